Source: an optimization exercise on an open RTL-to-GDS flow (aim: small area). Production flows keep margins and buffers that such runs may drop. At most, simulation tests tie the RTL to the original design; equivalence was not proved. Order is by start time. A run may have started before the one above it ended, and the first run may already hold edits. Some runs may be left out. An edit can pass the tests and still lose a function that they never use. Function not checked in runs 1, 21, 24 and 25: the RTL went through the layout flow alone. The clock cells of runs 13 to 31 come from the design's own scripts or RTL, not from TritonCTS. No driver is modelled on the clock port, so clock power and skew are understated where the tree is cut down; a real chip needs a root buffer or a tree. No activity file was given, so power comes from the tool's default toggle rates.

===== flow/config.mk =====
export PLATFORM = sky130hd
export DESIGN_NAME = pcs_8b_10b
export DESIGN_NICKNAME = pcs_8b_10b
export VERILOG_FILES = /design/flow/design.v
export SDC_FILE = /design/flow/constraint.sdc
export NUM_CORES = 4
export LEC_CHECK = 0
export CAP_MARGIN = 20
export CORE_MARGIN = 2
export CORE_UTILIZATION = 40
export SLEW_MARGIN = 20

===== flow/constraint.sdc =====
create_clock -name core_clock -period 4.0 [get_ports {clk}]
set_input_delay 0.8000 -clock core_clock [delete_from_list [all_inputs] [get_ports {clk}]]
set_output_delay 0.8000 -clock core_clock [all_outputs]
set_load 0.01 [all_outputs]

===== flow/design.v =====
module pcs_8b_10b (
        input  logic       clk,
        input  logic       reset,
        input  logic       tx_rd_in,
        input  logic       tx_char_val,
        input  logic [7:0] tx_data_in,
        output logic [9:0] tx_data_out,
        input  logic       rx_rd_in,
        output logic       rx_char_val,
        input  logic [9:0] rx_data_in,
        output logic [7:0] rx_data_out
);
enc_8b10b enc_8b10b_inst (
        .clk      ( clk         ) ,
        .reset    ( reset       ) ,
        .rd_in    ( tx_rd_in    ) ,
        .char_val ( tx_char_val ) ,
        .data_in  ( tx_data_in  ) ,
        .data_out ( tx_data_out ) 
);
dec_8b10b dec_8b10b_inst (
        .clk      ( clk         ) ,
        .reset    ( reset       ) ,
        .rd_in    ( rx_rd_in    ) ,
        .char_val ( rx_char_val ) ,
        .data_in  ( rx_data_in  ) ,
        .data_out ( rx_data_out ) 
);
endmodule
module dec_8b10b (
        input  logic clk,
        input  logic reset,
        input  logic rd_in,
        input  logic [9:0] data_in,
        output logic char_val,
        output logic [7:0] data_out
);
typedef struct packed {
        logic [4:0] enc_5b_6b;
        logic [2:0] enc_3b_4b;
        logic [7:0] data;
        logic       char;
} struct_8b_10b;
struct_8b_10b data_8b_10b;
struct_8b_10b comb_8b_10b;
logic [9:0] data_int_p;
logic [9:0] data_int_n;
logic [9:0] data_int_r;
assign data_int_p = rd_in ? ~data_in :  data_in;
assign data_int_n = rd_in ?  data_in : ~data_in;
always_ff @( posedge clk ) begin
        if (comb_8b_10b.char) begin
                data_int_r <= data_int_n;
        end else begin
                data_int_r <= data_int_p;
        end
end
always_ff @( posedge clk ) begin
        data_8b_10b <= comb_8b_10b;
end
always_ff @( posedge clk ) begin
        if (data_8b_10b.char) begin
                data_out <= data_8b_10b.data;
        end else begin
                data_out <= {data_8b_10b.enc_3b_4b,data_8b_10b.enc_5b_6b};
        end
        char_val <= data_8b_10b.char;
end
always_comb begin
        case(data_int_r[9:4])
                6'b100111,6'b011000 : begin comb_8b_10b.enc_5b_6b = 5'd00; end
                6'b011101,6'b100010 : begin comb_8b_10b.enc_5b_6b = 5'd01; end
                6'b101101,6'b010010 : begin comb_8b_10b.enc_5b_6b = 5'd02; end
                6'b110001           : begin comb_8b_10b.enc_5b_6b = 5'd03; end
                6'b110101,6'b001010 : begin comb_8b_10b.enc_5b_6b = 5'd04; end
                6'b101001           : begin comb_8b_10b.enc_5b_6b = 5'd05; end
                6'b011001           : begin comb_8b_10b.enc_5b_6b = 5'd06; end
                6'b111000,6'b000111 : begin comb_8b_10b.enc_5b_6b = 5'd07; end
                6'b111001,6'b000110 : begin comb_8b_10b.enc_5b_6b = 5'd08; end
                6'b100101           : begin comb_8b_10b.enc_5b_6b = 5'd09; end
                6'b010101           : begin comb_8b_10b.enc_5b_6b = 5'd10; end
                6'b110100           : begin comb_8b_10b.enc_5b_6b = 5'd11; end
                6'b001101           : begin comb_8b_10b.enc_5b_6b = 5'd12; end
                6'b101100           : begin comb_8b_10b.enc_5b_6b = 5'd13; end
                6'b011100           : begin comb_8b_10b.enc_5b_6b = 5'd14; end
                6'b010111,6'b101000 : begin comb_8b_10b.enc_5b_6b = 5'd15; end
                6'b011011,6'b100100 : begin comb_8b_10b.enc_5b_6b = 5'd16; end
                6'b100011           : begin comb_8b_10b.enc_5b_6b = 5'd17; end
                6'b010011           : begin comb_8b_10b.enc_5b_6b = 5'd18; end
                6'b110010           : begin comb_8b_10b.enc_5b_6b = 5'd19; end
                6'b001011           : begin comb_8b_10b.enc_5b_6b = 5'd20; end
                6'b101010           : begin comb_8b_10b.enc_5b_6b = 5'd21; end
                6'b011010           : begin comb_8b_10b.enc_5b_6b = 5'd22; end
                6'b111010,6'b000101 : begin comb_8b_10b.enc_5b_6b = 5'd23; end
                6'b110011,6'b001100 : begin comb_8b_10b.enc_5b_6b = 5'd24; end
                6'b100110           : begin comb_8b_10b.enc_5b_6b = 5'd25; end
                6'b010110           : begin comb_8b_10b.enc_5b_6b = 5'd26; end
                6'b110110,6'b001001 : begin comb_8b_10b.enc_5b_6b = 5'd27; end
                6'b001110           : begin comb_8b_10b.enc_5b_6b = 5'd28; end
                6'b101110,6'b010001 : begin comb_8b_10b.enc_5b_6b = 5'd29; end
                6'b011110,6'b100001 : begin comb_8b_10b.enc_5b_6b = 5'd30; end
                6'b101011,6'b010100 : begin comb_8b_10b.enc_5b_6b = 5'd31; end
                default             : begin comb_8b_10b.enc_5b_6b = 5'd0; end
        endcase
end
always_comb begin
        case(data_int_r[3:0])
                4'b1011,4'b0100 : begin comb_8b_10b.enc_3b_4b = 3'd0; end
                4'b1001         : begin comb_8b_10b.enc_3b_4b = 3'd1; end
                4'b0101         : begin comb_8b_10b.enc_3b_4b = 3'd2; end
                4'b1100,4'b0011 : begin comb_8b_10b.enc_3b_4b = 3'd3; end
                4'b1101,4'b0010 : begin comb_8b_10b.enc_3b_4b = 3'd4; end
                4'b1010         : begin comb_8b_10b.enc_3b_4b = 3'd5; end
                4'b0110         : begin comb_8b_10b.enc_3b_4b = 3'd6; end
                4'b1110,4'b0001 : begin comb_8b_10b.enc_3b_4b = 3'd7; end
                default         : begin comb_8b_10b.enc_3b_4b = 3'd0; end
        endcase
end
always_comb begin
        case(data_int_p)
                10'b001111_0100 : begin comb_8b_10b.char = 1; comb_8b_10b.data = 8'h1C; end 
                10'b001111_1001 : begin comb_8b_10b.char = 1; comb_8b_10b.data = 8'h3C; end 
                10'b001111_0101 : begin comb_8b_10b.char = 1; comb_8b_10b.data = 8'h5C; end 
                10'b001111_0011 : begin comb_8b_10b.char = 1; comb_8b_10b.data = 8'h7C; end 
                10'b001111_0010 : begin comb_8b_10b.char = 1; comb_8b_10b.data = 8'h9C; end 
                10'b001111_1010 : begin comb_8b_10b.char = 1; comb_8b_10b.data = 8'hBC; end 
                10'b001111_0110 : begin comb_8b_10b.char = 1; comb_8b_10b.data = 8'hDC; end 
                10'b001111_1000 : begin comb_8b_10b.char = 1; comb_8b_10b.data = 8'hFC; end 
                10'b111010_1000 : begin comb_8b_10b.char = 1; comb_8b_10b.data = 8'hF7; end 
                10'b110110_1000 : begin comb_8b_10b.char = 1; comb_8b_10b.data = 8'hFB; end 
                10'b101110_1000 : begin comb_8b_10b.char = 1; comb_8b_10b.data = 8'hFD; end 
                10'b011110_1000 : begin comb_8b_10b.char = 1; comb_8b_10b.data = 8'hFE; end 
                default         : begin comb_8b_10b.char = 0; comb_8b_10b.data = 8'h00; end
        endcase
end
endmodule
module enc_8b10b (
        input  logic clk,
        input  logic reset,
        input  logic rd_in,
        input  logic char_val,
        input  logic [7:0] data_in,
        output logic [9:0] data_out
);
typedef struct packed {
        logic [5:0] enc_5b_6b;
        logic [3:0] enc_3b_4b;
        logic       mux_5b_6b;
        logic       mux_3b_4b;
} struct_8b_10b;
struct_8b_10b data_8b_10b_0,data_8b_10b_1;
struct_8b_10b comb_8b_10b_0,comb_8b_10b_1;
logic [9:0] control_char;
logic [9:0] control_char_r;
always_ff @( posedge clk ) begin
        data_8b_10b_0.enc_5b_6b <= rd_in && comb_8b_10b_0.mux_5b_6b ?  ~comb_8b_10b_0.enc_5b_6b : comb_8b_10b_0.enc_5b_6b;
        data_8b_10b_1.enc_5b_6b <= rd_in && comb_8b_10b_1.mux_5b_6b ?  ~comb_8b_10b_1.enc_5b_6b : comb_8b_10b_1.enc_5b_6b;
        data_8b_10b_0.enc_3b_4b <= rd_in && comb_8b_10b_0.mux_3b_4b ?  ~comb_8b_10b_0.enc_3b_4b : comb_8b_10b_0.enc_3b_4b;
        data_8b_10b_1.enc_3b_4b <= rd_in && comb_8b_10b_1.mux_3b_4b ?  ~comb_8b_10b_1.enc_3b_4b : comb_8b_10b_1.enc_3b_4b;
        data_8b_10b_0.mux_5b_6b <= comb_8b_10b_0.mux_5b_6b;
        data_8b_10b_1.mux_5b_6b <= comb_8b_10b_1.mux_5b_6b;
        data_8b_10b_0.mux_3b_4b <= comb_8b_10b_0.mux_3b_4b;
        data_8b_10b_1.mux_3b_4b <= comb_8b_10b_1.mux_3b_4b;
end
always_ff @( posedge clk ) begin
        if (char_val) begin
                data_out <= control_char_r;
        end else begin
                case ({data_in[7],data_in[4]})
                        2'd0 : data_out <= {data_8b_10b_0.enc_5b_6b,data_8b_10b_0.enc_3b_4b};
                        2'd1 : data_out <= {data_8b_10b_1.enc_5b_6b,data_8b_10b_0.enc_3b_4b};
                        2'd2 : data_out <= {data_8b_10b_0.enc_5b_6b,data_8b_10b_1.enc_3b_4b};
                        2'd3 : data_out <= {data_8b_10b_1.enc_5b_6b,data_8b_10b_1.enc_3b_4b};
                endcase
        end
end
always_ff @( posedge clk ) begin
        control_char_r <= rd_in ? ~control_char : control_char;
end
always_comb begin
        case(data_in)
                8'h1C   : begin control_char = 10'b001111_0100; end  
                8'h3C   : begin control_char = 10'b001111_1001; end  
                8'h5C   : begin control_char = 10'b001111_0101; end  
                8'h7C   : begin control_char = 10'b001111_0011; end  
                8'h9C   : begin control_char = 10'b001111_0010; end  
                8'hBC   : begin control_char = 10'b001111_1010; end  
                8'hDC   : begin control_char = 10'b001111_0110; end  
                8'hFC   : begin control_char = 10'b001111_1000; end  
                8'hF7   : begin control_char = 10'b111010_1000; end  
                8'hFB   : begin control_char = 10'b110110_1000; end  
                8'hFD   : begin control_char = 10'b101110_1000; end  
                8'hFE   : begin control_char = 10'b011110_1000; end  
                default : begin control_char = 10'b000000_0000;   end
        endcase
end
always_comb begin
        case(data_in[3:0])
                4'd00   : begin comb_8b_10b_0.enc_5b_6b = 6'b100111; comb_8b_10b_0.mux_5b_6b = 1'b1; end
                4'd01   : begin comb_8b_10b_0.enc_5b_6b = 6'b011101; comb_8b_10b_0.mux_5b_6b = 1'b1; end
                4'd02   : begin comb_8b_10b_0.enc_5b_6b = 6'b101101; comb_8b_10b_0.mux_5b_6b = 1'b1; end
                4'd03   : begin comb_8b_10b_0.enc_5b_6b = 6'b110001; comb_8b_10b_0.mux_5b_6b = 1'b0; end
                4'd04   : begin comb_8b_10b_0.enc_5b_6b = 6'b110101; comb_8b_10b_0.mux_5b_6b = 1'b1; end
                4'd05   : begin comb_8b_10b_0.enc_5b_6b = 6'b101001; comb_8b_10b_0.mux_5b_6b = 1'b0; end
                4'd06   : begin comb_8b_10b_0.enc_5b_6b = 6'b011001; comb_8b_10b_0.mux_5b_6b = 1'b0; end
                4'd07   : begin comb_8b_10b_0.enc_5b_6b = 6'b111000; comb_8b_10b_0.mux_5b_6b = 1'b1; end
                4'd08   : begin comb_8b_10b_0.enc_5b_6b = 6'b111001; comb_8b_10b_0.mux_5b_6b = 1'b1; end
                4'd09   : begin comb_8b_10b_0.enc_5b_6b = 6'b100101; comb_8b_10b_0.mux_5b_6b = 1'b0; end
                4'd10   : begin comb_8b_10b_0.enc_5b_6b = 6'b010101; comb_8b_10b_0.mux_5b_6b = 1'b0; end
                4'd11   : begin comb_8b_10b_0.enc_5b_6b = 6'b110100; comb_8b_10b_0.mux_5b_6b = 1'b0; end
                4'd12   : begin comb_8b_10b_0.enc_5b_6b = 6'b001101; comb_8b_10b_0.mux_5b_6b = 1'b0; end
                4'd13   : begin comb_8b_10b_0.enc_5b_6b = 6'b101100; comb_8b_10b_0.mux_5b_6b = 1'b0; end
                4'd14   : begin comb_8b_10b_0.enc_5b_6b = 6'b011100; comb_8b_10b_0.mux_5b_6b = 1'b0; end
                4'd15   : begin comb_8b_10b_0.enc_5b_6b = 6'b010111; comb_8b_10b_0.mux_5b_6b = 1'b1; end
                default : begin comb_8b_10b_0.enc_5b_6b = 6'b100111; comb_8b_10b_0.mux_5b_6b = 1'b1; end
        endcase
end
always_comb begin
        case(data_in[3:0])
                4'd00   : begin comb_8b_10b_1.enc_5b_6b = 6'b011011; comb_8b_10b_1.mux_5b_6b = 1'b1; end
                4'd01   : begin comb_8b_10b_1.enc_5b_6b = 6'b100011; comb_8b_10b_1.mux_5b_6b = 1'b0; end
                4'd02   : begin comb_8b_10b_1.enc_5b_6b = 6'b010011; comb_8b_10b_1.mux_5b_6b = 1'b0; end
                4'd03   : begin comb_8b_10b_1.enc_5b_6b = 6'b110010; comb_8b_10b_1.mux_5b_6b = 1'b0; end
                4'd04   : begin comb_8b_10b_1.enc_5b_6b = 6'b001011; comb_8b_10b_1.mux_5b_6b = 1'b0; end
                4'd05   : begin comb_8b_10b_1.enc_5b_6b = 6'b101010; comb_8b_10b_1.mux_5b_6b = 1'b0; end
                4'd06   : begin comb_8b_10b_1.enc_5b_6b = 6'b011010; comb_8b_10b_1.mux_5b_6b = 1'b0; end
                4'd07   : begin comb_8b_10b_1.enc_5b_6b = 6'b111010; comb_8b_10b_1.mux_5b_6b = 1'b1; end
                4'd08   : begin comb_8b_10b_1.enc_5b_6b = 6'b110011; comb_8b_10b_1.mux_5b_6b = 1'b1; end
                4'd09   : begin comb_8b_10b_1.enc_5b_6b = 6'b100110; comb_8b_10b_1.mux_5b_6b = 1'b0; end
                4'd10   : begin comb_8b_10b_1.enc_5b_6b = 6'b010110; comb_8b_10b_1.mux_5b_6b = 1'b0; end
                4'd11   : begin comb_8b_10b_1.enc_5b_6b = 6'b110110; comb_8b_10b_1.mux_5b_6b = 1'b1; end
                4'd12   : begin comb_8b_10b_1.enc_5b_6b = 6'b001110; comb_8b_10b_1.mux_5b_6b = 1'b0; end
                4'd13   : begin comb_8b_10b_1.enc_5b_6b = 6'b101110; comb_8b_10b_1.mux_5b_6b = 1'b1; end
                4'd14   : begin comb_8b_10b_1.enc_5b_6b = 6'b011110; comb_8b_10b_1.mux_5b_6b = 1'b1; end
                4'd15   : begin comb_8b_10b_1.enc_5b_6b = 6'b101011; comb_8b_10b_1.mux_5b_6b = 1'b1; end
                default : begin comb_8b_10b_1.enc_5b_6b = 6'b011011; comb_8b_10b_1.mux_5b_6b = 1'b1; end
        endcase
end
always_comb begin
        case(data_in[6:5])
                2'd00   : begin comb_8b_10b_0.enc_3b_4b = 4'b1011; comb_8b_10b_0.mux_3b_4b = 1'b1; end
                2'd01   : begin comb_8b_10b_0.enc_3b_4b = 4'b1001; comb_8b_10b_0.mux_3b_4b = 1'b0; end
                2'd02   : begin comb_8b_10b_0.enc_3b_4b = 4'b0101; comb_8b_10b_0.mux_3b_4b = 1'b0; end
                2'd03   : begin comb_8b_10b_0.enc_3b_4b = 4'b1100; comb_8b_10b_0.mux_3b_4b = 1'b1; end
                default : begin comb_8b_10b_0.enc_3b_4b = 4'b1011; comb_8b_10b_0.mux_3b_4b = 1'b1; end
        endcase
end
always_comb begin
        case(data_in[6:5])
                2'd00   : begin comb_8b_10b_1.enc_3b_4b = 4'b1101; comb_8b_10b_1.mux_3b_4b = 1'b1; end
                2'd01   : begin comb_8b_10b_1.enc_3b_4b = 4'b1010; comb_8b_10b_1.mux_3b_4b = 1'b0; end
                2'd02   : begin comb_8b_10b_1.enc_3b_4b = 4'b0110; comb_8b_10b_1.mux_3b_4b = 1'b0; end
                2'd03   : begin comb_8b_10b_1.enc_3b_4b = 4'b1110; comb_8b_10b_1.mux_3b_4b = 1'b1; end
                default : begin comb_8b_10b_1.enc_3b_4b = 4'b1101; comb_8b_10b_1.mux_3b_4b = 1'b1; end
        endcase
end
endmodule

===== flow/run.sh =====
#!/bin/bash
# synth_recipe.tcl (not shown) runs the flow's synth.tcl, then flattens the netlist and writes it again
# the make line also repeats each setting of config.mk as NAME=value (left out here)
make -C /OpenROAD-flow-scripts/flow DESIGN_CONFIG=/design/flow/config.mk WORK_HOME=/design/flow/orfs CLKGATE_MAP_FILE= SYNTH_SCRIPT=/design/flow/synth_recipe.tcl finish

==> results of run 1 <==
[area by class of cell]
cell class	instances	area, um2	area share, %
multi-input cells	321	2340	49.6
flip-flops and latches	74	1480	31.4
repair buffers	45	438	9.29
well taps	133	166	3.53
clock buffers	9	124	2.63
clock inverters	7	85.1	1.81
inverters	21	78.8	1.67
[critical path, delay by kind of cell]
kind,cells,cell delay [ns]
buf+inv,2,1.05
simple gates,1,0.12
compound gates,3,0.94
xor+xnor,1,0.29
[final timing paths]
path                                          to                              from  slack, ns  cells after the start
hold / removal        enc_8b10b_inst.data_out[4]  enc_8b10b_inst.control_char_r[4]       0.43                      2
hold reg to reg       enc_8b10b_inst.data_out[4]  enc_8b10b_inst.control_char_r[4]       0.43                      2
setup / recovery    dec_8b10b_inst.data_int_r[6]                          rx_rd_in       1.02                      7
setup reg to reg  dec_8b10b_inst.data_8b_10b[15]      dec_8b10b_inst.data_int_r[4]       1.89                      7
[cells in the mapped netlist (5+ instances only)]
cell type and number:
a211oi_1 10, a21oi_1 26, buf_2 7, clkbuf_1 23, dfxtp_1 74, ha_1 15, inv_1 20, mux2_2 11
mux2i_1 21, nand2_1 33, nand2b_1 13, nand3_1 9, nor2_1 20, nor2b_1 10, o21ai_0 45, o31ai_1 5
xnor2_1 24, xnor3_1 8, xor2_1 9
[report_power, final]
| group | internal (mW) | switching (mW) | leakage, nW |
|---|---|---|---|
| Clock | 0.300 | 0.293 | 0.106 |
| Combinational | 0.237 | 0.202 | 1.20 |
| Sequential | 0.841 | 0.0582 | 0.620 |
| Total | 1.38 | 0.554 | 1.93 |
[cell usage in the layout, fill, tap and decap left out, types with 5 or more instances in the layout]
cell / synthesis / layout
o31ai_1: 5 / 5
inv_1: 20 / 20
nand3_1: 9 / 9
xor2_1: 9 / 9
nand2b_1: 13 / 13
xnor2_1: 24 / 24
dfxtp_1: 74 / 74
nor2b_1: 10 / 10
xnor3_1: 8 / 8
mux2_2: 11 / 11
buf_4: 0 / 5
o21ai_0: 45 / 45
nor2_1: 20 / 20
clkdlybuf4s50_1: 0 / 40
mux2i_1: 21 / 21
ha_1: 15 / 15
clkbuf_8: 0 / 9
a21oi_1: 26 / 26
a211oi_1: 10 / 10
nand2_1: 33 / 33
[cells by family after synthesis]
| kind of cell | Yosys count | synth area share [%] |
|---|---|---|
| buffers and inverters | 55 | 5.94 |
| multiplexers | 33 | 8.78 |
| AO/OA/AOI/OAI | 124 | 19.4 |
| flip-flops | 74 | 36.5 |
| adder cells (fa/ha/maj) | 15 | 4.62 |
| XOR/XNOR | 41 | 11.5 |
| AND/OR/NAND/NOR | 108 | 13.2 |
[layer usage]
layer / vias up / wire length (um)
met4: 0 / 114
met5: - / 0
met2: 71 / 3670
li1: 1619 / -
met1: 1441 / 3570
met3: 11 / 363
[per-stage QoR]
step	total power, mW	hold slack [ns]	utilization [%]	std cells	setup slack, ns
2_1_floorplan	1.20	0.329	-	450	1.58
3_3_place_gp	1.35	0.414	45.9	594	0.651
3_5_place_dp	1.36	0.416	45.9	594	0.641
4_1_cts	1.95	0.437	48.0	610	1.01
5_1_grt	2.05	0.475	48.0	610	0.834
6_report	1.93	0.434	48.0	610	1.02
==> impl_metrics.ini, run 1 <==
[run_status]
status = complete, no violations

[final_layout]
nNetsFinal = 510
fill_cells = 992
area_growth_syn_to_layout_pct = 16.0
fin_area_um2 = 4710
n_antenna_cell = 0
drive_gt1_share_pct = 7.97
largest_reg_flops = 17
regMostFlops = dec_8b10b_inst.data_8b_10b

[place]
place.gp.congestion = 0.852
port_buffers = 40
dp_hpwl_um = 5590
place_area_um2 = 4500

[global_routing]
met1_usage_pct = 19.0
overflow = 0
grt_busiest_layer = met2
grt_pass1_wl_um = 13400
antenna_found_initial = 0
track_usage_pct = 14.7
grt_max_degree = 27
grt_pass1_vias = 2888
grt_use_met2_pct = 23.7
grt_util_met3_pct = 3.43

[cts]
cts_root_buf = clkbuf_8
cts_setup_buffers = 0
hold_buffers = 0
clk_pin_slew_ns = 0.08
clk_latency_ns = 0.35
clock_path_buffers = 2
post_cts_resized = 0
htreeDepth = 3
numCtsBuffers = 9
tritoncts = yes
clock-sinks = 74

[floorplan]
start_util_pct = 41.4
num_rows = 36
design.die.area_um2 = 11000
fp.dieH_um = 105
core_um2 = 9820
die_x_um = 105
boundaryPins = 42

[synthesis]
ys_top_cells_by_area = dfxtp_1 (36%), o21ai_0 (5.5%), mux2i_1 (5.2%)
yosysWarnings = 2
synth_area_leader_cell = dfxtp_1
syn_inst = 450
synth_fp_nets = 488
syn_area_um2 = 4060
postSynthAreaPerCell_um2 = 9.03
synth_top_area_share_pct = 36.5
ys_ff_latch = 74
synth_edf_count = 0
ys_types = 58
ys_seq_area_share_pct = 36.5
synth_flop_cell = dfxtp_1
async_flop_share_pct = 0

[timing]
period_needed_ns = 2.98
fin_skew_ns = 0.00818
setup_viol_count_final = 0
tightest_slew_ns = 0.847
slew-limit-headroom_pct = 43.5
fin_crit_sh_pct = 74.6
slew_violations = 0
hold_viol_final = 0
max_freq_ghz = 0.335
tns_ns = 0
rsz0062_at_grt = no

[drt]
drt-total-wl_um = 7710
vias_per_cell = 5.15
vias = 3142
drc = 0
drt_iter0_drc = 97
drtAntennaViolNets = 0
post_drt_wl_per_cell_um = 12.6
dr.pass1.iters = 4

[power]
irDropWorstVdd_mv = 0.202
p_leak_nw = 1.93
power_density_nw_per_um2 = 410

[setup_path]
crit_required_ns = 4.22
path_max_fanout = 17
cp_slowest_cell = clkdlybuf4s50_1
arrival_ns = 3.21
cpPeakStageDelay_ns = 0.79
crit_chain = clkdlybuf4s50_1, buf_4, nand3b_1, a21oi_1, o221ai_1, o211a_1, xnor3_1
crit_path_start_kind = primary input
crit_type = primary input to flip-flop
critPathCaptureType = flip-flop

[job]
cap_violations = 0

[min_path]
hp-class = flip-flop to flip-flop
==> inputs of run 2 (changes only) <==
==> flow/design.v (replaced) <==
module pcs_8b_10b(clk, reset, tx_rd_in, tx_char_val, tx_data_in, tx_data_out, rx_rd_in, rx_char_val, rx_data_in, rx_data_out);
  input clk;
  wire clk;
  input reset;
  wire reset;
  input tx_rd_in;
  wire tx_rd_in;
  input tx_char_val;
  wire tx_char_val;
  input [7:0] tx_data_in;
  wire [7:0] tx_data_in;
  output [9:0] tx_data_out;
  reg [9:0] tx_data_out;
  input rx_rd_in;
  wire rx_rd_in;
  output rx_char_val;
  reg rx_char_val;
  input [9:0] rx_data_in;
  wire [9:0] rx_data_in;
  output [7:0] rx_data_out;
  reg [7:0] rx_data_out;
  wire [7:0] n000;
  wire [1:0] n001;
  wire [9:0] n002;
  wire [8:0] n003;
  wire n004;
  wire n005;
  wire n006;
  wire n007;
  wire n008;
  wire n009;
  wire n010;
  wire n011;
  wire n012;
  wire n013;
  wire n014;
  wire n015;
  wire n016;
  wire n017;
  wire n018;
  wire n019;
  wire n020;
  wire n021;
  wire n022;
  wire n023;
  wire n024;
  wire n025;
  wire n026;
  wire n027;
  wire n028;
  wire n029;
  wire n030;
  wire n031;
  wire n032;
  wire n033;
  wire n034;
  wire n035;
  wire n036;
  wire n037;
  wire n038;
  wire n039;
  wire n040;
  wire n041;
  wire n042;
  wire n043;
  wire n044;
  wire n045;
  wire n046;
  wire n047;
  wire n048;
  wire n049;
  wire n050;
  wire n051;
  wire n052;
  wire n053;
  wire n054;
  wire n055;
  wire n056;
  wire n057;
  wire n058;
  wire n059;
  wire n060;
  wire n061;
  wire n062;
  wire n063;
  wire n064;
  wire n065;
  wire n066;
  wire n067;
  wire n068;
  wire n069;
  wire n070;
  wire n071;
  wire n072;
  wire n073;
  wire n074;
  wire n075;
  wire n076;
  wire n077;
  wire n078;
  wire n079;
  wire n080;
  wire n081;
  wire n082;
  wire n083;
  wire n084;
  wire n085;
  wire n086;
  wire n087;
  wire n088;
  wire n089;
  wire n090;
  wire n091;
  wire n092;
  wire n093;
  wire n094;
  wire n095;
  wire n096;
  wire n097;
  wire n098;
  wire n099;
  wire n100;
  wire n101;
  wire n102;
  wire n103;
  wire n104;
  wire n105;
  wire n106;
  wire n107;
  wire n108;
  wire n109;
  wire n110;
  wire n111;
  wire n112;
  wire n113;
  wire n114;
  wire n115;
  wire n116;
  wire n117;
  wire n118;
  wire n119;
  wire n120;
  wire n121;
  wire n122;
  wire n123;
  wire n124;
  wire n125;
  wire n126;
  wire n127;
  wire n128;
  wire n129;
  wire n130;
  wire n131;
  wire n132;
  wire n133;
  wire n134;
  wire n135;
  wire n136;
  wire n137;
  wire n138;
  wire n139;
  wire n140;
  wire n141;
  wire n142;
  wire n143;
  wire n144;
  wire n145;
  wire n146;
  wire n147;
  wire n148;
  wire n149;
  wire n150;
  wire n151;
  wire n152;
  wire n153;
  wire n154;
  wire n155;
  wire n156;
  wire n157;
  wire n158;
  wire n159;
  wire n160;
  wire n161;
  wire n162;
  wire n163;
  wire n164;
  wire n165;
  wire n166;
  wire n167;
  wire n168;
  wire n169;
  wire n170;
  wire n171;
  wire n172;
  wire n173;
  wire n174;
  wire n175;
  wire n176;
  wire n177;
  wire n178;
  wire n179;
  wire n180;
  wire n181;
  wire n182;
  wire n183;
  wire n184;
  wire n185;
  wire n186;
  wire n187;
  wire n188;
  wire n189;
  wire n190;
  wire n191;
  wire n192;
  wire n193;
  wire n194;
  wire n195;
  wire n196;
  wire n197;
  wire n198;
  wire n199;
  wire n200;
  wire n201;
  wire n202;
  wire n203;
  wire n204;
  wire n205;
  wire n206;
  wire n207;
  wire n208;
  wire n209;
  wire n210;
  wire n211;
  wire n212;
  wire n213;
  wire n214;
  wire n215;
  wire n216;
  wire n217;
  wire n218;
  wire n219;
  wire n220;
  wire n221;
  wire n222;
  wire n223;
  wire n224;
  wire n225;
  wire n226;
  wire n227;
  wire n228;
  wire n229;
  wire n230;
  wire n231;
  wire n232;
  wire n233;
  wire n234;
  wire n235;
  wire n236;
  wire n237;
  wire n238;
  wire n239;
  wire n240;
  wire [4:0] d5;
  reg [7:0] dec_r;
  reg [1:0] e_hi_r;
  wire [1:0] e_kk_r;
  reg [3:0] e_lo_r;
  reg e_rd_r;
  wire in_k28;
  reg k28;
  wire kc;
  reg [8:0] sel_r;
  assign n208 = rx_data_in[7] & ~(rx_data_in[5]);
  assign n209 = ~(rx_data_in[7] & rx_data_in[4]);
  assign n210 = rx_data_in[5] | rx_data_in[4];
  assign n211 = ~(n210 & n209);
  assign n212 = n211 & ~(n208);
  assign n213 = rx_data_in[6] & rx_data_in[7];
  assign n214 = ~(rx_data_in[6] | rx_data_in[7]);
  assign n215 = ~(n214 | n213);
  assign n216 = n215 & ~(n212);
  assign n217 = ~(rx_data_in[9] ^ rx_data_in[4]);
  assign n218 = n216 & ~(n217);
  assign n219 = rx_data_in[9] & ~(rx_rd_in);
  assign n220 = rx_rd_in & ~(rx_data_in[9]);
  assign n221 = n220 | n219;
  assign n222 = n221 & n217;
  assign n223 = n222 & ~(n216);
  assign n224 = ~(rx_data_in[6] | rx_data_in[5]);
  assign n225 = rx_data_in[8] & ~(n224);
  assign n226 = n225 & n209;
  assign n227 = ~rx_data_in[8];
  assign n228 = rx_data_in[6] & rx_data_in[5];
  assign n229 = n227 & ~(n228);
  assign n230 = ~(rx_data_in[7] | rx_data_in[4]);
  assign n231 = n229 & ~(n230);
  assign n232 = rx_rd_in ? n231 : n226;
  assign n233 = n232 | n223;
  assign n234 = n233 | n218;
  assign n235 = n220 & ~(n228);
  assign n236 = n219 & ~(n224);
  assign n237 = ~(n236 | n235);
  assign n238 = n213 | rx_data_in[4];
  assign n239 = n225 & ~(n238);
  assign n240 = ~rx_data_in[4];
  assign n004 = n214 | n240;
  assign n005 = n229 & ~(n004);
  assign n006 = ~(n005 | n239);
  assign n007 = n006 & ~(n237);
  assign d5[1] = n234 & ~(n007);
  assign n008 = ~(rx_data_in[6] ^ rx_data_in[8]);
  assign n009 = ~(n224 | n228);
  assign n010 = ~(rx_data_in[6] | rx_data_in[4]);
  assign n011 = rx_data_in[6] & rx_data_in[4];
  assign n012 = ~(n011 | n010);
  assign n013 = ~(n012 | n009);
  assign n014 = ~(n008 | n212);
  assign n015 = n014 & ~(n013);
  assign d5[3] = d5[1] ? n008 : n015;
  assign n016 = d5[3] & ~(n013);
  assign n017 = ~(rx_data_in[6] ^ rx_data_in[9]);
  assign n018 = ~(n017 | n212);
  assign d5[0] = n018 ^ n016;
  assign n019 = ~(rx_data_in[5] & rx_data_in[4]);
  assign n020 = n227 ? n210 : n019;
  assign n021 = n020 | d5[0];
  assign n022 = n019 & n210;
  assign n023 = n022 | ~(n217);
  assign n024 = ~(n023 & n215);
  assign n025 = n024 ^ n016;
  assign d5[2] = n021 & ~(n025);
  assign n026 = rx_data_in[2] & ~(rx_data_in[3]);
  assign n027 = rx_data_in[3] & ~(rx_data_in[2]);
  assign n028 = ~(n027 | n026);
  assign n029 = ~(rx_data_in[1] | rx_data_in[0]);
  assign n030 = n029 | n028;
  assign n031 = rx_data_in[1] | ~(rx_data_in[2]);
  assign n032 = rx_data_in[3] & ~(n031);
  assign n033 = n032 | rx_data_in[4];
  assign n034 = n030 & ~(n033);
  assign n035 = rx_data_in[1] & rx_data_in[0];
  assign n036 = n035 | n028;
  assign n037 = rx_data_in[1] & ~(rx_data_in[2]);
  assign n038 = n037 & ~(rx_data_in[3]);
  assign n039 = n038 | n240;
  assign n040 = n036 & ~(n039);
  assign n041 = n040 | n034;
  assign n042 = ~rx_data_in[9];
  assign n043 = ~(n011 | n208);
  assign n044 = ~(n043 & n227);
  assign n045 = rx_data_in[5] & ~(rx_data_in[7]);
  assign n046 = ~(n045 | n010);
  assign n047 = rx_data_in[8] & ~(n043);
  assign n048 = ~(n047 | n046);
  assign n049 = n044 & ~(n048);
  assign n050 = n042 & ~(n049);
  assign n051 = n049 & ~(n042);
  assign n052 = n012 | n215;
  assign n053 = rx_data_in[8] ? n043 : n046;
  assign n054 = ~(n053 & n052);
  assign n055 = rx_data_in[5] & ~(rx_rd_in);
  assign n056 = n027 & ~(rx_data_in[1]);
  assign n057 = ~(n056 & n055);
  assign n058 = rx_rd_in & ~(rx_data_in[5]);
  assign n059 = ~(n026 & rx_data_in[1]);
  assign n060 = n058 & ~(n059);
  assign n061 = n057 & ~(n060);
  assign n062 = n061 | n054;
  assign n063 = ~(n062 | n051);
  assign n064 = n063 & ~(n050);
  assign n065 = n041 & ~(n064);
  assign n066 = rx_data_in[8] | rx_rd_in;
  assign n067 = n066 | n019;
  assign n068 = n067 | n017;
  assign n069 = n068 | d5[0];
  assign n070 = n234 & ~(n237);
  assign n071 = n054 & ~(n070);
  assign n072 = n230 & ~(n227);
  assign n073 = ~(n072 & n058);
  assign n074 = n071 & ~(n073);
  assign n075 = n074 | n041;
  assign n076 = n069 & ~(n075);
  assign kc = ~(n076 | n065);
  assign n077 = rx_data_in[0] & ~(rx_data_in[1]);
  assign n078 = rx_data_in[0] & ~(rx_data_in[3]);
  assign n079 = n078 | n077;
  assign n080 = rx_data_in[3] & ~(rx_data_in[0]);
  assign n081 = rx_data_in[1] & ~(rx_data_in[0]);
  assign n082 = n081 | n080;
  assign n083 = rx_rd_in ? n079 : n082;
  assign n003[7] = kc ? n083 : dec_r[7];
  assign n084 = ~(n081 | n077);
  assign n085 = rx_data_in[2] ^ rx_rd_in;
  assign n086 = n085 ^ n084;
  assign n003[6] = kc ? n086 : dec_r[6];
  assign n087 = ~(n080 | n078);
  assign n088 = n028 & ~(n087);
  assign n089 = rx_data_in[3] ^ rx_rd_in;
  assign n090 = n089 | n088;
  assign n003[5] = kc ? n090 : dec_r[5];
  assign n091 = n051 & ~(n058);
  assign n092 = n050 & ~(n055);
  assign n093 = ~(n092 | n091);
  assign d5[4] = n093 & ~(n071);
  assign n003[4] = kc | dec_r[4];
  assign n094 = ~n009;
  assign n003[3] = kc ? n094 : dec_r[3];
  assign n095 = ~(n012 & n215);
  assign n003[2] = kc ? n095 : dec_r[2];
  assign n003[1] = kc ? n232 : dec_r[1];
  assign n003[0] = kc ? d5[0] : dec_r[0];
  assign n096 = rx_rd_in & ~(n074);
  assign n097 = n069 & ~(n096);
  assign n098 = n026 & ~(n084);
  assign n099 = n098 | n088;
  assign n100 = n027 & ~(n084);
  assign n101 = n100 | n088;
  assign n000[6] = n097 ? n099 : n101;
  assign n000[5] = n097 ? n101 : n099;
  assign n102 = ~(k28 & tx_char_val);
  assign n103 = tx_char_val & ~(e_kk_r[0]);
  assign n104 = n102 & ~(n103);
  assign n105 = e_lo_r[2] | e_lo_r[0];
  assign n106 = e_lo_r[1] & e_lo_r[0];
  assign n107 = ~(e_lo_r[1] | e_lo_r[0]);
  assign n108 = e_lo_r[2] ? n106 : n107;
  assign n109 = ~e_lo_r[3];
  assign n110 = n106 ^ n109;
  assign n111 = n110 & n108;
  assign n112 = e_lo_r[1] & ~(n111);
  assign n113 = n105 & ~(n112);
  assign n114 = n104 & ~(n113);
  assign n115 = n108 | tx_char_val;
  assign n116 = e_lo_r[3] & ~(e_lo_r[2]);
  assign n117 = ~e_lo_r[2];
  assign n118 = n106 ? e_lo_r[3] : n117;
  assign n119 = n118 & ~(n116);
  assign n120 = e_lo_r[2] & e_lo_r[3];
  assign n121 = n107 & ~(n120);
  assign n122 = ~(n121 | n119);
  assign n123 = e_lo_r[3] & ~(n107);
  assign n124 = n117 & ~(n106);
  assign n125 = n124 | ~(n123);
  assign n126 = tx_data_in[4] ? n125 : n122;
  assign n127 = n126 & ~(n115);
  assign n128 = ~e_rd_r;
  assign n129 = tx_data_in[4] | tx_char_val;
  assign n130 = n110 & ~(n129);
  assign n131 = n130 ^ n128;
  assign n132 = ~(n131 | n127);
  assign n002[8] = n132 ^ n114;
  assign n133 = e_rd_r & ~(n127);
  assign n134 = ~(n107 & n109);
  assign n135 = n129 | n106;
  assign n136 = n135 | n123;
  assign n137 = n134 & ~(n136);
  assign n138 = n102 & ~(n137);
  assign n139 = ~n103;
  assign n140 = n134 & ~(e_lo_r[2]);
  assign n141 = n139 & ~(n140);
  assign n142 = n141 & ~(n130);
  assign n143 = n142 | ~(n138);
  assign n002[7] = n143 ^ n133;
  assign n144 = e_lo_r[3] & ~(n103);
  assign n145 = n144 & ~(n108);
  assign n146 = n145 | ~(n102);
  assign n002[6] = n146 ^ n132;
  assign n147 = n129 | n111;
  assign n148 = n103 & ~(k28);
  assign n149 = n147 & ~(n148);
  assign n002[5] = n149 ^ n133;
  assign n150 = n139 & ~(n122);
  assign n151 = n138 & ~(n150);
  assign n152 = n129 | e_lo_r[2];
  assign n153 = n152 | n110;
  assign n154 = ~(n153 & n151);
  assign n002[4] = n133 ? n151 : n154;
  assign n155 = tx_data_in[7] & ~(tx_char_val);
  assign n156 = ~(e_hi_r[1] | tx_char_val);
  assign n157 = e_hi_r[0] ? e_hi_r[1] : n156;
  assign n158 = n157 & ~(n155);
  assign n159 = tx_char_val & ~(k28);
  assign n160 = e_hi_r[0] | e_hi_r[1];
  assign n161 = n103 & ~(n160);
  assign n162 = n161 | n159;
  assign n163 = ~(n162 | n158);
  assign n164 = ~(n160 | tx_char_val);
  assign n165 = n103 & ~(n162);
  assign n166 = n165 | n164;
  assign n167 = ~tx_data_in[7];
  assign n168 = e_hi_r[0] & e_hi_r[1];
  assign n169 = n168 | tx_char_val;
  assign n170 = n169 ? e_rd_r : n167;
  assign n002[0] = n166 ? n128 : n170;
  assign n171 = ~(n002[0] ^ n163);
  assign n172 = n171 | e_hi_r[1];
  assign n173 = ~(n159 | e_hi_r[0]);
  assign n174 = e_rd_r & tx_char_val;
  assign n175 = ~(n174 & e_hi_r[1]);
  assign n176 = ~(n175 & n173);
  assign n177 = n172 & ~(n176);
  assign n178 = n174 & ~(n173);
  assign n179 = e_rd_r | tx_char_val;
  assign n180 = e_hi_r[1] & ~(n179);
  assign n181 = n180 | n178;
  assign n002[2] = n181 | n177;
  assign n002[1] = ~n171;
  assign n182 = n097 & ~(n028);
  assign n183 = n077 & ~(n182);
  assign n184 = ~(n097 | n028);
  assign n185 = n081 & ~(n184);
  assign n000[7] = n185 | n183;
  assign n186 = n116 & ~(e_lo_r[1]);
  assign n187 = ~(n186 | e_lo_r[0]);
  assign n188 = n104 & ~(n187);
  assign n002[9] = n188 ^ n132;
  assign n189 = n156 & e_hi_r[0];
  assign n190 = e_kk_r[0] & ~(n173);
  assign n191 = n156 | e_hi_r[0];
  assign n192 = k28 & ~(e_hi_r[1]);
  assign n193 = tx_char_val & ~(n192);
  assign n194 = n191 & ~(n193);
  assign n195 = n194 | n190;
  assign n196 = n195 ? n128 : n174;
  assign n002[3] = n196 | n189;
  assign n197 = ~(tx_data_in[0] | tx_data_in[1]);
  assign n198 = tx_data_in[2] & tx_data_in[3];
  assign n199 = ~(n198 & tx_data_in[4]);
  assign in_k28 = n197 & ~(n199);
  assign n200 = tx_data_in[0] & tx_data_in[1];
  assign n201 = n200 ^ n198;
  assign n202 = ~(tx_data_in[6] & tx_data_in[5]);
  assign n203 = n202 & ~(n197);
  assign n204 = ~(tx_data_in[2] | tx_data_in[3]);
  assign n205 = ~(tx_data_in[7] & tx_data_in[4]);
  assign n206 = n205 | n204;
  assign n207 = n206 | n203;
  assign n001[0] = n201 & ~(n207);
  always @(posedge clk)
    dec_r[0] <= d5[0];
  always @(posedge clk)
    dec_r[1] <= d5[1];
  always @(posedge clk)
    dec_r[2] <= d5[2];
  always @(posedge clk)
    dec_r[3] <= d5[3];
  always @(posedge clk)
    dec_r[4] <= d5[4];
  always @(posedge clk)
    dec_r[5] <= n000[5];
  always @(posedge clk)
    dec_r[6] <= n000[6];
  always @(posedge clk)
    dec_r[7] <= n000[7];
  always @(posedge clk)
    sel_r[0] <= n003[0];
  always @(posedge clk)
    sel_r[1] <= n003[1];
  always @(posedge clk)
    sel_r[2] <= n003[2];
  always @(posedge clk)
    sel_r[3] <= n003[3];
  always @(posedge clk)
    sel_r[4] <= n003[4];
  always @(posedge clk)
    sel_r[5] <= n003[5];
  always @(posedge clk)
    sel_r[6] <= n003[6];
  always @(posedge clk)
    sel_r[7] <= n003[7];
  always @(posedge clk)
    sel_r[8] <= kc;
  always @(posedge clk)
    rx_data_out[0] <= sel_r[0];
  always @(posedge clk)
    rx_data_out[1] <= sel_r[1];
  always @(posedge clk)
    rx_data_out[2] <= sel_r[2];
  always @(posedge clk)
    rx_data_out[3] <= sel_r[3];
  always @(posedge clk)
    rx_data_out[4] <= sel_r[4];
  always @(posedge clk)
    rx_data_out[5] <= sel_r[5];
  always @(posedge clk)
    rx_data_out[6] <= sel_r[6];
  always @(posedge clk)
    rx_data_out[7] <= sel_r[7];
  always @(posedge clk)
    rx_char_val <= sel_r[8];
  always @(posedge clk)
    e_lo_r[0] <= tx_data_in[0];
  always @(posedge clk)
    e_lo_r[1] <= tx_data_in[1];
  always @(posedge clk)
    e_lo_r[2] <= tx_data_in[2];
  always @(posedge clk)
    e_lo_r[3] <= tx_data_in[3];
  always @(posedge clk)
    e_hi_r[0] <= tx_data_in[5];
  always @(posedge clk)
    e_hi_r[1] <= tx_data_in[6];
  always @(posedge clk)
    e_rd_r <= tx_rd_in;
  reg \e_kk_r_reg[0] ;
  always @(posedge clk)
    \e_kk_r_reg[0]  <= n001[0];
  assign e_kk_r[0] = \e_kk_r_reg[0] ;
  always @(posedge clk)
    k28 <= in_k28;
  always @(posedge clk)
    tx_data_out[0] <= n002[0];
  always @(posedge clk)
    tx_data_out[1] <= n002[1];
  always @(posedge clk)
    tx_data_out[2] <= n002[2];
  always @(posedge clk)
    tx_data_out[3] <= n002[3];
  always @(posedge clk)
    tx_data_out[4] <= n002[4];
  always @(posedge clk)
    tx_data_out[5] <= n002[5];
  always @(posedge clk)
    tx_data_out[6] <= n002[6];
  always @(posedge clk)
    tx_data_out[7] <= n002[7];
  always @(posedge clk)
    tx_data_out[8] <= n002[8];
  always @(posedge clk)
    tx_data_out[9] <= n002[9];
  assign n000[4:0] = d5;
  assign n001[1] = in_k28;
  assign n003[8] = kc;
  assign e_kk_r[1] = k28;
endmodule
==> flow/flow/run.sh (new file) <==
#!/bin/bash
# Own layout flow: the standard layout, with two changes.
#  1. Synthesis is the standard script (synth_recipe.tcl) with the combinational
#     mapping step changed: no half/full-adder extraction and an area-only ABC
#     mapping (flow/area.abc). Registers are made by the same passes as in the
#     standard synthesis, so they keep their names and cell types.
#  2. Ports are buffered with sky130_fd_sc_hd__buf_1 instead of the default.
# Each tool's output goes to a log file of its own in the work folder.
set -euo pipefail
WORK="$(cd "$(dirname "$0")/.." && pwd)"
cd "$WORK"

# synthesis script: the standard one with our mapping step
sed -e "s#@AREA_ABC@#$WORK/flow/area.abc#" flow/synth_pre.tcl > "$WORK/own_synth.tcl"
tail -n +2 synth_recipe.tcl >> "$WORK/own_synth.tcl"

# the standard make line, with our synthesis script
sed -e "s#SYNTH_SCRIPT=[^ ]*#SYNTH_SCRIPT=$WORK/own_synth.tcl#" standard.sh > own_standard.sh

bash own_standard.sh synth > "$WORK/log_synth.txt" 2>&1
BUFFER_PORTS_ARGS="-buffer_cell sky130_fd_sc_hd__buf_1" bash own_standard.sh > "$WORK/log_layout.txt" 2>&1
test -s out/final.def
==> flow/flow/area.abc (new file) <==
strash
&get -n
&dch -f
&nf -R 1000
&put
topo
==> flow/flow/synth_pre.tcl (new file) <==
proc synth {args} { yosys synth -nofsm -noshare {*}$args }
# no half/full-adder extraction
proc extract_fa {args} { puts "extract_fa skipped" }
# area-only mapping script in place of the standard one
proc abc {args} {
  set out {}
  set skip 0
  foreach a $args {
    if { $skip } { set skip 0; continue }
    if { $a eq "-script" } { lappend out -script @AREA_ABC@; set skip 1; continue }
    if { $a eq "-D" } { set skip 1; continue }
    lappend out $a
  }
  yosys abc {*}$out
}
==> flow/standard.sh (new file) <==
#!/bin/bash
# synth_recipe.tcl (not shown) runs the flow's synth.tcl, then flattens the netlist and writes it again
# the make line also repeats each setting of config.mk as NAME=value (left out here)
make -C /OpenROAD-flow-scripts/flow DESIGN_CONFIG=/design/flow/config.mk WORK_HOME=/design/flow/orfs CLKGATE_MAP_FILE= SYNTH_SCRIPT=/design/flow/synth_recipe.tcl "${@:-finish}"
removed: flow/run.sh
==> impl_metrics.ini, run 2 <==
[synthesis]
ys_top_cells_by_area = dfxtp_1 (44%), a21oi_1 (7.4%), xnor2_1 (6.9%)
postSynthAreaPerCell_um2 = 8.34
ys_types = 33
synth_top_area_share_pct = 44.3
ys_seq_area_share_pct = 44.3
syn_area_um2 = 2030
synth.most_common_cell = dfxtp_1
synth_area_leader_cell = dfxtp_1
ys_ff_latch = 45
async_flop_share_pct = 0
yosysWarnings = 1
synthTopCellsByCount = dfxtp_1 (45), nor2_1 (32), a21oi_1 (30)
syn_inst = 244
synth_fp_nets = 267
synth_flop_cell = dfxtp_1
synth_edf_count = 0

[global_routing]
grt_max_degree = 21
antenna_found_initial = 0
grt_busiest_layer = met2
grt_util_met3_pct = 4.10
met1_usage_pct = 18.6
overflow = 0
grt_pass1_vias = 1642
grt_pass1_wl_um = 6990
track_usage_pct = 16.3
grt_use_met2_pct = 27.9

[setup_path]
crit_chain = buf_1, or2_0, a21boi_0, buf_4, nor3_1, nor2_1, o21ai_0, and2_0, mux2_1, nor2b_1, xnor2_1, nand2_1, a31oi_1, buf_4, nor2_1, a31oi_1
regToRegEndpoint = tx_data_out[7]
reg2reg_depth = 9
crit_path_start_kind = primary input
path_buf_inv = 3
cp_top_family = simple AND/OR/NAND/NOR gates
critPathCaptureType = flip-flop
crit_required_ns = 4.23
cpPeakStageDelay_ns = 0.36
cp.depth = 16
crit_type = primary input to flip-flop
cp_slowest_cell = a21boi_0
rrSetupSlack_ns = 2.19
path_max_fanout = 14
arrival_ns = 3.68
worstReg2RegStart = e_lo_r[0]

[run_status]
status = complete, no violations

[timing]
slew-limit-headroom_pct = 51.5
rsz0062_at_grt = no
setup_ws_ns = 0.544
period_needed_ns = 3.46
tightest_slew_ns = 0.727
hold_viol_final = 0
fin_skew_ns = 0.00790
fin_crit_sh_pct = 86.4
tns_ns = 0
slew_violations = 0
max_freq_ghz = 0.289
setup_viol_count_final = 0

[cts]
tritoncts = yes
numCtsBuffers = 5
clk_pin_slew_ns = 0.08
hold_buffers = 0
clock-sinks = 45
cts_setup_buffers = 0
cts_root_buf = clkbuf_8
post_cts_resized = 0
clock_path_buffers = 2
clk_latency_ns = 0.30
htreeDepth = 2

[floorplan]
boundaryPins = 42
design.die.area_um2 = 5670
num_rows = 25
start_util_pct = 42.2
die_x_um = 75.3
core_um2 = 4820
fp.dieH_um = 75.3

[place]
dp_hpwl_um = 3190
place.gp.congestion = 0.833
place_ws_ns = 0.227
dp.cells = 359
port_buffers = 40

[final_layout]
nNetsFinal = 322
final_cell_mix = dfxtp_1 (45), buf_1 (40), nor2_1 (32), a21oi_1 (30), nand2_1 (18)
drive_gt1_share_pct = 5.00
top_regs = tx_data_out x10, sel_r x9
largest_reg_flops = 10
mostFrequentLayoutCell = dfxtp_1
regMostFlops = tx_data_out
n_antenna_cell = 0
final_util_pct = 50.6
stdcell_count = 367
fill_cells = 483
area_growth_syn_to_layout_pct = 19.9

[power]
p_total_mw = 1.11
p_switching_uw = 305
p_leak_nw = 0.920
pwr-share-seq_pct = 49.3
power_density_nw_per_um2 = 457
power.share.clock_pct = 30.1
p_int_uw = 810
p_comb_share_pct = 20.6
swShare_pct = 27.3
irDropWorstVdd_mv = 0.162

[drt]
vias_per_cell = 4.85
post_drt_wl_per_cell_um = 11.1
drt-total-wl_um = 4080
vias = 1779
drtAntennaViolNets = 0
drc = 0
dr.pass1.iters = 4
drt_iter0_drc = 85

[min_path]
hp-class = flip-flop to flip-flop
hold_path_depth = 0
min_to = rx_data_out[1]
hp-start = sel_r[1]

[job]
cap_violations = 0
## run 2: cell types whose count changed after synthesis, sizes merged, moves of 11 or more
cell	delta
inv	-20
buf	-11
nand2	-15
ha	-15
clkbuf	-23
mux2i	-15
nor2	+12
o21ai	-29
dfxtp	-29
## run 2: metal layers
layer,wire length (um),vias to the layer above,part of all wire (%)
met5,0,-,0
met4,59,0,1.4
met3,151,5,3.7
met2,2040,35,50
met1,1830,777,45
li1,-,962,-
## run 2: worst max path at each step
stage,start,to,slack [ns]
after floorplan,rx_data_in[4],sel_r[1],0.22
final,rx_data_in[4],sel_r[2],0.54
after CTS,rx_data_in[4],sel_r[2],0.55
after global placement,rx_data_in[4],sel_r[2],0.22
after global routing,rx_data_in[4],sel_r[2],0.22
after detailed placement,rx_data_in[4],sel_r[2],0.23
## run 2: worst reg2reg max path, stage by stage (launching register included)
cell and delay, ns:
dfxtp_1 0.41, nand2_1 0.13, clkinv_1 0.09, nor2_1 0.05, a21oi_1 0.12, a21oi_1 0.05, nor3_1 0.26, o21ai_0 0.15
and2_0 0.25, xor2_1 0.18
## run 2: final cells by class
cell class | count | area [um2] | share of cell area [%]
Clock buffer | 6 | 72.6 | 2.97
Multi-Input combinational cell | 190 | 1100 | 45.1
Clock inverter | 2 | 38.8 | 1.59
Sequential cell | 45 | 901 | 36.9
Inverter | 9 | 33.8 | 1.38
Timing Repair Buffer | 48 | 210 | 8.62
Tap cell | 67 | 83.8 | 3.44
## run 2: power by group through the flow
stage | registers, mW | clock network (mW) | logic, mW
floorplan | 0.578 | 0 | 0.126
global placement | 0.560 | 0 | 0.228
detailed placement | 0.562 | 0 | 0.231
CTS | 0.551 | 0.351 | 0.231
global route | 0.560 | 0.360 | 0.262
finish | 0.550 | 0.336 | 0.229
## run 2: cells by family (layout without fill, tap and decap cells)
| family | after synthesis | count (layout) | synth area share (%) |
|---|---|---|---|
| buffers and inverters | 9 | 65 | 1.66 |
| multiplexers | 8 | 8 | 4.06 |
| AO/OA/AOI/OAI | 66 | 66 | 18.5 |
| AND/OR/NAND/NOR | 96 | 96 | 22.9 |
| flip-flops | 45 | 45 | 44.3 |
| XOR/XNOR | 20 | 20 | 8.61 |
## run 2: metrics by stage
step                area, um2  hold slack (ns)
floorplan                2030            0.310
global placement         2330            0.310
detailed placement       2330            0.312
CTS                      2440            0.332
global route             2440            0.343
finish                   2440            0.332
==> inputs of run 3 (changes only) <==
--- a/flow/config.mk
+++ b/flow/config.mk
@@ -8,4 +8,5 @@
 export CAP_MARGIN = 20
 export CORE_MARGIN = 2
 export CORE_UTILIZATION = 40
+export GPL_TIMING_DRIVEN = 0
 export SLEW_MARGIN = 20
==> impl_metrics.ini, run 3 <==
[setup_path]
worstReg2RegStart = e_kk_r_reg[0]
cp_slowest_cell = mux2_1
crit_required_ns = 4.18
cp_top_family = simple AND/OR/NAND/NOR gates
crit_path_start_kind = primary input
path_max_fanout = 12
cpPeakStageDelay_ns = 0.35
crit_chain = buf_1, or2_0, a21boi_2, o21ai_0, o21ai_0, and2_0, mux2_1, nor2b_1, xnor2_1, nand2_1, a31oi_4, mux2_1
crit_type = primary input to flip-flop
arrival_ns = 3.83
path_buf_inv = 1
crit_start = rx_data_in[4]
critPathCaptureType = flip-flop

[synthesis]
synth_fp_nets = 267
synth_flop_cell = dfxtp_1
synth_edf_count = 0
syn_inst = 244
postSynthAreaPerCell_um2 = 8.34
ys_seq_area_share_pct = 44.3
synth_area_leader_cell = dfxtp_1
ys_top_cells_by_area = dfxtp_1 (44%), a21oi_1 (7.4%), xnor2_1 (6.9%)
async_flop_share_pct = 0
synth_top_area_share_pct = 44.3
yosysWarnings = 1
synthTopCellsByCount = dfxtp_1 (45), nor2_1 (32), a21oi_1 (30)
syn_area_um2 = 2030
synth.most_common_cell = dfxtp_1
ys_types = 33
ys_ff_latch = 45

[drt]
post_drt_wl_per_cell_um = 11.0
drt-total-wl_um = 3990
dr.pass1.iters = 4
drc = 0
vias = 1783
drtAntennaViolNets = 0
drt_iter0_drc = 65
vias_per_cell = 4.91

[timing]
setup_viol_count_final = 0
fin_crit_sh_pct = 91.1
period_needed_ns = 3.65
slew_violations = 0
slew-limit-headroom_pct = 50.8
tightest_slew_ns = 0.738
max_freq_ghz = 0.274
setup_ws_ns = 0.355
fin_skew_ns = 0.00844
hold_viol_final = 0
rsz0062_at_grt = no
fin_hold_ws_ns = 0.331

[place]
port_buffers = 40
dp.cells = 351
dp_hpwl_um = 3010
place_area_um2 = 2270
place.gp.congestion = 0.872
place_ws_ns = -0.435

[power]
irDropWorstVdd_mv = 0.164
p_comb_share_pct = 21.0
swShare_pct = 27.8
power.share.clock_pct = 28.1
p_int_uw = 780
p_leak_nw = 0.903
pwr-share-seq_pct = 50.9
p_switching_uw = 300
power_density_nw_per_um2 = 446

[final_layout]
mostFrequentLayoutCell = dfxtp_1
final_util_pct = 50.3
regMostFlops = tx_data_out
n_antenna_cell = 0
fin_area_um2 = 2420
stdcell_count = 363
seqCellArea_um2 = 901
top_regs = tx_data_out x10, sel_r x9
largest_reg_flops = 10
drive_gt1_share_pct = 4.73
nNetsFinal = 318
fill_cells = 482
multi_input_area_um2 = 1120
area_growth_syn_to_layout_pct = 19.1
final_cell_mix = dfxtp_1 (45), buf_1 (40), nor2_1 (32), a21oi_1 (30), nand2_1 (18)

[job]
cap_violations = 0

[cts]
clk_latency_ns = 0.29
htreeDepth = 2
tritoncts = yes
cts_root_buf = clkbuf_8
numCtsBuffers = 5
clock-sinks = 45
hold_buffers = 0
clock_path_buffers = 2
clk_pin_slew_ns = 0.08

[floorplan]
num_rows = 25
start_util_pct = 42.2
die_x_um = 75.3
boundaryPins = 42
fp.dieH_um = 75.3
core_um2 = 4820
design.die.area_um2 = 5670

[global_routing]
grt_pass1_wl_um = 6930
track_usage_pct = 15.9
antenna_found_initial = 0
overflow = 0
grt_pass1_vias = 1628
grt_max_degree = 21

[min_path]
hp-start = sel_r[3]
hp-class = flip-flop to flip-flop

[run_status]
status = complete, no violations
==> run 3: cell types whose count changed in the layout (fill, tap and decap cells not counted), sizes merged <==
cell	delta
buf	-4
bufinv	-1
clkbuf	+1
clkinv	-1
inv	+1
==> run 3: worst paths after layout <==
| check | endpoint | slack, ns | depth (start not counted) |
|---|---|---|---|
| max | sel_r[1] | 0.35 | 12 |
| min | rx_data_out[3] | 0.33 | 0 |
| max reg2reg | tx_data_out[2] | 2.14 | 9 |
| min reg2reg | rx_data_out[3] | 0.33 | 0 |
==> run 3: layout make-up <==
type / count / share of cell area (%)
clock inverters: 1 / 0.362
inverters: 9 / 1.39
repair buffers: 44 / 7.44
flip-flops and latches: 45 / 37.2
well taps: 67 / 3.46
clock buffers: 7 / 3.98
multi-input cells: 190 / 46.2
==> run 3: worst register-to-register path, delay by kind of cell (launching register included) <==
kind            cells  cell delay (ns)
mux                 1             0.27
simple gates        3             0.46
compound gates      4             0.54
flops               1             0.33
xor+xnor            1             0.16
==> run 3: what timing repair did <==
item,4_1_cts,5_1_grt
setup endpoints to repair,1,9
buffers inserted,0,4
gates resized for setup,1,2
pin swaps,0,1
==> run 3: power groups by stage <==
| stage | clock network, mW | registers (mW) | logic, mW |
|---|---|---|---|
| floorplan | 0 | 0.578 | 0.126 |
| global placement | 0 | 0.560 | 0.216 |
| detailed placement | 0 | 0.562 | 0.219 |
| CTS | 0.318 | 0.551 | 0.221 |
| global route | 0.337 | 0.561 | 0.259 |
| finish | 0.303 | 0.550 | 0.227 |
==> run 3: cells by family (layout without fill, tap and decap cells) <==
family                    count (synthesis)  after routing  synth area share, %
AOI/OAI and AO/OA                        66             66                 18.5
xor gates and xnor gates                 20             20                 8.61
buffers and inverters                     9             61                 1.66
DFF                                      45             45                 44.3
muxes                                     8              8                 4.06
and+or+nand+nor                          96             96                 22.9
==> run 3: metrics by stage <==
step / setup TNS (ns) / total power, mW
6_report: 0 / 1.08
3_3_place_gp: -4.91 / 0.776
3_5_place_dp: -2.15 / 0.781
5_1_grt: 0 / 1.16
2_1_floorplan: 0 / 0.704
4_1_cts: 0 / 1.09
==> run 3: routing by layer <==
layer	share of wire, %	global-route usage, %	vias to the layer above	wire [um]
li1	-	-	960	-
met1	45	19.2	781	1800
met2	49	26.7	37	1950
met3	4.1	3.84	5	164
met4	1.9	7.60	0	74
met5	0	0	-	0
==> inputs of run 4 (changes only) <==
--- a/flow/flow/run.sh
+++ b/flow/flow/run.sh
@@ -5,6 +5,7 @@
 #     mapping (flow/area.abc). Registers are made by the same passes as in the
 #     standard synthesis, so they keep their names and cell types.
 #  2. Ports are buffered with sky130_fd_sc_hd__buf_1 instead of the default.
+#  3. Clock tree synthesis arguments from flow/cts_args.txt when it exists.
 # Each tool's output goes to a log file of its own in the work folder.
 set -euo pipefail
 WORK="$(cd "$(dirname "$0")/.." && pwd)"
@@ -18,5 +19,8 @@
 sed -e "s#SYNTH_SCRIPT=[^ ]*#SYNTH_SCRIPT=$WORK/own_synth.tcl#" standard.sh > own_standard.sh
 
 bash own_standard.sh synth > "$WORK/log_synth.txt" 2>&1
+if [[ -f flow/cts_args.txt ]]; then
+  export CTS_ARGS="$(tr '\n' ' ' < flow/cts_args.txt)"
+fi
 BUFFER_PORTS_ARGS="-buffer_cell sky130_fd_sc_hd__buf_1" bash own_standard.sh > "$WORK/log_layout.txt" 2>&1
 test -s out/final.def
==> flow/flow/cts_args.txt (new file) <==
-sink_clustering_enable -repair_clock_nets -dont_use_dummy_load
--- a/flow/config.mk
+++ b/flow/config.mk
@@ -8,5 +8,4 @@
 export CAP_MARGIN = 20
 export CORE_MARGIN = 2
 export CORE_UTILIZATION = 40
-export GPL_TIMING_DRIVEN = 0
 export SLEW_MARGIN = 20
==> impl_metrics.ini, run 4 <==
[run_status]
status = complete, no violations

[cts]
clock_path_buffers = 2
cts_root_buf = clkbuf_8
tritoncts = yes
clk_pin_slew_ns = 0.07
numCtsBuffers = 5
htreeDepth = 2
post_cts_resized = 0
hold_buffers = 0
clk_latency_ns = 0.30
cts_setup_buffers = 0
clock-sinks = 45

[final_layout]
final_util_pct = 49.8
final_cell_mix = dfxtp_1 (45), buf_1 (40), nor2_1 (32), a21oi_1 (30), nand2_1 (18)
fin_area_um2 = 2400
fill_cells = 485
multi_input_area_um2 = 1100
area_growth_syn_to_layout_pct = 17.8
regMostFlops = tx_data_out
largest_reg_flops = 10
seqCellArea_um2 = 901
n_antenna_cell = 0
drive_gt1_share_pct = 4.38
nNetsFinal = 322
top_regs = tx_data_out x10, sel_r x9
mostFrequentLayoutCell = dfxtp_1

[setup_path]
crit_start = rx_data_in[4]
arrival_ns = 3.67
critPathCaptureType = flip-flop
path_max_fanout = 14
crit_required_ns = 4.22
crit_path_start_kind = primary input
crit_type = primary input to flip-flop
worstReg2RegStart = e_lo_r[0]

[global_routing]
grt_max_degree = 21
antenna_found_initial = 0
grt_pass1_wl_um = 6980
grt_pass1_vias = 1631
overflow = 0
track_usage_pct = 16.3

[timing]
fin_crit_sh_pct = 86.1
slew-limit-headroom_pct = 51.0
tns_ns = 0
fin_skew_ns = 0.0204
hold_viol_final = 0
fin_hold_ws_ns = 0.330
max_freq_ghz = 0.290
rsz0062_at_grt = no
slew_violations = 0
tightest_slew_ns = 0.735
period_needed_ns = 3.44
setup_viol_count_final = 0

[place]
port_buffers = 40
dp_hpwl_um = 3190
place_area_um2 = 2330
place.gp.congestion = 0.833

[power]
p_total_mw = 1.02
power_density_nw_per_um2 = 427
irDropWorstVdd_mv = 0.132
p_leak_nw = 0.901

[synthesis]
ys_types = 33
postSynthAreaPerCell_um2 = 8.34
synthTopCellsByCount = dfxtp_1 (45), nor2_1 (32), a21oi_1 (30)
synth_area_leader_cell = dfxtp_1
yosysWarnings = 1
syn_area_um2 = 2030
ys_ff_latch = 45
synth_flop_cell = dfxtp_1
ys_top_cells_by_area = dfxtp_1 (44%), a21oi_1 (7.4%), xnor2_1 (6.9%)
synth_top_area_share_pct = 44.3
synth.most_common_cell = dfxtp_1
syn_inst = 244
ys_seq_area_share_pct = 44.3
synth_edf_count = 0
synth_fp_nets = 267
async_flop_share_pct = 0

[floorplan]
die_x_um = 75.3
core_um2 = 4820
start_util_pct = 42.2
fp.dieH_um = 75.3
design.die.area_um2 = 5670
num_rows = 25
boundaryPins = 42

[drt]
drtAntennaViolNets = 0
drt-total-wl_um = 4070
drc = 0
post_drt_wl_per_cell_um = 11.2
dr.pass1.iters = 4
vias = 1780
drt_iter0_drc = 93
vias_per_cell = 4.89

[min_path]
hp-class = flip-flop to flip-flop
hp-start = sel_r[1]

[job]
cap_violations = 0
[run 4: cell counts after synthesis]
No cell type changed its count.
[run 4: path summary, 6_finish.rpt]
kind	depth (start not counted)	to	slack (ns)
setup / recovery	16	sel_r[2]	0.56
hold reg to reg	0	rx_data_out[1]	0.33
setup reg to reg	9	tx_data_out[7]	2.19
hold / removal	0	rx_data_out[1]	0.33
[run 4: layout make-up]
type                            count  share of cell area, %
Multi-Input combinational cell    190                   45.9
Timing Repair Buffer               48                   8.77
Clock buffer                        5                   2.87
Inverter                            9                   1.41
Sequential cell                    45                   37.6
Tap cell                           67                   3.50
[run 4: worst max-delay path, stage by stage]
cell      delay (ns)
buf_1           0.16
or2_0           0.29
a21boi_0        0.36
buf_4           0.18
nor3_1          0.04
nor2_1          0.08
o21ai_0         0.10
and2_0          0.18
mux2_1          0.33
nor2b_1         0.17
xnor2_1         0.21
nand2_1         0.10
a31oi_1         0.24
buf_4           0.24
nor2_1          0.05
a31oi_1         0.14
[run 4: per-layer routing]
| layer | vias up | global-route usage (%) | part of all wire [%] |
|---|---|---|---|
| met5 | - | 0 | 0 |
| met2 | 37 | 27.7 | 50 |
| met4 | 0 | 8.58 | 1.4 |
| met1 | 777 | 18.8 | 45 |
| met3 | 5 | 4.10 | 3.8 |
| li1 | 961 | - | - |
[run 4: report_power, final]
group,leakage (nW),internal [mW],switching (mW)
Sequential,0.378,0.527,0.0230
Clock,0.0359,0.112,0.131
Combinational,0.486,0.0958,0.133
[run 4: cells by family after synthesis]
group           after synthesis  share of synthesized area (%)
flops                        45                           44.3
compound gates               66                           18.5
simple gates                 96                           22.9
buf+inv                       9                           1.66
mux                           8                           4.06
xor+xnor                     20                           8.61
[run 4: per-stage QoR]
step                      std cells  setup WS [ns]
final                           364          0.555
after detailed placement        359          0.227
after floorplan                 244          0.225
after global routing            364          0.220
after CTS                       364          0.546
after global placement          359          0.219
==> inputs of run 5 (changes only) <==
==> flow/flow/cts_args.txt (replaced) <==
-sink_clustering_enable -repair_clock_nets -dont_use_dummy_load -buf_list sky130_fd_sc_hd__clkbuf_4 -root_buf sky130_fd_sc_hd__clkbuf_4
==> impl_metrics.ini, run 5 <==
[synthesis]
postSynthAreaPerCell_um2 = 8.34
ys_seq_area_share_pct = 44.3
synthTopCellsByCount = dfxtp_1 (45), nor2_1 (32), a21oi_1 (30)
ys_ff_latch = 45
syn_area_um2 = 2030
synth.most_common_cell = dfxtp_1
syn_inst = 244
async_flop_share_pct = 0
yosysWarnings = 1
synth_fp_nets = 267
ys_top_cells_by_area = dfxtp_1 (44%), a21oi_1 (7.4%), xnor2_1 (6.9%)
synth_flop_cell = dfxtp_1
synth_top_area_share_pct = 44.3
synth_edf_count = 0
synth_area_leader_cell = dfxtp_1
ys_types = 33

[drt]
routed-wl-met2_um = 2050
vias_per_cell = 4.87
drtAntennaViolNets = 0
dr.pass1.iters = 4
post_drt_wl_per_cell_um = 11.1
drt-total-wl_um = 4040
top_layer = met4
met1_length_um = 1810
vias = 1771
drt_iter0_drc = 82
wl_met3_um = 142
drc = 0

[power]
pwr-share-seq_pct = 57.4
p_comb_share_pct = 23.9
power_density_nw_per_um2 = 405
p_switching_uw = 276
power.share.clock_pct = 18.7
p_int_uw = 681
swShare_pct = 28.9
irDropWorstVdd_mv = 0.111
p_leak_nw = 0.888

[global_routing]
grt_pass1_vias = 1633
overflow = 0
track_usage_pct = 16.0
grt_pass1_wl_um = 6980
grt_max_degree = 21
antenna_found_initial = 0

[cts]
clk_pin_slew_ns = 0.12
numCtsBuffers = 5
cts_root_buf = clkbuf_4
cts_setup_buffers = 0
clock-sinks = 45
clk_latency_ns = 0.34
hold_buffers = 0
htreeDepth = 2
post_cts_resized = 0
tritoncts = yes
clock_path_buffers = 2

[final_layout]
n_antenna_cell = 0
area_growth_syn_to_layout_pct = 16.3
fill_cells = 492
largest_reg_flops = 10
drive_gt1_share_pct = 4.38
final_cell_mix = dfxtp_1 (45), buf_1 (40), nor2_1 (32), a21oi_1 (30), nand2_1 (18)
regMostFlops = tx_data_out
mostFrequentLayoutCell = dfxtp_1
fin_area_um2 = 2370
top_regs = tx_data_out x10, sel_r x9
nNetsFinal = 322
stdcell_count = 364

[setup_path]
arrival_ns = 3.67
crit_chain = buf_1, or2_0, a21boi_0, buf_4, nor3_1, nor2_1, o21ai_0, and2_0, mux2_1, nor2b_1, xnor2_1, nand2_1, a31oi_1, buf_4, nor2_1, a31oi_1
path_max_fanout = 14
cp_slowest_cell = a21boi_0
cpPeakStageDelay_ns = 0.36
rrSetupSlack_ns = 2.19
crit_path_start_kind = primary input
crit_required_ns = 4.27
crit_type = primary input to flip-flop
path_buf_inv = 3
cp_top_family = simple AND/OR/NAND/NOR gates
critPathCaptureType = flip-flop

[floorplan]
fp.dieH_um = 75.3
num_rows = 25
core_um2 = 4820
design.die.area_um2 = 5670
start_util_pct = 42.2
boundaryPins = 42
die_x_um = 75.3

[place]
dp_hpwl_um = 3190
dp.cells = 359
port_buffers = 40
place.gp.congestion = 0.833
place_ws_ns = 0.227
place_area_um2 = 2330

[timing]
tightest_slew_ns = 0.733
slew-limit-headroom_pct = 51.1
slew_violations = 0
period_needed_ns = 3.39
hold_viol_final = 0
setup_viol_count_final = 0
fin_crit_sh_pct = 84.9
tns_ns = 0
fin_skew_ns = 0.0319
setup_ws_ns = 0.605
max_freq_ghz = 0.295
fin_hold_ws_ns = 0.341
rsz0062_at_grt = no

[min_path]
hp-class = flip-flop to flip-flop

[job]
cap_violations = 0

[run_status]
status = complete, no violations
## run 5: logic make-up after synthesis
family	Yosys count	share of synthesized area [%]
simple gates	96	22.9
xor+xnor	20	8.61
flops	45	44.3
buf+inv	9	1.66
compound gates	66	18.5
mux	8	4.06
## run 5: stage by stage
stage | util, % | power [mW]
floorplan | - | 0.704
global placement | 48.3 | 0.788
detailed placement | 48.3 | 0.793
CTS | 49.1 | 0.973
global route | 49.1 | 1.03
finish | 49.1 | 0.958
## run 5: worst register-to-register path, delay by kind of cell, from the launching register on
| family | cells | cell delay, ns |
|---|---|---|
| AO/OA/AOI/OAI | 4 | 0.51 |
| XOR/XNOR | 1 | 0.15 |
| flip-flops | 1 | 0.33 |
| multiplexers | 1 | 0.27 |
| AND/OR/NAND/NOR | 3 | 0.45 |
## run 5: final timing paths
check                                    from             end  cells after the start
worst max-delay path            rx_data_in[4]        sel_r[2]                     16
worst min register to register       sel_r[1]  rx_data_out[1]                      0
worst min-delay path                 sel_r[1]  rx_data_out[1]                      0
worst max register to register  e_kk_r_reg[0]  tx_data_out[2]                      9
## run 5: layout make-up
cell class                 instances  area (um2)  share of cell area, %
clock buffer                       5        37.5                   1.59
inverter                           9        33.8                   1.43
multi-input combinational        190        1100                   46.5
sequential                        45         901                   38.1
tap                               67        83.8                   3.54
timing repair buffer              48         210                   8.88
## run 5: metal layers
metal / track usage [%] / vias to the layer above
met5: 0 / -
met4: 7.41 / 0
met3: 3.70 / 2
met2: 27.9 / 34
met1: 18.7 / 773
li1: - / 962
## run 5: power by group through the flow
| stage | logic (mW) | registers [mW] | clock network (mW) |
|---|---|---|---|
| 6_report | 0.229 | 0.550 | 0.179 |
| 3_3_place_gp | 0.228 | 0.560 | 0 |
| 3_5_place_dp | 0.231 | 0.562 | 0 |
| 5_1_grt | 0.262 | 0.560 | 0.205 |
| 4_1_cts | 0.231 | 0.551 | 0.191 |
| 2_1_floorplan | 0.126 | 0.578 | 0 |
==> inputs of run 6 (changes only) <==
==> flow/flow/cts_args.txt (replaced) <==
-sink_clustering_enable -repair_clock_nets -dont_use_dummy_load -buf_list sky130_fd_sc_hd__clkbuf_8 -root_buf sky130_fd_sc_hd__clkbuf_8 -sink_clustering_size 25 -sink_clustering_max_diameter 100
==> impl_metrics.ini, run 6 <==
[synthesis]
async_flop_share_pct = 0
yosysWarnings = 1
yosys.area_share.simple_pct = 22.9
ys_ff_latch = 45
synth_top_area_share_pct = 44.3
synth_compound_area_share_pct = 18.5
synth_fp_nets = 267
ys_top_cells_by_area = dfxtp_1 (44%), a21oi_1 (7.4%), xnor2_1 (6.9%)
synth_area_leader_cell = dfxtp_1
synth_top_family_by_area = simple AND/OR/NAND/NOR gates
synthTopCellsByCount = dfxtp_1 (45), nor2_1 (32), a21oi_1 (30)
synth_flop_cell = dfxtp_1
ys_seq_area_share_pct = 44.3
synth.most_common_cell = dfxtp_1
syn_inst = 244
muxShareOfSynthArea_pct = 4.06
syn_area_um2 = 2030
ys_types = 33
synth-adder-area-share_pct = 0
synth-xor-area-share_pct = 8.61
postSynthAreaPerCell_um2 = 8.34
synth_edf_count = 0

[final_layout]
mostFrequentLayoutCell = dfxtp_1
largest_reg_flops = 10
final_cell_mix = dfxtp_1 (45), buf_1 (40), nor2_1 (32), a21oi_1 (30), nand2_1 (18)
n_antenna_cell = 0
area_growth_syn_to_layout_pct = 17.8
nNetsFinal = 322
top_regs = tx_data_out x10, sel_r x9
fill_cells = 485
regMostFlops = tx_data_out
drive_gt1_share_pct = 4.38

[timing]
tns_ns = 0
slew-limit-headroom_pct = 51.0
rsz0062_at_grt = no
fin_skew_ns = 0.0204
period_needed_ns = 3.44
max_freq_ghz = 0.290
hold_viol_final = 0
setup_viol_count_final = 0
slew_violations = 0
fin_crit_sh_pct = 86.1
setup_ws_ns = 0.555
tightest_slew_ns = 0.735

[floorplan]
fp.dieH_um = 75.3
start_util_pct = 42.2
design.die.area_um2 = 5670
core_um2 = 4820
num_rows = 25
die_x_um = 75.3
boundaryPins = 42

[place]
port_buffers = 40
place_ws_ns = 0.227
dp_hpwl_um = 3190
place.gp.congestion = 0.833

[drt]
drt-total-wl_um = 4070
drc = 0
vias = 1780
vias_per_cell = 4.89
drtAntennaViolNets = 0
post_drt_wl_per_cell_um = 11.2
drt_iter0_drc = 93
dr.pass1.iters = 4

[power]
power_density_nw_per_um2 = 427
p_int_uw = 735
p_leak_nw = 0.901
p_switching_uw = 287
swShare_pct = 28.1
p_comb_share_pct = 22.4
pwr-share-seq_pct = 53.8
irDropWorstVdd_mv = 0.132
power.share.clock_pct = 23.8

[setup_path]
path_max_fanout = 14
cp_slowest_cell = a21boi_0
crit_chain = buf_1, or2_0, a21boi_0, buf_4, nor3_1, nor2_1, o21ai_0, and2_0, mux2_1, nor2b_1, xnor2_1, nand2_1, a31oi_1, buf_4, nor2_1, a31oi_1
crit_required_ns = 4.22
reg2reg_depth = 9
crit_path_start_kind = primary input
critPathCaptureType = flip-flop
arrival_ns = 3.67
cpPeakStageDelay_ns = 0.36
crit_type = primary input to flip-flop

[cts]
htreeDepth = 2
clock_path_buffers = 2
cts_setup_buffers = 0
post_cts_resized = 0
clk_latency_ns = 0.30
cts_root_buf = clkbuf_8
clk_pin_slew_ns = 0.07
hold_buffers = 0
clock-sinks = 45
tritoncts = yes
numCtsBuffers = 5

[global_routing]
grt_max_degree = 21
track_usage_pct = 16.3
overflow = 0
grt_pass1_vias = 1631
antenna_found_initial = 0
grt_pass1_wl_um = 6980

[job]
cap_violations = 0

[min_path]
hp-class = flip-flop to flip-flop
hold_path_depth = 0

[run_status]
status = complete, no violations
[run 6: cell type report]
class / count / area [um2] / area share (%)
flip-flops and latches: 45 / 901 / 37.6
multi-input cells: 190 / 1100 / 45.9
clock buffers: 5 / 68.8 / 2.87
inverters: 9 / 33.8 / 1.41
repair buffers: 48 / 210 / 8.77
well taps: 67 / 83.8 / 3.50
[run 6: logic make-up (layout without fill, tap and decap cells)]
logic type / Yosys count / after routing
AND/OR/NAND/NOR: 96 / 96
AO/OA/AOI/OAI: 66 / 66
flip-flops: 45 / 45
XOR/XNOR: 20 / 20
buffers and inverters: 9 / 62
multiplexers: 8 / 8
[run 6: metrics by stage]
| step | hold WS (ns) | total power, mW | util, % | cells | area [um2] |
|---|---|---|---|---|---|
| final | 0.330 | 1.02 | 49.8 | 364 | 2400 |
| after global routing | 0.345 | 1.09 | 49.8 | 364 | 2400 |
| after CTS | 0.332 | 1.04 | 49.8 | 364 | 2400 |
| after detailed placement | 0.312 | 0.793 | 48.3 | 359 | 2330 |
| after global placement | 0.310 | 0.788 | 48.3 | 359 | 2330 |
| after floorplan | 0.310 | 0.704 | - | 244 | 2030 |
[run 6: worst paths after layout]
| kind | startpoint | slack (ns) | endpoint |
|---|---|---|---|
| worst max-delay path | rx_data_in[4] | 0.56 | sel_r[2] |
| worst min-delay path | sel_r[1] | 0.33 | rx_data_out[1] |
| worst max register to register | e_lo_r[0] | 2.19 | tx_data_out[7] |
| worst min register to register | sel_r[1] | 0.33 | rx_data_out[1] |
[run 6: worst max-delay path: cells and delay by family]
kind                   cells  cell delay [ns]
multiplexers               1             0.33
XOR/XNOR                   1             0.21
AO/OA/AOI/OAI              4             0.84
buffers and inverters      3             0.58
AND/OR/NAND/NOR            7             0.91
[run 6: power by group through the flow]
stage	sequential (mW)	clock (mW)	combinational, mW
5_1_grt	0.560	0.268	0.262
3_5_place_dp	0.562	0	0.231
3_3_place_gp	0.560	0	0.228
2_1_floorplan	0.578	0	0.126
6_report	0.550	0.244	0.229
4_1_cts	0.551	0.260	0.231
[run 6: layer usage]
metal / part of all wire [%] / routed length (um) / up-vias / global-route usage [%]
li1: - / - / 961 / -
met1: 45 / 1820 / 777 / 18.8
met2: 50 / 2040 / 37 / 27.7
met3: 3.8 / 155 / 5 / 4.10
met4: 1.4 / 59 / 0 / 8.58
met5: 0 / 0 / - / 0
==> inputs of run 7 (changes only) <==
==> flow/flow/cts_args.txt (replaced) <==
-sink_clustering_enable -repair_clock_nets -dont_use_dummy_load -buf_list sky130_fd_sc_hd__clkbuf_4 -root_buf sky130_fd_sc_hd__clkbuf_8 -sink_clustering_size 12 -sink_clustering_max_diameter 60
==> impl_metrics.ini, run 7 <==
[run_status]
status = complete, no violations

[final_layout]
regMostFlops = tx_data_out
fill_cells = 485
final_util_pct = 49.8
nNetsFinal = 322
n_antenna_cell = 0
drive_gt1_share_pct = 4.38
largest_reg_flops = 10
mostFrequentLayoutCell = dfxtp_1
stdcell_count = 364
final_cell_mix = dfxtp_1 (45), buf_1 (40), nor2_1 (32), a21oi_1 (30), nand2_1 (18)
top_regs = tx_data_out x10, sel_r x9
fin_area_um2 = 2400
area_growth_syn_to_layout_pct = 17.8

[floorplan]
design.die.area_um2 = 5670
boundaryPins = 42
fp.dieH_um = 75.3
die_x_um = 75.3
core_um2 = 4820
num_rows = 25
start_util_pct = 42.2

[place]
place_area_um2 = 2330
dp.cells = 359
dp_hpwl_um = 3190
place.gp.congestion = 0.833
port_buffers = 40

[synthesis]
synth_fp_nets = 267
synth_top_area_share_pct = 44.3
synth_edf_count = 0
ys_seq_area_share_pct = 44.3
postSynthAreaPerCell_um2 = 8.34
syn_area_um2 = 2030
synth.most_common_cell = dfxtp_1
async_flop_share_pct = 0
synth_flop_cell = dfxtp_1
yosysWarnings = 1
synthTopCellsByCount = dfxtp_1 (45), nor2_1 (32), a21oi_1 (30)
ys_top_cells_by_area = dfxtp_1 (44%), a21oi_1 (7.4%), xnor2_1 (6.9%)
synth_area_leader_cell = dfxtp_1
ys_ff_latch = 45
ys_types = 33
syn_inst = 244

[setup_path]
arrival_ns = 3.67
critPathCaptureType = flip-flop
cp_slowest_cell = a21boi_0
crit_required_ns = 4.22
cp_top_family = simple AND/OR/NAND/NOR gates
path_max_fanout = 14
crit_path_start_kind = primary input
cpPeakStageDelay_ns = 0.36
crit_type = primary input to flip-flop
path_buf_inv = 3
crit_chain = buf_1, or2_0, a21boi_0, buf_4, nor3_1, nor2_1, o21ai_0, and2_0, mux2_1, nor2b_1, xnor2_1, nand2_1, a31oi_1, buf_4, nor2_1, a31oi_1

[power]
irDropWorstVdd_mv = 0.132
pwr-share-seq_pct = 53.8
swShare_pct = 28.1
p_comb_share_pct = 22.4
power.share.clock_pct = 23.8
p_int_uw = 735
p_switching_uw = 287
power_density_nw_per_um2 = 427
p_leak_nw = 0.901

[cts]
tritoncts = yes
clock_path_buffers = 2
hold_buffers = 0
numCtsBuffers = 5
cts_root_buf = clkbuf_8
htreeDepth = 2
post_cts_resized = 0
clk_latency_ns = 0.30
clk_pin_slew_ns = 0.07
cts_setup_buffers = 0
clock-sinks = 45

[timing]
tns_ns = 0
period_needed_ns = 3.44
slew_violations = 0
hold_viol_final = 0
tightest_slew_ns = 0.735
fin_skew_ns = 0.0204
max_freq_ghz = 0.290
setup_viol_count_final = 0
rsz0062_at_grt = no
fin_crit_sh_pct = 86.1
slew-limit-headroom_pct = 51.0
fin_hold_ws_ns = 0.330

[drt]
post_drt_wl_per_cell_um = 11.2
drc = 0
vias = 1780
drt-total-wl_um = 4070
vias_per_cell = 4.89
drtAntennaViolNets = 0
dr.pass1.iters = 4
drt_iter0_drc = 93

[global_routing]
grt_pass1_vias = 1631
grt_max_degree = 21
antenna_found_initial = 0
met1_usage_pct = 18.8
grt_busiest_layer = met2
track_usage_pct = 16.3
grt_pass1_wl_um = 6980
grt_util_met3_pct = 4.10
grt_use_met2_pct = 27.7
overflow = 0

[job]
cap_violations = 0

[min_path]
hp-class = flip-flop to flip-flop
## run 7: cells by family (layout without fill, tap and decap cells)
kind of cell / after synthesis / count (layout) / synth area share, %
DFF: 45 / 45 / 44.3
AOI/OAI and AO/OA: 66 / 66 / 18.5
buffers and inverters: 9 / 62 / 1.66
and+or+nand+nor: 96 / 96 / 22.9
xor gates and xnor gates: 20 / 20 / 8.61
muxes: 8 / 8 / 4.06
## run 7: final cells by class
type | count | area [um2] | area share, %
clock buffers | 5 | 68.8 | 2.87
inverters | 9 | 33.8 | 1.41
repair buffers | 48 | 210 | 8.77
flip-flops and latches | 45 | 901 | 37.6
well taps | 67 | 83.8 | 3.50
multi-input cells | 190 | 1100 | 45.9
## run 7: path summary, 6_finish.rpt
kind | startpoint | to | slack [ns] | cells after the start
worst max-delay path | rx_data_in[4] | sel_r[2] | 0.56 | 16
worst min-delay path | sel_r[1] | rx_data_out[1] | 0.33 | 0
worst min register to register | sel_r[1] | rx_data_out[1] | 0.33 | 0
worst max register to register | e_lo_r[0] | tx_data_out[7] | 2.19 | 9
## run 7: per-layer routing
layer	share of wire, %	vias up
li1	-	961
met1	45	777
met2	50	37
met3	3.8	5
met4	1.4	0
met5	0	-
## run 7: power by group through the flow
| stage | Clock, mW | Sequential, mW | Combinational (mW) |
|---|---|---|---|
| final | 0.244 | 0.550 | 0.229 |
| after global routing | 0.268 | 0.560 | 0.262 |
| after CTS | 0.260 | 0.551 | 0.231 |
| after detailed placement | 0 | 0.562 | 0.231 |
| after global placement | 0 | 0.560 | 0.228 |
| after floorplan | 0 | 0.578 | 0.126 |
## run 7: stage by stage
stage | power, mW | setup slack, ns
5_1_grt | 1.09 | 0.220
4_1_cts | 1.04 | 0.546
6_report | 1.02 | 0.555
3_5_place_dp | 0.793 | 0.227
2_1_floorplan | 0.704 | 0.225
3_3_place_gp | 0.788 | 0.219
==> inputs of run 8 (changes only) <==
==> flow/flow/cts_args.txt (replaced) <==
-sink_clustering_enable -repair_clock_nets -dont_use_dummy_load
--- a/flow/config.mk
+++ b/flow/config.mk
@@ -7,5 +7,7 @@
 export LEC_CHECK = 0
 export CAP_MARGIN = 20
 export CORE_MARGIN = 2
-export CORE_UTILIZATION = 40
+export CORE_UTILIZATION = 60
+export GPL_TIMING_DRIVEN = 0
+export PLACE_DENSITY = 0.7
 export SLEW_MARGIN = 20
==> impl_metrics.ini, run 8 <==
[timing]
fin_skew_ns = 0.0203
setup_viol_count_final = 0
tightest_slew_ns = 0.717
hold_viol_final = 0
slew-limit-headroom_pct = 52.2
max_freq_ghz = 0.271
fin_crit_sh_pct = 92.3
rsz0062_at_grt = no
period_needed_ns = 3.69
slew_violations = 0

[global_routing]
grt_max_degree = 21
overflow = 0
track_usage_pct = 20.4
grt_pass1_wl_um = 6400
antenna_found_initial = 0
grt_pass1_vias = 1614

[final_layout]
n_antenna_cell = 0
final_util_pct = 70.3
stdcell_count = 337
regMostFlops = tx_data_out
largest_reg_flops = 10
nNetsFinal = 316
mostFrequentLayoutCell = dfxtp_1
fin_area_um2 = 2310
top_regs = tx_data_out x10, sel_r x9
drive_gt1_share_pct = 2.75
fill_cells = 285
area_growth_syn_to_layout_pct = 13.5
final_cell_mix = dfxtp_1 (45), buf_1 (40), nor2_1 (32), a21oi_1 (30), nand2_1 (18)

[min_path]
hp-class = flip-flop to flip-flop
hold_path_depth = 0

[setup_path]
crit_required_ns = 4.21
cpPeakStageDelay_ns = 0.36
cp.depth = 12
path_buf_inv = 1
cp_slowest_cell = mux2_1
crit_chain = buf_1, or2_0, a21boi_1, o21ai_0, o21ai_0, and2_0, mux2_1, nor2b_1, xnor2_1, nand2_1, a31oi_4, mux2_1
reg2reg_depth = 9
arrival_ns = 3.90
crit_path_start_kind = primary input
crit_type = primary input to flip-flop
critPathCaptureType = flip-flop
cp_top_family = compound AO/OA/AOI/OAI gates
path_max_fanout = 12

[synthesis]
synth_area_leader_cell = dfxtp_1
synthTopCellsByCount = dfxtp_1 (45), nor2_1 (32), a21oi_1 (30)
ys_seq_area_share_pct = 44.3
ys_top_cells_by_area = dfxtp_1 (44%), a21oi_1 (7.4%), xnor2_1 (6.9%)
ys_types = 33
synth_fp_nets = 267
postSynthAreaPerCell_um2 = 8.34
syn_inst = 244
ys_ff_latch = 45
synth_top_area_share_pct = 44.3
syn_area_um2 = 2030
synth.most_common_cell = dfxtp_1
async_flop_share_pct = 0
yosysWarnings = 1
synth_edf_count = 0
synth_flop_cell = dfxtp_1

[power]
irDropWorstVdd_mv = 0.255
p_leak_nw = 0.861
power_density_nw_per_um2 = 411

[floorplan]
num_rows = 21
boundaryPins = 42
design.die.area_um2 = 3870
die_x_um = 62.2
start_util_pct = 61.9
fp.dieH_um = 62.2
core_um2 = 3280

[cts]
numCtsBuffers = 5
htreeDepth = 2
clock_path_buffers = 2
clk_pin_slew_ns = 0.12
clk_latency_ns = 0.34
clock-sinks = 45
tritoncts = yes
cts_root_buf = clkbuf_4

[drt]
met1_length_um = 1640
post_drt_wl_per_cell_um = 11.2
dr.pass1.iters = 4
routed-wl-met2_um = 1850
vias_per_cell = 5.39
wl_met3_um = 231
drtAntennaViolNets = 0
top_layer = met4
drt_iter0_drc = 71
drt-total-wl_um = 3780
drc = 0
vias = 1816

[run_status]
status = complete, no violations

[place]
place_area_um2 = 2250
place.gp.congestion = 0.851
dp.cells = 330
dp_hpwl_um = 2850
port_buffers = 40

[job]
cap_violations = 0
## run 8: cell counts after synthesis
No cell type changed its count.
## run 8: path summary, 6_finish.rpt
kind	slack [ns]	to	from
setup reg to reg	2.13	tx_data_out[2]	e_kk_r_reg[0]
setup / recovery	0.31	sel_r[1]	rx_data_in[4]
hold / removal	0.32	rx_data_out[3]	sel_r[3]
hold reg to reg	0.32	rx_data_out[3]	sel_r[3]
## run 8: cell type report
class                   instances  area [um2]  share of cell area (%)
repair buffers                 42         165                    7.15
multi-input cells             190        1110                    48.3
clock buffers                   5        37.5                    1.63
well taps                      46        57.6                    2.49
inverters                       9        33.8                    1.46
flip-flops and latches         45         901                    39.0
## run 8: per-layer routing
| layer | GRT usage [%] | vias to the layer above |
|---|---|---|
| li1 | - | 946 |
| met1 | 22.2 | 804 |
| met2 | 38.2 | 60 |
| met3 | 4.53 | 6 |
| met4 | 8.33 | 0 |
| met5 | 0 | - |
## run 8: kinds of logic (layout without fill, tap and decap cells)
family / after synthesis / after routing / synth area share (%)
XOR/XNOR: 20 / 20 / 8.61
buffers and inverters: 9 / 56 / 1.66
flip-flops: 45 / 45 / 44.3
multiplexers: 8 / 8 / 4.06
AND/OR/NAND/NOR: 96 / 96 / 22.9
AO/OA/AOI/OAI: 66 / 66 / 18.5
## run 8: what timing repair did
| action | 4_1_cts | 5_1_grt |
|---|---|---|
| setup buffers | 2 | 0 |
| pin swaps | 1 | 0 |
| resized for setup | 1 | 1 |
| setup endpoints to repair | 1 | 9 |
| cloned | 0 | 0 |
| hold buffers | 0 | 0 |
## run 8: where the power goes
part / total, mW / internal [mW] / switching, mW
combinational: 0.224 / 0.0910 / 0.133
sequential: 0.548 / 0.527 / 0.0218
clock: 0.176 / 0.0589 / 0.117
## run 8: through the flow
| step | power, mW | setup slack (ns) | hold WS (ns) | setup TNS, ns |
|---|---|---|---|---|
| after detailed placement | 0.779 | -0.496 | 0.312 | -2.46 |
| after floorplan | 0.704 | 0.225 | 0.310 | 0 |
| after global placement | 0.772 | -0.813 | 0.310 | -5.61 |
| after global routing | 1.01 | 0.0261 | 0.323 | 0 |
| final | 0.949 | 0.307 | 0.316 | 0 |
| after CTS | 0.960 | 0.196 | 0.317 | 0 |
==> inputs of run 9 (changes only) <==
--- a/flow/config.mk
+++ b/flow/config.mk
@@ -7,7 +7,6 @@
 export LEC_CHECK = 0
 export CAP_MARGIN = 20
 export CORE_MARGIN = 2
-export CORE_UTILIZATION = 60
+export CORE_UTILIZATION = 40
 export GPL_TIMING_DRIVEN = 0
-export PLACE_DENSITY = 0.7
 export SLEW_MARGIN = 20
==> impl_metrics.ini, run 9 <==
[global_routing]
overflow = 0
grt_busiest_layer = met2
grt_pass1_wl_um = 6910
track_usage_pct = 15.8
grt_pass1_vias = 1625
grt_use_met2_pct = 27.0
met1_usage_pct = 18.9
antenna_found_initial = 0
grt_util_met3_pct = 3.44
grt_max_degree = 21

[timing]
setup_viol_count_final = 0
slew_violations = 0
tns_ns = 0
tightest_slew_ns = 0.747
period_needed_ns = 3.63
max_freq_ghz = 0.275
fin_crit_sh_pct = 90.8
rsz0062_at_grt = no
slew-limit-headroom_pct = 50.2
hold_viol_final = 0
fin_skew_ns = 0.0209

[job]
cap_violations = 0

[drt]
drtAntennaViolNets = 0
vias_per_cell = 5.00
dr.pass1.iters = 4
drc = 0
vias = 1801
drt-total-wl_um = 4000
post_drt_wl_per_cell_um = 11.1
drt_iter0_drc = 84

[power]
irDropWorstVdd_mv = 0.135
power_density_nw_per_um2 = 425
p_leak_nw = 0.884

[synthesis]
ys_top_cells_by_area = dfxtp_1 (44%), a21oi_1 (7.4%), xnor2_1 (6.9%)
async_flop_share_pct = 0
synth_area_leader_cell = dfxtp_1
synthTopCellsByCount = dfxtp_1 (45), nor2_1 (32), a21oi_1 (30)
syn_inst = 244
ys_seq_area_share_pct = 44.3
syn_area_um2 = 2030
synth.most_common_cell = dfxtp_1
synth_top_area_share_pct = 44.3
synth_edf_count = 0
postSynthAreaPerCell_um2 = 8.34
ys_ff_latch = 45
ys_types = 33
synth_fp_nets = 267
yosysWarnings = 1
synth_flop_cell = dfxtp_1

[final_layout]
n_antenna_cell = 0
final_cell_mix = dfxtp_1 (45), buf_1 (40), nor2_1 (32), a21oi_1 (30), nand2_1 (18)
multi_input_area_um2 = 1120
area_growth_syn_to_layout_pct = 17.3
nNetsFinal = 318
fin_area_um2 = 2390
regMostFlops = tx_data_out
mostFrequentLayoutCell = dfxtp_1
drive_gt1_share_pct = 3.75
top_regs = tx_data_out x10, sel_r x9
seqCellArea_um2 = 901
fill_cells = 486
largest_reg_flops = 10

[cts]
clk_latency_ns = 0.29
numCtsBuffers = 5
tritoncts = yes
hold_buffers = 0
htreeDepth = 2
clock-sinks = 45
cts_root_buf = clkbuf_8
clk_pin_slew_ns = 0.07
clock_path_buffers = 2

[floorplan]
core_um2 = 4820
design.die.area_um2 = 5670
num_rows = 25
boundaryPins = 42
fp.dieH_um = 75.3
die_x_um = 75.3
start_util_pct = 42.2

[setup_path]
crit_start = rx_data_in[4]
crit_path_start_kind = primary input
regToRegEndpoint = tx_data_out[2]
worstReg2RegStart = e_kk_r_reg[0]
rrSetupSlack_ns = 2.14
critPathCaptureType = flip-flop
arrival_ns = 3.81
crit_type = primary input to flip-flop
crit_required_ns = 4.18
reg2reg_depth = 9
cp-endpoint = sel_r[1]
path_max_fanout = 12

[min_path]
hp-class = flip-flop to flip-flop

[run_status]
status = complete, no violations

[place]
place.gp.congestion = 0.872
dp_hpwl_um = 3010
port_buffers = 40
place_area_um2 = 2270
## run 9: cell families (layout without fill, tap and decap cells)
family / Yosys count / in the layout / synth area share, %
AOI/OAI and AO/OA: 66 / 66 / 18.5
xor gates and xnor gates: 20 / 20 / 8.61
buffers and inverters: 9 / 58 / 1.66
DFF: 45 / 45 / 44.3
muxes: 8 / 8 / 4.06
and+or+nand+nor: 96 / 96 / 22.9
## run 9: critical path, stage by stage
cell      delay [ns]
buf_1           0.23
or2_0           0.34
a21boi_2        0.23
o21ai_0         0.12
o21ai_0         0.24
and2_0          0.21
mux2_1          0.35
nor2b_1         0.17
xnor2_1         0.31
nand2_1         0.17
a31oi_4         0.28
mux2_1          0.34
## run 9: how the worst min path moves through the flow
stage                     startpoint              to  slack (ns)  cells past startpoint
final                       sel_r[3]  rx_data_out[3]        0.33                      0
after global routing        sel_r[5]  rx_data_out[5]        0.34                      0
after CTS                   sel_r[3]  rx_data_out[3]        0.33                      0
after detailed placement    sel_r[3]  rx_data_out[3]        0.31                      0
after global placement      sel_r[1]  rx_data_out[1]        0.31                      0
after floorplan             sel_r[8]     rx_char_val        0.31                      0
## run 9: stage by stage
step                util (%)  hold WS (ns)  power [mW]  instances  worst slack, ns
finish                  49.5         0.330        1.01        360            0.370
global route            49.5         0.337        1.09        360           0.0533
CTS                     48.8         0.330        1.02        356           0.0169
detailed placement      47.2         0.312       0.781        351           -0.435
global placement        47.1         0.310       0.776        351           -0.729
floorplan                  -         0.310       0.704        244            0.225
## run 9: report_power, final
group,internal (mW),total (mW),switching [mW]
combinational,0.0940,0.227,0.133
clock,0.112,0.236,0.124
sequential,0.527,0.550,0.0233
## run 9: final cells by class
class,instances,area share [%]
clock buffer,5,2.88
inverter,9,1.42
multi-input combinational,190,46.9
sequential,45,37.8
tap,67,3.51
timing repair buffer,44,7.55
## run 9: repair_timing
| action | 4_1_cts | 5_1_grt |
|---|---|---|
| buffers inserted | 0 | 4 |
| pin swaps | 0 | 1 |
| gates resized for setup | 1 | 2 |
| setup endpoints to repair | 1 | 10 |
## run 9: layer usage
metal  up-vias  part of all wire, %
met2        46                   49
met4         0                  1.8
met3         4                  4.7
li1        955                    -
met1       796                   45
met5         -                    0
==> inputs of run 10 (changes only) <==
==> flow/flow/cts_args.txt (replaced) <==
-sink_clustering_enable -repair_clock_nets -dont_use_dummy_load -buf_list sky130_fd_sc_hd__clkbuf_16 -root_buf sky130_fd_sc_hd__clkbuf_16 -sink_clustering_size 50 -sink_clustering_max_diameter 500
--- a/flow/config.mk
+++ b/flow/config.mk
@@ -7,6 +7,7 @@
 export LEC_CHECK = 0
 export CAP_MARGIN = 20
 export CORE_MARGIN = 2
-export CORE_UTILIZATION = 40
+export CORE_UTILIZATION = 60
 export GPL_TIMING_DRIVEN = 0
+export PLACE_DENSITY = 0.7
 export SLEW_MARGIN = 20
==> impl_metrics.ini, run 10 <==
[run_status]
status = complete, no violations

[drt]
vias = 1837
drc = 0
dr.pass1.iters = 4
vias_per_cell = 5.45
drt-total-wl_um = 3880
post_drt_wl_per_cell_um = 11.5
drt_iter0_drc = 96
drtAntennaViolNets = 0

[final_layout]
mostFrequentLayoutCell = dfxtp_1
final_cell_mix = dfxtp_1 (45), buf_1 (40), nor2_1 (32), a21oi_1 (30), nand2_1 (18)
nNetsFinal = 316
seqCellArea_um2 = 901
drive_gt1_share_pct = 3.09
largest_reg_flops = 10
n_antenna_cell = 0
final_util_pct = 73.2
fill_cells = 274
fin_area_um2 = 2400
top_regs = tx_data_out x10, sel_r x9
regMostFlops = tx_data_out
multi_input_area_um2 = 1120
area_growth_syn_to_layout_pct = 18.2

[place]
dp_hpwl_um = 2850
port_buffers = 40
place.gp.congestion = 0.851
place_area_um2 = 2250
place_ws_ns = -0.496

[synthesis]
synth.most_common_cell = dfxtp_1
synth_flop_cell = dfxtp_1
ys_types = 33
synth_top_area_share_pct = 44.3
syn_area_um2 = 2030
synthTopCellsByCount = dfxtp_1 (45), nor2_1 (32), a21oi_1 (30)
synth_edf_count = 0
synth_area_leader_cell = dfxtp_1
async_flop_share_pct = 0
synth_fp_nets = 267
yosysWarnings = 1
ys_ff_latch = 45
postSynthAreaPerCell_um2 = 8.34
ys_seq_area_share_pct = 44.3
ys_top_cells_by_area = dfxtp_1 (44%), a21oi_1 (7.4%), xnor2_1 (6.9%)
syn_inst = 244

[power]
irDropWorstVdd_mv = 0.288
power_density_nw_per_um2 = 472
p_leak_nw = 0.904

[cts]
htreeDepth = 2
cts_root_buf = clkbuf_16
clk_pin_slew_ns = 0.05
clock_path_buffers = 2
tritoncts = yes
hold_buffers = 0
numCtsBuffers = 5
clk_latency_ns = 0.27
clock-sinks = 45

[floorplan]
design.die.area_um2 = 3870
fp.dieH_um = 62.2
core_um2 = 3280
start_util_pct = 61.9
die_x_um = 62.2
boundaryPins = 42
num_rows = 21

[global_routing]
grt_pass1_wl_um = 6560
antenna_found_initial = 0
overflow = 0
track_usage_pct = 21.3
grt_use_met2_pct = 38.9
grt_util_met3_pct = 6.16
met1_usage_pct = 22.5
grt_pass1_vias = 1626
grt_busiest_layer = met2
grt_max_degree = 21

[setup_path]
critPathCaptureType = flip-flop
crit_required_ns = 4.15
reg2reg_depth = 9
cpPeakStageDelay_ns = 0.35
cp_slowest_cell = mux2_1
cp_top_family = compound AO/OA/AOI/OAI gates
crit_path_start_kind = primary input
regToRegEndpoint = tx_data_out[4]
rrSetupSlack_ns = 2.15
worstReg2RegStart = e_lo_r[0]
crit_chain = buf_1, or2_0, a21boi_1, o21ai_0, o21ai_0, and2_0, mux2_1, nor2b_1, xnor2_2, nand2_1, a31oi_4, mux2_1
crit_type = primary input to flip-flop
arrival_ns = 3.79
path_buf_inv = 1
path_max_fanout = 12

[min_path]
hold_path_depth = 0
hp-start = sel_r[2]
hp-class = flip-flop to flip-flop
min_to = rx_data_out[2]

[job]
cap_violations = 0

[timing]
setup_viol_count_final = 0
period_needed_ns = 3.64
tightest_slew_ns = 0.725
hold_viol_final = 0
slew_violations = 0
fin_skew_ns = 0.00441
tns_ns = 0
slew-limit-headroom_pct = 51.6
max_freq_ghz = 0.275
fin_crit_sh_pct = 91.0
rsz0062_at_grt = no
setup_ws_ns = 0.361
==> run 10: timing repair <==
| item | in CTS | in global routing |
|---|---|---|
| pin swaps | 1 | 0 |
| setup endpoints to repair | 7 | 10 |
| resized for setup | 1 | 2 |
| buffers inserted | 2 | 0 |
==> run 10: report_power, final <==
part	switching (mW)	leakage (nW)	internal, mW
Clock	0.136	0.0616	0.220
Sequential	0.0228	0.378	0.528
Combinational	0.135	0.464	0.0927
==> run 10: worst max path at each step <==
stage	from	end	slack (ns)	cells after the start
finish	rx_data_in[4]	sel_r[1]	0.36	12
detailed placement	rx_data_in[4]	sel_r[1]	-0.50	12
floorplan	rx_data_in[4]	sel_r[1]	0.22	11
CTS	rx_data_in[4]	sel_r[1]	0.12	12
global placement	rx_data_in[4]	sel_r[1]	-0.81	12
global route	rx_data_in[4]	sel_r[1]	0.08	12
==> run 10: per-stage QoR <==
stage | hold slack (ns) | total power, mW | instances
finish | 0.320 | 1.13 | 337
global route | 0.324 | 1.20 | 337
CTS | 0.318 | 1.14 | 337
detailed placement | 0.312 | 0.779 | 330
global placement | 0.310 | 0.772 | 330
floorplan | 0.310 | 0.704 | 244
==> run 10: routing by layer <==
metal | wire (um) | up-vias
li1 | - | 947
met1 | 1560 | 801
met2 | 1890 | 77
met3 | 317 | 12
met4 | 114 | 0
met5 | 0 | -
==> run 10: layout make-up <==
| class | count | share of cell area (%) |
|---|---|---|
| Sequential cell | 45 | 37.5 |
| Clock buffer | 5 | 5.20 |
| Timing Repair Buffer | 42 | 6.87 |
| Multi-Input combinational cell | 190 | 46.7 |
| Tap cell | 46 | 2.39 |
| Inverter | 9 | 1.40 |
==> run 10: kinds of logic (layout without fill, tap and decap cells) <==
family,count (synthesis),count (layout),share of synthesized area [%]
AOI/OAI and AO/OA,66,66,18.5
xor gates and xnor gates,20,20,8.61
buffers and inverters,9,56,1.66
DFF,45,45,44.3
muxes,8,8,4.06
and+or+nand+nor,96,96,22.9
==> inputs of run 11 (changes only) <==
==> flow/flow/cts_args.txt (replaced) <==
-sink_clustering_enable -repair_clock_nets -dont_use_dummy_load -buf_list sky130_fd_sc_hd__clkbuf_8 -root_buf sky130_fd_sc_hd__clkbuf_8
==> impl_metrics.ini, run 11 <==
[run_status]
status = complete, no violations

[timing]
setup_viol_count_final = 0
slew-limit-headroom_pct = 52.0
period_needed_ns = 3.65
fin_crit_sh_pct = 91.2
max_freq_ghz = 0.274
tns_ns = 0
slew_violations = 0
tightest_slew_ns = 0.720
fin_skew_ns = 0.0117
hold_viol_final = 0
rsz0062_at_grt = no

[floorplan]
num_rows = 21
design.die.area_um2 = 3870
boundaryPins = 42
core_um2 = 3280
fp.dieH_um = 62.2
start_util_pct = 61.9
die_x_um = 62.2

[synthesis]
syn_inst = 244
synth_edf_count = 0
ys_types = 33
synth.most_common_cell = dfxtp_1
synth_fp_nets = 267
synth_area_leader_cell = dfxtp_1
syn_area_um2 = 2030
ys_seq_area_share_pct = 44.3
yosysWarnings = 1
async_flop_share_pct = 0
ys_top_cells_by_area = dfxtp_1 (44%), a21oi_1 (7.4%), xnor2_1 (6.9%)
synth_top_area_share_pct = 44.3
ys_ff_latch = 45
synth_flop_cell = dfxtp_1
postSynthAreaPerCell_um2 = 8.34
synthTopCellsByCount = dfxtp_1 (45), nor2_1 (32), a21oi_1 (30)

[final_layout]
drive_gt1_share_pct = 3.09
area_growth_syn_to_layout_pct = 15.4
n_antenna_cell = 0
nNetsFinal = 316
regMostFlops = tx_data_out
final_cell_mix = dfxtp_1 (45), buf_1 (40), nor2_1 (32), a21oi_1 (30), nand2_1 (18)
largest_reg_flops = 10
fill_cells = 286
mostFrequentLayoutCell = dfxtp_1
final_util_pct = 71.5
top_regs = tx_data_out x10, sel_r x9
stdcell_count = 337

[drt]
vias_per_cell = 5.37
drtAntennaViolNets = 0
dr.pass1.iters = 4
post_drt_wl_per_cell_um = 11.4
drt-total-wl_um = 3830
drt_iter0_drc = 100
drc = 0
vias = 1811

[power]
power_density_nw_per_um2 = 431
p_leak_nw = 0.878
p_total_mw = 1.01
irDropWorstVdd_mv = 0.236

[setup_path]
arrival_ns = 3.80
crit_required_ns = 4.16
crit_type = primary input to flip-flop
cp_slowest_cell = mux2_1
cpPeakStageDelay_ns = 0.36
cp_top_family = compound AO/OA/AOI/OAI gates
critPathCaptureType = flip-flop
crit_path_start_kind = primary input
crit_chain = buf_1, or2_0, a21boi_1, o21ai_0, o21ai_0, and2_0, mux2_1, nor2b_1, xnor2_2, nand2_1, a31oi_4, mux2_1
path_buf_inv = 1
path_max_fanout = 12

[cts]
clk_pin_slew_ns = 0.08
clock_path_buffers = 2
cts_root_buf = clkbuf_8
htreeDepth = 2
tritoncts = yes
numCtsBuffers = 5
clk_latency_ns = 0.28
clock-sinks = 45

[place]
dp.cells = 330
dp_hpwl_um = 2850
place.gp.congestion = 0.851
port_buffers = 40

[global_routing]
grt_pass1_vias = 1612
grt_max_degree = 21
overflow = 0
antenna_found_initial = 0
track_usage_pct = 20.7
grt_pass1_wl_um = 6440

[min_path]
hp-class = flip-flop to flip-flop

[job]
cap_violations = 0
[run 11: cell counts after synthesis]
No cell type changed its count.
[run 11: worst reg2reg max path: cells and delay by family (launching register included)]
family          cells  cell delay [ns]
compound gates      4             0.51
xor+xnor            1             0.17
flops               1             0.32
mux                 1             0.27
simple gates        3             0.46
[run 11: through the flow]
| step | area [um2] | hold WS, ns | setup slack [ns] |
|---|---|---|---|
| 2_1_floorplan | 2030 | 0.310 | 0.225 |
| 3_3_place_gp | 2240 | 0.310 | -0.813 |
| 3_5_place_dp | 2250 | 0.312 | -0.496 |
| 4_1_cts | 2340 | 0.319 | 0.129 |
| 5_1_grt | 2350 | 0.328 | 0.0968 |
| 6_report | 2350 | 0.315 | 0.353 |
[run 11: final timing paths]
| check | from | slack (ns) | end | depth (start not counted) |
|---|---|---|---|---|
| setup reg to reg | e_kk_r_reg[0] | 2.16 | tx_data_out[2] | 9 |
| hold reg to reg | sel_r[2] | 0.31 | rx_data_out[2] | 0 |
| setup / recovery | rx_data_in[4] | 0.35 | sel_r[1] | 12 |
| hold / removal | sel_r[2] | 0.31 | rx_data_out[2] | 0 |
[run 11: layout make-up]
type                    count  area [um2]  area share (%)
clock buffers               5        68.8            2.93
well taps                  46        57.6            2.45
repair buffers             42         165            7.03
multi-input cells         190        1120            47.8
flip-flops and latches     45         901            38.4
inverters                   9        33.8            1.44
[run 11: repair_timing]
action / 4_1_cts / 5_1_grt
pin swaps: 1 / 0
setup buffers: 2 / 0
resized for setup: 1 / 2
endpoints found under the setup margin: 4 / 10
hold buffers: 0 / 0
[run 11: routing by layer]
metal  up-vias  GRT usage [%]  routed length [um]
li1        943              -                   -
met1       801           22.2                1630
met2        63           38.7                1900
met3         4           6.16                 259
met4         0           6.67                  34
met5         -              0                   0
[run 11: kinds of logic (layout without fill, tap and decap cells)]
kind of cell | after synthesis | after routing | synth area share [%]
and+or+nand+nor | 96 | 96 | 22.9
AOI/OAI and AO/OA | 66 | 66 | 18.5
DFF | 45 | 45 | 44.3
xor gates and xnor gates | 20 | 20 | 8.61
buffers and inverters | 9 | 56 | 1.66
muxes | 8 | 8 | 4.06
[run 11: power by group]
part	internal (mW)	switching (mW)	total [mW]
sequential	0.527	0.0221	0.549
combinational	0.0927	0.134	0.227
clock	0.113	0.125	0.237
==> inputs of run 12 (changes only) <==
==> flow/design.v (replaced) <==
module pcs_8b_10b(clk, reset, tx_rd_in, tx_char_val, tx_data_in, tx_data_out, rx_rd_in, rx_char_val, rx_data_in, rx_data_out);
  input clk ;
  wire clk ;
  input reset ;
  wire reset ;
  input tx_rd_in ;
  wire tx_rd_in ;
  input tx_char_val ;
  wire tx_char_val ;
  input [7:0] tx_data_in ;
  wire [7:0] tx_data_in ;
  output [9:0] tx_data_out ;
  reg [9:0] tx_data_out ;
  input rx_rd_in ;
  wire rx_rd_in ;
  output rx_char_val ;
  input [9:0] rx_data_in ;
  wire [9:0] rx_data_in ;
  output [7:0] rx_data_out ;
  wire [1:0] e000 ;
  wire [9:0] e001 ;
  wire e002 ;
  wire e003 ;
  wire e004 ;
  wire e005 ;
  wire e006 ;
  wire e007 ;
  wire e008 ;
  wire e009 ;
  wire e010 ;
  wire e011 ;
  wire e012 ;
  wire e013 ;
  wire e014 ;
  wire e015 ;
  wire e016 ;
  wire e017 ;
  wire e018 ;
  wire e019 ;
  wire e020 ;
  wire e021 ;
  wire e022 ;
  wire e023 ;
  wire e024 ;
  wire e025 ;
  wire e026 ;
  wire e027 ;
  wire e028 ;
  wire e029 ;
  wire e030 ;
  wire e031 ;
  wire e032 ;
  wire e033 ;
  wire e034 ;
  wire e035 ;
  wire e036 ;
  wire e037 ;
  wire e038 ;
  wire e039 ;
  wire e040 ;
  wire e041 ;
  wire e042 ;
  wire e043 ;
  wire e044 ;
  wire e045 ;
  wire e046 ;
  wire e047 ;
  wire e048 ;
  wire e049 ;
  wire e050 ;
  wire e051 ;
  wire e052 ;
  wire e053 ;
  wire e054 ;
  wire e055 ;
  wire e056 ;
  wire e057 ;
  wire e058 ;
  wire e059 ;
  wire e060 ;
  wire e061 ;
  wire e062 ;
  wire e063 ;
  wire e064 ;
  wire e065 ;
  wire e066 ;
  wire e067 ;
  wire e068 ;
  wire e069 ;
  wire e070 ;
  wire e071 ;
  wire e072 ;
  wire e073 ;
  wire e074 ;
  wire e075 ;
  wire e076 ;
  wire e077 ;
  wire e078 ;
  wire e079 ;
  wire e080 ;
  wire e081 ;
  wire e082 ;
  wire e083 ;
  wire e084 ;
  wire e085 ;
  wire e086 ;
  wire e087 ;
  wire e088 ;
  wire e089 ;
  wire e090 ;
  wire e091 ;
  reg [1:0] e_hi_r ;
  wire [1:0] e_kk_r ;
  reg [3:0] e_lo_r ;
  reg e_rd_r ;
  wire in_k28 ;
  reg k28 ;
  assign e074 = ~(e053 | e037) ;
  assign e075 = ~(e074 | e052) ;
  assign e076 = ~(e041 & e030) ;
  assign e077 = ~(e076 & e075) ;
  assign e001[4] = e062 ? e077 : e075 ;
  assign e078 = e_hi_r[0] & e_hi_r[1] ;
  assign e079 = ~(e078 | tx_char_val) ;
  assign e080 = ~(e_hi_r[0] | e_hi_r[1]) ;
  assign e081 = e079 & ~(e080) ;
  assign e082 = e_rd_r & ~(e081) ;
  assign e083 = tx_char_val | ~(e_hi_r[1]) ;
  assign e084 = ~e_kk_r[0] ;
  assign e085 = ~(e052 & e084) ;
  assign e086 = tx_data_in[7] & ~(tx_char_val) ;
  assign e087 = e_hi_r[1] & k28 ;
  assign e088 = e087 | e086 ;
  assign e089 = e088 | ~(e085) ;
  assign e090 = e089 & ~(e_hi_r[0]) ;
  assign e091 = e090 | ~(e083) ;
  assign e001[2] = e091 ^ e082 ;
  assign e002 = e052 & ~(e078) ;
  assign e003 = e002 | e086 ;
  assign e004 = e080 & e053 ;
  assign e005 = e003 & ~(e004) ;
  assign e006 = e080 ? tx_char_val : e085 ;
  assign e007 = ~(e006 ^ e082) ;
  assign e001[1] = e007 ^ e005 ;
  assign e008 = e081 & ~(tx_data_in[7]) ;
  assign e001[0] = e008 | e007 ;
  assign e009 = ~(e063 & e050) ;
  assign e010 = e009 & ~(e_lo_r[0]) ;
  assign e011 = e010 | e054 ;
  assign e012 = e038 ? e_lo_r[0] : e011 ;
  assign e001[9] = e012 ^ e062 ;
  assign e013 = e083 | e_hi_r[0] ;
  assign e014 = e084 & ~(e002) ;
  assign e015 = e_hi_r[0] & ~(e014) ;
  assign e016 = e054 & ~(e015) ;
  assign e017 = e016 ^ e082 ;
  assign e001[3] = e013 & ~(e017) ;
  assign e018 = tx_data_in[2] & tx_data_in[3] ;
  assign e019 = tx_data_in[1] | ~(tx_data_in[4]) ;
  assign e020 = e019 | tx_data_in[0] ;
  assign in_k28 = e018 & ~(e020) ;
  assign e021 = tx_data_in[2] | tx_data_in[3] ;
  assign e022 = tx_data_in[5] & tx_data_in[4] ;
  assign e023 = ~(e022 & tx_data_in[6]) ;
  assign e024 = e021 & ~(e023) ;
  assign e025 = e024 | in_k28 ;
  assign e026 = ~(tx_data_in[0] & tx_data_in[1]) ;
  assign e027 = ~(e026 ^ e018) ;
  assign e028 = ~(e027 & tx_data_in[7]) ;
  assign e000[0] = e025 & ~(e028) ;
  assign e029 = ~e_rd_r ;
  assign e030 = ~(tx_char_val | tx_data_in[4]) ;
  assign e031 = e_lo_r[3] & e_lo_r[1] ;
  assign e032 = ~(e_lo_r[2] | e_lo_r[0]) ;
  assign e033 = e031 | ~(e032) ;
  assign e034 = e_lo_r[2] & e_lo_r[0] ;
  assign e035 = ~(e_lo_r[3] | e_lo_r[1]) ;
  assign e036 = e034 ? e031 : e035 ;
  assign e037 = e033 & ~(e036) ;
  assign e038 = e030 & ~(e037) ;
  assign e039 = e031 & ~(e032) ;
  assign e040 = e034 & ~(e035) ;
  assign e041 = ~(e040 | e039) ;
  assign e042 = e041 | ~(tx_data_in[4]) ;
  assign e043 = e_lo_r[1] ? e034 : e032 ;
  assign e044 = e043 | tx_char_val ;
  assign e045 = e042 & ~(e044) ;
  assign e046 = e_rd_r & ~(e045) ;
  assign e047 = e038 ? e029 : e046 ;
  assign e048 = e038 | e034 ;
  assign e049 = ~(e048 & e_lo_r[3]) ;
  assign e050 = ~e_lo_r[1] ;
  assign e051 = e050 & ~(e032) ;
  assign e052 = k28 & tx_char_val ;
  assign e053 = tx_char_val & ~(e_kk_r[0]) ;
  assign e054 = e053 | e052 ;
  assign e055 = e054 | e051 ;
  assign e056 = e049 & ~(e055) ;
  assign e001[8] = e056 ^ e047 ;
  assign e057 = e035 & e032 ;
  assign e058 = e057 | e_lo_r[2] ;
  assign e059 = e058 & ~(e053) ;
  assign e060 = e059 | e052 ;
  assign e001[7] = e060 ^ e047 ;
  assign e061 = e038 & ~(e029) ;
  assign e062 = ~(e046 | e061) ;
  assign e063 = e_lo_r[3] & ~(e_lo_r[2]) ;
  assign e064 = e063 | ~(e038) ;
  assign e065 = e_lo_r[3] & ~(e053) ;
  assign e066 = e065 & ~(e043) ;
  assign e067 = e066 | e052 ;
  assign e068 = e064 & ~(e067) ;
  assign e001[6] = e068 ^ e062 ;
  assign e069 = k28 | ~(e053) ;
  assign e070 = ~(e034 & e031) ;
  assign e071 = e070 & e030 ;
  assign e072 = e071 & ~(e057) ;
  assign e073 = e072 | ~(e069) ;
  assign e001[5] = e073 ^ e062 ;
  always @(posedge clk)
      e_lo_r[0] <= tx_data_in[0] ;
  always @(posedge clk)
      e_lo_r[1] <= tx_data_in[1] ;
  always @(posedge clk)
      e_lo_r[2] <= tx_data_in[2] ;
  always @(posedge clk)
      e_lo_r[3] <= tx_data_in[3] ;
  always @(posedge clk)
      e_hi_r[0] <= tx_data_in[5] ;
  always @(posedge clk)
      e_hi_r[1] <= tx_data_in[6] ;
  always @(posedge clk)
      e_rd_r <= tx_rd_in ;
  reg e_kk_r_reg_0 ;
  always @(posedge clk)
      e_kk_r_reg_0  <= e000[0] ;
  assign e_kk_r[0] = e_kk_r_reg_0 ;
  always @(posedge clk)
      k28 <= in_k28 ;
  always @(posedge clk)
      tx_data_out[0] <= e001[0] ;
  always @(posedge clk)
      tx_data_out[1] <= e001[1] ;
  always @(posedge clk)
      tx_data_out[2] <= e001[2] ;
  always @(posedge clk)
      tx_data_out[3] <= e001[3] ;
  always @(posedge clk)
      tx_data_out[4] <= e001[4] ;
  always @(posedge clk)
      tx_data_out[5] <= e001[5] ;
  always @(posedge clk)
      tx_data_out[6] <= e001[6] ;
  always @(posedge clk)
      tx_data_out[7] <= e001[7] ;
  always @(posedge clk)
      tx_data_out[8] <= e001[8] ;
  always @(posedge clk)
      tx_data_out[9] <= e001[9] ;
  assign e000[1] = in_k28 ;
  assign e_kk_r[1] = k28 ;
  reg rx_char_val ;
  reg [7:0] rx_data_out ;
  wire [7:0] d000 ;
  wire [8:0] d001 ;
  wire d002 ;
  wire d003 ;
  wire d004 ;
  wire d005 ;
  wire d006 ;
  wire d007 ;
  wire d008 ;
  wire d009 ;
  wire d010 ;
  wire d011 ;
  wire d012 ;
  wire d013 ;
  wire d014 ;
  wire d015 ;
  wire d016 ;
  wire d017 ;
  wire d018 ;
  wire d019 ;
  wire d020 ;
  wire d021 ;
  wire d022 ;
  wire d023 ;
  wire d024 ;
  wire d025 ;
  wire d026 ;
  wire d027 ;
  wire d028 ;
  wire d029 ;
  wire d030 ;
  wire d031 ;
  wire d032 ;
  wire d033 ;
  wire d034 ;
  wire d035 ;
  wire d036 ;
  wire d037 ;
  wire d038 ;
  wire d039 ;
  wire d040 ;
  wire d041 ;
  wire d042 ;
  wire d043 ;
  wire d044 ;
  wire d045 ;
  wire d046 ;
  wire d047 ;
  wire d048 ;
  wire d049 ;
  wire d050 ;
  wire d051 ;
  wire d052 ;
  wire d053 ;
  wire d054 ;
  wire d055 ;
  wire d056 ;
  wire d057 ;
  wire d058 ;
  wire d059 ;
  wire d060 ;
  wire d061 ;
  wire d062 ;
  wire d063 ;
  wire d064 ;
  wire d065 ;
  wire d066 ;
  wire d067 ;
  wire d068 ;
  wire d069 ;
  wire d070 ;
  wire d071 ;
  wire d072 ;
  wire d073 ;
  wire d074 ;
  wire d075 ;
  wire d076 ;
  wire d077 ;
  wire d078 ;
  wire d079 ;
  wire d080 ;
  wire d081 ;
  wire d082 ;
  wire d083 ;
  wire d084 ;
  wire d085 ;
  wire d086 ;
  wire d087 ;
  wire d088 ;
  wire d089 ;
  wire d090 ;
  wire d091 ;
  wire d092 ;
  wire d093 ;
  wire d094 ;
  wire d095 ;
  wire d096 ;
  wire d097 ;
  wire d098 ;
  wire d099 ;
  wire d100 ;
  wire d101 ;
  wire [4:0] d5 ;
  reg [7:0] dec_r ;
  wire kc ;
  reg [8:0] sel_r ;
  assign d043 = rx_data_in[5] | rx_data_in[4] ;
  assign d044 = rx_data_in[5] & rx_data_in[4] ;
  assign d045 = d043 & ~(d044) ;
  assign d046 = ~rx_data_in[4] ;
  assign d047 = rx_data_in[7] & ~(rx_rd_in) ;
  assign d048 = rx_rd_in & ~(rx_data_in[7]) ;
  assign d049 = d046 ? d047 : d048 ;
  assign d050 = ~(rx_data_in[6] | rx_rd_in) ;
  assign d051 = rx_data_in[6] & rx_rd_in ;
  assign d052 = rx_data_in[5] ? d050 : d051 ;
  assign d053 = d052 | d049 ;
  assign d054 = rx_data_in[7] & rx_data_in[6] ;
  assign d055 = ~(rx_data_in[7] | rx_data_in[6]) ;
  assign d056 = d055 | d054 ;
  assign d057 = d045 & ~(d056) ;
  assign d058 = d057 | d053 ;
  assign d059 = d045 & ~(d058) ;
  assign d060 = d046 ? d054 : d055 ;
  assign d061 = d060 | d045 ;
  assign d062 = d053 & ~(d061) ;
  assign d063 = ~(rx_data_in[9] | rx_data_in[8]) ;
  assign d064 = rx_data_in[9] & rx_data_in[8] ;
  assign d065 = ~(d064 | d063) ;
  assign d066 = ~d065 ;
  assign d067 = d066 | d062 ;
  assign d068 = d067 | d059 ;
  assign d069 = d046 & ~(d054) ;
  assign d070 = ~(d063 | d055) ;
  assign d071 = d070 & ~(d069) ;
  assign d072 = d055 | d046 ;
  assign d073 = d064 | d054 ;
  assign d074 = d072 & ~(d073) ;
  assign d075 = d074 | d071 ;
  assign d076 = ~(d051 | d050) ;
  assign d077 = d076 | ~(d045) ;
  assign d078 = ~(d056 | d052) ;
  assign d079 = d077 & ~(d078) ;
  assign d080 = ~(d079 | d075) ;
  assign d081 = ~(rx_data_in[9] ^ rx_rd_in) ;
  assign d082 = d065 & ~(d081) ;
  assign d083 = d082 | d080 ;
  assign d084 = d061 | ~(d056) ;
  assign d085 = d084 & ~(d083) ;
  assign d5[1] = d068 ? d083 : d085 ;
  assign d086 = rx_data_in[8] & rx_data_in[6] ;
  assign d087 = ~(rx_data_in[8] | rx_data_in[6]) ;
  assign d088 = d087 | d086 ;
  assign d089 = d061 & ~(d088) ;
  assign d5[3] = d5[1] ? d088 : d089 ;
  assign d090 = d086 | d043 ;
  assign d091 = ~(rx_data_in[9] ^ rx_data_in[7]) ;
  assign d092 = d044 & ~(d087) ;
  assign d093 = d092 | d091 ;
  assign d094 = d090 & ~(d093) ;
  assign d095 = d066 | d058 ;
  assign d5[0] = d095 ? d083 : d085 ;
  assign d5[2] = d5[0] ^ d094 ;
  assign d096 = d058 & ~(d075) ;
  assign d097 = d046 & ~(d047) ;
  assign d098 = rx_data_in[4] & ~(d048) ;
  assign d099 = rx_data_in[6] ? d098 : d097 ;
  assign d100 = d065 & ~(d099) ;
  assign d101 = d100 | d096 ;
  assign d002 = d047 & ~(d063) ;
  assign d003 = d048 & ~(d064) ;
  assign d004 = rx_data_in[5] ? d003 : d002 ;
  assign d5[4] = d101 & ~(d004) ;
  assign d005 = ~rx_data_in[0] ;
  assign d006 = rx_data_in[2] | rx_data_in[1] ;
  assign d007 = d005 & ~(d006) ;
  assign d008 = ~(d007 & d070) ;
  assign d009 = ~rx_data_in[2] ;
  assign d010 = ~(rx_data_in[1] & rx_data_in[0]) ;
  assign d011 = d010 | d009 ;
  assign d012 = d011 | d070 ;
  assign d013 = d073 ? d008 : d012 ;
  assign d014 = d5[4] & ~(d013) ;
  assign d015 = ~(d084 | d075) ;
  assign d016 = ~(d048 | d047) ;
  assign d017 = d015 & ~(d016) ;
  assign d018 = ~(d017 | d014) ;
  assign d019 = ~(rx_data_in[3] ^ rx_data_in[2]) ;
  assign d020 = rx_data_in[1] ^ rx_data_in[0] ;
  assign d021 = ~(d020 | d019) ;
  assign d022 = ~(rx_data_in[0] ^ rx_rd_in) ;
  assign d023 = d021 & ~(d022) ;
  assign d024 = rx_data_in[2] ^ rx_data_in[1] ;
  assign d025 = rx_data_in[3] ^ rx_rd_in ;
  assign d026 = d024 & ~(d025) ;
  assign d027 = d019 & ~(d026) ;
  assign d028 = d027 | d023 ;
  assign kc = ~(d028 | d018) ;
  assign d029 = d024 & ~(d020) ;
  assign d030 = d022 & ~(d029) ;
  assign d001[7] = kc ? d030 : dec_r[7] ;
  assign d031 = d024 ^ d022 ;
  assign d001[6] = kc ? d031 : dec_r[6] ;
  assign d032 = d005 ? d009 : rx_data_in[3] ;
  assign d033 = d019 & ~(d032) ;
  assign d034 = d033 | d025 ;
  assign d001[5] = kc ? d034 : dec_r[5] ;
  assign d001[4] = kc | dec_r[4] ;
  assign d001[3] = kc ? d076 : dec_r[3] ;
  assign d035 = ~d016 ;
  assign d001[2] = kc ? d035 : dec_r[2] ;
  assign d001[1] = kc ? d5[1] : dec_r[1] ;
  assign d001[0] = kc ? d5[0] : dec_r[0] ;
  assign d036 = d015 ? rx_data_in[6] : rx_rd_in ;
  assign d037 = ~(d032 | d021) ;
  assign d038 = rx_data_in[2] | ~(rx_data_in[3]) ;
  assign d039 = d020 & ~(d038) ;
  assign d040 = d039 | d033 ;
  assign d000[6] = d036 ? d040 : d037 ;
  assign d000[5] = d036 ? d037 : d040 ;
  assign d041 = d036 ^ rx_data_in[1] ;
  assign d042 = ~(d041 | d019) ;
  assign d000[7] = d020 & ~(d042) ;
  always @(posedge clk)
      dec_r[0] <= d5[0] ;
  always @(posedge clk)
      dec_r[1] <= d5[1] ;
  always @(posedge clk)
      dec_r[2] <= d5[2] ;
  always @(posedge clk)
      dec_r[3] <= d5[3] ;
  always @(posedge clk)
      dec_r[4] <= d5[4] ;
  always @(posedge clk)
      dec_r[5] <= d000[5] ;
  always @(posedge clk)
      dec_r[6] <= d000[6] ;
  always @(posedge clk)
      dec_r[7] <= d000[7] ;
  always @(posedge clk)
      sel_r[0] <= d001[0] ;
  always @(posedge clk)
      sel_r[1] <= d001[1] ;
  always @(posedge clk)
      sel_r[2] <= d001[2] ;
  always @(posedge clk)
      sel_r[3] <= d001[3] ;
  always @(posedge clk)
      sel_r[4] <= d001[4] ;
  always @(posedge clk)
      sel_r[5] <= d001[5] ;
  always @(posedge clk)
      sel_r[6] <= d001[6] ;
  always @(posedge clk)
      sel_r[7] <= d001[7] ;
  always @(posedge clk)
      sel_r[8] <= kc ;
  always @(posedge clk)
      rx_data_out[0] <= sel_r[0] ;
  always @(posedge clk)
      rx_data_out[1] <= sel_r[1] ;
  always @(posedge clk)
      rx_data_out[2] <= sel_r[2] ;
  always @(posedge clk)
      rx_data_out[3] <= sel_r[3] ;
  always @(posedge clk)
      rx_data_out[4] <= sel_r[4] ;
  always @(posedge clk)
      rx_data_out[5] <= sel_r[5] ;
  always @(posedge clk)
      rx_data_out[6] <= sel_r[6] ;
  always @(posedge clk)
      rx_data_out[7] <= sel_r[7] ;
  always @(posedge clk)
      rx_char_val <= sel_r[8] ;
  assign d000[4:0] = d5 ;
  assign d001[8] = kc ;
endmodule
==> flow/flow/area.abc (replaced) <==
strash
&get -n
&dch -f
&nf -R 1000 -p -C 32 -F 8
&put
topo
==> impl_metrics.ini, run 12 <==
[synthesis]
synth_top_area_share_pct = 47.4
synth_area_leader_cell = dfxtp_1
postSynthAreaPerCell_um2 = 9.32
synth_flop_cell = dfxtp_1
synth_edf_count = 0
synth-adder-area-share_pct = 0
synth_fp_nets = 227
synth_compound_area_share_pct = 19.8
yosysWarnings = 1
synthTopCellsByCount = dfxtp_1 (45), nand2_1 (23), o21ai_0 (19)
syn_area_um2 = 1900
syn_inst = 204
ys_types = 37
ys_seq_area_share_pct = 47.4
ys_ff_latch = 45
synth_top_family_by_area = compound AO/OA/AOI/OAI gates
async_flop_share_pct = 0
synth-xor-area-share_pct = 11.5
yosys.area_share.simple_pct = 15.0
synth.most_common_cell = dfxtp_1
ys_top_cells_by_area = dfxtp_1 (47%), xor2_1 (7.4%), o21ai_0 (5.0%)
muxShareOfSynthArea_pct = 5.53

[timing]
tightest_slew_ns = 0.700
setup_ws_ns = 0.967
fin_crit_sh_pct = 75.8
period_needed_ns = 3.03
slew-limit-headroom_pct = 52.8
hold_viol_final = 0
setup_viol_count_final = 0
fin_skew_ns = 0.00867
slew_violations = 0
max_freq_ghz = 0.330
tns_ns = 0
rsz0062_at_grt = no

[floorplan]
core_um2 = 3030
start_util_pct = 62.8
design.die.area_um2 = 3640
boundaryPins = 42
num_rows = 20
die_x_um = 60.3
fp.dieH_um = 60.3

[global_routing]
grt_pass1_vias = 1448
grt_max_degree = 15
antenna_found_initial = 0
track_usage_pct = 22.4
overflow = 0
grt_pass1_wl_um = 6000

[setup_path]
cpPeakStageDelay_ns = 0.47
crit_path_start_kind = primary input
crit_required_ns = 4.18
rrSetupSlack_ns = 1.90
regToRegEndpoint = tx_data_out[4]
path_max_fanout = 14
crit_chain = buf_1, nand2_1, o21ai_0, nor2_1, o21ai_0, nand2_1, a221oi_1, a22oi_1, a221o_1, mux2_1
cp_slowest_cell = a221o_1
arrival_ns = 3.21
reg2reg_depth = 7
critPathCaptureType = flip-flop
crit_start = rx_data_in[6]
worstReg2RegStart = e_lo_r[0]
crit_type = primary input to flip-flop

[final_layout]
final_cell_mix = dfxtp_1 (45), buf_1 (40), nand2_1 (23), o21ai_0 (19)
nNetsFinal = 274
regMostFlops = tx_data_out
multi_input_area_um2 = 986
drive_gt1_share_pct = 2.01
mostFrequentLayoutCell = dfxtp_1
top_regs = tx_data_out x10, sel_r x9
largest_reg_flops = 10
n_antenna_cell = 0
fill_cells = 262
area_growth_syn_to_layout_pct = 14.4
seqCellArea_um2 = 901

[power]
p_leak_nw = 0.869
power_density_nw_per_um2 = 453
irDropWorstVdd_mv = 0.277

[min_path]
hp-class = flip-flop to flip-flop
hold_path_depth = 0
min_to = rx_data_out[7]
hp-start = sel_r[7]

[cts]
post_cts_resized = 0
cts_root_buf = clkbuf_8
htreeDepth = 2
clk_pin_slew_ns = 0.08
numCtsBuffers = 5
clock_path_buffers = 2
clk_latency_ns = 0.29
tritoncts = yes
cts_setup_buffers = 0
hold_buffers = 0
clock-sinks = 45

[place]
port_buffers = 40
place_ws_ns = 0.692
place.gp.congestion = 0.938
dp_hpwl_um = 2750

[drt]
drtAntennaViolNets = 0
dr.pass1.iters = 4
drt-total-wl_um = 3670
drt_iter0_drc = 110
post_drt_wl_per_cell_um = 12.5
vias_per_cell = 5.64
vias = 1652
drc = 0

[job]
cap_violations = 0

[run_status]
status = complete, no violations
run 12: cell count changes after synthesis, moves of 3 or more:
cell,previous run,this run
clkinv_1,9,4
a211o_1,0,3
a31oi_1,5,1
nor2b_1,9,6
o21ai_0,16,19
and2_0,5,1
nor3_1,10,1
xor2_1,4,16
a22oi_1,0,3
nor2_1,32,16
a21oi_1,30,14
xnor2_1,16,9
nand2_1,18,23
or2_0,5,0
run 12: how the worst max path moves through the flow:
stage	end	cells past startpoint	slack (ns)
floorplan	sel_r[0]	10	1.38
global placement	sel_r[2]	10	0.68
detailed placement	sel_r[2]	10	0.69
CTS	sel_r[2]	10	0.99
global route	sel_r[7]	12	0.64
finish	sel_r[2]	10	0.97
run 12: kinds of logic (layout without fill, tap and decap cells):
kind of cell / after synthesis / count (layout)
AO/OA/AOI/OAI: 59 / 59
buffers and inverters: 4 / 49
flip-flops: 45 / 45
multiplexers: 10 / 10
AND/OR/NAND/NOR: 61 / 61
XOR/XNOR: 25 / 25
run 12: through the flow:
stage	utilization, %	hold WS (ns)	instances	total power, mW	area [um2]
after CTS	71.9	0.331	293	0.991	2180
after global routing	71.9	0.337	293	1.04	2180
after global placement	69.6	0.310	288	0.740	2110
final	71.9	0.324	293	0.985	2180
after detailed placement	69.6	0.314	288	0.750	2110
after floorplan	-	0.310	204	0.680	1900
run 12: report_power, final:
group / switching (mW) / total [mW] / leakage (nW) / internal (mW)
clock network: 0.134 / 0.246 / 0.0359 / 0.113
registers: 0.0219 / 0.547 / 0.378 / 0.526
logic: 0.114 / 0.191 / 0.455 / 0.0767
run 12: area by class of cell:
class | count | area share [%]
repair buffers | 40 | 6.90
flip-flops and latches | 45 | 41.4
multi-input cells | 155 | 45.3
clock buffers | 5 | 3.16
well taps | 44 | 2.53
inverters | 4 | 0.690
run 12: layer usage:
metal,up-vias,global-route usage [%],wire [um]
met5,-,0,0
met4,0,10.5,110
met3,12,7.14,245
met2,63,39.1,1860
met1,756,24.5,1450
li1,821,-,-
run 12: critical path, delay by kind of cell:
kind / cells / cell delay (ns)
compound gates: 5 / 1.30
buf+inv: 1 / 0.44
mux: 1 / 0.37
simple gates: 3 / 0.30
==> inputs of run 13 (changes only) <==
--- a/flow/flow/run.sh
+++ b/flow/flow/run.sh
@@ -5,7 +5,8 @@
 #     mapping (flow/area.abc). Registers are made by the same passes as in the
 #     standard synthesis, so they keep their names and cell types.
 #  2. Ports are buffered with sky130_fd_sc_hd__buf_1 instead of the default.
-#  3. Clock tree synthesis arguments from flow/cts_args.txt when it exists.
+#  3. Clock tree synthesis arguments from flow/cts_args.txt when it exists, or,
+#     when flow/cts_pre.tcl exists, the clock tree that script builds.
 # Each tool's output goes to a log file of its own in the work folder.
 set -euo pipefail
 WORK="$(cd "$(dirname "$0")/.." && pwd)"
@@ -22,5 +23,14 @@
 if [[ -f flow/cts_args.txt ]]; then
   export CTS_ARGS="$(tr '\n' ' ' < flow/cts_args.txt)"
 fi
+if [[ -f flow/cts_pre.tcl ]]; then
+  export PRE_CTS_TCL="$WORK/flow/cts_pre.tcl"
+fi
+if [[ -f flow/clkbuf_cell.txt ]]; then
+  export CLKBUF_CELL="$(cat flow/clkbuf_cell.txt)"
+fi
+if [[ -f flow/clk_groups.txt ]]; then
+  export CLK_GROUPS="$(cat flow/clk_groups.txt)"
+fi
 BUFFER_PORTS_ARGS="-buffer_cell sky130_fd_sc_hd__buf_1" bash own_standard.sh > "$WORK/log_layout.txt" 2>&1
 test -s out/final.def
==> flow/flow/clk_groups.txt (new file) <==
3
==> flow/flow/clkbuf_cell.txt (new file) <==
sky130_fd_sc_hd__clkbuf_8
==> flow/flow/cts_pre.tcl (new file) <==
# Clock tree: the clock pins are split into CLK_GROUPS groups (k-means on their
# positions, default 3) and each group gets one buffer (CLKBUF_CELL, default
# sky130_fd_sc_hd__clkbuf_8) at its centre, driven by the clock port. This
# replaces clock_tree_synthesis for this small design; the rest of the standard
# CTS step (legalisation, timing repair) runs as usual.
proc clock_tree_synthesis { args } {
  set cell sky130_fd_sc_hd__clkbuf_8
  if { [info exists ::env(CLKBUF_CELL)] } { set cell $::env(CLKBUF_CELL) }
  set k 3
  if { [info exists ::env(CLK_GROUPS)] } { set k $::env(CLK_GROUPS) }
  set block [ord::get_db_block]
  set clk_net [$block findNet clk]
  set master [[ord::get_db] findMaster $cell]
  set sinks {}
  set xs {}
  set ys {}
  foreach it [$clk_net getITerms] {
    set box [[$it getInst] getBBox]
    lappend sinks $it
    lappend xs [expr { ([$box xMin] + [$box xMax]) / 2.0 }]
    lappend ys [expr { ([$box yMin] + [$box yMax]) / 2.0 }]
  }
  set n [llength $sinks]
  # initial centres: sinks in x order, evenly spaced
  set order [lsort -real -indices $xs]
  set cx {}
  set cy {}
  for { set g 0 } { $g < $k } { incr g } {
    set i [lindex $order [expr { int(($g + 0.5) * $n / $k) }]]
    lappend cx [lindex $xs $i]
    lappend cy [lindex $ys $i]
  }
  for { set iter 0 } { $iter < 50 } { incr iter } {
    set assign {}
    for { set i 0 } { $i < $n } { incr i } {
      set best 0
      set bd 1e30
      for { set g 0 } { $g < $k } { incr g } {
        set d [expr { abs([lindex $xs $i] - [lindex $cx $g]) + abs([lindex $ys $i] - [lindex $cy $g]) }]
        if { $d < $bd } { set bd $d; set best $g }
      }
      lappend assign $best
    }
    set ncx {}
    set ncy {}
    for { set g 0 } { $g < $k } { incr g } {
      set m 0; set ax 0.0; set ay 0.0
      for { set i 0 } { $i < $n } { incr i } {
        if { [lindex $assign $i] == $g } {
          set ax [expr { $ax + [lindex $xs $i] }]
          set ay [expr { $ay + [lindex $ys $i] }]
          incr m
        }
      }
      if { $m > 0 } {
        lappend ncx [expr { $ax / $m }]
        lappend ncy [expr { $ay / $m }]
      } else {
        lappend ncx [lindex $cx $g]
        lappend ncy [lindex $cy $g]
      }
    }
    set cx $ncx
    set cy $ncy
  }
  for { set g 0 } { $g < $k } { incr g } {
    set buf [odb::dbInst_create $block $master clkbuf_$g]
    set net [odb::dbNet_create $block clknet_$g]
    $net setSigType CLOCK
    set m 0
    for { set i 0 } { $i < $n } { incr i } {
      if { [lindex $assign $i] == $g } {
        set it [lindex $sinks $i]
        $it disconnect
        $it connect $net
        incr m
      }
    }
    [$buf findITerm A] connect $clk_net
    [$buf findITerm X] connect $net
    $buf setLocation [expr { int([lindex $cx $g]) }] [expr { int([lindex $cy $g]) }]
    $buf setPlacementStatus PLACED
    puts "clock buffer clkbuf_$g ($cell) drives $m clock pins"
  }
  set_propagated_clock [all_clocks]
}
removed: flow/flow/cts_args.txt
==> impl_metrics.ini, run 13 <==
[final_layout]
final_cell_mix = dfxtp_1 (45), buf_1 (40), nand2_1 (23), o21ai_0 (19)
n_antenna_cell = 0
largest_reg_flops = 10
fin_area_um2 = 2150
nNetsFinal = 272
mostFrequentLayoutCell = dfxtp_1
final_util_pct = 71.0
top_regs = tx_data_out x10, sel_r x9
fill_cells = 260
area_growth_syn_to_layout_pct = 13.0
regMostFlops = tx_data_out
stdcell_count = 291
drive_gt1_share_pct = 1.21

[timing]
rsz0062_at_grt = no
tightest_slew_ns = 0.710
setup_viol_count_final = 0
hold_viol_final = 0
period_needed_ns = 3.18
slew_violations = 0
slew-limit-headroom_pct = 52.2
max_freq_ghz = 0.314
setup_ws_ns = 0.819
fin_skew_ns = 0.0251
tns_ns = 0
fin_crit_sh_pct = 79.5
fin_hold_ws_ns = 0.315

[floorplan]
boundaryPins = 42
start_util_pct = 62.8
fp.dieH_um = 60.3
core_um2 = 3030
design.die.area_um2 = 3640
die_x_um = 60.3
num_rows = 20

[synthesis]
syn_area_um2 = 1900
syn_inst = 204
synth-adder-area-share_pct = 0
synth_compound_area_share_pct = 19.8
yosysWarnings = 1
ys_types = 37
muxShareOfSynthArea_pct = 5.53
synth_area_leader_cell = dfxtp_1
synth_top_area_share_pct = 47.4
ys_seq_area_share_pct = 47.4
yosys.area_share.simple_pct = 15.0
async_flop_share_pct = 0
ys_top_cells_by_area = dfxtp_1 (47%), xor2_1 (7.4%), o21ai_0 (5.0%)
synth_flop_cell = dfxtp_1
ys_ff_latch = 45
synth_fp_nets = 227
synth_top_family_by_area = compound AO/OA/AOI/OAI gates
postSynthAreaPerCell_um2 = 9.32
synth-xor-area-share_pct = 11.5
synthTopCellsByCount = dfxtp_1 (45), nand2_1 (23), o21ai_0 (19)
synth_edf_count = 0
synth.most_common_cell = dfxtp_1

[drt]
drt-total-wl_um = 3600
dr.pass1.iters = 5
drt_iter0_drc = 109
post_drt_wl_per_cell_um = 12.4
drc = 0
vias_per_cell = 5.56
drtAntennaViolNets = 0
vias = 1619

[global_routing]
grt_max_degree = 21
grt_pass1_vias = 1440
antenna_found_initial = 0
track_usage_pct = 20.0
grt_pass1_wl_um = 5840
overflow = 0

[power]
p_leak_nw = 0.854
irDropWorstVdd_mv = 0.277
power_density_nw_per_um2 = 425
p_total_uw = 914

[place]
place.gp.congestion = 0.938
dp_hpwl_um = 2750
dp.cells = 288
port_buffers = 40
place_ws_ns = 0.692
place_area_um2 = 2110

[cts]
post_cts_resized = 0
hold_buffers = 0
cts_setup_buffers = 0
clk_pin_slew_ns = 0.11
clk_latency_ns = 0.16

[setup_path]
crit_start = rx_data_in[6]
cp_top_family = compound AO/OA/AOI/OAI gates
crit_chain = buf_1, nand2_1, o21ai_0, nor2_1, o21ai_0, nand2_1, a221oi_1, a22oi_1, a221o_1, mux2_1
critPathCaptureType = flip-flop
crit_path_start_kind = primary input
crit_required_ns = 4.03
cp-endpoint = sel_r[3]
cp.depth = 10
regToRegEndpoint = tx_data_out[4]
cpPeakStageDelay_ns = 0.47
worstReg2RegStart = e_lo_r[0]
rrSetupSlack_ns = 1.91
cp_slowest_cell = a221o_1
path_buf_inv = 1
path_max_fanout = 14
crit_type = primary input to flip-flop
reg2reg_depth = 7
arrival_ns = 3.21

[job]
cap_violations = 0

[run_status]
status = complete, no violations

[min_path]
hp-class = flip-flop to flip-flop
run 13: cell count changes in the layout (fill, tap and decap cells not counted), sizes merged:
cell | before | now
clkbuf | 5 | 3
run 13: kinds of logic (layout without fill, tap and decap cells):
logic type	after synthesis	count (layout)
xor+xnor	25	25
compound gates	59	59
mux	10	10
simple gates	61	61
flops	45	45
buf+inv	4	47
run 13: area by class of cell:
type / count / area (um2) / share of cell area, %
Multi-Input combinational cell: 155 / 986 / 45.9
Timing Repair Buffer: 40 / 150 / 6.99
Buffer: 3 / 41.3 / 1.92
Inverter: 4 / 15.0 / 0.699
Tap cell: 44 / 55.1 / 2.56
Sequential cell: 45 / 901 / 41.9
run 13: worst min path at each step:
stage | startpoint | to | slack [ns] | cells after the start
final | sel_r[5] | rx_data_out[5] | 0.31 | 0
after global routing | sel_r[5] | rx_data_out[5] | 0.32 | 0
after CTS | sel_r[5] | rx_data_out[5] | 0.31 | 0
after detailed placement | sel_r[2] | rx_data_out[2] | 0.31 | 0
after global placement | sel_r[6] | rx_data_out[6] | 0.31 | 0
after floorplan | sel_r[8] | rx_char_val | 0.31 | 0
run 13: layer usage:
metal | track usage, % | routed length [um]
met1 | 23.3 | 1450
met2 | 39.8 | 1910
met3 | 1.30 | 194
met4 | 3.81 | 40
met5 | 0 | 0
run 13: worst register-to-register path, cell delays in order, from the launching register on:
cell and delay, ns:
dfxtp_1 0.36, nand2_1 0.16, and2_0 0.18, o21ai_0 0.11, o21ai_0 0.13, nand2_1 0.21
o21ai_0 0.62, o21ai_0 0.18
run 13: power breakdown:
part | internal [mW] | total, mW | switching [mW]
registers | 0.525 | 0.547 | 0.0220
clock network | 0.0692 | 0.175 | 0.106
logic | 0.0767 | 0.191 | 0.114
==> inputs of run 14 (changes only) <==
==> flow/design.v (replaced) <==
module pcs_8b_10b(clk, reset, tx_rd_in, tx_char_val, tx_data_in, tx_data_out, rx_rd_in, rx_char_val, rx_data_in, rx_data_out);
  input clk ;
  wire clk ;
  input reset ;
  wire reset ;
  input tx_rd_in ;
  wire tx_rd_in ;
  input tx_char_val ;
  wire tx_char_val ;
  input [7:0] tx_data_in ;
  wire [7:0] tx_data_in ;
  output [9:0] tx_data_out ;
  reg [9:0] tx_data_out ;
  input rx_rd_in ;
  wire rx_rd_in ;
  output rx_char_val ;
  input [9:0] rx_data_in ;
  wire [9:0] rx_data_in ;
  output [7:0] rx_data_out ;
  wire [1:0] e000 ;
  wire [9:0] e001 ;
  wire e002 ;
  wire e003 ;
  wire e004 ;
  wire e005 ;
  wire e006 ;
  wire e007 ;
  wire e008 ;
  wire e009 ;
  wire e010 ;
  wire e011 ;
  wire e012 ;
  wire e013 ;
  wire e014 ;
  wire e015 ;
  wire e016 ;
  wire e017 ;
  wire e018 ;
  wire e019 ;
  wire e020 ;
  wire e021 ;
  wire e022 ;
  wire e023 ;
  wire e024 ;
  wire e025 ;
  wire e026 ;
  wire e027 ;
  wire e028 ;
  wire e029 ;
  wire e030 ;
  wire e031 ;
  wire e032 ;
  wire e033 ;
  wire e034 ;
  wire e035 ;
  wire e036 ;
  wire e037 ;
  wire e038 ;
  wire e039 ;
  wire e040 ;
  wire e041 ;
  wire e042 ;
  wire e043 ;
  wire e044 ;
  wire e045 ;
  wire e046 ;
  wire e047 ;
  wire e048 ;
  wire e049 ;
  wire e050 ;
  wire e051 ;
  wire e052 ;
  wire e053 ;
  wire e054 ;
  wire e055 ;
  wire e056 ;
  wire e057 ;
  wire e058 ;
  wire e059 ;
  wire e060 ;
  wire e061 ;
  wire e062 ;
  wire e063 ;
  wire e064 ;
  wire e065 ;
  wire e066 ;
  wire e067 ;
  wire e068 ;
  wire e069 ;
  wire e070 ;
  wire e071 ;
  wire e072 ;
  wire e073 ;
  wire e074 ;
  wire e075 ;
  wire e076 ;
  wire e077 ;
  wire e078 ;
  wire e079 ;
  wire e080 ;
  wire e081 ;
  wire e082 ;
  wire e083 ;
  wire e084 ;
  wire e085 ;
  wire e086 ;
  wire e087 ;
  wire e088 ;
  wire e089 ;
  wire e090 ;
  wire e091 ;
  reg [1:0] e_hi_r ;
  wire [1:0] e_kk_r ;
  reg [3:0] e_lo_r ;
  reg e_rd_r ;
  wire in_k28 ;
  reg k28 ;
  assign e074 = e066 & ~(e073) ;
  assign e075 = e048 | e031 ;
  assign e076 = e075 | ~(e051) ;
  assign e077 = ~(e076 & e074) ;
  assign e001[4] = e057 ? e077 : e074 ;
  assign e078 = tx_data_in[7] & ~(tx_char_val) ;
  assign e079 = ~(e_hi_r[0] | e_hi_r[1]) ;
  assign e080 = e_kk_r[0] | ~(e079) ;
  assign e081 = e_hi_r[0] & e_hi_r[1] ;
  assign e082 = e081 | ~(e034) ;
  assign e083 = e080 & ~(e082) ;
  assign e084 = ~(e083 | e078) ;
  assign e085 = e081 | tx_char_val ;
  assign e086 = ~(e085 | e079) ;
  assign e087 = e_rd_r & ~(e086) ;
  assign e088 = e_kk_r[0] | ~(e034) ;
  assign e089 = e079 ? tx_char_val : e088 ;
  assign e090 = e089 ^ e087 ;
  assign e001[1] = e090 ^ e084 ;
  assign e091 = k28 & ~(e_hi_r[1]) ;
  assign e002 = tx_char_val & ~(e091) ;
  assign e003 = e002 | e_hi_r[0] ;
  assign e004 = e003 | e001[1] ;
  assign e005 = e034 & ~(e_hi_r[0]) ;
  assign e006 = tx_char_val & ~(e005) ;
  assign e007 = e_hi_r[1] & ~(e006) ;
  assign e008 = e087 ? e006 : e007 ;
  assign e001[2] = e008 | ~(e004) ;
  assign e009 = ~tx_data_in[7] ;
  assign e010 = ~(e086 & e009) ;
  assign e001[0] = ~(e010 & e090) ;
  assign e011 = e041 & ~(e_lo_r[1]) ;
  assign e012 = ~(e011 | e_lo_r[0]) ;
  assign e013 = e012 | ~(e035) ;
  assign e001[9] = e013 ^ e060 ;
  assign e014 = e085 | ~(e_hi_r[1]) ;
  assign e015 = e033 & ~(e091) ;
  assign e016 = e015 | e005 ;
  assign e017 = e016 ^ e087 ;
  assign e001[3] = e014 & ~(e017) ;
  assign e018 = tx_data_in[2] & tx_data_in[3] ;
  assign e019 = tx_data_in[1] | ~(tx_data_in[4]) ;
  assign e020 = e019 | tx_data_in[0] ;
  assign in_k28 = e018 & ~(e020) ;
  assign e021 = tx_data_in[2] | tx_data_in[3] ;
  assign e022 = tx_data_in[5] & tx_data_in[4] ;
  assign e023 = ~(e022 & tx_data_in[6]) ;
  assign e024 = e021 & ~(e023) ;
  assign e025 = e024 | in_k28 ;
  assign e026 = ~(tx_data_in[0] & tx_data_in[1]) ;
  assign e027 = e026 ^ e018 ;
  assign e028 = e027 | e009 ;
  assign e000[0] = e025 & ~(e028) ;
  assign e029 = ~e_lo_r[3] ;
  assign e030 = ~(e_lo_r[2] & e_lo_r[1]) ;
  assign e031 = e_lo_r[0] & ~(e030) ;
  assign e032 = e031 & ~(e029) ;
  assign e033 = tx_char_val & ~(e_kk_r[0]) ;
  assign e034 = k28 & tx_char_val ;
  assign e035 = ~(e034 | e033) ;
  assign e036 = e035 & ~(e032) ;
  assign e037 = ~(e_lo_r[2] | e_lo_r[1]) ;
  assign e038 = e037 & ~(e_lo_r[0]) ;
  assign e039 = e038 | e_lo_r[1] ;
  assign e040 = ~(e039 & e036) ;
  assign e041 = e_lo_r[3] & ~(e_lo_r[2]) ;
  assign e042 = ~e_rd_r ;
  assign e043 = e038 | e029 ;
  assign e044 = e_lo_r[0] & ~(e037) ;
  assign e045 = e030 & ~(e044) ;
  assign e046 = e045 & e043 ;
  assign e047 = ~(e046 | e032) ;
  assign e048 = tx_char_val | tx_data_in[4] ;
  assign e049 = ~(e048 | e047) ;
  assign e050 = e049 & ~(e042) ;
  assign e051 = e045 | e029 ;
  assign e052 = e051 | ~(tx_data_in[4]) ;
  assign e053 = e038 | e031 ;
  assign e054 = e053 | tx_char_val ;
  assign e055 = e052 & ~(e054) ;
  assign e056 = e_rd_r & ~(e055) ;
  assign e057 = ~(e056 | e050) ;
  assign e058 = e049 ? e042 : e056 ;
  assign e059 = ~e058 ;
  assign e060 = e041 ? e057 : e059 ;
  assign e001[8] = e060 ^ e040 ;
  assign e061 = ~e033 ;
  assign e062 = e038 & ~(e_lo_r[3]) ;
  assign e063 = ~(e062 | e_lo_r[2]) ;
  assign e064 = e061 & ~(e063) ;
  assign e065 = e064 | e034 ;
  assign e001[7] = e065 ^ e058 ;
  assign e066 = ~e034 ;
  assign e067 = e036 & ~(e043) ;
  assign e068 = e066 & ~(e067) ;
  assign e001[6] = e068 ^ e060 ;
  assign e069 = k28 | ~(e033) ;
  assign e070 = ~(e048 | e032) ;
  assign e071 = e070 & ~(e062) ;
  assign e072 = e071 | ~(e069) ;
  assign e001[5] = e072 ^ e057 ;
  assign e073 = e061 & ~(e047) ;
  always @(posedge clk)
      e_lo_r[0] <= tx_data_in[0] ;
  always @(posedge clk)
      e_lo_r[1] <= tx_data_in[1] ;
  always @(posedge clk)
      e_lo_r[2] <= tx_data_in[2] ;
  always @(posedge clk)
      e_lo_r[3] <= tx_data_in[3] ;
  always @(posedge clk)
      e_hi_r[0] <= tx_data_in[5] ;
  always @(posedge clk)
      e_hi_r[1] <= tx_data_in[6] ;
  always @(posedge clk)
      e_rd_r <= tx_rd_in ;
  reg e_kk_r_reg_0 ;
  always @(posedge clk)
      e_kk_r_reg_0  <= e000[0] ;
  assign e_kk_r[0] = e_kk_r_reg_0 ;
  always @(posedge clk)
      k28 <= in_k28 ;
  always @(posedge clk)
      tx_data_out[0] <= e001[0] ;
  always @(posedge clk)
      tx_data_out[1] <= e001[1] ;
  always @(posedge clk)
      tx_data_out[2] <= e001[2] ;
  always @(posedge clk)
      tx_data_out[3] <= e001[3] ;
  always @(posedge clk)
      tx_data_out[4] <= e001[4] ;
  always @(posedge clk)
      tx_data_out[5] <= e001[5] ;
  always @(posedge clk)
      tx_data_out[6] <= e001[6] ;
  always @(posedge clk)
      tx_data_out[7] <= e001[7] ;
  always @(posedge clk)
      tx_data_out[8] <= e001[8] ;
  always @(posedge clk)
      tx_data_out[9] <= e001[9] ;
  assign e000[1] = in_k28 ;
  assign e_kk_r[1] = k28 ;
  reg rx_char_val ;
  reg [7:0] rx_data_out ;
  wire [7:0] d000 ;
  wire [8:0] d001 ;
  wire d002 ;
  wire d003 ;
  wire d004 ;
  wire d005 ;
  wire d006 ;
  wire d007 ;
  wire d008 ;
  wire d009 ;
  wire d010 ;
  wire d011 ;
  wire d012 ;
  wire d013 ;
  wire d014 ;
  wire d015 ;
  wire d016 ;
  wire d017 ;
  wire d018 ;
  wire d019 ;
  wire d020 ;
  wire d021 ;
  wire d022 ;
  wire d023 ;
  wire d024 ;
  wire d025 ;
  wire d026 ;
  wire d027 ;
  wire d028 ;
  wire d029 ;
  wire d030 ;
  wire d031 ;
  wire d032 ;
  wire d033 ;
  wire d034 ;
  wire d035 ;
  wire d036 ;
  wire d037 ;
  wire d038 ;
  wire d039 ;
  wire d040 ;
  wire d041 ;
  wire d042 ;
  wire d043 ;
  wire d044 ;
  wire d045 ;
  wire d046 ;
  wire d047 ;
  wire d048 ;
  wire d049 ;
  wire d050 ;
  wire d051 ;
  wire d052 ;
  wire d053 ;
  wire d054 ;
  wire d055 ;
  wire d056 ;
  wire d057 ;
  wire d058 ;
  wire d059 ;
  wire d060 ;
  wire d061 ;
  wire d062 ;
  wire d063 ;
  wire d064 ;
  wire d065 ;
  wire d066 ;
  wire d067 ;
  wire d068 ;
  wire d069 ;
  wire d070 ;
  wire d071 ;
  wire d072 ;
  wire d073 ;
  wire d074 ;
  wire d075 ;
  wire d076 ;
  wire d077 ;
  wire d078 ;
  wire d079 ;
  wire d080 ;
  wire d081 ;
  wire d082 ;
  wire d083 ;
  wire d084 ;
  wire d085 ;
  wire d086 ;
  wire d087 ;
  wire d088 ;
  wire d089 ;
  wire d090 ;
  wire d091 ;
  wire d092 ;
  wire d093 ;
  wire d094 ;
  wire d095 ;
  wire d096 ;
  wire d097 ;
  wire d098 ;
  wire d099 ;
  wire d100 ;
  wire d101 ;
  wire d102 ;
  wire d103 ;
  wire [4:0] d5 ;
  reg [7:0] dec_r ;
  wire kc ;
  reg [8:0] sel_r ;
  assign d045 = rx_data_in[8] & rx_data_in[6] ;
  assign d046 = ~(rx_data_in[7] | rx_data_in[9]) ;
  assign d047 = ~(d046 | d045) ;
  assign d048 = rx_data_in[7] & rx_data_in[9] ;
  assign d049 = ~(rx_data_in[8] | rx_data_in[6]) ;
  assign d050 = ~(d049 | d048) ;
  assign d051 = ~(d050 | d047) ;
  assign d052 = rx_data_in[5] | rx_data_in[4] ;
  assign d053 = ~(d048 | d045) ;
  assign d054 = d053 & ~(d052) ;
  assign d055 = ~(rx_data_in[5] & rx_data_in[4]) ;
  assign d056 = ~(d049 | d046) ;
  assign d057 = d056 & ~(d055) ;
  assign d058 = d057 | d054 ;
  assign d059 = ~(d058 | d051) ;
  assign d060 = ~(d055 & d052) ;
  assign d061 = ~(d056 ^ d053) ;
  assign d062 = ~(d061 & d060) ;
  assign d063 = ~rx_data_in[5] ;
  assign d064 = ~(d048 | rx_data_in[8]) ;
  assign d065 = ~(d064 | d046) ;
  assign d066 = d046 & ~(rx_data_in[8]) ;
  assign d067 = d066 | rx_rd_in ;
  assign d068 = d067 | d065 ;
  assign d069 = rx_data_in[4] & ~(d068) ;
  assign d070 = rx_data_in[4] | ~(rx_data_in[6]) ;
  assign d071 = d061 | ~(d070) ;
  assign d072 = ~(d071 & rx_rd_in) ;
  assign d073 = ~(rx_data_in[6] | rx_data_in[4]) ;
  assign d074 = d073 & ~(d072) ;
  assign d075 = ~(d074 | d069) ;
  assign d076 = ~(d065 & d063) ;
  assign d077 = d072 & ~(d076) ;
  assign d078 = ~(d061 | d059) ;
  assign d079 = rx_data_in[5] & ~(d065) ;
  assign d080 = d079 | d078 ;
  assign d081 = d080 | d077 ;
  assign d082 = d075 & ~(d081) ;
  assign d083 = d068 & ~(d082) ;
  assign d084 = d083 | d063 ;
  assign d085 = d061 ^ rx_data_in[4] ;
  assign d086 = ~(d085 | d082) ;
  assign d087 = d084 & ~(d086) ;
  assign d088 = d087 ^ rx_data_in[9] ;
  assign d089 = d062 & ~(d088) ;
  assign d5[0] = d059 & ~(d089) ;
  assign d090 = d087 ^ rx_data_in[8] ;
  assign d091 = d062 & ~(d090) ;
  assign d5[1] = d059 & ~(d091) ;
  assign d092 = d087 ^ rx_data_in[7] ;
  assign d093 = d062 & ~(d092) ;
  assign d5[2] = d059 & ~(d093) ;
  assign d094 = d075 | d059 ;
  assign d095 = d092 & ~(d094) ;
  assign d5[4] = ~(d086 | d083) ;
  assign d096 = ~(rx_data_in[1] | rx_data_in[0]) ;
  assign d097 = ~(rx_data_in[2] & rx_data_in[4]) ;
  assign d098 = d097 & ~(d096) ;
  assign d099 = rx_data_in[2] | rx_data_in[4] ;
  assign d100 = rx_data_in[1] & rx_data_in[0] ;
  assign d101 = d099 & ~(d100) ;
  assign d102 = d101 | d098 ;
  assign d103 = d102 | d061 ;
  assign d002 = d5[4] & ~(d103) ;
  assign d003 = ~(d002 | d095) ;
  assign d004 = rx_data_in[3] ^ rx_data_in[2] ;
  assign d005 = ~d004 ;
  assign d006 = rx_data_in[2] | rx_data_in[1] ;
  assign d007 = ~(rx_data_in[2] & rx_data_in[1]) ;
  assign d008 = d007 & d006 ;
  assign d009 = ~(rx_data_in[3] ^ rx_rd_in) ;
  assign d010 = d009 & d008 ;
  assign d011 = d005 & ~(d010) ;
  assign d012 = rx_data_in[3] & ~(rx_data_in[0]) ;
  assign d013 = rx_data_in[0] & ~(rx_data_in[3]) ;
  assign d014 = ~(d013 | d012) ;
  assign d015 = d005 & ~(d014) ;
  assign d016 = ~(d100 | d096) ;
  assign d017 = ~(rx_data_in[0] ^ rx_rd_in) ;
  assign d018 = ~(d017 | d016) ;
  assign d019 = d018 & ~(d015) ;
  assign d020 = d019 | d011 ;
  assign kc = ~(d020 | d003) ;
  assign d001[2] = kc ? d092 : dec_r[2] ;
  assign d021 = d087 ^ rx_data_in[6] ;
  assign d022 = d088 & ~(d021) ;
  assign d023 = d022 | d059 ;
  assign d024 = d062 & ~(d021) ;
  assign d5[3] = d023 & ~(d024) ;
  assign d001[3] = kc ? d021 : dec_r[3] ;
  assign d025 = kc | dec_r[5] ;
  assign d026 = d095 ^ rx_rd_in ;
  assign d027 = d006 & ~(d012) ;
  assign d028 = d027 | d096 ;
  assign d029 = d026 & ~(d028) ;
  assign d030 = d007 & ~(d013) ;
  assign d031 = d030 | d100 ;
  assign d032 = ~(d031 | d026) ;
  assign d033 = d032 | d015 ;
  assign d034 = ~(d033 | d029) ;
  assign d035 = ~(kc & d009) ;
  assign d036 = d034 & ~(d035) ;
  assign d001[5] = d025 & ~(d036) ;
  assign d037 = d009 & ~(d016) ;
  assign d038 = d017 & ~(d037) ;
  assign d001[7] = kc ? d038 : dec_r[7] ;
  assign d039 = d017 ^ d008 ;
  assign d001[6] = kc ? d039 : dec_r[6] ;
  assign d001[4] = kc | dec_r[4] ;
  assign d000[6] = ~d034 ;
  assign d040 = ~(d028 | d026) ;
  assign d041 = d026 & ~(d031) ;
  assign d042 = d041 | d015 ;
  assign d000[5] = d042 | d040 ;
  assign d001[0] = kc ? d5[0] : dec_r[0] ;
  assign d043 = d026 ^ rx_data_in[1] ;
  assign d044 = d004 & ~(d043) ;
  assign d000[7] = d016 & ~(d044) ;
  assign d001[1] = kc ? d5[1] : dec_r[1] ;
  always @(posedge clk)
      sel_r[1] <= d001[1] ;
  always @(posedge clk)
      sel_r[2] <= d001[2] ;
  always @(posedge clk)
      sel_r[3] <= d001[3] ;
  always @(posedge clk)
      sel_r[4] <= d001[4] ;
  always @(posedge clk)
      sel_r[5] <= d001[5] ;
  always @(posedge clk)
      sel_r[6] <= d001[6] ;
  always @(posedge clk)
      sel_r[7] <= d001[7] ;
  always @(posedge clk)
      sel_r[8] <= kc ;
  always @(posedge clk)
      rx_data_out[0] <= sel_r[0] ;
  always @(posedge clk)
      rx_data_out[1] <= sel_r[1] ;
  always @(posedge clk)
      rx_data_out[2] <= sel_r[2] ;
  always @(posedge clk)
      rx_data_out[3] <= sel_r[3] ;
  always @(posedge clk)
      rx_data_out[4] <= sel_r[4] ;
  always @(posedge clk)
      rx_data_out[5] <= sel_r[5] ;
  always @(posedge clk)
      rx_data_out[6] <= sel_r[6] ;
  always @(posedge clk)
      rx_data_out[7] <= sel_r[7] ;
  always @(posedge clk)
      rx_char_val <= sel_r[8] ;
  always @(posedge clk)
      dec_r[0] <= d5[0] ;
  always @(posedge clk)
      dec_r[1] <= d5[1] ;
  always @(posedge clk)
      dec_r[2] <= d5[2] ;
  always @(posedge clk)
      dec_r[3] <= d5[3] ;
  always @(posedge clk)
      dec_r[4] <= d5[4] ;
  always @(posedge clk)
      dec_r[5] <= d000[5] ;
  always @(posedge clk)
      dec_r[6] <= d000[6] ;
  always @(posedge clk)
      dec_r[7] <= d000[7] ;
  always @(posedge clk)
      sel_r[0] <= d001[0] ;
  assign d000[4:0] = d5 ;
  assign d001[8] = kc ;
endmodule
==> flow/flow/run.sh (replaced) <==
#!/bin/bash
# Own layout flow: the standard layout (standard.sh) with three changes.
#  1. Synthesis is the standard script (synth_recipe.tcl) with the combinational
#     mapping step changed: no half/full-adder extraction and an area-oriented
#     ABC mapping (flow/area.abc). Registers are made by the same Yosys passes as
#     in the standard synthesis, so they keep their names and cell types.
#  2. Ports are buffered with sky130_fd_sc_hd__buf_1 instead of the default.
#  3. The clock tree is built by flow/cts_pre.tcl (a few clock buffers, each
#     driving one group of nearby clock pins) in place of clock_tree_synthesis.
# Each tool's output goes to a log file of its own in the work folder.
set -euo pipefail
WORK="$(cd "$(dirname "$0")/.." && pwd)"
cd "$WORK"

# synthesis script: the standard one with our mapping step
sed -e "s#@AREA_ABC@#$WORK/flow/area.abc#" flow/synth_pre.tcl > "$WORK/own_synth.tcl"
tail -n +2 synth_recipe.tcl >> "$WORK/own_synth.tcl"

# the standard make line, with our synthesis script
sed -e "s#SYNTH_SCRIPT=[^ ]*#SYNTH_SCRIPT=$WORK/own_synth.tcl#" standard.sh > own_standard.sh

bash own_standard.sh synth > "$WORK/log_synth.txt" 2>&1

export PRE_CTS_TCL="$WORK/flow/cts_pre.tcl"
export BUFFER_PORTS_ARGS="-buffer_cell sky130_fd_sc_hd__buf_1"
bash own_standard.sh > "$WORK/log_layout.txt" 2>&1
test -s out/final.def
removed: flow/flow/clk_groups.txt
removed: flow/flow/clkbuf_cell.txt
==> impl_metrics.ini, run 14 <==
[synthesis]
synthTopCellsByCount = dfxtp_1 (45), a21oi_1 (21), nand2_1 (16)
postSynthAreaPerCell_um2 = 9.37
synth_fp_nets = 218
yosysWarnings = 1
async_flop_share_pct = 0
synth.most_common_cell = dfxtp_1
synth_top_area_share_pct = 49.3
synth_flop_cell = dfxtp_1
syn_area_um2 = 1830
ys_ff_latch = 45
synth_area_leader_cell = dfxtp_1
ys_types = 36
ys_seq_area_share_pct = 49.3
ys_top_cells_by_area = dfxtp_1 (49%), xor2_1 (6.7%), a21oi_1 (5.7%)
syn_inst = 195
synth_edf_count = 0

[final_layout]
area_growth_syn_to_layout_pct = 16.1
drive_gt1_share_pct = 5.37
final_util_pct = 71.3
mostFrequentLayoutCell = dfxtp_1
top_regs = tx_data_out x10, sel_r x9
final_cell_mix = dfxtp_1 (45), buf_1 (38), a21oi_1 (21), nand2_1 (16)
n_antenna_cell = 0
regMostFlops = tx_data_out
fill_cells = 256
largest_reg_flops = 10
nNetsFinal = 267

[setup_path]
arrival_ns = 3.84
path_max_fanout = 7
rrSetupSlack_ns = 1.87
crit_start = rx_data_in[8]
cp.depth = 14
crit_chain = buf_1, or4_1, nand4_1, clkinv_1, o22ai_1, a311o_1, nand2b_1, a21o_2, xnor2_1, nand3_1, a221oi_4, buf_4, nor2_1, a41oi_1
crit_path_start_kind = primary input
cp_slowest_cell = or4_1
path_buf_inv = 3
crit_required_ns = 4.08
worstReg2RegStart = e_lo_r[1]
cpPeakStageDelay_ns = 0.53
cp_top_family = compound AO/OA/AOI/OAI gates
reg2reg_depth = 7
crit_type = primary input to flip-flop
critPathCaptureType = flip-flop
regToRegEndpoint = tx_data_out[8]

[global_routing]
overflow = 0
grt_pass1_vias = 1374
grt_max_degree = 18
track_usage_pct = 19.6
antenna_found_initial = 0
grt_pass1_wl_um = 5580

[drt]
post_drt_wl_per_cell_um = 12.2
vias = 1517
dr.pass1.iters = 4
drtAntennaViolNets = 0
drt_iter0_drc = 63
drt-total-wl_um = 3370
vias_per_cell = 5.52
drc = 0

[run_status]
status = complete, no violations

[timing]
max_freq_ghz = 0.266
fin_skew_ns = 0.0160
fin_crit_sh_pct = 93.9
setup_viol_count_final = 0
slew_violations = 0
hold_viol_final = 0
setup_ws_ns = 0.243
tightest_slew_ns = 0.479
period_needed_ns = 3.76
slew-limit-headroom_pct = 67.7

[cts]
clk_latency_ns = 0.15
clk_pin_slew_ns = 0.09

[floorplan]
start_util_pct = 61.4
num_rows = 20
design.die.area_um2 = 3500
die_x_um = 59.2
boundaryPins = 42
fp.dieH_um = 59.2
core_um2 = 2980

[job]
cap_violations = 0

[min_path]
hold_path_depth = 0
hp-class = flip-flop to flip-flop
min_to = rx_data_out[7]
hp-start = sel_r[7]

[power]
power_density_nw_per_um2 = 441
p_leak_nw = 0.829
irDropWorstVdd_mv = 0.286

[place]
place_ws_ns = -0.425
dp_hpwl_um = 2530
port_buffers = 40
place.gp.congestion = 0.928
## run 14: changes by cell type after synthesis, sizes merged, moves of 3 or more
| cell | before | now |
|---|---|---|
| o21ai | 19 | 9 |
| nand3 | 3 | 6 |
| nor3 | 1 | 6 |
| a211o | 3 | 0 |
| a21oi | 14 | 21 |
| nand2 | 23 | 16 |
## run 14: worst max-delay path by stage
stage               slack (ns)        to
finish                    0.24  sel_r[5]
global placement         -0.33  sel_r[1]
detailed placement       -0.43  sel_r[0]
CTS                       0.09  sel_r[5]
global route             -0.01  sel_r[5]
floorplan                 0.29  sel_r[0]
## run 14: where the power goes
group	internal, mW	leakage (nW)	switching (mW)
Clock	0.0691	0.0216	0.102
Combinational	0.0890	0.430	0.124
Sequential	0.528	0.378	0.0229
## run 14: area by class of cell
type / count / area (um2) / share of cell area (%)
buffer: 3 / 41.3 / 1.95
inverter: 5 / 18.8 / 0.884
multi-input combinational: 145 / 937 / 44.2
sequential: 45 / 901 / 42.5
tap: 33 / 41.3 / 1.95
timing repair buffer: 44 / 183 / 8.61
## run 14: through the flow
step	cell area (um2)	instances	hold slack, ns	power (mW)	setup TNS (ns)
2_1_floorplan	1830	195	0.310	0.697	0
3_3_place_gp	2030	268	0.310	0.757	-1.41
3_5_place_dp	2030	268	0.315	0.765	-2.36
4_1_cts	2090	273	0.338	0.936	0
5_1_grt	2120	275	0.345	0.996	-0.0145
6_report	2120	275	0.335	0.936	0
## run 14: cells by family (layout without fill, tap and decap cells)
logic type	count (synthesis)	after routing	share of synthesized area, %
mux	6	6	3.42
xor+xnor	23	23	11.0
buf+inv	5	52	1.03
simple gates	63	63	16.8
flops	45	45	49.3
fa+ha+maj	2	2	1.10
compound gates	51	51	17.3
## run 14: repair_timing
| action | in CTS | in global routing |
|---|---|---|
| hold buffers | 0 | 0 |
| resized for setup | 1 | 6 |
| setup buffers | 2 | 2 |
| pin swaps | 1 | 2 |
| endpoints found under the setup margin | 8 | 10 |
## run 14: metal layers
layer,global-route usage (%),wire length (um),part of all wire [%]
met1,21.8,1370,41
met2,39.7,1790,53
met3,1.31,147,4.4
met4,3.90,66,2.0
met5,0,0,0
==> inputs of run 15 (changes only) <==
==> flow/flow/area.abc (replaced) <==
strash
&get -n
&dch -f
&nf -R 30 -p -C 32 -F 8
&put
topo
==> impl_metrics.ini, run 15 <==
[run_status]
status = complete, no violations

[final_layout]
fill_cells = 245
n_antenna_cell = 0
regMostFlops = tx_data_out
largest_reg_flops = 10
nNetsFinal = 266
final_cell_mix = dfxtp_1 (45), buf_1 (40), a21oi_1 (19), nand2_1 (18), nor2_1 (13)
area_growth_syn_to_layout_pct = 13.2
mostFrequentLayoutCell = dfxtp_1
top_regs = tx_data_out x10, sel_r x9
drive_gt1_share_pct = 2.07
stdcell_count = 274

[synthesis]
syn_area_um2 = 1850
ys_ff_latch = 45
async_flop_share_pct = 0
synth_edf_count = 0
postSynthAreaPerCell_um2 = 9.37
syn_inst = 197
synthTopCellsByCount = dfxtp_1 (45), a21oi_1 (19), nand2_1 (18)
yosysWarnings = 1
synth_fp_nets = 220
synth_flop_cell = dfxtp_1
ys_types = 36
synth.most_common_cell = dfxtp_1
synth_area_leader_cell = dfxtp_1
ys_seq_area_share_pct = 48.8
synth_top_area_share_pct = 48.8
ys_top_cells_by_area = dfxtp_1 (49%), xor2_1 (5.7%), xnor2_1 (5.2%)

[floorplan]
core_um2 = 2980
num_rows = 20
die_x_um = 59.5
design.die.area_um2 = 3540
boundaryPins = 42
start_util_pct = 62.0
fp.dieH_um = 59.5

[place]
dp_hpwl_um = 2490
place.gp.congestion = 0.940
port_buffers = 40
dp.cells = 271

[setup_path]
crit_required_ns = 4.06
arrival_ns = 3.73
critPathCaptureType = flip-flop
crit_type = primary input to flip-flop
path_max_fanout = 8
reg2reg_depth = 7
crit_path_start_kind = primary input

[min_path]
hold_path_depth = 0
hp-class = flip-flop to flip-flop

[timing]
max_freq_ghz = 0.273
tightest_slew_ns = 0.375
rsz0062_at_grt = no
slew-limit-headroom_pct = 74.3
period_needed_ns = 3.67
hold_viol_final = 0
setup_viol_count_final = 0
slew_violations = 0
fin_skew_ns = 0.0400
fin_crit_sh_pct = 91.7
tns_ns = 0

[drt]
drtAntennaViolNets = 0
vias = 1507
drt_iter0_drc = 75
vias_per_cell = 5.50
dr.pass1.iters = 4
drt-total-wl_um = 3140
drc = 0
post_drt_wl_per_cell_um = 11.4

[cts]
clk_latency_ns = 0.16
clk_pin_slew_ns = 0.11
cts_setup_buffers = 0

[power]
p_leak_nw = 0.806
p_total_uw = 922
irDropWorstVdd_mv = 0.248
power_density_nw_per_um2 = 441

[global_routing]
grt_pass1_vias = 1352
overflow = 0
antenna_found_initial = 0
grt_pass1_wl_um = 5220
grt_max_degree = 23
track_usage_pct = 18.2

[job]
cap_violations = 0
==> run 15: changes by cell type after synthesis, moves of 2 or more <==
cell      change
a21boi_0      +2
a21oi_1       -2
a22o_1        +2
and2_0        -2
nand2_1       +2
nor2b_1       -3
or2_0         +2
xnor2_1       +2
xor2_1        -2
==> run 15: critical path, stage by stage <==
cell	delay, ns
buf_1	0.15
o22ai_1	0.33
xor2_1	0.34
a21boi_0	0.15
o2111ai_1	0.31
nand2_1	0.09
a22o_1	0.31
xnor2_1	0.23
nand3b_1	0.18
a21boi_2	0.31
buf_4	0.21
mux2_1	0.32
==> run 15: metal layers <==
layer  vias to the layer above  wire (um)  global-route usage [%]
met3                         6        140                    1.53
met4                         0         58                    5.52
met1                       675       1350                    20.7
met5                         -          0                       0
li1                        788          -                       -
met2                        38       1590                    35.2
==> run 15: cell families (layout without fill, tap and decap cells) <==
group	count (synthesis)	in the layout	synth area share (%)
muxes	6	6	3.39
AOI/OAI and AO/OA	53	53	18.2
xor gates and xnor gates	23	23	10.9
DFF	45	45	48.8
and+or+nand+nor	62	62	16.4
buffers and inverters	6	50	1.22
adders and majority gates	2	2	1.08
==> run 15: path summary, 6_finish.rpt <==
kind / start / end / slack, ns
worst min register to register: sel_r[7] / rx_data_out[7] / 0.33
worst max-delay path: rx_data_in[8] / sel_r[1] / 0.33
worst min-delay path: sel_r[7] / rx_data_out[7] / 0.33
worst max register to register: e_lo_r[1] / tx_data_out[8] / 1.90
==> run 15: what timing repair did <==
action | in CTS | in global routing
setup endpoints to repair | 0 | 2
gates resized for setup | 0 | 1
hold buffers | 0 | 0
==> run 15: layout make-up <==
| class | instances | area [um2] | area share [%] |
|---|---|---|---|
| multi-input cells | 146 | 927 | 44.3 |
| repair buffers | 41 | 158 | 7.54 |
| well taps | 33 | 41.3 | 1.97 |
| inverters | 6 | 22.5 | 1.08 |
| plain buffers | 3 | 41.3 | 1.97 |
| flip-flops and latches | 45 | 901 | 43.1 |
==> run 15: metrics by stage <==
step                      setup slack, ns  cell area [um2]  util (%)  hold WS, ns
after floorplan                     0.261             1850         -        0.310
final                               0.330             2090      70.2        0.334
after detailed placement           0.0408             2050      68.7        0.313
after global routing               0.0189             2090      70.2        0.339
after global placement             -0.444             2040      68.4        0.310
after CTS                           0.227             2090      70.1        0.333
==> run 15: power by group <==
part           switching, mW  total [mW]  internal, mW
Combinational          0.118       0.202        0.0840
Sequential            0.0228       0.550         0.527
Clock                  0.101       0.170        0.0690
Total                  0.242       0.922         0.680
==> inputs of run 16 (changes only) <==
==> flow/flow/area.abc (replaced) <==
strash
&get -n
&dch -f
&nf -R 100 -p -C 32 -F 8
&put
topo
==> impl_metrics.ini, run 16 <==
[drt]
dr.pass1.iters = 4
drt_iter0_drc = 63
vias = 1517
drtAntennaViolNets = 0
drc = 0
post_drt_wl_per_cell_um = 12.2
drt-total-wl_um = 3370
vias_per_cell = 5.52

[timing]
slew-limit-headroom_pct = 67.7
fin_crit_sh_pct = 93.9
max_freq_ghz = 0.266
slew_violations = 0
setup_viol_count_final = 0
period_needed_ns = 3.76
hold_viol_final = 0
fin_skew_ns = 0.0160
tightest_slew_ns = 0.479

[global_routing]
antenna_found_initial = 0
grt_pass1_vias = 1374
grt_pass1_wl_um = 5580
track_usage_pct = 19.6
grt_max_degree = 18
overflow = 0

[setup_path]
path_max_fanout = 7
crit_type = primary input to flip-flop
crit_required_ns = 4.08
arrival_ns = 3.84
crit_path_start_kind = primary input
critPathCaptureType = flip-flop

[synthesis]
synth_area_leader_cell = dfxtp_1
yosysWarnings = 1
async_flop_share_pct = 0
synth.most_common_cell = dfxtp_1
synth_fp_nets = 218
ys_ff_latch = 45
synthTopCellsByCount = dfxtp_1 (45), a21oi_1 (21), nand2_1 (16)
postSynthAreaPerCell_um2 = 9.37
synth_edf_count = 0
syn_area_um2 = 1830
ys_top_cells_by_area = dfxtp_1 (49%), xor2_1 (6.7%), a21oi_1 (5.7%)
synth_top_area_share_pct = 49.3
synth_flop_cell = dfxtp_1
ys_seq_area_share_pct = 49.3
ys_types = 36
syn_inst = 195

[power]
swShare_pct = 26.7
pwr-share-seq_pct = 58.9
power_density_nw_per_um2 = 441
p_comb_share_pct = 22.8
p_total_uw = 936
irDropWorstVdd_mv = 0.286
power.share.clock_pct = 18.3
p_int_uw = 686
p_leak_nw = 0.829
p_switching_uw = 249

[final_layout]
multi_input_area_um2 = 937
fill_cells = 256
largest_reg_flops = 10
regMostFlops = tx_data_out
nNetsFinal = 267
n_antenna_cell = 0
top_regs = tx_data_out x10, sel_r x9
final_cell_mix = dfxtp_1 (45), buf_1 (38), a21oi_1 (21), nand2_1 (16)
seqCellArea_um2 = 901
area_growth_syn_to_layout_pct = 16.1
mostFrequentLayoutCell = dfxtp_1
drive_gt1_share_pct = 5.37
fin_area_um2 = 2120

[floorplan]
fp.dieH_um = 59.2
die_x_um = 59.2
boundaryPins = 42
num_rows = 20
core_um2 = 2980
design.die.area_um2 = 3500
start_util_pct = 61.4

[place]
place.gp.congestion = 0.928
dp_hpwl_um = 2530
port_buffers = 40
place_area_um2 = 2030

[run_status]
status = complete, no violations

[cts]
hold_buffers = 0
clk_pin_slew_ns = 0.09
clk_latency_ns = 0.15

[min_path]
hp-class = flip-flop to flip-flop

[job]
cap_violations = 0
==> run 16: timing repair <==
item	CTS	global route
cloned	0	0
pin swaps	1	2
setup buffers	2	2
setup endpoints to repair	8	10
resized for setup	1	6
==> run 16: path summary, 6_finish.rpt <==
path,startpoint,endpoint,slack (ns),depth (start not counted)
worst min-delay path,sel_r[7],rx_data_out[7],0.34,0
worst max register to register,e_lo_r[1],tx_data_out[8],1.87,7
worst min register to register,sel_r[7],rx_data_out[7],0.34,0
worst max-delay path,rx_data_in[8],sel_r[5],0.24,14
==> run 16: power by group through the flow <==
| stage | registers, mW | clock network (mW) | logic, mW |
|---|---|---|---|
| 2_1_floorplan | 0.578 | 0 | 0.119 |
| 3_3_place_gp | 0.560 | 0 | 0.197 |
| 3_5_place_dp | 0.563 | 0 | 0.202 |
| 4_1_cts | 0.553 | 0.177 | 0.206 |
| 5_1_grt | 0.562 | 0.194 | 0.241 |
| 6_report | 0.551 | 0.172 | 0.213 |
==> run 16: worst max-delay path: stages <==
cell and delay [ns]:
buf_1 0.16, or4_1 0.53, nand4_1 0.20, clkinv_1 0.15
o22ai_1 0.21, a311o_1 0.16, nand2b_1 0.07, a21o_2 0.27
xnor2_1 0.20, nand3_1 0.21, a221oi_4 0.46, buf_4 0.22
nor2_1 0.05, a41oi_1 0.14
==> run 16: kinds of logic (layout without fill, tap and decap cells) <==
logic type	after synthesis	after routing	share of synthesized area, %
AND/OR/NAND/NOR	63	63	16.8
AO/OA/AOI/OAI	51	51	17.3
flip-flops	45	45	49.3
XOR/XNOR	23	23	11.0
multiplexers	6	6	3.42
buffers and inverters	5	52	1.03
adder cells (fa/ha/maj)	2	2	1.10
==> run 16: metal layers <==
metal | routed length (um) | track usage (%)
met1 | 1370 | 21.8
met2 | 1790 | 39.7
met3 | 147 | 1.31
met4 | 66 | 3.90
met5 | 0 | 0
==> run 16: area by class of cell <==
class                           count  area share [%]
Sequential cell                    45            42.5
Timing Repair Buffer               44            8.61
Inverter                            5           0.884
Tap cell                           33            1.95
Multi-Input combinational cell    145            44.2
Buffer                              3            1.95
==> run 16: stage by stage <==
stage               setup slack (ns)  instances  setup TNS [ns]  hold WS [ns]  utilization (%)
finish                         0.243        275               0         0.335             71.3
global route                 -0.0145        275         -0.0145         0.345             71.3
CTS                           0.0857        273               0         0.338             70.3
detailed placement            -0.425        268           -2.36         0.315             68.0
global placement              -0.327        268           -1.41         0.310             68.0
floorplan                      0.293        195               0         0.310                -
==> inputs of run 17 (changes only) <==
==> flow/flow/area.abc (replaced) <==
strash
&get -n
&dch -f
&nf -R 20 -p -C 32 -F 8
&put
topo
==> impl_metrics.ini, run 17 <==
[cts]
post_cts_resized = 0
cts_setup_buffers = 0
hold_buffers = 0
clk_pin_slew_ns = 0.11
clk_latency_ns = 0.16

[final_layout]
n_antenna_cell = 0
nNetsFinal = 267
fill_cells = 250
final_util_pct = 70.0
final_cell_mix = dfxtp_1 (45), buf_1 (40), a21oi_1 (17), nand2_1 (15)
largest_reg_flops = 10
drive_gt1_share_pct = 1.24
top_regs = tx_data_out x10, sel_r x9
area_growth_syn_to_layout_pct = 12.5
mostFrequentLayoutCell = dfxtp_1
fin_area_um2 = 2100
regMostFlops = tx_data_out
stdcell_count = 275

[timing]
fin_hold_ws_ns = 0.319
fin_skew_ns = 0.0411
fin_crit_sh_pct = 91.5
slew_violations = 0
tightest_slew_ns = 0.459
setup_ws_ns = 0.341
hold_viol_final = 0
rsz0062_at_grt = no
tns_ns = 0
slew-limit-headroom_pct = 69.1
setup_viol_count_final = 0
period_needed_ns = 3.66
max_freq_ghz = 0.273

[floorplan]
num_rows = 20
die_x_um = 59.8
core_um2 = 3000
boundaryPins = 42
fp.dieH_um = 59.8
start_util_pct = 62.3
design.die.area_um2 = 3580

[global_routing]
grt_max_degree = 22
overflow = 0
antenna_found_initial = 0
grt_pass1_vias = 1482
grt_pass1_wl_um = 5770
track_usage_pct = 20.0

[min_path]
hold_path_depth = 0
hp-start = sel_r[2]
min_to = rx_data_out[2]
hp-class = flip-flop to flip-flop

[synthesis]
syn_inst = 199
synth.most_common_cell = dfxtp_1
synthTopCellsByCount = dfxtp_1 (45), a21oi_1 (17), nand2_1 (15)
async_flop_share_pct = 0
synth_top_area_share_pct = 48.2
ys_top_cells_by_area = dfxtp_1 (48%), xor2_1 (6.1%), a21oi_1 (4.6%)
syn_area_um2 = 1870
yosysWarnings = 1
postSynthAreaPerCell_um2 = 9.39
ys_seq_area_share_pct = 48.2
synth_flop_cell = dfxtp_1
synth_edf_count = 0
synth_fp_nets = 222
ys_ff_latch = 45
synth_area_leader_cell = dfxtp_1
ys_types = 39

[power]
power_density_nw_per_um2 = 434
p_comb_share_pct = 21.7
pwr-share-seq_pct = 59.9
irDropWorstVdd_mv = 0.260
power.share.clock_pct = 18.4
p_leak_nw = 0.821
p_int_uw = 674
p_total_uw = 911
swShare_pct = 26.0
p_switching_uw = 237

[setup_path]
crit_path_start_kind = primary input
crit_required_ns = 4.06
regToRegEndpoint = tx_data_out[8]
reg2reg_depth = 7
critPathCaptureType = flip-flop
crit_type = primary input to flip-flop
rrSetupSlack_ns = 1.85
path_max_fanout = 9
arrival_ns = 3.72
worstReg2RegStart = e_lo_r[1]
crit_start = rx_data_in[8]

[drt]
post_drt_wl_per_cell_um = 12.1
drt_iter0_drc = 111
vias = 1569
drtAntennaViolNets = 0
drc = 0
routed-wl-met2_um = 1740
vias_per_cell = 5.71
top_layer = met4
wl_met3_um = 156
met1_length_um = 1350
dr.pass1.iters = 5
drt-total-wl_um = 3340

[place]
place_area_um2 = 2060
place_ws_ns = 0.165
port_buffers = 40
dp_hpwl_um = 2680
place.gp.congestion = 0.906
dp.cells = 272

[run_status]
status = complete, no violations

[job]
cap_violations = 0
==> run 17: power by group through the flow <==
stage	logic [mW]	registers, mW	clock network [mW]
finish	0.198	0.546	0.168
global route	0.226	0.557	0.197
CTS	0.198	0.547	0.174
detailed placement	0.197	0.558	0
global placement	0.192	0.554	0
floorplan	0.115	0.573	0
==> run 17: layout make-up <==
class	count	area, um2	area share, %
plain buffers	3	41.3	1.96
well taps	33	41.3	1.96
flip-flops and latches	45	901	42.9
multi-input cells	148	946	45.0
repair buffers	40	150	7.14
inverters	6	22.5	1.07
==> run 17: worst max-delay path: stages <==
cell and delay (ns):
buf_1 0.15, a22oi_1 0.38, xor2_1 0.20, a41oi_1 0.30, o2111ai_1 0.18, and3_1 0.24
a21o_1 0.18, or4_1 0.51, a21o_1 0.26, clkinv_1 0.17, mux2_1 0.34
==> run 17: worst max path at each step <==
stage	slack, ns	cells after the start	end
after floorplan	0.67	10	sel_r[0]
after global placement	0.25	11	sel_r[0]
after detailed placement	0.16	11	sel_r[0]
after CTS	0.34	11	sel_r[0]
after global routing	0.10	11	sel_r[0]
final	0.34	11	sel_r[0]
==> run 17: logic make-up after synthesis <==
| logic type | Yosys count | synth area share (%) |
|---|---|---|
| AOI/OAI and AO/OA | 56 | 19.3 |
| xor gates and xnor gates | 21 | 9.84 |
| adders and majority gates | 2 | 1.07 |
| buffers and inverters | 6 | 1.20 |
| DFF | 45 | 48.2 |
| muxes | 6 | 3.35 |
| and+or+nand+nor | 63 | 17.0 |
==> run 17: metal layers <==
metal | GRT usage (%) | vias to the layer above
met1 | 22.8 | 693
li1 | - | 804
met4 | 7.62 | 0
met2 | 37.7 | 58
met5 | 0 | -
met3 | 1.95 | 14
==> inputs of run 18 (changes only) <==
==> flow/flow/area.abc (replaced) <==
strash
&get -n
&dch -f
&nf -R 10 -p -C 32 -F 8
&put
topo
==> impl_metrics.ini, run 18 <==
[synthesis]
ys_seq_area_share_pct = 47.5
synth_top_area_share_pct = 47.5
syn_area_um2 = 1900
yosysWarnings = 1
ys_top_cells_by_area = dfxtp_1 (47%), xor2_1 (5.5%), a21oi_1 (5.0%)
ys_types = 42
syn_inst = 203
synth_flop_cell = dfxtp_1
synth_area_leader_cell = dfxtp_1
async_flop_share_pct = 0
synth_edf_count = 0
synth_fp_nets = 226
synthTopCellsByCount = dfxtp_1 (45), a21oi_1 (19), nand2_1 (15)
synth.most_common_cell = dfxtp_1
ys_ff_latch = 45
postSynthAreaPerCell_um2 = 9.35

[min_path]
min_to = rx_data_out[4]
hp-class = flip-flop to flip-flop
hold_path_depth = 0
hp-start = sel_r[4]

[global_routing]
overflow = 0
grt_max_degree = 19
grt_pass1_wl_um = 5720
grt_pass1_vias = 1408
track_usage_pct = 19.8
antenna_found_initial = 0

[final_layout]
area_growth_syn_to_layout_pct = 14.0
nNetsFinal = 271
top_regs = tx_data_out x10, sel_r x9
final_cell_mix = dfxtp_1 (45), buf_1 (40), a21oi_1 (19), nand2_1 (15), nor2_1 (14)
final_util_pct = 71.5
regMostFlops = tx_data_out
largest_reg_flops = 10
drive_gt1_share_pct = 2.85
n_antenna_cell = 0
fill_cells = 255
mostFrequentLayoutCell = dfxtp_1
fin_area_um2 = 2160

[timing]
tightest_slew_ns = 0.426
slew_violations = 0
fin_crit_sh_pct = 93.2
slew-limit-headroom_pct = 71.2
max_freq_ghz = 0.268
tns_ns = 0
hold_viol_final = 0
fin_skew_ns = 0.0154
period_needed_ns = 3.73
rsz0062_at_grt = no
setup_viol_count_final = 0

[setup_path]
cp_slowest_cell = a2111oi_1
reg2reg_depth = 7
crit_path_start_kind = primary input
crit_required_ns = 4.04
regToRegEndpoint = tx_data_out[8]
worstReg2RegStart = e_lo_r[1]
rrSetupSlack_ns = 1.88
path_max_fanout = 7
arrival_ns = 3.77
crit_top_cell = o21ai_0
critPathCaptureType = flip-flop
crit_chain = buf_1, a22oi_1, xor2_2, o21ai_0, a2111oi_1, o21ai_0, and3_1, o31ai_2, a21boi_0, a311o_1
crit_type = primary input to flip-flop
crit_start = rx_data_in[8]
cpPeakStageDelay_ns = 0.47

[floorplan]
fp.dieH_um = 60.2
start_util_pct = 62.7
design.die.area_um2 = 3630
num_rows = 20
die_x_um = 60.2
core_um2 = 3030
boundaryPins = 42

[drt]
drtAntennaViolNets = 0
drt_iter0_drc = 53
vias_per_cell = 5.53
vias = 1604
post_drt_wl_per_cell_um = 12.3
drt-total-wl_um = 3580
dr.pass1.iters = 4
drc = 0

[power]
p_leak_nw = 0.826
power_density_nw_per_um2 = 426
irDropWorstVdd_mv = 0.171
p_total_uw = 923

[place]
dp_hpwl_um = 2850
place_area_um2 = 2100
place.gp.congestion = 0.898
port_buffers = 40

[cts]
clk_latency_ns = 0.15
clk_pin_slew_ns = 0.09
hold_buffers = 0
cts_setup_buffers = 0

[job]
cap_violations = 0

[run_status]
status = complete, no violations
-- run 18: power breakdown --
group,switching (mW),leakage (nW),internal [mW]
clock,0.102,0.0216,0.0691
combinational,0.124,0.426,0.0817
sequential,0.0226,0.378,0.524
-- run 18: cell type report --
type,instances,area (um2),area share [%]
sequential,45,901,41.6
multi-input combinational,153,998,46.1
buffer,3,41.3,1.91
inverter,5,18.8,0.867
tap,44,55.1,2.54
timing repair buffer,40,150,6.94
-- run 18: timing repair --
item	4_1_cts	5_1_grt
endpoints found under the hold margin	0	0
pin swaps	0	0
setup endpoints to repair	6	10
gates resized for setup	2	4
-- run 18: how the worst max path moves through the flow --
stage | slack [ns] | endpoint | depth (start not counted)
6_report | 0.27 | dec_r[5] | 10
3_3_place_gp | -0.09 | sel_r[6] | 10
4_1_cts | 0.01 | sel_r[1] | 10
2_1_floorplan | 0.48 | sel_r[0] | 9
5_1_grt | 0.08 | sel_r[0] | 10
3_5_place_dp | -0.27 | sel_r[6] | 10
-- run 18: layer usage --
layer | up-vias | track usage (%) | wire (um)
met5 | - | 0 | 0
met2 | 42 | 41.0 | 1980
li1 | 835 | - | -
met4 | 0 | 5.08 | 62
met3 | 8 | 1.30 | 120
met1 | 719 | 21.0 | 1420
-- run 18: worst max-delay path, delay by kind of cell --
kind | cells | cell delay [ns]
xor+xnor | 1 | 0.31
buf+inv | 1 | 0.15
compound gates | 7 | 2.24
simple gates | 1 | 0.26
-- run 18: kinds of logic (layout without fill, tap and decap cells) --
kind of cell | after synthesis | count (layout) | share of synthesized area, %
AND/OR/NAND/NOR | 67 | 67 | 17.7
AO/OA/AOI/OAI | 59 | 59 | 20.4
flip-flops | 45 | 45 | 47.5
XOR/XNOR | 18 | 18 | 8.31
multiplexers | 7 | 7 | 4.02
buffers and inverters | 5 | 48 | 0.989
adder cells (fa/ha/maj) | 2 | 2 | 1.05
-- run 18: through the flow --
step                      cells  setup WS [ns]  hold slack [ns]
after floorplan             203          0.482            0.310
after global placement      287        -0.0870            0.311
after detailed placement    287         -0.274            0.312
after CTS                   290         0.0111            0.335
after global routing        290         0.0790            0.339
final                       290          0.270            0.333
==> inputs of run 19 (changes only) <==
--- a/flow/design.v
+++ b/flow/design.v
@@ -365,129 +365,151 @@
   wire d101 ;
   wire d102 ;
   wire d103 ;
+  wire d104 ;
+  wire d105 ;
   wire [4:0] d5 ;
   reg [7:0] dec_r ;
   wire kc ;
   reg [8:0] sel_r ;
-  assign d045 = rx_data_in[8] & rx_data_in[6] ;
-  assign d046 = ~(rx_data_in[7] | rx_data_in[9]) ;
-  assign d047 = ~(d046 | d045) ;
-  assign d048 = rx_data_in[7] & rx_data_in[9] ;
-  assign d049 = ~(rx_data_in[8] | rx_data_in[6]) ;
-  assign d050 = ~(d049 | d048) ;
-  assign d051 = ~(d050 | d047) ;
-  assign d052 = rx_data_in[5] | rx_data_in[4] ;
-  assign d053 = ~(d048 | d045) ;
-  assign d054 = d053 & ~(d052) ;
-  assign d055 = ~(rx_data_in[5] & rx_data_in[4]) ;
-  assign d056 = ~(d049 | d046) ;
-  assign d057 = d056 & ~(d055) ;
-  assign d058 = d057 | d054 ;
-  assign d059 = ~(d058 | d051) ;
-  assign d060 = ~(d055 & d052) ;
-  assign d061 = ~(d056 ^ d053) ;
-  assign d062 = ~(d061 & d060) ;
-  assign d063 = ~rx_data_in[5] ;
-  assign d064 = ~(d048 | rx_data_in[8]) ;
-  assign d065 = ~(d064 | d046) ;
-  assign d066 = d046 & ~(rx_data_in[8]) ;
-  assign d067 = d066 | rx_rd_in ;
-  assign d068 = d067 | d065 ;
-  assign d069 = rx_data_in[4] & ~(d068) ;
-  assign d070 = rx_data_in[4] | ~(rx_data_in[6]) ;
-  assign d071 = d061 | ~(d070) ;
-  assign d072 = ~(d071 & rx_rd_in) ;
-  assign d073 = ~(rx_data_in[6] | rx_data_in[4]) ;
-  assign d074 = d073 & ~(d072) ;
-  assign d075 = ~(d074 | d069) ;
-  assign d076 = ~(d065 & d063) ;
-  assign d077 = d072 & ~(d076) ;
-  assign d078 = ~(d061 | d059) ;
-  assign d079 = rx_data_in[5] & ~(d065) ;
-  assign d080 = d079 | d078 ;
-  assign d081 = d080 | d077 ;
-  assign d082 = d075 & ~(d081) ;
-  assign d083 = d068 & ~(d082) ;
-  assign d084 = d083 | d063 ;
-  assign d085 = d061 ^ rx_data_in[4] ;
-  assign d086 = ~(d085 | d082) ;
+  assign d046 = ~(rx_data_in[5] & rx_data_in[4]) ;
+  assign d047 = ~(rx_data_in[9] | rx_data_in[7]) ;
+  assign d048 = ~(rx_data_in[8] | rx_data_in[6]) ;
+  assign d049 = ~(d048 | d047) ;
+  assign d050 = d049 & ~(d046) ;
+  assign d051 = rx_data_in[5] | rx_data_in[4] ;
+  assign d052 = rx_data_in[9] & rx_data_in[7] ;
+  assign d053 = rx_data_in[8] & rx_data_in[6] ;
+  assign d054 = ~(d053 | d052) ;
+  assign d055 = d054 & ~(d051) ;
+  assign d056 = d055 | d050 ;
+  assign d057 = ~rx_data_in[8] ;
+  assign d058 = d057 ? d047 : d052 ;
+  assign d059 = ~(d053 | d048) ;
+  assign d060 = d058 & ~(d059) ;
+  assign d061 = ~(d060 | d056) ;
+  assign d062 = d054 & d049 ;
+  assign d063 = ~(d062 | d061) ;
+  assign d064 = ~d058 ;
+  assign d065 = d057 & ~(d052) ;
+  assign d066 = d065 | d047 ;
+  assign d067 = d051 & d046 ;
+  assign d068 = ~(d067 ^ rx_data_in[6]) ;
+  assign d069 = d068 ^ d066 ;
+  assign d070 = d064 & ~(d069) ;
+  assign d071 = rx_data_in[8] | rx_data_in[5] ;
+  assign d072 = rx_data_in[9] & ~(d071) ;
+  assign d073 = ~(d072 | rx_data_in[4]) ;
+  assign d074 = ~rx_data_in[9] ;
+  assign d075 = ~(rx_data_in[8] & rx_data_in[5]) ;
+  assign d076 = d074 & ~(d075) ;
+  assign d077 = ~(d076 | d073) ;
+  assign d078 = d070 ? rx_rd_in : d077 ;
+  assign d079 = d078 ^ rx_data_in[6] ;
+  assign d5[3] = d079 & ~(d063) ;
+  assign d080 = ~(d070 | d067) ;
+  assign d081 = d078 ^ rx_data_in[7] ;
+  assign d082 = ~(d081 | d080) ;
+  assign d5[2] = d061 & ~(d082) ;
+  assign d083 = d078 ^ d057 ;
+  assign d5[1] = d061 & ~(d083) ;
+  assign d084 = ~rx_rd_in ;
+  assign d085 = d078 & ~(rx_data_in[9]) ;
+  assign d086 = d085 & d056 ;
   assign d087 = d084 & ~(d086) ;
-  assign d088 = d087 ^ rx_data_in[9] ;
-  assign d089 = d062 & ~(d088) ;
-  assign d5[0] = d059 & ~(d089) ;
-  assign d090 = d087 ^ rx_data_in[8] ;
-  assign d091 = d062 & ~(d090) ;
-  assign d5[1] = d059 & ~(d091) ;
-  assign d092 = d087 ^ rx_data_in[7] ;
-  assign d093 = d062 & ~(d092) ;
-  assign d5[2] = d059 & ~(d093) ;
-  assign d094 = d075 | d059 ;
-  assign d095 = d092 & ~(d094) ;
-  assign d5[4] = ~(d086 | d083) ;
-  assign d096 = ~(rx_data_in[1] | rx_data_in[0]) ;
-  assign d097 = ~(rx_data_in[2] & rx_data_in[4]) ;
-  assign d098 = d097 & ~(d096) ;
-  assign d099 = rx_data_in[2] | rx_data_in[4] ;
-  assign d100 = rx_data_in[1] & rx_data_in[0] ;
-  assign d101 = d099 & ~(d100) ;
-  assign d102 = d101 | d098 ;
-  assign d103 = d102 | d061 ;
-  assign d002 = d5[4] & ~(d103) ;
-  assign d003 = ~(d002 | d095) ;
-  assign d004 = rx_data_in[3] ^ rx_data_in[2] ;
-  assign d005 = ~d004 ;
-  assign d006 = rx_data_in[2] | rx_data_in[1] ;
-  assign d007 = ~(rx_data_in[2] & rx_data_in[1]) ;
-  assign d008 = d007 & d006 ;
-  assign d009 = ~(rx_data_in[3] ^ rx_rd_in) ;
-  assign d010 = d009 & d008 ;
-  assign d011 = d005 & ~(d010) ;
-  assign d012 = rx_data_in[3] & ~(rx_data_in[0]) ;
-  assign d013 = rx_data_in[0] & ~(rx_data_in[3]) ;
-  assign d014 = ~(d013 | d012) ;
-  assign d015 = d005 & ~(d014) ;
-  assign d016 = ~(d100 | d096) ;
-  assign d017 = ~(rx_data_in[0] ^ rx_rd_in) ;
-  assign d018 = ~(d017 | d016) ;
-  assign d019 = d018 & ~(d015) ;
-  assign d020 = d019 | d011 ;
-  assign kc = ~(d020 | d003) ;
-  assign d001[2] = kc ? d092 : dec_r[2] ;
-  assign d021 = d087 ^ rx_data_in[6] ;
-  assign d022 = d088 & ~(d021) ;
-  assign d023 = d022 | d059 ;
-  assign d024 = d062 & ~(d021) ;
-  assign d5[3] = d023 & ~(d024) ;
-  assign d001[3] = kc ? d021 : dec_r[3] ;
-  assign d025 = kc | dec_r[5] ;
-  assign d026 = d095 ^ rx_rd_in ;
-  assign d027 = d006 & ~(d012) ;
-  assign d028 = d027 | d096 ;
-  assign d029 = d026 & ~(d028) ;
-  assign d030 = d007 & ~(d013) ;
-  assign d031 = d030 | d100 ;
-  assign d032 = ~(d031 | d026) ;
-  assign d033 = d032 | d015 ;
-  assign d034 = ~(d033 | d029) ;
-  assign d035 = ~(kc & d009) ;
-  assign d036 = d034 & ~(d035) ;
-  assign d001[5] = d025 & ~(d036) ;
-  assign d037 = d009 & ~(d016) ;
-  assign d038 = d017 & ~(d037) ;
-  assign d001[7] = kc ? d038 : dec_r[7] ;
-  assign d039 = d017 ^ d008 ;
-  assign d001[6] = kc ? d039 : dec_r[6] ;
-  assign d001[4] = kc | dec_r[4] ;
-  assign d000[6] = ~d034 ;
-  assign d040 = ~(d028 | d026) ;
-  assign d041 = d026 & ~(d031) ;
-  assign d042 = d041 | d015 ;
-  assign d000[5] = d042 | d040 ;
-  assign d001[0] = kc ? d5[0] : dec_r[0] ;
-  assign d043 = d026 ^ rx_data_in[1] ;
-  assign d044 = d004 & ~(d043) ;
-  assign d000[7] = d016 & ~(d044) ;
-  assign d001[1] = kc ? d5[1] : dec_r[1] ;
+  assign d088 = d078 | d074 ;
+  assign d089 = d056 & ~(d088) ;
+  assign d090 = ~(d089 | d087) ;
+  assign d091 = rx_data_in[3] & rx_data_in[2] ;
+  assign d092 = ~(rx_data_in[3] | rx_data_in[2]) ;
+  assign d093 = rx_data_in[0] ? d092 : d091 ;
+  assign d094 = ~d093 ;
+  assign d095 = rx_data_in[2] & ~(rx_data_in[3]) ;
+  assign d096 = ~d095 ;
+  assign d097 = ~(rx_data_in[1] & rx_data_in[0]) ;
+  assign d098 = rx_data_in[1] | rx_data_in[0] ;
+  assign d099 = d098 & d097 ;
+  assign d100 = d099 & ~(d096) ;
+  assign d101 = d094 & ~(d100) ;
+  assign d102 = rx_data_in[0] | ~(rx_data_in[1]) ;
+  assign d103 = rx_data_in[3] & ~(d102) ;
+  assign d104 = rx_data_in[0] & ~(rx_data_in[2]) ;
+  assign d105 = d104 & ~(rx_data_in[1]) ;
+  assign d002 = d105 | d103 ;
+  assign d003 = d094 & ~(d002) ;
+  assign d004 = d090 ? d101 : d003 ;
+  assign d000[5] = ~d004 ;
+  assign d005 = d070 ? rx_rd_in : d066 ;
+  assign d006 = d005 | rx_data_in[5] ;
+  assign d007 = d005 & rx_data_in[5] ;
+  assign d008 = d007 | d063 ;
+  assign d5[4] = d006 & ~(d008) ;
+  assign d009 = d084 & ~(d091) ;
+  assign d010 = rx_data_in[3] & ~(d098) ;
+  assign d011 = ~(d010 & d049) ;
+  assign d012 = d011 | ~(d009) ;
+  assign d013 = d097 | d084 ;
+  assign d014 = d013 | d096 ;
+  assign d015 = d054 & ~(d014) ;
+  assign d016 = d012 & ~(d015) ;
+  assign d017 = d016 | d062 ;
+  assign d018 = d5[4] & ~(d017) ;
+  assign d019 = ~(d097 | d092) ;
+  assign d020 = d019 | ~(d009) ;
+  assign d021 = ~(d020 & d090) ;
+  assign d022 = d098 | d091 ;
+  assign d023 = d092 | d084 ;
+  assign d024 = d023 | ~(d022) ;
+  assign d025 = d024 & ~(d090) ;
+  assign d026 = rx_data_in[1] ? d091 : d092 ;
+  assign d027 = d026 | d025 ;
+  assign d028 = d021 & ~(d027) ;
+  assign d029 = ~(d028 | d018) ;
+  assign kc = ~d029 ;
+  assign d001[3] = d029 ? dec_r[3] : d064 ;
+  assign d030 = d090 ? d003 : d101 ;
+  assign d000[6] = ~d030 ;
+  assign d031 = dec_r[7] | ~(d029) ;
+  assign d032 = rx_data_in[1] | ~(rx_data_in[0]) ;
+  assign d033 = d084 ? d102 : d032 ;
+  assign d034 = ~(d028 & d016) ;
+  assign d035 = d033 & ~(d034) ;
+  assign d001[7] = d031 & ~(d035) ;
+  assign d001[4] = dec_r[4] | ~(d029) ;
+  assign d036 = d085 | d080 ;
+  assign d037 = d088 & ~(d036) ;
+  assign d5[0] = d061 & ~(d037) ;
+  assign d001[0] = d029 ? dec_r[0] : d5[0] ;
+  assign d038 = dec_r[6] | ~(d029) ;
+  assign d039 = d004 & ~(d034) ;
+  assign d001[6] = d038 & ~(d039) ;
+  assign d040 = dec_r[5] | ~(d029) ;
+  assign d041 = d030 & ~(d034) ;
+  assign d001[5] = d040 & ~(d041) ;
+  assign d042 = ~d082 ;
+  assign d001[2] = d029 ? dec_r[2] : d042 ;
+  assign d001[1] = d029 ? dec_r[1] : d5[1] ;
+  assign d043 = ~(d092 | d091) ;
+  assign d044 = d090 ^ rx_data_in[1] ;
+  assign d045 = d043 & ~(d044) ;
+  assign d000[7] = d099 & ~(d045) ;
+  always @(posedge clk)
+      dec_r[0] <= d5[0] ;
+  always @(posedge clk)
+      dec_r[1] <= d5[1] ;
+  always @(posedge clk)
+      dec_r[2] <= d5[2] ;
+  always @(posedge clk)
+      dec_r[3] <= d5[3] ;
+  always @(posedge clk)
+      dec_r[4] <= d5[4] ;
+  always @(posedge clk)
+      dec_r[5] <= d000[5] ;
+  always @(posedge clk)
+      dec_r[6] <= d000[6] ;
+  always @(posedge clk)
+      dec_r[7] <= d000[7] ;
+  always @(posedge clk)
+      sel_r[0] <= d001[0] ;
   always @(posedge clk)
       sel_r[1] <= d001[1] ;
   always @(posedge clk)
@@ -522,24 +544,6 @@
       rx_data_out[7] <= sel_r[7] ;
   always @(posedge clk)
       rx_char_val <= sel_r[8] ;
-  always @(posedge clk)
-      dec_r[0] <= d5[0] ;
-  always @(posedge clk)
-      dec_r[1] <= d5[1] ;
-  always @(posedge clk)
-      dec_r[2] <= d5[2] ;
-  always @(posedge clk)
-      dec_r[3] <= d5[3] ;
-  always @(posedge clk)
-      dec_r[4] <= d5[4] ;
-  always @(posedge clk)
-      dec_r[5] <= d000[5] ;
-  always @(posedge clk)
-      dec_r[6] <= d000[6] ;
-  always @(posedge clk)
-      dec_r[7] <= d000[7] ;
-  always @(posedge clk)
-      sel_r[0] <= d001[0] ;
   assign d000[4:0] = d5 ;
   assign d001[8] = kc ;
 endmodule
==> flow/flow/area.abc (replaced) <==
strash
&get -n
&dch -f
&nf -R 30 -p -C 32 -F 8
&put
topo
==> impl_metrics.ini, run 19 <==
[run_status]
status = complete, no violations

[job]
cap_violations = 0

[global_routing]
grt_pass1_vias = 1253
track_usage_pct = 18.1
grt_max_degree = 19
overflow = 0
grt_pass1_wl_um = 5220
antenna_found_initial = 0

[setup_path]
arrival_ns = 3.79
critPathCaptureType = flip-flop
crit_type = primary input to flip-flop
path_max_fanout = 11
cp_slowest_cell = mux2i_2
crit_chain = buf_1, maj3_1, xor3_1, nand2_1, mux2i_2, nor3b_1, o21a_1, mux2i_1, a22o_1, mux2_1
crit_path_start_kind = primary input
cpPeakStageDelay_ns = 0.47
path_buf_inv = 1
cp_top_family = multiplexers
crit_required_ns = 4.04

[synthesis]
synth_top_family_by_area = compound AO/OA/AOI/OAI gates
syn_inst = 194
synth_flop_cell = dfxtp_1
synth_fp_nets = 217
synth_edf_count = 0
synth_top_area_share_pct = 49.1
yosys.area_share.simple_pct = 16.8
syn_area_um2 = 1840
synth-xor-area-share_pct = 8.93
synthTopCellsByCount = dfxtp_1 (45), nand2_1 (21), nor2_1 (18)
synth_compound_area_share_pct = 17.3
ys_top_cells_by_area = dfxtp_1 (49%), nand2_1 (4.3%), xnor2_1 (3.8%)
ys_seq_area_share_pct = 49.1
async_flop_share_pct = 0
synth_area_leader_cell = dfxtp_1
synth.most_common_cell = dfxtp_1
synth-adder-area-share_pct = 1.09
muxShareOfSynthArea_pct = 5.73
ys_types = 37
yosysWarnings = 1
postSynthAreaPerCell_um2 = 9.46
ys_ff_latch = 45

[timing]
slew_violations = 0
max_freq_ghz = 0.266
slew-limit-headroom_pct = 68.7
hold_viol_final = 0
rsz0062_at_grt = no
tightest_slew_ns = 0.461
setup_viol_count_final = 0
fin_skew_ns = 0.0210
period_needed_ns = 3.75
fin_crit_sh_pct = 93.8
tns_ns = 0

[floorplan]
core_um2 = 2980
start_util_pct = 61.6
num_rows = 20
design.die.area_um2 = 3520
fp.dieH_um = 59.3
boundaryPins = 42
die_x_um = 59.3

[final_layout]
top_regs = tx_data_out x10, sel_r x9
fill_cells = 250
drive_gt1_share_pct = 1.69
seqCellArea_um2 = 901
area_growth_syn_to_layout_pct = 12.9
regMostFlops = tx_data_out
largest_reg_flops = 10
n_antenna_cell = 0
nNetsFinal = 262
stdcell_count = 270
final_cell_mix = dfxtp_1 (45), buf_1 (40), nand2_1 (21), nor2_1 (18), o21ai_0 (12)
mostFrequentLayoutCell = dfxtp_1
multi_input_area_um2 = 920

[place]
dp_hpwl_um = 2490
place.gp.congestion = 0.879
port_buffers = 40
dp.cells = 267

[power]
p_total_uw = 915
power_density_nw_per_um2 = 442
p_leak_nw = 0.819
irDropWorstVdd_mv = 0.274

[min_path]
hp-class = flip-flop to flip-flop

[drt]
dr.pass1.iters = 4
vias = 1500
drt_iter0_drc = 61
drc = 0
drtAntennaViolNets = 0
post_drt_wl_per_cell_um = 12.0
vias_per_cell = 5.56
drt-total-wl_um = 3240

[cts]
clk_pin_slew_ns = 0.08
cts_setup_buffers = 0
hold_buffers = 0
clk_latency_ns = 0.15
==> run 19: cell type report <==
type,instances,share of cell area [%]
buffer,3,1.99
inverter,5,0.906
multi-input combinational,144,44.4
sequential,45,43.5
tap,33,1.99
timing repair buffer,40,7.25
==> run 19: logic make-up (layout without fill, tap and decap cells) <==
group	after synthesis	count (layout)
compound gates	48	48
xor+xnor	17	17
fa+ha+maj	2	2
buf+inv	5	48
flops	45	45
mux	10	10
simple gates	67	67
==> run 19: repair_timing <==
item,in CTS,in global routing
endpoints found under the setup margin,0,4
hold endpoints to repair,0,0
resized for setup,0,1
==> run 19: worst reg2reg max path, delay by kind of cell, from the launching register on <==
family                    cells  cell delay [ns]
and+or+nand+nor               3             0.78
muxes                         2             0.52
DFF                           1             0.36
xor gates and xnor gates      1             0.20
AOI/OAI and AO/OA             1             0.17
==> run 19: routing by layer <==
layer | up-vias | track usage, % | part of all wire, %
met5 | - | 0 | 0
met4 | 0 | 2.27 | 1.4
met3 | 4 | 1.09 | 4.1
met2 | 41 | 35.2 | 53
met1 | 683 | 22.2 | 42
li1 | 772 | - | -
==> run 19: stage by stage <==
stage / util, % / worst slack [ns] / area (um2) / hold WS [ns]
detailed placement: 68.1 / -0.0655 / 2030 / 0.313
global placement: 68.1 / 0.0128 / 2030 / 0.310
global route: 69.6 / 0.0249 / 2070 / 0.345
finish: 69.6 / 0.247 / 2070 / 0.333
CTS: 69.5 / 0.0891 / 2070 / 0.333
floorplan: - / 0.562 / 1840 / 0.310
==> run 19: final timing paths <==
kind / cells after the start / startpoint / slack (ns) / endpoint
worst max register to register: 7 / e_lo_r[1] / 1.83 / tx_data_out[8]
worst max-delay path: 10 / rx_data_in[9] / 0.25 / sel_r[1]
worst min register to register: 0 / sel_r[0] / 0.33 / rx_data_out[0]
worst min-delay path: 0 / sel_r[0] / 0.33 / rx_data_out[0]
==> run 19: report_power, final <==
part / switching, mW / internal, mW / total, mW
registers: 0.0220 / 0.527 / 0.549
clock network: 0.101 / 0.0690 / 0.170
logic: 0.114 / 0.0824 / 0.196
==> inputs of run 20 (changes only) <==
--- a/flow/config.mk
+++ b/flow/config.mk
@@ -7,7 +7,7 @@
 export LEC_CHECK = 0
 export CAP_MARGIN = 20
 export CORE_MARGIN = 2
-export CORE_UTILIZATION = 60
+export CORE_UTILIZATION = 75
 export GPL_TIMING_DRIVEN = 0
-export PLACE_DENSITY = 0.7
+export PLACE_DENSITY = 0.85
 export SLEW_MARGIN = 20
==> impl_metrics.ini, run 20 <==
[run_status]
status = complete, no violations

[power]
p_total_uw = 942
power_density_nw_per_um2 = 456
irDropWorstVdd_mv = 0.478
p_leak_nw = 0.819

[final_layout]
drive_gt1_share_pct = 1.69
fin_area_um2 = 2070
largest_reg_flops = 10
n_antenna_cell = 0
top_regs = tx_data_out x10, sel_r x9
area_growth_syn_to_layout_pct = 12.5
nNetsFinal = 262
stdcell_count = 265
regMostFlops = tx_data_out
final_cell_mix = dfxtp_1 (45), buf_1 (40), nand2_1 (21), nor2_1 (18), o21ai_0 (12)
fill_cells = 94
mostFrequentLayoutCell = dfxtp_1
final_util_pct = 91.6

[drt]
dr.pass1.iters = 4
vias = 1680
drc = 0
post_drt_wl_per_cell_um = 16.9
vias_per_cell = 6.34
drtAntennaViolNets = 0
drt_iter0_drc = 70
drt-total-wl_um = 4470

[synthesis]
synthTopCellsByCount = dfxtp_1 (45), nand2_1 (21), nor2_1 (18)
ys_seq_area_share_pct = 49.1
ys_top_cells_by_area = dfxtp_1 (49%), nand2_1 (4.3%), xnor2_1 (3.8%)
ys_types = 37
synth_flop_cell = dfxtp_1
synth.most_common_cell = dfxtp_1
ys_ff_latch = 45
syn_inst = 194
async_flop_share_pct = 0
synth_fp_nets = 217
synth_top_area_share_pct = 49.1
synth_edf_count = 0
yosysWarnings = 1
postSynthAreaPerCell_um2 = 9.46
syn_area_um2 = 1840
synth_area_leader_cell = dfxtp_1

[setup_path]
crit_required_ns = 4.06
cp_slowest_cell = maj3_1
crit_type = primary input to flip-flop
crit_chain = buf_1, maj3_1, xor3_1, nand2_1, mux2i_2, nor3b_1, o21a_1, mux2i_1, a22o_1, mux2_1
reg2reg_depth = 7
path_max_fanout = 11
worstReg2RegStart = e_lo_r[1]
regToRegEndpoint = tx_data_out[8]
crit_path_start_kind = primary input
crit_start = rx_data_in[9]
cp_top_family = multiplexers
cpPeakStageDelay_ns = 0.45
critPathCaptureType = flip-flop
path_buf_inv = 1
rrSetupSlack_ns = 1.64
arrival_ns = 3.84

[job]
cap_violations = 0

[place]
port_buffers = 40
place_area_um2 = 2020
place.gp.congestion = 0.851
place_ws_ns = -0.0888
dp.cells = 262
dp_hpwl_um = 3220

[timing]
rsz0062_at_grt = no
period_needed_ns = 3.78
fin_skew_ns = 0.0311
slew-limit-headroom_pct = 68.5
setup_viol_count_final = 0
slew_violations = 0
fin_hold_ws_ns = 0.338
max_freq_ghz = 0.264
tightest_slew_ns = 0.460
hold_viol_final = 0
setup_ws_ns = 0.217
fin_crit_sh_pct = 94.6
tns_ns = 0

[floorplan]
fp.dieH_um = 53.5
num_rows = 17
boundaryPins = 42
design.die.area_um2 = 2860
start_util_pct = 81.4
core_um2 = 2250
die_x_um = 53.5

[min_path]
hold_path_depth = 0
hp-class = flip-flop to flip-flop
hp-start = sel_r[7]
min_to = rx_data_out[7]

[cts]
clk_pin_slew_ns = 0.11
hold_buffers = 0
clk_latency_ns = 0.16

[global_routing]
grt_pass1_wl_um = 7040
antenna_found_initial = 0
grt_pass1_vias = 1564
overflow = 0
grt_max_degree = 20
track_usage_pct = 33.8
-- run 20: worst max path at each step --
| stage | depth (start not counted) | end |
|---|---|---|
| 2_1_floorplan | 9 | sel_r[0] |
| 3_5_place_dp | 10 | sel_r[1] |
| 5_1_grt | 10 | sel_r[3] |
| 6_report | 10 | sel_r[2] |
| 3_3_place_gp | 10 | sel_r[2] |
| 4_1_cts | 10 | sel_r[1] |
-- run 20: logic make-up (layout without fill, tap and decap cells) --
group	count (synthesis)	after routing	synth area share (%)
flip-flops	45	45	49.1
adder cells (fa/ha/maj)	2	2	1.09
AO/OA/AOI/OAI	48	48	17.3
AND/OR/NAND/NOR	67	67	16.8
buffers and inverters	5	48	1.02
XOR/XNOR	17	17	8.93
multiplexers	10	10	5.73
-- run 20: worst register-to-register path: stages, from the launching register on --
cell and delay (ns):
dfxtp_1 0.37, or3_1 0.47, a21oi_1 0.24, nor2_1 0.11
nor3_1 0.26, mux2i_1 0.31, mux2i_1 0.23, xor2_1 0.21
-- run 20: report_power, final --
part	leakage (nW)	internal [mW]	total (mW)	switching, mW
Combinational	0.419	0.0825	0.212	0.130
Clock	0.0216	0.0692	0.176	0.107
Sequential	0.378	0.527	0.554	0.0271
Total	0.819	0.679	0.942	0.264
-- run 20: what timing repair did --
action	CTS	global route
endpoints found under the hold margin	0	0
setup endpoints to repair	0	4
resized for setup	0	1
setup buffers	0	0
-- run 20: routing by layer --
metal	wire length, um	track usage (%)	up-vias
met2	2370	63.8	96
met3	269	5.08	21
li1	-	-	779
met4	192	16.2	0
met5	0	0	-
met1	1640	35.7	784
-- run 20: final cells by class --
cell class                      count  area, um2  share of cell area, %
Tap cell                           28       35.0                   1.70
Sequential cell                    45        901                   43.6
Multi-Input combinational cell    144        920                   44.5
Timing Repair Buffer               40        150                   7.27
Inverter                            5       18.8                  0.909
Buffer                              3       41.3                   2.00
==> inputs of run 21 (changes only) <==
==> flow/design.v (replaced) <==
module pcs_8b_10b(clk, reset, tx_rd_in, tx_char_val, tx_data_in, tx_data_out, rx_rd_in, rx_char_val, rx_data_in, rx_data_out);
  input clk ;
  wire clk ;
  input reset ;
  wire reset ;
  input tx_rd_in ;
  wire tx_rd_in ;
  input tx_char_val ;
  wire tx_char_val ;
  input [7:0] tx_data_in ;
  wire [7:0] tx_data_in ;
  output [9:0] tx_data_out ;
  reg [9:0] tx_data_out ;
  input rx_rd_in ;
  wire rx_rd_in ;
  output rx_char_val ;
  input [9:0] rx_data_in ;
  wire [9:0] rx_data_in ;
  output [7:0] rx_data_out ;
  wire [1:0] e000 ;
  wire [9:0] e001 ;
  wire e002 ;
  wire e003 ;
  wire e004 ;
  wire e005 ;
  wire e006 ;
  wire e007 ;
  wire e008 ;
  wire e009 ;
  wire e010 ;
  wire e011 ;
  wire e012 ;
  wire e013 ;
  wire e014 ;
  wire e015 ;
  wire e016 ;
  wire e017 ;
  wire e018 ;
  wire e019 ;
  wire e020 ;
  wire e021 ;
  wire e022 ;
  wire e023 ;
  wire e024 ;
  wire e025 ;
  wire e026 ;
  wire e027 ;
  wire e028 ;
  wire e029 ;
  wire e030 ;
  wire e031 ;
  wire e032 ;
  wire e033 ;
  wire e034 ;
  wire e035 ;
  wire e036 ;
  wire e037 ;
  wire e038 ;
  wire e039 ;
  wire e040 ;
  wire e041 ;
  wire e042 ;
  wire e043 ;
  wire e044 ;
  wire e045 ;
  wire e046 ;
  wire e047 ;
  wire e048 ;
  wire e049 ;
  wire e050 ;
  wire e051 ;
  wire e052 ;
  wire e053 ;
  wire e054 ;
  wire e055 ;
  wire e056 ;
  wire e057 ;
  wire e058 ;
  wire e059 ;
  wire e060 ;
  wire e061 ;
  wire e062 ;
  wire e063 ;
  wire e064 ;
  wire e065 ;
  wire e066 ;
  wire e067 ;
  wire e068 ;
  wire e069 ;
  wire e070 ;
  wire e071 ;
  wire e072 ;
  wire e073 ;
  wire e074 ;
  wire e075 ;
  wire e076 ;
  wire e077 ;
  wire e078 ;
  wire e079 ;
  wire e080 ;
  wire e081 ;
  wire e082 ;
  wire e083 ;
  wire e084 ;
  wire e085 ;
  wire e086 ;
  wire e087 ;
  wire e088 ;
  wire e089 ;
  wire e090 ;
  wire e091 ;
  wire e092 ;
  wire e093 ;
  wire e094 ;
  reg [1:0] e_hi_r ;
  wire [1:0] e_kk_r ;
  reg [3:0] e_lo_r ;
  reg e_rd_r ;
  wire in_k28 ;
  reg k28 ;
  assign e031 = ~e_lo_r[2] ;
  assign e032 = ~e_lo_r[3] ;
  assign e033 = ~e_lo_r[1] ;
  assign e034 = ~(e_lo_r[0] | e_lo_r[2]) ;
  assign e035 = e_lo_r[0] & e_lo_r[2] ;
  assign e036 = e033 ? e034 : e035 ;
  assign e037 = e036 & ~(e032) ;
  assign e038 = e037 & ~(e031) ;
  assign e039 = e034 | e_lo_r[1] ;
  assign e040 = k28 & tx_char_val ;
  assign e041 = tx_char_val & ~(e_kk_r[0]) ;
  assign e042 = ~(e041 | e040) ;
  assign e043 = ~(e042 & e039) ;
  assign e044 = ~(e043 | e038) ;
  assign e045 = ~(tx_char_val | tx_data_in[4]) ;
  assign e046 = ~e036 ;
  assign e047 = e033 & ~(e035) ;
  assign e048 = ~(e047 | e034) ;
  assign e049 = e048 | e_lo_r[3] ;
  assign e050 = e036 & ~(e049) ;
  assign e051 = e038 | ~(e045) ;
  assign e052 = e051 | e050 ;
  assign e053 = ~(e052 | e046) ;
  assign e054 = e045 & ~(e053) ;
  assign e055 = e048 & ~(e032) ;
  assign e056 = e046 & ~(e055) ;
  assign e057 = tx_char_val | ~(tx_data_in[4]) ;
  assign e058 = e056 & ~(e057) ;
  assign e059 = e_rd_r & ~(e058) ;
  assign e060 = e_lo_r[3] ? e046 : e048 ;
  assign e061 = ~(e060 | e059) ;
  assign e062 = e054 ? e061 : e059 ;
  assign e001[8] = e062 ^ e044 ;
  assign e063 = e050 | e_lo_r[2] ;
  assign e064 = e063 & ~(e041) ;
  assign e065 = e064 | e040 ;
  assign e066 = e065 | e053 ;
  assign e001[7] = e066 ^ e062 ;
  assign e067 = ~e040 ;
  assign e068 = e_lo_r[3] & ~(e041) ;
  assign e069 = e068 & ~(e036) ;
  assign e070 = e069 | ~(e067) ;
  assign e001[6] = e070 ^ e062 ;
  assign e071 = e041 & ~(k28) ;
  assign e072 = e052 & ~(e071) ;
  assign e073 = e060 & e054 ;
  assign e074 = e059 & ~(e073) ;
  assign e001[5] = e074 ^ e072 ;
  assign e075 = ~(e060 | e041) ;
  assign e076 = e067 & ~(e075) ;
  assign e077 = ~(e056 & e045) ;
  assign e078 = ~(e077 & e076) ;
  assign e001[4] = e074 ? e076 : e078 ;
  assign e079 = k28 | ~(tx_char_val) ;
  assign e080 = ~(e_hi_r[0] | e_hi_r[1]) ;
  assign e081 = e_hi_r[0] & e_hi_r[1] ;
  assign e082 = ~(e081 ^ e_kk_r[0]) ;
  assign e083 = ~(e082 | e067) ;
  assign e084 = e080 ^ tx_data_in[7] ;
  assign e085 = e084 & ~(tx_char_val) ;
  assign e086 = ~(e085 | e083) ;
  assign e087 = e080 & ~(e086) ;
  assign e088 = e079 & ~(e087) ;
  assign e089 = e_hi_r[0] & tx_char_val ;
  assign e090 = e088 & ~(e089) ;
  assign e091 = e_rd_r & ~(e090) ;
  assign e092 = e_hi_r[0] | e_rd_r ;
  assign e093 = e088 & ~(e092) ;
  assign e094 = e081 | tx_char_val ;
  assign e002 = ~(e094 | e080) ;
  assign e003 = e_rd_r & ~(e002) ;
  assign e004 = e_hi_r[1] & ~(tx_char_val) ;
  assign e005 = e004 & ~(e003) ;
  assign e006 = e005 | e093 ;
  assign e001[2] = e006 | e091 ;
  assign e001[1] = ~(e003 ^ e086) ;
  assign e007 = e002 & tx_data_in[7] ;
  assign e008 = ~e003 ;
  assign e009 = e040 & ~(e_kk_r[0]) ;
  assign e010 = e009 & ~(e080) ;
  assign e011 = e094 & ~(e010) ;
  assign e012 = e011 ? e_rd_r : e008 ;
  assign e001[0] = e012 & ~(e007) ;
  assign e013 = ~(e037 | e_lo_r[0]) ;
  assign e014 = e042 & ~(e013) ;
  assign e001[9] = e014 ^ e062 ;
  assign e015 = e002 | ~(e042) ;
  assign e016 = k28 & ~(e_hi_r[1]) ;
  assign e017 = e041 & ~(e016) ;
  assign e018 = e_hi_r[0] & ~(e017) ;
  assign e019 = e015 & ~(e018) ;
  assign e001[3] = e019 ^ e008 ;
  assign e020 = ~(tx_data_in[0] | tx_data_in[1]) ;
  assign e021 = tx_data_in[2] & tx_data_in[3] ;
  assign e022 = ~(e021 & tx_data_in[4]) ;
  assign in_k28 = e020 & ~(e022) ;
  assign e023 = tx_data_in[0] & tx_data_in[1] ;
  assign e024 = e023 ^ e021 ;
  assign e025 = ~(tx_data_in[6] & tx_data_in[5]) ;
  assign e026 = e025 & ~(e020) ;
  assign e027 = ~(tx_data_in[2] | tx_data_in[3]) ;
  assign e028 = ~(tx_data_in[7] & tx_data_in[4]) ;
  assign e029 = e028 | e027 ;
  assign e030 = e029 | e026 ;
  assign e000[0] = e024 & ~(e030) ;
  always @(posedge clk)
      e_lo_r[0] <= tx_data_in[0] ;
  always @(posedge clk)
      e_lo_r[1] <= tx_data_in[1] ;
  always @(posedge clk)
      e_lo_r[2] <= tx_data_in[2] ;
  always @(posedge clk)
      e_lo_r[3] <= tx_data_in[3] ;
  always @(posedge clk)
      e_hi_r[0] <= tx_data_in[5] ;
  always @(posedge clk)
      e_hi_r[1] <= tx_data_in[6] ;
  always @(posedge clk)
      e_rd_r <= tx_rd_in ;
  reg e_kk_r_reg_0 ;
  always @(posedge clk)
      e_kk_r_reg_0  <= e000[0] ;
  assign e_kk_r[0] = e_kk_r_reg_0 ;
  always @(posedge clk)
      k28 <= in_k28 ;
  always @(posedge clk)
      tx_data_out[0] <= e001[0] ;
  always @(posedge clk)
      tx_data_out[1] <= e001[1] ;
  always @(posedge clk)
      tx_data_out[2] <= e001[2] ;
  always @(posedge clk)
      tx_data_out[3] <= e001[3] ;
  always @(posedge clk)
      tx_data_out[4] <= e001[4] ;
  always @(posedge clk)
      tx_data_out[5] <= e001[5] ;
  always @(posedge clk)
      tx_data_out[6] <= e001[6] ;
  always @(posedge clk)
      tx_data_out[7] <= e001[7] ;
  always @(posedge clk)
      tx_data_out[8] <= e001[8] ;
  always @(posedge clk)
      tx_data_out[9] <= e001[9] ;
  assign e000[1] = in_k28 ;
  assign e_kk_r[1] = k28 ;
  reg rx_char_val ;
  reg [7:0] rx_data_out ;
  wire [7:0] d000 ;
  wire [8:0] d001 ;
  wire d002 ;
  wire d003 ;
  wire d004 ;
  wire d005 ;
  wire d006 ;
  wire d007 ;
  wire d008 ;
  wire d009 ;
  wire d010 ;
  wire d011 ;
  wire d012 ;
  wire d013 ;
  wire d014 ;
  wire d015 ;
  wire d016 ;
  wire d017 ;
  wire d018 ;
  wire d019 ;
  wire d020 ;
  wire d021 ;
  wire d022 ;
  wire d023 ;
  wire d024 ;
  wire d025 ;
  wire d026 ;
  wire d027 ;
  wire d028 ;
  wire d029 ;
  wire d030 ;
  wire d031 ;
  wire d032 ;
  wire d033 ;
  wire d034 ;
  wire d035 ;
  wire d036 ;
  wire d037 ;
  wire d038 ;
  wire d039 ;
  wire d040 ;
  wire d041 ;
  wire d042 ;
  wire d043 ;
  wire d044 ;
  wire d045 ;
  wire d046 ;
  wire d047 ;
  wire d048 ;
  wire d049 ;
  wire d050 ;
  wire d051 ;
  wire d052 ;
  wire d053 ;
  wire d054 ;
  wire d055 ;
  wire d056 ;
  wire d057 ;
  wire d058 ;
  wire d059 ;
  wire d060 ;
  wire d061 ;
  wire d062 ;
  wire d063 ;
  wire d064 ;
  wire d065 ;
  wire d066 ;
  wire d067 ;
  wire d068 ;
  wire d069 ;
  wire d070 ;
  wire d071 ;
  wire d072 ;
  wire d073 ;
  wire d074 ;
  wire d075 ;
  wire d076 ;
  wire d077 ;
  wire d078 ;
  wire d079 ;
  wire d080 ;
  wire d081 ;
  wire d082 ;
  wire d083 ;
  wire d084 ;
  wire d085 ;
  wire d086 ;
  wire d087 ;
  wire d088 ;
  wire d089 ;
  wire d090 ;
  wire d091 ;
  wire d092 ;
  wire d093 ;
  wire d094 ;
  wire d095 ;
  wire d096 ;
  wire d097 ;
  wire d098 ;
  wire d099 ;
  wire d100 ;
  wire [4:0] d5 ;
  reg [7:0] dec_r ;
  wire kc ;
  reg [8:0] sel_r ;
  assign d041 = rx_data_in[6] & rx_data_in[7] ;
  assign d042 = rx_data_in[8] & rx_data_in[9] ;
  assign d043 = d042 & d041 ;
  assign d044 = ~(rx_data_in[6] | rx_data_in[7]) ;
  assign d045 = ~(rx_data_in[8] | rx_data_in[9]) ;
  assign d046 = ~(d045 | d044) ;
  assign d047 = rx_data_in[4] | rx_data_in[5] ;
  assign d048 = ~(d047 | d041) ;
  assign d049 = d048 & ~(d046) ;
  assign d050 = ~(d049 | d043) ;
  assign d051 = d045 & d044 ;
  assign d052 = ~(d042 | d041) ;
  assign d053 = rx_data_in[4] & rx_data_in[5] ;
  assign d054 = d053 & ~(d044) ;
  assign d055 = d054 & ~(d052) ;
  assign d056 = d055 | d051 ;
  assign d057 = d050 & ~(d056) ;
  assign d058 = ~rx_rd_in ;
  assign d059 = ~(d045 | d042) ;
  assign d060 = ~d059 ;
  assign d061 = ~rx_data_in[7] ;
  assign d062 = ~rx_data_in[6] ;
  assign d063 = d062 & ~(d053) ;
  assign d064 = d047 & ~(d063) ;
  assign d065 = d064 ^ d061 ;
  assign d066 = d048 | d054 ;
  assign d067 = d059 & ~(d066) ;
  assign d068 = d065 ? d060 : d067 ;
  assign d069 = rx_data_in[4] | ~(rx_data_in[5]) ;
  assign d070 = rx_data_in[4] & ~(rx_data_in[5]) ;
  assign d071 = rx_data_in[9] & ~(d070) ;
  assign d072 = d071 | ~(d069) ;
  assign d073 = d068 ? d058 : d072 ;
  assign d074 = d073 ^ rx_data_in[7] ;
  assign d5[2] = d057 & ~(d074) ;
  assign d075 = ~rx_data_in[8] ;
  assign d076 = rx_data_in[5] | ~(rx_data_in[9]) ;
  assign d077 = d075 & ~(d076) ;
  assign d078 = ~(d077 | rx_data_in[4]) ;
  assign d079 = rx_data_in[9] | ~(rx_data_in[5]) ;
  assign d080 = rx_data_in[8] & ~(d079) ;
  assign d081 = ~(d080 | d078) ;
  assign d082 = d068 ? rx_rd_in : d081 ;
  assign d083 = d082 ^ d062 ;
  assign d5[3] = d057 & ~(d083) ;
  assign d084 = d061 & ~(d042) ;
  assign d085 = d084 | d045 ;
  assign d086 = d068 ? rx_rd_in : d085 ;
  assign d087 = ~(d086 ^ rx_data_in[5]) ;
  assign d5[4] = d057 & ~(d087) ;
  assign d088 = d073 | rx_data_in[8] ;
  assign d089 = ~d082 ;
  assign d090 = rx_data_in[7] ? d073 : d089 ;
  assign d091 = d088 & ~(d090) ;
  assign d092 = d075 & ~(d082) ;
  assign d093 = d092 | d091 ;
  assign d094 = d074 | d057 ;
  assign d095 = d094 | ~(d093) ;
  assign d096 = rx_data_in[1] & rx_data_in[0] ;
  assign d097 = d096 & rx_data_in[2] ;
  assign d098 = ~(d097 & d070) ;
  assign d099 = ~(rx_data_in[1] | rx_data_in[0]) ;
  assign d100 = rx_data_in[2] | ~(d099) ;
  assign d002 = d100 | d069 ;
  assign d003 = d085 ? d098 : d002 ;
  assign d004 = ~(d003 | d068) ;
  assign d005 = d095 & ~(d004) ;
  assign d006 = ~(rx_data_in[3] | rx_data_in[2]) ;
  assign d007 = rx_data_in[3] & rx_data_in[2] ;
  assign d008 = ~(d007 | d096) ;
  assign d009 = d008 | d006 ;
  assign d010 = ~(d006 | d007) ;
  assign d011 = ~(d099 | d096) ;
  assign d012 = d011 & d010 ;
  assign d013 = d012 | d058 ;
  assign d014 = d009 & ~(d013) ;
  assign d015 = rx_data_in[1] ^ rx_data_in[3] ;
  assign d016 = ~(d015 | d010) ;
  assign d017 = d058 & ~(d009) ;
  assign d018 = d017 | d016 ;
  assign d019 = d018 | d014 ;
  assign kc = ~(d019 | d005) ;
  assign d020 = kc | dec_r[3] ;
  assign d021 = d015 | d011 ;
  assign d022 = rx_data_in[0] ^ rx_rd_in ;
  assign d023 = d021 & ~(d022) ;
  assign d024 = ~(d023 & d004) ;
  assign d025 = ~(d024 | d5[3]) ;
  assign d001[3] = d020 & ~(d025) ;
  assign d5[1] = d057 & ~(d093) ;
  assign d026 = kc | dec_r[2] ;
  assign d027 = ~(d024 | d5[2]) ;
  assign d001[2] = d026 & ~(d027) ;
  assign d028 = rx_data_in[9] | ~(d082) ;
  assign d029 = d073 & ~(rx_data_in[9]) ;
  assign d030 = d090 & ~(d029) ;
  assign d031 = d028 & ~(d030) ;
  assign d5[0] = d057 & ~(d031) ;
  assign d001[1] = kc ? d5[1] : dec_r[1] ;
  assign d032 = d022 ^ d095 ;
  assign d033 = d010 & ~(d032) ;
  assign d000[7] = d011 & ~(d033) ;
  assign d034 = d000[7] ^ d015 ;
  assign d001[6] = kc ? d034 : dec_r[6] ;
  assign d001[7] = kc ? d023 : dec_r[7] ;
  assign d001[4] = kc | dec_r[4] ;
  assign d035 = ~d010 ;
  assign d000[6] = d034 ? d035 : d012 ;
  assign d036 = rx_data_in[2] ? d096 : d099 ;
  assign d000[5] = d034 & ~(d036) ;
  assign d037 = ~rx_data_in[3] ;
  assign d038 = rx_rd_in & ~(d099) ;
  assign d039 = d096 | rx_data_in[3] ;
  assign d040 = d038 ? d037 : d039 ;
  assign d001[5] = kc ? d040 : dec_r[5] ;
  assign d001[0] = kc ? d5[0] : dec_r[0] ;
  always @(posedge clk)
      dec_r[0] <= d5[0] ;
  always @(posedge clk)
      dec_r[1] <= d5[1] ;
  always @(posedge clk)
      dec_r[2] <= d5[2] ;
  always @(posedge clk)
      dec_r[3] <= d5[3] ;
  always @(posedge clk)
      dec_r[4] <= d5[4] ;
  always @(posedge clk)
      dec_r[5] <= d000[5] ;
  always @(posedge clk)
      dec_r[6] <= d000[6] ;
  always @(posedge clk)
      dec_r[7] <= d000[7] ;
  always @(posedge clk)
      sel_r[0] <= d001[0] ;
  always @(posedge clk)
      sel_r[1] <= d001[1] ;
  always @(posedge clk)
      sel_r[2] <= d001[2] ;
  always @(posedge clk)
      sel_r[3] <= d001[3] ;
  always @(posedge clk)
      sel_r[4] <= d001[4] ;
  always @(posedge clk)
      sel_r[5] <= d001[5] ;
  always @(posedge clk)
      sel_r[6] <= d001[6] ;
  always @(posedge clk)
      sel_r[7] <= d001[7] ;
  always @(posedge clk)
      sel_r[8] <= kc ;
  always @(posedge clk)
      rx_data_out[0] <= sel_r[0] ;
  always @(posedge clk)
      rx_data_out[1] <= sel_r[1] ;
  always @(posedge clk)
      rx_data_out[2] <= sel_r[2] ;
  always @(posedge clk)
      rx_data_out[3] <= sel_r[3] ;
  always @(posedge clk)
      rx_data_out[4] <= sel_r[4] ;
  always @(posedge clk)
      rx_data_out[5] <= sel_r[5] ;
  always @(posedge clk)
      rx_data_out[6] <= sel_r[6] ;
  always @(posedge clk)
      rx_data_out[7] <= sel_r[7] ;
  always @(posedge clk)
      rx_char_val <= sel_r[8] ;
  assign d000[4:0] = d5 ;
  assign d001[8] = kc ;
endmodule
--- a/flow/config.mk
+++ b/flow/config.mk
@@ -7,7 +7,7 @@
 export LEC_CHECK = 0
 export CAP_MARGIN = 20
 export CORE_MARGIN = 2
-export CORE_UTILIZATION = 75
+export CORE_UTILIZATION = 60
 export GPL_TIMING_DRIVEN = 0
-export PLACE_DENSITY = 0.85
+export PLACE_DENSITY = 0.7
 export SLEW_MARGIN = 20
==> impl_metrics.ini, run 21 <==
[synthesis]
synthTopCellsByCount = dfxtp_1 (45), nor2_1 (19), nand2_1 (18)
ys_seq_area_share_pct = 49.0
synth_fp_nets = 221
async_flop_share_pct = 0
synth_edf_count = 0
ys_ff_latch = 45
synth_flop_cell = dfxtp_1
syn_area_um2 = 1840
postSynthAreaPerCell_um2 = 9.28
ys_types = 32
synth_top_area_share_pct = 49.0
synth_area_leader_cell = dfxtp_1
ys_top_cells_by_area = dfxtp_1 (49%), xor2_1 (5.2%), o21ai_0 (4.6%)
yosysWarnings = 1
syn_inst = 198
synth.most_common_cell = dfxtp_1

[final_layout]
final_cell_mix = dfxtp_1 (45), buf_1 (40), nor2_1 (19), nand2_1 (18), o21ai_0 (17)
nNetsFinal = 266
drive_gt1_share_pct = 1.66
multi_input_area_um2 = 930
regMostFlops = tx_data_out
mostFrequentLayoutCell = dfxtp_1
area_growth_syn_to_layout_pct = 12.9
fin_area_um2 = 2070
seqCellArea_um2 = 901
n_antenna_cell = 0
fill_cells = 253
top_regs = tx_data_out x10, sel_r x9
largest_reg_flops = 10
stdcell_count = 274

[setup_path]
crit_required_ns = 4.04
cp_slowest_cell = maj3_1
cp_top_family = compound AO/OA/AOI/OAI gates
worstReg2RegStart = e_lo_r[2]
arrival_ns = 3.67
reg2reg_depth = 9
critPathCaptureType = flip-flop
crit_chain = buf_1, maj3_1, xor2_1, mux2i_2, nor2b_1, a31oi_1, nand2_1, o21ai_0, o22ai_1, nand3b_1, nand2_1, nand2_1, clkinv_1, o22a_1
crit_path_start_kind = primary input
crit_top_cell = nand2_1
crit_start = rx_data_in[5]
cpPeakStageDelay_ns = 0.40
path_buf_inv = 2
regToRegEndpoint = tx_data_out[8]
rrSetupSlack_ns = 1.40
crit_type = primary input to flip-flop
path_max_fanout = 9

[job]
cap_violations = 0

[timing]
slew_violations = 0
fin_skew_ns = 0.0175
tightest_slew_ns = 0.710
max_freq_ghz = 0.275
tns_ns = 0
fin_hold_ws_ns = 0.330
hold_viol_final = 0
slew-limit-headroom_pct = 52.2
period_needed_ns = 3.63
rsz0062_at_grt = no
fin_crit_sh_pct = 90.8
setup_viol_count_final = 0

[global_routing]
grt_pass1_wl_um = 5720
antenna_found_initial = 0
track_usage_pct = 19.9
grt_pass1_vias = 1386
overflow = 0
grt_max_degree = 18

[drt]
drc = 0
drt-total-wl_um = 3440
dr.pass1.iters = 4
vias = 1540
drt_iter0_drc = 54
drtAntennaViolNets = 0
post_drt_wl_per_cell_um = 12.5
vias_per_cell = 5.62

[place]
place_area_um2 = 2030
port_buffers = 40
place.gp.congestion = 0.864
dp_hpwl_um = 2680
dp.cells = 271

[floorplan]
design.die.area_um2 = 3520
die_x_um = 59.3
core_um2 = 2980
num_rows = 20
start_util_pct = 61.7
fp.dieH_um = 59.3
boundaryPins = 42

[power]
p_leak_nw = 0.800
irDropWorstVdd_mv = 0.340
power_density_nw_per_um2 = 449
p_total_uw = 931

[min_path]
hold_path_depth = 0
hp-class = flip-flop to flip-flop
min_to = rx_data_out[2]
hp-start = sel_r[2]

[cts]
hold_buffers = 0
post_cts_resized = 0
clk_latency_ns = 0.15
cts_setup_buffers = 0
clk_pin_slew_ns = 0.08

[run_status]
status = complete, no violations
-- run 21: cell count changes after synthesis, moves of 5 or more --
cell and change:
a21oi_1 +5, nand2b_1 +8, o21ai_0 +5, nand3_1 -6
-- run 21: per-stage QoR --
step	worst slack [ns]	util, %
finish	0.367	69.7
CTS	0.295	69.5
global placement	0.265	68.2
detailed placement	0.156	68.2
floorplan	0.792	-
global route	0.0106	69.7
-- run 21: cell type report --
class,instances,area share [%]
plain buffers,3,1.99
inverters,3,0.543
multi-input cells,150,44.8
flip-flops and latches,45,43.4
well taps,33,1.99
repair buffers,40,7.24
-- run 21: kinds of logic (layout without fill, tap and decap cells) --
kind of cell	count (synthesis)	after routing	share of synthesized area, %
AND/OR/NAND/NOR	69	69	18.6
AO/OA/AOI/OAI	52	52	17.1
flip-flops	45	45	49.0
XOR/XNOR	20	20	9.53
multiplexers	7	7	4.08
buffers and inverters	3	46	0.613
adder cells (fa/ha/maj)	2	2	1.09
-- run 21: worst max-delay path by stage --
stage | to | cells past startpoint | slack, ns
floorplan | dec_r[6] | 12 | 0.79
global placement | dec_r[6] | 13 | 0.27
detailed placement | sel_r[3] | 14 | 0.16
CTS | sel_r[3] | 14 | 0.29
global route | sel_r[3] | 14 | 0.01
finish | sel_r[2] | 14 | 0.37
-- run 21: report_power, final --
part | leakage (nW) | switching (mW) | total [mW] | internal (mW)
registers | 0.378 | 0.0241 | 0.555 | 0.530
logic | 0.400 | 0.124 | 0.207 | 0.0831
clock network | 0.0216 | 0.101 | 0.170 | 0.0690
-- run 21: layer usage --
layer	GRT usage, %	up-vias	share of wire [%]
li1	-	789	-
met1	23.1	714	43
met2	40.0	33	53
met3	2.40	4	4.2
met4	0.974	0	0.58
met5	0	-	0
==> inputs of run 22 (changes only) <==
==> flow/design.v: back to that of run 19 <==
==> flow/flow/area.abc (replaced) <==
strash
&get -n
&dch -f
&nf -R 30 -p -C 32 -F 8 -a
&put
topo
==> impl_metrics.ini, run 22 <==
[global_routing]
grt_pass1_vias = 1253
overflow = 0
grt_pass1_wl_um = 5220
grt_max_degree = 19
track_usage_pct = 18.1
antenna_found_initial = 0

[synthesis]
synth_edf_count = 0
synth_flop_cell = dfxtp_1
synthTopCellsByCount = dfxtp_1 (45), nand2_1 (21), nor2_1 (18)
ys_types = 37
synth_fp_nets = 217
postSynthAreaPerCell_um2 = 9.46
ys_seq_area_share_pct = 49.1
async_flop_share_pct = 0
synth_top_area_share_pct = 49.1
synth_area_leader_cell = dfxtp_1
syn_inst = 194
synth.most_common_cell = dfxtp_1
syn_area_um2 = 1840
yosysWarnings = 1
ys_top_cells_by_area = dfxtp_1 (49%), nand2_1 (4.3%), xnor2_1 (3.8%)
ys_ff_latch = 45

[floorplan]
boundaryPins = 42
core_um2 = 2980
num_rows = 20
die_x_um = 59.3
design.die.area_um2 = 3520
start_util_pct = 61.6
fp.dieH_um = 59.3

[setup_path]
crit_path_start_kind = primary input
reg2reg_depth = 7
rrSetupSlack_ns = 1.83
critPathCaptureType = flip-flop
regToRegEndpoint = tx_data_out[8]
arrival_ns = 3.79
crit_chain = buf_1, maj3_1, xor3_1, nand2_1, mux2i_2, nor3b_1, o21a_1, mux2i_1, a22o_1, mux2_1
worstReg2RegStart = e_lo_r[1]
crit_start = rx_data_in[9]
cp-endpoint = sel_r[1]
crit_required_ns = 4.04
cpPeakStageDelay_ns = 0.47
path_max_fanout = 11
crit_type = primary input to flip-flop
cp_top_family = multiplexers
path_buf_inv = 1
cp_slowest_cell = mux2i_2
cp.depth = 10

[final_layout]
area_growth_syn_to_layout_pct = 12.9
final_cell_mix = dfxtp_1 (45), buf_1 (40), nand2_1 (21), nor2_1 (18), o21ai_0 (12)
nNetsFinal = 262
top_regs = tx_data_out x10, sel_r x9
largest_reg_flops = 10
fin_area_um2 = 2070
mostFrequentLayoutCell = dfxtp_1
n_antenna_cell = 0
drive_gt1_share_pct = 1.69
regMostFlops = tx_data_out

[place]
port_buffers = 40
place.gp.congestion = 0.879
dp_hpwl_um = 2490
place_area_um2 = 2030

[cts]
clk_latency_ns = 0.15
cts_setup_buffers = 0
clk_pin_slew_ns = 0.08

[drt]
vias_per_cell = 5.56
post_drt_wl_per_cell_um = 12.0
vias = 1500
drt-total-wl_um = 3240
dr.pass1.iters = 4
drtAntennaViolNets = 0
drc = 0
drt_iter0_drc = 61

[timing]
max_freq_ghz = 0.266
period_needed_ns = 3.75
slew-limit-headroom_pct = 68.7
slew_violations = 0
setup_viol_count_final = 0
rsz0062_at_grt = no
hold_viol_final = 0
fin_skew_ns = 0.0210
tightest_slew_ns = 0.461
fin_crit_sh_pct = 93.8

[power]
irDropWorstVdd_mv = 0.274
p_total_uw = 915
p_leak_nw = 0.819
power_density_nw_per_um2 = 442

[job]
cap_violations = 0

[run_status]
status = complete, no violations

[min_path]
hp-class = flip-flop to flip-flop
run 22: worst min path at each step:
stage               slack (ns)      from  cells past startpoint        endpoint
floorplan                 0.31  sel_r[8]                      0     rx_char_val
global placement          0.31  sel_r[7]                      0  rx_data_out[7]
detailed placement        0.31  sel_r[0]                      0  rx_data_out[0]
CTS                       0.33  sel_r[0]                      0  rx_data_out[0]
global route              0.35  sel_r[1]                      0  rx_data_out[1]
finish                    0.33  sel_r[0]                      0  rx_data_out[0]
run 22: cell type report:
| class | count | area, um2 |
|---|---|---|
| multi-input cells | 144 | 920 |
| well taps | 33 | 41.3 |
| repair buffers | 40 | 150 |
| fillers | 250 | 906 |
| inverters | 5 | 18.8 |
| flip-flops and latches | 45 | 901 |
| plain buffers | 3 | 41.3 |
run 22: report_power, final:
group / internal, mW / total, mW / switching, mW
Sequential: 0.527 / 0.549 / 0.0220
Combinational: 0.0824 / 0.196 / 0.114
Clock: 0.0690 / 0.170 / 0.101
run 22: timing repair:
action / in CTS / in global routing
setup endpoints to repair: 0 / 4
hold buffers: 0 / 0
resized for setup: 0 / 1
run 22: worst register-to-register path: cells and delay by family (launching register included):
family           cells  cell delay [ns]
AO/OA/AOI/OAI        1             0.17
XOR/XNOR             1             0.20
flip-flops           1             0.36
multiplexers         2             0.52
AND/OR/NAND/NOR      3             0.78
run 22: logic make-up (layout without fill, tap and decap cells):
group | count (synthesis) | count (layout) | synth area share, %
XOR/XNOR | 17 | 17 | 8.93
adder cells (fa/ha/maj) | 2 | 2 | 1.09
multiplexers | 10 | 10 | 5.73
buffers and inverters | 5 | 48 | 1.02
flip-flops | 45 | 45 | 49.1
AO/OA/AOI/OAI | 48 | 48 | 17.3
AND/OR/NAND/NOR | 67 | 67 | 16.8
run 22: metrics by stage:
stage / worst slack, ns / std cells / util, % / setup TNS, ns / hold slack [ns]
floorplan: 0.562 / 194 / - / 0 / 0.310
global placement: 0.0128 / 267 / 68.1 / 0 / 0.310
detailed placement: -0.0655 / 267 / 68.1 / -0.253 / 0.313
CTS: 0.0891 / 270 / 69.5 / 0 / 0.333
global route: 0.0249 / 270 / 69.6 / 0 / 0.345
finish: 0.247 / 270 / 69.6 / 0 / 0.333
run 22: routing by layer:
layer	global-route usage, %	wire length (um)	vias up
met5	0	0	-
met4	2.27	46	0
met3	1.09	133	4
met2	35.2	1700	41
met1	22.2	1360	683
li1	-	-	772
==> inputs of run 23 (changes only) <==
==> flow/flow/area.abc (replaced) <==
strash
&get -n
&synch2
&nf -R 30 -p -C 32 -F 8
&put
topo
==> impl_metrics.ini, run 23 <==
[synthesis]
ys_ff_latch = 45
synth_edf_count = 0
syn_inst = 193
synth_flop_cell = dfxtp_1
synthTopCellsByCount = dfxtp_1 (45), nand2_1 (18), nor2_1 (17)
postSynthAreaPerCell_um2 = 9.58
ys_types = 40
async_flop_share_pct = 0
synth_top_area_share_pct = 48.7
ys_seq_area_share_pct = 48.7
ys_top_cells_by_area = dfxtp_1 (49%), xor2_1 (4.7%), o21ai_0 (3.8%)
yosysWarnings = 1
syn_area_um2 = 1850
synth_fp_nets = 216
synth_area_leader_cell = dfxtp_1
synth.most_common_cell = dfxtp_1

[job]
cap_violations = 0

[global_routing]
grt_pass1_vias = 1336
overflow = 0
grt_max_degree = 19
antenna_found_initial = 0
grt_pass1_wl_um = 5460
track_usage_pct = 18.7

[power]
p_comb_share_pct = 21.2
pwr-share-seq_pct = 59.9
power_density_nw_per_um2 = 442
p_leak_nw = 0.786
p_total_uw = 919
irDropWorstVdd_mv = 0.254
swShare_pct = 26.0
power.share.clock_pct = 18.8
p_int_uw = 680
p_switching_uw = 239

[drt]
post_drt_wl_per_cell_um = 12.0
drc = 0
vias_per_cell = 5.58
dr.pass1.iters = 4
vias = 1501
drt_iter0_drc = 77
drt-total-wl_um = 3230
drtAntennaViolNets = 0

[final_layout]
area_growth_syn_to_layout_pct = 12.6
fin_area_um2 = 2080
final_cell_mix = dfxtp_1 (45), buf_1 (40), nand2_1 (18), nor2_1 (17), o21ai_0 (14)
nNetsFinal = 261
stdcell_count = 269
regMostFlops = tx_data_out
fill_cells = 265
mostFrequentLayoutCell = dfxtp_1
drive_gt1_share_pct = 1.27
n_antenna_cell = 0
top_regs = tx_data_out x10, sel_r x9
largest_reg_flops = 10

[timing]
tightest_slew_ns = 0.554
fin_crit_sh_pct = 92.9
max_freq_ghz = 0.269
period_needed_ns = 3.71
fin_skew_ns = 0.0186
fin_hold_ws_ns = 0.331
tns_ns = 0
hold_viol_final = 0
slew_violations = 0
slew-limit-headroom_pct = 62.0
rsz0062_at_grt = no
setup_viol_count_final = 0

[floorplan]
design.die.area_um2 = 3540
die_x_um = 59.5
core_um2 = 3000
fp.dieH_um = 59.5
num_rows = 20
boundaryPins = 42
start_util_pct = 61.5

[cts]
clk_latency_ns = 0.16
cts_setup_buffers = 0
hold_buffers = 0
clk_pin_slew_ns = 0.10
post_cts_resized = 0

[setup_path]
crit_required_ns = 4.05
critPathCaptureType = flip-flop
crit_path_start_kind = primary input
crit_type = primary input to flip-flop
arrival_ns = 3.77
path_max_fanout = 9

[min_path]
hp-class = flip-flop to flip-flop

[place]
place_area_um2 = 2040
port_buffers = 40
place.gp.congestion = 0.936
dp.cells = 266
dp_hpwl_um = 2540

[run_status]
status = complete, no violations
## run 23: routing by layer
metal  routed length (um)  vias up  GRT usage [%]
li1                     -      777              -
met1                 1390      674           23.8
met2                 1650       45           34.9
met3                  161        5           1.75
met4                   29        0           2.86
met5                    0        -              0
## run 23: worst paths after layout
check / from / endpoint / slack (ns) / cells past startpoint
max: rx_data_in[5] / sel_r[1] / 0.29 / 10
min: sel_r[6] / rx_data_out[6] / 0.33 / 0
max reg2reg: e_lo_r[1] / tx_data_out[9] / 1.97 / 6
min reg2reg: sel_r[6] / rx_data_out[6] / 0.33 / 0
## run 23: through the flow
step / utilization (%) / worst slack (ns)
floorplan: - / 0.655
global placement: 67.9 / 0.134
detailed placement: 67.9 / 0.0591
CTS: 69.3 / 0.242
global route: 69.3 / 0.0423
finish: 69.3 / 0.286
## run 23: kinds of logic (layout without fill, tap and decap cells)
family / after synthesis / after routing / share of synthesized area [%]
buf+inv: 5 / 48 / 1.02
simple gates: 63 / 63 / 16.6
flops: 45 / 45 / 48.7
compound gates: 50 / 50 / 17.5
fa+ha+maj: 2 / 2 / 1.08
mux: 10 / 10 / 5.75
xor+xnor: 18 / 18 / 9.28
## run 23: area by class of cell
class	count	area, um2	share of cell area (%)
multi-input combinational	143	928	44.6
inverter	5	18.8	0.902
timing repair buffer	40	150	7.22
tap	33	41.3	1.98
sequential	45	901	43.3
buffer	3	41.3	1.98
## run 23: power by group through the flow
stage / logic [mW] / registers (mW) / clock network (mW)
2_1_floorplan: 0.113 / 0.579 / 0
3_3_place_gp: 0.192 / 0.559 / 0
3_5_place_dp: 0.197 / 0.562 / 0
4_1_cts: 0.198 / 0.552 / 0.176
5_1_grt: 0.222 / 0.561 / 0.194
6_report: 0.195 / 0.551 / 0.173
## run 23: worst max-delay path, stage by stage
cell	delay [ns]
buf_1	0.23
xor2_1	0.28
xnor3_1	0.35
and2_0	0.25
o31ai_1	0.23
o2bb2ai_1	0.29
mux2_1	0.37
a211oi_1	0.24
a31o_1	0.36
mux2_1	0.36
==> inputs of run 24 (changes only) <==
--- a/flow/design.v
+++ b/flow/design.v
@@ -108,115 +108,113 @@
   wire e088 ;
   wire e089 ;
   wire e090 ;
-  wire e091 ;
   reg [1:0] e_hi_r ;
   wire [1:0] e_kk_r ;
   reg [3:0] e_lo_r ;
   reg e_rd_r ;
   wire in_k28 ;
   reg k28 ;
-  assign e074 = e066 & ~(e073) ;
-  assign e075 = e048 | e031 ;
-  assign e076 = e075 | ~(e051) ;
-  assign e077 = ~(e076 & e074) ;
-  assign e001[4] = e057 ? e077 : e074 ;
-  assign e078 = tx_data_in[7] & ~(tx_char_val) ;
-  assign e079 = ~(e_hi_r[0] | e_hi_r[1]) ;
-  assign e080 = e_kk_r[0] | ~(e079) ;
-  assign e081 = e_hi_r[0] & e_hi_r[1] ;
-  assign e082 = e081 | ~(e034) ;
-  assign e083 = e080 & ~(e082) ;
-  assign e084 = ~(e083 | e078) ;
-  assign e085 = e081 | tx_char_val ;
-  assign e086 = ~(e085 | e079) ;
-  assign e087 = e_rd_r & ~(e086) ;
-  assign e088 = e_kk_r[0] | ~(e034) ;
-  assign e089 = e079 ? tx_char_val : e088 ;
-  assign e090 = e089 ^ e087 ;
-  assign e001[1] = e090 ^ e084 ;
-  assign e091 = k28 & ~(e_hi_r[1]) ;
-  assign e002 = tx_char_val & ~(e091) ;
-  assign e003 = e002 | e_hi_r[0] ;
-  assign e004 = e003 | e001[1] ;
-  assign e005 = e034 & ~(e_hi_r[0]) ;
-  assign e006 = tx_char_val & ~(e005) ;
-  assign e007 = e_hi_r[1] & ~(e006) ;
-  assign e008 = e087 ? e006 : e007 ;
-  assign e001[2] = e008 | ~(e004) ;
-  assign e009 = ~tx_data_in[7] ;
-  assign e010 = ~(e086 & e009) ;
-  assign e001[0] = ~(e010 & e090) ;
-  assign e011 = e041 & ~(e_lo_r[1]) ;
-  assign e012 = ~(e011 | e_lo_r[0]) ;
-  assign e013 = e012 | ~(e035) ;
-  assign e001[9] = e013 ^ e060 ;
-  assign e014 = e085 | ~(e_hi_r[1]) ;
-  assign e015 = e033 & ~(e091) ;
-  assign e016 = e015 | e005 ;
-  assign e017 = e016 ^ e087 ;
-  assign e001[3] = e014 & ~(e017) ;
-  assign e018 = tx_data_in[2] & tx_data_in[3] ;
-  assign e019 = tx_data_in[1] | ~(tx_data_in[4]) ;
-  assign e020 = e019 | tx_data_in[0] ;
-  assign in_k28 = e018 & ~(e020) ;
-  assign e021 = tx_data_in[2] | tx_data_in[3] ;
-  assign e022 = tx_data_in[5] & tx_data_in[4] ;
-  assign e023 = ~(e022 & tx_data_in[6]) ;
-  assign e024 = e021 & ~(e023) ;
-  assign e025 = e024 | in_k28 ;
-  assign e026 = ~(tx_data_in[0] & tx_data_in[1]) ;
-  assign e027 = e026 ^ e018 ;
-  assign e028 = e027 | e009 ;
-  assign e000[0] = e025 & ~(e028) ;
-  assign e029 = ~e_lo_r[3] ;
-  assign e030 = ~(e_lo_r[2] & e_lo_r[1]) ;
-  assign e031 = e_lo_r[0] & ~(e030) ;
-  assign e032 = e031 & ~(e029) ;
-  assign e033 = tx_char_val & ~(e_kk_r[0]) ;
-  assign e034 = k28 & tx_char_val ;
-  assign e035 = ~(e034 | e033) ;
-  assign e036 = e035 & ~(e032) ;
-  assign e037 = ~(e_lo_r[2] | e_lo_r[1]) ;
-  assign e038 = e037 & ~(e_lo_r[0]) ;
-  assign e039 = e038 | e_lo_r[1] ;
-  assign e040 = ~(e039 & e036) ;
-  assign e041 = e_lo_r[3] & ~(e_lo_r[2]) ;
-  assign e042 = ~e_rd_r ;
-  assign e043 = e038 | e029 ;
-  assign e044 = e_lo_r[0] & ~(e037) ;
-  assign e045 = e030 & ~(e044) ;
-  assign e046 = e045 & e043 ;
-  assign e047 = ~(e046 | e032) ;
-  assign e048 = tx_char_val | tx_data_in[4] ;
-  assign e049 = ~(e048 | e047) ;
-  assign e050 = e049 & ~(e042) ;
-  assign e051 = e045 | e029 ;
-  assign e052 = e051 | ~(tx_data_in[4]) ;
-  assign e053 = e038 | e031 ;
-  assign e054 = e053 | tx_char_val ;
-  assign e055 = e052 & ~(e054) ;
-  assign e056 = e_rd_r & ~(e055) ;
-  assign e057 = ~(e056 | e050) ;
-  assign e058 = e049 ? e042 : e056 ;
-  assign e059 = ~e058 ;
-  assign e060 = e041 ? e057 : e059 ;
-  assign e001[8] = e060 ^ e040 ;
-  assign e061 = ~e033 ;
-  assign e062 = e038 & ~(e_lo_r[3]) ;
-  assign e063 = ~(e062 | e_lo_r[2]) ;
-  assign e064 = e061 & ~(e063) ;
-  assign e065 = e064 | e034 ;
-  assign e001[7] = e065 ^ e058 ;
-  assign e066 = ~e034 ;
-  assign e067 = e036 & ~(e043) ;
-  assign e068 = e066 & ~(e067) ;
-  assign e001[6] = e068 ^ e060 ;
-  assign e069 = k28 | ~(e033) ;
-  assign e070 = ~(e048 | e032) ;
-  assign e071 = e070 & ~(e062) ;
-  assign e072 = e071 | ~(e069) ;
-  assign e001[5] = e072 ^ e057 ;
-  assign e073 = e061 & ~(e047) ;
+  assign e027 = ~e_lo_r[2] ;
+  assign e028 = ~e_lo_r[3] ;
+  assign e029 = ~e_lo_r[1] ;
+  assign e030 = ~(e_lo_r[0] | e_lo_r[2]) ;
+  assign e031 = e_lo_r[0] & e_lo_r[2] ;
+  assign e032 = e029 ? e030 : e031 ;
+  assign e033 = e032 & ~(e028) ;
+  assign e034 = e033 & ~(e027) ;
+  assign e035 = e030 | e_lo_r[1] ;
+  assign e036 = tx_char_val & ~(e_kk_r[0]) ;
+  assign e037 = k28 & tx_char_val ;
+  assign e038 = ~(e037 | e036) ;
+  assign e039 = ~(e038 & e035) ;
+  assign e040 = ~(e039 | e034) ;
+  assign e041 = ~(tx_char_val | tx_data_in[4]) ;
+  assign e042 = ~e032 ;
+  assign e043 = e029 & ~(e031) ;
+  assign e044 = ~(e043 | e030) ;
+  assign e045 = e044 | e_lo_r[3] ;
+  assign e046 = ~(e045 | e042) ;
+  assign e047 = e034 | ~(e041) ;
+  assign e048 = e047 | e046 ;
+  assign e049 = ~(e048 | e042) ;
+  assign e050 = e041 & ~(e049) ;
+  assign e051 = e044 & ~(e028) ;
+  assign e052 = e042 & ~(e051) ;
+  assign e053 = tx_char_val | ~(tx_data_in[4]) ;
+  assign e054 = e052 & ~(e053) ;
+  assign e055 = e_rd_r & ~(e054) ;
+  assign e056 = e_lo_r[3] ? e042 : e044 ;
+  assign e057 = ~e056 ;
+  assign e058 = e057 & ~(e055) ;
+  assign e059 = e050 ? e058 : e055 ;
+  assign e001[8] = e059 ^ e040 ;
+  assign e060 = ~e036 ;
+  assign e061 = e027 & ~(e046) ;
+  assign e062 = e060 & ~(e061) ;
+  assign e063 = e062 | e037 ;
+  assign e064 = e063 | e049 ;
+  assign e001[7] = e064 ^ e059 ;
+  assign e065 = e_lo_r[3] & ~(e036) ;
+  assign e066 = e065 & ~(e032) ;
+  assign e067 = e066 | e037 ;
+  assign e001[6] = e067 ^ e059 ;
+  assign e068 = e036 & ~(k28) ;
+  assign e069 = e068 | ~(e048) ;
+  assign e070 = e050 & ~(e057) ;
+  assign e071 = e070 | ~(e055) ;
+  assign e001[5] = e071 ^ e069 ;
+  assign e072 = e060 & ~(e056) ;
+  assign e073 = ~(e072 | e037) ;
+  assign e074 = ~(e052 & e041) ;
+  assign e075 = ~(e074 & e073) ;
+  assign e001[4] = e071 ? e075 : e073 ;
+  assign e076 = ~(e_hi_r[0] | e_hi_r[1]) ;
+  assign e077 = ~e076 ;
+  assign e078 = e_hi_r[0] & e_hi_r[1] ;
+  assign e079 = e078 | tx_char_val ;
+  assign e080 = e077 & ~(e079) ;
+  assign e081 = e_rd_r & ~(e080) ;
+  assign e082 = ~(e078 ^ e_kk_r[0]) ;
+  assign e083 = e082 | ~(e037) ;
+  assign e084 = e076 ^ tx_data_in[7] ;
+  assign e085 = e084 & ~(tx_char_val) ;
+  assign e086 = e083 & ~(e085) ;
+  assign e087 = e086 & ~(e_hi_r[0]) ;
+  assign e088 = e087 | e_hi_r[1] ;
+  assign e089 = k28 & ~(e_hi_r[0]) ;
+  assign e090 = tx_char_val & ~(e089) ;
+  assign e002 = e088 & ~(e090) ;
+  assign e001[2] = e002 ^ e081 ;
+  assign e001[1] = ~(e086 ^ e081) ;
+  assign e003 = e080 & tx_data_in[7] ;
+  assign e004 = ~e081 ;
+  assign e005 = e_kk_r[0] | ~(e037) ;
+  assign e006 = e077 & ~(e005) ;
+  assign e007 = e079 & ~(e006) ;
+  assign e008 = e007 ? e_rd_r : e004 ;
+  assign e001[0] = e008 & ~(e003) ;
+  assign e009 = ~(e033 | e_lo_r[0]) ;
+  assign e010 = e038 & ~(e009) ;
+  assign e001[9] = e010 ^ e059 ;
+  assign e011 = k28 & ~(e_hi_r[1]) ;
+  assign e012 = e011 | ~(e036) ;
+  assign e013 = ~(e012 & e_hi_r[0]) ;
+  assign e014 = e038 & ~(e080) ;
+  assign e015 = e013 & ~(e014) ;
+  assign e001[3] = e015 ^ e004 ;
+  assign e016 = ~(tx_data_in[0] | tx_data_in[1]) ;
+  assign e017 = tx_data_in[2] & tx_data_in[3] ;
+  assign e018 = ~(e017 & tx_data_in[4]) ;
+  assign in_k28 = e016 & ~(e018) ;
+  assign e019 = tx_data_in[0] & tx_data_in[1] ;
+  assign e020 = e019 ^ e017 ;
+  assign e021 = ~(tx_data_in[6] & tx_data_in[5]) ;
+  assign e022 = e021 & ~(e016) ;
+  assign e023 = ~(tx_data_in[2] | tx_data_in[3]) ;
+  assign e024 = ~(tx_data_in[7] & tx_data_in[4]) ;
+  assign e025 = e024 | e023 ;
+  assign e026 = e025 | e022 ;
+  assign e000[0] = e020 & ~(e026) ;
   always @(posedge clk)
       e_lo_r[0] <= tx_data_in[0] ;
   always @(posedge clk)
==> flow/flow/area.abc (replaced) <==
strash
&get -n
&dch -f
&nf -R 30 -p -C 32 -F 8
&put
topo
==> impl_metrics.ini, run 24 <==
[synthesis]
synth_fp_nets = 220
synth.most_common_cell = dfxtp_1
synth_top_area_share_pct = 48.9
muxShareOfSynthArea_pct = 5.23
synthTopCellsByCount = dfxtp_1 (45), nand2_1 (20), nor2_1 (20)
yosys.area_share.simple_pct = 19.6
ys_seq_area_share_pct = 48.9
syn_inst = 197
synth-xor-area-share_pct = 9.78
synth_edf_count = 0
postSynthAreaPerCell_um2 = 9.35
ys_ff_latch = 45
synth_compound_area_share_pct = 15.1
syn_area_um2 = 1840
yosysWarnings = 1
ys_types = 40
async_flop_share_pct = 0
synth_top_family_by_area = simple AND/OR/NAND/NOR gates
synth-adder-area-share_pct = 0.543
synth_area_leader_cell = dfxtp_1
synth_flop_cell = dfxtp_1
ys_top_cells_by_area = dfxtp_1 (49%), xor2_1 (4.8%), a21oi_1 (4.1%)

[timing]
max_freq_ghz = 0.265
period_needed_ns = 3.78
setup_ws_ns = 0.221
hold_viol_final = 0
rsz0062_at_grt = no
slew-limit-headroom_pct = 55.5
setup_viol_count_final = 0
fin_skew_ns = 0.00491
slew_violations = 0
fin_hold_ws_ns = 0.332
fin_crit_sh_pct = 94.5
tightest_slew_ns = 0.660

[power]
swShare_pct = 26.5
p_total_uw = 921
power.share.clock_pct = 19.0
p_comb_share_pct = 21.6
power_density_nw_per_um2 = 442
p_leak_nw = 0.815
pwr-share-seq_pct = 59.4
p_int_uw = 676
irDropWorstVdd_mv = 0.215
p_switching_uw = 244

[setup_path]
reg2reg_depth = 7
crit_type = primary input to flip-flop
crit_path_start_kind = primary input
arrival_ns = 3.81
path_max_fanout = 9
crit_required_ns = 4.03
critPathCaptureType = flip-flop

[min_path]
hold_path_depth = 0
hp-class = flip-flop to flip-flop

[final_layout]
fin_area_um2 = 2080
mostFrequentLayoutCell = dfxtp_1
stdcell_count = 273
regMostFlops = tx_data_out
nNetsFinal = 265
n_antenna_cell = 0
final_cell_mix = dfxtp_1 (45), buf_1 (40), nor2_1 (20), nand2_1 (20), a21oi_1 (15)
area_growth_syn_to_layout_pct = 13.2
drive_gt1_share_pct = 2.08
largest_reg_flops = 10
top_regs = tx_data_out x10, sel_r x9

[place]
dp.cells = 270
dp_hpwl_um = 2660
place.gp.congestion = 0.846
port_buffers = 40
place_area_um2 = 2030
place_ws_ns = -0.308

[drt]
drt_iter0_drc = 79
drc = 0
post_drt_wl_per_cell_um = 12.6
vias = 1542
vias_per_cell = 5.65
dr.pass1.iters = 4
drtAntennaViolNets = 0
drt-total-wl_um = 3440

[global_routing]
antenna_found_initial = 0
grt_pass1_wl_um = 5940
grt_pass1_vias = 1453
grt_max_degree = 17
track_usage_pct = 21.0
overflow = 0

[floorplan]
num_rows = 20
core_um2 = 2980
design.die.area_um2 = 3530
die_x_um = 59.4
fp.dieH_um = 59.4
start_util_pct = 61.8
boundaryPins = 42

[cts]
clk_pin_slew_ns = 0.08
clk_latency_ns = 0.15

[job]
cap_violations = 0

[run_status]
status = complete, no violations
-- run 24: cell types whose count changed after synthesis, sizes merged, moves of 2 or more --
cell     delta
and2        -2
and3        +2
o2111ai     -2
or2         +3
o21ai       -3
nor2        +3
a21oi       +5
nand3       +2
nor2b       -2
nand2       +2
nand2b      +3
-- run 24: worst paths after layout --
path,from,to,slack (ns)
worst max-delay path,rx_data_in[5],sel_r[1],0.22
worst min-delay path,sel_r[2],rx_data_out[2],0.33
worst max register to register,e_lo_r[2],tx_data_out[9],1.99
worst min register to register,sel_r[2],rx_data_out[2],0.33
-- run 24: area by class of cell --
| cell class | count | area (um2) |
|---|---|---|
| Buffer | 3 | 41.3 |
| Inverter | 4 | 15.0 |
| Multi-Input combinational cell | 148 | 936 |
| Sequential cell | 45 | 901 |
| Timing Repair Buffer | 40 | 150 |
| Fill cell | 268 | 893 |
| Tap cell | 33 | 41.3 |
-- run 24: stage by stage --
| step | util (%) | TNS (ns) |
|---|---|---|
| 2_1_floorplan | - | 0 |
| 3_3_place_gp | 68.3 | -0.775 |
| 3_5_place_dp | 68.3 | -1.46 |
| 4_1_cts | 69.9 | 0 |
| 5_1_grt | 70.0 | 0 |
| 6_report | 70.0 | 0 |
-- run 24: worst max-delay path, cell delays in order --
cell	delay [ns]
buf_1	0.23
xnor3_1	0.47
xor2_1	0.15
nand2_1	0.15
mux2i_2	0.48
nor3b_1	0.10
o21a_1	0.27
mux2_1	0.39
o2bb2ai_2	0.39
mux2_1	0.38
-- run 24: routing by layer --
metal	wire length (um)	up-vias	GRT usage, %
met5	0	-	0
met4	91	0	6.82
met3	107	10	1.09
met2	1910	48	40.7
met1	1330	707	24.1
li1	-	777	-
-- run 24: power groups by stage --
stage | combinational [mW] | sequential (mW) | clock, mW
after global routing | 0.226 | 0.557 | 0.201
after CTS | 0.198 | 0.548 | 0.175
final | 0.199 | 0.547 | 0.175
after detailed placement | 0.195 | 0.558 | 0
after floorplan | 0.111 | 0.573 | 0
after global placement | 0.189 | 0.555 | 0
-- run 24: cell families after synthesis --
group	after synthesis
muxes	9
DFF	45
adders and majority gates	1
buffers and inverters	4
xor gates and xnor gates	19
AOI/OAI and AO/OA	45
and+or+nand+nor	74
-- run 24: timing repair --
item / in CTS / in global routing
hold buffers: 0 / 0
buffers inserted: 0 / 0
gates resized for setup: 1 / 1
hold endpoints to repair: 0 / 0
endpoints found under the setup margin: 4 / 4
pin swaps: 0 / 0
==> inputs of run 25 (changes only) <==
==> flow/design.v (replaced) <==
module pcs_8b_10b(clk, reset, tx_rd_in, tx_char_val, tx_data_in, tx_data_out, rx_rd_in, rx_char_val, rx_data_in, rx_data_out);
  input clk ;
  wire clk ;
  input reset ;
  wire reset ;
  input tx_rd_in ;
  wire tx_rd_in ;
  input tx_char_val ;
  wire tx_char_val ;
  input [7:0] tx_data_in ;
  wire [7:0] tx_data_in ;
  output [9:0] tx_data_out ;
  reg [9:0] tx_data_out ;
  input rx_rd_in ;
  wire rx_rd_in ;
  output rx_char_val ;
  input [9:0] rx_data_in ;
  wire [9:0] rx_data_in ;
  output [7:0] rx_data_out ;
  wire [1:0] e000 ;
  wire [9:0] e001 ;
  wire e002 ;
  wire e003 ;
  wire e004 ;
  wire e005 ;
  wire e006 ;
  wire e007 ;
  wire e008 ;
  wire e009 ;
  wire e010 ;
  wire e011 ;
  wire e012 ;
  wire e013 ;
  wire e014 ;
  wire e015 ;
  wire e016 ;
  wire e017 ;
  wire e018 ;
  wire e019 ;
  wire e020 ;
  wire e021 ;
  wire e022 ;
  wire e023 ;
  wire e024 ;
  wire e025 ;
  wire e026 ;
  wire e027 ;
  wire e028 ;
  wire e029 ;
  wire e030 ;
  wire e031 ;
  wire e032 ;
  wire e033 ;
  wire e034 ;
  wire e035 ;
  wire e036 ;
  wire e037 ;
  wire e038 ;
  wire e039 ;
  wire e040 ;
  wire e041 ;
  wire e042 ;
  wire e043 ;
  wire e044 ;
  wire e045 ;
  wire e046 ;
  wire e047 ;
  wire e048 ;
  wire e049 ;
  wire e050 ;
  wire e051 ;
  wire e052 ;
  wire e053 ;
  wire e054 ;
  wire e055 ;
  wire e056 ;
  wire e057 ;
  wire e058 ;
  wire e059 ;
  wire e060 ;
  wire e061 ;
  wire e062 ;
  wire e063 ;
  wire e064 ;
  wire e065 ;
  wire e066 ;
  wire e067 ;
  wire e068 ;
  wire e069 ;
  wire e070 ;
  wire e071 ;
  wire e072 ;
  wire e073 ;
  wire e074 ;
  wire e075 ;
  wire e076 ;
  wire e077 ;
  wire e078 ;
  wire e079 ;
  wire e080 ;
  wire e081 ;
  wire e082 ;
  wire e083 ;
  wire e084 ;
  wire e085 ;
  wire e086 ;
  wire e087 ;
  wire e088 ;
  wire e089 ;
  wire e090 ;
  wire e091 ;
  reg [1:0] e_hi_r ;
  wire [1:0] e_kk_r ;
  reg [3:0] e_lo_r ;
  reg e_rd_r ;
  wire in_k28 ;
  reg k28 ;
  assign e074 = e066 & ~(e073) ;
  assign e075 = e048 | e031 ;
  assign e076 = e075 | ~(e051) ;
  assign e077 = ~(e076 & e074) ;
  assign e001[4] = e057 ? e077 : e074 ;
  assign e078 = tx_data_in[7] & ~(tx_char_val) ;
  assign e079 = ~(e_hi_r[0] | e_hi_r[1]) ;
  assign e080 = e_kk_r[0] | ~(e079) ;
  assign e081 = e_hi_r[0] & e_hi_r[1] ;
  assign e082 = e081 | ~(e034) ;
  assign e083 = e080 & ~(e082) ;
  assign e084 = ~(e083 | e078) ;
  assign e085 = e081 | tx_char_val ;
  assign e086 = ~(e085 | e079) ;
  assign e087 = e_rd_r & ~(e086) ;
  assign e088 = e_kk_r[0] | ~(e034) ;
  assign e089 = e079 ? tx_char_val : e088 ;
  assign e090 = e089 ^ e087 ;
  assign e001[1] = e090 ^ e084 ;
  assign e091 = k28 & ~(e_hi_r[1]) ;
  assign e002 = tx_char_val & ~(e091) ;
  assign e003 = e002 | e_hi_r[0] ;
  assign e004 = e003 | e001[1] ;
  assign e005 = e034 & ~(e_hi_r[0]) ;
  assign e006 = tx_char_val & ~(e005) ;
  assign e007 = e_hi_r[1] & ~(e006) ;
  assign e008 = e087 ? e006 : e007 ;
  assign e001[2] = e008 | ~(e004) ;
  assign e009 = ~tx_data_in[7] ;
  assign e010 = ~(e086 & e009) ;
  assign e001[0] = ~(e010 & e090) ;
  assign e011 = e041 & ~(e_lo_r[1]) ;
  assign e012 = ~(e011 | e_lo_r[0]) ;
  assign e013 = e012 | ~(e035) ;
  assign e001[9] = e013 ^ e060 ;
  assign e014 = e085 | ~(e_hi_r[1]) ;
  assign e015 = e033 & ~(e091) ;
  assign e016 = e015 | e005 ;
  assign e017 = e016 ^ e087 ;
  assign e001[3] = e014 & ~(e017) ;
  assign e018 = tx_data_in[2] & tx_data_in[3] ;
  assign e019 = tx_data_in[1] | ~(tx_data_in[4]) ;
  assign e020 = e019 | tx_data_in[0] ;
  assign in_k28 = e018 & ~(e020) ;
  assign e021 = tx_data_in[2] | tx_data_in[3] ;
  assign e022 = tx_data_in[5] & tx_data_in[4] ;
  assign e023 = ~(e022 & tx_data_in[6]) ;
  assign e024 = e021 & ~(e023) ;
  assign e025 = e024 | in_k28 ;
  assign e026 = ~(tx_data_in[0] & tx_data_in[1]) ;
  assign e027 = e026 ^ e018 ;
  assign e028 = e027 | e009 ;
  assign e000[0] = e025 & ~(e028) ;
  assign e029 = ~e_lo_r[3] ;
  assign e030 = ~(e_lo_r[2] & e_lo_r[1]) ;
  assign e031 = e_lo_r[0] & ~(e030) ;
  assign e032 = e031 & ~(e029) ;
  assign e033 = tx_char_val & ~(e_kk_r[0]) ;
  assign e034 = k28 & tx_char_val ;
  assign e035 = ~(e034 | e033) ;
  assign e036 = e035 & ~(e032) ;
  assign e037 = ~(e_lo_r[2] | e_lo_r[1]) ;
  assign e038 = e037 & ~(e_lo_r[0]) ;
  assign e039 = e038 | e_lo_r[1] ;
  assign e040 = ~(e039 & e036) ;
  assign e041 = e_lo_r[3] & ~(e_lo_r[2]) ;
  assign e042 = ~e_rd_r ;
  assign e043 = e038 | e029 ;
  assign e044 = e_lo_r[0] & ~(e037) ;
  assign e045 = e030 & ~(e044) ;
  assign e046 = e045 & e043 ;
  assign e047 = ~(e046 | e032) ;
  assign e048 = tx_char_val | tx_data_in[4] ;
  assign e049 = ~(e048 | e047) ;
  assign e050 = e049 & ~(e042) ;
  assign e051 = e045 | e029 ;
  assign e052 = e051 | ~(tx_data_in[4]) ;
  assign e053 = e038 | e031 ;
  assign e054 = e053 | tx_char_val ;
  assign e055 = e052 & ~(e054) ;
  assign e056 = e_rd_r & ~(e055) ;
  assign e057 = ~(e056 | e050) ;
  assign e058 = e049 ? e042 : e056 ;
  assign e059 = ~e058 ;
  assign e060 = e041 ? e057 : e059 ;
  assign e001[8] = e060 ^ e040 ;
  assign e061 = ~e033 ;
  assign e062 = e038 & ~(e_lo_r[3]) ;
  assign e063 = ~(e062 | e_lo_r[2]) ;
  assign e064 = e061 & ~(e063) ;
  assign e065 = e064 | e034 ;
  assign e001[7] = e065 ^ e058 ;
  assign e066 = ~e034 ;
  assign e067 = e036 & ~(e043) ;
  assign e068 = e066 & ~(e067) ;
  assign e001[6] = e068 ^ e060 ;
  assign e069 = k28 | ~(e033) ;
  assign e070 = ~(e048 | e032) ;
  assign e071 = e070 & ~(e062) ;
  assign e072 = e071 | ~(e069) ;
  assign e001[5] = e072 ^ e057 ;
  assign e073 = e061 & ~(e047) ;
  always @(posedge clk)
      e_lo_r[0] <= tx_data_in[0] ;
  always @(posedge clk)
      e_lo_r[1] <= tx_data_in[1] ;
  always @(posedge clk)
      e_lo_r[2] <= tx_data_in[2] ;
  always @(posedge clk)
      e_lo_r[3] <= tx_data_in[3] ;
  always @(posedge clk)
      e_hi_r[0] <= tx_data_in[5] ;
  always @(posedge clk)
      e_hi_r[1] <= tx_data_in[6] ;
  always @(posedge clk)
      e_rd_r <= tx_rd_in ;
  reg e_kk_r_reg_0 ;
  always @(posedge clk)
      e_kk_r_reg_0  <= e000[0] ;
  assign e_kk_r[0] = e_kk_r_reg_0 ;
  always @(posedge clk)
      k28 <= in_k28 ;
  always @(posedge clk)
      tx_data_out[0] <= e001[0] ;
  always @(posedge clk)
      tx_data_out[1] <= e001[1] ;
  always @(posedge clk)
      tx_data_out[2] <= e001[2] ;
  always @(posedge clk)
      tx_data_out[3] <= e001[3] ;
  always @(posedge clk)
      tx_data_out[4] <= e001[4] ;
  always @(posedge clk)
      tx_data_out[5] <= e001[5] ;
  always @(posedge clk)
      tx_data_out[6] <= e001[6] ;
  always @(posedge clk)
      tx_data_out[7] <= e001[7] ;
  always @(posedge clk)
      tx_data_out[8] <= e001[8] ;
  always @(posedge clk)
      tx_data_out[9] <= e001[9] ;
  assign e000[1] = in_k28 ;
  assign e_kk_r[1] = k28 ;
  reg rx_char_val ;
  reg [7:0] rx_data_out ;
  wire [7:0] d000 ;
  wire [8:0] d001 ;
  wire d002 ;
  wire d003 ;
  wire d004 ;
  wire d005 ;
  wire d006 ;
  wire d007 ;
  wire d008 ;
  wire d009 ;
  wire d010 ;
  wire d011 ;
  wire d012 ;
  wire d013 ;
  wire d014 ;
  wire d015 ;
  wire d016 ;
  wire d017 ;
  wire d018 ;
  wire d019 ;
  wire d020 ;
  wire d021 ;
  wire d022 ;
  wire d023 ;
  wire d024 ;
  wire d025 ;
  wire d026 ;
  wire d027 ;
  wire d028 ;
  wire d029 ;
  wire d030 ;
  wire d031 ;
  wire d032 ;
  wire d033 ;
  wire d034 ;
  wire d035 ;
  wire d036 ;
  wire d037 ;
  wire d038 ;
  wire d039 ;
  wire d040 ;
  wire d041 ;
  wire d042 ;
  wire d043 ;
  wire d044 ;
  wire d045 ;
  wire d046 ;
  wire d047 ;
  wire d048 ;
  wire d049 ;
  wire d050 ;
  wire d051 ;
  wire d052 ;
  wire d053 ;
  wire d054 ;
  wire d055 ;
  wire d056 ;
  wire d057 ;
  wire d058 ;
  wire d059 ;
  wire d060 ;
  wire d061 ;
  wire d062 ;
  wire d063 ;
  wire d064 ;
  wire d065 ;
  wire d066 ;
  wire d067 ;
  wire d068 ;
  wire d069 ;
  wire d070 ;
  wire d071 ;
  wire d072 ;
  wire d073 ;
  wire d074 ;
  wire d075 ;
  wire d076 ;
  wire d077 ;
  wire d078 ;
  wire d079 ;
  wire d080 ;
  wire d081 ;
  wire d082 ;
  wire d083 ;
  wire d084 ;
  wire d085 ;
  wire d086 ;
  wire d087 ;
  wire d088 ;
  wire d089 ;
  wire d090 ;
  wire d091 ;
  wire d092 ;
  wire d093 ;
  wire d094 ;
  wire d095 ;
  wire d096 ;
  wire d097 ;
  wire d098 ;
  wire d099 ;
  wire d100 ;
  wire [4:0] d5 ;
  reg [7:0] dec_r ;
  wire kc ;
  reg [8:0] sel_r ;
  assign d041 = rx_data_in[6] & rx_data_in[7] ;
  assign d042 = rx_data_in[8] & rx_data_in[9] ;
  assign d043 = d042 & d041 ;
  assign d044 = ~(rx_data_in[6] | rx_data_in[7]) ;
  assign d045 = ~(rx_data_in[8] | rx_data_in[9]) ;
  assign d046 = ~(d045 | d044) ;
  assign d047 = rx_data_in[4] | rx_data_in[5] ;
  assign d048 = ~(d047 | d041) ;
  assign d049 = d048 & ~(d046) ;
  assign d050 = ~(d049 | d043) ;
  assign d051 = d045 & d044 ;
  assign d052 = ~(d042 | d041) ;
  assign d053 = rx_data_in[4] & rx_data_in[5] ;
  assign d054 = d053 & ~(d044) ;
  assign d055 = d054 & ~(d052) ;
  assign d056 = d055 | d051 ;
  assign d057 = d050 & ~(d056) ;
  assign d058 = ~rx_rd_in ;
  assign d059 = ~(d045 | d042) ;
  assign d060 = ~d059 ;
  assign d061 = ~rx_data_in[7] ;
  assign d062 = ~rx_data_in[6] ;
  assign d063 = d062 & ~(d053) ;
  assign d064 = d047 & ~(d063) ;
  assign d065 = d064 ^ d061 ;
  assign d066 = d048 | d054 ;
  assign d067 = d059 & ~(d066) ;
  assign d068 = d065 ? d060 : d067 ;
  assign d069 = rx_data_in[4] | ~(rx_data_in[5]) ;
  assign d070 = rx_data_in[4] & ~(rx_data_in[5]) ;
  assign d071 = rx_data_in[9] & ~(d070) ;
  assign d072 = d071 | ~(d069) ;
  assign d073 = d068 ? d058 : d072 ;
  assign d074 = d073 ^ rx_data_in[7] ;
  assign d5[2] = d057 & ~(d074) ;
  assign d075 = ~rx_data_in[8] ;
  assign d076 = rx_data_in[5] | ~(rx_data_in[9]) ;
  assign d077 = d075 & ~(d076) ;
  assign d078 = ~(d077 | rx_data_in[4]) ;
  assign d079 = rx_data_in[9] | ~(rx_data_in[5]) ;
  assign d080 = rx_data_in[8] & ~(d079) ;
  assign d081 = ~(d080 | d078) ;
  assign d082 = d068 ? rx_rd_in : d081 ;
  assign d083 = d082 ^ d062 ;
  assign d5[3] = d057 & ~(d083) ;
  assign d084 = d061 & ~(d042) ;
  assign d085 = d084 | d045 ;
  assign d086 = d068 ? rx_rd_in : d085 ;
  assign d087 = ~(d086 ^ rx_data_in[5]) ;
  assign d5[4] = d057 & ~(d087) ;
  assign d088 = d073 | rx_data_in[8] ;
  assign d089 = ~d082 ;
  assign d090 = rx_data_in[7] ? d073 : d089 ;
  assign d091 = d088 & ~(d090) ;
  assign d092 = d075 & ~(d082) ;
  assign d093 = d092 | d091 ;
  assign d094 = d074 | d057 ;
  assign d095 = d094 | ~(d093) ;
  assign d096 = rx_data_in[1] & rx_data_in[0] ;
  assign d097 = d096 & rx_data_in[2] ;
  assign d098 = ~(d097 & d070) ;
  assign d099 = ~(rx_data_in[1] | rx_data_in[0]) ;
  assign d100 = rx_data_in[2] | ~(d099) ;
  assign d002 = d100 | d069 ;
  assign d003 = d085 ? d098 : d002 ;
  assign d004 = ~(d003 | d068) ;
  assign d005 = d095 & ~(d004) ;
  assign d006 = ~(rx_data_in[3] | rx_data_in[2]) ;
  assign d007 = rx_data_in[3] & rx_data_in[2] ;
  assign d008 = ~(d007 | d096) ;
  assign d009 = d008 | d006 ;
  assign d010 = ~(d006 | d007) ;
  assign d011 = ~(d099 | d096) ;
  assign d012 = d011 & d010 ;
  assign d013 = d012 | d058 ;
  assign d014 = d009 & ~(d013) ;
  assign d015 = rx_data_in[1] ^ rx_data_in[3] ;
  assign d016 = ~(d015 | d010) ;
  assign d017 = d058 & ~(d009) ;
  assign d018 = d017 | d016 ;
  assign d019 = d018 | d014 ;
  assign kc = ~(d019 | d005) ;
  assign d020 = kc | dec_r[3] ;
  assign d021 = d015 | d011 ;
  assign d022 = rx_data_in[0] ^ rx_rd_in ;
  assign d023 = d021 & ~(d022) ;
  assign d024 = ~(d023 & d004) ;
  assign d025 = ~(d024 | d5[3]) ;
  assign d001[3] = d020 & ~(d025) ;
  assign d5[1] = d057 & ~(d093) ;
  assign d026 = kc | dec_r[2] ;
  assign d027 = ~(d024 | d5[2]) ;
  assign d001[2] = d026 & ~(d027) ;
  assign d028 = rx_data_in[9] | ~(d082) ;
  assign d029 = d073 & ~(rx_data_in[9]) ;
  assign d030 = d090 & ~(d029) ;
  assign d031 = d028 & ~(d030) ;
  assign d5[0] = d057 & ~(d031) ;
  assign d001[1] = kc ? d5[1] : dec_r[1] ;
  assign d032 = d022 ^ d095 ;
  assign d033 = d010 & ~(d032) ;
  assign d000[7] = d011 & ~(d033) ;
  assign d034 = d000[7] ^ d015 ;
  assign d001[6] = kc ? d034 : dec_r[6] ;
  assign d001[7] = kc ? d023 : dec_r[7] ;
  assign d001[4] = kc | dec_r[4] ;
  assign d035 = ~d010 ;
  assign d000[6] = d034 ? d035 : d012 ;
  assign d036 = rx_data_in[2] ? d096 : d099 ;
  assign d000[5] = d034 & ~(d036) ;
  assign d037 = ~rx_data_in[3] ;
  assign d038 = rx_rd_in & ~(d099) ;
  assign d039 = d096 | rx_data_in[3] ;
  assign d040 = d038 ? d037 : d039 ;
  assign d001[5] = kc ? d040 : dec_r[5] ;
  assign d001[0] = kc ? d5[0] : dec_r[0] ;
  always @(posedge clk)
      dec_r[0] <= d5[0] ;
  always @(posedge clk)
      dec_r[1] <= d5[1] ;
  always @(posedge clk)
      dec_r[2] <= d5[2] ;
  always @(posedge clk)
      dec_r[3] <= d5[3] ;
  always @(posedge clk)
      dec_r[4] <= d5[4] ;
  always @(posedge clk)
      dec_r[5] <= d000[5] ;
  always @(posedge clk)
      dec_r[6] <= d000[6] ;
  always @(posedge clk)
      dec_r[7] <= d000[7] ;
  always @(posedge clk)
      sel_r[0] <= d001[0] ;
  always @(posedge clk)
      sel_r[1] <= d001[1] ;
  always @(posedge clk)
      sel_r[2] <= d001[2] ;
  always @(posedge clk)
      sel_r[3] <= d001[3] ;
  always @(posedge clk)
      sel_r[4] <= d001[4] ;
  always @(posedge clk)
      sel_r[5] <= d001[5] ;
  always @(posedge clk)
      sel_r[6] <= d001[6] ;
  always @(posedge clk)
      sel_r[7] <= d001[7] ;
  always @(posedge clk)
      sel_r[8] <= kc ;
  always @(posedge clk)
      rx_data_out[0] <= sel_r[0] ;
  always @(posedge clk)
      rx_data_out[1] <= sel_r[1] ;
  always @(posedge clk)
      rx_data_out[2] <= sel_r[2] ;
  always @(posedge clk)
      rx_data_out[3] <= sel_r[3] ;
  always @(posedge clk)
      rx_data_out[4] <= sel_r[4] ;
  always @(posedge clk)
      rx_data_out[5] <= sel_r[5] ;
  always @(posedge clk)
      rx_data_out[6] <= sel_r[6] ;
  always @(posedge clk)
      rx_data_out[7] <= sel_r[7] ;
  always @(posedge clk)
      rx_char_val <= sel_r[8] ;
  assign d000[4:0] = d5 ;
  assign d001[8] = kc ;
endmodule
==> impl_metrics.ini, run 25 <==
[timing]
tns_ns = 0
max_freq_ghz = 0.263
fin_hold_ws_ns = 0.335
slew-limit-headroom_pct = 60.6
slew_violations = 0
period_needed_ns = 3.81
tightest_slew_ns = 0.584
fin_skew_ns = 0.0239
fin_crit_sh_pct = 95.2
setup_viol_count_final = 0
hold_viol_final = 0
rsz0062_at_grt = no
setup_ws_ns = 0.194

[synthesis]
synth_fp_nets = 217
synth_flop_cell = dfxtp_1
synth_edf_count = 0
syn_area_um2 = 1820
ys_types = 35
ys_ff_latch = 45
ys_top_cells_by_area = dfxtp_1 (49%), o21ai_0 (5.8%), xor2_1 (5.3%)
syn_inst = 194
async_flop_share_pct = 0
synthTopCellsByCount = dfxtp_1 (45), o21ai_0 (21), nor2_1 (18)
postSynthAreaPerCell_um2 = 9.40
yosysWarnings = 1
ys_seq_area_share_pct = 49.4
synth_top_area_share_pct = 49.4
synth.most_common_cell = dfxtp_1
synth_area_leader_cell = dfxtp_1

[floorplan]
num_rows = 20
start_util_pct = 61.2
fp.dieH_um = 59.1
die_x_um = 59.1
core_um2 = 2980
design.die.area_um2 = 3500
boundaryPins = 42

[drt]
drt_iter0_drc = 59
dr.pass1.iters = 4
vias = 1558
drt-total-wl_um = 3460
vias_per_cell = 5.71
drtAntennaViolNets = 0
drc = 0
post_drt_wl_per_cell_um = 12.7

[place]
place.gp.congestion = 0.899
place_ws_ns = -0.313
port_buffers = 40
dp.cells = 267
dp_hpwl_um = 2600

[final_layout]
n_antenna_cell = 0
area_growth_syn_to_layout_pct = 15.6
mostFrequentLayoutCell = dfxtp_1
nNetsFinal = 265
final_cell_mix = dfxtp_1 (45), buf_1 (40), o21ai_0 (21), nor2_1 (18), nand2_1 (15)
top_regs = tx_data_out x10, sel_r x9
largest_reg_flops = 10
drive_gt1_share_pct = 4.17
fill_cells = 240
regMostFlops = tx_data_out
stdcell_count = 273

[setup_path]
critPathCaptureType = flip-flop
crit_type = primary input to flip-flop
crit_required_ns = 4.05
arrival_ns = 3.85
path_max_fanout = 7
crit_path_start_kind = primary input

[global_routing]
met1_usage_pct = 22.1
grt_pass1_vias = 1413
overflow = 0
grt_use_met2_pct = 40.6
grt_util_met3_pct = 1.31
antenna_found_initial = 0
grt_pass1_wl_um = 5640
grt_busiest_layer = met2
track_usage_pct = 19.9
grt_max_degree = 19

[power]
irDropWorstVdd_mv = 0.225
p_total_uw = 951
power_density_nw_per_um2 = 451
p_leak_nw = 0.808

[min_path]
hp-class = flip-flop to flip-flop

[cts]
clk_latency_ns = 0.15
clk_pin_slew_ns = 0.10

[job]
cap_violations = 0

[run_status]
status = complete, no violations
run 25: changes by cell type in the layout (fill, tap and decap cells not counted), moves of 3 or more:
cell,previous run,this run
o21ai_0,11,21
nand2_1,20,15
buf_4,0,3
or2_0,5,1
run 25: layout make-up:
cell class	instances	area, um2	share of cell area (%)
inverter	5	18.8	0.890
multi-input combinational	144	933	44.3
buffer	3	41.3	1.96
timing repair buffer	43	173	8.19
tap	33	41.3	1.96
sequential	45	901	42.7
run 25: critical path: stages:
cell,delay [ns]
buf_1,0.17
maj3_1,0.40
xor2_1,0.24
mux2i_2,0.36
nor2_1,0.14
a21o_1,0.23
nand2_1,0.09
o21ai_0,0.12
o22a_1,0.23
nor3b_2,0.23
nor2_1,0.10
a311oi_4,0.40
mux2_1,0.36
run 25: cells by family after synthesis:
family                   Yosys count  share of synthesized area [%]
flip-flops                        45                           49.4
buffers and inverters              5                           1.03
AO/OA/AOI/OAI                     57                           19.4
multiplexers                       8                           4.67
XOR/XNOR                          19                           9.13
AND/OR/NAND/NOR                   57                           14.7
adder cells (fa/ha/maj)            3                           1.65
run 25: path summary, 6_finish.rpt:
path / endpoint / slack [ns] / cells after the start / start
setup / recovery: sel_r[0] / 0.19 / 13 / rx_data_in[5]
hold reg to reg: rx_data_out[7] / 0.34 / 0 / sel_r[7]
hold / removal: rx_data_out[7] / 0.34 / 0 / sel_r[7]
setup reg to reg: tx_data_out[8] / 1.89 / 7 / e_lo_r[1]
run 25: repair_timing:
item                       in CTS  in global routing
setup endpoints to repair       3                  9
pin swaps                       1                  0
buffers inserted                2                  1
hold buffers                    0                  0
gates resized for setup         1                  3
cloned                          0                  0
run 25: power breakdown:
| group | total, mW | switching [mW] | internal (mW) | leakage, nW |
|---|---|---|---|---|
| Combinational | 0.220 | 0.129 | 0.0916 | 0.409 |
| Clock | 0.173 | 0.104 | 0.0691 | 0.0216 |
| Sequential | 0.557 | 0.0241 | 0.533 | 0.378 |
| Total | 0.951 | 0.257 | 0.694 | 0.808 |
run 25: stage by stage:
step / instance area, um2 / util [%]
6_report: 2110 / 70.8
5_1_grt: 2110 / 70.8
3_3_place_gp: 2010 / 67.6
4_1_cts: 2090 / 70.1
2_1_floorplan: 1820 / -
3_5_place_dp: 2020 / 67.9
run 25: layer usage:
| metal | share of wire [%] | vias to the layer above |
|---|---|---|
| met2 | 55 | 45 |
| met5 | 0 | - |
| met3 | 4.5 | 6 |
| li1 | - | 790 |
| met4 | 1.9 | 0 |
| met1 | 39 | 717 |
==> inputs of run 26 (changes only) <==
--- a/flow/design.v
+++ b/flow/design.v
@@ -358,129 +358,121 @@
   wire d094 ;
   wire d095 ;
   wire d096 ;
-  wire d097 ;
-  wire d098 ;
-  wire d099 ;
-  wire d100 ;
   wire [4:0] d5 ;
   reg [7:0] dec_r ;
   wire kc ;
   reg [8:0] sel_r ;
-  assign d041 = rx_data_in[6] & rx_data_in[7] ;
-  assign d042 = rx_data_in[8] & rx_data_in[9] ;
-  assign d043 = d042 & d041 ;
-  assign d044 = ~(rx_data_in[6] | rx_data_in[7]) ;
-  assign d045 = ~(rx_data_in[8] | rx_data_in[9]) ;
-  assign d046 = ~(d045 | d044) ;
-  assign d047 = rx_data_in[4] | rx_data_in[5] ;
-  assign d048 = ~(d047 | d041) ;
-  assign d049 = d048 & ~(d046) ;
-  assign d050 = ~(d049 | d043) ;
-  assign d051 = d045 & d044 ;
-  assign d052 = ~(d042 | d041) ;
-  assign d053 = rx_data_in[4] & rx_data_in[5] ;
-  assign d054 = d053 & ~(d044) ;
-  assign d055 = d054 & ~(d052) ;
-  assign d056 = d055 | d051 ;
-  assign d057 = d050 & ~(d056) ;
-  assign d058 = ~rx_rd_in ;
-  assign d059 = ~(d045 | d042) ;
-  assign d060 = ~d059 ;
-  assign d061 = ~rx_data_in[7] ;
-  assign d062 = ~rx_data_in[6] ;
-  assign d063 = d062 & ~(d053) ;
-  assign d064 = d047 & ~(d063) ;
-  assign d065 = d064 ^ d061 ;
-  assign d066 = d048 | d054 ;
-  assign d067 = d059 & ~(d066) ;
-  assign d068 = d065 ? d060 : d067 ;
-  assign d069 = rx_data_in[4] | ~(rx_data_in[5]) ;
-  assign d070 = rx_data_in[4] & ~(rx_data_in[5]) ;
-  assign d071 = rx_data_in[9] & ~(d070) ;
-  assign d072 = d071 | ~(d069) ;
-  assign d073 = d068 ? d058 : d072 ;
-  assign d074 = d073 ^ rx_data_in[7] ;
-  assign d5[2] = d057 & ~(d074) ;
-  assign d075 = ~rx_data_in[8] ;
-  assign d076 = rx_data_in[5] | ~(rx_data_in[9]) ;
-  assign d077 = d075 & ~(d076) ;
-  assign d078 = ~(d077 | rx_data_in[4]) ;
-  assign d079 = rx_data_in[9] | ~(rx_data_in[5]) ;
-  assign d080 = rx_data_in[8] & ~(d079) ;
-  assign d081 = ~(d080 | d078) ;
-  assign d082 = d068 ? rx_rd_in : d081 ;
-  assign d083 = d082 ^ d062 ;
-  assign d5[3] = d057 & ~(d083) ;
-  assign d084 = d061 & ~(d042) ;
-  assign d085 = d084 | d045 ;
-  assign d086 = d068 ? rx_rd_in : d085 ;
-  assign d087 = ~(d086 ^ rx_data_in[5]) ;
-  assign d5[4] = d057 & ~(d087) ;
-  assign d088 = d073 | rx_data_in[8] ;
-  assign d089 = ~d082 ;
-  assign d090 = rx_data_in[7] ? d073 : d089 ;
-  assign d091 = d088 & ~(d090) ;
-  assign d092 = d075 & ~(d082) ;
-  assign d093 = d092 | d091 ;
-  assign d094 = d074 | d057 ;
-  assign d095 = d094 | ~(d093) ;
-  assign d096 = rx_data_in[1] & rx_data_in[0] ;
-  assign d097 = d096 & rx_data_in[2] ;
-  assign d098 = ~(d097 & d070) ;
-  assign d099 = ~(rx_data_in[1] | rx_data_in[0]) ;
-  assign d100 = rx_data_in[2] | ~(d099) ;
-  assign d002 = d100 | d069 ;
-  assign d003 = d085 ? d098 : d002 ;
-  assign d004 = ~(d003 | d068) ;
-  assign d005 = d095 & ~(d004) ;
-  assign d006 = ~(rx_data_in[3] | rx_data_in[2]) ;
-  assign d007 = rx_data_in[3] & rx_data_in[2] ;
-  assign d008 = ~(d007 | d096) ;
-  assign d009 = d008 | d006 ;
-  assign d010 = ~(d006 | d007) ;
-  assign d011 = ~(d099 | d096) ;
-  assign d012 = d011 & d010 ;
-  assign d013 = d012 | d058 ;
-  assign d014 = d009 & ~(d013) ;
-  assign d015 = rx_data_in[1] ^ rx_data_in[3] ;
-  assign d016 = ~(d015 | d010) ;
-  assign d017 = d058 & ~(d009) ;
-  assign d018 = d017 | d016 ;
-  assign d019 = d018 | d014 ;
-  assign kc = ~(d019 | d005) ;
-  assign d020 = kc | dec_r[3] ;
-  assign d021 = d015 | d011 ;
-  assign d022 = rx_data_in[0] ^ rx_rd_in ;
-  assign d023 = d021 & ~(d022) ;
-  assign d024 = ~(d023 & d004) ;
-  assign d025 = ~(d024 | d5[3]) ;
-  assign d001[3] = d020 & ~(d025) ;
-  assign d5[1] = d057 & ~(d093) ;
-  assign d026 = kc | dec_r[2] ;
-  assign d027 = ~(d024 | d5[2]) ;
-  assign d001[2] = d026 & ~(d027) ;
-  assign d028 = rx_data_in[9] | ~(d082) ;
-  assign d029 = d073 & ~(rx_data_in[9]) ;
-  assign d030 = d090 & ~(d029) ;
-  assign d031 = d028 & ~(d030) ;
-  assign d5[0] = d057 & ~(d031) ;
+  assign d037 = ~rx_data_in[7] ;
+  assign d038 = ~(rx_data_in[4] | rx_data_in[5]) ;
+  assign d039 = rx_data_in[4] & rx_data_in[5] ;
+  assign d040 = d039 | rx_data_in[6] ;
+  assign d041 = d040 & ~(d038) ;
+  assign d042 = d041 ^ d037 ;
+  assign d043 = rx_data_in[8] & rx_data_in[9] ;
+  assign d044 = ~(rx_data_in[8] | rx_data_in[9]) ;
+  assign d045 = d044 | d043 ;
+  assign d046 = ~(rx_data_in[6] | rx_data_in[7]) ;
+  assign d047 = d039 & ~(d046) ;
+  assign d048 = ~(d047 | d043) ;
+  assign d049 = rx_data_in[6] & rx_data_in[7] ;
+  assign d050 = d038 & ~(d049) ;
+  assign d051 = ~(d050 | d044) ;
+  assign d052 = d051 & d048 ;
+  assign d053 = d042 ? d045 : d052 ;
+  assign d054 = rx_data_in[4] | ~(rx_data_in[5]) ;
+  assign d055 = rx_data_in[4] & ~(rx_data_in[5]) ;
+  assign d056 = rx_data_in[9] & ~(d055) ;
+  assign d057 = d054 & ~(d056) ;
+  assign d058 = d053 ? rx_rd_in : d057 ;
+  assign d059 = d058 ^ d037 ;
+  assign d060 = d046 & ~(d051) ;
+  assign d061 = d050 & d044 ;
+  assign d062 = d061 | d060 ;
+  assign d063 = d047 & d043 ;
+  assign d064 = d063 | d049 ;
+  assign d065 = d064 & ~(d048) ;
+  assign d066 = ~(d065 | d062) ;
+  assign d5[2] = d066 & ~(d059) ;
+  assign d067 = ~rx_data_in[8] ;
+  assign d068 = rx_data_in[5] | ~(rx_data_in[9]) ;
+  assign d069 = d067 & ~(d068) ;
+  assign d070 = ~(d069 | rx_data_in[4]) ;
+  assign d071 = rx_data_in[9] | ~(rx_data_in[5]) ;
+  assign d072 = rx_data_in[8] & ~(d071) ;
+  assign d073 = ~(d072 | d070) ;
+  assign d074 = d053 ? rx_rd_in : d073 ;
+  assign d075 = ~(d074 ^ rx_data_in[6]) ;
+  assign d5[3] = d066 & ~(d075) ;
+  assign d076 = d037 & ~(d043) ;
+  assign d077 = d076 | d044 ;
+  assign d078 = d053 ? rx_rd_in : d077 ;
+  assign d079 = ~(d078 ^ rx_data_in[5]) ;
+  assign d5[4] = d066 & ~(d079) ;
+  assign d080 = ~d058 ;
+  assign d081 = ~d074 ;
+  assign d082 = rx_data_in[7] ? d080 : d081 ;
+  assign d083 = d058 & ~(rx_data_in[8]) ;
+  assign d084 = ~(d083 | d082) ;
+  assign d085 = d067 & ~(d074) ;
+  assign d086 = d085 | d084 ;
+  assign d087 = d066 | d059 ;
+  assign d088 = d087 | ~(d086) ;
+  assign d089 = rx_data_in[1] & rx_data_in[0] ;
+  assign d090 = d089 & rx_data_in[2] ;
+  assign d091 = ~(d090 & d055) ;
+  assign d092 = ~(rx_data_in[1] | rx_data_in[0]) ;
+  assign d093 = rx_data_in[2] | ~(d092) ;
+  assign d094 = d093 | d054 ;
+  assign d095 = d077 ? d091 : d094 ;
+  assign d096 = ~(d095 | d053) ;
+  assign d002 = d088 & ~(d096) ;
+  assign d003 = ~(rx_data_in[3] | rx_data_in[2]) ;
+  assign d004 = rx_data_in[3] & rx_data_in[2] ;
+  assign d005 = ~(d004 | d003) ;
+  assign d006 = rx_data_in[1] ^ rx_data_in[3] ;
+  assign d007 = ~(d006 | d005) ;
+  assign d008 = ~rx_rd_in ;
+  assign d009 = d089 & ~(d003) ;
+  assign d010 = d009 | d004 ;
+  assign d011 = ~(d092 | d089) ;
+  assign d012 = d011 & d005 ;
+  assign d013 = rx_rd_in & ~(d012) ;
+  assign d014 = d010 ? d008 : d013 ;
+  assign d015 = d014 | d007 ;
+  assign kc = ~(d015 | d002) ;
+  assign d016 = d006 | d011 ;
+  assign d017 = rx_data_in[0] ^ rx_rd_in ;
+  assign d018 = d016 & ~(d017) ;
+  assign d019 = ~(d018 & d096) ;
+  assign d020 = d019 | d5[3] ;
+  assign d021 = ~(kc | dec_r[3]) ;
+  assign d001[3] = d020 & ~(d021) ;
+  assign d5[1] = d066 & ~(d086) ;
+  assign d022 = d019 | d5[2] ;
+  assign d023 = ~(kc | dec_r[2]) ;
+  assign d001[2] = d022 & ~(d023) ;
+  assign d024 = rx_data_in[9] | ~(d074) ;
+  assign d025 = ~(d058 | rx_data_in[9]) ;
+  assign d026 = d082 & ~(d025) ;
+  assign d027 = d024 & ~(d026) ;
+  assign d5[0] = d066 & ~(d027) ;
   assign d001[1] = kc ? d5[1] : dec_r[1] ;
-  assign d032 = d022 ^ d095 ;
-  assign d033 = d010 & ~(d032) ;
-  assign d000[7] = d011 & ~(d033) ;
-  assign d034 = d000[7] ^ d015 ;
-  assign d001[6] = kc ? d034 : dec_r[6] ;
-  assign d001[7] = kc ? d023 : dec_r[7] ;
+  assign d028 = d017 ^ d088 ;
+  assign d029 = d005 & ~(d028) ;
+  assign d000[7] = d011 & ~(d029) ;
+  assign d030 = d000[7] ^ d006 ;
+  assign d001[6] = kc ? d030 : dec_r[6] ;
+  assign d001[7] = kc ? d018 : dec_r[7] ;
   assign d001[4] = kc | dec_r[4] ;
-  assign d035 = ~d010 ;
-  assign d000[6] = d034 ? d035 : d012 ;
-  assign d036 = rx_data_in[2] ? d096 : d099 ;
-  assign d000[5] = d034 & ~(d036) ;
-  assign d037 = ~rx_data_in[3] ;
-  assign d038 = rx_rd_in & ~(d099) ;
-  assign d039 = d096 | rx_data_in[3] ;
-  assign d040 = d038 ? d037 : d039 ;
-  assign d001[5] = kc ? d040 : dec_r[5] ;
+  assign d031 = ~d005 ;
+  assign d000[6] = d030 ? d031 : d012 ;
+  assign d032 = rx_data_in[2] ? d089 : d092 ;
+  assign d000[5] = d030 & ~(d032) ;
+  assign d033 = ~rx_data_in[3] ;
+  assign d034 = rx_rd_in & ~(d092) ;
+  assign d035 = d089 | rx_data_in[3] ;
+  assign d036 = d034 ? d033 : d035 ;
+  assign d001[5] = kc ? d036 : dec_r[5] ;
   assign d001[0] = kc ? d5[0] : dec_r[0] ;
   always @(posedge clk)
       dec_r[0] <= d5[0] ;
==> impl_metrics.ini, run 26 <==
[run_status]
status = complete, no violations

[place]
port_buffers = 40
place_ws_ns = -0.231
place_area_um2 = 2010
dp_hpwl_um = 2680
dp.cells = 263
place.gp.congestion = 0.909

[drt]
vias = 1522
drt-total-wl_um = 3470
dr.pass1.iters = 4
drtAntennaViolNets = 0
drc = 0
drt_iter0_drc = 125
post_drt_wl_per_cell_um = 12.9
vias_per_cell = 5.68

[final_layout]
nNetsFinal = 262
top_regs = tx_data_out x10, sel_r x9
regMostFlops = tx_data_out
final_cell_mix = dfxtp_1 (45), buf_1 (40), nor2_1 (20), a21oi_1 (18), nand2_1 (14)
mostFrequentLayoutCell = dfxtp_1
fill_cells = 223
drive_gt1_share_pct = 3.38
n_antenna_cell = 0
stdcell_count = 268
fin_area_um2 = 2080
area_growth_syn_to_layout_pct = 14.1
largest_reg_flops = 10

[synthesis]
synthTopCellsByCount = dfxtp_1 (45), nor2_1 (20), a21oi_1 (19)
synth_flop_cell = dfxtp_1
syn_inst = 192
yosysWarnings = 1
ys_top_cells_by_area = dfxtp_1 (49%), a21oi_1 (5.2%), xor2_1 (4.3%)
synth_top_area_share_pct = 49.5
synth.most_common_cell = dfxtp_1
synth_area_leader_cell = dfxtp_1
ys_seq_area_share_pct = 49.5
ys_types = 36
synth_edf_count = 0
postSynthAreaPerCell_um2 = 9.48
syn_area_um2 = 1820
ys_ff_latch = 45
synth_fp_nets = 215
async_flop_share_pct = 0

[timing]
rsz0062_at_grt = no
fin_skew_ns = 0.0334
max_freq_ghz = 0.263
slew_violations = 0
fin_hold_ws_ns = 0.333
period_needed_ns = 3.80
setup_ws_ns = 0.196
slew-limit-headroom_pct = 72.9
tightest_slew_ns = 0.396
tns_ns = 0
fin_crit_sh_pct = 95.1
hold_viol_final = 0
setup_viol_count_final = 0

[power]
p_switching_uw = 248
swShare_pct = 26.6
p_comb_share_pct = 22.3
p_leak_nw = 0.800
power.share.clock_pct = 18.4
p_int_uw = 685
power_density_nw_per_um2 = 449
irDropWorstVdd_mv = 0.281
pwr-share-seq_pct = 59.2

[min_path]
hp-class = flip-flop to flip-flop
hold_path_depth = 0
min_to = rx_data_out[6]
hp-start = sel_r[6]

[setup_path]
path_max_fanout = 9
worstReg2RegStart = e_lo_r[1]
rrSetupSlack_ns = 1.81
critPathCaptureType = flip-flop
crit_required_ns = 4.03
reg2reg_depth = 7
regToRegEndpoint = tx_data_out[8]
arrival_ns = 3.84
crit_path_start_kind = primary input
crit_type = primary input to flip-flop

[floorplan]
start_util_pct = 64.4
fp.dieH_um = 59.1
die_x_um = 59.1
boundaryPins = 42
core_um2 = 2830
design.die.area_um2 = 3490
num_rows = 19

[global_routing]
grt_pass1_wl_um = 6100
overflow = 0
track_usage_pct = 21.5
antenna_found_initial = 0
grt_max_degree = 22
grt_pass1_vias = 1480

[cts]
clk_latency_ns = 0.16
clk_pin_slew_ns = 0.08

[job]
cap_violations = 0
run 26: cell count changes in the layout (fill, tap and decap cells not counted), sizes merged, moves of 2 or more:
cell	change
xor2	-2
a21oi	+4
nor2b	+2
clkinv	-3
nand3b	+2
o21ai	-7
nor2	+2
nor3	+2
run 26: cell type report:
class,instances,area [um2],share of cell area (%)
multi-input cells,145,923,44.5
flip-flops and latches,45,901,43.4
repair buffers,42,165,7.95
plain buffers,3,41.3,1.99
well taps,31,38.8,1.87
inverters,2,7.51,0.361
run 26: routing by layer:
layer / routed length, um / global-route usage, %
met5: 0 / 0
met3: 123 / 1.09
met4: 42 / 2.92
met1: 1370 / 23.6
met2: 1930 / 45.1
run 26: timing repair:
item | 4_1_cts | 5_1_grt
setup buffers | 0 | 2
hold buffers | 0 | 0
gates resized for setup | 1 | 3
endpoints found under the setup margin | 1 | 2
run 26: power by group through the flow:
stage | clock (mW) | sequential (mW) | combinational [mW]
6_report | 0.172 | 0.552 | 0.208
5_1_grt | 0.195 | 0.561 | 0.233
4_1_cts | 0.174 | 0.553 | 0.198
3_5_place_dp | 0 | 0.564 | 0.197
3_3_place_gp | 0 | 0.560 | 0.189
2_1_floorplan | 0 | 0.580 | 0.110
run 26: metrics by stage:
| stage | utilization, % | power (mW) |
|---|---|---|
| after floorplan | - | 0.689 |
| after global placement | 71.0 | 0.749 |
| after detailed placement | 71.0 | 0.761 |
| after CTS | 72.5 | 0.925 |
| after global routing | 73.4 | 0.989 |
| final | 73.4 | 0.932 |
run 26: worst max path at each step:
stage	start	to	depth (start not counted)
after floorplan	rx_data_in[6]	dec_r[6]	12
after global placement	rx_data_in[5]	dec_r[6]	13
after detailed placement	rx_data_in[5]	dec_r[6]	13
after CTS	rx_data_in[5]	dec_r[6]	14
after global routing	rx_data_in[5]	dec_r[6]	14
final	rx_data_in[5]	dec_r[6]	14
run 26: worst max-delay path, stage by stage:
cell and delay [ns]:
buf_1 0.17, maj3_1 0.40, xnor2_1 0.24, nand3b_1 0.13, o21ai_2 0.14, nor2_1 0.11
a21oi_2 0.19, o21ai_0 0.14, o22a_1 0.21, nor3b_1 0.32, a21oi_1 0.12, a21oi_1 0.23
xor2_1 0.27, mux2_1 0.35
run 26: cells by family (layout without fill, tap and decap cells):
group	Yosys count	after routing	synth area share (%)
multiplexers	8	8	4.74
XOR/XNOR	17	17	8.18
buffers and inverters	2	47	0.413
adder cells (fa/ha/maj)	3	3	1.65
flip-flops	45	45	49.5
AO/OA/AOI/OAI	53	53	18.6
AND/OR/NAND/NOR	64	64	16.9
==> inputs of run 27 (changes only) <==
==> flow/design.v: back to that of run 19 <==
==> flow/flow/area.abc (replaced) <==
strash
&get -n
&dch -f
&nf -p -C 32 -F 8 -D 2400
&put
topo
==> impl_metrics.ini, run 27 <==
[synthesis]
postSynthAreaPerCell_um2 = 9.40
synth-adder-area-share_pct = 1.07
synth_top_family_by_area = compound AO/OA/AOI/OAI gates
synth-xor-area-share_pct = 8.19
muxShareOfSynthArea_pct = 4.53
syn_area_um2 = 1880
synth_compound_area_share_pct = 19.1
ys_types = 41
yosysWarnings = 1
synth_top_area_share_pct = 47.9
synthTopCellsByCount = dfxtp_1 (45), nand2_1 (19), nor2_1 (15)
synth_area_leader_cell = dfxtp_1
ys_ff_latch = 45
yosys.area_share.simple_pct = 17.2
ys_top_cells_by_area = dfxtp_1 (48%), xor2_1 (4.7%), nand2_1 (3.8%)
syn_inst = 200
async_flop_share_pct = 0
ys_seq_area_share_pct = 47.9
synth.most_common_cell = dfxtp_1
synth_flop_cell = dfxtp_1
synth_fp_nets = 223
synth_edf_count = 0

[setup_path]
regToRegEndpoint = tx_data_out[8]
worstReg2RegStart = e_lo_r[1]
path_max_fanout = 9
crit_start = rx_data_in[5]
crit_type = primary input to flip-flop
critPathCaptureType = flip-flop
rrSetupSlack_ns = 1.93
crit_required_ns = 4.04
reg2reg_depth = 6
arrival_ns = 3.74
crit_path_start_kind = primary input
cp-endpoint = sel_r[0]

[final_layout]
nNetsFinal = 268
area_growth_syn_to_layout_pct = 13.5
final_cell_mix = dfxtp_1 (45), buf_1 (40), nand2_1 (19), nor2_1 (15)
drive_gt1_share_pct = 1.65
regMostFlops = tx_data_out
mostFrequentLayoutCell = dfxtp_1
stdcell_count = 287
largest_reg_flops = 10
top_regs = tx_data_out x10, sel_r x9
final_util_pct = 70.5
n_antenna_cell = 0

[cts]
clk_latency_ns = 0.17
clk_pin_slew_ns = 0.09
hold_buffers = 0

[global_routing]
grt_pass1_vias = 1415
track_usage_pct = 19.3
grt_pass1_wl_um = 5630
antenna_found_initial = 0
grt_max_degree = 24
overflow = 0

[run_status]
status = complete, no violations

[floorplan]
design.die.area_um2 = 3600
num_rows = 20
core_um2 = 3030
boundaryPins = 42
start_util_pct = 62.1
die_x_um = 60.0
fp.dieH_um = 60.0

[place]
dp.cells = 284
dp_hpwl_um = 2690
place.gp.congestion = 0.949
port_buffers = 40

[timing]
setup_viol_count_final = 0
hold_viol_final = 0
fin_skew_ns = 0.0597
tightest_slew_ns = 0.508
period_needed_ns = 3.70
fin_crit_sh_pct = 92.4
slew_violations = 0
max_freq_ghz = 0.270
tns_ns = 0
slew-limit-headroom_pct = 65.9
fin_hold_ws_ns = 0.333
rsz0062_at_grt = no

[drt]
drt_iter0_drc = 116
vias_per_cell = 5.47
post_drt_wl_per_cell_um = 11.8
vias = 1571
dr.pass1.iters = 4
drtAntennaViolNets = 0
drc = 0
drt-total-wl_um = 3390

[power]
p_total_uw = 921
p_leak_nw = 0.826
power_density_nw_per_um2 = 432
irDropWorstVdd_mv = 0.176

[min_path]
hp-class = flip-flop to flip-flop

[job]
cap_violations = 0
run 27: cell types whose count changed after synthesis, sizes merged, moves of 4 or more:
cell     delta
a21oi       -9
clkinv      +8
nand2       +5
nor2        -5
o21ai       -5
a2bb2oi     +4
run 27: timing repair:
item | in CTS | in global routing
resized for setup | 0 | 1
setup endpoints to repair | 0 | 5
setup buffers | 0 | 0
run 27: power by group:
group | total, mW | leakage, nW | switching [mW] | internal (mW)
Clock | 0.172 | 0.0216 | 0.103 | 0.0689
Sequential | 0.549 | 0.378 | 0.0221 | 0.527
Combinational | 0.200 | 0.426 | 0.117 | 0.0828
run 27: worst min-delay path by stage:
stage / depth (start not counted) / start / slack, ns / to
after detailed placement: 0 / sel_r[3] / 0.31 / rx_data_out[3]
after CTS: 0 / sel_r[3] / 0.34 / rx_data_out[3]
after global placement: 0 / sel_r[3] / 0.31 / rx_data_out[3]
after floorplan: 0 / sel_r[8] / 0.31 / rx_char_val
after global routing: 0 / sel_r[3] / 0.34 / rx_data_out[3]
final: 0 / sel_r[3] / 0.33 / rx_data_out[3]
run 27: critical path, stage by stage:
cell,delay (ns)
buf_1,0.21
xnor3_1,0.49
a211oi_1,0.50
a2bb2oi_1,0.20
o41ai_1,0.44
nand3_1,0.21
a32oi_2,0.51
mux2_1,0.37
run 27: layout make-up:
type,instances,area [um2]
Buffer,3,41.3
Fill cell,249,895
Inverter,10,37.5
Multi-Input combinational cell,145,948
Sequential cell,45,901
Tap cell,44,55.1
Timing Repair Buffer,40,150
run 27: stage by stage:
stage | instance area [um2] | setup slack [ns]
2_1_floorplan | 1880 | 0.712
3_3_place_gp | 2080 | 0.0520
3_5_place_dp | 2080 | -0.0522
4_1_cts | 2130 | 0.0877
5_1_grt | 2130 | 0.0570
6_report | 2130 | 0.303
run 27: per-layer routing:
layer	up-vias	wire length [um]	GRT usage (%)
li1	808	-	-
met1	711	1330	21.2
met2	45	1840	38.5
met3	7	158	1.95
met4	0	49	4.76
met5	-	0	0
run 27: cells by family after synthesis:
family                   after synthesis
multiplexers                           8
adder cells (fa/ha/maj)                2
flip-flops                            45
buffers and inverters                 10
AND/OR/NAND/NOR                       67
XOR/XNOR                              16
AO/OA/AOI/OAI                         52
==> inputs of run 28 (changes only) <==
==> flow/design.v: back to that of run 26 <==
==> impl_metrics.ini, run 28 <==
[run_status]
status = complete, no violations

[floorplan]
core_um2 = 2980
die_x_um = 59.3
fp.dieH_um = 59.3
design.die.area_um2 = 3520
start_util_pct = 61.7
boundaryPins = 42
num_rows = 20

[setup_path]
path_max_fanout = 9
crit_required_ns = 4.07
arrival_ns = 3.88
reg2reg_depth = 7
crit_chain = buf_1, maj3_1, xor2_1, mux2i_2, mux2_1, nor2b_1, o22ai_1, a31oi_1, a21oi_1, xor2_1, mux2_1
path_buf_inv = 1
crit_path_start_kind = primary input
cp_top_family = multiplexers
worstReg2RegStart = e_lo_r[1]
critPathCaptureType = flip-flop
regToRegEndpoint = tx_data_out[9]
rrSetupSlack_ns = 1.80
crit_type = primary input to flip-flop
cpPeakStageDelay_ns = 0.42
cp_slowest_cell = mux2_1

[timing]
max_freq_ghz = 0.263
fin_skew_ns = 0.0440
period_needed_ns = 3.81
hold_viol_final = 0
fin_crit_sh_pct = 95.2
setup_ws_ns = 0.191
setup_viol_count_final = 0
slew_violations = 0
slew-limit-headroom_pct = 60.9
rsz0062_at_grt = no
tightest_slew_ns = 0.580

[synthesis]
syn_inst = 193
ys_types = 36
synthTopCellsByCount = dfxtp_1 (45), nor2_1 (20), a21oi_1 (18)
ys_ff_latch = 45
muxShareOfSynthArea_pct = 6.40
synth.most_common_cell = dfxtp_1
synth-xor-area-share_pct = 8.10
ys_top_cells_by_area = dfxtp_1 (49%), a21oi_1 (4.9%), xor2_1 (4.3%)
syn_area_um2 = 1840
async_flop_share_pct = 0
synth_edf_count = 0
synth_compound_area_share_pct = 18.0
postSynthAreaPerCell_um2 = 9.52
synth-adder-area-share_pct = 1.63
synth_top_area_share_pct = 49.0
synth_fp_nets = 216
synth_top_family_by_area = compound AO/OA/AOI/OAI gates
yosysWarnings = 1
yosys.area_share.simple_pct = 16.4
synth_area_leader_cell = dfxtp_1
synth_flop_cell = dfxtp_1
ys_seq_area_share_pct = 49.0

[global_routing]
grt_max_degree = 22
track_usage_pct = 19.8
grt_pass1_vias = 1426
antenna_found_initial = 0
overflow = 0
grt_pass1_wl_um = 5670

[final_layout]
drive_gt1_share_pct = 3.35
final_cell_mix = dfxtp_1 (45), buf_1 (40), nor2_1 (20), a21oi_1 (18), o21ai_0 (14)
stdcell_count = 272
fill_cells = 251
top_regs = tx_data_out x10, sel_r x9
area_growth_syn_to_layout_pct = 14.8
largest_reg_flops = 10
mostFrequentLayoutCell = dfxtp_1
n_antenna_cell = 0
nNetsFinal = 264
regMostFlops = tx_data_out
fin_area_um2 = 2110
final_util_pct = 70.8

[drt]
dr.pass1.iters = 4
vias_per_cell = 5.55
vias = 1510
drtAntennaViolNets = 0
post_drt_wl_per_cell_um = 11.8
drt_iter0_drc = 90
drt-total-wl_um = 3220
drc = 0

[job]
cap_violations = 0

[place]
dp_hpwl_um = 2530
place.gp.congestion = 0.886
port_buffers = 40
place_area_um2 = 2030
dp.cells = 266
place_ws_ns = -0.179

[min_path]
hp-start = sel_r[3]
hold_path_depth = 0
min_to = rx_data_out[3]
hp-class = flip-flop to flip-flop

[cts]
clk_pin_slew_ns = 0.11
hold_buffers = 0
clk_latency_ns = 0.17

[power]
irDropWorstVdd_mv = 0.227
p_leak_nw = 0.820
power_density_nw_per_um2 = 438
run 28: worst max-delay path by stage:
| stage | end | slack, ns | cells past startpoint | start |
|---|---|---|---|---|
| after floorplan | sel_r[0] | 0.22 | 9 | rx_data_in[6] |
| after global placement | sel_r[7] | -0.45 | 10 | rx_data_in[5] |
| after detailed placement | sel_r[7] | -0.18 | 10 | rx_data_in[5] |
| after CTS | sel_r[1] | 0.08 | 10 | rx_data_in[5] |
| after global routing | sel_r[1] | 0.008 | 11 | rx_data_in[5] |
| final | dec_r[6] | 0.19 | 11 | rx_data_in[5] |
run 28: metal layers:
layer	wire, um	track usage, %	vias to the layer above
li1	-	-	789
met1	1300	20.4	676
met2	1750	42.2	41
met3	131	1.53	4
met4	37	3.25	0
met5	0	0	-
run 28: logic make-up (layout without fill, tap and decap cells):
family,count (synthesis),after routing
xor gates and xnor gates,17,17
DFF,45,45
and+or+nand+nor,62,62
AOI/OAI and AO/OA,53,53
adders and majority gates,3,3
muxes,11,11
buffers and inverters,2,48
run 28: repair_timing:
item / 4_1_cts / 5_1_grt
pin swaps: 0 / 1
buffers inserted: 0 / 3
setup endpoints to repair: 2 / 4
resized for setup: 1 / 1
run 28: area by class of cell:
cell class	instances	area (um2)	share of cell area, %
multi-input combinational	146	946	44.8
sequential	45	901	42.7
timing repair buffer	43	173	8.19
buffer	3	41.3	1.96
tap	33	41.3	1.96
inverter	2	7.51	0.356
run 28: power breakdown:
part           switching, mW  leakage, nW  internal [mW]
registers             0.0220        0.378          0.527
logic                  0.119        0.420         0.0842
clock network          0.102       0.0216         0.0691
total                  0.243        0.820          0.681
run 28: stage by stage:
stage | setup TNS, ns | hold WS [ns] | power, mW
2_1_floorplan | 0 | 0.310 | 0.686
3_3_place_gp | -2.69 | 0.310 | 0.747
3_5_place_dp | -0.551 | 0.313 | 0.755
4_1_cts | 0 | 0.299 | 0.923
5_1_grt | 0 | 0.304 | 0.979
6_report | 0 | 0.300 | 0.923
==> inputs of run 29 (changes only) <==
==> flow/flow/area.abc (replaced) <==
strash
&get -n
&dch -f
&nf -R 1000 -p -C 32 -F 8
&put
topo
==> impl_metrics.ini, run 29 <==
[place]
place_ws_ns = -0.184
place_area_um2 = 2010
dp_hpwl_um = 2510
port_buffers = 40
place.gp.congestion = 0.896
dp.cells = 267

[final_layout]
stdcell_count = 270
largest_reg_flops = 10
mostFrequentLayoutCell = dfxtp_1
fin_area_um2 = 2060
regMostFlops = tx_data_out
drive_gt1_share_pct = 2.11
final_cell_mix = dfxtp_1 (45), buf_1 (40), nor2_1 (20), a21oi_1 (18), nand2_1 (15)
nNetsFinal = 262
area_growth_syn_to_layout_pct = 13.0
top_regs = tx_data_out x10, sel_r x9
fill_cells = 254
n_antenna_cell = 0

[drt]
drc = 0
drt_iter0_drc = 99
vias_per_cell = 5.64
post_drt_wl_per_cell_um = 11.7
drt-total-wl_um = 3160
drtAntennaViolNets = 0
vias = 1522
dr.pass1.iters = 4

[synthesis]
synth_top_area_share_pct = 49.4
ys_ff_latch = 45
synth_fp_nets = 217
synth_edf_count = 0
postSynthAreaPerCell_um2 = 9.40
ys_seq_area_share_pct = 49.4
async_flop_share_pct = 0
synth.most_common_cell = dfxtp_1
synth_flop_cell = dfxtp_1
yosysWarnings = 1
ys_types = 35
syn_inst = 194
synth_area_leader_cell = dfxtp_1
syn_area_um2 = 1820
ys_top_cells_by_area = dfxtp_1 (49%), xor2_1 (5.3%), a21oi_1 (5.2%)
synthTopCellsByCount = dfxtp_1 (45), nor2_1 (20), a21oi_1 (19)

[timing]
setup_ws_ns = 0.369
slew-limit-headroom_pct = 69.2
period_needed_ns = 3.63
setup_viol_count_final = 0
hold_viol_final = 0
tns_ns = 0
rsz0062_at_grt = no
fin_crit_sh_pct = 90.8
slew_violations = 0
max_freq_ghz = 0.275
fin_skew_ns = 0.0150
tightest_slew_ns = 0.462

[global_routing]
overflow = 0
track_usage_pct = 19.1
grt_pass1_vias = 1401
antenna_found_initial = 0
grt_pass1_wl_um = 5490
grt_max_degree = 19

[cts]
clk_pin_slew_ns = 0.10
hold_buffers = 0
clk_latency_ns = 0.15
post_cts_resized = 1
cts_setup_buffers = 0

[setup_path]
arrival_ns = 3.72
crit_required_ns = 4.09
crit_path_start_kind = primary input
crit_type = primary input to flip-flop
path_max_fanout = 9
critPathCaptureType = flip-flop

[floorplan]
core_um2 = 2980
num_rows = 20
design.die.area_um2 = 3500
start_util_pct = 61.2
fp.dieH_um = 59.1
die_x_um = 59.1
boundaryPins = 42

[job]
cap_violations = 0

[min_path]
hp-class = flip-flop to flip-flop

[power]
irDropWorstVdd_mv = 0.262
p_leak_nw = 0.796
p_total_uw = 926
power_density_nw_per_um2 = 449

[run_status]
status = complete, no violations
## run 29: cell types whose count changed after synthesis, sizes merged, moves of 2 or more
cell,delta
mux2,-2
nand2,+2
mux2i,-2
nor3,+2
xor2,+2
## run 29: worst paths after layout
kind	from	to	slack [ns]	cells after the start
min	sel_r[2]	rx_data_out[2]	0.32	0
min reg2reg	sel_r[2]	rx_data_out[2]	0.32	0
max	rx_data_in[5]	dec_r[6]	0.37	13
max reg2reg	e_lo_r[1]	tx_data_out[8]	1.84	7
## run 29: area by class of cell
type	instances	area, um2	area share, %
Buffer	3	41.3	2.00
Inverter	2	7.51	0.365
Multi-Input combinational cell	147	918	44.6
Sequential cell	45	901	43.7
Tap cell	33	41.3	2.00
Timing Repair Buffer	40	150	7.29
## run 29: per-layer routing
layer,vias to the layer above,global-route usage (%),wire length (um)
li1,784,-,-
met1,699,22.4,1280
met2,37,37.9,1750
met3,2,1.09,105
met4,0,3.57,21
met5,-,0,0
## run 29: logic make-up (layout without fill, tap and decap cells)
family,Yosys count,count (layout),share of synthesized area [%]
adders and majority gates,2,2,1.10
buffers and inverters,2,45,0.412
and+or+nand+nor,65,65,17.0
AOI/OAI and AO/OA,54,54,18.8
xor gates and xnor gates,19,19,9.13
muxes,7,7,4.12
DFF,45,45,49.4
## run 29: stage by stage
step	util, %	hold WS, ns
global placement	67.6	0.310
floorplan	-	0.310
finish	69.2	0.318
CTS	69.0	0.317
detailed placement	67.6	0.315
global route	69.2	0.330
## run 29: critical path, cell delays in order
cell	delay (ns)
buf_1	0.17
maj3_1	0.40
xnor2_1	0.14
o21ai_1	0.38
mux2i_1	0.42
nor2_1	0.09
o22a_1	0.20
nor3b_1	0.32
xor2_1	0.11
a21oi_1	0.22
xor2_1	0.31
nand2_1	0.09
o21ai_0	0.07
## run 29: report_power, final
group | internal, mW | switching [mW] | total (mW)
Clock | 0.0692 | 0.108 | 0.177
Combinational | 0.0790 | 0.116 | 0.195
Sequential | 0.530 | 0.0233 | 0.553
Total | 0.678 | 0.248 | 0.926
==> inputs of run 30 (changes only) <==
==> flow/flow/area.abc (replaced) <==
strash
&get -n
&dch -f
&nf -R 50 -p -C 32 -F 8
&put
topo
==> impl_metrics.ini, run 30 <==
[global_routing]
grt_pass1_wl_um = 5490
antenna_found_initial = 0
grt_max_degree = 19
overflow = 0
grt_pass1_vias = 1401
track_usage_pct = 19.1

[synthesis]
synth_flop_cell = dfxtp_1
synth.most_common_cell = dfxtp_1
postSynthAreaPerCell_um2 = 9.40
ys_top_cells_by_area = dfxtp_1 (49%), xor2_1 (5.3%), a21oi_1 (5.2%)
async_flop_share_pct = 0
synth_area_leader_cell = dfxtp_1
ys_types = 35
synth_top_area_share_pct = 49.4
ys_seq_area_share_pct = 49.4
syn_inst = 194
synth_fp_nets = 217
synthTopCellsByCount = dfxtp_1 (45), nor2_1 (20), a21oi_1 (19)
syn_area_um2 = 1820
synth_edf_count = 0
ys_ff_latch = 45
yosysWarnings = 1

[timing]
tns_ns = 0
hold_viol_final = 0
fin_hold_ws_ns = 0.318
rsz0062_at_grt = no
period_needed_ns = 3.63
slew-limit-headroom_pct = 69.2
setup_viol_count_final = 0
fin_crit_sh_pct = 90.8
fin_skew_ns = 0.0150
tightest_slew_ns = 0.462
max_freq_ghz = 0.275
slew_violations = 0

[floorplan]
die_x_um = 59.1
core_um2 = 2980
start_util_pct = 61.2
num_rows = 20
boundaryPins = 42
design.die.area_um2 = 3500
fp.dieH_um = 59.1

[place]
dp_hpwl_um = 2510
port_buffers = 40
dp.cells = 267
place.gp.congestion = 0.896
place_area_um2 = 2010

[final_layout]
final_cell_mix = dfxtp_1 (45), buf_1 (40), nor2_1 (20), a21oi_1 (18), nand2_1 (15)
top_regs = tx_data_out x10, sel_r x9
mostFrequentLayoutCell = dfxtp_1
drive_gt1_share_pct = 2.11
final_util_pct = 69.2
nNetsFinal = 262
stdcell_count = 270
n_antenna_cell = 0
area_growth_syn_to_layout_pct = 13.0
fill_cells = 254
largest_reg_flops = 10
fin_area_um2 = 2060
regMostFlops = tx_data_out

[setup_path]
arrival_ns = 3.72
crit_type = primary input to flip-flop
crit_required_ns = 4.09
crit_path_start_kind = primary input
worstReg2RegStart = e_lo_r[1]
path_max_fanout = 9
crit_start = rx_data_in[5]
critPathCaptureType = flip-flop

[job]
cap_violations = 0

[power]
p_leak_nw = 0.796
power_density_nw_per_um2 = 449
irDropWorstVdd_mv = 0.262

[drt]
drc = 0
drt_iter0_drc = 99
post_drt_wl_per_cell_um = 11.7
drt-total-wl_um = 3160
vias = 1522
dr.pass1.iters = 4
vias_per_cell = 5.64
drtAntennaViolNets = 0

[cts]
clk_latency_ns = 0.15
clk_pin_slew_ns = 0.10

[min_path]
hp-start = sel_r[2]
hp-class = flip-flop to flip-flop

[run_status]
status = complete, no violations
==> run 30: cell counts in the layout (fill, tap and decap cells not counted) <==
Identical to the previous run, type by type.
==> run 30: per-layer routing <==
metal	vias up	GRT usage (%)	part of all wire (%)
li1	784	-	-
met1	699	22.4	41
met2	37	37.9	55
met3	2	1.09	3.3
met4	0	3.57	0.66
met5	-	0	0
==> run 30: per-stage QoR <==
stage	setup WS, ns	power [mW]
after detailed placement	-0.184	0.760
after floorplan	0.523	0.690
after CTS	0.154	0.927
final	0.369	0.926
after global placement	-0.0401	0.751
after global routing	0.00875	0.979
==> run 30: layout make-up <==
type / count / area, um2 / share of cell area (%)
Buffer: 3 / 41.3 / 2.00
Inverter: 2 / 7.51 / 0.365
Multi-Input combinational cell: 147 / 918 / 44.6
Sequential cell: 45 / 901 / 43.7
Tap cell: 33 / 41.3 / 2.00
Timing Repair Buffer: 40 / 150 / 7.29
==> run 30: kinds of logic after synthesis <==
group | count (synthesis) | synth area share [%]
buffers and inverters | 2 | 0.412
adder cells (fa/ha/maj) | 2 | 1.10
AND/OR/NAND/NOR | 65 | 17.0
multiplexers | 7 | 4.12
AO/OA/AOI/OAI | 54 | 18.8
XOR/XNOR | 19 | 9.13
flip-flops | 45 | 49.4
==> run 30: where the power goes <==
part	total (mW)	switching, mW	internal (mW)
sequential	0.553	0.0233	0.530
clock	0.177	0.108	0.0692
combinational	0.195	0.116	0.0790
==> run 30: final timing paths <==
path | endpoint | cells after the start | slack (ns)
worst min-delay path | rx_data_out[2] | 0 | 0.32
worst max-delay path | dec_r[6] | 13 | 0.37
worst max register to register | tx_data_out[8] | 7 | 1.84
worst min register to register | rx_data_out[2] | 0 | 0.32
==> run 30: critical path, stage by stage <==
cell and delay [ns]:
buf_1 0.17, maj3_1 0.40, xnor2_1 0.14, o21ai_1 0.38
mux2i_1 0.42, nor2_1 0.09, o22a_1 0.20, nor3b_1 0.32
xor2_1 0.11, a21oi_1 0.22, xor2_1 0.31, nand2_1 0.09
o21ai_0 0.07
==> run 30: what timing repair did <==
action / CTS / global route
buffers inserted: 0 / 0
setup endpoints to repair: 1 / 4
gates cloned: 0 / 0
hold buffers: 0 / 0
resized for setup: 1 / 2
==> inputs of run 31 (changes only) <==
--- a/flow/flow/cts_pre.tcl
+++ b/flow/flow/cts_pre.tcl
@@ -6,7 +6,7 @@
 proc clock_tree_synthesis { args } {
   set cell sky130_fd_sc_hd__clkbuf_8
   if { [info exists ::env(CLKBUF_CELL)] } { set cell $::env(CLKBUF_CELL) }
-  set k 3
+  set k 2
   if { [info exists ::env(CLK_GROUPS)] } { set k $::env(CLK_GROUPS) }
   set block [ord::get_db_block]
   set clk_net [$block findNet clk]
--- a/flow/config.mk
+++ b/flow/config.mk
@@ -7,7 +7,7 @@
 export LEC_CHECK = 0
 export CAP_MARGIN = 20
 export CORE_MARGIN = 2
-export CORE_UTILIZATION = 60
+export CORE_UTILIZATION = 80
 export GPL_TIMING_DRIVEN = 0
-export PLACE_DENSITY = 0.7
+export PLACE_DENSITY = 0.95
 export SLEW_MARGIN = 20
==> impl_metrics.ini, run 31 <==
[run_status]
status = finished with violations
violatedChecks = setup timing

[global_routing]
grt_pass1_wl_um = 8500
grt_max_degree = 24
antenna_found_initial = 0
overflow = 0
grt_pass1_vias = 1752
track_usage_pct = 42.8

[final_layout]
n_antenna_cell = 0
final_cell_mix = dfxtp_1 (45), buf_1 (40), nor2_1 (20), a21oi_1 (18), nand2_1 (15)
area_growth_syn_to_layout_pct = 12.6
final_util_pct = 93.7
top_regs = tx_data_out x10, sel_r x9
largest_reg_flops = 10
seqCellArea_um2 = 901
fill_cells = 77
regMostFlops = tx_data_out
nNetsFinal = 261
drive_gt1_share_pct = 2.54
multi_input_area_um2 = 931
mostFrequentLayoutCell = dfxtp_1

[floorplan]
num_rows = 17
fp.dieH_um = 51.7
boundaryPins = 42
design.die.area_um2 = 2680
die_x_um = 51.7
start_util_pct = 83.2
core_um2 = 2190

[synthesis]
synth_top_family_by_area = compound AO/OA/AOI/OAI gates
syn_inst = 194
postSynthAreaPerCell_um2 = 9.40
ys_top_cells_by_area = dfxtp_1 (49%), xor2_1 (5.3%), a21oi_1 (5.2%)
synth-adder-area-share_pct = 1.10
synth_edf_count = 0
synth.most_common_cell = dfxtp_1
synth-xor-area-share_pct = 9.13
synth_compound_area_share_pct = 18.8
yosysWarnings = 1
synth_area_leader_cell = dfxtp_1
synthTopCellsByCount = dfxtp_1 (45), nor2_1 (20), a21oi_1 (19)
ys_seq_area_share_pct = 49.4
synth_top_area_share_pct = 49.4
ys_ff_latch = 45
ys_types = 35
muxShareOfSynthArea_pct = 4.12
yosys.area_share.simple_pct = 17.0
syn_area_um2 = 1820
async_flop_share_pct = 0
synth_flop_cell = dfxtp_1
synth_fp_nets = 217

[timing]
fin_skew_ns = 0.00315
slew_violations = 0
tns_ns = -0.0401
fin_hold_ws_ns = 0.342
fin_crit_sh_pct = 101
setup_ws_ns = -0.0264
tightest_slew_ns = 0.670
hold_viol_final = 0
period_needed_ns = 4.03
max_freq_ghz = 0.248
slew-limit-headroom_pct = 55.3
setup_viol_count_final = 2

[power]
p_leak_nw = 0.791
irDropWorstVdd_mv = 0.353
power_density_nw_per_um2 = 461
p_total_uw = 946

[setup_path]
crit_path_start_kind = primary input
crit_required_ns = 4.06
critPathCaptureType = flip-flop
crit_type = primary input to flip-flop
arrival_ns = 4.09
path_max_fanout = 9

[place]
place_ws_ns = -0.220
port_buffers = 40
dp_hpwl_um = 3600
place.gp.congestion = 0.895

[cts]
clk_latency_ns = 0.17
hold_buffers = 0
post_cts_resized = 1
clk_pin_slew_ns = 0.12
cts_setup_buffers = 0

[drt]
drtAntennaViolNets = 0
drc = 0
vias_per_cell = 7.25
vias = 1913
drt-total-wl_um = 5970
post_drt_wl_per_cell_um = 22.6
dr.pass1.iters = 6
drt_iter0_drc = 125

[min_path]
hp-class = flip-flop to flip-flop

[job]
cap_violations = 0
run 31: cell types whose count changed in the layout (fill, tap and decap cells not counted), sizes merged:
cell / before / now
clkbuf: 3 / 2
run 31: worst paths after layout:
path                                     from  slack (ns)        endpoint  cells after the start
worst min register to register       sel_r[3]        0.34  rx_data_out[3]                      0
worst max-delay path            rx_data_in[7]       -0.03        sel_r[6]                     13
worst min-delay path                 sel_r[3]        0.34  rx_data_out[3]                      0
worst max register to register      e_lo_r[1]        1.51  tx_data_out[8]                      7
run 31: final cells by class:
type,count,share of cell area [%]
Buffer,2,1.34
Inverter,2,0.366
Multi-Input combinational cell,147,45.4
Sequential cell,45,43.9
Tap cell,28,1.71
Timing Repair Buffer,40,7.32
run 31: report_power, final:
| group | internal [mW] | total, mW | switching, mW | leakage (nW) |
|---|---|---|---|---|
| Clock | 0.0471 | 0.153 | 0.105 | 0.0144 |
| Combinational | 0.0801 | 0.233 | 0.153 | 0.398 |
| Sequential | 0.530 | 0.561 | 0.0305 | 0.378 |
| Total | 0.657 | 0.946 | 0.289 | 0.791 |
run 31: metal layers:
layer,vias up,share of wire [%],wire [um],track usage [%]
met2,208,46,2730,80.8
met1,840,31,1860,45.9
met5,-,0,0,0
li1,778,-,-,-
met3,87,11,686,6.32
met4,0,12,693,21.5
run 31: cells by family (layout without fill, tap and decap cells):
logic type | after synthesis | in the layout
flip-flops | 45 | 45
AO/OA/AOI/OAI | 54 | 54
multiplexers | 7 | 7
AND/OR/NAND/NOR | 65 | 65
buffers and inverters | 2 | 44
adder cells (fa/ha/maj) | 2 | 2
XOR/XNOR | 19 | 19
run 31: worst max-delay path: stages:
cell,delay (ns)
buf_1,0.37
o211ai_1,0.24
nand2_1,0.16
nor3_1,0.06
o21ai_1,0.38
mux2i_1,0.51
nor2_1,0.12
o22a_1,0.23
nor3b_1,0.35
xor2_1,0.14
a21oi_1,0.31
xor2_2,0.28
a21oi_1,0.12
run 31: per-stage QoR:
step / std cells / cell area [um2]
after global routing: 264 / 2050
after floorplan: 194 / 1820
after detailed placement: 262 / 2010
final: 264 / 2050
after global placement: 262 / 2010
after CTS: 264 / 2040

static timing again, ports no longer ideal:
No port has a modelled driver above. Below, the same layouts with a new extraction and two added sets of constraints.
Step 1: set_driving_cell puts a clkbuf_16 on clk and a buf_2 on each other input, an assumption about the parent block.
Step 2 adds t to the input delays and takes it off the output delays; t is the mean of the earliest and latest rising clock arrival at the registers after step 1. Input paths then give back, and output paths get back, about the clock's delay inside the block.
Three values: ideal ports, drivers, drivers and shift; two values: the first two.
run	shift t [ns]	setup WS [ns]	worst setup path at the end	worst register clock-pin slew, ns	worst slew at a driven data input, ns
run 1	0.374	1.015 / 1.014 / 0.640	input to register	0.09 / 0.09	0.04
run 2	0.320	0.544 / 0.546 / 0.226	input to register	0.08 / 0.08	0.04
run 3	0.318	0.355 / 0.363 / 0.045	input to register	0.08 / 0.08	0.04
run 4	0.314	0.555 / 0.556 / 0.242	input to register	0.08 / 0.08	0.04
run 5	0.352	0.605 / 0.609 / 0.257	input to register	0.13 / 0.13	0.04
run 6	0.314	0.555 / 0.556 / 0.242	input to register	0.08 / 0.08	0.04
run 7	0.314	0.555 / 0.556 / 0.242	input to register	0.08 / 0.08	0.04
run 8	0.348	0.307 / 0.310 / -0.038	input to register	0.12 / 0.12	0.04
run 9	0.303	0.370 / 0.376 / 0.073	input to register	0.08 / 0.08	0.03
run 10	0.303	0.361 / 0.375 / 0.072	input to register	0.06 / 0.06	0.04
run 11	0.300	0.353 / 0.359 / 0.059	input to register	0.08 / 0.08	0.04
run 12	0.315	0.967 / 0.972 / 0.657	input to register	0.08 / 0.08	0.03
run 13	0.196	0.819 / 0.844 / 0.648	input to register	0.11 / 0.11	0.03
run 14	0.190	0.243 / 0.269 / 0.079	input to register	0.09 / 0.09	0.03
run 15	0.190	0.330 / 0.356 / 0.167	input to register	0.11 / 0.11	0.03
run 16	0.190	0.243 / 0.269 / 0.079	input to register	0.09 / 0.09	0.03
run 17	0.183	0.341 / 0.364 / 0.181	input to register	0.11 / 0.11	0.03
run 18	0.186	0.270 / 0.292 / 0.106	input to register	0.09 / 0.09	0.03
run 19	0.191	0.247 / 0.274 / 0.083	input to register	0.10 / 0.10	0.03
run 20	0.190	0.217 / 0.241 / 0.051	input to register	0.11 / 0.11	0.03
run 21	0.188	0.367 / 0.388 / 0.200	input to register	0.10 / 0.10	0.04
run 22	0.191	0.247 / 0.274 / 0.083	input to register	0.10 / 0.10	0.03
run 23	0.191	0.286 / 0.306 / 0.115	input to register	0.10 / 0.10	0.03
run 24	0.188	0.221 / 0.241 / 0.053	input to register	0.09 / 0.09	0.04
run 25	0.185	0.194 / 0.217 / 0.031	input to register	0.10 / 0.10	0.03
run 26	0.189	0.196 / 0.219 / 0.030	input to register	0.11 / 0.11	0.03
run 27	0.186	0.303 / 0.323 / 0.137	input to register	0.12 / 0.12	0.03
run 28	0.189	0.191 / 0.215 / 0.027	input to register	0.11 / 0.11	0.03
run 29	0.188	0.369 / 0.390 / 0.202	input to register	0.10 / 0.10	0.03
run 30	0.188	0.369 / 0.390 / 0.202	input to register	0.10 / 0.10	0.03
run 31	0.212	-0.026 / -0.035 / -0.248	input to register	0.12 / 0.12	0.05
Met with ideal ports but missed after step 2: setup timing in run 8. For run 1, which loses most, drivers alone change the setup slack by -0.001 ns; drivers and shift together by -0.375 ns.
